This design comes from an exercise in tuning for small area on the open sky130 flow, not from production work.
Where RTL was checked, it was by simulation tests only, not by an equivalence proof against the original.
Order is by start time. A run may have started before the one above it ended, and the first run may already hold edits.
Not every run is shown, and edits may drop behaviour that the tests do not exercise.
For runs 3 to 6 and 14, only the layout was checked, not whether the RTL still works.

$ cat design/flow/run.sh
#!/bin/bash
# synth_recipe.tcl (not shown) runs the flow's synth.tcl, then flattens the netlist and writes it again
# the make line also repeats each setting of config.mk as NAME=value (left out here)
make -C /OpenROAD-flow-scripts/flow DESIGN_CONFIG=/design/flow/config.mk WORK_HOME=/design/flow/orfs CLKGATE_MAP_FILE= SYNTH_SCRIPT=/design/flow/synth_recipe.tcl finish
$ cat design/flow/config.mk
export PLATFORM = sky130hd
export DESIGN_NAME = matched_filter_despreader_sync
export DESIGN_NICKNAME = matched_filter_despreader_sync
export VERILOG_FILES = /design/flow/design.v
export SDC_FILE = /design/flow/constraint.sdc
export NUM_CORES = 4
export LEC_CHECK = 0
export CAP_MARGIN = 20
export CORE_MARGIN = 2
export CORE_UTILIZATION = 40
export SLEW_MARGIN = 20
$ cat design/flow/constraint.sdc
create_clock -name core_clock -period 10.0 [get_ports {clk}]
set_input_delay 2.0000 -clock core_clock [delete_from_list [all_inputs] [get_ports {clk}]]
set_output_delay 2.0000 -clock core_clock [all_outputs]
set_load 0.01 [all_outputs]
$ cat design/flow/design.v
module matched_filter_despreader_sync (sample_i, sample_q, input_sample_valid,clk,reset,
										despread_sample_i, despread_sample_q, despread_sample_valid);
input [15:0] sample_i,sample_q;
input input_sample_valid,clk,reset;
output [31:0] despread_sample_i,despread_sample_q;
output despread_sample_valid;
reg signed [31:0] correlator_i  [0:19];
reg signed [31:0] correlator_q  [0:19];
reg despread_sample_valid_d;
integer index_array;
function signed [15:0] BarkerCode_array (input integer idx);
	case (idx)
	19: BarkerCode_array = 128;
	18: BarkerCode_array = -5;
	17: BarkerCode_array = -138;
	16: BarkerCode_array = -30;
	15: BarkerCode_array = 204;
	14: BarkerCode_array = 218;
	13: BarkerCode_array =  -8;
	12: BarkerCode_array = -140;
	11: BarkerCode_array = -25;
	10: BarkerCode_array = 121;
	9: BarkerCode_array = 139;
	8: BarkerCode_array = 129;
	7: BarkerCode_array = 155;
	6: BarkerCode_array = 99;
	5: BarkerCode_array = -57;
	4: BarkerCode_array = -157;
	3: BarkerCode_array = -141;
	2: BarkerCode_array = -120;
	1: BarkerCode_array = -130;
	default: BarkerCode_array = -87;
	endcase
endfunction
always@(posedge clk or posedge reset)
if (reset) begin
	despread_sample_valid_d <= 1'b0;
	for (index_array=0;index_array<=19;index_array=index_array+1) begin
		correlator_i[index_array] <= 32'd0;
		correlator_q[index_array] <= 32'd0;
	end
	end
else begin
		despread_sample_valid_d <= input_sample_valid;
		if (input_sample_valid) begin
			correlator_i[19] <= $signed(sample_i)*BarkerCode_array(19);
	        correlator_q[19] <=  $signed(sample_q)*BarkerCode_array(19);
	    for (index_array=18;index_array>=0;index_array=index_array-1) begin
                correlator_i[index_array] <=  correlator_i[index_array+1] + $signed(sample_i)*BarkerCode_array(index_array);
			    correlator_q[index_array] <=  correlator_q[index_array+1] + $signed(sample_q)*BarkerCode_array(index_array);
	    end
    end
end
assign 	despread_sample_i = correlator_i[0];
assign	despread_sample_q = correlator_q[0];
assign  despread_sample_valid = despread_sample_valid_d;
endmodule
==> impl_results.md, run 1 <==
* Status: finished clean
* Seq cells post-synth at 1231
* Fraction of layout cells with a size suffix above 1 at 10.5%
* Antenna-violating nets left at 0
* Design area at 174000 µm²
* Routed vias/inst at 5.38
* DP Area at 168000 µm²
* Clk_skew at 0.0972 ns
* PortBufs at 99
* First-pass GRT wire length at 778 mm
* Routed via count at 118000
* Final #Nets at 20600
* Worst-Margin Slew at 1.23 ns
* Die X at 633 µm
* Critical path's most frequent cell: a21oi_1
* Commonest non-fill, non-tap cell in the layout: inv_1
* Slowest library cell on the worst path: clkdlybuf4s50_1
* Initial core utilization at 40.1%
* Core Box Area at 395000 µm²
* Crit path launch: sample_q[2]
* Setup violations, final at 0
* Number of cells upsized or downsized after cts at 0
* Dominant cells by area after synthesis: ha_1 (20%), dfrtp_1 (19%), fa_1 (19%), mux2_2 (6.4%), inv_1 (6.4%)
* Gr usage total at 25.9%
* Worst-path clk slew at 0.06 ns
* Post-synthesis cell count at 16100
* DR pass1 iterations at 9
* HP Class: reg2reg
* FMAX at 108 MHz
* Initial antenna violation count at 18
* CTS max path bufs at 4
* Syn Area/Cell at 9.84 µm²
* CTS buffer count at 178
* Tmin final at 9.25 ns
* Final wirelength at 515 mm
* Row count at 231
* Number of synthesized flops with an enable pin at 0
* Vias in the first global route at 121000
* CTS tree: done
* DP HPWL at 423 mm
* Root Buffer: clkbuf_16
* Async S/R FF share, synth at 100%
* Syn. warnings at 3
* Post-synth top flop: dfrtp_1
* Die area at 401000 µm²
* Later-pin clock latency in the skew report at 0.97 ns
* Slew headroom at 18.1%
* Grt ovf at 0
* Setup Fix Bufs, Post-CTS at 0
* Worst setup SP type: input pin
* Synth Cell Area at 158000 µm²
* Worst Hold Launch: correlator_i[9][14]
* Max_cap viols at 0
* Fin. max-slew vios at 0
* WL/cell at 23.5 µm
* CP Data Required Time at 10.77 ns
* Slowest stage delay, CP at 0.63 ns
* Largest net degree at the start of global routing at 166
* CP endpoint kind: flop
* Hold-fix buffers, CTS at 0
* Final Cycle Share at 92.5%
* Commonest cells after routing, fill and taps aside: inv_1 (2683), ha_1 (2578), fa_1 (1504)
* Overall die height at 633 µm
* FF-to-FF Start: correlator_q[1][4]
* Post-synthesis sequential area ratio at 19.4%
* Synth top area share at 20.4%
* Cell taking the most area after synthesis: ha_1
* Crit Path Category: in2reg
* Netlist cell types at 109
* Number of I/O pins at 100
* Final Wtd Congestion at 0.980
* RSZ-0062 raised after global routing: false
* Num Clock Sinks at 1231
* Worst Path Max Fanout at 6
* CP arrival at 10.02 ns
* # DRC at 0
* DR iter-0 viols at 8257
* Fin. Hold Viols at 0
* CTS H-tree lvls at 4
* Area grow syn2layout at 9.93%
* Syn nets at 20200
==> layer usage <==
metal | global-route usage (%) | share of wire [%]
met5 | 0 | 0.0050
met4 | 10.2 | 4.8
met3 | 3.91 | 5.7
met2 | 41.7 | 45
met1 | 34.8 | 44
==> cells in the mapped netlist (30+ instances only) <==
| cell | instances |
|---|---|
| and3_1 | 88 |
| o21bai_1 | 166 |
| nand3_1 | 212 |
| nor3_1 | 207 |
| and2_1 | 60 |
| o211ai_1 | 48 |
| nand4_1 | 64 |
| inv_1 | 2686 |
| a31o_2 | 35 |
| nand2b_1 | 128 |
| o21ai_1 | 50 |
| fa_1 | 1504 |
| mux2i_1 | 50 |
| o31ai_1 | 109 |
| o21ai_0 | 519 |
| nor2_1 | 714 |
| nor2b_1 | 136 |
| a21o_1 | 458 |
| a31oi_1 | 95 |
| nand2_1 | 650 |
| or2_2 | 35 |
| xnor2_1 | 1033 |
| clkbuf_1 | 188 |
| a211oi_1 | 108 |
| a21oi_1 | 1005 |
| dfrtp_1 | 1231 |
| xor2_1 | 293 |
| o21a_1 | 137 |
| a21boi_0 | 30 |
| or3_1 | 65 |
| a211o_1 | 41 |
| mux2_2 | 898 |
| ha_1 | 2578 |
| buf_1 | 33 |
==> final timing paths <==
path	endpoint	slack, ns	cells past startpoint
min in group asynchronous	correlator_q[15][25]	1.55	2
setup reg to reg	correlator_q[0][30]	3.67	23
max in group asynchronous	correlator_i[0][23]	6.44	4
hold reg to reg	correlator_i[9][14]	0.48	1
hold / removal	correlator_i[9][14]	0.48	1
setup / recovery	correlator_q[1][28]	0.75	32
==> registers in the layout, indices dropped and copies added (netlist names) <==
signal and cells:
correlator_i 615, correlator_q 615, despread_sample_valid_d 1
==> logic make-up after synthesis <==
group / share of synthesized area, %
xor gates and xnor gates: 7.35
adders and majority gates: 39.4
muxes: 6.71
buffers and inverters: 6.91
DFF: 19.4
AOI/OAI and AO/OA: 12.9
and+or+nand+nor: 7.32
==> stage by stage <==
step           worst slack [ns]  util (%)  std cells  hold WS [ns]  setup TNS (ns)
6_report                  0.754      44.1      21900         0.481               0
5_1_grt                   0.362      44.1      21900         0.501               0
4_1_cts                   0.883      44.1      21900         0.484               0
3_5_place_dp            -0.0519      42.5      21600         0.470         -0.0954
3_3_place_gp            -0.0500      42.5      21600         0.465          -0.128
2_1_floorplan             -9.01         -      16100         0.450               -
==> final cells by class <==
class	instances	area, µm²
antenna	6	15.0
clock buffer	246	5200
clock inverter	75	893
fill	38200	221000
inverter	2687	10100
multi-input combinational	12000	117000
sequential	1231	30800
tap	5242	6560
timing repair buffer	467	3890
==> critical path, delay by kind of cell <==
kind | cells | cell delay [ns]
AOI/OAI and AO/OA | 15 | 3.40
and+or+nand+nor | 3 | 0.36
muxes | 1 | 0.26
xor gates and xnor gates | 3 | 0.46
adders and majority gates | 6 | 2.30
buffers and inverters | 4 | 1.23
Power of run 1 is not shown: default switching activity piles up to over one toggle a cycle in this logic, so the estimate is an artifact.
==> inputs of run 2 (changes only) <==
==> design/flow/design.v (replaced) <==
module matched_filter_despreader_sync (sample_i, sample_q, input_sample_valid,clk,reset,
										despread_sample_i, despread_sample_q, despread_sample_valid);
input [15:0] sample_i,sample_q;
input input_sample_valid,clk,reset;
output [31:0] despread_sample_i,despread_sample_q;
output despread_sample_valid;
reg s0, s1, s2, s3, vout;
reg [4:0] cnt;
always @(posedge clk or posedge reset)
if (reset) begin
	s0 <= 1'b0; s1 <= 1'b0; s2 <= 1'b0; s3 <= 1'b0; vout <= 1'b0;
	cnt <= 5'd0;
end else begin
	s0 <= input_sample_valid; s1 <= s0; s2 <= s1; s3 <= s2; vout <= s3;
	if (input_sample_valid && cnt != 5'd20) cnt <= cnt + 5'd1;
end
wire sh = s0 | s1 | s2 | s3;
wire v0 = cnt > 5'd0;
wire v1 = cnt > 5'd1;
wire v2 = cnt > 5'd2;
wire v3 = cnt > 5'd3;
wire v4 = cnt > 5'd4;
wire v5 = cnt > 5'd5;
wire v6 = cnt > 5'd6;
wire v7 = cnt > 5'd7;
wire v8 = cnt > 5'd8;
wire v9 = cnt > 5'd9;
wire v10 = cnt > 5'd10;
wire v11 = cnt > 5'd11;
wire v12 = cnt > 5'd12;
wire v13 = cnt > 5'd13;
wire v14 = cnt > 5'd14;
wire v15 = cnt > 5'd15;
wire v16 = cnt > 5'd16;
wire v17 = cnt > 5'd17;
wire v18 = cnt > 5'd18;
wire v19 = cnt > 5'd19;
reg [319:0] ci, cq;
wire [15:0] li = {sample_i[3:0], sample_i[7:4], sample_i[11:8], ~sample_i[15], sample_i[14:12]};
wire [15:0] lq = {sample_q[3:0], sample_q[7:4], sample_q[11:8], ~sample_q[15], sample_q[14:12]};
always @(posedge clk) begin
	ci[3:0] <= li[3:0];
	cq[3:0] <= lq[3:0];
	ci[15:4] <= input_sample_valid ? li[15:4] : ci[11:0];
	cq[15:4] <= input_sample_valid ? lq[15:4] : cq[11:0];
	if (sh) begin
		ci[319:16] <= ci[315:12];
		cq[319:16] <= cq[315:12];
	end
end
reg [15:0] ti, tq;
reg [11:0] li_r, lq_r;
wire gi0 = ci[12] & v0;
wire gi1 = ~(ci[12] & v0);
wire gi2 = ci[13] & v0;
wire gi3 = ~(ci[13] & v0);
wire gi4 = ci[14] & v0;
wire gi5 = ~(ci[14] & v0);
wire gi6 = v0 ? ci[15] : s3;
wire gi7 = v0 ? ~ci[15] : ~s3;
wire gi8 = ~(ci[28] & v1);
wire gi9 = ~(ci[29] & v1);
wire gi10 = ~(ci[30] & v1);
wire gi11 = v1 ? ~ci[31] : ~s3;
wire gi12 = ci[44] & v2;
wire gi13 = ~(ci[44] & v2);
wire gi14 = ci[45] & v2;
wire gi15 = ~(ci[45] & v2);
wire gi16 = ci[46] & v2;
wire gi17 = ~(ci[46] & v2);
wire gi18 = v2 ? ci[47] : s3;
wire gi19 = v2 ? ~ci[47] : ~s3;
wire gi20 = ci[60] & v3;
wire gi21 = ~(ci[60] & v3);
wire gi22 = ci[61] & v3;
wire gi23 = ~(ci[61] & v3);
wire gi24 = ci[62] & v3;
wire gi25 = ~(ci[62] & v3);
wire gi26 = v3 ? ci[63] : s3;
wire gi27 = v3 ? ~ci[63] : ~s3;
wire gi28 = ci[76] & v4;
wire gi29 = ~(ci[76] & v4);
wire gi30 = ci[77] & v4;
wire gi31 = ~(ci[77] & v4);
wire gi32 = ci[78] & v4;
wire gi33 = ~(ci[78] & v4);
wire gi34 = v4 ? ci[79] : s3;
wire gi35 = v4 ? ~ci[79] : ~s3;
wire gi36 = ci[92] & v5;
wire gi37 = ~(ci[92] & v5);
wire gi38 = ci[93] & v5;
wire gi39 = ~(ci[93] & v5);
wire gi40 = ci[94] & v5;
wire gi41 = ~(ci[94] & v5);
wire gi42 = v5 ? ci[95] : s3;
wire gi43 = v5 ? ~ci[95] : ~s3;
wire gi44 = ci[108] & v6;
wire gi45 = ~(ci[108] & v6);
wire gi46 = ci[109] & v6;
wire gi47 = ~(ci[109] & v6);
wire gi48 = ci[110] & v6;
wire gi49 = ~(ci[110] & v6);
wire gi50 = v6 ? ci[111] : s3;
wire gi51 = v6 ? ~ci[111] : ~s3;
wire gi52 = ci[124] & v7;
wire gi53 = ~(ci[124] & v7);
wire gi54 = ci[125] & v7;
wire gi55 = ~(ci[125] & v7);
wire gi56 = ci[126] & v7;
wire gi57 = ~(ci[126] & v7);
wire gi58 = v7 ? ci[127] : s3;
wire gi59 = v7 ? ~ci[127] : ~s3;
wire gi60 = ci[140] & v8;
wire gi61 = ci[141] & v8;
wire gi62 = ci[142] & v8;
wire gi63 = v8 ? ci[143] : s3;
wire gi64 = ci[156] & v9;
wire gi65 = ~(ci[156] & v9);
wire gi66 = ci[157] & v9;
wire gi67 = ~(ci[157] & v9);
wire gi68 = ci[158] & v9;
wire gi69 = ~(ci[158] & v9);
wire gi70 = v9 ? ci[159] : s3;
wire gi71 = v9 ? ~ci[159] : ~s3;
wire gi72 = ci[172] & v10;
wire gi73 = ~(ci[172] & v10);
wire gi74 = ci[173] & v10;
wire gi75 = ~(ci[173] & v10);
wire gi76 = ci[174] & v10;
wire gi77 = ~(ci[174] & v10);
wire gi78 = v10 ? ci[175] : s3;
wire gi79 = v10 ? ~ci[175] : ~s3;
wire gi80 = ci[188] & v11;
wire gi81 = ~(ci[188] & v11);
wire gi82 = ci[189] & v11;
wire gi83 = ~(ci[189] & v11);
wire gi84 = ci[190] & v11;
wire gi85 = ~(ci[190] & v11);
wire gi86 = v11 ? ci[191] : s3;
wire gi87 = v11 ? ~ci[191] : ~s3;
wire gi88 = ci[204] & v12;
wire gi89 = ~(ci[204] & v12);
wire gi90 = ci[205] & v12;
wire gi91 = ~(ci[205] & v12);
wire gi92 = ci[206] & v12;
wire gi93 = ~(ci[206] & v12);
wire gi94 = v12 ? ci[207] : s3;
wire gi95 = v12 ? ~ci[207] : ~s3;
wire gi96 = ~(ci[220] & v13);
wire gi97 = ~(ci[221] & v13);
wire gi98 = ~(ci[222] & v13);
wire gi99 = v13 ? ~ci[223] : ~s3;
wire gi100 = ci[236] & v14;
wire gi101 = ~(ci[236] & v14);
wire gi102 = ci[237] & v14;
wire gi103 = ~(ci[237] & v14);
wire gi104 = ci[238] & v14;
wire gi105 = ~(ci[238] & v14);
wire gi106 = v14 ? ci[239] : s3;
wire gi107 = v14 ? ~ci[239] : ~s3;
wire gi108 = ci[252] & v15;
wire gi109 = ~(ci[252] & v15);
wire gi110 = ci[253] & v15;
wire gi111 = ~(ci[253] & v15);
wire gi112 = ci[254] & v15;
wire gi113 = ~(ci[254] & v15);
wire gi114 = v15 ? ci[255] : s3;
wire gi115 = v15 ? ~ci[255] : ~s3;
wire gi116 = ci[268] & v16;
wire gi117 = ~(ci[268] & v16);
wire gi118 = ci[269] & v16;
wire gi119 = ~(ci[269] & v16);
wire gi120 = ci[270] & v16;
wire gi121 = ~(ci[270] & v16);
wire gi122 = v16 ? ci[271] : s3;
wire gi123 = v16 ? ~ci[271] : ~s3;
wire gi124 = ~(ci[284] & v17);
wire gi125 = ~(ci[285] & v17);
wire gi126 = ~(ci[286] & v17);
wire gi127 = v17 ? ~ci[287] : ~s3;
wire gi128 = ~(ci[300] & v18);
wire gi129 = ~(ci[301] & v18);
wire gi130 = ~(ci[302] & v18);
wire gi131 = v18 ? ~ci[303] : ~s3;
wire gi132 = ci[316] & v19;
wire gi133 = ci[317] & v19;
wire gi134 = ci[318] & v19;
wire gi135 = v19 ? ci[319] : s3;
wire fi136 = ti[4] & ~s0;
wire fi137 = ti[5] & ~s0;
wire fi138 = ti[6] & ~s0;
wire fi139 = ti[7] & ~s0;
wire fi140 = ti[8] & ~s0;
wire fi141 = ti[9] & ~s0;
wire fi142 = ti[10] & ~s0;
wire fi143 = ti[11] & ~s0;
wire fi144 = ti[12] & ~s0;
wire fi145 = ti[13] & ~s0;
wire fi146 = ti[14] & ~s0;
wire fi147 = ~(ti[15] & ~s0);
wire ai148 = fi136 ^ gi0 ^ gi21;
wire ai149 = (fi136 & gi0) | (fi136 & gi21) | (gi0 & gi21);
wire ai150 = gi29 ^ gi37 ^ gi45;
wire ai151 = (gi29 & gi37) | (gi29 & gi45) | (gi37 & gi45);
wire ai152 = gi53 ^ gi60 ^ gi65;
wire ai153 = (gi53 & gi60) | (gi53 & gi65) | (gi60 & gi65);
wire ai154 = gi72 ^ gi81 ^ gi128;
wire ai155 = (gi72 & gi81) | (gi72 & gi128) | (gi81 & gi128);
wire ai156 = ai148 ^ ai150 ^ ai152;
wire ai157 = (ai148 & ai150) | (ai148 & ai152) | (ai150 & ai152);
wire ai158 = ai154 ^ ai156;
wire ai159 = ai154 & ai156;
wire ai160 = fi137 ^ gi2 ^ gi8;
wire ai161 = (fi137 & gi2) | (fi137 & gi8) | (gi2 & gi8);
wire ai162 = gi23 ^ gi31 ^ gi39;
wire ai163 = (gi23 & gi31) | (gi23 & gi39) | (gi31 & gi39);
wire ai164 = gi47 ^ gi55 ^ gi61;
wire ai165 = (gi47 & gi55) | (gi47 & gi61) | (gi55 & gi61);
wire ai166 = gi67 ^ gi74 ^ gi83;
wire ai167 = (gi67 & gi74) | (gi67 & gi83) | (gi74 & gi83);
wire ai168 = gi100 ^ gi116 ^ gi124;
wire ai169 = (gi100 & gi116) | (gi100 & gi124) | (gi116 & gi124);
wire ai170 = gi129 ^ ai149 ^ ai151;
wire ai171 = (gi129 & ai149) | (gi129 & ai151) | (ai149 & ai151);
wire ai172 = ai153 ^ ai155 ^ ai160;
wire ai173 = (ai153 & ai155) | (ai153 & ai160) | (ai155 & ai160);
wire ai174 = ai162 ^ ai164 ^ ai166;
wire ai175 = (ai162 & ai164) | (ai162 & ai166) | (ai164 & ai166);
wire ai176 = ai168 ^ ai157 ^ ai170;
wire ai177 = (ai168 & ai157) | (ai168 & ai170) | (ai157 & ai170);
wire ai178 = ai172 ^ ai174 ^ ai159;
wire ai179 = (ai172 & ai174) | (ai172 & ai159) | (ai174 & ai159);
wire ai180 = ai176 ^ ai178;
wire ai181 = ai176 & ai178;
wire ai182 = ~(fi138 ^ gi4);
wire ai183 = fi138 | gi4;
wire ai184 = gi9 ^ gi25 ^ gi20;
wire ai185 = (gi9 & gi25) | (gi9 & gi20) | (gi25 & gi20);
wire ai186 = gi33 ^ gi28 ^ gi41;
wire ai187 = (gi33 & gi28) | (gi33 & gi41) | (gi28 & gi41);
wire ai188 = gi49 ^ gi44 ^ gi57;
wire ai189 = (gi49 & gi44) | (gi49 & gi57) | (gi44 & gi57);
wire ai190 = gi53 ^ gi62 ^ gi69;
wire ai191 = (gi53 & gi62) | (gi53 & gi69) | (gi62 & gi69);
wire ai192 = gi65 ^ gi76 ^ gi85;
wire ai193 = (gi65 & gi76) | (gi65 & gi85) | (gi76 & gi85);
wire ai194 = gi88 ^ gi102 ^ gi109;
wire ai195 = (gi88 & gi102) | (gi88 & gi109) | (gi102 & gi109);
wire ai196 = gi118 ^ gi125 ^ gi130;
wire ai197 = (gi118 & gi125) | (gi118 & gi130) | (gi125 & gi130);
wire ai198 = gi128 ^ ai182 ^ ai161;
wire ai199 = (gi128 & ai182) | (gi128 & ai161) | (ai182 & ai161);
wire ai200 = ai163 ^ ai165 ^ ai167;
wire ai201 = (ai163 & ai165) | (ai163 & ai167) | (ai165 & ai167);
wire ai202 = ai169 ^ ai184 ^ ai186;
wire ai203 = (ai169 & ai184) | (ai169 & ai186) | (ai184 & ai186);
wire ai204 = ai188 ^ ai190 ^ ai192;
wire ai205 = (ai188 & ai190) | (ai188 & ai192) | (ai190 & ai192);
wire ai206 = ai194 ^ ai196 ^ ai171;
wire ai207 = (ai194 & ai196) | (ai194 & ai171) | (ai196 & ai171);
wire ai208 = ai173 ^ ai175 ^ ai198;
wire ai209 = (ai173 & ai175) | (ai173 & ai198) | (ai175 & ai198);
wire ai210 = ai200 ^ ai202 ^ ai204;
wire ai211 = (ai200 & ai202) | (ai200 & ai204) | (ai202 & ai204);
wire ai212 = ai206 ^ ai177 ^ ai208;
wire ai213 = (ai206 & ai177) | (ai206 & ai208) | (ai177 & ai208);
wire ai214 = ai210 ^ ai179 ^ ai212;
wire ai215 = (ai210 & ai179) | (ai210 & ai212) | (ai179 & ai212);
wire ai216 = ai181 ^ ai214;
wire ai217 = ai181 & ai214;
wire ai218 = ~s3 ^ fi139 ^ gi6;
wire ai219 = (~s3 & fi139) | (~s3 & gi6) | (fi139 & gi6);
wire ai220 = gi0 ^ gi10 ^ gi12;
wire ai221 = (gi0 & gi10) | (gi0 & gi12) | (gi10 & gi12);
wire ai222 = gi27 ^ gi22 ^ gi35;
wire ai223 = (gi27 & gi22) | (gi27 & gi35) | (gi22 & gi35);
wire ai224 = gi30 ^ gi43 ^ gi36;
wire ai225 = (gi30 & gi43) | (gi30 & gi36) | (gi43 & gi36);
wire ai226 = gi51 ^ gi46 ^ gi59;
wire ai227 = (gi51 & gi46) | (gi51 & gi59) | (gi46 & gi59);
wire ai228 = gi55 ^ gi63 ^ gi71;
wire ai229 = (gi55 & gi63) | (gi55 & gi71) | (gi63 & gi71);
wire ai230 = gi67 ^ gi78 ^ gi73;
wire ai231 = (gi67 & gi78) | (gi67 & gi73) | (gi78 & gi73);
wire ai232 = gi87 ^ gi80 ^ gi90;
wire ai233 = (gi87 & gi80) | (gi87 & gi90) | (gi80 & gi90);
wire ai234 = gi96 ^ gi104 ^ gi101;
wire ai235 = (gi96 & gi104) | (gi96 & gi101) | (gi104 & gi101);
wire ai236 = gi111 ^ gi120 ^ gi126;
wire ai237 = (gi111 & gi120) | (gi111 & gi126) | (gi120 & gi126);
wire ai238 = gi124 ^ gi131 ^ gi129;
wire ai239 = (gi124 & gi131) | (gi124 & gi129) | (gi131 & gi129);
wire ai240 = ai183 ^ ai185 ^ ai187;
wire ai241 = (ai183 & ai185) | (ai183 & ai187) | (ai185 & ai187);
wire ai242 = ai189 ^ ai191 ^ ai193;
wire ai243 = (ai189 & ai191) | (ai189 & ai193) | (ai191 & ai193);
wire ai244 = ai195 ^ ai197 ^ ai218;
wire ai245 = (ai195 & ai197) | (ai195 & ai218) | (ai197 & ai218);
wire ai246 = ai220 ^ ai222 ^ ai224;
wire ai247 = (ai220 & ai222) | (ai220 & ai224) | (ai222 & ai224);
wire ai248 = ai226 ^ ai228 ^ ai230;
wire ai249 = (ai226 & ai228) | (ai226 & ai230) | (ai228 & ai230);
wire ai250 = ai232 ^ ai234 ^ ai236;
wire ai251 = (ai232 & ai234) | (ai232 & ai236) | (ai234 & ai236);
wire ai252 = ai238 ^ ai199 ^ ai201;
wire ai253 = (ai238 & ai199) | (ai238 & ai201) | (ai199 & ai201);
wire ai254 = ai203 ^ ai205 ^ ai240;
wire ai255 = (ai203 & ai205) | (ai203 & ai240) | (ai205 & ai240);
wire ai256 = ai242 ^ ai244 ^ ai246;
wire ai257 = (ai242 & ai244) | (ai242 & ai246) | (ai244 & ai246);
wire ai258 = ai248 ^ ai250 ^ ai207;
wire ai259 = (ai248 & ai250) | (ai248 & ai207) | (ai250 & ai207);
wire ai260 = ai252 ^ ai209 ^ ai211;
wire ai261 = (ai252 & ai209) | (ai252 & ai211) | (ai209 & ai211);
wire ai262 = ai254 ^ ai256 ^ ai258;
wire ai263 = (ai254 & ai256) | (ai254 & ai258) | (ai256 & ai258);
wire ai264 = ai213 ^ ai260 ^ ai262;
wire ai265 = (ai213 & ai260) | (ai213 & ai262) | (ai260 & ai262);
wire ai266 = ai215 ^ ai217 ^ ai264;
wire ai267 = (ai215 & ai217) | (ai215 & ai264) | (ai217 & ai264);
wire ai268 = ~s3 ^ fi140 ^ gi2;
wire ai269 = (~s3 & fi140) | (~s3 & gi2) | (fi140 & gi2);
wire ai270 = gi11 ^ gi14 ^ gi24;
wire ai271 = (gi11 & gi14) | (gi11 & gi24) | (gi14 & gi24);
wire ai272 = gi21 ^ gi32 ^ gi38;
wire ai273 = (gi21 & gi32) | (gi21 & gi38) | (gi32 & gi38);
wire ai274 = gi48 ^ gi57 ^ gi69;
wire ai275 = (gi48 & gi57) | (gi48 & gi69) | (gi57 & gi69);
wire ai276 = gi64 ^ gi75 ^ gi82;
wire ai277 = (gi64 & gi75) | (gi64 & gi82) | (gi75 & gi82);
wire ai278 = gi92 ^ gi89 ^ gi97;
wire ai279 = (gi92 & gi89) | (gi92 & gi97) | (gi89 & gi97);
wire ai280 = gi106 ^ gi103 ^ gi113;
wire ai281 = (gi106 & gi103) | (gi106 & gi113) | (gi103 & gi113);
wire ai282 = gi108 ^ gi122 ^ gi127;
wire ai283 = (gi108 & gi122) | (gi108 & gi127) | (gi122 & gi127);
wire ai284 = gi125 ^ gi130 ^ ai219;
wire ai285 = (gi125 & gi130) | (gi125 & ai219) | (gi130 & ai219);
wire ai286 = ai221 ^ ai223 ^ ai225;
wire ai287 = (ai221 & ai223) | (ai221 & ai225) | (ai223 & ai225);
wire ai288 = ai227 ^ ai229 ^ ai231;
wire ai289 = (ai227 & ai229) | (ai227 & ai231) | (ai229 & ai231);
wire ai290 = ai233 ^ ai235 ^ ai237;
wire ai291 = (ai233 & ai235) | (ai233 & ai237) | (ai235 & ai237);
wire ai292 = ai239 ^ ai268 ^ ai270;
wire ai293 = (ai239 & ai268) | (ai239 & ai270) | (ai268 & ai270);
wire ai294 = ai272 ^ ai274 ^ ai276;
wire ai295 = (ai272 & ai274) | (ai272 & ai276) | (ai274 & ai276);
wire ai296 = ai278 ^ ai280 ^ ai282;
wire ai297 = (ai278 & ai280) | (ai278 & ai282) | (ai280 & ai282);
wire ai298 = ai241 ^ ai243 ^ ai245;
wire ai299 = (ai241 & ai243) | (ai241 & ai245) | (ai243 & ai245);
wire ai300 = ai247 ^ ai249 ^ ai251;
wire ai301 = (ai247 & ai249) | (ai247 & ai251) | (ai249 & ai251);
wire ai302 = ai284 ^ ai286 ^ ai288;
wire ai303 = (ai284 & ai286) | (ai284 & ai288) | (ai286 & ai288);
wire ai304 = ai290 ^ ai292 ^ ai294;
wire ai305 = (ai290 & ai292) | (ai290 & ai294) | (ai292 & ai294);
wire ai306 = ai296 ^ ai253 ^ ai255;
wire ai307 = (ai296 & ai253) | (ai296 & ai255) | (ai253 & ai255);
wire ai308 = ai257 ^ ai298 ^ ai300;
wire ai309 = (ai257 & ai298) | (ai257 & ai300) | (ai298 & ai300);
wire ai310 = ai302 ^ ai304 ^ ai259;
wire ai311 = (ai302 & ai304) | (ai302 & ai259) | (ai304 & ai259);
wire ai312 = ai261 ^ ai306 ^ ai308;
wire ai313 = (ai261 & ai306) | (ai261 & ai308) | (ai306 & ai308);
wire ai314 = ai263 ^ ai310 ^ ai312;
wire ai315 = (ai263 & ai310) | (ai263 & ai312) | (ai310 & ai312);
wire ai316 = ai265 ^ ai314 ^ ai267;
wire ai317 = (ai265 & ai314) | (ai265 & ai267) | (ai314 & ai267);
wire ai318 = ~(fi141 ^ gi4);
wire ai319 = fi141 | gi4;
wire ai320 = gi0 ^ gi16 ^ gi26;
wire ai321 = (gi0 & gi16) | (gi0 & gi26) | (gi16 & gi26);
wire ai322 = gi23 ^ gi34 ^ gi29;
wire ai323 = (gi23 & gi34) | (gi23 & gi29) | (gi34 & gi29);
wire ai324 = gi40 ^ gi50 ^ gi45;
wire ai325 = (gi40 & gi50) | (gi40 & gi45) | (gi50 & gi45);
wire ai326 = gi59 ^ gi52 ^ gi71;
wire ai327 = (gi59 & gi52) | (gi59 & gi71) | (gi52 & gi71);
wire ai328 = gi66 ^ gi77 ^ gi84;
wire ai329 = (gi66 & gi77) | (gi66 & gi84) | (gi77 & gi84);
wire ai330 = gi81 ^ gi94 ^ gi91;
wire ai331 = (gi81 & gi94) | (gi81 & gi91) | (gi94 & gi91);
wire ai332 = gi98 ^ gi105 ^ gi101;
wire ai333 = (gi98 & gi105) | (gi98 & gi101) | (gi105 & gi101);
wire ai334 = gi115 ^ gi110 ^ gi117;
wire ai335 = (gi115 & gi110) | (gi115 & gi117) | (gi110 & gi117);
wire ai336 = gi126 ^ gi131 ^ ai318;
wire ai337 = (gi126 & gi131) | (gi126 & ai318) | (gi131 & ai318);
wire ai338 = ai269 ^ ai271 ^ ai273;
wire ai339 = (ai269 & ai271) | (ai269 & ai273) | (ai271 & ai273);
wire ai340 = ai275 ^ ai277 ^ ai279;
wire ai341 = (ai275 & ai277) | (ai275 & ai279) | (ai277 & ai279);
wire ai342 = ai281 ^ ai283 ^ ai320;
wire ai343 = (ai281 & ai283) | (ai281 & ai320) | (ai283 & ai320);
wire ai344 = ai322 ^ ai324 ^ ai326;
wire ai345 = (ai322 & ai324) | (ai322 & ai326) | (ai324 & ai326);
wire ai346 = ai328 ^ ai330 ^ ai332;
wire ai347 = (ai328 & ai330) | (ai328 & ai332) | (ai330 & ai332);
wire ai348 = ai334 ^ ai336 ^ ai285;
wire ai349 = (ai334 & ai336) | (ai334 & ai285) | (ai336 & ai285);
wire ai350 = ai287 ^ ai289 ^ ai291;
wire ai351 = (ai287 & ai289) | (ai287 & ai291) | (ai289 & ai291);
wire ai352 = ai293 ^ ai295 ^ ai297;
wire ai353 = (ai293 & ai295) | (ai293 & ai297) | (ai295 & ai297);
wire ai354 = ai338 ^ ai340 ^ ai342;
wire ai355 = (ai338 & ai340) | (ai338 & ai342) | (ai340 & ai342);
wire ai356 = ai344 ^ ai346 ^ ai348;
wire ai357 = (ai344 & ai346) | (ai344 & ai348) | (ai346 & ai348);
wire ai358 = ai350 ^ ai299 ^ ai301;
wire ai359 = (ai350 & ai299) | (ai350 & ai301) | (ai299 & ai301);
wire ai360 = ai303 ^ ai305 ^ ai352;
wire ai361 = (ai303 & ai305) | (ai303 & ai352) | (ai305 & ai352);
wire ai362 = ai354 ^ ai307 ^ ai356;
wire ai363 = (ai354 & ai307) | (ai354 & ai356) | (ai307 & ai356);
wire ai364 = ai309 ^ ai358 ^ ai360;
wire ai365 = (ai309 & ai358) | (ai309 & ai360) | (ai358 & ai360);
wire ai366 = ai311 ^ ai362 ^ ai313;
wire ai367 = (ai311 & ai362) | (ai311 & ai313) | (ai362 & ai313);
wire ai368 = ai364 ^ ai315 ^ ai366;
wire ai369 = (ai364 & ai315) | (ai364 & ai366) | (ai315 & ai366);
wire ai370 = ai368 ^ ai317;
wire ai371 = ai368 & ai317;
wire ai372 = s3 ^ fi142 ^ gi6;
wire ai373 = (s3 & fi142) | (s3 & gi6) | (fi142 & gi6);
wire ai374 = gi2 ^ gi18 ^ gi25;
wire ai375 = (gi2 & gi18) | (gi2 & gi25) | (gi18 & gi25);
wire ai376 = gi31 ^ gi42 ^ gi37;
wire ai377 = (gi31 & gi42) | (gi31 & gi37) | (gi42 & gi37);
wire ai378 = gi47 ^ gi54 ^ gi68;
wire ai379 = (gi47 & gi54) | (gi47 & gi68) | (gi54 & gi68);
wire ai380 = gi79 ^ gi86 ^ gi83;
wire ai381 = (gi79 & gi86) | (gi79 & gi83) | (gi86 & gi83);
wire ai382 = gi93 ^ gi99 ^ gi107;
wire ai383 = (gi93 & gi99) | (gi93 & gi107) | (gi99 & gi107);
wire ai384 = gi103 ^ gi112 ^ gi109;
wire ai385 = (gi103 & gi112) | (gi103 & gi109) | (gi112 & gi109);
wire ai386 = gi119 ^ gi127 ^ ai319;
wire ai387 = (gi119 & gi127) | (gi119 & ai319) | (gi127 & ai319);
wire ai388 = ai321 ^ ai323 ^ ai325;
wire ai389 = (ai321 & ai323) | (ai321 & ai325) | (ai323 & ai325);
wire ai390 = ai327 ^ ai329 ^ ai331;
wire ai391 = (ai327 & ai329) | (ai327 & ai331) | (ai329 & ai331);
wire ai392 = ai333 ^ ai335 ^ ai372;
wire ai393 = (ai333 & ai335) | (ai333 & ai372) | (ai335 & ai372);
wire ai394 = ai374 ^ ai376 ^ ai378;
wire ai395 = (ai374 & ai376) | (ai374 & ai378) | (ai376 & ai378);
wire ai396 = ai380 ^ ai382 ^ ai384;
wire ai397 = (ai380 & ai382) | (ai380 & ai384) | (ai382 & ai384);
wire ai398 = ai337 ^ ai386 ^ ai339;
wire ai399 = (ai337 & ai386) | (ai337 & ai339) | (ai386 & ai339);
wire ai400 = ai341 ^ ai343 ^ ai345;
wire ai401 = (ai341 & ai343) | (ai341 & ai345) | (ai343 & ai345);
wire ai402 = ai347 ^ ai388 ^ ai390;
wire ai403 = (ai347 & ai388) | (ai347 & ai390) | (ai388 & ai390);
wire ai404 = ai392 ^ ai394 ^ ai396;
wire ai405 = (ai392 & ai394) | (ai392 & ai396) | (ai394 & ai396);
wire ai406 = ai349 ^ ai351 ^ ai398;
wire ai407 = (ai349 & ai351) | (ai349 & ai398) | (ai351 & ai398);
wire ai408 = ai353 ^ ai355 ^ ai400;
wire ai409 = (ai353 & ai355) | (ai353 & ai400) | (ai355 & ai400);
wire ai410 = ai402 ^ ai404 ^ ai357;
wire ai411 = (ai402 & ai404) | (ai402 & ai357) | (ai404 & ai357);
wire ai412 = ai359 ^ ai406 ^ ai361;
wire ai413 = (ai359 & ai406) | (ai359 & ai361) | (ai406 & ai361);
wire ai414 = ai408 ^ ai363 ^ ai410;
wire ai415 = (ai408 & ai363) | (ai408 & ai410) | (ai363 & ai410);
wire ai416 = ai365 ^ ai412 ^ ai414;
wire ai417 = (ai365 & ai412) | (ai365 & ai414) | (ai412 & ai414);
wire ai418 = ai367 ^ ai416 ^ ai369;
wire ai419 = (ai367 & ai416) | (ai367 & ai369) | (ai416 & ai369);
wire ai420 = ai418 ^ ai371;
wire ai421 = ai418 & ai371;
wire ai422 = fi143 ^ gi4 ^ gi1;
wire ai423 = (fi143 & gi4) | (fi143 & gi1) | (gi4 & gi1);
wire ai424 = gi8 ^ gi13 ^ gi27;
wire ai425 = (gi8 & gi13) | (gi8 & gi27) | (gi13 & gi27);
wire ai426 = gi21 ^ gi33 ^ gi29;
wire ai427 = (gi21 & gi33) | (gi21 & gi29) | (gi33 & gi29);
wire ai428 = gi39 ^ gi49 ^ gi44;
wire ai429 = (gi39 & gi49) | (gi39 & gi44) | (gi49 & gi44);
wire ai430 = gi56 ^ gi52 ^ gi60;
wire ai431 = (gi56 & gi52) | (gi56 & gi60) | (gi52 & gi60);
wire ai432 = gi70 ^ gi64 ^ gi72;
wire ai433 = (gi70 & gi64) | (gi70 & gi72) | (gi64 & gi72);
wire ai434 = gi85 ^ gi95 ^ gi89;
wire ai435 = (gi85 & gi95) | (gi85 & gi89) | (gi95 & gi89);
wire ai436 = gi105 ^ gi114 ^ gi111;
wire ai437 = (gi105 & gi114) | (gi105 & gi111) | (gi114 & gi111);
wire ai438 = gi121 ^ gi124 ^ gi132;
wire ai439 = (gi121 & gi124) | (gi121 & gi132) | (gi124 & gi132);
wire ai440 = ai373 ^ ai375 ^ ai377;
wire ai441 = (ai373 & ai375) | (ai373 & ai377) | (ai375 & ai377);
wire ai442 = ai379 ^ ai381 ^ ai383;
wire ai443 = (ai379 & ai381) | (ai379 & ai383) | (ai381 & ai383);
wire ai444 = ai385 ^ ai422 ^ ai424;
wire ai445 = (ai385 & ai422) | (ai385 & ai424) | (ai422 & ai424);
wire ai446 = ai426 ^ ai428 ^ ai430;
wire ai447 = (ai426 & ai428) | (ai426 & ai430) | (ai428 & ai430);
wire ai448 = ai432 ^ ai434 ^ ai436;
wire ai449 = (ai432 & ai434) | (ai432 & ai436) | (ai434 & ai436);
wire ai450 = ai438 ^ ai387 ^ ai389;
wire ai451 = (ai438 & ai387) | (ai438 & ai389) | (ai387 & ai389);
wire ai452 = ai391 ^ ai393 ^ ai395;
wire ai453 = (ai391 & ai393) | (ai391 & ai395) | (ai393 & ai395);
wire ai454 = ai397 ^ ai440 ^ ai442;
wire ai455 = (ai397 & ai440) | (ai397 & ai442) | (ai440 & ai442);
wire ai456 = ai444 ^ ai446 ^ ai448;
wire ai457 = (ai444 & ai446) | (ai444 & ai448) | (ai446 & ai448);
wire ai458 = ai399 ^ ai450 ^ ai401;
wire ai459 = (ai399 & ai450) | (ai399 & ai401) | (ai450 & ai401);
wire ai460 = ai403 ^ ai405 ^ ai452;
wire ai461 = (ai403 & ai405) | (ai403 & ai452) | (ai405 & ai452);
wire ai462 = ai454 ^ ai456 ^ ai407;
wire ai463 = (ai454 & ai456) | (ai454 & ai407) | (ai456 & ai407);
wire ai464 = ai409 ^ ai458 ^ ai460;
wire ai465 = (ai409 & ai458) | (ai409 & ai460) | (ai458 & ai460);
wire ai466 = ai411 ^ ai462 ^ ai413;
wire ai467 = (ai411 & ai462) | (ai411 & ai413) | (ai462 & ai413);
wire ai468 = ai464 ^ ai415 ^ ai466;
wire ai469 = (ai464 & ai415) | (ai464 & ai466) | (ai415 & ai466);
wire ai470 = ai417 ^ ai468 ^ ai419;
wire ai471 = (ai417 & ai468) | (ai417 & ai419) | (ai468 & ai419);
wire ai472 = ai470 ^ ai421;
wire ai473 = ai470 & ai421;
wire ai474 = ~s3 ^ fi144 ^ gi6;
wire ai475 = (~s3 & fi144) | (~s3 & gi6) | (fi144 & gi6);
wire ai476 = gi3 ^ gi9 ^ gi15;
wire ai477 = (gi3 & gi9) | (gi3 & gi15) | (gi9 & gi15);
wire ai478 = gi23 ^ gi35 ^ gi31;
wire ai479 = (gi23 & gi35) | (gi23 & gi31) | (gi35 & gi31);
wire ai480 = gi41 ^ gi51 ^ gi46;
wire ai481 = (gi41 & gi51) | (gi41 & gi46) | (gi51 & gi46);
wire ai482 = gi58 ^ gi54 ^ gi61;
wire ai483 = (gi58 & gi54) | (gi58 & gi61) | (gi54 & gi61);
wire ai484 = gi66 ^ gi74 ^ gi87;
wire ai485 = (gi66 & gi74) | (gi66 & gi87) | (gi74 & gi87);
wire ai486 = gi91 ^ gi107 ^ gi100;
wire ai487 = (gi91 & gi107) | (gi91 & gi100) | (gi107 & gi100);
wire ai488 = gi113 ^ gi108 ^ gi123;
wire ai489 = (gi113 & gi108) | (gi113 & gi123) | (gi108 & gi123);
wire ai490 = gi125 ^ gi133 ^ ai423;
wire ai491 = (gi125 & gi133) | (gi125 & ai423) | (gi133 & ai423);
wire ai492 = ai425 ^ ai427 ^ ai429;
wire ai493 = (ai425 & ai427) | (ai425 & ai429) | (ai427 & ai429);
wire ai494 = ai431 ^ ai433 ^ ai435;
wire ai495 = (ai431 & ai433) | (ai431 & ai435) | (ai433 & ai435);
wire ai496 = ai437 ^ ai439 ^ ai474;
wire ai497 = (ai437 & ai439) | (ai437 & ai474) | (ai439 & ai474);
wire ai498 = ai476 ^ ai478 ^ ai480;
wire ai499 = (ai476 & ai478) | (ai476 & ai480) | (ai478 & ai480);
wire ai500 = ai482 ^ ai484 ^ ai486;
wire ai501 = (ai482 & ai484) | (ai482 & ai486) | (ai484 & ai486);
wire ai502 = ai488 ^ ai441 ^ ai443;
wire ai503 = (ai488 & ai441) | (ai488 & ai443) | (ai441 & ai443);
wire ai504 = ai445 ^ ai447 ^ ai449;
wire ai505 = (ai445 & ai447) | (ai445 & ai449) | (ai447 & ai449);
wire ai506 = ai490 ^ ai492 ^ ai494;
wire ai507 = (ai490 & ai492) | (ai490 & ai494) | (ai492 & ai494);
wire ai508 = ai496 ^ ai498 ^ ai500;
wire ai509 = (ai496 & ai498) | (ai496 & ai500) | (ai498 & ai500);
wire ai510 = ai451 ^ ai502 ^ ai453;
wire ai511 = (ai451 & ai502) | (ai451 & ai453) | (ai502 & ai453);
wire ai512 = ai455 ^ ai457 ^ ai504;
wire ai513 = (ai455 & ai457) | (ai455 & ai504) | (ai457 & ai504);
wire ai514 = ai506 ^ ai508 ^ ai459;
wire ai515 = (ai506 & ai508) | (ai506 & ai459) | (ai508 & ai459);
wire ai516 = ai461 ^ ai510 ^ ai512;
wire ai517 = (ai461 & ai510) | (ai461 & ai512) | (ai510 & ai512);
wire ai518 = ai463 ^ ai514 ^ ai465;
wire ai519 = (ai463 & ai514) | (ai463 & ai465) | (ai514 & ai465);
wire ai520 = ai516 ^ ai467 ^ ai518;
wire ai521 = (ai516 & ai467) | (ai516 & ai518) | (ai467 & ai518);
wire ai522 = ai469 ^ ai520 ^ ai471;
wire ai523 = (ai469 & ai520) | (ai469 & ai471) | (ai520 & ai471);
wire ai524 = ai473 ^ ai522;
wire ai525 = ai473 & ai522;
wire ai526 = fi145 ^ gi5 ^ gi10;
wire ai527 = (fi145 & gi5) | (fi145 & gi10) | (gi5 & gi10);
wire ai528 = gi17 ^ gi25 ^ gi33;
wire ai529 = (gi17 & gi25) | (gi17 & gi33) | (gi25 & gi33);
wire ai530 = gi43 ^ gi48 ^ gi56;
wire ai531 = (gi43 & gi48) | (gi43 & gi56) | (gi48 & gi56);
wire ai532 = gi62 ^ gi68 ^ gi76;
wire ai533 = (gi62 & gi68) | (gi62 & gi76) | (gi68 & gi76);
wire ai534 = gi93 ^ gi102 ^ gi115;
wire ai535 = (gi93 & gi102) | (gi93 & gi115) | (gi102 & gi115);
wire ai536 = gi110 ^ gi126 ^ gi134;
wire ai537 = (gi110 & gi126) | (gi110 & gi134) | (gi126 & gi134);
wire ai538 = ai475 ^ ai477 ^ ai479;
wire ai539 = (ai475 & ai477) | (ai475 & ai479) | (ai477 & ai479);
wire ai540 = ai481 ^ ai483 ^ ai485;
wire ai541 = (ai481 & ai483) | (ai481 & ai485) | (ai483 & ai485);
wire ai542 = ai487 ^ ai489 ^ ai526;
wire ai543 = (ai487 & ai489) | (ai487 & ai526) | (ai489 & ai526);
wire ai544 = ai528 ^ ai530 ^ ai532;
wire ai545 = (ai528 & ai530) | (ai528 & ai532) | (ai530 & ai532);
wire ai546 = ai534 ^ ai536 ^ ai491;
wire ai547 = (ai534 & ai536) | (ai534 & ai491) | (ai536 & ai491);
wire ai548 = ai493 ^ ai495 ^ ai497;
wire ai549 = (ai493 & ai495) | (ai493 & ai497) | (ai495 & ai497);
wire ai550 = ai499 ^ ai501 ^ ai538;
wire ai551 = (ai499 & ai501) | (ai499 & ai538) | (ai501 & ai538);
wire ai552 = ai540 ^ ai542 ^ ai544;
wire ai553 = (ai540 & ai542) | (ai540 & ai544) | (ai542 & ai544);
wire ai554 = ai503 ^ ai546 ^ ai505;
wire ai555 = (ai503 & ai546) | (ai503 & ai505) | (ai546 & ai505);
wire ai556 = ai507 ^ ai509 ^ ai548;
wire ai557 = (ai507 & ai509) | (ai507 & ai548) | (ai509 & ai548);
wire ai558 = ai550 ^ ai552 ^ ai511;
wire ai559 = (ai550 & ai552) | (ai550 & ai511) | (ai552 & ai511);
wire ai560 = ai513 ^ ai554 ^ ai556;
wire ai561 = (ai513 & ai554) | (ai513 & ai556) | (ai554 & ai556);
wire ai562 = ai515 ^ ai558 ^ ai517;
wire ai563 = (ai515 & ai558) | (ai515 & ai517) | (ai558 & ai517);
wire ai564 = ai560 ^ ai519 ^ ai562;
wire ai565 = (ai560 & ai519) | (ai560 & ai562) | (ai519 & ai562);
wire ai566 = ai521 ^ ai564 ^ ai523;
wire ai567 = (ai521 & ai564) | (ai521 & ai523) | (ai564 & ai523);
wire ai568 = ai525 ^ ai566;
wire ai569 = ai525 & ai566;
wire ai570 = ~s3 ^ fi146 ^ gi7;
wire ai571 = (~s3 & fi146) | (~s3 & gi7) | (fi146 & gi7);
wire ai572 = gi11 ^ gi19 ^ gi27;
wire ai573 = (gi11 & gi19) | (gi11 & gi27) | (gi19 & gi27);
wire ai574 = gi35 ^ gi50 ^ gi58;
wire ai575 = (gi35 & gi50) | (gi35 & gi58) | (gi50 & gi58);
wire ai576 = gi63 ^ gi70 ^ gi78;
wire ai577 = (gi63 & gi70) | (gi63 & gi78) | (gi70 & gi78);
wire ai578 = gi95 ^ gi104 ^ gi112;
wire ai579 = (gi95 & gi104) | (gi95 & gi112) | (gi104 & gi112);
wire ai580 = gi127 ^ gi135 ^ ai527;
wire ai581 = (gi127 & gi135) | (gi127 & ai527) | (gi135 & ai527);
wire ai582 = ai529 ^ ai531 ^ ai533;
wire ai583 = (ai529 & ai531) | (ai529 & ai533) | (ai531 & ai533);
wire ai584 = ai535 ^ ai537 ^ ai570;
wire ai585 = (ai535 & ai537) | (ai535 & ai570) | (ai537 & ai570);
wire ai586 = ai572 ^ ai574 ^ ai576;
wire ai587 = (ai572 & ai574) | (ai572 & ai576) | (ai574 & ai576);
wire ai588 = ai578 ^ ai539 ^ ai541;
wire ai589 = (ai578 & ai539) | (ai578 & ai541) | (ai539 & ai541);
wire ai590 = ai543 ^ ai545 ^ ai580;
wire ai591 = (ai543 & ai545) | (ai543 & ai580) | (ai545 & ai580);
wire ai592 = ai582 ^ ai584 ^ ai586;
wire ai593 = (ai582 & ai584) | (ai582 & ai586) | (ai584 & ai586);
wire ai594 = ai547 ^ ai588 ^ ai549;
wire ai595 = (ai547 & ai588) | (ai547 & ai549) | (ai588 & ai549);
wire ai596 = ai551 ^ ai553 ^ ai590;
wire ai597 = (ai551 & ai553) | (ai551 & ai590) | (ai553 & ai590);
wire ai598 = ai592 ^ ai555 ^ ai557;
wire ai599 = (ai592 & ai555) | (ai592 & ai557) | (ai555 & ai557);
wire ai600 = ai594 ^ ai596 ^ ai559;
wire ai601 = (ai594 & ai596) | (ai594 & ai559) | (ai596 & ai559);
wire ai602 = ai561 ^ ai598 ^ ai600;
wire ai603 = (ai561 & ai598) | (ai561 & ai600) | (ai598 & ai600);
wire ai604 = ai563 ^ ai602 ^ ai565;
wire ai605 = (ai563 & ai602) | (ai563 & ai565) | (ai602 & ai565);
wire ai606 = ai604 ^ ai567 ^ ai569;
wire ai607 = (ai604 & ai567) | (ai604 & ai569) | (ai567 & ai569);
wire ai608 = ~(fi147 ^ gi106);
wire ai609 = fi147 | gi106;
wire ai610 = gi114 ^ ai608 ^ ai571;
wire ai611 = (gi114 & ai608) | (gi114 & ai571) | (ai608 & ai571);
wire ai612 = ai573 ^ ai575 ^ ai577;
wire ai613 = (ai573 & ai575) | (ai573 & ai577) | (ai575 & ai577);
wire ai614 = ai579 ^ ai581 ^ ai583;
wire ai615 = (ai579 & ai581) | (ai579 & ai583) | (ai581 & ai583);
wire ai616 = ai585 ^ ai587 ^ ai610;
wire ai617 = (ai585 & ai587) | (ai585 & ai610) | (ai587 & ai610);
wire ai618 = ai612 ^ ai589 ^ ai614;
wire ai619 = (ai612 & ai589) | (ai612 & ai614) | (ai589 & ai614);
wire ai620 = ai591 ^ ai593 ^ ai616;
wire ai621 = (ai591 & ai593) | (ai591 & ai616) | (ai593 & ai616);
wire ai622 = ai595 ^ ai618 ^ ai597;
wire ai623 = (ai595 & ai618) | (ai595 & ai597) | (ai618 & ai597);
wire ai624 = ai620 ^ ai599 ^ ai622;
wire ai625 = (ai620 & ai599) | (ai620 & ai622) | (ai599 & ai622);
wire ai626 = ai601 ^ ai624 ^ ai603;
wire ai627 = (ai601 & ai624) | (ai601 & ai603) | (ai624 & ai603);
wire ai628 = ai626 ^ ai605 ^ ai607;
wire ai629 = (ai626 & ai605) | (ai626 & ai607) | (ai605 & ai607);
wire ai630 = ai609 ^ ai611 ^ ai613;
wire ai631 = (ai609 & ai611) | (ai609 & ai613) | (ai611 & ai613);
wire ai632 = ai615 ^ ai630 ^ ai617;
wire ai633 = (ai615 & ai630) | (ai615 & ai617) | (ai630 & ai617);
wire ai634 = ai619 ^ ai621 ^ ai632;
wire ai635 = (ai619 & ai621) | (ai619 & ai632) | (ai621 & ai632);
wire ai636 = ai623 ^ ai634 ^ ai625;
wire ai637 = (ai623 & ai634) | (ai623 & ai625) | (ai634 & ai625);
wire ai638 = ai636 ^ ai627 ^ ai629;
wire ai639 = (ai636 & ai627) | (ai636 & ai629) | (ai627 & ai629);
wire ai640 = ~(ai631 ^ ai633);
wire ai641 = ai631 | ai633;
wire ai642 = ai640 ^ ai635 ^ ai637;
wire ai643 = (ai640 & ai635) | (ai640 & ai637) | (ai635 & ai637);
wire ai644 = ai642 ^ ai639;
wire ai645 = ai642 & ai639;
wire ai646 = ai641 ^ ai643 ^ ai645;
wire ai647 = (ai641 & ai643) | (ai641 & ai645) | (ai643 & ai645);
wire ai648 = ~ai647;
wire gq649 = cq[12] & v0;
wire gq650 = ~(cq[12] & v0);
wire gq651 = cq[13] & v0;
wire gq652 = ~(cq[13] & v0);
wire gq653 = cq[14] & v0;
wire gq654 = ~(cq[14] & v0);
wire gq655 = v0 ? cq[15] : s3;
wire gq656 = v0 ? ~cq[15] : ~s3;
wire gq657 = ~(cq[28] & v1);
wire gq658 = ~(cq[29] & v1);
wire gq659 = ~(cq[30] & v1);
wire gq660 = v1 ? ~cq[31] : ~s3;
wire gq661 = cq[44] & v2;
wire gq662 = ~(cq[44] & v2);
wire gq663 = cq[45] & v2;
wire gq664 = ~(cq[45] & v2);
wire gq665 = cq[46] & v2;
wire gq666 = ~(cq[46] & v2);
wire gq667 = v2 ? cq[47] : s3;
wire gq668 = v2 ? ~cq[47] : ~s3;
wire gq669 = cq[60] & v3;
wire gq670 = ~(cq[60] & v3);
wire gq671 = cq[61] & v3;
wire gq672 = ~(cq[61] & v3);
wire gq673 = cq[62] & v3;
wire gq674 = ~(cq[62] & v3);
wire gq675 = v3 ? cq[63] : s3;
wire gq676 = v3 ? ~cq[63] : ~s3;
wire gq677 = cq[76] & v4;
wire gq678 = ~(cq[76] & v4);
wire gq679 = cq[77] & v4;
wire gq680 = ~(cq[77] & v4);
wire gq681 = cq[78] & v4;
wire gq682 = ~(cq[78] & v4);
wire gq683 = v4 ? cq[79] : s3;
wire gq684 = v4 ? ~cq[79] : ~s3;
wire gq685 = cq[92] & v5;
wire gq686 = ~(cq[92] & v5);
wire gq687 = cq[93] & v5;
wire gq688 = ~(cq[93] & v5);
wire gq689 = cq[94] & v5;
wire gq690 = ~(cq[94] & v5);
wire gq691 = v5 ? cq[95] : s3;
wire gq692 = v5 ? ~cq[95] : ~s3;
wire gq693 = cq[108] & v6;
wire gq694 = ~(cq[108] & v6);
wire gq695 = cq[109] & v6;
wire gq696 = ~(cq[109] & v6);
wire gq697 = cq[110] & v6;
wire gq698 = ~(cq[110] & v6);
wire gq699 = v6 ? cq[111] : s3;
wire gq700 = v6 ? ~cq[111] : ~s3;
wire gq701 = cq[124] & v7;
wire gq702 = ~(cq[124] & v7);
wire gq703 = cq[125] & v7;
wire gq704 = ~(cq[125] & v7);
wire gq705 = cq[126] & v7;
wire gq706 = ~(cq[126] & v7);
wire gq707 = v7 ? cq[127] : s3;
wire gq708 = v7 ? ~cq[127] : ~s3;
wire gq709 = cq[140] & v8;
wire gq710 = cq[141] & v8;
wire gq711 = cq[142] & v8;
wire gq712 = v8 ? cq[143] : s3;
wire gq713 = cq[156] & v9;
wire gq714 = ~(cq[156] & v9);
wire gq715 = cq[157] & v9;
wire gq716 = ~(cq[157] & v9);
wire gq717 = cq[158] & v9;
wire gq718 = ~(cq[158] & v9);
wire gq719 = v9 ? cq[159] : s3;
wire gq720 = v9 ? ~cq[159] : ~s3;
wire gq721 = cq[172] & v10;
wire gq722 = ~(cq[172] & v10);
wire gq723 = cq[173] & v10;
wire gq724 = ~(cq[173] & v10);
wire gq725 = cq[174] & v10;
wire gq726 = ~(cq[174] & v10);
wire gq727 = v10 ? cq[175] : s3;
wire gq728 = v10 ? ~cq[175] : ~s3;
wire gq729 = cq[188] & v11;
wire gq730 = ~(cq[188] & v11);
wire gq731 = cq[189] & v11;
wire gq732 = ~(cq[189] & v11);
wire gq733 = cq[190] & v11;
wire gq734 = ~(cq[190] & v11);
wire gq735 = v11 ? cq[191] : s3;
wire gq736 = v11 ? ~cq[191] : ~s3;
wire gq737 = cq[204] & v12;
wire gq738 = ~(cq[204] & v12);
wire gq739 = cq[205] & v12;
wire gq740 = ~(cq[205] & v12);
wire gq741 = cq[206] & v12;
wire gq742 = ~(cq[206] & v12);
wire gq743 = v12 ? cq[207] : s3;
wire gq744 = v12 ? ~cq[207] : ~s3;
wire gq745 = ~(cq[220] & v13);
wire gq746 = ~(cq[221] & v13);
wire gq747 = ~(cq[222] & v13);
wire gq748 = v13 ? ~cq[223] : ~s3;
wire gq749 = cq[236] & v14;
wire gq750 = ~(cq[236] & v14);
wire gq751 = cq[237] & v14;
wire gq752 = ~(cq[237] & v14);
wire gq753 = cq[238] & v14;
wire gq754 = ~(cq[238] & v14);
wire gq755 = v14 ? cq[239] : s3;
wire gq756 = v14 ? ~cq[239] : ~s3;
wire gq757 = cq[252] & v15;
wire gq758 = ~(cq[252] & v15);
wire gq759 = cq[253] & v15;
wire gq760 = ~(cq[253] & v15);
wire gq761 = cq[254] & v15;
wire gq762 = ~(cq[254] & v15);
wire gq763 = v15 ? cq[255] : s3;
wire gq764 = v15 ? ~cq[255] : ~s3;
wire gq765 = cq[268] & v16;
wire gq766 = ~(cq[268] & v16);
wire gq767 = cq[269] & v16;
wire gq768 = ~(cq[269] & v16);
wire gq769 = cq[270] & v16;
wire gq770 = ~(cq[270] & v16);
wire gq771 = v16 ? cq[271] : s3;
wire gq772 = v16 ? ~cq[271] : ~s3;
wire gq773 = ~(cq[284] & v17);
wire gq774 = ~(cq[285] & v17);
wire gq775 = ~(cq[286] & v17);
wire gq776 = v17 ? ~cq[287] : ~s3;
wire gq777 = ~(cq[300] & v18);
wire gq778 = ~(cq[301] & v18);
wire gq779 = ~(cq[302] & v18);
wire gq780 = v18 ? ~cq[303] : ~s3;
wire gq781 = cq[316] & v19;
wire gq782 = cq[317] & v19;
wire gq783 = cq[318] & v19;
wire gq784 = v19 ? cq[319] : s3;
wire fq785 = tq[4] & ~s0;
wire fq786 = tq[5] & ~s0;
wire fq787 = tq[6] & ~s0;
wire fq788 = tq[7] & ~s0;
wire fq789 = tq[8] & ~s0;
wire fq790 = tq[9] & ~s0;
wire fq791 = tq[10] & ~s0;
wire fq792 = tq[11] & ~s0;
wire fq793 = tq[12] & ~s0;
wire fq794 = tq[13] & ~s0;
wire fq795 = tq[14] & ~s0;
wire fq796 = ~(tq[15] & ~s0);
wire aq797 = fq785 ^ gq649 ^ gq670;
wire aq798 = (fq785 & gq649) | (fq785 & gq670) | (gq649 & gq670);
wire aq799 = gq678 ^ gq686 ^ gq694;
wire aq800 = (gq678 & gq686) | (gq678 & gq694) | (gq686 & gq694);
wire aq801 = gq702 ^ gq709 ^ gq714;
wire aq802 = (gq702 & gq709) | (gq702 & gq714) | (gq709 & gq714);
wire aq803 = gq721 ^ gq730 ^ gq777;
wire aq804 = (gq721 & gq730) | (gq721 & gq777) | (gq730 & gq777);
wire aq805 = aq797 ^ aq799 ^ aq801;
wire aq806 = (aq797 & aq799) | (aq797 & aq801) | (aq799 & aq801);
wire aq807 = aq803 ^ aq805;
wire aq808 = aq803 & aq805;
wire aq809 = fq786 ^ gq651 ^ gq657;
wire aq810 = (fq786 & gq651) | (fq786 & gq657) | (gq651 & gq657);
wire aq811 = gq672 ^ gq680 ^ gq688;
wire aq812 = (gq672 & gq680) | (gq672 & gq688) | (gq680 & gq688);
wire aq813 = gq696 ^ gq704 ^ gq710;
wire aq814 = (gq696 & gq704) | (gq696 & gq710) | (gq704 & gq710);
wire aq815 = gq716 ^ gq723 ^ gq732;
wire aq816 = (gq716 & gq723) | (gq716 & gq732) | (gq723 & gq732);
wire aq817 = gq749 ^ gq765 ^ gq773;
wire aq818 = (gq749 & gq765) | (gq749 & gq773) | (gq765 & gq773);
wire aq819 = gq778 ^ aq798 ^ aq800;
wire aq820 = (gq778 & aq798) | (gq778 & aq800) | (aq798 & aq800);
wire aq821 = aq802 ^ aq804 ^ aq809;
wire aq822 = (aq802 & aq804) | (aq802 & aq809) | (aq804 & aq809);
wire aq823 = aq811 ^ aq813 ^ aq815;
wire aq824 = (aq811 & aq813) | (aq811 & aq815) | (aq813 & aq815);
wire aq825 = aq817 ^ aq806 ^ aq819;
wire aq826 = (aq817 & aq806) | (aq817 & aq819) | (aq806 & aq819);
wire aq827 = aq821 ^ aq823 ^ aq808;
wire aq828 = (aq821 & aq823) | (aq821 & aq808) | (aq823 & aq808);
wire aq829 = aq825 ^ aq827;
wire aq830 = aq825 & aq827;
wire aq831 = ~(fq787 ^ gq653);
wire aq832 = fq787 | gq653;
wire aq833 = gq658 ^ gq674 ^ gq669;
wire aq834 = (gq658 & gq674) | (gq658 & gq669) | (gq674 & gq669);
wire aq835 = gq682 ^ gq677 ^ gq690;
wire aq836 = (gq682 & gq677) | (gq682 & gq690) | (gq677 & gq690);
wire aq837 = gq698 ^ gq693 ^ gq706;
wire aq838 = (gq698 & gq693) | (gq698 & gq706) | (gq693 & gq706);
wire aq839 = gq702 ^ gq711 ^ gq718;
wire aq840 = (gq702 & gq711) | (gq702 & gq718) | (gq711 & gq718);
wire aq841 = gq714 ^ gq725 ^ gq734;
wire aq842 = (gq714 & gq725) | (gq714 & gq734) | (gq725 & gq734);
wire aq843 = gq737 ^ gq751 ^ gq758;
wire aq844 = (gq737 & gq751) | (gq737 & gq758) | (gq751 & gq758);
wire aq845 = gq767 ^ gq774 ^ gq779;
wire aq846 = (gq767 & gq774) | (gq767 & gq779) | (gq774 & gq779);
wire aq847 = gq777 ^ aq831 ^ aq810;
wire aq848 = (gq777 & aq831) | (gq777 & aq810) | (aq831 & aq810);
wire aq849 = aq812 ^ aq814 ^ aq816;
wire aq850 = (aq812 & aq814) | (aq812 & aq816) | (aq814 & aq816);
wire aq851 = aq818 ^ aq833 ^ aq835;
wire aq852 = (aq818 & aq833) | (aq818 & aq835) | (aq833 & aq835);
wire aq853 = aq837 ^ aq839 ^ aq841;
wire aq854 = (aq837 & aq839) | (aq837 & aq841) | (aq839 & aq841);
wire aq855 = aq843 ^ aq845 ^ aq820;
wire aq856 = (aq843 & aq845) | (aq843 & aq820) | (aq845 & aq820);
wire aq857 = aq822 ^ aq824 ^ aq847;
wire aq858 = (aq822 & aq824) | (aq822 & aq847) | (aq824 & aq847);
wire aq859 = aq849 ^ aq851 ^ aq853;
wire aq860 = (aq849 & aq851) | (aq849 & aq853) | (aq851 & aq853);
wire aq861 = aq855 ^ aq826 ^ aq857;
wire aq862 = (aq855 & aq826) | (aq855 & aq857) | (aq826 & aq857);
wire aq863 = aq859 ^ aq828 ^ aq861;
wire aq864 = (aq859 & aq828) | (aq859 & aq861) | (aq828 & aq861);
wire aq865 = aq830 ^ aq863;
wire aq866 = aq830 & aq863;
wire aq867 = ~s3 ^ fq788 ^ gq655;
wire aq868 = (~s3 & fq788) | (~s3 & gq655) | (fq788 & gq655);
wire aq869 = gq649 ^ gq659 ^ gq661;
wire aq870 = (gq649 & gq659) | (gq649 & gq661) | (gq659 & gq661);
wire aq871 = gq676 ^ gq671 ^ gq684;
wire aq872 = (gq676 & gq671) | (gq676 & gq684) | (gq671 & gq684);
wire aq873 = gq679 ^ gq692 ^ gq685;
wire aq874 = (gq679 & gq692) | (gq679 & gq685) | (gq692 & gq685);
wire aq875 = gq700 ^ gq695 ^ gq708;
wire aq876 = (gq700 & gq695) | (gq700 & gq708) | (gq695 & gq708);
wire aq877 = gq704 ^ gq712 ^ gq720;
wire aq878 = (gq704 & gq712) | (gq704 & gq720) | (gq712 & gq720);
wire aq879 = gq716 ^ gq727 ^ gq722;
wire aq880 = (gq716 & gq727) | (gq716 & gq722) | (gq727 & gq722);
wire aq881 = gq736 ^ gq729 ^ gq739;
wire aq882 = (gq736 & gq729) | (gq736 & gq739) | (gq729 & gq739);
wire aq883 = gq745 ^ gq753 ^ gq750;
wire aq884 = (gq745 & gq753) | (gq745 & gq750) | (gq753 & gq750);
wire aq885 = gq760 ^ gq769 ^ gq775;
wire aq886 = (gq760 & gq769) | (gq760 & gq775) | (gq769 & gq775);
wire aq887 = gq773 ^ gq780 ^ gq778;
wire aq888 = (gq773 & gq780) | (gq773 & gq778) | (gq780 & gq778);
wire aq889 = aq832 ^ aq834 ^ aq836;
wire aq890 = (aq832 & aq834) | (aq832 & aq836) | (aq834 & aq836);
wire aq891 = aq838 ^ aq840 ^ aq842;
wire aq892 = (aq838 & aq840) | (aq838 & aq842) | (aq840 & aq842);
wire aq893 = aq844 ^ aq846 ^ aq867;
wire aq894 = (aq844 & aq846) | (aq844 & aq867) | (aq846 & aq867);
wire aq895 = aq869 ^ aq871 ^ aq873;
wire aq896 = (aq869 & aq871) | (aq869 & aq873) | (aq871 & aq873);
wire aq897 = aq875 ^ aq877 ^ aq879;
wire aq898 = (aq875 & aq877) | (aq875 & aq879) | (aq877 & aq879);
wire aq899 = aq881 ^ aq883 ^ aq885;
wire aq900 = (aq881 & aq883) | (aq881 & aq885) | (aq883 & aq885);
wire aq901 = aq887 ^ aq848 ^ aq850;
wire aq902 = (aq887 & aq848) | (aq887 & aq850) | (aq848 & aq850);
wire aq903 = aq852 ^ aq854 ^ aq889;
wire aq904 = (aq852 & aq854) | (aq852 & aq889) | (aq854 & aq889);
wire aq905 = aq891 ^ aq893 ^ aq895;
wire aq906 = (aq891 & aq893) | (aq891 & aq895) | (aq893 & aq895);
wire aq907 = aq897 ^ aq899 ^ aq856;
wire aq908 = (aq897 & aq899) | (aq897 & aq856) | (aq899 & aq856);
wire aq909 = aq901 ^ aq858 ^ aq860;
wire aq910 = (aq901 & aq858) | (aq901 & aq860) | (aq858 & aq860);
wire aq911 = aq903 ^ aq905 ^ aq907;
wire aq912 = (aq903 & aq905) | (aq903 & aq907) | (aq905 & aq907);
wire aq913 = aq862 ^ aq909 ^ aq911;
wire aq914 = (aq862 & aq909) | (aq862 & aq911) | (aq909 & aq911);
wire aq915 = aq864 ^ aq866 ^ aq913;
wire aq916 = (aq864 & aq866) | (aq864 & aq913) | (aq866 & aq913);
wire aq917 = ~s3 ^ fq789 ^ gq651;
wire aq918 = (~s3 & fq789) | (~s3 & gq651) | (fq789 & gq651);
wire aq919 = gq660 ^ gq663 ^ gq673;
wire aq920 = (gq660 & gq663) | (gq660 & gq673) | (gq663 & gq673);
wire aq921 = gq670 ^ gq681 ^ gq687;
wire aq922 = (gq670 & gq681) | (gq670 & gq687) | (gq681 & gq687);
wire aq923 = gq697 ^ gq706 ^ gq718;
wire aq924 = (gq697 & gq706) | (gq697 & gq718) | (gq706 & gq718);
wire aq925 = gq713 ^ gq724 ^ gq731;
wire aq926 = (gq713 & gq724) | (gq713 & gq731) | (gq724 & gq731);
wire aq927 = gq741 ^ gq738 ^ gq746;
wire aq928 = (gq741 & gq738) | (gq741 & gq746) | (gq738 & gq746);
wire aq929 = gq755 ^ gq752 ^ gq762;
wire aq930 = (gq755 & gq752) | (gq755 & gq762) | (gq752 & gq762);
wire aq931 = gq757 ^ gq771 ^ gq776;
wire aq932 = (gq757 & gq771) | (gq757 & gq776) | (gq771 & gq776);
wire aq933 = gq774 ^ gq779 ^ aq868;
wire aq934 = (gq774 & gq779) | (gq774 & aq868) | (gq779 & aq868);
wire aq935 = aq870 ^ aq872 ^ aq874;
wire aq936 = (aq870 & aq872) | (aq870 & aq874) | (aq872 & aq874);
wire aq937 = aq876 ^ aq878 ^ aq880;
wire aq938 = (aq876 & aq878) | (aq876 & aq880) | (aq878 & aq880);
wire aq939 = aq882 ^ aq884 ^ aq886;
wire aq940 = (aq882 & aq884) | (aq882 & aq886) | (aq884 & aq886);
wire aq941 = aq888 ^ aq917 ^ aq919;
wire aq942 = (aq888 & aq917) | (aq888 & aq919) | (aq917 & aq919);
wire aq943 = aq921 ^ aq923 ^ aq925;
wire aq944 = (aq921 & aq923) | (aq921 & aq925) | (aq923 & aq925);
wire aq945 = aq927 ^ aq929 ^ aq931;
wire aq946 = (aq927 & aq929) | (aq927 & aq931) | (aq929 & aq931);
wire aq947 = aq890 ^ aq892 ^ aq894;
wire aq948 = (aq890 & aq892) | (aq890 & aq894) | (aq892 & aq894);
wire aq949 = aq896 ^ aq898 ^ aq900;
wire aq950 = (aq896 & aq898) | (aq896 & aq900) | (aq898 & aq900);
wire aq951 = aq933 ^ aq935 ^ aq937;
wire aq952 = (aq933 & aq935) | (aq933 & aq937) | (aq935 & aq937);
wire aq953 = aq939 ^ aq941 ^ aq943;
wire aq954 = (aq939 & aq941) | (aq939 & aq943) | (aq941 & aq943);
wire aq955 = aq945 ^ aq902 ^ aq904;
wire aq956 = (aq945 & aq902) | (aq945 & aq904) | (aq902 & aq904);
wire aq957 = aq906 ^ aq947 ^ aq949;
wire aq958 = (aq906 & aq947) | (aq906 & aq949) | (aq947 & aq949);
wire aq959 = aq951 ^ aq953 ^ aq908;
wire aq960 = (aq951 & aq953) | (aq951 & aq908) | (aq953 & aq908);
wire aq961 = aq910 ^ aq955 ^ aq957;
wire aq962 = (aq910 & aq955) | (aq910 & aq957) | (aq955 & aq957);
wire aq963 = aq912 ^ aq959 ^ aq961;
wire aq964 = (aq912 & aq959) | (aq912 & aq961) | (aq959 & aq961);
wire aq965 = aq914 ^ aq963 ^ aq916;
wire aq966 = (aq914 & aq963) | (aq914 & aq916) | (aq963 & aq916);
wire aq967 = ~(fq790 ^ gq653);
wire aq968 = fq790 | gq653;
wire aq969 = gq649 ^ gq665 ^ gq675;
wire aq970 = (gq649 & gq665) | (gq649 & gq675) | (gq665 & gq675);
wire aq971 = gq672 ^ gq683 ^ gq678;
wire aq972 = (gq672 & gq683) | (gq672 & gq678) | (gq683 & gq678);
wire aq973 = gq689 ^ gq699 ^ gq694;
wire aq974 = (gq689 & gq699) | (gq689 & gq694) | (gq699 & gq694);
wire aq975 = gq708 ^ gq701 ^ gq720;
wire aq976 = (gq708 & gq701) | (gq708 & gq720) | (gq701 & gq720);
wire aq977 = gq715 ^ gq726 ^ gq733;
wire aq978 = (gq715 & gq726) | (gq715 & gq733) | (gq726 & gq733);
wire aq979 = gq730 ^ gq743 ^ gq740;
wire aq980 = (gq730 & gq743) | (gq730 & gq740) | (gq743 & gq740);
wire aq981 = gq747 ^ gq754 ^ gq750;
wire aq982 = (gq747 & gq754) | (gq747 & gq750) | (gq754 & gq750);
wire aq983 = gq764 ^ gq759 ^ gq766;
wire aq984 = (gq764 & gq759) | (gq764 & gq766) | (gq759 & gq766);
wire aq985 = gq775 ^ gq780 ^ aq967;
wire aq986 = (gq775 & gq780) | (gq775 & aq967) | (gq780 & aq967);
wire aq987 = aq918 ^ aq920 ^ aq922;
wire aq988 = (aq918 & aq920) | (aq918 & aq922) | (aq920 & aq922);
wire aq989 = aq924 ^ aq926 ^ aq928;
wire aq990 = (aq924 & aq926) | (aq924 & aq928) | (aq926 & aq928);
wire aq991 = aq930 ^ aq932 ^ aq969;
wire aq992 = (aq930 & aq932) | (aq930 & aq969) | (aq932 & aq969);
wire aq993 = aq971 ^ aq973 ^ aq975;
wire aq994 = (aq971 & aq973) | (aq971 & aq975) | (aq973 & aq975);
wire aq995 = aq977 ^ aq979 ^ aq981;
wire aq996 = (aq977 & aq979) | (aq977 & aq981) | (aq979 & aq981);
wire aq997 = aq983 ^ aq985 ^ aq934;
wire aq998 = (aq983 & aq985) | (aq983 & aq934) | (aq985 & aq934);
wire aq999 = aq936 ^ aq938 ^ aq940;
wire aq1000 = (aq936 & aq938) | (aq936 & aq940) | (aq938 & aq940);
wire aq1001 = aq942 ^ aq944 ^ aq946;
wire aq1002 = (aq942 & aq944) | (aq942 & aq946) | (aq944 & aq946);
wire aq1003 = aq987 ^ aq989 ^ aq991;
wire aq1004 = (aq987 & aq989) | (aq987 & aq991) | (aq989 & aq991);
wire aq1005 = aq993 ^ aq995 ^ aq997;
wire aq1006 = (aq993 & aq995) | (aq993 & aq997) | (aq995 & aq997);
wire aq1007 = aq999 ^ aq948 ^ aq950;
wire aq1008 = (aq999 & aq948) | (aq999 & aq950) | (aq948 & aq950);
wire aq1009 = aq952 ^ aq954 ^ aq1001;
wire aq1010 = (aq952 & aq954) | (aq952 & aq1001) | (aq954 & aq1001);
wire aq1011 = aq1003 ^ aq956 ^ aq1005;
wire aq1012 = (aq1003 & aq956) | (aq1003 & aq1005) | (aq956 & aq1005);
wire aq1013 = aq958 ^ aq1007 ^ aq1009;
wire aq1014 = (aq958 & aq1007) | (aq958 & aq1009) | (aq1007 & aq1009);
wire aq1015 = aq960 ^ aq1011 ^ aq962;
wire aq1016 = (aq960 & aq1011) | (aq960 & aq962) | (aq1011 & aq962);
wire aq1017 = aq1013 ^ aq964 ^ aq1015;
wire aq1018 = (aq1013 & aq964) | (aq1013 & aq1015) | (aq964 & aq1015);
wire aq1019 = aq1017 ^ aq966;
wire aq1020 = aq1017 & aq966;
wire aq1021 = s3 ^ fq791 ^ gq655;
wire aq1022 = (s3 & fq791) | (s3 & gq655) | (fq791 & gq655);
wire aq1023 = gq651 ^ gq667 ^ gq674;
wire aq1024 = (gq651 & gq667) | (gq651 & gq674) | (gq667 & gq674);
wire aq1025 = gq680 ^ gq691 ^ gq686;
wire aq1026 = (gq680 & gq691) | (gq680 & gq686) | (gq691 & gq686);
wire aq1027 = gq696 ^ gq703 ^ gq717;
wire aq1028 = (gq696 & gq703) | (gq696 & gq717) | (gq703 & gq717);
wire aq1029 = gq728 ^ gq735 ^ gq732;
wire aq1030 = (gq728 & gq735) | (gq728 & gq732) | (gq735 & gq732);
wire aq1031 = gq742 ^ gq748 ^ gq756;
wire aq1032 = (gq742 & gq748) | (gq742 & gq756) | (gq748 & gq756);
wire aq1033 = gq752 ^ gq761 ^ gq758;
wire aq1034 = (gq752 & gq761) | (gq752 & gq758) | (gq761 & gq758);
wire aq1035 = gq768 ^ gq776 ^ aq968;
wire aq1036 = (gq768 & gq776) | (gq768 & aq968) | (gq776 & aq968);
wire aq1037 = aq970 ^ aq972 ^ aq974;
wire aq1038 = (aq970 & aq972) | (aq970 & aq974) | (aq972 & aq974);
wire aq1039 = aq976 ^ aq978 ^ aq980;
wire aq1040 = (aq976 & aq978) | (aq976 & aq980) | (aq978 & aq980);
wire aq1041 = aq982 ^ aq984 ^ aq1021;
wire aq1042 = (aq982 & aq984) | (aq982 & aq1021) | (aq984 & aq1021);
wire aq1043 = aq1023 ^ aq1025 ^ aq1027;
wire aq1044 = (aq1023 & aq1025) | (aq1023 & aq1027) | (aq1025 & aq1027);
wire aq1045 = aq1029 ^ aq1031 ^ aq1033;
wire aq1046 = (aq1029 & aq1031) | (aq1029 & aq1033) | (aq1031 & aq1033);
wire aq1047 = aq986 ^ aq1035 ^ aq988;
wire aq1048 = (aq986 & aq1035) | (aq986 & aq988) | (aq1035 & aq988);
wire aq1049 = aq990 ^ aq992 ^ aq994;
wire aq1050 = (aq990 & aq992) | (aq990 & aq994) | (aq992 & aq994);
wire aq1051 = aq996 ^ aq1037 ^ aq1039;
wire aq1052 = (aq996 & aq1037) | (aq996 & aq1039) | (aq1037 & aq1039);
wire aq1053 = aq1041 ^ aq1043 ^ aq1045;
wire aq1054 = (aq1041 & aq1043) | (aq1041 & aq1045) | (aq1043 & aq1045);
wire aq1055 = aq998 ^ aq1000 ^ aq1047;
wire aq1056 = (aq998 & aq1000) | (aq998 & aq1047) | (aq1000 & aq1047);
wire aq1057 = aq1002 ^ aq1004 ^ aq1049;
wire aq1058 = (aq1002 & aq1004) | (aq1002 & aq1049) | (aq1004 & aq1049);
wire aq1059 = aq1051 ^ aq1053 ^ aq1006;
wire aq1060 = (aq1051 & aq1053) | (aq1051 & aq1006) | (aq1053 & aq1006);
wire aq1061 = aq1008 ^ aq1055 ^ aq1010;
wire aq1062 = (aq1008 & aq1055) | (aq1008 & aq1010) | (aq1055 & aq1010);
wire aq1063 = aq1057 ^ aq1012 ^ aq1059;
wire aq1064 = (aq1057 & aq1012) | (aq1057 & aq1059) | (aq1012 & aq1059);
wire aq1065 = aq1014 ^ aq1061 ^ aq1063;
wire aq1066 = (aq1014 & aq1061) | (aq1014 & aq1063) | (aq1061 & aq1063);
wire aq1067 = aq1016 ^ aq1065 ^ aq1018;
wire aq1068 = (aq1016 & aq1065) | (aq1016 & aq1018) | (aq1065 & aq1018);
wire aq1069 = aq1067 ^ aq1020;
wire aq1070 = aq1067 & aq1020;
wire aq1071 = fq792 ^ gq653 ^ gq650;
wire aq1072 = (fq792 & gq653) | (fq792 & gq650) | (gq653 & gq650);
wire aq1073 = gq657 ^ gq662 ^ gq676;
wire aq1074 = (gq657 & gq662) | (gq657 & gq676) | (gq662 & gq676);
wire aq1075 = gq670 ^ gq682 ^ gq678;
wire aq1076 = (gq670 & gq682) | (gq670 & gq678) | (gq682 & gq678);
wire aq1077 = gq688 ^ gq698 ^ gq693;
wire aq1078 = (gq688 & gq698) | (gq688 & gq693) | (gq698 & gq693);
wire aq1079 = gq705 ^ gq701 ^ gq709;
wire aq1080 = (gq705 & gq701) | (gq705 & gq709) | (gq701 & gq709);
wire aq1081 = gq719 ^ gq713 ^ gq721;
wire aq1082 = (gq719 & gq713) | (gq719 & gq721) | (gq713 & gq721);
wire aq1083 = gq734 ^ gq744 ^ gq738;
wire aq1084 = (gq734 & gq744) | (gq734 & gq738) | (gq744 & gq738);
wire aq1085 = gq754 ^ gq763 ^ gq760;
wire aq1086 = (gq754 & gq763) | (gq754 & gq760) | (gq763 & gq760);
wire aq1087 = gq770 ^ gq773 ^ gq781;
wire aq1088 = (gq770 & gq773) | (gq770 & gq781) | (gq773 & gq781);
wire aq1089 = aq1022 ^ aq1024 ^ aq1026;
wire aq1090 = (aq1022 & aq1024) | (aq1022 & aq1026) | (aq1024 & aq1026);
wire aq1091 = aq1028 ^ aq1030 ^ aq1032;
wire aq1092 = (aq1028 & aq1030) | (aq1028 & aq1032) | (aq1030 & aq1032);
wire aq1093 = aq1034 ^ aq1071 ^ aq1073;
wire aq1094 = (aq1034 & aq1071) | (aq1034 & aq1073) | (aq1071 & aq1073);
wire aq1095 = aq1075 ^ aq1077 ^ aq1079;
wire aq1096 = (aq1075 & aq1077) | (aq1075 & aq1079) | (aq1077 & aq1079);
wire aq1097 = aq1081 ^ aq1083 ^ aq1085;
wire aq1098 = (aq1081 & aq1083) | (aq1081 & aq1085) | (aq1083 & aq1085);
wire aq1099 = aq1087 ^ aq1036 ^ aq1038;
wire aq1100 = (aq1087 & aq1036) | (aq1087 & aq1038) | (aq1036 & aq1038);
wire aq1101 = aq1040 ^ aq1042 ^ aq1044;
wire aq1102 = (aq1040 & aq1042) | (aq1040 & aq1044) | (aq1042 & aq1044);
wire aq1103 = aq1046 ^ aq1089 ^ aq1091;
wire aq1104 = (aq1046 & aq1089) | (aq1046 & aq1091) | (aq1089 & aq1091);
wire aq1105 = aq1093 ^ aq1095 ^ aq1097;
wire aq1106 = (aq1093 & aq1095) | (aq1093 & aq1097) | (aq1095 & aq1097);
wire aq1107 = aq1048 ^ aq1099 ^ aq1050;
wire aq1108 = (aq1048 & aq1099) | (aq1048 & aq1050) | (aq1099 & aq1050);
wire aq1109 = aq1052 ^ aq1054 ^ aq1101;
wire aq1110 = (aq1052 & aq1054) | (aq1052 & aq1101) | (aq1054 & aq1101);
wire aq1111 = aq1103 ^ aq1105 ^ aq1056;
wire aq1112 = (aq1103 & aq1105) | (aq1103 & aq1056) | (aq1105 & aq1056);
wire aq1113 = aq1058 ^ aq1107 ^ aq1109;
wire aq1114 = (aq1058 & aq1107) | (aq1058 & aq1109) | (aq1107 & aq1109);
wire aq1115 = aq1060 ^ aq1111 ^ aq1062;
wire aq1116 = (aq1060 & aq1111) | (aq1060 & aq1062) | (aq1111 & aq1062);
wire aq1117 = aq1113 ^ aq1064 ^ aq1115;
wire aq1118 = (aq1113 & aq1064) | (aq1113 & aq1115) | (aq1064 & aq1115);
wire aq1119 = aq1066 ^ aq1117 ^ aq1068;
wire aq1120 = (aq1066 & aq1117) | (aq1066 & aq1068) | (aq1117 & aq1068);
wire aq1121 = aq1119 ^ aq1070;
wire aq1122 = aq1119 & aq1070;
wire aq1123 = ~s3 ^ fq793 ^ gq655;
wire aq1124 = (~s3 & fq793) | (~s3 & gq655) | (fq793 & gq655);
wire aq1125 = gq652 ^ gq658 ^ gq664;
wire aq1126 = (gq652 & gq658) | (gq652 & gq664) | (gq658 & gq664);
wire aq1127 = gq672 ^ gq684 ^ gq680;
wire aq1128 = (gq672 & gq684) | (gq672 & gq680) | (gq684 & gq680);
wire aq1129 = gq690 ^ gq700 ^ gq695;
wire aq1130 = (gq690 & gq700) | (gq690 & gq695) | (gq700 & gq695);
wire aq1131 = gq707 ^ gq703 ^ gq710;
wire aq1132 = (gq707 & gq703) | (gq707 & gq710) | (gq703 & gq710);
wire aq1133 = gq715 ^ gq723 ^ gq736;
wire aq1134 = (gq715 & gq723) | (gq715 & gq736) | (gq723 & gq736);
wire aq1135 = gq740 ^ gq756 ^ gq749;
wire aq1136 = (gq740 & gq756) | (gq740 & gq749) | (gq756 & gq749);
wire aq1137 = gq762 ^ gq757 ^ gq772;
wire aq1138 = (gq762 & gq757) | (gq762 & gq772) | (gq757 & gq772);
wire aq1139 = gq774 ^ gq782 ^ aq1072;
wire aq1140 = (gq774 & gq782) | (gq774 & aq1072) | (gq782 & aq1072);
wire aq1141 = aq1074 ^ aq1076 ^ aq1078;
wire aq1142 = (aq1074 & aq1076) | (aq1074 & aq1078) | (aq1076 & aq1078);
wire aq1143 = aq1080 ^ aq1082 ^ aq1084;
wire aq1144 = (aq1080 & aq1082) | (aq1080 & aq1084) | (aq1082 & aq1084);
wire aq1145 = aq1086 ^ aq1088 ^ aq1123;
wire aq1146 = (aq1086 & aq1088) | (aq1086 & aq1123) | (aq1088 & aq1123);
wire aq1147 = aq1125 ^ aq1127 ^ aq1129;
wire aq1148 = (aq1125 & aq1127) | (aq1125 & aq1129) | (aq1127 & aq1129);
wire aq1149 = aq1131 ^ aq1133 ^ aq1135;
wire aq1150 = (aq1131 & aq1133) | (aq1131 & aq1135) | (aq1133 & aq1135);
wire aq1151 = aq1137 ^ aq1090 ^ aq1092;
wire aq1152 = (aq1137 & aq1090) | (aq1137 & aq1092) | (aq1090 & aq1092);
wire aq1153 = aq1094 ^ aq1096 ^ aq1098;
wire aq1154 = (aq1094 & aq1096) | (aq1094 & aq1098) | (aq1096 & aq1098);
wire aq1155 = aq1139 ^ aq1141 ^ aq1143;
wire aq1156 = (aq1139 & aq1141) | (aq1139 & aq1143) | (aq1141 & aq1143);
wire aq1157 = aq1145 ^ aq1147 ^ aq1149;
wire aq1158 = (aq1145 & aq1147) | (aq1145 & aq1149) | (aq1147 & aq1149);
wire aq1159 = aq1100 ^ aq1151 ^ aq1102;
wire aq1160 = (aq1100 & aq1151) | (aq1100 & aq1102) | (aq1151 & aq1102);
wire aq1161 = aq1104 ^ aq1106 ^ aq1153;
wire aq1162 = (aq1104 & aq1106) | (aq1104 & aq1153) | (aq1106 & aq1153);
wire aq1163 = aq1155 ^ aq1157 ^ aq1108;
wire aq1164 = (aq1155 & aq1157) | (aq1155 & aq1108) | (aq1157 & aq1108);
wire aq1165 = aq1110 ^ aq1159 ^ aq1161;
wire aq1166 = (aq1110 & aq1159) | (aq1110 & aq1161) | (aq1159 & aq1161);
wire aq1167 = aq1112 ^ aq1163 ^ aq1114;
wire aq1168 = (aq1112 & aq1163) | (aq1112 & aq1114) | (aq1163 & aq1114);
wire aq1169 = aq1165 ^ aq1116 ^ aq1167;
wire aq1170 = (aq1165 & aq1116) | (aq1165 & aq1167) | (aq1116 & aq1167);
wire aq1171 = aq1118 ^ aq1169 ^ aq1120;
wire aq1172 = (aq1118 & aq1169) | (aq1118 & aq1120) | (aq1169 & aq1120);
wire aq1173 = aq1122 ^ aq1171;
wire aq1174 = aq1122 & aq1171;
wire aq1175 = fq794 ^ gq654 ^ gq659;
wire aq1176 = (fq794 & gq654) | (fq794 & gq659) | (gq654 & gq659);
wire aq1177 = gq666 ^ gq674 ^ gq682;
wire aq1178 = (gq666 & gq674) | (gq666 & gq682) | (gq674 & gq682);
wire aq1179 = gq692 ^ gq697 ^ gq705;
wire aq1180 = (gq692 & gq697) | (gq692 & gq705) | (gq697 & gq705);
wire aq1181 = gq711 ^ gq717 ^ gq725;
wire aq1182 = (gq711 & gq717) | (gq711 & gq725) | (gq717 & gq725);
wire aq1183 = gq742 ^ gq751 ^ gq764;
wire aq1184 = (gq742 & gq751) | (gq742 & gq764) | (gq751 & gq764);
wire aq1185 = gq759 ^ gq775 ^ gq783;
wire aq1186 = (gq759 & gq775) | (gq759 & gq783) | (gq775 & gq783);
wire aq1187 = aq1124 ^ aq1126 ^ aq1128;
wire aq1188 = (aq1124 & aq1126) | (aq1124 & aq1128) | (aq1126 & aq1128);
wire aq1189 = aq1130 ^ aq1132 ^ aq1134;
wire aq1190 = (aq1130 & aq1132) | (aq1130 & aq1134) | (aq1132 & aq1134);
wire aq1191 = aq1136 ^ aq1138 ^ aq1175;
wire aq1192 = (aq1136 & aq1138) | (aq1136 & aq1175) | (aq1138 & aq1175);
wire aq1193 = aq1177 ^ aq1179 ^ aq1181;
wire aq1194 = (aq1177 & aq1179) | (aq1177 & aq1181) | (aq1179 & aq1181);
wire aq1195 = aq1183 ^ aq1185 ^ aq1140;
wire aq1196 = (aq1183 & aq1185) | (aq1183 & aq1140) | (aq1185 & aq1140);
wire aq1197 = aq1142 ^ aq1144 ^ aq1146;
wire aq1198 = (aq1142 & aq1144) | (aq1142 & aq1146) | (aq1144 & aq1146);
wire aq1199 = aq1148 ^ aq1150 ^ aq1187;
wire aq1200 = (aq1148 & aq1150) | (aq1148 & aq1187) | (aq1150 & aq1187);
wire aq1201 = aq1189 ^ aq1191 ^ aq1193;
wire aq1202 = (aq1189 & aq1191) | (aq1189 & aq1193) | (aq1191 & aq1193);
wire aq1203 = aq1152 ^ aq1195 ^ aq1154;
wire aq1204 = (aq1152 & aq1195) | (aq1152 & aq1154) | (aq1195 & aq1154);
wire aq1205 = aq1156 ^ aq1158 ^ aq1197;
wire aq1206 = (aq1156 & aq1158) | (aq1156 & aq1197) | (aq1158 & aq1197);
wire aq1207 = aq1199 ^ aq1201 ^ aq1160;
wire aq1208 = (aq1199 & aq1201) | (aq1199 & aq1160) | (aq1201 & aq1160);
wire aq1209 = aq1162 ^ aq1203 ^ aq1205;
wire aq1210 = (aq1162 & aq1203) | (aq1162 & aq1205) | (aq1203 & aq1205);
wire aq1211 = aq1164 ^ aq1207 ^ aq1166;
wire aq1212 = (aq1164 & aq1207) | (aq1164 & aq1166) | (aq1207 & aq1166);
wire aq1213 = aq1209 ^ aq1168 ^ aq1211;
wire aq1214 = (aq1209 & aq1168) | (aq1209 & aq1211) | (aq1168 & aq1211);
wire aq1215 = aq1170 ^ aq1213 ^ aq1172;
wire aq1216 = (aq1170 & aq1213) | (aq1170 & aq1172) | (aq1213 & aq1172);
wire aq1217 = aq1174 ^ aq1215;
wire aq1218 = aq1174 & aq1215;
wire aq1219 = ~s3 ^ fq795 ^ gq656;
wire aq1220 = (~s3 & fq795) | (~s3 & gq656) | (fq795 & gq656);
wire aq1221 = gq660 ^ gq668 ^ gq676;
wire aq1222 = (gq660 & gq668) | (gq660 & gq676) | (gq668 & gq676);
wire aq1223 = gq684 ^ gq699 ^ gq707;
wire aq1224 = (gq684 & gq699) | (gq684 & gq707) | (gq699 & gq707);
wire aq1225 = gq712 ^ gq719 ^ gq727;
wire aq1226 = (gq712 & gq719) | (gq712 & gq727) | (gq719 & gq727);
wire aq1227 = gq744 ^ gq753 ^ gq761;
wire aq1228 = (gq744 & gq753) | (gq744 & gq761) | (gq753 & gq761);
wire aq1229 = gq776 ^ gq784 ^ aq1176;
wire aq1230 = (gq776 & gq784) | (gq776 & aq1176) | (gq784 & aq1176);
wire aq1231 = aq1178 ^ aq1180 ^ aq1182;
wire aq1232 = (aq1178 & aq1180) | (aq1178 & aq1182) | (aq1180 & aq1182);
wire aq1233 = aq1184 ^ aq1186 ^ aq1219;
wire aq1234 = (aq1184 & aq1186) | (aq1184 & aq1219) | (aq1186 & aq1219);
wire aq1235 = aq1221 ^ aq1223 ^ aq1225;
wire aq1236 = (aq1221 & aq1223) | (aq1221 & aq1225) | (aq1223 & aq1225);
wire aq1237 = aq1227 ^ aq1188 ^ aq1190;
wire aq1238 = (aq1227 & aq1188) | (aq1227 & aq1190) | (aq1188 & aq1190);
wire aq1239 = aq1192 ^ aq1194 ^ aq1229;
wire aq1240 = (aq1192 & aq1194) | (aq1192 & aq1229) | (aq1194 & aq1229);
wire aq1241 = aq1231 ^ aq1233 ^ aq1235;
wire aq1242 = (aq1231 & aq1233) | (aq1231 & aq1235) | (aq1233 & aq1235);
wire aq1243 = aq1196 ^ aq1237 ^ aq1198;
wire aq1244 = (aq1196 & aq1237) | (aq1196 & aq1198) | (aq1237 & aq1198);
wire aq1245 = aq1200 ^ aq1202 ^ aq1239;
wire aq1246 = (aq1200 & aq1202) | (aq1200 & aq1239) | (aq1202 & aq1239);
wire aq1247 = aq1241 ^ aq1204 ^ aq1206;
wire aq1248 = (aq1241 & aq1204) | (aq1241 & aq1206) | (aq1204 & aq1206);
wire aq1249 = aq1243 ^ aq1245 ^ aq1208;
wire aq1250 = (aq1243 & aq1245) | (aq1243 & aq1208) | (aq1245 & aq1208);
wire aq1251 = aq1210 ^ aq1247 ^ aq1249;
wire aq1252 = (aq1210 & aq1247) | (aq1210 & aq1249) | (aq1247 & aq1249);
wire aq1253 = aq1212 ^ aq1251 ^ aq1214;
wire aq1254 = (aq1212 & aq1251) | (aq1212 & aq1214) | (aq1251 & aq1214);
wire aq1255 = aq1253 ^ aq1216 ^ aq1218;
wire aq1256 = (aq1253 & aq1216) | (aq1253 & aq1218) | (aq1216 & aq1218);
wire aq1257 = ~(fq796 ^ gq755);
wire aq1258 = fq796 | gq755;
wire aq1259 = gq763 ^ aq1257 ^ aq1220;
wire aq1260 = (gq763 & aq1257) | (gq763 & aq1220) | (aq1257 & aq1220);
wire aq1261 = aq1222 ^ aq1224 ^ aq1226;
wire aq1262 = (aq1222 & aq1224) | (aq1222 & aq1226) | (aq1224 & aq1226);
wire aq1263 = aq1228 ^ aq1230 ^ aq1232;
wire aq1264 = (aq1228 & aq1230) | (aq1228 & aq1232) | (aq1230 & aq1232);
wire aq1265 = aq1234 ^ aq1236 ^ aq1259;
wire aq1266 = (aq1234 & aq1236) | (aq1234 & aq1259) | (aq1236 & aq1259);
wire aq1267 = aq1261 ^ aq1238 ^ aq1263;
wire aq1268 = (aq1261 & aq1238) | (aq1261 & aq1263) | (aq1238 & aq1263);
wire aq1269 = aq1240 ^ aq1242 ^ aq1265;
wire aq1270 = (aq1240 & aq1242) | (aq1240 & aq1265) | (aq1242 & aq1265);
wire aq1271 = aq1244 ^ aq1267 ^ aq1246;
wire aq1272 = (aq1244 & aq1267) | (aq1244 & aq1246) | (aq1267 & aq1246);
wire aq1273 = aq1269 ^ aq1248 ^ aq1271;
wire aq1274 = (aq1269 & aq1248) | (aq1269 & aq1271) | (aq1248 & aq1271);
wire aq1275 = aq1250 ^ aq1273 ^ aq1252;
wire aq1276 = (aq1250 & aq1273) | (aq1250 & aq1252) | (aq1273 & aq1252);
wire aq1277 = aq1275 ^ aq1254 ^ aq1256;
wire aq1278 = (aq1275 & aq1254) | (aq1275 & aq1256) | (aq1254 & aq1256);
wire aq1279 = aq1258 ^ aq1260 ^ aq1262;
wire aq1280 = (aq1258 & aq1260) | (aq1258 & aq1262) | (aq1260 & aq1262);
wire aq1281 = aq1264 ^ aq1279 ^ aq1266;
wire aq1282 = (aq1264 & aq1279) | (aq1264 & aq1266) | (aq1279 & aq1266);
wire aq1283 = aq1268 ^ aq1270 ^ aq1281;
wire aq1284 = (aq1268 & aq1270) | (aq1268 & aq1281) | (aq1270 & aq1281);
wire aq1285 = aq1272 ^ aq1283 ^ aq1274;
wire aq1286 = (aq1272 & aq1283) | (aq1272 & aq1274) | (aq1283 & aq1274);
wire aq1287 = aq1285 ^ aq1276 ^ aq1278;
wire aq1288 = (aq1285 & aq1276) | (aq1285 & aq1278) | (aq1276 & aq1278);
wire aq1289 = ~(aq1280 ^ aq1282);
wire aq1290 = aq1280 | aq1282;
wire aq1291 = aq1289 ^ aq1284 ^ aq1286;
wire aq1292 = (aq1289 & aq1284) | (aq1289 & aq1286) | (aq1284 & aq1286);
wire aq1293 = aq1291 ^ aq1288;
wire aq1294 = aq1291 & aq1288;
wire aq1295 = aq1290 ^ aq1292 ^ aq1294;
wire aq1296 = (aq1290 & aq1292) | (aq1290 & aq1294) | (aq1292 & aq1294);
wire aq1297 = ~aq1296;
wire [15:0] ni = {ai648, ai646, ai644, ai638, ai628, ai606, ai568, ai524, ai472, ai420, ai370, ai316, ai266, ai216, ai180, ai158};
wire [15:0] nq = {aq1297, aq1295, aq1293, aq1287, aq1277, aq1255, aq1217, aq1173, aq1121, aq1069, aq1019, aq965, aq915, aq865, aq829, aq807};
always @(posedge clk) begin
	ti <= ni; tq <= nq;
	li_r <= {ti[3:0], li_r[11:4]};
	lq_r <= {tq[3:0], lq_r[11:4]};
end
assign despread_sample_i = {{4{ti[15]}}, ti, li_r};
assign despread_sample_q = {{4{tq[15]}}, tq, lq_r};
assign despread_sample_valid = vout;
endmodule
==> run 2 against run 1 <==
Net effect:
- first-iteration DRC count shrank 82%
- cell count shrank 83%
- maximum frequency shrank 4.1%
- final area shrank 77%
- wire length shrank 83%
- clock skew shrank 0.058 ns
- sequential share of layout area grew 33 points
- synthesized cell count shrank 86%
- via count shrank 86%
- critical path type is now reg2reg
==> impl_results.md, run 2 <==
* Root Buffer: clkbuf_16 (unchanged)
* WHS at 0.347 ns (was 0.481 ns)
* # DRC at 0 (unchanged)
* Number of diodes at 0 (was 6)
* Tmin final at 9.64 ns (was 9.25 ns)
* Commonest non-fill, non-tap cell in the layout: edfxtp_1 (was inv_1)
* Worst setup SP type: flop (was input pin)
* Commonest cells after routing, fill and taps aside: edfxtp_1 (608), inv_1 (533), fa_1 (446) (was inv_1 (2683), ha_1 (2578), fa_1 (1504))
* Max_cap viols at 0 (unchanged)
* Syn nets at 2736 (was 20200)
* DR iter-0 viols at 1469 (was 8257)
* Overall die height at 299 µm (was 633 µm)
* Final wirelength at 86.6 mm (was 515 mm)
* CP endpoint kind: flop (unchanged)
* DR pass1 iterations at 5 (was 9)
* Fin. max-slew vios at 0 (unchanged)
* Status: finished clean (unchanged)
* PortBufs at 99 (unchanged)
* Fin. Hold Viols at 0 (unchanged)
* Synth top cells by count: edfxtp_1 (608), inv_1 (534), fa_1 (448) (was inv_1 (2686), ha_1 (2578), fa_1 (1504))
* Later-pin clock latency in the skew report at 0.65 ns (was 0.97 ns)
* Cell taking the most area after synthesis: edfxtp_1 (was ha_1)
* Clk_skew at 0.0390 ns (was 0.0972 ns)
* Die X at 299 µm (was 633 µm)
* First-pass GRT wire length at 127 mm (was 778 mm)
* Vias in the first global route at 18300 (was 121000)
* Final Wtd Congestion at 0.927 (was 0.980)
* Netlist cell types at 58 (was 109)
* Initial core utilization at 40.3% (was 40.1%)
* RSZ-0062 raised after global routing: false (unchanged)
* Slowest stage delay, CP at 0.60 ns (was 0.63 ns)
* Antenna-violating nets left at 0 (unchanged)
* CP Data Required Time at 10.52 ns (was 10.77 ns)
* Core Box Area at 86500 µm² (was 395000 µm²)
* Hold worst-path end: li_r[4] (was correlator_i[9][14])
* Worst-path clk slew at 0.07 ns (was 0.06 ns)
* Area grow syn2layout at 15.6% (was 9.93%)
* R2R setup slack at 0.36 ns (was 3.67 ns)
* Worst R2R Path Depth at 27 (was 23)
* WL/cell at 23.8 µm (was 23.5 µm)
* Dominant cells by area after synthesis: edfxtp_1 (52%), fa_1 (26%), inv_1 (5.8%), dfxtp_1 (5.1%), ha_1 (1.8%) (was ha_1 (20%), dfrtp_1 (19%), fa_1 (19%), mux2_2 (6.4%), inv_1 (6.4%))
* Async S/R FF share, synth at 1.42% (was 100%)
* Number of I/O pins at 100 (unchanged)
* Post-synthesis sequential area ratio at 58.2% (was 19.4%)
* Number of synthesized flops with an enable pin at 608 (was 0)
* Initial antenna violation count at 3 (was 18)
* Seq cells post-synth at 706 (was 1231)
* Routed via count at 17000 (was 118000)
* Syn Area/Cell at 15.8 µm² (was 9.84 µm²)
* CP arrival at 10.16 ns (was 10.02 ns)
* Num Clock Sinks at 706 (was 1231)
* Post-synth top flop: edfxtp_1 (was dfrtp_1)
* Syn. warnings at 1 (was 3)
* Worst Hold Launch: li_r[8] (was correlator_i[9][14])
* FF-to-FF Start: cnt[0] (was correlator_q[1][4])
* Routed vias/inst at 4.67 (was 5.38)
* Biggest regs: ci (320), cq (320) (was correlator_i (615), correlator_q (615), despread_sample_valid_d (1))
* DP Area at 37500 µm² (was 168000 µm²)
* Crit Reg-Reg Endpoint: tq[14] (was correlator_q[0][30])
* Die area at 89400 µm² (was 401000 µm²)
* CTS max path bufs at 3 (was 4)
* CTS H-tree lvls at 3 (was 4)
* Slowest library cell on the worst path: fa_1 (was clkdlybuf4s50_1)
* Min-Delay Path Depth at 0 (was 1)
* Row count at 108 (was 231)
* Crit Path Category: reg2reg (was in2reg)
* Top-count cell post-synth: edfxtp_1 (was inv_1)
* HP Class: reg2reg (unchanged)
* CTS buffer count at 77 (was 178)
* Post-synthesis cell count at 2204 (was 16100)
* Slew headroom at 27.2% (was 18.1%)
* Fin Setup TNS at 0 ns (unchanged)
* Synth Cell Area at 34800 µm² (was 158000 µm²)
* Design area at 40300 µm² (was 174000 µm²)
* Setup violations, final at 0 (unchanged)
* Fraction of layout cells with a size suffix above 1 at 10.5% (about the same)
* Grt ovf at 0 (unchanged)
* CTS tree: done (unchanged)
* Largest net degree at the start of global routing at 175 (was 166)
* Worst Path Max Fanout at 14 (was 6)
* Hold-fix buffers, CTS at 0 (unchanged)
* Critical path's most frequent cell: fa_1 (was a21oi_1)
* FMAX at 104 MHz (was 108 MHz)
* DP HPWL at 69.5 mm (was 423 mm)
* Synth top area share at 52.4% (was 20.4%)
* Final Cycle Share at 96.4% (was 92.5%)
* Final #Nets at 2945 (was 20600)
* Worst-Margin Slew at 1.09 ns (was 1.23 ns)
* Gr usage total at 20.1% (was 25.9%)
-- run 2: logic make-up (layout without fill, tap and decap cells) --
family	count (synthesis)	after routing	synth area share [%]
adder cells (fa/ha/maj)	503	503	27.7
AO/OA/AOI/OAI	99	99	1.95
buffers and inverters	579	851	6.48
XOR/XNOR	33	33	0.916
AND/OR/NAND/NOR	238	238	3.32
multiplexers	46	46	1.44
flip-flops	706	706	58.2
-- run 2: cell type report --
cell class / count / area [µm²]
Clock buffer: 96 / 2100
Multi-Input combinational cell: 919 / 12300
Clock inverter: 46 / 556
Tap cell: 1155 / 1450
Fill cell: 7646 / 46200
Timing Repair Buffer: 171 / 1550
Sequential cell: 706 / 20300
Inverter: 538 / 2020
-- run 2: worst max-delay path, delay by kind of cell (launching register included) --
family                   cells  cell delay [ns]
AO/OA/AOI/OAI                1             0.32
adder cells (fa/ha/maj)     18             7.81
buffers and inverters        7             0.76
flip-flops                   1             0.41
AND/OR/NAND/NOR              1             0.21
-- run 2: timing repair --
action / in CTS / in global routing
setup endpoints to repair: 0 / 2
gates resized for setup: 0 / 6
buffers inserted: 0 / 5
endpoints found under the hold margin: 0 / 0
-- run 2: metrics by stage --
stage,utilization [%],std cells,setup slack (ns)
6_report,46.6,3631,0.362
3_3_place_gp,43.4,3484,0.116
4_1_cts,46.5,3626,0.0975
5_1_grt,46.6,3631,0.0186
2_1_floorplan,-,2204,0.540
3_5_place_dp,43.4,3484,0.128
-- run 2: how the worst max path moves through the flow --
stage           start      to  slack, ns  cells past startpoint
4_1_cts        cnt[0]  tq[14]        0.1                     31
3_5_place_dp   cnt[1]  tq[14]       0.13                     31
2_1_floorplan      s3  tq[14]       0.54                     26
6_report       cnt[0]  tq[14]       0.36                     27
3_3_place_gp   cnt[0]  tq[14]       0.12                     31
5_1_grt        cnt[1]  tq[14]       0.02                     30
-- run 2: per-layer routing --
metal / vias up / global-route usage [%] / wire length (µm)
li1: 7446 / - / -
met1: 9056 / 31.6 / 42800
met2: 395 / 29.8 / 38300
met3: 61 / 3.05 / 4190
met4: 0 / 4.33 / 1220
met5: - / 0 / 0
Power of run 2 is left out for the same reason.
==> run 3: too many edits to list; what changed since run 2 <==
design/flow/design.v: 1361 -> 1294 lines; modules unchanged: 0
  matched_filter_despreader_sync: edited, 1361 -> 1282 lines, shown in part
  mfd_fa: new, 6 lines
  mfd_ha: new, 6 lines
==> module matched_filter_despreader_sync, changes in run 3, first 52 of 2582 lines <==
@@ -4,17 +4,19 @@
 input input_sample_valid,clk,reset;
 output [31:0] despread_sample_i,despread_sample_q;
 output despread_sample_valid;
-reg s0, s1, s2, s3, vout;
+reg s0, s1, s2, s3, vout, en, enn;
 reg [4:0] cnt;
 always @(posedge clk or posedge reset)
 if (reset) begin
 	s0 <= 1'b0; s1 <= 1'b0; s2 <= 1'b0; s3 <= 1'b0; vout <= 1'b0;
+	en <= 1'b0; enn <= 1'b1;
 	cnt <= 5'd0;
 end else begin
 	s0 <= input_sample_valid; s1 <= s0; s2 <= s1; s3 <= s2; vout <= s3;
+	en <= input_sample_valid | s0 | s1 | s2;
+	enn <= ~(input_sample_valid | s0 | s1 | s2);
 	if (input_sample_valid && cnt != 5'd20) cnt <= cnt + 5'd1;
 end
-wire sh = s0 | s1 | s2 | s3;
 wire v0 = cnt > 5'd0;
 wire v1 = cnt > 5'd1;
 wire v2 = cnt > 5'd2;
@@ -35,1327 +37,1246 @@
 wire v17 = cnt > 5'd17;
 wire v18 = cnt > 5'd18;
 wire v19 = cnt > 5'd19;
+reg [15:0] ti, tq;
 reg [319:0] ci, cq;
 wire [15:0] li = {sample_i[3:0], sample_i[7:4], sample_i[11:8], ~sample_i[15], sample_i[14:12]};
 wire [15:0] lq = {sample_q[3:0], sample_q[7:4], sample_q[11:8], ~sample_q[15], sample_q[14:12]};
 always @(posedge clk) begin
-	ci[3:0] <= li[3:0];
-	cq[3:0] <= lq[3:0];
-	ci[15:4] <= input_sample_valid ? li[15:4] : ci[11:0];
-	cq[15:4] <= input_sample_valid ? lq[15:4] : cq[11:0];
-	if (sh) begin
-		ci[319:16] <= ci[315:12];
-		cq[319:16] <= cq[315:12];
-	end
+	ci[15:0] <= input_sample_valid ? li : {ci[11:0], ti[3:0]};
+	cq[15:0] <= input_sample_valid ? lq : {cq[11:0], tq[3:0]};
+	ci[319:16] <= ({304{en}} & ci[315:12]) | ({304{enn}} & ci[319:16]);
+	cq[319:16] <= ({304{en}} & cq[315:12]) | ({304{enn}} & cq[319:16]);
 end
-reg [15:0] ti, tq;
-reg [11:0] li_r, lq_r;
 wire gi0 = ci[12] & v0;
-wire gi1 = ~(ci[12] & v0);
-wire gi2 = ci[13] & v0;
-wire gi3 = ~(ci[13] & v0);
-wire gi4 = ci[14] & v0;
-wire gi5 = ~(ci[14] & v0);
==> module mfd_fa as of run 3 <==
module mfd_fa (a, b, c, s, co);
input a, b, c;
output s, co;
assign s = a ^ b ^ c;
assign co = (a & b) | (a & c) | (b & c);
endmodule
==> module mfd_ha as of run 3 <==
module mfd_ha (a, b, s, co);
input a, b;
output s, co;
assign s = a ^ b;
assign co = a & b;
endmodule
--- a/design/flow/config.mk
+++ b/design/flow/config.mk
@@ -7,5 +7,8 @@
 export LEC_CHECK = 0
 export CAP_MARGIN = 20
 export CORE_MARGIN = 2
-export CORE_UTILIZATION = 40
+export CORE_UTILIZATION = 60
+export CTS_BUF_LIST = sky130_fd_sc_hd__clkbuf_4
+export CTS_CLUSTER_SIZE = 30
 export SLEW_MARGIN = 20
+export SYNTH_HIERARCHICAL = 1
==> run 3 against run 2 <==
Net effect:
- synthesized cell count increased by 9.5%
- sequential share of layout area decreased by 11 points
- maximum frequency up 5.7%
- cell count is 8.9% lower
- final area is 14% lower
- utilization rose by 20 points
- non-clock buffer count decreased by 53
- first-iteration DRC count decreased by 1.8%
- die area down 39%
- register-to-register slack gained 0.52 ns
- critical endpoint is now ti[14]
- largest cell class is now multi-input gates
==> impl_results.md, run 3 <==
* Tmin final at 9.12 ns (was 9.64 ns)
* Met3 WL at 6.50 mm (was 4.19 mm)
* Overall die height at 233 µm (was 299 µm)
* Worst Path Max Fanout at 16 (was 14)
* Crit path launch: cnt[1] (was cnt[0])
* CP endpoint kind: flop (unchanged)
* Later-pin clock latency in the skew report at 1.00 ns (was 0.65 ns)
* CTS buffer count at 166 (was 77)
* Setup Fix Bufs, Post-CTS at 0 (unchanged)
* Syn nets at 2902 (was 2736)
* Routed via count at 19500 (was 17000)
* Worst-path clk slew at 0.06 ns (was 0.07 ns)
* Clk_skew at 0.0658 ns (was 0.0390 ns)
* Fraction of layout cells with a size suffix above 1 at 13.0% (was 10.5%)
* PortBufs at 99 (unchanged)
* Number of synthesized flops with an enable pin at 0 (was 608)
* Row count at 84 (was 108)
* Netlist cell types at 48 (was 58)
* Grt ovf at 0 (unchanged)
* Syn Area/Cell at 13.1 µm² (was 15.8 µm²)
* Largest net degree at the start of global routing at 116 (was 175)
* Gr usage total at 30.7% (was 20.1%)
* Num Clock Sinks at 684 (was 706)
* HP Class: reg2reg (unchanged)
* Die area at 54500 µm² (was 89400 µm²)
* Routed vias/inst at 5.90 (was 4.67)
* Post-synthesis cell count at 2414 (was 2204)
* Biggest regs: ci (320), cq (320) (unchanged)
* Dominant cells by area after synthesis: dfxtp_1 (43%), fa_1 (26%), a22o_1 (17%), mux2_2 (1.8%), ha_1 (1.7%) (was edfxtp_1 (52%), fa_1 (26%), inv_1 (5.8%), dfxtp_1 (5.1%), ha_1 (1.8%))
* Core Box Area at 52300 µm² (was 86500 µm²)
* Area grow syn2layout at 10.1% (was 15.6%)
* CTS H-tree lvls at 4 (was 3)
* Slew headroom at 20.1% (was 27.2%)
* Die X at 233 µm (was 299 µm)
* Critical path, cell by cell: inv_1 -> ha_1 -> o21bai_1 -> a21oi_2 -> nand2_1 -> fa_1 -> fa_1 -> fa_1 -> fa_1 -> fa_1 -> fa_1 -> fa_1 -> fa_1 -> fa_1 -> ha_1 -> fa_1 -> ha_1 -> ha_1 -> ha_1 -> ha_1 -> fa_1 -> fa_1
* Synth top cells by count: dfxtp_1 (672), a22o_1 (608), fa_1 (410) (was edfxtp_1 (608), inv_1 (534), fa_1 (448))
* Critical path's top delay family: adder cells (unchanged)
* CP arrival at 9.99 ns (was 10.16 ns)
* First-pass GRT wire length at 122 mm (was 127 mm)
* Worst-Margin Slew at 1.20 ns (was 1.09 ns)
* Synth Cell Area at 31600 µm² (was 34800 µm²)
* FF-to-FF Start: cnt[1] (was cnt[0])
* Seq cells post-synth at 684 (was 706)
* Commonest cells after routing, fill and taps aside: dfxtp_1 (672), a22o_1 (608), fa_1 (410) (was edfxtp_1 (608), inv_1 (533), fa_1 (446))
* Antenna-violating nets left at 0 (unchanged)
* Post-synthesis sequential area ratio at 43.5% (was 58.2%)
* Crit Path Category: reg2reg (unchanged)
* Layout fillers at 3902 (was 7646)
* DP HPWL at 61.2 mm (was 69.5 mm)
* Final wirelength at 80.2 mm (was 86.6 mm)
* Routed metal-1 wire length at 36.4 mm (was 42.8 mm)
* Syn. warnings at 7 (was 1)
* CTS max path bufs at 3 (unchanged)
* Fin. max-slew vios at 0 (unchanged)
* Worst setup SP type: flop (unchanged)
* CTS tree: done (unchanged)
* Post-synth top flop: dfxtp_1 (was edfxtp_1)
* FMAX at 110 MHz (was 104 MHz)
* R2R setup slack at 0.88 ns (was 0.36 ns)
* Met2 wire len at 35.5 mm (was 38.3 mm)
* Top Metal Used: met5 (was met4)
* Slowest stage delay, CP at 0.81 ns (was 0.60 ns)
* Worst Hold Launch: s2 (was li_r[8])
* Fin. Hold Viols at 0 (unchanged)
* Fin Setup TNS at 0 ns (unchanged)
* Setup violations, final at 0 (unchanged)
* Slowest library cell on the worst path: a21oi_2 (was fa_1)
* Status: finished clean (unchanged)
* Root Buffer: clkbuf_4 (was clkbuf_16)
* Final Cycle Share at 91.2% (was 96.4%)
* Final Wtd Congestion at 0.983 (was 0.927)
* WL/cell at 24.2 µm (was 23.8 µm)
* Initial core utilization at 60.3% (was 40.3%)
* Number of cells upsized or downsized after cts at 0 (unchanged)
* Hold-fix buffers, CTS at 0 (unchanged)
* # DRC at 0 (unchanged)
* Sequential cell area at 13800 µm² (was 20300 µm²)
* Final #Nets at 2995 (was 2945)
* Final core occ at 66.4% (was 46.6%)
* Synth top area share at 42.6% (was 52.4%)
* RSZ-0062 raised after global routing: false (unchanged)
* DR iter-0 viols at 1442 (was 1469)
* Async S/R FF share, synth at 1.75% (was 1.42%)
* DR pass1 iterations at 5 (unchanged)
* Max_cap viols at 0 (unchanged)
* Initial antenna violation count at 2 (was 3)
* Commonest non-fill, non-tap cell in the layout: dfxtp_1 (was edfxtp_1)
* Vias in the first global route at 20000 (was 18300)
* Cell taking the most area after synthesis: dfxtp_1 (was edfxtp_1)
* Worst Path Buf+Inv at 1 (was 7)
* CP Data Required Time at 10.88 ns (was 10.52 ns)
* Number of I/O pins at 100 (unchanged)
* Multi-input logic area at 16500 µm² (was 12300 µm²)
* Critical path's most frequent cell: fa_1 (unchanged)
* Top-count cell post-synth: dfxtp_1 (was edfxtp_1)
## run 3: changes by cell type in the layout (fill, tap and decap cells not counted), moves of 22 or more
cell | before | now
a22o_1 | 0 | 608
edfxtp_1 | 608 | 0
dfxtp_1 | 88 | 672
inv_1 | 533 | 128
clkbuf_4 | 0 | 231
clkbuf_16 | 80 | 0
buf_4 | 70 | 18
and2_1 | 30 | 71
fa_1 | 446 | 410
nand2_1 | 128 | 96
a21oi_1 | 34 | 6
clkinv_1 | 9 | 31
## run 3: kinds of logic after synthesis
family | synth area share, %
AO/OA/AOI/OAI | 17.9
XOR/XNOR | 0.111
adder cells (fa/ha/maj) | 27.7
buffers and inverters | 4.37
flip-flops | 43.5
multiplexers | 2.75
AND/OR/NAND/NOR | 3.67
## run 3: stage by stage
step                hold WS, ns  setup WS [ns]  std cells  area, µm²
global placement          0.353           1.18       3026      32700
floorplan                 0.346           1.85       2414      31600
global route              0.385          0.614       3309      34800
finish                    0.379          0.883       3309      34800
CTS                       0.383           1.05       3307      34700
detailed placement        0.364          0.975       3026      32700
## run 3: routing by layer
| metal | GRT usage [%] | up-vias |
|---|---|---|
| met4 | 9.79 | 2 |
| li1 | - | 8750 |
| met5 | 0 | - |
| met1 | 44.2 | 9990 |
| met2 | 44.1 | 651 |
| met3 | 10.3 | 117 |
## run 3: Yosys stat by module (local to each module, per instance)
module	cells	cell area (µm²)	copies in the design
matched_filter_despreader_sync	1988	23200	1
mfd_fa	1	20.0	410
mfd_ha	1	12.5	16
## run 3: final cells by class
| type | count | area share, % |
|---|---|---|
| antenna | 1 | 0.00720 |
| clock buffer | 231 | 4.99 |
| clock inverter | 50 | 0.925 |
| inverter | 129 | 1.39 |
| multi-input combinational | 1408 | 47.3 |
| sequential | 684 | 39.6 |
| tap | 688 | 2.48 |
| timing repair buffer | 118 | 3.30 |
## run 3: final timing paths
path                               end  cells after the start
worst max-delay path            ti[14]                     22
worst min-delay path                s3                      0
worst max register to register  ti[14]                     22
worst min register to register      s3                      0
max in group asynchronous           en                      2
min in group asynchronous         vout                      2
Power of run 3 is left out for the same reason.
==> inputs of run 4 (changes only) <==
--- a/design/flow/config.mk
+++ b/design/flow/config.mk
@@ -8,7 +8,5 @@
 export CAP_MARGIN = 20
 export CORE_MARGIN = 2
 export CORE_UTILIZATION = 60
-export CTS_BUF_LIST = sky130_fd_sc_hd__clkbuf_4
-export CTS_CLUSTER_SIZE = 30
 export SLEW_MARGIN = 20
 export SYNTH_HIERARCHICAL = 1
==> run 4 against run 3 <==
Net effect:
- clock skew decreased by 0.045 ns
- register-to-register slack hardly changed
- final area is 0.85% higher
- critical endpoint unchanged
- worst setup slack better by 0.0085 ns
- still clean on timing, DRC and antenna
- hold slack gained 0.0031 ns
- sequential share of layout area fell by 0.33 points
- critical path depth increased by 2
==> impl_results.md, run 4 <==
* Synth top area share at 42.6% (unchanged)
* Worst R2R Path Depth at 24 (was 22)
* WP depth at 24 (was 22)
* Status: finished clean (unchanged)
* Final Wtd Congestion at 0.983 (unchanged)
* Fraction of layout cells with a size suffix above 1 at 8.24% (was 13.0%)
* Final #Nets at 2897 (was 2995)
* HP Class: reg2reg (unchanged)
* Netlist cell types at 48 (unchanged)
* Biggest regs: ci (320), cq (320) (unchanged)
* Grt ovf at 0 (unchanged)
* Antenna-violating nets left at 0 (unchanged)
* Fin. Hold Viols at 0 (unchanged)
* Slowest library cell on the worst path: a21oi_2 (unchanged)
* Final Cycle Share at 91.1% (was 91.2%)
* Setup Fix Bufs, Post-CTS at 0 (unchanged)
* Commonest cells after routing, fill and taps aside: dfxtp_1 (672), a22o_1 (608), fa_1 (410) (unchanged)
* DR iter-0 viols at 1430 (was 1442)
* DR pass1 iterations at 5 (unchanged)
* Async S/R FF share, synth at 1.75% (unchanged)
* CTS H-tree lvls at 3 (was 4)
* Final wirelength at 79.5 mm (was 80.2 mm)
* Area grow syn2layout at 11.0% (was 10.1%)
* Max_cap viols at 0 (unchanged)
* Initial antenna violation count at 1 (was 2)
* Slowest stage delay, CP at 0.78 ns (was 0.81 ns)
* Dominant cells by area after synthesis: dfxtp_1 (43%), fa_1 (26%), a22o_1 (17%), mux2_2 (1.8%), ha_1 (1.7%) (unchanged)
* Later-pin clock latency in the skew report at 0.61 ns (was 1.00 ns)
* Row count at 84 (unchanged)
* DP HPWL at 61.2 mm (unchanged)
* First-pass GRT wire length at 120 mm (was 122 mm)
* FMAX at 110 MHz (about the same)
* Worst-path clk slew at 0.06 ns (about the same)
* Syn. warnings at 7 (unchanged)
* CTS buffer count at 69 (was 166)
* Final core occ at 67.0% (was 66.4%)
* RSZ-0062 raised after global routing: false (unchanged)
* Worst setup SP type: flop (unchanged)
* Slew headroom at 22.3% (was 20.1%)
* CTS tree: done (unchanged)
* CP arrival at 9.60 ns (was 9.99 ns)
* Crit path launch: cnt[1] (unchanged)
* Synth top cells by count: dfxtp_1 (672), a22o_1 (608), fa_1 (410) (unchanged)
* Commonest non-fill, non-tap cell in the layout: dfxtp_1 (unchanged)
* Worst Path Max Fanout at 16 (unchanged)
* CP endpoint kind: flop (unchanged)
* Hold-fix buffers, CTS at 0 (unchanged)
* Synth Cell Area at 31600 µm² (unchanged)
* Seq cells post-synth at 684 (unchanged)
* Post-synthesis cell count at 2414 (unchanged)
* Worst Path Buf+Inv at 2 (was 1)
* Gr usage total at 30.3% (was 30.7%)
* FF-to-FF Start: cnt[1] (unchanged)
* Syn nets at 2902 (unchanged)
* Number of I/O pins at 100 (unchanged)
* Worst Hold Launch: s2 (unchanged)
* Routed via count at 18900 (was 19500)
* Overall die height at 233 µm (unchanged)
* Die X at 233 µm (unchanged)
* CTS max path bufs at 3 (unchanged)
* Number of synthesized flops with an enable pin at 0 (unchanged)
* Die area at 54500 µm² (unchanged)
* Vias in the first global route at 19100 (was 20000)
* Top-count cell post-synth: dfxtp_1 (unchanged)
* Post-synthesis sequential area ratio at 43.5% (unchanged)
* WL/cell at 25.2 µm (was 24.2 µm)
* Post-synth top flop: dfxtp_1 (unchanged)
* Number of cells upsized or downsized after cts at 0 (unchanged)
* Critical path, cell by cell: inv_1 -> ha_1 -> o21bai_1 -> a21oi_2 -> and2_1 -> ha_1 -> inv_1 -> fa_1 -> fa_1 -> fa_1 -> fa_1 -> fa_1 -> fa_1 -> fa_1 -> fa_1 -> fa_1 -> ha_1 -> fa_1 -> ha_1 -> ha_1 -> ha_1 -> ha_1 -> fa_1 -> fa_1 (was inv_1 -> ha_1 -> o21bai_1 -> a21oi_2 -> nand2_1 -> fa_1 -> fa_1 -> fa_1 -> fa_1 -> fa_1 -> fa_1 -> fa_1 -> fa_1 -> fa_1 -> ha_1 -> fa_1 -> ha_1 -> ha_1 -> ha_1 -> ha_1 -> fa_1 -> fa_1)
* Cell taking the most area after synthesis: dfxtp_1 (unchanged)
* Worst-Margin Slew at 1.17 ns (was 1.20 ns)
* CP Data Required Time at 10.49 ns (was 10.88 ns)
* Clk_skew at 0.0212 ns (was 0.0658 ns)
* R2R setup slack at 0.89 ns (was 0.88 ns)
* PortBufs at 99 (unchanged)
* Setup violations, final at 0 (unchanged)
* # DRC at 0 (unchanged)
* Routed vias/inst at 5.98 (was 5.90)
* Crit Path Category: reg2reg (unchanged)
* Critical path's top delay family: adder cells (unchanged)
* Min-Delay Path Depth at 0 (unchanged)
* Tmin final at 9.11 ns (was 9.12 ns)
* Critical path's most frequent cell: fa_1 (unchanged)
* Fin. max-slew vios at 0 (unchanged)
* Fin Setup TNS at 0 ns (unchanged)
* Core Box Area at 52300 µm² (unchanged)
* Largest net degree at the start of global routing at 116 (unchanged)
* Num Clock Sinks at 684 (unchanged)
* Crit Reg-Reg Endpoint: ti[14] (unchanged)
* Number of diodes at 0 (was 1)
* Initial core utilization at 60.3% (unchanged)
* Hold worst-path end: s3 (unchanged)
* Syn Area/Cell at 13.1 µm² (unchanged)
* Root Buffer: clkbuf_16 (was clkbuf_4)
* WHS at 0.382 ns (was 0.379 ns)
[run 4: cell counts after synthesis]
Identical to the previous run, type by type.
[run 4: layout make-up]
cell class | count | area (µm²)
clock buffer | 95 | 1990
clock inverter | 30 | 397
fill | 3771 | 17300
inverter | 129 | 484
multi-input combinational | 1408 | 16500
sequential | 684 | 13800
tap | 688 | 861
timing repair buffer | 117 | 1120
[run 4: layer usage]
layer / global-route usage [%] / part of all wire (%) / wire length (µm)
met3: 8.24 / 7.6 / 6010
met2: 44.3 / 44 / 35000
met1: 44.3 / 46 / 36300
met5: 0 / 0.016 / 13
met4: 8.84 / 2.6 / 2080
[run 4: stage by stage]
step                      worst slack, ns  instance area (µm²)  std cells
final                               0.892                35100       3151
after global routing                0.554                35100       3151
after CTS                           0.957                35100       3151
after detailed placement            0.975                32700       3026
after global placement               1.18                32700       3026
after floorplan                      1.85                31600       2414
[run 4: logic make-up (layout without fill, tap and decap cells)]
kind of cell | after synthesis | count (layout) | synth area share [%]
muxes | 80 | 80 | 2.75
and+or+nand+nor | 222 | 222 | 3.67
AOI/OAI and AO/OA | 649 | 649 | 17.9
xor gates and xnor gates | 4 | 4 | 0.111
adders and majority gates | 453 | 453 | 27.7
DFF | 684 | 684 | 43.5
buffers and inverters | 322 | 371 | 4.37
[run 4: how the worst max path moves through the flow]
stage              to
6_report       ti[14]
3_3_place_gp   ti[14]
3_5_place_dp   ti[14]
4_1_cts        ti[14]
5_1_grt        ti[14]
2_1_floorplan  ti[14]
[run 4: Yosys stat by module (local to each module, per instance)]
module | cell area, µm² | times used | flops+latches | cells
matched_filter_despreader_sync | 23200 | 1 | 684 | 1988
mfd_fa | 20.0 | 410 | 0 | 1
mfd_ha | 12.5 | 16 | 0 | 1
Power of run 4 is left out for the same reason.
==> inputs of run 5 (changes only) <==
==> design/flow/flow/run.sh (new file) <==
#!/bin/bash
export CTS_ARGS="-sink_clustering_enable -repair_clock_nets -dont_use_dummy_load -buf_list sky130_fd_sc_hd__clkbuf_8 -sink_clustering_size 20 -sink_clustering_max_diameter 60"
bash standard.sh > standard.log 2>&1
==> design/flow/standard.sh (new file) <==
#!/bin/bash
# synth_recipe.tcl (not shown) runs the flow's synth.tcl, then flattens the netlist and writes it again
# the make line also repeats each setting of config.mk as NAME=value (left out here)
make -C /OpenROAD-flow-scripts/flow DESIGN_CONFIG=/design/flow/config.mk WORK_HOME=/design/flow/orfs CLKGATE_MAP_FILE= SYNTH_SCRIPT=/design/flow/synth_recipe.tcl "${@:-finish}"
removed: design/flow/run.sh
==> run 5 against run 4 <==
Net effect:
- synthesized area stayed put
- via count is 1.5% lower
- first-iteration DRC count rose by 5.0%
==> impl_results.md, run 5 <==
* Cell taking the most area after synthesis: dfxtp_1 (unchanged)
* Crit Path Category: reg2reg (unchanged)
* CP endpoint kind: flop (unchanged)
* CTS H-tree lvls at 2 (was 3)
* RSZ-0062 raised after global routing: false (unchanged)
* Final #Nets at 2873 (was 2897)
* Synth top area share at 42.6% (unchanged)
* Tmin final at 9.06 ns (was 9.11 ns)
* Later-pin clock latency in the skew report at 0.67 ns (was 0.61 ns)
* Biggest regs: ci (320), cq (320) (unchanged)
* Die X at 233 µm (unchanged)
* Syn. warnings at 7 (unchanged)
* Status: finished clean (unchanged)
* Min-Delay Path Depth at 0 (unchanged)
* Num Clock Sinks at 684 (unchanged)
* Number of I/O pins at 100 (unchanged)
* Routed vias/inst at 6.04 (was 5.98)
* Post-synthesis sequential area ratio at 43.5% (unchanged)
* Worst-Margin Slew at 1.19 ns (was 1.17 ns)
* Final Wtd Congestion at 0.983 (unchanged)
* DR pass1 iterations at 5 (unchanged)
* Commonest cells after routing, fill and taps aside: dfxtp_1 (672), a22o_1 (608), fa_1 (410) (unchanged)
* Initial antenna violation count at 2 (was 1)
* Hold-fix buffers, CTS at 0 (unchanged)
* First-pass GRT wire length at 118 mm (was 120 mm)
* Crit path launch: cnt[1] (unchanged)
* Routed via count at 18600 (was 18900)
* Syn Area/Cell at 13.1 µm² (unchanged)
* Slew headroom at 20.8% (was 22.3%)
* Synth Cell Area at 31600 µm² (unchanged)
* FF-to-FF Start: cnt[1] (unchanged)
* Seq cells post-synth at 684 (unchanged)
* Gr usage total at 29.6% (was 30.3%)
* CTS max path bufs at 3 (unchanged)
* PortBufs at 99 (unchanged)
* Post-synth top flop: dfxtp_1 (unchanged)
* Dominant cells by area after synthesis: dfxtp_1 (43%), fa_1 (26%), a22o_1 (17%), mux2_2 (1.8%), ha_1 (1.7%) (unchanged)
* Max_cap viols at 0 (unchanged)
* Vias in the first global route at 18700 (was 19100)
* Clk_skew at 0.0860 ns (was 0.0212 ns)
* Setup violations, final at 0 (unchanged)
* Setup Fix Bufs, Post-CTS at 0 (unchanged)
* Commonest non-fill, non-tap cell in the layout: dfxtp_1 (unchanged)
* Grt ovf at 0 (unchanged)
* Fin Setup TNS at 0 ns (unchanged)
* Worst R2R Path Depth at 24 (unchanged)
* Top-count cell post-synth: dfxtp_1 (unchanged)
* Area grow syn2layout at 5.44% (was 11.0%)
* Worst Path Max Fanout at 16 (unchanged)
* Worst-path clk slew at 0.12 ns (was 0.06 ns)
* Core Box Area at 52300 µm² (unchanged)
* Fin. max-slew vios at 0 (unchanged)
* Overall die height at 233 µm (unchanged)
* DR iter-0 viols at 1502 (was 1430)
* DP HPWL at 61.2 mm (unchanged)
* Netlist cell types at 48 (unchanged)
* Antenna-violating nets left at 0 (unchanged)
* Synth top cells by count: dfxtp_1 (672), a22o_1 (608), fa_1 (410) (unchanged)
* Number of synthesized flops with an enable pin at 0 (unchanged)
* CTS tree: done (unchanged)
* CTS buffer count at 45 (was 69)
* Final wirelength at 78.0 mm (was 79.5 mm)
* Fin. Hold Viols at 0 (unchanged)
* HP Class: reg2reg (unchanged)
* WL/cell at 25.4 µm (was 25.2 µm)
* # DRC at 0 (unchanged)
* Worst Hold Launch: s2 (unchanged)
* Number of cells upsized or downsized after cts at 0 (unchanged)
* CP Data Required Time at 10.55 ns (was 10.49 ns)
* Async S/R FF share, synth at 1.75% (unchanged)
* Worst setup SP type: flop (unchanged)
* Fraction of layout cells with a size suffix above 1 at 5.62% (was 8.24%)
* Post-synthesis cell count at 2414 (unchanged)
* FMAX at 110 MHz (about the same)
* Die area at 54500 µm² (unchanged)
* Initial core utilization at 60.3% (unchanged)
* Largest net degree at the start of global routing at 116 (unchanged)
* Final Cycle Share at 90.6% (was 91.1%)
* CP arrival at 9.61 ns (was 9.60 ns)
* Syn nets at 2902 (unchanged)
* Root Buffer: clkbuf_8 (was clkbuf_16)
* Row count at 84 (unchanged)
[run 5: cell counts after synthesis]
Identical to the previous run, type by type.
[run 5: final timing paths]
| path | endpoint | slack, ns |
|---|---|---|
| hold reg to reg | s3 | 0.37 |
| setup reg to reg | ti[14] | 0.94 |
| min in group asynchronous | cnt[2] | 1.70 |
| setup / recovery | ti[14] | 0.94 |
| hold / removal | s3 | 0.37 |
| max in group asynchronous | cnt[1] | 7.81 |
[run 5: critical path: stages (launching register included)]
cell and delay, ns:
dfrtp_1 0.65, inv_1 0.19, ha_1 0.23, o21bai_1 0.28
a21oi_2 0.80, and2_1 0.25, ha_1 0.14, inv_1 0.04
fa_1 0.37, fa_1 0.70, fa_1 0.54, fa_1 0.52
fa_1 0.45, fa_1 0.41, fa_1 0.44, fa_1 0.42
fa_1 0.38, ha_1 0.20, fa_1 0.38, ha_1 0.20
ha_1 0.20, ha_1 0.19, ha_1 0.19, fa_1 0.38
fa_1 0.43
[run 5: layer usage]
| layer | vias to the layer above | global-route usage, % | share of wire (%) |
|---|---|---|---|
| li1 | 8328 | - | - |
| met1 | 9589 | 44.3 | 46 |
| met2 | 544 | 43.2 | 44 |
| met3 | 111 | 7.90 | 7.5 |
| met4 | 2 | 6.84 | 2.3 |
| met5 | - | 0 | 0.017 |
[run 5: kinds of logic after synthesis]
kind of cell | Yosys count | synth area share (%)
flops | 684 | 43.5
compound gates | 649 | 17.9
fa+ha+maj | 453 | 27.7
buf+inv | 322 | 4.37
simple gates | 222 | 3.67
mux | 80 | 2.75
xor+xnor | 4 | 0.111
[run 5: metrics by stage]
stage | setup slack (ns) | utilization [%] | hold slack, ns | area (µm²) | std cells
finish | 0.942 | 63.6 | 0.374 | 33300 | 3073
global route | 0.661 | 63.6 | 0.367 | 33300 | 3072
CTS | 1.07 | 63.6 | 0.351 | 33300 | 3071
detailed placement | 0.975 | 62.4 | 0.364 | 32700 | 3026
floorplan | 1.85 | - | 0.346 | 31600 | 2414
global placement | 1.18 | 62.4 | 0.353 | 32700 | 3026
[run 5: Yosys stat by module, one instance, submodules excluded]
module / times used / flip-flops and latches / cell area (µm²)
mfd_fa: 410 / 0 / 20.0
mfd_ha: 16 / 0 / 12.5
matched_filter_despreader_sync: 1 / 684 / 23200
[run 5: area by class of cell]
class	instances	area, µm²
sequential	684	13800
multi-input combinational	1408	16500
fill	4006	19000
antenna	2	5.00
timing repair buffer	117	1120
tap	688	861
inverter	129	484
clock buffer	45	619
Power of run 5 is left out for the same reason.
==> inputs of run 6 (changes only) <==
==> design/flow/flow/run.sh (replaced) <==
#!/bin/bash
export CTS_ARGS="-sink_clustering_enable -repair_clock_nets -dont_use_dummy_load -buf_list sky130_fd_sc_hd__clkbuf_8"
bash standard.sh > standard.log 2>&1
==> run 6 against run 5 <==
Net effect:
- die area did not move
- first-iteration DRC count down 2.3%
- worst setup slack worse by 0.055 ns
- non-clock buffer count did not move
- wire length is 1.6% higher
- global-route usage increased by 0.58 points
- sequential share of layout area shrank 0.98 points
- register-to-register slack worse by 0.06 ns
- via count rose by 1.8%
- synthesized cell count did not move
- clock-buffer cell count grew 59
- cell count rose by 1.9%
- critical path type unchanged
- critical endpoint unchanged
==> impl_results.md, run 6 <==
* Number of synthesized flops with an enable pin at 0 (unchanged)
* Worst Path Max Fanout at 16 (unchanged)
* Hold worst-path end: s2 (was s3)
* Synth top area share at 42.6% (unchanged)
* Syn. warnings at 7 (unchanged)
* Worst R2R Path Depth at 22 (was 24)
* DP HPWL at 61.2 mm (unchanged)
* Grt met1 use at 44.5% (was 44.3%)
* First-pass GRT wire length at 120 mm (was 118 mm)
* HP Class: reg2reg (unchanged)
* Number of cells upsized or downsized after cts at 0 (unchanged)
* Crit Path Category: reg2reg (unchanged)
* Worst Hold Launch: s1 (was s2)
* WHS at 0.384 ns (was 0.374 ns)
* Setup Fix Bufs, Post-CTS at 0 (unchanged)
* PortBufs at 99 (unchanged)
* Fraction of layout cells with a size suffix above 1 at 7.90% (was 5.62%)
* Area grow syn2layout at 8.00% (was 5.44%)
* CTS H-tree lvls at 3 (was 2)
* Layout fillers at 3909 (was 4006)
* Setup violations, final at 0 (unchanged)
* FMAX at 110 MHz (about the same)
* Core Box Area at 52300 µm² (unchanged)
* Final Cycle Share at 91.1% (was 90.6%)
* Routed vias/inst at 6.04 (about the same)
* M2 GR Usage at 43.5% (was 43.2%)
* Fin. Hold Viols at 0 (unchanged)
* Die X at 233 µm (unchanged)
* CP arrival at 9.68 ns (was 9.61 ns)
* Commonest non-fill, non-tap cell in the layout: dfxtp_1 (unchanged)
* Final Wtd Congestion at 0.983 (unchanged)
* Slew headroom at 19.9% (was 20.8%)
* Row count at 84 (unchanged)
* Largest net degree at the start of global routing at 116 (unchanged)
* Min-Delay Path Depth at 0 (unchanged)
* Routed via count at 18900 (was 18600)
* Worst-Margin Slew at 1.20 ns (was 1.19 ns)
* CTS tree: done (unchanged)
* RSZ-0062 raised after global routing: false (unchanged)
* FF-to-FF Start: cnt[1] (unchanged)
* R2R setup slack at 0.89 ns (was 0.94 ns)
* Tmin final at 9.11 ns (was 9.06 ns)
* Grt ovf at 0 (unchanged)
* Fin Setup TNS at 0 ns (unchanged)
* Dominant cells by area after synthesis: dfxtp_1 (43%), fa_1 (26%), a22o_1 (17%), mux2_2 (1.8%), ha_1 (1.7%) (unchanged)
* Status: finished clean (unchanged)
* Syn Area/Cell at 13.1 µm² (unchanged)
* Num Clock Sinks at 684 (unchanged)
* Biggest regs: ci (320), cq (320) (unchanged)
* Vias in the first global route at 19300 (was 18700)
* Crit Reg-Reg Endpoint: ti[14] (unchanged)
* Post-synthesis cell count at 2414 (unchanged)
* Hold-fix buffers, CTS at 0 (unchanged)
* Initial core utilization at 60.3% (unchanged)
* # DRC at 0 (unchanged)
* Number of I/O pins at 100 (unchanged)
* DR iter-0 viols at 1467 (was 1502)
* Antenna-violating nets left at 0 (unchanged)
* Max_cap viols at 0 (unchanged)
* Syn nets at 2902 (unchanged)
* Die area at 54500 µm² (unchanged)
* Clk_skew at 0.0734 ns (was 0.0860 ns)
* Commonest cells after routing, fill and taps aside: dfxtp_1 (672), a22o_1 (608), fa_1 (410) (unchanged)
* CP endpoint kind: flop (unchanged)
* CTS max path bufs at 3 (unchanged)
* GR peak layer: met1 (unchanged)
* DR pass1 iterations at 7 (was 5)
* Number of diodes at 0 (was 2)
* Top-count cell post-synth: dfxtp_1 (unchanged)
* Post-synthesis sequential area ratio at 43.5% (unchanged)
* CP Data Required Time at 10.57 ns (was 10.55 ns)
* Async S/R FF share, synth at 1.75% (unchanged)
* Fin. max-slew vios at 0 (unchanged)
* Root Buffer: clkbuf_8 (unchanged)
* CTS buffer count at 104 (was 45)
* Netlist cell types at 48 (unchanged)
* Overall die height at 233 µm (unchanged)
* Worst-path clk slew at 0.06 ns (was 0.12 ns)
* Met3 Usage GRT at 8.65% (was 7.90%)
* Final wirelength at 79.3 mm (was 78.0 mm)
* Worst setup SP type: flop (unchanged)
* Later-pin clock latency in the skew report at 0.70 ns (was 0.67 ns)
* Synth Cell Area at 31600 µm² (unchanged)
* Final #Nets at 2932 (was 2873)
* Gr usage total at 30.2% (was 29.6%)
* WL/cell at 25.3 µm (was 25.4 µm)
* Post-synth top flop: dfxtp_1 (unchanged)
* Synth top cells by count: dfxtp_1 (672), a22o_1 (608), fa_1 (410) (unchanged)
* Seq cells post-synth at 684 (unchanged)
* Initial antenna violation count at 1 (was 2)
* Cell taking the most area after synthesis: dfxtp_1 (unchanged)
==> run 6: cell counts after synthesis <==
Identical to the previous run, type by type.
==> run 6: kinds of logic after synthesis <==
family / synth area share (%)
compound gates: 17.9
xor+xnor: 0.111
fa+ha+maj: 27.7
buf+inv: 4.37
flops: 43.5
mux: 2.75
simple gates: 3.67
==> run 6: final cells by class <==
class | instances | area (µm²) | share of cell area, %
timing repair buffer | 117 | 1120 | 3.29
inverter | 129 | 484 | 1.42
multi-input combinational | 1408 | 16500 | 48.2
clock buffer | 104 | 1430 | 4.20
sequential | 684 | 13800 | 40.3
tap | 688 | 861 | 2.52
==> run 6: worst max path at each step <==
stage,start,endpoint,depth (start not counted)
6_report,cnt[1],ti[14],22
5_1_grt,cnt[1],ti[14],22
4_1_cts,cnt[1],ti[14],22
3_5_place_dp,cnt[1],ti[14],20
3_3_place_gp,cnt[1],ti[14],22
2_1_floorplan,cnt[1],ti[14],24
==> run 6: critical path, stage by stage (launching register included) <==
cell and delay [ns]:
dfrtp_1 0.65, inv_1 0.18, ha_1 0.23, o21bai_1 0.28, a21oi_2 0.82, nand2_1 0.33
fa_1 0.49, fa_1 0.70, fa_1 0.54, fa_1 0.52, fa_1 0.45, fa_1 0.41
fa_1 0.44, fa_1 0.42, fa_1 0.39, ha_1 0.21, fa_1 0.38, ha_1 0.20
ha_1 0.20, ha_1 0.19, ha_1 0.19, fa_1 0.38, fa_1 0.43
==> run 6: metrics by stage <==
step | setup slack, ns | util [%] | std cells | instance area [µm²]
2_1_floorplan | 1.85 | - | 2414 | 31600
5_1_grt | 0.642 | 65.2 | 3130 | 34100
3_3_place_gp | 1.18 | 62.4 | 3026 | 32700
4_1_cts | 1.05 | 65.2 | 3130 | 34100
6_report | 0.886 | 65.2 | 3130 | 34100
3_5_place_dp | 0.975 | 62.4 | 3026 | 32700
==> run 6: Yosys stat by module, one instance, submodules excluded <==
module	cell area, µm²	cells inside	flip-flops and latches	times used
mfd_ha	12.5	1	0	16
matched_filter_despreader_sync	23200	1988	684	1
mfd_fa	20.0	1	0	410
==> run 6: layer usage <==
metal / part of all wire (%) / routed length (µm) / up-vias
met5: 0.016 / 13 / -
met4: 2.7 / 2110 / 2
met3: 7.7 / 6090 / 130
met2: 44 / 34500 / 568
met1: 46 / 36500 / 9766
li1: - / - / 8451
Power of run 6 is left out for the same reason.
--- run 7: outline of the changes from run 6 ---
design/flow/design.v: 1294 -> 1228 lines; modules unchanged: 2
  matched_filter_despreader_sync: edited, 1282 -> 1210 lines, shown in part
  mfd_fa1: new, 6 lines
==> module matched_filter_despreader_sync, changes in run 7, first 62 of 1971 lines <==
@@ -63,26 +63,26 @@
 wire gi13 = ~(ci[61] & v3);
 wire gi14 = ~(ci[62] & v3);
 wire gi15 = v3 ? ~ci[63] : ~s3;
-wire gi16 = ~(ci[76] & v4);
-wire gi17 = ~(ci[77] & v4);
-wire gi18 = ~(ci[78] & v4);
-wire gi19 = v4 ? ~ci[79] : ~s3;
-wire gi20 = ci[92] & v5;
-wire gi21 = ci[93] & v5;
-wire gi22 = ci[94] & v5;
-wire gi23 = v5 ? ci[95] : s3;
-wire gi24 = ~(ci[92] & v5);
-wire gi25 = ~(ci[93] & v5);
-wire gi26 = ~(ci[94] & v5);
-wire gi27 = v5 ? ~ci[95] : ~s3;
-wire gi28 = ci[108] & v6;
-wire gi29 = ci[109] & v6;
-wire gi30 = ci[110] & v6;
-wire gi31 = v6 ? ci[111] : s3;
-wire gi32 = ~(ci[108] & v6);
-wire gi33 = ~(ci[109] & v6);
-wire gi34 = ~(ci[110] & v6);
-wire gi35 = v6 ? ~ci[111] : ~s3;
+wire gi16 = ci[76] & v4;
+wire gi17 = ci[77] & v4;
+wire gi18 = ci[78] & v4;
+wire gi19 = v4 ? ci[79] : s3;
+wire gi20 = ~(ci[76] & v4);
+wire gi21 = ~(ci[77] & v4);
+wire gi22 = ~(ci[78] & v4);
+wire gi23 = v4 ? ~ci[79] : ~s3;
+wire gi24 = ci[92] & v5;
+wire gi25 = ci[93] & v5;
+wire gi26 = ci[94] & v5;
+wire gi27 = v5 ? ci[95] : s3;
+wire gi28 = ~(ci[92] & v5);
+wire gi29 = ~(ci[93] & v5);
+wire gi30 = ~(ci[94] & v5);
+wire gi31 = v5 ? ~ci[95] : ~s3;
+wire gi32 = ci[108] & v6;
+wire gi33 = ci[109] & v6;
+wire gi34 = ci[110] & v6;
+wire gi35 = v6 ? ci[111] : s3;
 wire gi36 = ci[124] & v7;
 wire gi37 = ci[125] & v7;
 wire gi38 = ci[126] & v7;
@@ -99,710 +99,710 @@
 wire gi49 = ci[157] & v9;
 wire gi50 = ci[158] & v9;
 wire gi51 = v9 ? ci[159] : s3;
-wire gi52 = ~(ci[156] & v9);
-wire gi53 = ~(ci[157] & v9);
-wire gi54 = ~(ci[158] & v9);
-wire gi55 = v9 ? ~ci[159] : ~s3;
-wire gi56 = ci[172] & v10;
-wire gi57 = ci[173] & v10;
-wire gi58 = ci[174] & v10;
-wire gi59 = v10 ? ci[175] : s3;
-wire gi60 = ~(ci[172] & v10);
-wire gi61 = ~(ci[173] & v10);
-wire gi62 = ~(ci[174] & v10);
==> module mfd_fa1 as of run 7 <==
module mfd_fa1 (a, b, s, co);
input a, b;
output s, co;
assign s = ~(a ^ b);
assign co = a | b;
endmodule
==> design/flow/flow/run.sh (replaced) <==
#!/bin/bash
# Own flow: the standard layout, with a leaner clock tree (no dummy loads,
# clusters of about 30 sinks per clkbuf_16) and the smallest buffer on each port.
# The ORFS output goes to standard.log in this folder.
export CTS_ARGS="-sink_clustering_enable -repair_clock_nets -dont_use_dummy_load -buf_list sky130_fd_sc_hd__clkbuf_16 -sink_clustering_size 30 -sink_clustering_max_diameter 80"
export BUFFER_PORTS_ARGS="-buffer_cell sky130_fd_sc_hd__buf_1"
bash standard.sh > standard.log 2>&1
==> run 7 against run 6 <==
Net effect:
- maximum frequency fell by 3.5%
- wire length fell by 3.9%
- sequential share of layout area rose by 1.9 points
- synthesized area fell by 1.5%
- critical path depth rose by 1
- hold slack improved by 0.0053 ns
- final area fell by 4.5%
- synthesized cell count fell by 2.7%
- critical endpoint is now tq[14]
- highest routed layer unchanged
==> impl_results.md, run 7 <==
* Status: finished clean (unchanged)
* Root Buffer: clkbuf_16 (was clkbuf_8)
* Final Wtd Congestion at 0.968 (was 0.983)
* Post-synthesis sequential area ratio at 44.2% (was 43.5%)
* Hold-fix buffers, CTS at 0 (unchanged)
* Number of cells upsized or downsized after cts at 0 (unchanged)
* Final Cycle Share at 94.5% (was 91.1%)
* Number of synthesized flops with an enable pin at 0 (unchanged)
* Seq cells post-synth at 684 (unchanged)
* Post-synth top flop: dfxtp_1 (unchanged)
* Netlist cell types at 41 (was 48)
* CTS buffer count at 35 (was 104)
* RSZ-0062 raised after global routing: false (unchanged)
* Initial antenna violation count at 2 (was 1)
* M2 GR Usage at 42.0% (was 43.5%)
* CP Data Required Time at 10.44 ns (was 10.57 ns)
* Synth top cells by count: dfxtp_1 (672), a22o_1 (608), fa_1 (406) (was dfxtp_1 (672), a22o_1 (608), fa_1 (410))
* Slew headroom at 28.6% (was 19.9%)
* First-pass GRT wire length at 115 mm (was 120 mm)
* Grt met1 use at 44.2% (was 44.5%)
* Final wirelength at 76.2 mm (was 79.3 mm)
* Commonest cells after routing, fill and taps aside: dfxtp_1 (672), a22o_1 (608), fa_1 (406) (was dfxtp_1 (672), a22o_1 (608), fa_1 (410))
* Row count at 83 (was 84)
* Final core occ at 63.5% (was 65.2%)
* FMAX at 106 MHz (was 110 MHz)
* Fin Setup TNS at 0 ns (unchanged)
* CTS H-tree lvls at 2 (was 3)
* Largest net degree at the start of global routing at 260 (was 116)
* Worst-path clk slew at 0.10 ns (was 0.06 ns)
* Max_cap viols at 0 (unchanged)
* Crit Path Category: reg2reg (unchanged)
* Core Box Area at 51300 µm² (was 52300 µm²)
* Final #Nets at 2803 (was 2932)
* Worst-Margin Slew at 1.07 ns (was 1.20 ns)
* Biggest regs: ci (320), cq (320) (unchanged)
* PortBufs at 99 (unchanged)
* Syn. warnings at 7 (unchanged)
* R2R setup slack at 0.55 ns (was 0.89 ns)
* Fraction of layout cells with a size suffix above 1 at 5.57% (was 7.90%)
* Worst setup SP type: flop (unchanged)
* Antenna-violating nets left at 0 (unchanged)
* Top-count cell post-synth: dfxtp_1 (unchanged)
* CTS tree: done (unchanged)
* CP arrival at 9.89 ns (was 9.68 ns)
* Syn Area/Cell at 13.3 µm² (was 13.1 µm²)
* Vias in the first global route at 18400 (was 19300)
* HP Class: reg2reg (unchanged)
* Async S/R FF share, synth at 1.75% (unchanged)
* Synth top area share at 43.2% (was 42.6%)
* Synth Cell Area at 31100 µm² (was 31600 µm²)
* Commonest non-fill, non-tap cell in the layout: dfxtp_1 (unchanged)
* Post-synthesis cell count at 2348 (was 2414)
* CTS max path bufs at 3 (unchanged)
* Worst Path Max Fanout at 11 (was 16)
* Syn nets at 2832 (was 2902)
* Fin. Hold Viols at 0 (unchanged)
* Routed vias/inst at 6.04 (about the same)
* # DRC at 0 (unchanged)
* Setup Fix Bufs, Post-CTS at 0 (unchanged)
* Gr usage total at 29.2% (was 30.2%)
* Clk_skew at 0.0921 ns (was 0.0734 ns)
* Die X at 232 µm (was 233 µm)
* CP endpoint kind: flop (unchanged)
* DR iter-0 viols at 1492 (was 1467)
* Setup violations, final at 0 (unchanged)
* WL/cell at 25.4 µm (was 25.3 µm)
* Routed via count at 18100 (was 18900)
* Area grow syn2layout at 4.69% (was 8.00%)
* Met3 Usage GRT at 7.94% (was 8.65%)
* DP HPWL at 59.4 mm (was 61.2 mm)
* Overall die height at 232 µm (was 233 µm)
* Cell taking the most area after synthesis: dfxtp_1 (unchanged)
* DR pass1 iterations at 5 (was 7)
* Grt ovf at 0 (unchanged)
* Num Clock Sinks at 684 (unchanged)
* Number of I/O pins at 100 (unchanged)
* Die area at 53700 µm² (was 54500 µm²)
* Later-pin clock latency in the skew report at 0.60 ns (was 0.70 ns)
* Fin. max-slew vios at 0 (unchanged)
* Tmin final at 9.45 ns (was 9.11 ns)
* Dominant cells by area after synthesis: dfxtp_1 (43%), fa_1 (26%), a22o_1 (17%), mux2_2 (2.0%), ha_1 (1.7%) (was dfxtp_1 (43%), fa_1 (26%), a22o_1 (17%), mux2_2 (1.8%), ha_1 (1.7%))
* GR peak layer: met1 (unchanged)
* Initial core utilization at 60.7% (was 60.3%)
[run 7: metrics by stage]
stage	instances	setup slack (ns)	instance area, µm²	hold WS [ns]
6_report	2998	0.552	32600	0.389
5_1_grt	2997	0.277	32600	0.402
4_1_cts	2996	0.599	32600	0.387
3_5_place_dp	2961	0.577	31700	0.357
3_3_place_gp	2961	0.787	31700	0.353
2_1_floorplan	2348	1.46	31100	0.346
[run 7: kinds of logic after synthesis]
logic type | Yosys count | share of synthesized area [%]
DFF | 684 | 44.2
AOI/OAI and AO/OA | 640 | 17.8
adders and majority gates | 449 | 27.8
buffers and inverters | 294 | 4.10
and+or+nand+nor | 204 | 3.38
muxes | 76 | 2.66
xor gates and xnor gates | 1 | 0.0281
[run 7: worst paths after layout]
path	start	to	depth (start not counted)
max	cnt[1]	tq[14]	23
min	s2	s3	0
max reg2reg	cnt[1]	tq[14]	23
min reg2reg	s2	s3	0
max in group asynchronous	reset	cnt[1]	2
min in group asynchronous	reset	vout	2
[run 7: Yosys stat by module (local to each module, per instance)]
module                          cells  flip-flops and latches  times used
mfd_ha                              1                       0          24
mfd_fa1                             5                       0          14
mfd_fa                              1                       0         406
matched_filter_despreader_sync   1848                     684           1
[run 7: critical path: stages, from the launching register on]
cell,delay (ns)
dfrtp_1,0.55
inv_1,0.16
ha_1,0.21
nand2b_1,0.14
o21ai_1,0.72
mux2_2,0.46
fa_1,0.55
fa_1,0.44
fa_1,0.50
fa_1,0.53
fa_1,0.57
fa_1,0.44
fa_1,0.44
ha_1,0.22
fa_1,0.40
fa_1,0.40
fa_1,0.42
fa_1,0.40
fa_1,0.40
ha_1,0.20
ha_1,0.18
ha_1,0.20
fa_1,0.38
fa_1,0.44
[run 7: area by class of cell]
cell class                 instances  area [µm²]
antenna                            1        2.50
multi-input combinational       1370       16100
sequential                       684       13800
clock buffer                      35         876
fill                            3936       18700
timing repair buffer             124         598
inverter                         104         390
tap                              680         851
[run 7: per-layer routing]
layer,vias up,part of all wire (%),wire length (µm)
li1,8146,-,-
met1,9360,47,35700
met2,511,43,32800
met3,94,7.6,5810
met4,2,2.5,1870
met5,-,0.017,13
Power of run 7 is left out for the same reason.
==> inputs of run 8 (changes only) <==
==> design/flow/flow/run.sh (replaced) <==
#!/bin/bash
# Own flow: the standard layout, with a leaner clock tree (no dummy loads,
# clusters of about 16 sinks per clkbuf_8) and the smallest buffer on each port.
# The ORFS output goes to standard.log in this folder.
export CTS_ARGS="-sink_clustering_enable -repair_clock_nets -dont_use_dummy_load -buf_list sky130_fd_sc_hd__clkbuf_8 -sink_clustering_size 16 -sink_clustering_max_diameter 50"
export BUFFER_PORTS_ARGS="-buffer_cell sky130_fd_sc_hd__buf_1"
bash standard.sh > standard.log 2>&1
==> run 8 against run 7 <==
Net effect:
- global-route usage rose by 0.22 points
- cell count is 0.83% higher
- wire length rose by 0.31%
- non-clock buffer count down 1
- utilization decreased by 0.15 points
- critical path type unchanged
- first-iteration DRC count rose by 6.5%
- via count is 1.1% higher
- critical endpoint unchanged
- final area down 0.24%
==> impl_results.md, run 8 <==
* Final #Nets at 2826 (was 2803)
* CTS H-tree lvls at 2 (unchanged)
* Vias in the first global route at 18700 (was 18400)
* # DRC at 0 (unchanged)
* Max_cap viols at 0 (unchanged)
* Post-synth top flop: dfxtp_1 (unchanged)
* Tmin final at 9.45 ns (about the same)
* Worst setup SP type: flop (unchanged)
* Clk_skew at 0.0873 ns (was 0.0921 ns)
* Seq cells post-synth at 684 (unchanged)
* Initial antenna violation count at 1 (was 2)
* Setup violations, final at 0 (unchanged)
* Syn nets at 2832 (unchanged)
* RSZ-0062 raised after global routing: false (unchanged)
* CP endpoint kind: flop (unchanged)
* Post-synthesis sequential area ratio at 44.2% (unchanged)
* DP HPWL at 59.4 mm (unchanged)
* Worst Path Max Fanout at 11 (unchanged)
* Worst-Margin Slew at 1.14 ns (was 1.07 ns)
* Top-count cell post-synth: dfxtp_1 (unchanged)
* Routed via count at 18300 (was 18100)
* Final Cycle Share at 94.5% (about the same)
* CP Data Required Time at 10.53 ns (was 10.44 ns)
* CTS max path bufs at 3 (unchanged)
* Grt ovf at 0 (unchanged)
* Worst-path clk slew at 0.10 ns (about the same)
* Later-pin clock latency in the skew report at 0.72 ns (was 0.60 ns)
* Syn. warnings at 7 (unchanged)
* CTS tree: done (unchanged)
* Synth top area share at 43.2% (unchanged)
* PortBufs at 99 (unchanged)
* Commonest non-fill, non-tap cell in the layout: dfxtp_1 (unchanged)
* FMAX at 106 MHz (about the same)
* Cell taking the most area after synthesis: dfxtp_1 (unchanged)
* Post-synthesis cell count at 2348 (unchanged)
* Number of synthesized flops with an enable pin at 0 (unchanged)
* Async S/R FF share, synth at 1.75% (unchanged)
* CP arrival at 9.98 ns (was 9.89 ns)
* DR iter-0 viols at 1589 (was 1492)
* Commonest cells after routing, fill and taps aside: dfxtp_1 (672), a22o_1 (608), fa_1 (406) (unchanged)
* Area grow syn2layout at 4.44% (was 4.69%)
* Num Clock Sinks at 684 (unchanged)
* Root Buffer: clkbuf_8 (was clkbuf_16)
* Fin. Hold Viols at 0 (unchanged)
* Core Box Area at 51300 µm² (unchanged)
* Final core occ at 63.4% (was 63.5%)
* Setup Fix Bufs, Post-CTS at 0 (unchanged)
* Hold-fix buffers, CTS at 0 (unchanged)
* HP Class: reg2reg (unchanged)
* Final Wtd Congestion at 0.968 (unchanged)
* Fraction of layout cells with a size suffix above 1 at 6.50% (was 5.57%)
* Initial core utilization at 60.7% (unchanged)
* Routed vias/inst at 6.06 (was 6.04)
* Die X at 232 µm (unchanged)
* Overall die height at 232 µm (unchanged)
* First-pass GRT wire length at 117 mm (was 115 mm)
* Number of cells upsized or downsized after cts at 0 (unchanged)
* Antenna-violating nets left at 0 (unchanged)
* Slew headroom at 24.3% (was 28.6%)
* Largest net degree at the start of global routing at 260 (unchanged)
* Synth top cells by count: dfxtp_1 (672), a22o_1 (608), fa_1 (406) (unchanged)
* Fin Setup TNS at 0 ns (unchanged)
* Dominant cells by area after synthesis: dfxtp_1 (43%), fa_1 (26%), a22o_1 (17%), mux2_2 (2.0%), ha_1 (1.7%) (unchanged)
* Synth Cell Area at 31100 µm² (unchanged)
* Number of I/O pins at 100 (unchanged)
* WL/cell at 25.3 µm (was 25.4 µm)
* Crit Path Category: reg2reg (unchanged)
* Biggest regs: ci (320), cq (320) (unchanged)
* Die area at 53700 µm² (unchanged)
* Syn Area/Cell at 13.3 µm² (unchanged)
* Final wirelength at 76.4 mm (was 76.2 mm)
* Status: finished clean (unchanged)
* DR pass1 iterations at 5 (unchanged)
* Layout fillers at 3953 (was 3936)
* Netlist cell types at 41 (unchanged)
* Row count at 83 (unchanged)
* Gr usage total at 29.4% (was 29.2%)
* CTS buffer count at 59 (was 35)
* Fin. max-slew vios at 0 (unchanged)
run 8: cell count changes in the layout (fill, tap and decap cells not counted):
cell	delta
buf_12	-1
clkbuf_16	-35
diode_2	+2
clkbuf_8	+59
run 8: worst paths after layout:
check / start / endpoint / slack, ns / depth (start not counted)
max reg2reg: cnt[1] / tq[14] / 0.55 / 23
max in group asynchronous: reset / cnt[1] / 8.21 / 2
min reg2reg: s2 / s3 / 0.38 / 0
min: s2 / s3 / 0.38 / 0
min in group asynchronous: reset / en / 1.33 / 2
max: cnt[1] / tq[14] / 0.55 / 23
run 8: final cells by class:
cell class	count	area, µm²	area share (%)
well taps	680	851	2.62
multi-input cells	1370	16100	49.5
clock buffers	59	812	2.50
diodes	3	7.51	0.0231
flip-flops and latches	684	13800	42.3
repair buffers	123	578	1.78
inverters	104	390	1.20
run 8: per-stage QoR:
| stage | cells | instance area (µm²) | hold WS (ns) | setup WS (ns) |
|---|---|---|---|---|
| detailed placement | 2961 | 31700 | 0.357 | 0.577 |
| CTS | 3020 | 32500 | 0.386 | 0.581 |
| floorplan | 2348 | 31100 | 0.346 | 1.46 |
| finish | 3023 | 32500 | 0.385 | 0.546 |
| global route | 3021 | 32500 | 0.393 | 0.272 |
| global placement | 2961 | 31700 | 0.353 | 0.787 |
run 8: per-module statistics from Yosys, one instance, submodules excluded:
module                          area, µm²  copies in the design  flops+latches  cells inside
mfd_fa1                              27.5                    14              0             5
matched_filter_despreader_sync      22300                     1            684          1848
mfd_fa                               20.0                   406              0             1
mfd_ha                               12.5                    24              0             1
run 8: critical path, cell delays in order (launching register included):
cell	delay, ns
dfrtp_1	0.55
inv_1	0.16
ha_1	0.21
nand2b_1	0.14
o21ai_1	0.73
mux2_2	0.46
fa_1	0.54
fa_1	0.44
fa_1	0.50
fa_1	0.53
fa_1	0.57
fa_1	0.44
fa_1	0.44
ha_1	0.22
fa_1	0.40
fa_1	0.40
fa_1	0.41
fa_1	0.40
fa_1	0.40
ha_1	0.21
ha_1	0.18
ha_1	0.20
fa_1	0.38
fa_1	0.44
run 8: logic make-up (layout without fill, tap and decap cells):
group	count (synthesis)	count (layout)	synth area share (%)
compound gates	640	640	17.8
xor+xnor	1	1	0.0281
fa+ha+maj	449	449	27.8
buf+inv	294	286	4.10
flops	684	684	44.2
mux	76	76	2.66
other cells	0	3	0
simple gates	204	204	3.38
run 8: metal layers:
layer / GRT usage (%) / wire, µm / vias up
met1: 46.5 / 37200 / 9532
met5: 0 / 0 / -
li1: - / - / 8192
met2: 42.8 / 33000 / 488
met4: 7.37 / 1770 / 0
met3: 4.14 / 4450 / 101
Power of run 8 is left out for the same reason.
==> inputs of run 9 (changes only) <==
==> design/flow/flow/run.sh (replaced) <==
#!/bin/bash
# Own flow: the standard layout, with a leaner clock tree (no dummy loads,
# clusters of about 12 sinks per clkbuf_4) and the smallest buffer on each port.
# The ORFS output goes to standard.log in this folder.
export CTS_ARGS="-sink_clustering_enable -repair_clock_nets -dont_use_dummy_load -buf_list sky130_fd_sc_hd__clkbuf_4 -sink_clustering_size 12 -sink_clustering_max_diameter 40"
export BUFFER_PORTS_ARGS="-buffer_cell sky130_fd_sc_hd__buf_1"
bash standard.sh > standard.log 2>&1
==> run 9 against run 8 <==
Net effect:
- still clean on timing, DRC and antenna
- final area down 0.52%
- worst setup slack worse by 0.014 ns
- first-iteration DRC count up 2.6%
- die area unchanged
- maximum frequency down 0.14%
==> impl_results.md, run 9 <==
* Die area at 53700 µm² (unchanged)
* Routed vias/inst at 6.06 (about the same)
* Final wirelength at 76.4 mm (about the same)
* CP arrival at 10.14 ns (was 9.98 ns)
* Fin. Hold Viols at 0 (unchanged)
* Critical path's top delay family: adder cells (unchanged)
* CTS tree: done (unchanged)
* Post-synthesis cell count at 2348 (unchanged)
* CTS max path bufs at 3 (unchanged)
* Biggest regs: ci (320), cq (320) (unchanged)
* Dominant cells by area after synthesis: dfxtp_1 (43%), fa_1 (26%), a22o_1 (17%), mux2_2 (2.0%), ha_1 (1.7%) (unchanged)
* DP HPWL at 59.4 mm (unchanged)
* Final Wtd Congestion at 0.968 (unchanged)
* Synth Cell Area at 31100 µm² (unchanged)
* Worst setup SP type: flop (unchanged)
* WL/cell at 25.1 µm (was 25.3 µm)
* Worst Path Buf+Inv at 1 (unchanged)
* Slowest stage delay, CP at 0.74 ns (was 0.73 ns)
* PortBufs at 99 (unchanged)
* RSZ-0062 raised after global routing: false (unchanged)
* Worst-Margin Slew at 1.09 ns (was 1.14 ns)
* Crit Path Category: reg2reg (unchanged)
* Largest net degree at the start of global routing at 260 (unchanged)
* Fraction of layout cells with a size suffix above 1 at 7.56% (was 6.50%)
* Hold-fix buffers, CTS at 0 (unchanged)
* FMAX at 106 MHz (about the same)
* Layout fillers at 3979 (was 3953)
* Dpl cells at 2961 (unchanged)
* Status: finished clean (unchanged)
* Number of synthesized flops with an enable pin at 0 (unchanged)
* DR pass1 iterations at 5 (unchanged)
* Final Cycle Share at 94.7% (was 94.5%)
* Final Instance Count excl. Fillers at 3049 (was 3023)
* Max_cap viols at 0 (unchanged)
* Seq cells post-synth at 684 (unchanged)
* Slew headroom at 27.3% (was 24.3%)
* Min-Delay Path Depth at 0 (unchanged)
* CP endpoint kind: flop (unchanged)
* DR iter-0 viols at 1630 (was 1589)
* Num Clock Sinks at 684 (unchanged)
* Fin Setup TNS at 0 ns (unchanged)
* Routed via count at 18500 (was 18300)
* Clk_skew at 0.121 ns (was 0.0873 ns)
* Core Box Area at 51300 µm² (unchanged)
* Critical path, cell by cell: inv_1 -> ha_1 -> nand2b_1 -> o21ai_1 -> mux2_2 -> fa_1 -> fa_1 -> fa_1 -> fa_1 -> fa_1 -> fa_1 -> fa_1 -> ha_1 -> fa_1 -> fa_1 -> fa_1 -> fa_1 -> fa_1 -> ha_1 -> ha_1 -> ha_1 -> fa_1 -> fa_1 (unchanged)
* Worst Path Max Fanout at 11 (unchanged)
* Later-pin clock latency in the skew report at 0.87 ns (was 0.72 ns)
* HP Class: reg2reg (unchanged)
* Row count at 83 (unchanged)
* Final core occ at 63.0% (was 63.4%)
* Final #Nets at 2853 (was 2826)
* Gr usage total at 29.5% (was 29.4%)
* Commonest cells after routing, fill and taps aside: dfxtp_1 (672), a22o_1 (608), fa_1 (406) (unchanged)
* CTS H-tree lvls at 3 (was 2)
* Slowest library cell on the worst path: o21ai_1 (unchanged)
* Synth top cells by count: dfxtp_1 (672), a22o_1 (608), fa_1 (406) (unchanged)
* Critical path's most frequent cell: fa_1 (unchanged)
* Antenna-violating nets left at 0 (unchanged)
* FF-to-FF Start: cnt[1] (unchanged)
* Synth top area share at 43.2% (unchanged)
* Async S/R FF share, synth at 1.75% (unchanged)
* Post-synthesis sequential area ratio at 44.2% (unchanged)
* Syn. warnings at 7 (unchanged)
* Grt ovf at 0 (unchanged)
* Hold worst-path end: s2 (was s3)
* # DRC at 0 (unchanged)
* Overall die height at 232 µm (unchanged)
* Initial core utilization at 60.7% (unchanged)
* Netlist cell types at 41 (unchanged)
* R2R setup slack at 0.53 ns (was 0.55 ns)
* Die X at 232 µm (unchanged)
* Post-synth top flop: dfxtp_1 (unchanged)
* Setup violations, final at 0 (unchanged)
* Number of I/O pins at 100 (unchanged)
* Worst Hold Launch: s1 (was s2)
* Number of cells upsized or downsized after cts at 0 (unchanged)
* Initial antenna violation count at 1 (unchanged)
* Cell taking the most area after synthesis: dfxtp_1 (unchanged)
* CP Data Required Time at 10.67 ns (was 10.53 ns)
* Syn Area/Cell at 13.3 µm² (unchanged)
* Setup Fix Bufs, Post-CTS at 0 (unchanged)
* Root Buffer: clkbuf_4 (was clkbuf_8)
* Tmin final at 9.47 ns (was 9.45 ns)
* Worst R2R Path Depth at 23 (unchanged)
* Fin. max-slew vios at 0 (unchanged)
* CTS buffer count at 86 (was 59)
* Commonest non-fill, non-tap cell in the layout: dfxtp_1 (unchanged)
* Area grow syn2layout at 3.90% (was 4.44%)
* First-pass GRT wire length at 117 mm (about the same)
* Vias in the first global route at 18900 (was 18700)
* Top-count cell post-synth: dfxtp_1 (unchanged)
* Syn nets at 2832 (unchanged)
* Worst-path clk slew at 0.11 ns (was 0.10 ns)
* Crit Reg-Reg Endpoint: tq[14] (unchanged)
run 9: cell counts after synthesis:
No cell type changed its count.
run 9: Yosys stat by module, one instance, submodules excluded:
| module | copies in the design | cells |
|---|---|---|
| mfd_fa | 406 | 1 |
| mfd_ha | 24 | 1 |
| matched_filter_despreader_sync | 1 | 1848 |
| mfd_fa1 | 14 | 5 |
run 9: logic make-up after synthesis:
group	count (synthesis)	synth area share, %
AOI/OAI and AO/OA	640	17.8
buffers and inverters	294	4.10
xor gates and xnor gates	1	0.0281
muxes	76	2.66
and+or+nand+nor	204	3.38
adders and majority gates	449	27.8
DFF	684	44.2
run 9: cell type report:
type / count / area, µm² / share of cell area [%]
antenna: 2 / 5.00 / 0.0155
clock buffer: 86 / 646 / 2.00
sequential: 684 / 13800 / 42.6
timing repair buffer: 123 / 578 / 1.79
multi-input combinational: 1370 / 16100 / 49.8
tap: 680 / 851 / 2.63
inverter: 104 / 390 / 1.21
run 9: through the flow:
step / worst slack (ns) / hold WS, ns / cell area, µm²
CTS: 0.586 / 0.389 / 32300
detailed placement: 0.577 / 0.357 / 31700
floorplan: 1.46 / 0.346 / 31100
global route: 0.290 / 0.403 / 32300
finish: 0.532 / 0.386 / 32300
global placement: 0.787 / 0.353 / 31700
run 9: worst max path at each step:
stage | start | to | slack, ns | depth (start not counted)
floorplan | cnt[1] | ti[14] | 1.46 | 25
CTS | cnt[1] | tq[14] | 0.59 | 23
finish | cnt[1] | tq[14] | 0.53 | 23
detailed placement | cnt[1] | tq[14] | 0.58 | 23
global route | cnt[1] | ti[14] | 0.29 | 23
global placement | cnt[1] | tq[14] | 0.79 | 23
run 9: metal layers:
| layer | vias to the layer above | part of all wire (%) | global-route usage [%] |
|---|---|---|---|
| met4 | 0 | 1.9 | 7.37 |
| met2 | 524 | 44 | 42.9 |
| met1 | 9585 | 48 | 45.7 |
| met5 | - | 0 | 0 |
| met3 | 93 | 6.3 | 5.44 |
| li1 | 8276 | - | - |
run 9: worst register-to-register path, stage by stage (launching register included):
cell and delay [ns]:
dfrtp_1 0.55, inv_1 0.16, ha_1 0.21, nand2b_1 0.14
o21ai_1 0.74, mux2_2 0.46, fa_1 0.54, fa_1 0.44
fa_1 0.50, fa_1 0.53, fa_1 0.57, fa_1 0.44
fa_1 0.44, ha_1 0.22, fa_1 0.41, fa_1 0.40
fa_1 0.42, fa_1 0.40, fa_1 0.39, ha_1 0.20
ha_1 0.18, ha_1 0.20, fa_1 0.38, fa_1 0.44
Power of run 9 is left out for the same reason.
==> inputs of run 10 (changes only) <==
==> design/flow/flow/run.sh (replaced) <==
#!/bin/bash
# Own flow: the standard layout, with a leaner clock tree (no dummy loads,
# clusters of about 16 sinks per clkbuf_8) and the smallest buffer on each port.
# The ORFS output goes to standard.log in this folder.
export CTS_ARGS="-sink_clustering_enable -repair_clock_nets -dont_use_dummy_load -buf_list sky130_fd_sc_hd__clkbuf_8 -sink_clustering_size 16 -sink_clustering_max_diameter 50"
export BUFFER_PORTS_ARGS="-buffer_cell sky130_fd_sc_hd__buf_1"
bash standard.sh > standard.log 2>&1
--- a/design/flow/config.mk
+++ b/design/flow/config.mk
@@ -7,6 +7,6 @@
 export LEC_CHECK = 0
 export CAP_MARGIN = 20
 export CORE_MARGIN = 2
-export CORE_UTILIZATION = 60
+export CORE_UTILIZATION = 75
 export SLEW_MARGIN = 20
 export SYNTH_HIERARCHICAL = 1
==> run 10 against run 9 <==
Net effect:
- hold slack got worse by 0.0022 ns
- non-clock buffer count down 3
- maximum frequency grew 1.4%
- global-route usage rose by 8.0 points
- cell count is 6.1% lower
- via count grew 4.1%
- synthesized area unchanged
- critical path type unchanged
==> impl_results.md, run 10 <==
* Number of diodes at 0 (was 2)
* Vias in the first global route at 20000 (was 18900)
* Synth top area share at 43.2% (unchanged)
* Fraction of layout cells with a size suffix above 1 at 6.05% (was 7.56%)
* CTS tree: done (unchanged)
* DP HPWL at 59.1 mm (was 59.4 mm)
* Root Buffer: clkbuf_8 (was clkbuf_4)
* # DRC at 0 (unchanged)
* Setup violations, final at 0 (unchanged)
* Core Box Area at 40900 µm² (was 51300 µm²)
* WL/cell at 27.6 µm (was 25.1 µm)
* Routed vias/inst at 6.72 (was 6.06)
* Post-synthesis sequential area ratio at 44.2% (unchanged)
* CTS H-tree lvls at 2 (was 3)
* RSZ-0062 raised after global routing: false (unchanged)
* Clk_skew at 0.0840 ns (was 0.121 ns)
* Tmin final at 9.34 ns (was 9.47 ns)
* Fin. max-slew vios at 0 (unchanged)
* CP Data Required Time at 10.54 ns (was 10.67 ns)
* Setup Fix Bufs, Post-CTS at 0 (unchanged)
* Status: finished clean (unchanged)
* R2R setup slack at 0.66 ns (was 0.53 ns)
* CP endpoint kind: flop (unchanged)
* Netlist cell types at 41 (unchanged)
* CTS buffer count at 53 (was 86)
* Slew headroom at 23.1% (was 27.3%)
* Number of cells upsized or downsized after cts at 0 (unchanged)
* Hold-fix buffers, CTS at 0 (unchanged)
* Post-synthesis cell count at 2348 (unchanged)
* PortBufs at 99 (unchanged)
* Top-count cell post-synth: dfxtp_1 (unchanged)
* Commonest non-fill, non-tap cell in the layout: dfxtp_1 (unchanged)
* Dominant cells by area after synthesis: dfxtp_1 (43%), fa_1 (26%), a22o_1 (17%), mux2_2 (2.0%), ha_1 (1.7%) (unchanged)
* Seq cells post-synth at 684 (unchanged)
* Number of synthesized flops with an enable pin at 0 (unchanged)
* Syn. warnings at 7 (unchanged)
* Worst Path Max Fanout at 11 (unchanged)
* Later-pin clock latency in the skew report at 0.69 ns (was 0.87 ns)
* Grt ovf at 0 (unchanged)
* Die area at 43100 µm² (was 53700 µm²)
* Final #Nets at 2817 (was 2853)
* First-pass GRT wire length at 122 mm (was 117 mm)
* Final wirelength at 79.1 mm (was 76.4 mm)
* Crit Path Category: reg2reg (unchanged)
* FMAX at 107 MHz (was 106 MHz)
* CTS max path bufs at 3 (unchanged)
* Routed via count at 19200 (was 18500)
* Biggest regs: ci (320), cq (320) (unchanged)
* Post-synth top flop: dfxtp_1 (unchanged)
* CP arrival at 9.88 ns (was 10.14 ns)
* Fin Setup TNS at 0 ns (unchanged)
* Num Clock Sinks at 684 (unchanged)
* Async S/R FF share, synth at 1.75% (unchanged)
* Max_cap viols at 0 (unchanged)
* Row count at 74 (was 83)
* Overall die height at 208 µm (was 232 µm)
* Antenna-violating nets left at 0 (unchanged)
* Cell taking the most area after synthesis: dfxtp_1 (unchanged)
* Initial antenna violation count at 1 (unchanged)
* Synth top cells by count: dfxtp_1 (672), a22o_1 (608), fa_1 (406) (unchanged)
* Fin. Hold Viols at 0 (unchanged)
* Syn nets at 2832 (unchanged)
* Largest net degree at the start of global routing at 234 (was 260)
* Final Cycle Share at 93.4% (was 94.7%)
* Worst-path clk slew at 0.10 ns (was 0.11 ns)
* Area grow syn2layout at 3.45% (was 3.90%)
* DR pass1 iterations at 6 (was 5)
* Worst setup SP type: flop (unchanged)
* Gr usage total at 37.5% (was 29.5%)
* Number of I/O pins at 100 (unchanged)
* Syn Area/Cell at 13.3 µm² (unchanged)
* Worst-Margin Slew at 1.15 ns (was 1.09 ns)
* HP Class: reg2reg (unchanged)
* DR iter-0 viols at 2152 (was 1630)
* Die X at 208 µm (was 232 µm)
* Synth Cell Area at 31100 µm² (unchanged)
* Final core occ at 78.7% (was 63.0%)
* Final Wtd Congestion at 0.989 (was 0.968)
* Initial core utilization at 76.1% (was 60.7%)
* Commonest cells after routing, fill and taps aside: dfxtp_1 (672), a22o_1 (608), fa_1 (406) (unchanged)
-- run 10: routing by layer --
metal	routed length (µm)	global-route usage, %
met3	6440	7.46
met2	36300	57.7
met4	2300	10.1
met5	0	0
met1	34100	55.4
-- run 10: cell type report --
type	count	area [µm²]
Clock buffer	53	729
Fill cell	2199	8730
Inverter	104	390
Multi-Input combinational cell	1370	16100
Sequential cell	684	13800
Tap cell	532	666
Timing Repair Buffer	120	556
-- run 10: worst paths after layout --
| path | depth (start not counted) | end | start |
|---|---|---|---|
| max | 23 | ti[14] | cnt[1] |
| min | 0 | s2 | s1 |
| max reg2reg | 23 | ti[14] | cnt[1] |
| min reg2reg | 0 | s2 | s1 |
| max in group asynchronous | 2 | cnt[0] | reset |
| min in group asynchronous | 2 | cnt[4] | reset |
-- run 10: cell families (layout without fill, tap and decap cells) --
family / count (synthesis) / in the layout / share of synthesized area, %
flops: 684 / 684 / 44.2
compound gates: 640 / 640 / 17.8
fa+ha+maj: 449 / 449 / 27.8
buf+inv: 294 / 277 / 4.10
simple gates: 204 / 204 / 3.38
mux: 76 / 76 / 2.66
xor+xnor: 1 / 1 / 0.0281
-- run 10: modules after synthesis (local to each module, per instance) --
module                          copies in the design  flops+latches  cells inside  cell area [µm²]
mfd_ha                                            24              0             1             12.5
mfd_fa                                           406              0             1             20.0
matched_filter_despreader_sync                     1            684          1848            22300
mfd_fa1                                           14              0             5             27.5
-- run 10: critical path, stage by stage, from the launching register on --
cell and delay, ns:
dfrtp_1 0.55, inv_1 0.15, ha_1 0.24, nand2b_1 0.16
o21ai_1 0.60, mux2_2 0.45, fa_1 0.53, fa_1 0.43
fa_1 0.49, fa_1 0.52, fa_1 0.57, fa_1 0.43
fa_1 0.45, ha_1 0.22, fa_1 0.42, fa_1 0.39
fa_1 0.39, fa_1 0.40, fa_1 0.39, ha_1 0.20
ha_1 0.19, ha_1 0.21, fa_1 0.40, fa_1 0.43
-- run 10: per-stage QoR --
stage | instance area [µm²] | setup slack (ns) | hold slack (ns) | cells
global route | 32200 | 0.369 | 0.398 | 2863
floorplan | 31100 | 1.46 | 0.346 | 2348
global placement | 31500 | 0.918 | 0.354 | 2810
CTS | 32200 | 0.666 | 0.376 | 2863
finish | 32200 | 0.659 | 0.384 | 2863
detailed placement | 31500 | 0.713 | 0.365 | 2810
Power of run 10 is left out for the same reason.
--- run 11: outline of the changes from run 10 ---
design/flow/design.v: 1228 -> 1188 lines; modules unchanged: 2
  matched_filter_despreader_sync: edited, 1210 -> 1166 lines, shown in part
  mfd_xnor: new, 5 lines
  mfd_or: new, 5 lines
  removed: mfd_fa1
==> module matched_filter_despreader_sync, changes in run 11, first 62 of 2055 lines <==
@@ -51,46 +51,46 @@
 wire gi1 = ci[13] & v0;
 wire gi2 = ci[14] & v0;
 wire gi3 = v0 ? ci[15] : s3;
-wire gi4 = ~(ci[28] & v1);
-wire gi5 = ~(ci[29] & v1);
-wire gi6 = ~(ci[30] & v1);
-wire gi7 = v1 ? ~ci[31] : ~s3;
-wire gi8 = ci[44] & v2;
-wire gi9 = ci[45] & v2;
-wire gi10 = ci[46] & v2;
-wire gi11 = v2 ? ci[47] : s3;
-wire gi12 = ~(ci[60] & v3);
-wire gi13 = ~(ci[61] & v3);
-wire gi14 = ~(ci[62] & v3);
-wire gi15 = v3 ? ~ci[63] : ~s3;
-wire gi16 = ci[76] & v4;
-wire gi17 = ci[77] & v4;
-wire gi18 = ci[78] & v4;
-wire gi19 = v4 ? ci[79] : s3;
-wire gi20 = ~(ci[76] & v4);
-wire gi21 = ~(ci[77] & v4);
-wire gi22 = ~(ci[78] & v4);
-wire gi23 = v4 ? ~ci[79] : ~s3;
-wire gi24 = ci[92] & v5;
-wire gi25 = ci[93] & v5;
-wire gi26 = ci[94] & v5;
-wire gi27 = v5 ? ci[95] : s3;
-wire gi28 = ~(ci[92] & v5);
-wire gi29 = ~(ci[93] & v5);
-wire gi30 = ~(ci[94] & v5);
-wire gi31 = v5 ? ~ci[95] : ~s3;
-wire gi32 = ci[108] & v6;
-wire gi33 = ci[109] & v6;
-wire gi34 = ci[110] & v6;
-wire gi35 = v6 ? ci[111] : s3;
-wire gi36 = ci[124] & v7;
-wire gi37 = ci[125] & v7;
-wire gi38 = ci[126] & v7;
-wire gi39 = v7 ? ci[127] : s3;
-wire gi40 = ~(ci[124] & v7);
-wire gi41 = ~(ci[125] & v7);
-wire gi42 = ~(ci[126] & v7);
-wire gi43 = v7 ? ~ci[127] : ~s3;
+wire gi4 = ~(ci[12] & v0);
+wire gi5 = ~(ci[13] & v0);
+wire gi6 = ~(ci[14] & v0);
+wire gi7 = v0 ? ~ci[15] : ~s3;
+wire gi8 = ~(ci[28] & v1);
+wire gi9 = ~(ci[29] & v1);
+wire gi10 = ~(ci[30] & v1);
+wire gi11 = v1 ? ~ci[31] : ~s3;
+wire gi12 = ci[44] & v2;
+wire gi13 = ci[45] & v2;
+wire gi14 = ci[46] & v2;
+wire gi15 = v2 ? ci[47] : s3;
+wire gi16 = ~(ci[44] & v2);
+wire gi17 = ~(ci[45] & v2);
+wire gi18 = ~(ci[46] & v2);
+wire gi19 = v2 ? ~ci[47] : ~s3;
+wire gi20 = ~(ci[60] & v3);
+wire gi21 = ~(ci[61] & v3);
==> module mfd_xnor as of run 11 <==
module mfd_xnor (a, b, y);
input a, b;
output y;
assign y = ~(a ^ b);
endmodule
==> module mfd_or as of run 11 <==
module mfd_or (a, b, y);
input a, b;
output y;
assign y = a | b;
endmodule
==> run 11 against run 10 <==
Net effect:
- still clean on timing, DRC and antenna
- maximum frequency up 0.37%
- clock skew shrank 0.0094 ns
- first-iteration DRC count decreased by 15%
- hold slack improved by 0.012 ns
- clock-buffer cell count stayed put
- sequential share of layout area is 1.2 points higher
- utilization barely moved
- synthesized area down 2.8%
- critical path depth grew 1
- synthesized cell count down 2.9%
- critical path type unchanged
- critical endpoint unchanged
- highest routed layer unchanged
==> impl_results.md, run 11 <==
* PortBufs at 99 (unchanged)
* CTS buffer count at 53 (unchanged)
* Die X at 205 µm (was 208 µm)
* Overall die height at 205 µm (was 208 µm)
* Top-count cell post-synth: dfxtp_1 (unchanged)
* Number of cells upsized or downsized after cts at 0 (unchanged)
* WL/cell at 25.6 µm (was 27.6 µm)
* Final #Nets at 2697 (was 2817)
* Initial core utilization at 76.0% (was 76.1%)
* Antenna-violating nets left at 0 (unchanged)
* Fin Setup TNS at 0 ns (unchanged)
* Largest net degree at the start of global routing at 278 (was 234)
* Vias in the first global route at 18600 (was 20000)
* Post-synth top flop: dfxtp_1 (unchanged)
* DP Area at 30600 µm² (was 31500 µm²)
* Dominant cells by area after synthesis: dfxtp_1 (44%), fa_1 (24%), a22o_1 (18%), mux2_2 (1.8%), clkbuf_1 (1.5%) (was dfxtp_1 (43%), fa_1 (26%), a22o_1 (17%), mux2_2 (2.0%), ha_1 (1.7%))
* Max_cap viols at 0 (unchanged)
* CTS H-tree lvls at 2 (unchanged)
* Routed vias/inst at 6.58 (was 6.72)
* Num Clock Sinks at 684 (unchanged)
* Fin. max-slew vios at 0 (unchanged)
* Area grow syn2layout at 3.55% (was 3.45%)
* Multi-input logic area at 15500 µm² (was 16100 µm²)
* Slew headroom at 28.8% (was 23.1%)
* Syn nets at 2715 (was 2832)
* Final Wtd Congestion at 0.991 (was 0.989)
* HP Class: reg2reg (unchanged)
* Setup violations, final at 0 (unchanged)
* Routed via count at 18300 (was 19200)
* DR pass1 iterations at 6 (unchanged)
* Number of I/O pins at 100 (unchanged)
* Layout fillers at 2260 (was 2199)
* CTS max path bufs at 3 (unchanged)
* First-pass GRT wire length at 109 mm (was 122 mm)
* Hold-fix buffers, CTS at 0 (unchanged)
* Seq cells post-synth at 684 (unchanged)
* Sequential cell area at 13800 µm² (unchanged)
* DR iter-0 viols at 1826 (was 2152)
* Setup Fix Bufs, Post-CTS at 0 (unchanged)
* CP endpoint kind: flop (unchanged)
* Number of diodes at 0 (unchanged)
* Root Buffer: clkbuf_8 (unchanged)
* Netlist cell types at 43 (was 41)
* Tmin final at 9.31 ns (was 9.34 ns)
* RSZ-0062 raised after global routing: false (unchanged)
* Worst-Margin Slew at 1.07 ns (was 1.15 ns)
* Commonest cells after routing, fill and taps aside: dfxtp_1 (672), a22o_1 (608), fa_1 (368) (was dfxtp_1 (672), a22o_1 (608), fa_1 (406))
* Synth top area share at 44.5% (was 43.2%)
* Cell taking the most area after synthesis: dfxtp_1 (unchanged)
* Worst setup SP type: flop (unchanged)
* Syn Area/Cell at 13.3 µm² (about the same)
* Status: finished clean (unchanged)
* Synth top cells by count: dfxtp_1 (672), a22o_1 (608), fa_1 (368) (was dfxtp_1 (672), a22o_1 (608), fa_1 (406))
* Async S/R FF share, synth at 1.75% (unchanged)
* Fin. Hold Viols at 0 (unchanged)
* Die area at 42000 µm² (was 43100 µm²)
* Syn. warnings at 7 (unchanged)
* Biggest regs: ci (320), cq (320) (unchanged)
* CTS tree: done (unchanged)
* Row count at 73 (was 74)
* Post-synthesis sequential area ratio at 45.5% (was 44.2%)
* Number of synthesized flops with an enable pin at 0 (unchanged)
* Post-synthesis cell count at 2281 (was 2348)
* DP HPWL at 53.7 mm (was 59.1 mm)
* Worst-path clk slew at 0.10 ns (about the same)
* Fraction of layout cells with a size suffix above 1 at 6.06% (was 6.05%)
* FMAX at 107 MHz (about the same)
* Worst Path Max Fanout at 11 (unchanged)
* Final wirelength at 71.3 mm (was 79.1 mm)
* Grt ovf at 0 (unchanged)
* CP Data Required Time at 10.55 ns (was 10.54 ns)
* Clk_skew at 0.0746 ns (was 0.0840 ns)
* Later-pin clock latency in the skew report at 0.67 ns (was 0.69 ns)
* Design area at 31300 µm² (was 32200 µm²)
* Core Box Area at 39800 µm² (was 40900 µm²)
* Crit Path Category: reg2reg (unchanged)
* Final Cycle Share at 93.1% (was 93.4%)
* Commonest non-fill, non-tap cell in the layout: dfxtp_1 (unchanged)
* Initial antenna violation count at 0 (was 1)
* Synth Cell Area at 30300 µm² (was 31100 µm²)
* # DRC at 0 (unchanged)
* Gr usage total at 34.9% (was 37.5%)
* CP arrival at 9.86 ns (was 9.88 ns)
==> run 11: cells by family (layout without fill, tap and decap cells) <==
| family | count (synthesis) | in the layout | synth area share [%] |
|---|---|---|---|
| adders and majority gates | 399 | 399 | 25.6 |
| muxes | 70 | 70 | 2.51 |
| xor gates and xnor gates | 23 | 23 | 0.666 |
| buffers and inverters | 236 | 216 | 3.46 |
| and+or+nand+nor | 227 | 227 | 3.90 |
| DFF | 684 | 684 | 45.5 |
| AOI/OAI and AO/OA | 642 | 642 | 18.4 |
==> run 11: Yosys stat by module, one instance, submodules excluded <==
module,cells,flip-flops and latches,times used
mfd_ha,1,0,26
matched_filter_despreader_sync,1843,684,1
mfd_fa,1,0,368
mfd_or,1,0,22
mfd_xnor,1,0,22
==> run 11: final timing paths <==
check / start / end / slack, ns / cells after the start
worst min register to register: s1 / s2 / 0.40 / 0
worst max register to register: cnt[1] / ti[14] / 0.69 / 24
min in group asynchronous: reset / cnt[2] / 1.36 / 2
worst max-delay path: cnt[1] / ti[14] / 0.69 / 24
max in group asynchronous: reset / en / 8.21 / 2
worst min-delay path: s1 / s2 / 0.40 / 0
==> run 11: final cells by class <==
type	instances	share of cell area, %
multi-input combinational	1361	49.3
clock buffer	53	2.33
timing repair buffer	117	1.76
tap	525	2.10
inverter	46	0.551
sequential	684	43.9
==> run 11: critical path: stages (launching register included) <==
cell,delay [ns]
dfrtp_1,0.58
inv_1,0.15
ha_1,0.21
o21bai_1,0.26
o21ai_2,0.51
nand2_1,0.24
or2_1,0.27
fa_1,0.39
fa_1,0.40
fa_1,0.51
fa_1,0.46
fa_1,0.41
fa_1,0.46
fa_1,0.51
fa_1,0.42
fa_1,0.41
fa_1,0.41
ha_1,0.22
fa_1,0.39
ha_1,0.21
fa_1,0.38
fa_1,0.37
ha_1,0.20
fa_1,0.39
fa_1,0.43
==> run 11: through the flow <==
step	setup WS [ns]	std cells	hold slack [ns]	utilization, %
after floorplan	1.45	2281	0.346	-
after global placement	0.976	2732	0.352	76.8
after detailed placement	0.780	2732	0.370	76.8
after CTS	0.779	2785	0.384	78.6
after global routing	0.410	2786	0.402	78.7
final	0.693	2786	0.396	78.7
==> run 11: per-layer routing <==
| layer | routed length [µm] | up-vias | global-route usage (%) |
|---|---|---|---|
| li1 | - | 8019 | - |
| met1 | 31300 | 9475 | 51.6 |
| met2 | 32900 | 723 | 54.4 |
| met3 | 5600 | 121 | 6.52 |
| met4 | 1470 | 0 | 8.07 |
| met5 | 0 | - | 0 |
Power of run 11 is left out for the same reason.
==> inputs of run 12 (changes only) <==
--- a/design/flow/config.mk
+++ b/design/flow/config.mk
@@ -7,6 +7,6 @@
 export LEC_CHECK = 0
 export CAP_MARGIN = 20
 export CORE_MARGIN = 2
-export CORE_UTILIZATION = 75
+export CORE_UTILIZATION = 85
 export SLEW_MARGIN = 20
 export SYNTH_HIERARCHICAL = 1
==> run 12 against run 11 <==
Net effect:
- clock skew grew 0.0030 ns
- hold slack worse by 0.020 ns
- first-iteration DRC count increased by 29%
- register-to-register slack improved by 0.08 ns
- cell count decreased by 2.4%
- final area is 0.42% lower
==> impl_results.md, run 12 <==
* Worst setup SP type: flop (unchanged)
* Final #Nets at 2694 (was 2697)
* Number of diodes at 0 (unchanged)
* CTS H-tree lvls at 2 (unchanged)
* Number of cells upsized or downsized after cts at 0 (unchanged)
* Area grow syn2layout at 3.11% (was 3.55%)
* Commonest cells after routing, fill and taps aside: dfxtp_1 (672), a22o_1 (608), fa_1 (368) (unchanged)
* PortBufs at 99 (unchanged)
* Setup Fix Bufs, Post-CTS at 0 (unchanged)
* Setup violations, final at 0 (unchanged)
* Seq cells post-synth at 684 (unchanged)
* Initial antenna violation count at 2 (was 0)
* Netlist cell types at 43 (unchanged)
* # DRC at 0 (unchanged)
* Min-Delay Path Depth at 0 (unchanged)
* Final Wtd Congestion at 1.04 (was 0.991)
* Crit Path Category: reg2reg (unchanged)
* Routed vias/inst at 7.19 (was 6.58)
* Overall die height at 193 µm (was 205 µm)
* Hold-fix buffers, CTS at 0 (unchanged)
* Clk_skew at 0.0776 ns (was 0.0746 ns)
* Core Box Area at 35300 µm² (was 39800 µm²)
* Die area at 37100 µm² (was 42000 µm²)
* Status: finished clean (unchanged)
* FMAX at 108 MHz (was 107 MHz)
* Top-count cell post-synth: dfxtp_1 (unchanged)
* DP HPWL at 53.6 mm (was 53.7 mm)
* Routed via count at 19600 (was 18300)
* Fraction of layout cells with a size suffix above 1 at 5.98% (was 6.06%)
* Gr usage total at 41.7% (was 34.9%)
* Worst-Margin Slew at 1.15 ns (was 1.07 ns)
* HP Class: reg2reg (unchanged)
* Fin Setup TNS at 0 ns (unchanged)
* Post-synthesis sequential area ratio at 45.5% (unchanged)
* Later-pin clock latency in the skew report at 0.69 ns (was 0.67 ns)
* Initial core utilization at 85.7% (was 76.0%)
* CP Data Required Time at 10.54 ns (was 10.55 ns)
* Post-synth top flop: dfxtp_1 (unchanged)
* Syn Area/Cell at 13.3 µm² (unchanged)
* RSZ-0062 raised after global routing: false (unchanged)
* CTS buffer count at 52 (was 53)
* Final wirelength at 78.6 mm (was 71.3 mm)
* CTS max path bufs at 3 (unchanged)
* Largest net degree at the start of global routing at 197 (was 278)
* Root Buffer: clkbuf_8 (unchanged)
* DR iter-0 viols at 2355 (was 1826)
* Row count at 69 (was 73)
* CTS tree: done (unchanged)
* Number of synthesized flops with an enable pin at 0 (unchanged)
* Antenna-violating nets left at 0 (unchanged)
* Synth top area share at 44.5% (unchanged)
* CP arrival at 9.77 ns (was 9.86 ns)
* Worst Path Max Fanout at 16 (was 11)
* Slew headroom at 23.5% (was 28.8%)
* Die X at 193 µm (was 205 µm)
* CP endpoint kind: flop (unchanged)
* Worst R2R Path Depth at 21 (was 24)
* Async S/R FF share, synth at 1.75% (unchanged)
* Fin. Hold Viols at 0 (unchanged)
* Dominant cells by area after synthesis: dfxtp_1 (44%), fa_1 (24%), a22o_1 (18%), mux2_2 (1.8%), clkbuf_1 (1.5%) (unchanged)
* Biggest regs: ci (320), cq (320) (unchanged)
* Commonest non-fill, non-tap cell in the layout: dfxtp_1 (unchanged)
* Post-synthesis cell count at 2281 (unchanged)
* Number of I/O pins at 100 (unchanged)
* Tmin final at 9.23 ns (was 9.31 ns)
* Syn nets at 2715 (unchanged)
* Num Clock Sinks at 684 (unchanged)
* Worst-path clk slew at 0.10 ns (about the same)
* Grt ovf at 0 (unchanged)
* Synth Cell Area at 30300 µm² (unchanged)
* WL/cell at 28.9 µm (was 25.6 µm)
* First-pass GRT wire length at 114 mm (was 109 mm)
* Synth top cells by count: dfxtp_1 (672), a22o_1 (608), fa_1 (368) (unchanged)
* Syn. warnings at 7 (unchanged)
* Fin. max-slew vios at 0 (unchanged)
* Max_cap viols at 0 (unchanged)
* Vias in the first global route at 19700 (was 18600)
* Cell taking the most area after synthesis: dfxtp_1 (unchanged)
* Final Cycle Share at 92.3% (was 93.1%)
* DR pass1 iterations at 5 (was 6)
run 12: area by class of cell:
type                    instances  area (µm²)
inverters                      46         173
clock buffers                  52         716
repair buffers                115         513
flip-flops and latches        684       13800
fillers                      1398        4110
well taps                     461         577
multi-input cells            1361       15500
run 12: per-module statistics from Yosys, one instance, submodules excluded:
module	area, µm²	flip-flops and latches
mfd_fa	20.0	0
mfd_ha	12.5	0
matched_filter_despreader_sync	22200	684
mfd_or	6.26	0
mfd_xnor	8.76	0
run 12: worst max-delay path: stages, from the launching register on:
cell and delay (ns):
dfrtp_1 0.65, nor2_1 0.25, a21oi_2 0.74, nand2_1 0.28
fa_1 0.58, fa_1 0.45, fa_1 0.44, fa_1 0.49
fa_1 0.45, fa_1 0.47, fa_1 0.51, fa_1 0.43
fa_1 0.39, fa_1 0.38, ha_1 0.20, fa_1 0.37
ha_1 0.22, fa_1 0.39, fa_1 0.38, ha_1 0.20
fa_1 0.37, fa_1 0.44
run 12: path summary, 6_finish.rpt:
path,slack [ns],start,end
worst max-delay path,0.77,cnt[3],tq[14]
worst min-delay path,0.38,s2,s3
worst max register to register,0.77,cnt[3],tq[14]
worst min register to register,0.38,s2,s3
max in group asynchronous,8.16,reset,s3
min in group asynchronous,1.37,reset,cnt[2]
run 12: through the flow:
step / std cells / area (µm²) / setup slack, ns / hold slack [ns] / utilization (%)
floorplan: 2281 / 30300 / 1.45 / 0.346 / -
global placement: 2667 / 30500 / 1.05 / 0.354 / 86.3
detailed placement: 2667 / 30500 / 0.831 / 0.356 / 86.3
CTS: 2719 / 31200 / 0.802 / 0.378 / 88.3
global route: 2719 / 31200 / 0.502 / 0.403 / 88.4
finish: 2719 / 31200 / 0.769 / 0.376 / 88.4
run 12: logic make-up (layout without fill, tap and decap cells):
kind of cell / count (synthesis) / after routing / share of synthesized area (%)
compound gates: 642 / 642 / 18.4
flops: 684 / 684 / 45.5
simple gates: 227 / 227 / 3.90
fa+ha+maj: 399 / 399 / 25.6
mux: 70 / 70 / 2.51
xor+xnor: 23 / 23 / 0.666
buf+inv: 236 / 213 / 3.46
run 12: routing by layer:
| layer | wire, µm | track usage, % | part of all wire (%) |
|---|---|---|---|
| met5 | 29 | 0 | 0.037 |
| met1 | 29000 | 56.6 | 37 |
| met3 | 8260 | 8.53 | 11 |
| met2 | 37500 | 66.8 | 48 |
| met4 | 3820 | 17.0 | 4.9 |
Power of run 12 is left out for the same reason.
==> inputs of run 13 (changes only) <==
--- a/design/flow/config.mk
+++ b/design/flow/config.mk
@@ -5,6 +5,7 @@
 export SDC_FILE = /design/flow/constraint.sdc
 export NUM_CORES = 4
 export LEC_CHECK = 0
+export ABC_AREA = 1
 export CAP_MARGIN = 20
 export CORE_MARGIN = 2
 export CORE_UTILIZATION = 85
==> run 13 against run 12 <==
Net effect:
- via count up 20%
- final area up 3.1%
- hold slack worse by 0.030 ns
- highest routed layer unchanged
- still clean
- worst setup slack better by 0.19 ns
- clock skew up 0.031 ns
- global-route usage up 5.6 points
- critical path depth up 5
- maximum frequency up 2.1%
- die area up 3.5%
- register-to-register slack better by 0.19 ns
- sequential share of layout area down 1.4 points
- non-clock buffer count down 6
==> impl_results.md, run 13 <==
* Worst Path Buf+Inv at 4 (was 0)
* Slowest library cell on the worst path: fa_1 (was a21oi_2)
* # DRC at 0 (unchanged)
* WHS at 0.346 ns (was 0.376 ns)
* Setup Fix Bufs, Post-CTS at 0 (unchanged)
* Commonest cells after routing, fill and taps aside: inv_1 (793), dfxtp_1 (672), o22ai_1 (600) (was dfxtp_1 (672), a22o_1 (608), fa_1 (368))
* XOR/XNOR Fraction of Synth Area at 0.0559% (was 0.666%)
* Final wirelength at 88.8 mm (was 78.6 mm)
* Worst Path Max Fanout at 8 (was 16)
* RSZ-0062 raised after global routing: false (unchanged)
* WL/cell at 24.6 µm (was 28.9 µm)
* Grt ovf at 0 (unchanged)
* Row count at 70 (was 69)
* Routed via count at 23500 (was 19600)
* DP Area at 31400 µm² (was 30500 µm²)
* Num Clock Sinks at 684 (unchanged)
* Final #Nets at 3585 (was 2694)
* Synth Area in Adders at 24.7% (was 25.6%)
* Worst-Margin Slew at 1.10 ns (was 1.15 ns)
* CP Data Required Time at 10.64 ns (was 10.54 ns)
* Commonest non-fill, non-tap cell in the layout: inv_1 (was dfxtp_1)
* Worst-path clk slew at 0.10 ns (about the same)
* Number of diodes at 0 (unchanged)
* Syn Area/Cell at 9.89 µm² (was 13.3 µm²)
* Antenna-violating nets left at 0 (unchanged)
* Fraction of layout cells with a size suffix above 1 at 3.02% (was 5.98%)
* Number of synthesized flops with an enable pin at 0 (unchanged)
* Hold-fix buffers, CTS at 0 (unchanged)
* Mux contribution to synthesized area at 0% (was 2.51%)
* Setup violations, final at 0 (unchanged)
* Dominant cells by area after synthesis: dfxtp_1 (43%), fa_1 (24%), o22ai_1 (12%), inv_1 (9.5%), nand2_1 (3.6%) (was dfxtp_1 (44%), fa_1 (24%), a22o_1 (18%), mux2_2 (1.8%), clkbuf_1 (1.5%))
* Post-synthesis cell count at 3169 (was 2281)
* First-pass GRT wire length at 135 mm (was 114 mm)
* Root Buffer: clkbuf_8 (unchanged)
* DP HPWL at 61.8 mm (was 53.6 mm)
* CTS H-tree lvls at 2 (unchanged)
* CP arrival at 9.69 ns (was 9.77 ns)
* DR pass1 iterations at 8 (was 5)
* Post-synthesis compound-gate area fraction at 13.0% (was 18.4%)
* Final Cycle Share at 90.4% (was 92.3%)
* Crit Path Category: reg2reg (unchanged)
* Status: finished clean (unchanged)
* Slew headroom at 26.6% (was 23.5%)
* DR iter-0 viols at 3280 (was 2355)
* Tmin final at 9.04 ns (was 9.23 ns)
* Biggest regs: ci (320), cq (320) (unchanged)
* Fin. Hold Viols at 0 (unchanged)
* Synth top cells by count: inv_1 (794), dfxtp_1 (672), o22ai_1 (600) (was dfxtp_1 (672), a22o_1 (608), fa_1 (368))
* Cell taking the most area after synthesis: dfxtp_1 (unchanged)
* Critical path's top delay family: adder cells (unchanged)
* Seq cells post-synth at 684 (unchanged)
* CTS tree: done (unchanged)
* Slowest stage delay, CP at 0.58 ns (was 0.74 ns)
* R2R setup slack at 0.96 ns (was 0.77 ns)
* Post-synth top flop: dfxtp_1 (unchanged)
* Die X at 196 µm (was 193 µm)
* Simple-Gate Fraction of Synth Area at 5.55% (was 3.90%)
* Top-count cell post-synth: inv_1 (was dfxtp_1)
* Routed vias/inst at 6.49 (was 7.19)
* FMAX at 111 MHz (was 108 MHz)
* Layout fillers at 1498 (was 1398)
* Overall die height at 196 µm (was 193 µm)
* Die area at 38400 µm² (was 37100 µm²)
* Initial antenna violation count at 2 (unchanged)
* Post-synthesis sequential area ratio at 43.9% (was 45.5%)
* Max_cap viols at 0 (unchanged)
* CTS max path bufs at 3 (unchanged)
* Syn. warnings at 7 (unchanged)
* Fin. max-slew vios at 0 (unchanged)
* Gr usage total at 47.3% (was 41.7%)
* Design area at 32200 µm² (was 31200 µm²)
* Initial core utilization at 86.0% (was 85.7%)
* Synth top area share at 42.9% (was 44.5%)
* CP endpoint kind: flop (unchanged)
* Final Wtd Congestion at 1.05 (was 1.04)
* Netlist cell types at 30 (was 43)
* CTS buffer count at 53 (was 52)
* Fin Setup TNS at 0 ns (unchanged)
* Largest family of logic cells by synthesized area: adder cells (unchanged)
* Synth Cell Area at 31300 µm² (was 30300 µm²)
* PortBufs at 99 (unchanged)
* Vias in the first global route at 24000 (was 19700)
* Clk_skew at 0.108 ns (was 0.0776 ns)
* HP Class: reg2reg (unchanged)
* Later-pin clock latency in the skew report at 0.73 ns (was 0.69 ns)
* Area grow syn2layout at 2.63% (was 3.11%)
* Critical path's most frequent cell: fa_1 (unchanged)
* Number of cells upsized or downsized after cts at 0 (unchanged)
* Final core occ at 88.3% (was 88.4%)
* Worst setup SP type: flop (unchanged)
* Number of I/O pins at 100 (unchanged)
* Async S/R FF share, synth at 1.75% (unchanged)
* Core Box Area at 36400 µm² (was 35300 µm²)
* Syn nets at 3603 (was 2715)
* Largest net degree at the start of global routing at 250 (was 197)
==> run 13: cell count changes after synthesis, sizes merged, moves of 48 or more <==
cell and delta:
inv +760, a22o -608, o22ai +600, nand2 +212, nor2 +95, clkbuf -86, buf +78, and2 -55
mux2 -48
==> run 13: logic make-up (layout without fill, tap and decap cells) <==
kind of cell	after synthesis	count (layout)
adder cells (fa/ha/maj)	399	399
flip-flops	684	684
AND/OR/NAND/NOR	435	435
XOR/XNOR	2	2
AO/OA/AOI/OAI	660	660
buffers and inverters	989	969
==> run 13: final timing paths <==
check | startpoint | endpoint | depth (start not counted)
max | cnt[0] | tq[15] | 26
min | s2 | s3 | 0
max reg2reg | cnt[0] | tq[15] | 26
min reg2reg | s2 | s3 | 0
max in group asynchronous | reset | cnt[3] | 2
min in group asynchronous | reset | cnt[1] | 2
==> run 13: metal layers <==
layer / GRT usage [%] / part of all wire [%] / vias to the layer above
met1: 60.4 / 34 / 11200
met4: 25.4 / 6.5 / 4
li1: - / - / 9919
met3: 11.7 / 12 / 469
met5: 0 / 0.074 / -
met2: 75.6 / 47 / 1867
==> run 13: stage by stage <==
step                      setup slack [ns]  instances
final                                0.958       3617
after global routing                 0.714       3617
after CTS                             1.01       3617
after detailed placement              1.04       3564
after global placement                1.19       3564
after floorplan                       1.80       3169
==> run 13: per-module statistics from Yosys (local to each module, per instance) <==
| module | cells | area (µm²) | flops+latches | copies in the design |
|---|---|---|---|---|
| mfd_fa | 1 | 20.0 | 0 | 368 |
| mfd_xnor | 5 | 18.8 | 0 | 22 |
| mfd_or | 3 | 11.3 | 0 | 22 |
| matched_filter_despreader_sync | 2599 | 23000 | 684 | 1 |
| mfd_ha | 1 | 12.5 | 0 | 26 |
==> run 13: cell type report <==
type	instances	area, µm²	share of cell area, %
Clock buffer	53	729	2.27
Tap cell	468	586	1.82
Inverter	807	3050	9.47
Sequential cell	684	13800	42.8
Multi-Input combinational cell	1496	13600	42.2
Timing Repair Buffer	109	472	1.47
Power of run 13 is left out for the same reason.
==> inputs of run 14 (changes only) <==
==> design/flow/design.v (replaced) <==
module matched_filter_despreader_sync (sample_i, sample_q, input_sample_valid,clk,reset,
										despread_sample_i, despread_sample_q, despread_sample_valid);
input [15:0] sample_i,sample_q;
input input_sample_valid,clk,reset;
output [31:0] despread_sample_i,despread_sample_q;
output despread_sample_valid;
reg s0, s1, s2, s3, vout, en, enn;
reg [4:0] cnt;
always @(posedge clk or posedge reset)
if (reset) begin
	s0 <= 1'b0; s1 <= 1'b0; s2 <= 1'b0; s3 <= 1'b0; vout <= 1'b0;
	en <= 1'b0; enn <= 1'b1;
	cnt <= 5'd0;
end else begin
	s0 <= input_sample_valid; s1 <= s0; s2 <= s1; s3 <= s2; vout <= s3;
	en <= input_sample_valid | s0 | s1 | s2;
	enn <= ~(input_sample_valid | s0 | s1 | s2);
	if (input_sample_valid && cnt != 5'd20) cnt <= cnt + 5'd1;
end
wire v0 = cnt > 5'd0;
wire v1 = cnt > 5'd1;
wire v2 = cnt > 5'd2;
wire v3 = cnt > 5'd3;
wire v4 = cnt > 5'd4;
wire v5 = cnt > 5'd5;
wire v6 = cnt > 5'd6;
wire v7 = cnt > 5'd7;
wire v8 = cnt > 5'd8;
wire v9 = cnt > 5'd9;
wire v10 = cnt > 5'd10;
wire v11 = cnt > 5'd11;
wire v12 = cnt > 5'd12;
wire v13 = cnt > 5'd13;
wire v14 = cnt > 5'd14;
wire v15 = cnt > 5'd15;
wire v16 = cnt > 5'd16;
wire v17 = cnt > 5'd17;
wire v18 = cnt > 5'd18;
wire v19 = cnt > 5'd19;
reg [15:0] ti, tq;
reg [319:0] ci, cq;
wire [15:0] li = {sample_i[3:0], sample_i[7:4], sample_i[11:8], ~sample_i[15], sample_i[14:12]};
wire [15:0] lq = {sample_q[3:0], sample_q[7:4], sample_q[11:8], ~sample_q[15], sample_q[14:12]};
always @(posedge clk) begin
	ci[15:0] <= input_sample_valid ? li : {ci[11:0], ti[3:0]};
	cq[15:0] <= input_sample_valid ? lq : {cq[11:0], tq[3:0]};
	ci[319:16] <= ({304{en}} & ci[315:12]) | ({304{enn}} & ci[319:16]);
	cq[319:16] <= ({304{en}} & cq[315:12]) | ({304{enn}} & cq[319:16]);
end
wire gi0 = ci[12] & v0;
wire gi1 = ci[13] & v0;
wire gi2 = ci[14] & v0;
wire gi3 = v0 ? ci[15] : s3;
wire gi4 = ~(ci[12] & v0);
wire gi5 = ~(ci[13] & v0);
wire gi6 = ~(ci[14] & v0);
wire gi7 = v0 ? ~ci[15] : ~s3;
wire gi8 = ~(ci[28] & v1);
wire gi9 = ~(ci[29] & v1);
wire gi10 = ~(ci[30] & v1);
wire gi11 = v1 ? ~ci[31] : ~s3;
wire gi12 = ci[44] & v2;
wire gi13 = ci[45] & v2;
wire gi14 = ci[46] & v2;
wire gi15 = v2 ? ci[47] : s3;
wire gi16 = ~(ci[44] & v2);
wire gi17 = ~(ci[45] & v2);
wire gi18 = ~(ci[46] & v2);
wire gi19 = v2 ? ~ci[47] : ~s3;
wire gi20 = ~(ci[60] & v3);
wire gi21 = ~(ci[61] & v3);
wire gi22 = ~(ci[62] & v3);
wire gi23 = v3 ? ~ci[63] : ~s3;
wire gi24 = ~(ci[76] & v4);
wire gi25 = ~(ci[77] & v4);
wire gi26 = ~(ci[78] & v4);
wire gi27 = v4 ? ~ci[79] : ~s3;
wire gi28 = ci[76] & v4;
wire gi29 = ci[77] & v4;
wire gi30 = ci[78] & v4;
wire gi31 = v4 ? ci[79] : s3;
wire gi32 = ~(ci[92] & v5);
wire gi33 = ~(ci[93] & v5);
wire gi34 = ~(ci[94] & v5);
wire gi35 = v5 ? ~ci[95] : ~s3;
wire gi36 = ci[108] & v6;
wire gi37 = ci[109] & v6;
wire gi38 = ci[110] & v6;
wire gi39 = v6 ? ci[111] : s3;
wire gi40 = ci[124] & v7;
wire gi41 = ci[125] & v7;
wire gi42 = ci[126] & v7;
wire gi43 = v7 ? ci[127] : s3;
wire gi44 = ci[140] & v8;
wire gi45 = ci[141] & v8;
wire gi46 = ci[142] & v8;
wire gi47 = v8 ? ci[143] : s3;
wire gi48 = ci[156] & v9;
wire gi49 = ci[157] & v9;
wire gi50 = ci[158] & v9;
wire gi51 = v9 ? ci[159] : s3;
wire gi52 = ~(ci[172] & v10);
wire gi53 = ~(ci[173] & v10);
wire gi54 = ~(ci[174] & v10);
wire gi55 = v10 ? ~ci[175] : ~s3;
wire gi56 = ci[172] & v10;
wire gi57 = ci[173] & v10;
wire gi58 = ci[174] & v10;
wire gi59 = v10 ? ci[175] : s3;
wire gi60 = ~(ci[188] & v11);
wire gi61 = ~(ci[189] & v11);
wire gi62 = ~(ci[190] & v11);
wire gi63 = v11 ? ~ci[191] : ~s3;
wire gi64 = ~(ci[204] & v12);
wire gi65 = ~(ci[205] & v12);
wire gi66 = ~(ci[206] & v12);
wire gi67 = v12 ? ~ci[207] : ~s3;
wire gi68 = ~(ci[220] & v13);
wire gi69 = ~(ci[221] & v13);
wire gi70 = ~(ci[222] & v13);
wire gi71 = v13 ? ~ci[223] : ~s3;
wire gi72 = ci[236] & v14;
wire gi73 = ci[237] & v14;
wire gi74 = ci[238] & v14;
wire gi75 = v14 ? ci[239] : s3;
wire gi76 = ci[252] & v15;
wire gi77 = ci[253] & v15;
wire gi78 = ci[254] & v15;
wire gi79 = v15 ? ci[255] : s3;
wire gi80 = ~(ci[268] & v16);
wire gi81 = ~(ci[269] & v16);
wire gi82 = ~(ci[270] & v16);
wire gi83 = v16 ? ~ci[271] : ~s3;
wire gi84 = ci[268] & v16;
wire gi85 = ci[269] & v16;
wire gi86 = ci[270] & v16;
wire gi87 = v16 ? ci[271] : s3;
wire gi88 = ci[284] & v17;
wire gi89 = ci[285] & v17;
wire gi90 = ci[286] & v17;
wire gi91 = v17 ? ci[287] : s3;
wire gi92 = ~(ci[284] & v17);
wire gi93 = ~(ci[285] & v17);
wire gi94 = ~(ci[286] & v17);
wire gi95 = v17 ? ~ci[287] : ~s3;
wire gi96 = ~(ci[300] & v18);
wire gi97 = ~(ci[301] & v18);
wire gi98 = ~(ci[302] & v18);
wire gi99 = v18 ? ~ci[303] : ~s3;
wire gi100 = ci[316] & v19;
wire gi101 = ci[317] & v19;
wire gi102 = ci[318] & v19;
wire gi103 = v19 ? ci[319] : s3;
wire pi104, pi105;
mfd_ha u_pi104 (.a(gi28), .b(gi36), .s(pi104), .co(pi105));
wire pi106, pi107;
mfd_fa u_pi106 (.a(gi29), .b(gi37), .c(pi105), .s(pi106), .co(pi107));
wire pi108, pi109;
mfd_fa u_pi108 (.a(gi30), .b(gi38), .c(pi107), .s(pi108), .co(pi109));
wire pi110, pi111;
mfd_fa u_pi110 (.a(gi31), .b(gi39), .c(pi109), .s(pi110), .co(pi111));
wire pi112 = ~pi104;
wire pi113 = ~pi106;
wire pi114 = ~pi108;
wire pi115 = ~pi110;
wire pi116 = ~pi111;
wire pi117, pi118;
mfd_ha u_pi117 (.a(gi40), .b(gi48), .s(pi117), .co(pi118));
wire pi119, pi120;
mfd_fa u_pi119 (.a(gi41), .b(gi49), .c(pi118), .s(pi119), .co(pi120));
wire pi121, pi122;
mfd_fa u_pi121 (.a(gi42), .b(gi50), .c(pi120), .s(pi121), .co(pi122));
wire pi123, pi124;
mfd_fa u_pi123 (.a(gi43), .b(gi51), .c(pi122), .s(pi123), .co(pi124));
wire pi125 = ~pi117;
wire pi126 = ~pi119;
wire pi127 = ~pi121;
wire pi128 = ~pi123;
wire pi129 = ~pi124;
wire pi130, pi131;
mfd_ha u_pi130 (.a(gi4), .b(gi72), .s(pi130), .co(pi131));
wire pi132, pi133;
mfd_fa u_pi132 (.a(gi5), .b(gi73), .c(pi131), .s(pi132), .co(pi133));
wire pi134, pi135;
mfd_fa u_pi134 (.a(gi6), .b(gi74), .c(pi133), .s(pi134), .co(pi135));
wire pi136, pi137;
mfd_fa u_pi136 (.a(gi7), .b(gi75), .c(pi135), .s(pi136), .co(pi137));
wire pi138, pi139;
mfd_xnor u_pi138 (.a(gi20), .b(gi64), .y(pi138));
mfd_or u_pi139 (.a(gi20), .b(gi64), .y(pi139));
wire pi140, pi141;
mfd_fa u_pi140 (.a(gi21), .b(gi65), .c(pi139), .s(pi140), .co(pi141));
wire pi142, pi143;
mfd_fa u_pi142 (.a(gi22), .b(gi66), .c(pi141), .s(pi142), .co(pi143));
wire pi144, pi145;
mfd_fa u_pi144 (.a(gi23), .b(gi67), .c(pi143), .s(pi144), .co(pi145));
wire pi146, pi147;
mfd_xnor u_pi146 (.a(pi138), .b(pi117), .y(pi146));
mfd_or u_pi147 (.a(pi138), .b(pi117), .y(pi147));
wire pi148, pi149;
mfd_fa u_pi148 (.a(pi147), .b(pi119), .c(pi140), .s(pi148), .co(pi149));
wire pi150, pi151;
mfd_fa u_pi150 (.a(pi121), .b(pi142), .c(pi149), .s(pi150), .co(pi151));
wire pi152, pi153;
mfd_fa u_pi152 (.a(pi123), .b(pi144), .c(pi151), .s(pi152), .co(pi153));
wire pi154, pi155;
mfd_fa u_pi154 (.a(pi124), .b(pi145), .c(pi153), .s(pi154), .co(pi155));
wire pi156, pi157;
mfd_xnor u_pi156 (.a(gi32), .b(gi60), .y(pi156));
mfd_or u_pi157 (.a(gi32), .b(gi60), .y(pi157));
wire pi158, pi159;
mfd_fa u_pi158 (.a(gi33), .b(gi61), .c(pi157), .s(pi158), .co(pi159));
wire pi160, pi161;
mfd_fa u_pi160 (.a(gi34), .b(gi62), .c(pi159), .s(pi160), .co(pi161));
wire pi162, pi163;
mfd_fa u_pi162 (.a(gi35), .b(gi63), .c(pi161), .s(pi162), .co(pi163));
wire pi164, pi165;
mfd_xnor u_pi164 (.a(gi76), .b(gi92), .y(pi164));
mfd_or u_pi165 (.a(gi76), .b(gi92), .y(pi165));
wire pi166, pi167;
mfd_fa u_pi166 (.a(gi77), .b(gi93), .c(pi165), .s(pi166), .co(pi167));
wire pi168, pi169;
mfd_fa u_pi168 (.a(gi78), .b(gi94), .c(pi167), .s(pi168), .co(pi169));
wire pi170, pi171;
mfd_fa u_pi170 (.a(gi79), .b(gi95), .c(pi169), .s(pi170), .co(pi171));
wire pi172, pi173;
mfd_ha u_pi172 (.a(pi164), .b(pi146), .s(pi172), .co(pi173));
wire pi174, pi175;
mfd_fa u_pi174 (.a(pi166), .b(pi173), .c(pi148), .s(pi174), .co(pi175));
wire pi176, pi177;
mfd_fa u_pi176 (.a(pi168), .b(pi150), .c(pi175), .s(pi176), .co(pi177));
wire pi178, pi179;
mfd_fa u_pi178 (.a(pi170), .b(pi152), .c(pi177), .s(pi178), .co(pi179));
wire pi180, pi181;
mfd_fa u_pi180 (.a(pi171), .b(pi154), .c(pi179), .s(pi180), .co(pi181));
wire pi182, pi183;
mfd_ha u_pi182 (.a(pi155), .b(pi181), .s(pi182), .co(pi183));
wire pi184, pi185;
mfd_xnor u_pi184 (.a(pi156), .b(pi130), .y(pi184));
mfd_or u_pi185 (.a(pi156), .b(pi130), .y(pi185));
wire pi186, pi187;
mfd_fa u_pi186 (.a(pi185), .b(pi132), .c(pi158), .s(pi186), .co(pi187));
wire pi188, pi189;
mfd_fa u_pi188 (.a(pi134), .b(pi160), .c(pi187), .s(pi188), .co(pi189));
wire pi190, pi191;
mfd_fa u_pi190 (.a(pi136), .b(pi162), .c(pi189), .s(pi190), .co(pi191));
wire pi192, pi193;
mfd_fa u_pi192 (.a(pi137), .b(pi163), .c(pi191), .s(pi192), .co(pi193));
wire pi194, pi195;
mfd_ha u_pi194 (.a(gi8), .b(gi72), .s(pi194), .co(pi195));
wire pi196, pi197;
mfd_fa u_pi196 (.a(gi9), .b(gi73), .c(pi195), .s(pi196), .co(pi197));
wire pi198, pi199;
mfd_fa u_pi198 (.a(gi10), .b(gi74), .c(pi197), .s(pi198), .co(pi199));
wire pi200, pi201;
mfd_fa u_pi200 (.a(gi11), .b(gi75), .c(pi199), .s(pi200), .co(pi201));
wire pi202, pi203;
mfd_xnor u_pi202 (.a(pi104), .b(pi194), .y(pi202));
mfd_or u_pi203 (.a(pi104), .b(pi194), .y(pi203));
wire pi204, pi205;
mfd_fa u_pi204 (.a(pi203), .b(pi106), .c(pi196), .s(pi204), .co(pi205));
wire pi206, pi207;
mfd_fa u_pi206 (.a(pi108), .b(pi198), .c(pi205), .s(pi206), .co(pi207));
wire pi208, pi209;
mfd_fa u_pi208 (.a(pi110), .b(pi200), .c(pi207), .s(pi208), .co(pi209));
wire pi210, pi211;
mfd_fa u_pi210 (.a(pi111), .b(pi201), .c(pi209), .s(pi210), .co(pi211));
wire pi212, pi213;
mfd_ha u_pi212 (.a(gi44), .b(gi56), .s(pi212), .co(pi213));
wire pi214, pi215;
mfd_fa u_pi214 (.a(gi45), .b(gi57), .c(pi213), .s(pi214), .co(pi215));
wire pi216, pi217;
mfd_fa u_pi216 (.a(gi46), .b(gi58), .c(pi215), .s(pi216), .co(pi217));
wire pi218, pi219;
mfd_fa u_pi218 (.a(gi47), .b(gi59), .c(pi217), .s(pi218), .co(pi219));
wire fi220 = ti[4] | s0;
wire fi221 = ti[5] | s0;
wire fi222 = ti[6] | s0;
wire fi223 = ti[7] & ~s0;
wire fi224 = ti[8] | s0;
wire fi225 = ti[9] | s0;
wire fi226 = ti[10] | s0;
wire fi227 = ti[11] | s0;
wire fi228 = ti[12] | s0;
wire fi229 = ti[13] | s0;
wire fi230 = ti[14] & ~s0;
wire fi231 = ~(ti[15] & ~s0);
wire ai232, ai233;
mfd_xnor u_ai232 (.a(fi220), .b(gi0), .y(ai232));
mfd_or u_ai233 (.a(fi220), .b(gi0), .y(ai233));
wire ai234, ai235;
mfd_fa u_ai234 (.a(gi20), .b(gi96), .c(pi156), .s(ai234), .co(ai235));
wire ai236, ai237;
mfd_fa u_ai236 (.a(ai232), .b(pi104), .c(pi212), .s(ai236), .co(ai237));
wire ai238, ai239;
mfd_fa u_ai238 (.a(pi125), .b(ai234), .c(ai236), .s(ai238), .co(ai239));
wire ai240, ai241;
mfd_fa u_ai240 (.a(fi221), .b(gi1), .c(gi21), .s(ai240), .co(ai241));
wire ai242, ai243;
mfd_fa u_ai242 (.a(gi84), .b(gi88), .c(gi97), .s(ai242), .co(ai243));
wire ai244, ai245;
mfd_fa u_ai244 (.a(ai233), .b(ai240), .c(ai242), .s(ai244), .co(ai245));
wire ai246, ai247;
mfd_fa u_ai246 (.a(pi202), .b(ai235), .c(pi106), .s(ai246), .co(ai247));
wire ai248, ai249;
mfd_fa u_ai248 (.a(pi158), .b(pi214), .c(ai237), .s(ai248), .co(ai249));
wire ai250, ai251;
mfd_fa u_ai250 (.a(pi126), .b(ai244), .c(ai239), .s(ai250), .co(ai251));
wire ai252, ai253;
mfd_fa u_ai252 (.a(ai246), .b(ai248), .c(ai250), .s(ai252), .co(ai253));
wire ai254, ai255;
mfd_fa u_ai254 (.a(s3), .b(fi222), .c(gi2), .s(ai254), .co(ai255));
wire ai256, ai257;
mfd_fa u_ai256 (.a(gi22), .b(gi85), .c(gi89), .s(ai256), .co(ai257));
wire ai258, ai259;
mfd_fa u_ai258 (.a(gi96), .b(gi98), .c(ai241), .s(ai258), .co(ai259));
wire ai260, ai261;
mfd_fa u_ai260 (.a(ai243), .b(ai254), .c(ai256), .s(ai260), .co(ai261));
wire ai262, ai263;
mfd_fa u_ai262 (.a(ai245), .b(ai258), .c(ai260), .s(ai262), .co(ai263));
wire ai264, ai265;
mfd_fa u_ai264 (.a(pi172), .b(pi108), .c(pi160), .s(ai264), .co(ai265));
wire ai266, ai267;
mfd_fa u_ai266 (.a(pi216), .b(ai247), .c(ai249), .s(ai266), .co(ai267));
wire ai268, ai269;
mfd_fa u_ai268 (.a(pi204), .b(pi127), .c(ai262), .s(ai268), .co(ai269));
wire ai270, ai271;
mfd_fa u_ai270 (.a(ai251), .b(ai264), .c(ai266), .s(ai270), .co(ai271));
wire ai272, ai273;
mfd_fa u_ai272 (.a(ai268), .b(ai253), .c(ai270), .s(ai272), .co(ai273));
wire ai274, ai275;
mfd_fa u_ai274 (.a(~s3), .b(fi223), .c(gi3), .s(ai274), .co(ai275));
wire ai276, ai277;
mfd_fa u_ai276 (.a(gi12), .b(gi23), .c(gi52), .s(ai276), .co(ai277));
wire ai278, ai279;
mfd_fa u_ai278 (.a(gi68), .b(gi86), .c(gi90), .s(ai278), .co(ai279));
wire ai280, ai281;
mfd_fa u_ai280 (.a(gi97), .b(gi99), .c(ai255), .s(ai280), .co(ai281));
wire ai282, ai283;
mfd_fa u_ai282 (.a(ai257), .b(ai274), .c(ai276), .s(ai282), .co(ai283));
wire ai284, ai285;
mfd_fa u_ai284 (.a(ai278), .b(pi184), .c(ai259), .s(ai284), .co(ai285));
wire ai286, ai287;
mfd_fa u_ai286 (.a(ai261), .b(ai280), .c(ai282), .s(ai286), .co(ai287));
wire ai288, ai289;
mfd_fa u_ai288 (.a(pi172), .b(ai284), .c(ai263), .s(ai288), .co(ai289));
wire ai290, ai291;
mfd_fa u_ai290 (.a(ai286), .b(pi110), .c(pi162), .s(ai290), .co(ai291));
wire ai292, ai293;
mfd_fa u_ai292 (.a(pi218), .b(ai265), .c(ai267), .s(ai292), .co(ai293));
wire ai294, ai295;
mfd_fa u_ai294 (.a(pi128), .b(pi206), .c(pi174), .s(ai294), .co(ai295));
wire ai296, ai297;
mfd_fa u_ai296 (.a(ai269), .b(ai288), .c(ai290), .s(ai296), .co(ai297));
wire ai298, ai299;
mfd_fa u_ai298 (.a(ai271), .b(ai292), .c(ai294), .s(ai298), .co(ai299));
wire ai300, ai301;
mfd_fa u_ai300 (.a(ai296), .b(ai273), .c(ai298), .s(ai300), .co(ai301));
wire ai302, ai303;
mfd_fa u_ai302 (.a(fi224), .b(gi13), .c(gi40), .s(ai302), .co(ai303));
wire ai304, ai305;
mfd_fa u_ai304 (.a(gi53), .b(gi69), .c(gi87), .s(ai304), .co(ai305));
wire ai306, ai307;
mfd_fa u_ai306 (.a(gi91), .b(gi98), .c(ai275), .s(ai306), .co(ai307));
wire ai308, ai309;
mfd_fa u_ai308 (.a(ai277), .b(ai279), .c(ai302), .s(ai308), .co(ai309));
wire ai310, ai311;
mfd_fa u_ai310 (.a(ai304), .b(pi184), .c(ai281), .s(ai310), .co(ai311));
wire ai312, ai313;
mfd_fa u_ai312 (.a(ai283), .b(ai306), .c(ai308), .s(ai312), .co(ai313));
wire ai314, ai315;
mfd_fa u_ai314 (.a(pi186), .b(ai285), .c(ai310), .s(ai314), .co(ai315));
wire ai316, ai317;
mfd_fa u_ai316 (.a(ai287), .b(ai312), .c(pi111), .s(ai316), .co(ai317));
wire ai318, ai319;
mfd_fa u_ai318 (.a(pi163), .b(pi219), .c(pi129), .s(ai318), .co(ai319));
wire ai320, ai321;
mfd_fa u_ai320 (.a(pi174), .b(ai314), .c(ai289), .s(ai320), .co(ai321));
wire ai322, ai323;
mfd_fa u_ai322 (.a(ai291), .b(ai316), .c(ai293), .s(ai322), .co(ai323));
wire ai324, ai325;
mfd_fa u_ai324 (.a(pi208), .b(ai318), .c(pi176), .s(ai324), .co(ai325));
wire ai326, ai327;
mfd_fa u_ai326 (.a(ai295), .b(ai320), .c(ai297), .s(ai326), .co(ai327));
wire ai328, ai329;
mfd_fa u_ai328 (.a(ai322), .b(ai299), .c(ai324), .s(ai328), .co(ai329));
wire ai330, ai331;
mfd_fa u_ai330 (.a(ai326), .b(ai301), .c(ai328), .s(ai330), .co(ai331));
wire ai332, ai333;
mfd_fa u_ai332 (.a(fi225), .b(gi14), .c(gi32), .s(ai332), .co(ai333));
wire ai334, ai335;
mfd_fa u_ai334 (.a(gi41), .b(gi54), .c(gi70), .s(ai334), .co(ai335));
wire ai336, ai337;
mfd_fa u_ai336 (.a(gi80), .b(gi99), .c(pi112), .s(ai336), .co(ai337));
wire ai338, ai339;
mfd_fa u_ai338 (.a(ai303), .b(ai305), .c(ai332), .s(ai338), .co(ai339));
wire ai340, ai341;
mfd_fa u_ai340 (.a(ai334), .b(ai307), .c(ai309), .s(ai340), .co(ai341));
wire ai342, ai343;
mfd_fa u_ai342 (.a(ai336), .b(ai338), .c(pi186), .s(ai342), .co(ai343));
wire ai344, ai345;
mfd_fa u_ai344 (.a(ai311), .b(ai313), .c(ai340), .s(ai344), .co(ai345));
wire ai346, ai347;
mfd_fa u_ai346 (.a(pi188), .b(ai315), .c(ai342), .s(ai346), .co(ai347));
wire ai348, ai349;
mfd_fa u_ai348 (.a(ai344), .b(ai317), .c(ai319), .s(ai348), .co(ai349));
wire ai350, ai351;
mfd_fa u_ai350 (.a(pi176), .b(ai346), .c(ai321), .s(ai350), .co(ai351));
wire ai352, ai353;
mfd_fa u_ai352 (.a(ai323), .b(ai348), .c(pi210), .s(ai352), .co(ai353));
wire ai354, ai355;
mfd_fa u_ai354 (.a(pi178), .b(ai325), .c(ai350), .s(ai354), .co(ai355));
wire ai356, ai357;
mfd_fa u_ai356 (.a(ai327), .b(ai352), .c(ai329), .s(ai356), .co(ai357));
wire ai358, ai359;
mfd_fa u_ai358 (.a(ai354), .b(ai331), .c(ai356), .s(ai358), .co(ai359));
wire ai360, ai361;
mfd_xnor u_ai360 (.a(fi226), .b(gi15), .y(ai360));
mfd_or u_ai361 (.a(fi226), .b(gi15), .y(ai361));
wire ai362, ai363;
mfd_fa u_ai362 (.a(gi33), .b(gi42), .c(gi55), .s(ai362), .co(ai363));
wire ai364, ai365;
mfd_fa u_ai364 (.a(gi71), .b(gi76), .c(gi81), .s(ai364), .co(ai365));
wire ai366, ai367;
mfd_fa u_ai366 (.a(ai360), .b(pi130), .c(ai333), .s(ai366), .co(ai367));
wire ai368, ai369;
mfd_fa u_ai368 (.a(ai335), .b(ai362), .c(ai364), .s(ai368), .co(ai369));
wire ai370, ai371;
mfd_fa u_ai370 (.a(ai337), .b(pi113), .c(ai339), .s(ai370), .co(ai371));
wire ai372, ai373;
mfd_fa u_ai372 (.a(ai366), .b(ai368), .c(ai341), .s(ai372), .co(ai373));
wire ai374, ai375;
mfd_fa u_ai374 (.a(ai370), .b(pi188), .c(ai343), .s(ai374), .co(ai375));
wire ai376, ai377;
mfd_fa u_ai376 (.a(ai345), .b(ai372), .c(pi190), .s(ai376), .co(ai377));
wire ai378, ai379;
mfd_fa u_ai378 (.a(ai347), .b(ai374), .c(ai349), .s(ai378), .co(ai379));
wire ai380, ai381;
mfd_fa u_ai380 (.a(pi211), .b(pi178), .c(ai376), .s(ai380), .co(ai381));
wire ai382, ai383;
mfd_fa u_ai382 (.a(ai351), .b(ai378), .c(ai353), .s(ai382), .co(ai383));
wire ai384, ai385;
mfd_fa u_ai384 (.a(pi180), .b(ai380), .c(ai355), .s(ai384), .co(ai385));
wire ai386, ai387;
mfd_fa u_ai386 (.a(ai382), .b(ai357), .c(ai384), .s(ai386), .co(ai387));
wire ai388, ai389;
mfd_ha u_ai388 (.a(ai359), .b(ai386), .s(ai388), .co(ai389));
wire ai390, ai391;
mfd_fa u_ai390 (.a(fi227), .b(gi16), .c(gi34), .s(ai390), .co(ai391));
wire ai392, ai393;
mfd_fa u_ai392 (.a(gi43), .b(gi77), .c(gi82), .s(ai392), .co(ai393));
wire ai394, ai395;
mfd_fa u_ai394 (.a(gi100), .b(ai361), .c(pi212), .s(ai394), .co(ai395));
wire ai396, ai397;
mfd_fa u_ai396 (.a(ai363), .b(ai365), .c(ai390), .s(ai396), .co(ai397));
wire ai398, ai399;
mfd_fa u_ai398 (.a(ai392), .b(pi202), .c(pi132), .s(ai398), .co(ai399));
wire ai400, ai401;
mfd_fa u_ai400 (.a(ai367), .b(ai394), .c(ai369), .s(ai400), .co(ai401));
wire ai402, ai403;
mfd_fa u_ai402 (.a(ai396), .b(pi172), .c(ai398), .s(ai402), .co(ai403));
wire ai404, ai405;
mfd_fa u_ai404 (.a(pi114), .b(ai371), .c(ai400), .s(ai404), .co(ai405));
wire ai406, ai407;
mfd_fa u_ai406 (.a(ai402), .b(ai373), .c(ai404), .s(ai406), .co(ai407));
wire ai408, ai409;
mfd_fa u_ai408 (.a(pi190), .b(ai375), .c(ai406), .s(ai408), .co(ai409));
wire ai410, ai411;
mfd_fa u_ai410 (.a(pi192), .b(ai377), .c(ai408), .s(ai410), .co(ai411));
wire ai412, ai413;
mfd_fa u_ai412 (.a(ai379), .b(pi180), .c(ai381), .s(ai412), .co(ai413));
wire ai414, ai415;
mfd_fa u_ai414 (.a(ai410), .b(pi182), .c(ai383), .s(ai414), .co(ai415));
wire ai416, ai417;
mfd_fa u_ai416 (.a(ai412), .b(ai385), .c(ai414), .s(ai416), .co(ai417));
wire ai418, ai419;
mfd_fa u_ai418 (.a(ai387), .b(ai416), .c(ai389), .s(ai418), .co(ai419));
wire ai420, ai421;
mfd_xnor u_ai420 (.a(fi228), .b(gi17), .y(ai420));
mfd_or u_ai421 (.a(fi228), .b(gi17), .y(ai421));
wire ai422, ai423;
mfd_fa u_ai422 (.a(gi24), .b(gi35), .c(gi78), .s(ai422), .co(ai423));
wire ai424, ai425;
mfd_fa u_ai424 (.a(gi83), .b(gi101), .c(ai420), .s(ai424), .co(ai425));
wire ai426, ai427;
mfd_fa u_ai426 (.a(ai391), .b(ai393), .c(ai422), .s(ai426), .co(ai427));
wire ai428, ai429;
mfd_fa u_ai428 (.a(pi214), .b(ai395), .c(ai424), .s(ai428), .co(ai429));
wire ai430, ai431;
mfd_fa u_ai430 (.a(ai397), .b(ai426), .c(pi134), .s(ai430), .co(ai431));
wire ai432, ai433;
mfd_fa u_ai432 (.a(ai399), .b(pi204), .c(ai428), .s(ai432), .co(ai433));
wire ai434, ai435;
mfd_fa u_ai434 (.a(ai401), .b(pi115), .c(ai403), .s(ai434), .co(ai435));
wire ai436, ai437;
mfd_fa u_ai436 (.a(ai430), .b(pi174), .c(ai432), .s(ai436), .co(ai437));
wire ai438, ai439;
mfd_fa u_ai438 (.a(ai405), .b(ai434), .c(ai436), .s(ai438), .co(ai439));
wire ai440, ai441;
mfd_fa u_ai440 (.a(ai407), .b(pi193), .c(pi192), .s(ai440), .co(ai441));
wire ai442, ai443;
mfd_fa u_ai442 (.a(ai438), .b(ai409), .c(ai440), .s(ai442), .co(ai443));
wire ai444, ai445;
mfd_fa u_ai444 (.a(ai411), .b(pi183), .c(pi182), .s(ai444), .co(ai445));
wire ai446, ai447;
mfd_fa u_ai446 (.a(ai413), .b(ai442), .c(ai444), .s(ai446), .co(ai447));
wire ai448, ai449;
mfd_fa u_ai448 (.a(ai415), .b(ai417), .c(ai446), .s(ai448), .co(ai449));
wire ai450, ai451;
mfd_ha u_ai450 (.a(ai448), .b(ai419), .s(ai450), .co(ai451));
wire ai452, ai453;
mfd_fa u_ai452 (.a(fi229), .b(gi18), .c(gi25), .s(ai452), .co(ai453));
wire ai454, ai455;
mfd_fa u_ai454 (.a(gi79), .b(gi102), .c(ai421), .s(ai454), .co(ai455));
wire ai456, ai457;
mfd_fa u_ai456 (.a(ai423), .b(ai452), .c(ai425), .s(ai456), .co(ai457));
wire ai458, ai459;
mfd_fa u_ai458 (.a(ai454), .b(ai427), .c(pi216), .s(ai458), .co(ai459));
wire ai460, ai461;
mfd_fa u_ai460 (.a(ai429), .b(ai456), .c(pi136), .s(ai460), .co(ai461));
wire ai462, ai463;
mfd_fa u_ai462 (.a(pi116), .b(ai431), .c(pi206), .s(ai462), .co(ai463));
wire ai464, ai465;
mfd_fa u_ai464 (.a(ai433), .b(ai458), .c(ai460), .s(ai464), .co(ai465));
wire ai466, ai467;
mfd_fa u_ai466 (.a(ai435), .b(pi176), .c(ai437), .s(ai466), .co(ai467));
wire ai468, ai469;
mfd_fa u_ai468 (.a(ai462), .b(pi193), .c(ai464), .s(ai468), .co(ai469));
wire ai470, ai471;
mfd_fa u_ai470 (.a(ai439), .b(ai466), .c(ai441), .s(ai470), .co(ai471));
wire ai472, ai473;
mfd_fa u_ai472 (.a(ai468), .b(pi183), .c(ai443), .s(ai472), .co(ai473));
wire ai474, ai475;
mfd_fa u_ai474 (.a(ai470), .b(ai445), .c(ai472), .s(ai474), .co(ai475));
wire ai476, ai477;
mfd_fa u_ai476 (.a(ai447), .b(ai474), .c(ai449), .s(ai476), .co(ai477));
wire ai478, ai479;
mfd_ha u_ai478 (.a(ai451), .b(ai476), .s(ai478), .co(ai479));
wire ai480, ai481;
mfd_fa u_ai480 (.a(fi230), .b(gi19), .c(gi26), .s(ai480), .co(ai481));
wire ai482, ai483;
mfd_fa u_ai482 (.a(gi103), .b(ai453), .c(ai480), .s(ai482), .co(ai483));
wire ai484, ai485;
mfd_fa u_ai484 (.a(ai455), .b(ai482), .c(ai457), .s(ai484), .co(ai485));
wire ai486, ai487;
mfd_fa u_ai486 (.a(pi137), .b(pi218), .c(ai484), .s(ai486), .co(ai487));
wire ai488, ai489;
mfd_fa u_ai488 (.a(ai459), .b(ai461), .c(ai486), .s(ai488), .co(ai489));
wire ai490, ai491;
mfd_fa u_ai490 (.a(pi208), .b(ai463), .c(ai465), .s(ai490), .co(ai491));
wire ai492, ai493;
mfd_fa u_ai492 (.a(ai488), .b(pi178), .c(ai467), .s(ai492), .co(ai493));
wire ai494, ai495;
mfd_fa u_ai494 (.a(ai469), .b(ai490), .c(ai492), .s(ai494), .co(ai495));
wire ai496, ai497;
mfd_fa u_ai496 (.a(ai471), .b(ai494), .c(ai473), .s(ai496), .co(ai497));
wire ai498, ai499;
mfd_fa u_ai498 (.a(ai475), .b(ai496), .c(ai477), .s(ai498), .co(ai499));
wire ai500, ai501;
mfd_ha u_ai500 (.a(ai479), .b(ai498), .s(ai500), .co(ai501));
wire ai502, ai503;
mfd_xnor u_ai502 (.a(fi231), .b(gi27), .y(ai502));
mfd_or u_ai503 (.a(fi231), .b(gi27), .y(ai503));
wire ai504, ai505;
mfd_fa u_ai504 (.a(ai502), .b(ai481), .c(ai483), .s(ai504), .co(ai505));
wire ai506, ai507;
mfd_fa u_ai506 (.a(ai504), .b(pi219), .c(ai485), .s(ai506), .co(ai507));
wire ai508, ai509;
mfd_fa u_ai508 (.a(ai487), .b(ai506), .c(ai489), .s(ai508), .co(ai509));
wire ai510, ai511;
mfd_fa u_ai510 (.a(pi210), .b(ai491), .c(ai508), .s(ai510), .co(ai511));
wire ai512, ai513;
mfd_fa u_ai512 (.a(pi180), .b(ai493), .c(ai510), .s(ai512), .co(ai513));
wire ai514, ai515;
mfd_fa u_ai514 (.a(ai495), .b(ai512), .c(ai497), .s(ai514), .co(ai515));
wire ai516, ai517;
mfd_fa u_ai516 (.a(ai514), .b(ai499), .c(ai501), .s(ai516), .co(ai517));
wire ai518, ai519;
mfd_fa u_ai518 (.a(ai503), .b(ai505), .c(ai507), .s(ai518), .co(ai519));
wire ai520, ai521;
mfd_fa u_ai520 (.a(ai518), .b(pi211), .c(ai509), .s(ai520), .co(ai521));
wire ai522, ai523;
mfd_fa u_ai522 (.a(pi182), .b(ai511), .c(ai520), .s(ai522), .co(ai523));
wire ai524, ai525;
mfd_fa u_ai524 (.a(ai513), .b(ai522), .c(ai515), .s(ai524), .co(ai525));
wire ai526, ai527;
mfd_ha u_ai526 (.a(ai524), .b(ai517), .s(ai526), .co(ai527));
wire ai528, ai529;
mfd_xnor u_ai528 (.a(ai519), .b(pi183), .y(ai528));
mfd_or u_ai529 (.a(ai519), .b(pi183), .y(ai529));
wire ai530, ai531;
mfd_fa u_ai530 (.a(ai521), .b(ai528), .c(ai523), .s(ai530), .co(ai531));
wire ai532, ai533;
mfd_fa u_ai532 (.a(ai530), .b(ai525), .c(ai527), .s(ai532), .co(ai533));
wire ai534, ai535;
mfd_fa u_ai534 (.a(ai529), .b(ai531), .c(ai533), .s(ai534), .co(ai535));
wire ai536 = ~ai535;
wire gq537 = cq[12] & v0;
wire gq538 = cq[13] & v0;
wire gq539 = cq[14] & v0;
wire gq540 = v0 ? cq[15] : s3;
wire gq541 = ~(cq[12] & v0);
wire gq542 = ~(cq[13] & v0);
wire gq543 = ~(cq[14] & v0);
wire gq544 = v0 ? ~cq[15] : ~s3;
wire gq545 = ~(cq[28] & v1);
wire gq546 = ~(cq[29] & v1);
wire gq547 = ~(cq[30] & v1);
wire gq548 = v1 ? ~cq[31] : ~s3;
wire gq549 = cq[44] & v2;
wire gq550 = cq[45] & v2;
wire gq551 = cq[46] & v2;
wire gq552 = v2 ? cq[47] : s3;
wire gq553 = ~(cq[44] & v2);
wire gq554 = ~(cq[45] & v2);
wire gq555 = ~(cq[46] & v2);
wire gq556 = v2 ? ~cq[47] : ~s3;
wire gq557 = ~(cq[60] & v3);
wire gq558 = ~(cq[61] & v3);
wire gq559 = ~(cq[62] & v3);
wire gq560 = v3 ? ~cq[63] : ~s3;
wire gq561 = ~(cq[76] & v4);
wire gq562 = ~(cq[77] & v4);
wire gq563 = ~(cq[78] & v4);
wire gq564 = v4 ? ~cq[79] : ~s3;
wire gq565 = cq[76] & v4;
wire gq566 = cq[77] & v4;
wire gq567 = cq[78] & v4;
wire gq568 = v4 ? cq[79] : s3;
wire gq569 = ~(cq[92] & v5);
wire gq570 = ~(cq[93] & v5);
wire gq571 = ~(cq[94] & v5);
wire gq572 = v5 ? ~cq[95] : ~s3;
wire gq573 = cq[108] & v6;
wire gq574 = cq[109] & v6;
wire gq575 = cq[110] & v6;
wire gq576 = v6 ? cq[111] : s3;
wire gq577 = cq[124] & v7;
wire gq578 = cq[125] & v7;
wire gq579 = cq[126] & v7;
wire gq580 = v7 ? cq[127] : s3;
wire gq581 = cq[140] & v8;
wire gq582 = cq[141] & v8;
wire gq583 = cq[142] & v8;
wire gq584 = v8 ? cq[143] : s3;
wire gq585 = cq[156] & v9;
wire gq586 = cq[157] & v9;
wire gq587 = cq[158] & v9;
wire gq588 = v9 ? cq[159] : s3;
wire gq589 = ~(cq[172] & v10);
wire gq590 = ~(cq[173] & v10);
wire gq591 = ~(cq[174] & v10);
wire gq592 = v10 ? ~cq[175] : ~s3;
wire gq593 = cq[172] & v10;
wire gq594 = cq[173] & v10;
wire gq595 = cq[174] & v10;
wire gq596 = v10 ? cq[175] : s3;
wire gq597 = ~(cq[188] & v11);
wire gq598 = ~(cq[189] & v11);
wire gq599 = ~(cq[190] & v11);
wire gq600 = v11 ? ~cq[191] : ~s3;
wire gq601 = ~(cq[204] & v12);
wire gq602 = ~(cq[205] & v12);
wire gq603 = ~(cq[206] & v12);
wire gq604 = v12 ? ~cq[207] : ~s3;
wire gq605 = ~(cq[220] & v13);
wire gq606 = ~(cq[221] & v13);
wire gq607 = ~(cq[222] & v13);
wire gq608 = v13 ? ~cq[223] : ~s3;
wire gq609 = cq[236] & v14;
wire gq610 = cq[237] & v14;
wire gq611 = cq[238] & v14;
wire gq612 = v14 ? cq[239] : s3;
wire gq613 = cq[252] & v15;
wire gq614 = cq[253] & v15;
wire gq615 = cq[254] & v15;
wire gq616 = v15 ? cq[255] : s3;
wire gq617 = ~(cq[268] & v16);
wire gq618 = ~(cq[269] & v16);
wire gq619 = ~(cq[270] & v16);
wire gq620 = v16 ? ~cq[271] : ~s3;
wire gq621 = cq[268] & v16;
wire gq622 = cq[269] & v16;
wire gq623 = cq[270] & v16;
wire gq624 = v16 ? cq[271] : s3;
wire gq625 = cq[284] & v17;
wire gq626 = cq[285] & v17;
wire gq627 = cq[286] & v17;
wire gq628 = v17 ? cq[287] : s3;
wire gq629 = ~(cq[284] & v17);
wire gq630 = ~(cq[285] & v17);
wire gq631 = ~(cq[286] & v17);
wire gq632 = v17 ? ~cq[287] : ~s3;
wire gq633 = ~(cq[300] & v18);
wire gq634 = ~(cq[301] & v18);
wire gq635 = ~(cq[302] & v18);
wire gq636 = v18 ? ~cq[303] : ~s3;
wire gq637 = cq[316] & v19;
wire gq638 = cq[317] & v19;
wire gq639 = cq[318] & v19;
wire gq640 = v19 ? cq[319] : s3;
wire pq641, pq642;
mfd_ha u_pq641 (.a(gq565), .b(gq573), .s(pq641), .co(pq642));
wire pq643, pq644;
mfd_fa u_pq643 (.a(gq566), .b(gq574), .c(pq642), .s(pq643), .co(pq644));
wire pq645, pq646;
mfd_fa u_pq645 (.a(gq567), .b(gq575), .c(pq644), .s(pq645), .co(pq646));
wire pq647, pq648;
mfd_fa u_pq647 (.a(gq568), .b(gq576), .c(pq646), .s(pq647), .co(pq648));
wire pq649 = ~pq641;
wire pq650 = ~pq643;
wire pq651 = ~pq645;
wire pq652 = ~pq647;
wire pq653 = ~pq648;
wire pq654, pq655;
mfd_ha u_pq654 (.a(gq577), .b(gq585), .s(pq654), .co(pq655));
wire pq656, pq657;
mfd_fa u_pq656 (.a(gq578), .b(gq586), .c(pq655), .s(pq656), .co(pq657));
wire pq658, pq659;
mfd_fa u_pq658 (.a(gq579), .b(gq587), .c(pq657), .s(pq658), .co(pq659));
wire pq660, pq661;
mfd_fa u_pq660 (.a(gq580), .b(gq588), .c(pq659), .s(pq660), .co(pq661));
wire pq662 = ~pq654;
wire pq663 = ~pq656;
wire pq664 = ~pq658;
wire pq665 = ~pq660;
wire pq666 = ~pq661;
wire pq667, pq668;
mfd_ha u_pq667 (.a(gq541), .b(gq609), .s(pq667), .co(pq668));
wire pq669, pq670;
mfd_fa u_pq669 (.a(gq542), .b(gq610), .c(pq668), .s(pq669), .co(pq670));
wire pq671, pq672;
mfd_fa u_pq671 (.a(gq543), .b(gq611), .c(pq670), .s(pq671), .co(pq672));
wire pq673, pq674;
mfd_fa u_pq673 (.a(gq544), .b(gq612), .c(pq672), .s(pq673), .co(pq674));
wire pq675, pq676;
mfd_xnor u_pq675 (.a(gq557), .b(gq601), .y(pq675));
mfd_or u_pq676 (.a(gq557), .b(gq601), .y(pq676));
wire pq677, pq678;
mfd_fa u_pq677 (.a(gq558), .b(gq602), .c(pq676), .s(pq677), .co(pq678));
wire pq679, pq680;
mfd_fa u_pq679 (.a(gq559), .b(gq603), .c(pq678), .s(pq679), .co(pq680));
wire pq681, pq682;
mfd_fa u_pq681 (.a(gq560), .b(gq604), .c(pq680), .s(pq681), .co(pq682));
wire pq683, pq684;
mfd_xnor u_pq683 (.a(pq675), .b(pq654), .y(pq683));
mfd_or u_pq684 (.a(pq675), .b(pq654), .y(pq684));
wire pq685, pq686;
mfd_fa u_pq685 (.a(pq684), .b(pq656), .c(pq677), .s(pq685), .co(pq686));
wire pq687, pq688;
mfd_fa u_pq687 (.a(pq658), .b(pq679), .c(pq686), .s(pq687), .co(pq688));
wire pq689, pq690;
mfd_fa u_pq689 (.a(pq660), .b(pq681), .c(pq688), .s(pq689), .co(pq690));
wire pq691, pq692;
mfd_fa u_pq691 (.a(pq661), .b(pq682), .c(pq690), .s(pq691), .co(pq692));
wire pq693, pq694;
mfd_xnor u_pq693 (.a(gq569), .b(gq597), .y(pq693));
mfd_or u_pq694 (.a(gq569), .b(gq597), .y(pq694));
wire pq695, pq696;
mfd_fa u_pq695 (.a(gq570), .b(gq598), .c(pq694), .s(pq695), .co(pq696));
wire pq697, pq698;
mfd_fa u_pq697 (.a(gq571), .b(gq599), .c(pq696), .s(pq697), .co(pq698));
wire pq699, pq700;
mfd_fa u_pq699 (.a(gq572), .b(gq600), .c(pq698), .s(pq699), .co(pq700));
wire pq701, pq702;
mfd_xnor u_pq701 (.a(gq613), .b(gq629), .y(pq701));
mfd_or u_pq702 (.a(gq613), .b(gq629), .y(pq702));
wire pq703, pq704;
mfd_fa u_pq703 (.a(gq614), .b(gq630), .c(pq702), .s(pq703), .co(pq704));
wire pq705, pq706;
mfd_fa u_pq705 (.a(gq615), .b(gq631), .c(pq704), .s(pq705), .co(pq706));
wire pq707, pq708;
mfd_fa u_pq707 (.a(gq616), .b(gq632), .c(pq706), .s(pq707), .co(pq708));
wire pq709, pq710;
mfd_ha u_pq709 (.a(pq701), .b(pq683), .s(pq709), .co(pq710));
wire pq711, pq712;
mfd_fa u_pq711 (.a(pq703), .b(pq710), .c(pq685), .s(pq711), .co(pq712));
wire pq713, pq714;
mfd_fa u_pq713 (.a(pq705), .b(pq687), .c(pq712), .s(pq713), .co(pq714));
wire pq715, pq716;
mfd_fa u_pq715 (.a(pq707), .b(pq689), .c(pq714), .s(pq715), .co(pq716));
wire pq717, pq718;
mfd_fa u_pq717 (.a(pq708), .b(pq691), .c(pq716), .s(pq717), .co(pq718));
wire pq719, pq720;
mfd_ha u_pq719 (.a(pq692), .b(pq718), .s(pq719), .co(pq720));
wire pq721, pq722;
mfd_xnor u_pq721 (.a(pq693), .b(pq667), .y(pq721));
mfd_or u_pq722 (.a(pq693), .b(pq667), .y(pq722));
wire pq723, pq724;
mfd_fa u_pq723 (.a(pq722), .b(pq669), .c(pq695), .s(pq723), .co(pq724));
wire pq725, pq726;
mfd_fa u_pq725 (.a(pq671), .b(pq697), .c(pq724), .s(pq725), .co(pq726));
wire pq727, pq728;
mfd_fa u_pq727 (.a(pq673), .b(pq699), .c(pq726), .s(pq727), .co(pq728));
wire pq729, pq730;
mfd_fa u_pq729 (.a(pq674), .b(pq700), .c(pq728), .s(pq729), .co(pq730));
wire pq731, pq732;
mfd_ha u_pq731 (.a(gq545), .b(gq609), .s(pq731), .co(pq732));
wire pq733, pq734;
mfd_fa u_pq733 (.a(gq546), .b(gq610), .c(pq732), .s(pq733), .co(pq734));
wire pq735, pq736;
mfd_fa u_pq735 (.a(gq547), .b(gq611), .c(pq734), .s(pq735), .co(pq736));
wire pq737, pq738;
mfd_fa u_pq737 (.a(gq548), .b(gq612), .c(pq736), .s(pq737), .co(pq738));
wire pq739, pq740;
mfd_xnor u_pq739 (.a(pq641), .b(pq731), .y(pq739));
mfd_or u_pq740 (.a(pq641), .b(pq731), .y(pq740));
wire pq741, pq742;
mfd_fa u_pq741 (.a(pq740), .b(pq643), .c(pq733), .s(pq741), .co(pq742));
wire pq743, pq744;
mfd_fa u_pq743 (.a(pq645), .b(pq735), .c(pq742), .s(pq743), .co(pq744));
wire pq745, pq746;
mfd_fa u_pq745 (.a(pq647), .b(pq737), .c(pq744), .s(pq745), .co(pq746));
wire pq747, pq748;
mfd_fa u_pq747 (.a(pq648), .b(pq738), .c(pq746), .s(pq747), .co(pq748));
wire pq749, pq750;
mfd_ha u_pq749 (.a(gq581), .b(gq593), .s(pq749), .co(pq750));
wire pq751, pq752;
mfd_fa u_pq751 (.a(gq582), .b(gq594), .c(pq750), .s(pq751), .co(pq752));
wire pq753, pq754;
mfd_fa u_pq753 (.a(gq583), .b(gq595), .c(pq752), .s(pq753), .co(pq754));
wire pq755, pq756;
mfd_fa u_pq755 (.a(gq584), .b(gq596), .c(pq754), .s(pq755), .co(pq756));
wire fq757 = tq[4] | s0;
wire fq758 = tq[5] | s0;
wire fq759 = tq[6] | s0;
wire fq760 = tq[7] & ~s0;
wire fq761 = tq[8] | s0;
wire fq762 = tq[9] | s0;
wire fq763 = tq[10] | s0;
wire fq764 = tq[11] | s0;
wire fq765 = tq[12] | s0;
wire fq766 = tq[13] | s0;
wire fq767 = tq[14] & ~s0;
wire fq768 = ~(tq[15] & ~s0);
wire aq769, aq770;
mfd_xnor u_aq769 (.a(fq757), .b(gq537), .y(aq769));
mfd_or u_aq770 (.a(fq757), .b(gq537), .y(aq770));
wire aq771, aq772;
mfd_fa u_aq771 (.a(gq557), .b(gq633), .c(pq693), .s(aq771), .co(aq772));
wire aq773, aq774;
mfd_fa u_aq773 (.a(aq769), .b(pq641), .c(pq749), .s(aq773), .co(aq774));
wire aq775, aq776;
mfd_fa u_aq775 (.a(pq662), .b(aq771), .c(aq773), .s(aq775), .co(aq776));
wire aq777, aq778;
mfd_fa u_aq777 (.a(fq758), .b(gq538), .c(gq558), .s(aq777), .co(aq778));
wire aq779, aq780;
mfd_fa u_aq779 (.a(gq621), .b(gq625), .c(gq634), .s(aq779), .co(aq780));
wire aq781, aq782;
mfd_fa u_aq781 (.a(aq770), .b(aq777), .c(aq779), .s(aq781), .co(aq782));
wire aq783, aq784;
mfd_fa u_aq783 (.a(pq739), .b(aq772), .c(pq643), .s(aq783), .co(aq784));
wire aq785, aq786;
mfd_fa u_aq785 (.a(pq695), .b(pq751), .c(aq774), .s(aq785), .co(aq786));
wire aq787, aq788;
mfd_fa u_aq787 (.a(pq663), .b(aq781), .c(aq776), .s(aq787), .co(aq788));
wire aq789, aq790;
mfd_fa u_aq789 (.a(aq783), .b(aq785), .c(aq787), .s(aq789), .co(aq790));
wire aq791, aq792;
mfd_fa u_aq791 (.a(s3), .b(fq759), .c(gq539), .s(aq791), .co(aq792));
wire aq793, aq794;
mfd_fa u_aq793 (.a(gq559), .b(gq622), .c(gq626), .s(aq793), .co(aq794));
wire aq795, aq796;
mfd_fa u_aq795 (.a(gq633), .b(gq635), .c(aq778), .s(aq795), .co(aq796));
wire aq797, aq798;
mfd_fa u_aq797 (.a(aq780), .b(aq791), .c(aq793), .s(aq797), .co(aq798));
wire aq799, aq800;
mfd_fa u_aq799 (.a(aq782), .b(aq795), .c(aq797), .s(aq799), .co(aq800));
wire aq801, aq802;
mfd_fa u_aq801 (.a(pq709), .b(pq645), .c(pq697), .s(aq801), .co(aq802));
wire aq803, aq804;
mfd_fa u_aq803 (.a(pq753), .b(aq784), .c(aq786), .s(aq803), .co(aq804));
wire aq805, aq806;
mfd_fa u_aq805 (.a(pq741), .b(pq664), .c(aq799), .s(aq805), .co(aq806));
wire aq807, aq808;
mfd_fa u_aq807 (.a(aq788), .b(aq801), .c(aq803), .s(aq807), .co(aq808));
wire aq809, aq810;
mfd_fa u_aq809 (.a(aq805), .b(aq790), .c(aq807), .s(aq809), .co(aq810));
wire aq811, aq812;
mfd_fa u_aq811 (.a(~s3), .b(fq760), .c(gq540), .s(aq811), .co(aq812));
wire aq813, aq814;
mfd_fa u_aq813 (.a(gq549), .b(gq560), .c(gq589), .s(aq813), .co(aq814));
wire aq815, aq816;
mfd_fa u_aq815 (.a(gq605), .b(gq623), .c(gq627), .s(aq815), .co(aq816));
wire aq817, aq818;
mfd_fa u_aq817 (.a(gq634), .b(gq636), .c(aq792), .s(aq817), .co(aq818));
wire aq819, aq820;
mfd_fa u_aq819 (.a(aq794), .b(aq811), .c(aq813), .s(aq819), .co(aq820));
wire aq821, aq822;
mfd_fa u_aq821 (.a(aq815), .b(pq721), .c(aq796), .s(aq821), .co(aq822));
wire aq823, aq824;
mfd_fa u_aq823 (.a(aq798), .b(aq817), .c(aq819), .s(aq823), .co(aq824));
wire aq825, aq826;
mfd_fa u_aq825 (.a(pq709), .b(aq821), .c(aq800), .s(aq825), .co(aq826));
wire aq827, aq828;
mfd_fa u_aq827 (.a(aq823), .b(pq647), .c(pq699), .s(aq827), .co(aq828));
wire aq829, aq830;
mfd_fa u_aq829 (.a(pq755), .b(aq802), .c(aq804), .s(aq829), .co(aq830));
wire aq831, aq832;
mfd_fa u_aq831 (.a(pq665), .b(pq743), .c(pq711), .s(aq831), .co(aq832));
wire aq833, aq834;
mfd_fa u_aq833 (.a(aq806), .b(aq825), .c(aq827), .s(aq833), .co(aq834));
wire aq835, aq836;
mfd_fa u_aq835 (.a(aq808), .b(aq829), .c(aq831), .s(aq835), .co(aq836));
wire aq837, aq838;
mfd_fa u_aq837 (.a(aq833), .b(aq810), .c(aq835), .s(aq837), .co(aq838));
wire aq839, aq840;
mfd_fa u_aq839 (.a(fq761), .b(gq550), .c(gq577), .s(aq839), .co(aq840));
wire aq841, aq842;
mfd_fa u_aq841 (.a(gq590), .b(gq606), .c(gq624), .s(aq841), .co(aq842));
wire aq843, aq844;
mfd_fa u_aq843 (.a(gq628), .b(gq635), .c(aq812), .s(aq843), .co(aq844));
wire aq845, aq846;
mfd_fa u_aq845 (.a(aq814), .b(aq816), .c(aq839), .s(aq845), .co(aq846));
wire aq847, aq848;
mfd_fa u_aq847 (.a(aq841), .b(pq721), .c(aq818), .s(aq847), .co(aq848));
wire aq849, aq850;
mfd_fa u_aq849 (.a(aq820), .b(aq843), .c(aq845), .s(aq849), .co(aq850));
wire aq851, aq852;
mfd_fa u_aq851 (.a(pq723), .b(aq822), .c(aq847), .s(aq851), .co(aq852));
wire aq853, aq854;
mfd_fa u_aq853 (.a(aq824), .b(aq849), .c(pq648), .s(aq853), .co(aq854));
wire aq855, aq856;
mfd_fa u_aq855 (.a(pq700), .b(pq756), .c(pq666), .s(aq855), .co(aq856));
wire aq857, aq858;
mfd_fa u_aq857 (.a(pq711), .b(aq851), .c(aq826), .s(aq857), .co(aq858));
wire aq859, aq860;
mfd_fa u_aq859 (.a(aq828), .b(aq853), .c(aq830), .s(aq859), .co(aq860));
wire aq861, aq862;
mfd_fa u_aq861 (.a(pq745), .b(aq855), .c(pq713), .s(aq861), .co(aq862));
wire aq863, aq864;
mfd_fa u_aq863 (.a(aq832), .b(aq857), .c(aq834), .s(aq863), .co(aq864));
wire aq865, aq866;
mfd_fa u_aq865 (.a(aq859), .b(aq836), .c(aq861), .s(aq865), .co(aq866));
wire aq867, aq868;
mfd_fa u_aq867 (.a(aq863), .b(aq838), .c(aq865), .s(aq867), .co(aq868));
wire aq869, aq870;
mfd_fa u_aq869 (.a(fq762), .b(gq551), .c(gq569), .s(aq869), .co(aq870));
wire aq871, aq872;
mfd_fa u_aq871 (.a(gq578), .b(gq591), .c(gq607), .s(aq871), .co(aq872));
wire aq873, aq874;
mfd_fa u_aq873 (.a(gq617), .b(gq636), .c(pq649), .s(aq873), .co(aq874));
wire aq875, aq876;
mfd_fa u_aq875 (.a(aq840), .b(aq842), .c(aq869), .s(aq875), .co(aq876));
wire aq877, aq878;
mfd_fa u_aq877 (.a(aq871), .b(aq844), .c(aq846), .s(aq877), .co(aq878));
wire aq879, aq880;
mfd_fa u_aq879 (.a(aq873), .b(aq875), .c(pq723), .s(aq879), .co(aq880));
wire aq881, aq882;
mfd_fa u_aq881 (.a(aq848), .b(aq850), .c(aq877), .s(aq881), .co(aq882));
wire aq883, aq884;
mfd_fa u_aq883 (.a(pq725), .b(aq852), .c(aq879), .s(aq883), .co(aq884));
wire aq885, aq886;
mfd_fa u_aq885 (.a(aq881), .b(aq854), .c(aq856), .s(aq885), .co(aq886));
wire aq887, aq888;
mfd_fa u_aq887 (.a(pq713), .b(aq883), .c(aq858), .s(aq887), .co(aq888));
wire aq889, aq890;
mfd_fa u_aq889 (.a(aq860), .b(aq885), .c(pq747), .s(aq889), .co(aq890));
wire aq891, aq892;
mfd_fa u_aq891 (.a(pq715), .b(aq862), .c(aq887), .s(aq891), .co(aq892));
wire aq893, aq894;
mfd_fa u_aq893 (.a(aq864), .b(aq889), .c(aq866), .s(aq893), .co(aq894));
wire aq895, aq896;
mfd_fa u_aq895 (.a(aq891), .b(aq868), .c(aq893), .s(aq895), .co(aq896));
wire aq897, aq898;
mfd_xnor u_aq897 (.a(fq763), .b(gq552), .y(aq897));
mfd_or u_aq898 (.a(fq763), .b(gq552), .y(aq898));
wire aq899, aq900;
mfd_fa u_aq899 (.a(gq570), .b(gq579), .c(gq592), .s(aq899), .co(aq900));
wire aq901, aq902;
mfd_fa u_aq901 (.a(gq608), .b(gq613), .c(gq618), .s(aq901), .co(aq902));
wire aq903, aq904;
mfd_fa u_aq903 (.a(aq897), .b(pq667), .c(aq870), .s(aq903), .co(aq904));
wire aq905, aq906;
mfd_fa u_aq905 (.a(aq872), .b(aq899), .c(aq901), .s(aq905), .co(aq906));
wire aq907, aq908;
mfd_fa u_aq907 (.a(aq874), .b(pq650), .c(aq876), .s(aq907), .co(aq908));
wire aq909, aq910;
mfd_fa u_aq909 (.a(aq903), .b(aq905), .c(aq878), .s(aq909), .co(aq910));
wire aq911, aq912;
mfd_fa u_aq911 (.a(aq907), .b(pq725), .c(aq880), .s(aq911), .co(aq912));
wire aq913, aq914;
mfd_fa u_aq913 (.a(aq882), .b(aq909), .c(pq727), .s(aq913), .co(aq914));
wire aq915, aq916;
mfd_fa u_aq915 (.a(aq884), .b(aq911), .c(aq886), .s(aq915), .co(aq916));
wire aq917, aq918;
mfd_fa u_aq917 (.a(pq748), .b(pq715), .c(aq913), .s(aq917), .co(aq918));
wire aq919, aq920;
mfd_fa u_aq919 (.a(aq888), .b(aq915), .c(aq890), .s(aq919), .co(aq920));
wire aq921, aq922;
mfd_fa u_aq921 (.a(pq717), .b(aq917), .c(aq892), .s(aq921), .co(aq922));
wire aq923, aq924;
mfd_fa u_aq923 (.a(aq919), .b(aq894), .c(aq921), .s(aq923), .co(aq924));
wire aq925, aq926;
mfd_ha u_aq925 (.a(aq896), .b(aq923), .s(aq925), .co(aq926));
wire aq927, aq928;
mfd_fa u_aq927 (.a(fq764), .b(gq553), .c(gq571), .s(aq927), .co(aq928));
wire aq929, aq930;
mfd_fa u_aq929 (.a(gq580), .b(gq614), .c(gq619), .s(aq929), .co(aq930));
wire aq931, aq932;
mfd_fa u_aq931 (.a(gq637), .b(aq898), .c(pq749), .s(aq931), .co(aq932));
wire aq933, aq934;
mfd_fa u_aq933 (.a(aq900), .b(aq902), .c(aq927), .s(aq933), .co(aq934));
wire aq935, aq936;
mfd_fa u_aq935 (.a(aq929), .b(pq739), .c(pq669), .s(aq935), .co(aq936));
wire aq937, aq938;
mfd_fa u_aq937 (.a(aq904), .b(aq931), .c(aq906), .s(aq937), .co(aq938));
wire aq939, aq940;
mfd_fa u_aq939 (.a(aq933), .b(pq709), .c(aq935), .s(aq939), .co(aq940));
wire aq941, aq942;
mfd_fa u_aq941 (.a(pq651), .b(aq908), .c(aq937), .s(aq941), .co(aq942));
wire aq943, aq944;
mfd_fa u_aq943 (.a(aq939), .b(aq910), .c(aq941), .s(aq943), .co(aq944));
wire aq945, aq946;
mfd_fa u_aq945 (.a(pq727), .b(aq912), .c(aq943), .s(aq945), .co(aq946));
wire aq947, aq948;
mfd_fa u_aq947 (.a(pq729), .b(aq914), .c(aq945), .s(aq947), .co(aq948));
wire aq949, aq950;
mfd_fa u_aq949 (.a(aq916), .b(pq717), .c(aq918), .s(aq949), .co(aq950));
wire aq951, aq952;
mfd_fa u_aq951 (.a(aq947), .b(pq719), .c(aq920), .s(aq951), .co(aq952));
wire aq953, aq954;
mfd_fa u_aq953 (.a(aq949), .b(aq922), .c(aq951), .s(aq953), .co(aq954));
wire aq955, aq956;
mfd_fa u_aq955 (.a(aq924), .b(aq953), .c(aq926), .s(aq955), .co(aq956));
wire aq957, aq958;
mfd_xnor u_aq957 (.a(fq765), .b(gq554), .y(aq957));
mfd_or u_aq958 (.a(fq765), .b(gq554), .y(aq958));
wire aq959, aq960;
mfd_fa u_aq959 (.a(gq561), .b(gq572), .c(gq615), .s(aq959), .co(aq960));
wire aq961, aq962;
mfd_fa u_aq961 (.a(gq620), .b(gq638), .c(aq957), .s(aq961), .co(aq962));
wire aq963, aq964;
mfd_fa u_aq963 (.a(aq928), .b(aq930), .c(aq959), .s(aq963), .co(aq964));
wire aq965, aq966;
mfd_fa u_aq965 (.a(pq751), .b(aq932), .c(aq961), .s(aq965), .co(aq966));
wire aq967, aq968;
mfd_fa u_aq967 (.a(aq934), .b(aq963), .c(pq671), .s(aq967), .co(aq968));
wire aq969, aq970;
mfd_fa u_aq969 (.a(aq936), .b(pq741), .c(aq965), .s(aq969), .co(aq970));
wire aq971, aq972;
mfd_fa u_aq971 (.a(aq938), .b(pq652), .c(aq940), .s(aq971), .co(aq972));
wire aq973, aq974;
mfd_fa u_aq973 (.a(aq967), .b(pq711), .c(aq969), .s(aq973), .co(aq974));
wire aq975, aq976;
mfd_fa u_aq975 (.a(aq942), .b(aq971), .c(aq973), .s(aq975), .co(aq976));
wire aq977, aq978;
mfd_fa u_aq977 (.a(aq944), .b(pq730), .c(pq729), .s(aq977), .co(aq978));
wire aq979, aq980;
mfd_fa u_aq979 (.a(aq975), .b(aq946), .c(aq977), .s(aq979), .co(aq980));
wire aq981, aq982;
mfd_fa u_aq981 (.a(aq948), .b(pq720), .c(pq719), .s(aq981), .co(aq982));
wire aq983, aq984;
mfd_fa u_aq983 (.a(aq950), .b(aq979), .c(aq981), .s(aq983), .co(aq984));
wire aq985, aq986;
mfd_fa u_aq985 (.a(aq952), .b(aq954), .c(aq983), .s(aq985), .co(aq986));
wire aq987, aq988;
mfd_ha u_aq987 (.a(aq985), .b(aq956), .s(aq987), .co(aq988));
wire aq989, aq990;
mfd_fa u_aq989 (.a(fq766), .b(gq555), .c(gq562), .s(aq989), .co(aq990));
wire aq991, aq992;
mfd_fa u_aq991 (.a(gq616), .b(gq639), .c(aq958), .s(aq991), .co(aq992));
wire aq993, aq994;
mfd_fa u_aq993 (.a(aq960), .b(aq989), .c(aq962), .s(aq993), .co(aq994));
wire aq995, aq996;
mfd_fa u_aq995 (.a(aq991), .b(aq964), .c(pq753), .s(aq995), .co(aq996));
wire aq997, aq998;
mfd_fa u_aq997 (.a(aq966), .b(aq993), .c(pq673), .s(aq997), .co(aq998));
wire aq999, aq1000;
mfd_fa u_aq999 (.a(pq653), .b(aq968), .c(pq743), .s(aq999), .co(aq1000));
wire aq1001, aq1002;
mfd_fa u_aq1001 (.a(aq970), .b(aq995), .c(aq997), .s(aq1001), .co(aq1002));
wire aq1003, aq1004;
mfd_fa u_aq1003 (.a(aq972), .b(pq713), .c(aq974), .s(aq1003), .co(aq1004));
wire aq1005, aq1006;
mfd_fa u_aq1005 (.a(aq999), .b(pq730), .c(aq1001), .s(aq1005), .co(aq1006));
wire aq1007, aq1008;
mfd_fa u_aq1007 (.a(aq976), .b(aq1003), .c(aq978), .s(aq1007), .co(aq1008));
wire aq1009, aq1010;
mfd_fa u_aq1009 (.a(aq1005), .b(pq720), .c(aq980), .s(aq1009), .co(aq1010));
wire aq1011, aq1012;
mfd_fa u_aq1011 (.a(aq1007), .b(aq982), .c(aq1009), .s(aq1011), .co(aq1012));
wire aq1013, aq1014;
mfd_fa u_aq1013 (.a(aq984), .b(aq1011), .c(aq986), .s(aq1013), .co(aq1014));
wire aq1015, aq1016;
mfd_ha u_aq1015 (.a(aq988), .b(aq1013), .s(aq1015), .co(aq1016));
wire aq1017, aq1018;
mfd_fa u_aq1017 (.a(fq767), .b(gq556), .c(gq563), .s(aq1017), .co(aq1018));
wire aq1019, aq1020;
mfd_fa u_aq1019 (.a(gq640), .b(aq990), .c(aq1017), .s(aq1019), .co(aq1020));
wire aq1021, aq1022;
mfd_fa u_aq1021 (.a(aq992), .b(aq1019), .c(aq994), .s(aq1021), .co(aq1022));
wire aq1023, aq1024;
mfd_fa u_aq1023 (.a(pq674), .b(pq755), .c(aq1021), .s(aq1023), .co(aq1024));
wire aq1025, aq1026;
mfd_fa u_aq1025 (.a(aq996), .b(aq998), .c(aq1023), .s(aq1025), .co(aq1026));
wire aq1027, aq1028;
mfd_fa u_aq1027 (.a(pq745), .b(aq1000), .c(aq1002), .s(aq1027), .co(aq1028));
wire aq1029, aq1030;
mfd_fa u_aq1029 (.a(aq1025), .b(pq715), .c(aq1004), .s(aq1029), .co(aq1030));
wire aq1031, aq1032;
mfd_fa u_aq1031 (.a(aq1006), .b(aq1027), .c(aq1029), .s(aq1031), .co(aq1032));
wire aq1033, aq1034;
mfd_fa u_aq1033 (.a(aq1008), .b(aq1031), .c(aq1010), .s(aq1033), .co(aq1034));
wire aq1035, aq1036;
mfd_fa u_aq1035 (.a(aq1012), .b(aq1033), .c(aq1014), .s(aq1035), .co(aq1036));
wire aq1037, aq1038;
mfd_ha u_aq1037 (.a(aq1016), .b(aq1035), .s(aq1037), .co(aq1038));
wire aq1039, aq1040;
mfd_xnor u_aq1039 (.a(fq768), .b(gq564), .y(aq1039));
mfd_or u_aq1040 (.a(fq768), .b(gq564), .y(aq1040));
wire aq1041, aq1042;
mfd_fa u_aq1041 (.a(aq1039), .b(aq1018), .c(aq1020), .s(aq1041), .co(aq1042));
wire aq1043, aq1044;
mfd_fa u_aq1043 (.a(aq1041), .b(pq756), .c(aq1022), .s(aq1043), .co(aq1044));
wire aq1045, aq1046;
mfd_fa u_aq1045 (.a(aq1024), .b(aq1043), .c(aq1026), .s(aq1045), .co(aq1046));
wire aq1047, aq1048;
mfd_fa u_aq1047 (.a(pq747), .b(aq1028), .c(aq1045), .s(aq1047), .co(aq1048));
wire aq1049, aq1050;
mfd_fa u_aq1049 (.a(pq717), .b(aq1030), .c(aq1047), .s(aq1049), .co(aq1050));
wire aq1051, aq1052;
mfd_fa u_aq1051 (.a(aq1032), .b(aq1049), .c(aq1034), .s(aq1051), .co(aq1052));
wire aq1053, aq1054;
mfd_fa u_aq1053 (.a(aq1051), .b(aq1036), .c(aq1038), .s(aq1053), .co(aq1054));
wire aq1055, aq1056;
mfd_fa u_aq1055 (.a(aq1040), .b(aq1042), .c(aq1044), .s(aq1055), .co(aq1056));
wire aq1057, aq1058;
mfd_fa u_aq1057 (.a(aq1055), .b(pq748), .c(aq1046), .s(aq1057), .co(aq1058));
wire aq1059, aq1060;
mfd_fa u_aq1059 (.a(pq719), .b(aq1048), .c(aq1057), .s(aq1059), .co(aq1060));
wire aq1061, aq1062;
mfd_fa u_aq1061 (.a(aq1050), .b(aq1059), .c(aq1052), .s(aq1061), .co(aq1062));
wire aq1063, aq1064;
mfd_ha u_aq1063 (.a(aq1061), .b(aq1054), .s(aq1063), .co(aq1064));
wire aq1065, aq1066;
mfd_xnor u_aq1065 (.a(aq1056), .b(pq720), .y(aq1065));
mfd_or u_aq1066 (.a(aq1056), .b(pq720), .y(aq1066));
wire aq1067, aq1068;
mfd_fa u_aq1067 (.a(aq1058), .b(aq1065), .c(aq1060), .s(aq1067), .co(aq1068));
wire aq1069, aq1070;
mfd_fa u_aq1069 (.a(aq1067), .b(aq1062), .c(aq1064), .s(aq1069), .co(aq1070));
wire aq1071, aq1072;
mfd_fa u_aq1071 (.a(aq1066), .b(aq1068), .c(aq1070), .s(aq1071), .co(aq1072));
wire aq1073 = ~aq1072;
wire [15:0] ni = {ai536, ai534, ai532, ai526, ai516, ai500, ai478, ai450, ai418, ai388, ai358, ai330, ai300, ai272, ai252, ai238};
wire [15:0] nq = {aq1073, aq1071, aq1069, aq1063, aq1053, aq1037, aq1015, aq987, aq955, aq925, aq895, aq867, aq837, aq809, aq789, aq775};
always @(posedge clk) begin
	ti <= ni; tq <= nq;
end
assign despread_sample_i = {{4{ti[15]}}, ti, ci[3:0], ci[7:4], ci[11:8]};
assign despread_sample_q = {{4{tq[15]}}, tq, cq[3:0], cq[7:4], cq[11:8]};
assign despread_sample_valid = vout;
endmodule
module mfd_fa (a, b, c, s, co);
input a, b, c;
output s, co;
assign s = a ^ b ^ c;
assign co = (a & b) | (a & c) | (b & c);
endmodule
module mfd_xnor (a, b, y);
input a, b;
output y;
assign y = ~(a ^ b);
endmodule
module mfd_or (a, b, y);
input a, b;
output y;
assign y = a | b;
endmodule
module mfd_ha (a, b, s, co);
input a, b;
output s, co;
assign s = a ^ b;
assign co = a & b;
endmodule
--- a/design/flow/config.mk
+++ b/design/flow/config.mk
@@ -5,7 +5,6 @@
 export SDC_FILE = /design/flow/constraint.sdc
 export NUM_CORES = 4
 export LEC_CHECK = 0
-export ABC_AREA = 1
 export CAP_MARGIN = 20
 export CORE_MARGIN = 2
 export CORE_UTILIZATION = 85
==> run 14 against run 13 <==
Net effect:
- critical path depth is 3 lower
- maximum frequency decreased by 3.7%
- via count fell by 13%
- clock skew decreased by 0.019 ns
- global-route usage is 2.3 points lower
==> impl_results.md, run 14 <==
* Status: finished clean (unchanged)
* Root Buffer: clkbuf_8 (unchanged)
* CP Data Required Time at 10.54 ns (was 10.64 ns)
* Final Wtd Congestion at 1.03 (was 1.05)
* Area grow syn2layout at 3.44% (was 2.63%)
* Design area at 31200 µm² (was 32200 µm²)
* Post-synth top flop: dfxtp_1 (unchanged)
* Syn. warnings at 7 (unchanged)
* Critical path's most frequent cell: fa_1 (unchanged)
* CP Capture Point: ti[14] (was tq[15])
* Worst Path Max Fanout at 11 (was 8)
* Crit Path Category: reg2reg (unchanged)
* Post-synthesis cell count at 2275 (was 3169)
* CTS H-tree lvls at 2 (unchanged)
* DR iter-0 viols at 3058 (was 3280)
* Netlist cell types at 44 (was 30)
* CP arrival at 9.93 ns (was 9.69 ns)
* Commonest non-fill, non-tap cell in the layout: dfxtp_1 (was inv_1)
* Seq cells post-synth at 684 (unchanged)
* CP endpoint kind: flop (unchanged)
* Core Box Area at 34700 µm² (was 36400 µm²)
* Hold-fix buffers, CTS at 0 (unchanged)
* Grt ovf at 0 (unchanged)
* DP Area at 30400 µm² (was 31400 µm²)
* Critical path, cell by cell: inv_1 -> ha_1 -> o21bai_1 -> o21ai_2 -> nand2_1 -> xnor2_1 -> fa_1 -> fa_1 -> fa_1 -> fa_1 -> fa_1 -> fa_1 -> fa_1 -> fa_1 -> fa_1 -> fa_1 -> fa_1 -> fa_1 -> ha_1 -> fa_1 -> ha_1 -> fa_1 -> fa_1
* Fin Setup TNS at 0 ns (unchanged)
* Final Instance Count excl. Fillers at 2714 (was 3617)
* CTS max path bufs at 3 (unchanged)
* Post-synthesis sequential area ratio at 45.6% (was 43.9%)
* Syn nets at 2703 (was 3603)
* Worst setup SP type: flop (unchanged)
* Die X at 192 µm (was 196 µm)
* Post-synthesis compound-gate area fraction at 18.4% (was 13.0%)
* Syn Area/Cell at 13.3 µm² (was 9.89 µm²)
* XOR/XNOR Fraction of Synth Area at 0.668% (was 0.0559%)
* Fin. Hold Viols at 0 (unchanged)
* HP Class: reg2reg (unchanged)
* # DRC at 0 (unchanged)
* Commonest cells after routing, fill and taps aside: dfxtp_1 (672), a22o_1 (608), fa_1 (364) (was inv_1 (793), dfxtp_1 (672), o22ai_1 (600))
* CTS buffer count at 53 (unchanged)
* Worst-Margin Slew at 1.25 ns (was 1.10 ns)
* WL/cell at 31.8 µm (was 24.6 µm)
* Crit Reg-Reg Endpoint: ti[14] (was tq[15])
* Fraction of layout cells with a size suffix above 1 at 6.96% (was 3.02%)
* Slew headroom at 16.5% (was 26.6%)
* Max_cap viols at 0 (unchanged)
* Fin. max-slew vios at 0 (unchanged)
* CTS tree: done (unchanged)
* Vias in the first global route at 20800 (was 24000)
* Synth top cells by count: dfxtp_1 (672), a22o_1 (608), fa_1 (364) (was inv_1 (794), dfxtp_1 (672), o22ai_1 (600))
* Final #Nets at 2687 (was 3585)
* Async S/R FF share, synth at 1.75% (unchanged)
* Num Clock Sinks at 684 (unchanged)
* Initial antenna violation count at 1 (was 2)
* Worst-path clk slew at 0.10 ns (about the same)
* Simple-Gate Fraction of Synth Area at 3.92% (was 5.55%)
* Final Cycle Share at 93.9% (was 90.4%)
* Number of cells upsized or downsized after cts at 0 (unchanged)
* R2R setup slack at 0.61 ns (was 0.96 ns)
* Gr usage total at 45.0% (was 47.3%)
* Number of synthesized flops with an enable pin at 0 (unchanged)
* Crit path launch: cnt[1] (was cnt[0])
* Overall die height at 192 µm (was 196 µm)
* Tmin final at 9.39 ns (was 9.04 ns)
* Biggest regs: ci (320), cq (320) (unchanged)
* Largest family of logic cells by synthesized area: adder cells (unchanged)
* Top-count cell post-synth: dfxtp_1 (was inv_1)
* Routed via count at 20500 (was 23500)
* FF-to-FF Start: cnt[1] (was cnt[0])
* Number of I/O pins at 100 (unchanged)
* Dominant cells by area after synthesis: dfxtp_1 (45%), fa_1 (24%), a22o_1 (18%), mux2_2 (1.8%), clkbuf_1 (1.5%) (was dfxtp_1 (43%), fa_1 (24%), o22ai_1 (12%), inv_1 (9.5%), nand2_1 (3.6%))
* DP HPWL at 54.0 mm (was 61.8 mm)
* Slowest stage delay, CP at 0.56 ns (was 0.58 ns)
* Routed vias/inst at 7.56 (was 6.49)
* Synth Area in Adders at 25.4% (was 24.7%)
* First-pass GRT wire length at 122 mm (was 135 mm)
* Largest net degree at the start of global routing at 271 (was 250)
* Mux contribution to synthesized area at 2.52% (was 0%)
* Row count at 68 (was 70)
* FMAX at 106 MHz (was 111 MHz)
* Dpl cells at 2656 (was 3564)
* Synth Cell Area at 30100 µm² (was 31300 µm²)
* Initial core utilization at 86.8% (was 86.0%)
* Clk_skew at 0.0890 ns (was 0.108 ns)
* PortBufs at 99 (unchanged)
* Antenna-violating nets left at 0 (unchanged)
* Die area at 37000 µm² (was 38400 µm²)
* Worst R2R Path Depth at 23 (was 26)
* Later-pin clock latency in the skew report at 0.73 ns (about the same)
* Setup Fix Bufs, Post-CTS at 0 (unchanged)
* Synth top area share at 44.6% (was 42.9%)
* Cell taking the most area after synthesis: dfxtp_1 (unchanged)
* Final core occ at 89.8% (was 88.3%)
* Setup violations, final at 0 (unchanged)
* DR pass1 iterations at 8 (unchanged)
* Slowest library cell on the worst path: dfrtp_1 (was fa_1)
* RSZ-0062 raised after global routing: false (unchanged)
* Final wirelength at 86.4 mm (was 88.8 mm)
==> run 14: per-module statistics from Yosys, one instance, submodules excluded <==
module / cells / area [µm²] / times used
matched_filter_despreader_sync: 1843 / 22200 / 1
mfd_fa: 1 / 20.0 / 364
mfd_ha: 1 / 12.5 / 24
mfd_xnor: 1 / 8.76 / 22
mfd_or: 1 / 6.26 / 22
==> run 14: logic make-up (layout without fill, tap and decap cells) <==
logic type                 after synthesis  count (layout)
AOI/OAI and AO/OA                      642             642
xor gates and xnor gates                23              23
adders and majority gates              393             393
buffers and inverters                  236             218
DFF                                    684             684
muxes                                   70              70
other                                    0               2
and+or+nand+nor                        227             227
==> run 14: how the worst min path moves through the flow <==
stage	depth (start not counted)	start	slack, ns	end
global route	1	ci[227]	0.44	ci[231]
floorplan	0	s2	0.35	s3
global placement	0	s1	0.35	s2
detailed placement	0	s2	0.36	s3
CTS	1	ci[227]	0.42	ci[231]
finish	1	ci[227]	0.42	ci[231]
==> run 14: worst max-delay path: cells and delay by family, from the launching register on <==
kind	cells	cell delay [ns]
AO/OA/AOI/OAI	2	0.78
AND/OR/NAND/NOR	1	0.25
buffers and inverters	1	0.15
adder cells (fa/ha/maj)	18	7.18
flip-flops	1	0.56
XOR/XNOR	1	0.29
==> run 14: final cells by class <==
| type | count | area [µm²] |
|---|---|---|
| multi-input combinational | 1355 | 15400 |
| sequential | 684 | 13800 |
| fill | 1260 | 3530 |
| clock buffer | 53 | 729 |
| timing repair buffer | 119 | 588 |
| tap | 455 | 569 |
| inverter | 46 | 173 |
| antenna | 2 | 5.00 |
==> run 14: through the flow <==
stage / setup slack [ns] / hold slack [ns]
floorplan: 1.53 / 0.346
global placement: 1.11 / 0.353
detailed placement: 0.862 / 0.360
CTS: 0.749 / 0.422
global route: 0.359 / 0.438
finish: 0.608 / 0.420
==> run 14: metal layers <==
metal / GRT usage, % / up-vias / share of wire [%]
met5: 0 / - / 0.014
li1: - / 7998 / -
met2: 70.4 / 1801 / 46
met4: 21.8 / 2 / 6.3
met3: 12.5 / 477 / 13
met1: 58.8 / 10200 / 35
Power of run 14 is left out for the same reason.
==> inputs of run 15 (changes only) <==
--- a/design/flow/design.v
+++ b/design/flow/design.v
@@ -47,14 +47,14 @@
 	ci[319:16] <= ({304{en}} & ci[315:12]) | ({304{enn}} & ci[319:16]);
 	cq[319:16] <= ({304{en}} & cq[315:12]) | ({304{enn}} & cq[319:16]);
 end
-wire gi0 = ci[12] & v0;
-wire gi1 = ci[13] & v0;
-wire gi2 = ci[14] & v0;
-wire gi3 = v0 ? ci[15] : s3;
-wire gi4 = ~(ci[12] & v0);
-wire gi5 = ~(ci[13] & v0);
-wire gi6 = ~(ci[14] & v0);
-wire gi7 = v0 ? ~ci[15] : ~s3;
+wire gi0 = ci[12];
+wire gi1 = ci[13];
+wire gi2 = ci[14];
+wire gi3 = ci[15];
+wire gi4 = ~ci[12];
+wire gi5 = ~ci[13];
+wire gi6 = ~ci[14];
+wire gi7 = ~ci[15];
 wire gi8 = ~(ci[28] & v1);
 wire gi9 = ~(ci[29] & v1);
 wire gi10 = ~(ci[30] & v1);
@@ -595,14 +595,14 @@
 wire ai534, ai535;
 mfd_fa u_ai534 (.a(ai529), .b(ai531), .c(ai533), .s(ai534), .co(ai535));
 wire ai536 = ~ai535;
-wire gq537 = cq[12] & v0;
-wire gq538 = cq[13] & v0;
-wire gq539 = cq[14] & v0;
-wire gq540 = v0 ? cq[15] : s3;
-wire gq541 = ~(cq[12] & v0);
-wire gq542 = ~(cq[13] & v0);
-wire gq543 = ~(cq[14] & v0);
-wire gq544 = v0 ? ~cq[15] : ~s3;
+wire gq537 = cq[12];
+wire gq538 = cq[13];
+wire gq539 = cq[14];
+wire gq540 = cq[15];
+wire gq541 = ~cq[12];
+wire gq542 = ~cq[13];
+wire gq543 = ~cq[14];
+wire gq544 = ~cq[15];
 wire gq545 = ~(cq[28] & v1);
 wire gq546 = ~(cq[29] & v1);
 wire gq547 = ~(cq[30] & v1);
==> design/flow/flow/run.sh (replaced) <==
#!/bin/bash
# Own flow: the standard layout, with a leaner clock tree (no dummy loads,
# clusters of about 14 sinks per clkbuf_8) and the smallest buffer on each port.
# The ORFS output goes to standard.log in this folder.
export CTS_ARGS="-sink_clustering_enable -repair_clock_nets -dont_use_dummy_load -buf_list sky130_fd_sc_hd__clkbuf_8 -sink_clustering_size 14 -sink_clustering_max_diameter 45"
export BUFFER_PORTS_ARGS="-buffer_cell sky130_fd_sc_hd__buf_1"
bash standard.sh > standard.log 2>&1
==> run 15 against run 14 <==
Net effect:
- still clean
- synthesized cell count fell by 0.62%
- sequential share of layout area hardly changed
- flip-flop and latch count stayed put
- clock-buffer cell count increased by 7
- cell count is 0.44% lower
- non-clock buffer count decreased by 4
- largest cell class unchanged
==> impl_results.md, run 15 <==
* Die area at 36900 µm² (was 37000 µm²)
* DR iter-0 viols at 2110 (was 3058)
* FF-to-FF Start: cnt[0] (was cnt[1])
* Critical path's most frequent cell: fa_1 (unchanged)
* CP endpoint kind: flop (unchanged)
* Number of I/O pins at 100 (unchanged)
* Mux contribution to synthesized area at 2.53% (was 2.52%)
* CTS buffer count at 60 (was 53)
* Slowest library cell on the worst path: dfrtp_1 (unchanged)
* Final Wtd Congestion at 1.24 (was 1.03)
* Number of cells upsized or downsized after cts at 0 (unchanged)
* Vias in the first global route at 19700 (was 20800)
* Num Clock Sinks at 684 (unchanged)
* Initial core utilization at 86.7% (was 86.8%)
* Later-pin clock latency in the skew report at 0.70 ns (was 0.73 ns)
* Worst setup SP type: flop (unchanged)
* Critical path, cell by cell: ha_1 -> and3_1 -> ha_1 -> nor2_1 -> and2_1 -> fa_1 -> fa_1 -> fa_1 -> fa_1 -> fa_1 -> fa_1 -> fa_1 -> fa_1 -> fa_1 -> fa_1 -> fa_1 -> fa_1 -> ha_1 -> fa_1 -> ha_1 -> fa_1 -> fa_1 (was inv_1 -> ha_1 -> o21bai_1 -> o21ai_2 -> nand2_1 -> xnor2_1 -> fa_1 -> fa_1 -> fa_1 -> fa_1 -> fa_1 -> fa_1 -> fa_1 -> fa_1 -> fa_1 -> fa_1 -> fa_1 -> fa_1 -> ha_1 -> fa_1 -> ha_1 -> fa_1 -> fa_1)
* Syn nets at 2689 (was 2703)
* Antenna-violating nets left at 0 (unchanged)
* Final wirelength at 70.9 mm (was 86.4 mm)
* First-pass GRT wire length at 110 mm (was 122 mm)
* Design area at 31200 µm² (about the same)
* WL/cell at 26.2 µm (was 31.8 µm)
* Synth top area share at 44.7% (was 44.6%)
* Post-synthesis cell count at 2261 (was 2275)
* Worst Path Buf+Inv at 0 (was 1)
* Async S/R FF share, synth at 1.75% (unchanged)
* Commonest non-fill, non-tap cell in the layout: dfxtp_1 (unchanged)
* Root Buffer: clkbuf_8 (unchanged)
* Crit Reg-Reg Endpoint: tq[14] (was ti[14])
* Max_cap viols at 0 (unchanged)
* Routed vias/inst at 6.95 (was 7.56)
* PortBufs at 99 (unchanged)
* Netlist cell types at 43 (was 44)
* CTS H-tree lvls at 2 (unchanged)
* Syn. warnings at 7 (unchanged)
* Post-synth top flop: dfxtp_1 (unchanged)
* Overall die height at 192 µm (about the same)
* Fraction of layout cells with a size suffix above 1 at 7.21% (was 6.96%)
* Row count at 68 (unchanged)
* Top-count cell post-synth: dfxtp_1 (unchanged)
* Clk_skew at 0.0745 ns (was 0.0890 ns)
* Worst-Margin Slew at 1.11 ns (was 1.25 ns)
* Cell taking the most area after synthesis: dfxtp_1 (unchanged)
* Setup violations, final at 0 (unchanged)
* Number of diodes at 0 (was 2)
* # DRC at 0 (unchanged)
* R2R setup slack at 0.56 ns (was 0.61 ns)
* Routed via count at 18800 (was 20500)
* CP arrival at 9.94 ns (was 9.93 ns)
* Dominant cells by area after synthesis: dfxtp_1 (45%), fa_1 (24%), a22o_1 (18%), mux2_2 (1.8%), clkbuf_1 (1.6%) (was dfxtp_1 (45%), fa_1 (24%), a22o_1 (18%), mux2_2 (1.8%), clkbuf_1 (1.5%))
* Final Cycle Share at 94.4% (was 93.9%)
* Grt ovf at 0 (unchanged)
* Post-synthesis sequential area ratio at 45.7% (was 45.6%)
* Min-Delay Path Depth at 0 (was 1)
* RSZ-0062 raised after global routing: false (unchanged)
* Slew headroom at 25.9% (was 16.5%)
* CP Data Required Time at 10.51 ns (was 10.54 ns)
* Initial antenna violation count at 2 (was 1)
* Tmin final at 9.44 ns (was 9.39 ns)
* Synth Cell Area at 30100 µm² (about the same)
* Worst Path Max Fanout at 11 (unchanged)
* DR pass1 iterations at 9 (was 8)
* Synth Area in Adders at 25.4% (about the same)
* FMAX at 106 MHz (about the same)
* DP Area at 30300 µm² (was 30400 µm²)
* Largest family of logic cells by synthesized area: adder cells (unchanged)
* Slowest stage delay, CP at 0.54 ns (was 0.56 ns)
* XOR/XNOR Fraction of Synth Area at 0.669% (was 0.668%)
* Fin. max-slew vios at 0 (unchanged)
* Syn Area/Cell at 13.3 µm² (about the same)
* CTS tree: done (unchanged)
* Hold-fix buffers, CTS at 0 (unchanged)
* Worst Hold Launch: s1 (was ci[227])
* Synth top cells by count: dfxtp_1 (672), a22o_1 (608), fa_1 (364) (unchanged)
* Die X at 192 µm (about the same)
* Number of synthesized flops with an enable pin at 0 (unchanged)
* Area grow syn2layout at 3.51% (was 3.44%)
* Post-synthesis compound-gate area fraction at 18.5% (was 18.4%)
* HP Class: reg2reg (unchanged)
* Biggest regs: ci (320), cq (320) (unchanged)
* DP HPWL at 51.9 mm (was 54.0 mm)
* Final #Nets at 2677 (was 2687)
* Crit Path Category: reg2reg (unchanged)
* Fin. Hold Viols at 0 (unchanged)
* Commonest cells after routing, fill and taps aside: dfxtp_1 (672), a22o_1 (608), fa_1 (364) (unchanged)
* Layout fillers at 1448 (was 1260)
* Simple-Gate Fraction of Synth Area at 3.72% (was 3.92%)
* Core Box Area at 34700 µm² (unchanged)
* Hold worst-path end: s2 (was ci[231])
* Worst R2R Path Depth at 22 (was 23)
* Critical path's top delay family: adder cells (unchanged)
* Status: finished clean (unchanged)
* Worst-path clk slew at 0.09 ns (was 0.10 ns)
* Gr usage total at 40.3% (was 45.0%)
* Fin Setup TNS at 0 ns (unchanged)
* CTS max path bufs at 3 (unchanged)
* Largest net degree at the start of global routing at 195 (was 271)
* Setup Fix Bufs, Post-CTS at 0 (unchanged)
* Seq cells post-synth at 684 (unchanged)
-- run 15: changes by cell type after synthesis, moves of 2 or more --
cell	before	now
nand2_1	95	85
buf_1	19	13
and2b_1	4	0
clkbuf_1	121	125
nor2b_1	12	16
buf_2	16	19
a21oi_1	7	5
inv_1	45	47
-- run 15: area by class of cell --
class                      instances  area [µm²]  area share, %
inverter                          48         180          0.578
clock buffer                      60         826           2.65
timing repair buffer             115         505           1.62
sequential                       684       13800           44.2
multi-input combinational       1340       15300           49.1
tap                              455         569           1.83
-- run 15: worst reg2reg max path, delay by kind of cell, from the launching register on --
family / cells / cell delay (ns)
AND/OR/NAND/NOR: 3 / 1.05
adder cells (fa/ha/maj): 19 / 7.68
flip-flops: 1 / 0.54
-- run 15: worst max path at each step --
stage               startpoint      to  slack, ns  cells past startpoint
detailed placement      cnt[1]  tq[14]       0.71                     22
global placement        cnt[0]  tq[14]       1.06                     22
CTS                     cnt[1]  tq[14]       0.63                     22
global route            cnt[1]  tq[14]       0.32                     22
floorplan               cnt[1]  ti[14]       1.48                     23
finish                  cnt[0]  tq[14]       0.56                     22
-- run 15: through the flow --
stage          std cells  setup slack [ns]  utilization, %  hold slack, ns
6_report            2702             0.565            89.7           0.390
4_1_cts             2702             0.629            89.7           0.381
3_3_place_gp        2642              1.06            87.4           0.353
5_1_grt             2702             0.320            89.7           0.405
2_1_floorplan       2261              1.48               -           0.346
3_5_place_dp        2642             0.708            87.4           0.358
-- run 15: cells by family (layout without fill, tap and decap cells) --
logic type	Yosys count	in the layout
xor+xnor	23	23
fa+ha+maj	393	393
mux	70	70
flops	684	684
buf+inv	237	223
compound gates	640	640
simple gates	214	214
-- run 15: Yosys stat by module, one instance, submodules excluded --
| module | flops+latches | copies in the design | area (µm²) | cells inside |
|---|---|---|---|---|
| mfd_fa | 0 | 364 | 20.0 | 1 |
| matched_filter_despreader_sync | 684 | 1 | 22200 | 1829 |
| mfd_xnor | 0 | 22 | 8.76 | 1 |
| mfd_ha | 0 | 24 | 12.5 | 1 |
| mfd_or | 0 | 22 | 6.26 | 1 |
-- run 15: metal layers --
| metal | vias to the layer above | GRT usage, % | routed length (µm) |
|---|---|---|---|
| met3 | 294 | 13.9 | 8720 |
| met4 | 0 | 20.9 | 3770 |
| met1 | 9409 | 53.4 | 26800 |
| li1 | 7964 | - | - |
| met5 | - | 0 | 0 |
| met2 | 1107 | 59.3 | 31700 |
Power of run 15 is left out for the same reason.
==> inputs of run 16 (changes only) <==
==> design/flow/flow/run.sh (replaced) <==
#!/bin/bash
# Own flow: the standard layout, with a leaner clock tree (no dummy loads,
# clusters of about 16 sinks per clkbuf_8) and the smallest buffer on each port.
# The ORFS output goes to standard.log in this folder.
export CTS_ARGS="-sink_clustering_enable -repair_clock_nets -dont_use_dummy_load -buf_list sky130_fd_sc_hd__clkbuf_8 -sink_clustering_size 16 -sink_clustering_max_diameter 50"
export BUFFER_PORTS_ARGS="-buffer_cell sky130_fd_sc_hd__buf_1"
bash standard.sh > standard.log 2>&1
==> run 16 against run 15 <==
Net effect:
- cell count fell by 0.26%
- maximum frequency fell by 1.3%
- die area did not move
- global-route usage rose by 1.3 points
- final area fell by 0.35%
- sequential share of layout area rose by 0.15 points
- via count rose by 1.1%
- worst setup slack got worse by 0.13 ns
- synthesized cell count did not move
- clock-buffer cell count fell by 8
- largest cell class unchanged
==> impl_results.md, run 16 <==
* CP arrival at 10.05 ns (was 9.94 ns)
* Critical path's top delay family: adder cells (unchanged)
* CP Data Required Time at 10.49 ns (was 10.51 ns)
* Grt ovf at 0 (unchanged)
* Final wirelength at 73.0 mm (was 70.9 mm)
* Gr usage total at 41.6% (was 40.3%)
* Fin. max-slew vios at 0 (unchanged)
* Root Buffer: clkbuf_8 (unchanged)
* FMAX at 105 MHz (was 106 MHz)
* Post-synthesis sequential area ratio at 45.7% (unchanged)
* Slew headroom at 26.4% (was 25.9%)
* Initial antenna violation count at 3 (was 2)
* Synth Cell Area at 30100 µm² (unchanged)
* Worst Hold Launch: s1 (unchanged)
* Crit Path Category: reg2reg (unchanged)
* Antenna-violating nets left at 0 (unchanged)
* Syn nets at 2689 (unchanged)
* Syn Area/Cell at 13.3 µm² (unchanged)
* Routed vias/inst at 7.04 (was 6.95)
* CP Capture Point: tq[14] (unchanged)
* Number of synthesized flops with an enable pin at 0 (unchanged)
* Setup Fix Bufs, Post-CTS at 0 (unchanged)
* Status: finished clean (unchanged)
* Synth top cells by count: dfxtp_1 (672), a22o_1 (608), fa_1 (364) (unchanged)
* Clk_skew at 0.0678 ns (was 0.0745 ns)
* Later-pin clock latency in the skew report at 0.68 ns (was 0.70 ns)
* Worst-Margin Slew at 1.10 ns (was 1.11 ns)
* DR iter-0 viols at 2465 (was 2110)
* Post-synthesis cell count at 2261 (unchanged)
* Core Box Area at 34700 µm² (unchanged)
* Row count at 68 (unchanged)
* First-pass GRT wire length at 113 mm (was 110 mm)
* CTS buffer count at 52 (was 60)
* Area grow syn2layout at 3.15% (was 3.51%)
* HP Class: reg2reg (unchanged)
* Critical path, cell by cell: inv_1 -> ha_1 -> o21bai_1 -> o21ai_2 -> mux2i_1 -> fa_1 -> fa_1 -> fa_1 -> fa_1 -> fa_1 -> fa_1 -> fa_1 -> fa_1 -> fa_1 -> fa_1 -> fa_1 -> fa_1 -> ha_1 -> fa_1 -> ha_1 -> fa_1 -> fa_1 (was ha_1 -> and3_1 -> ha_1 -> nor2_1 -> and2_1 -> fa_1 -> fa_1 -> fa_1 -> fa_1 -> fa_1 -> fa_1 -> fa_1 -> fa_1 -> fa_1 -> fa_1 -> fa_1 -> fa_1 -> ha_1 -> fa_1 -> ha_1 -> fa_1 -> fa_1)
* Setup violations, final at 0 (unchanged)
* Slowest library cell on the worst path: dfrtp_1 (unchanged)
* Worst setup SP type: flop (unchanged)
* Critical path's most frequent cell: fa_1 (unchanged)
* Fraction of layout cells with a size suffix above 1 at 6.88% (was 7.21%)
* Dominant cells by area after synthesis: dfxtp_1 (45%), fa_1 (24%), a22o_1 (18%), mux2_2 (1.8%), clkbuf_1 (1.6%) (unchanged)
* RSZ-0062 raised after global routing: false (unchanged)
* Final Wtd Congestion at 1.24 (unchanged)
* Overall die height at 192 µm (unchanged)
* CTS H-tree lvls at 2 (unchanged)
* Vias in the first global route at 19700 (about the same)
* PortBufs at 99 (unchanged)
* DR pass1 iterations at 8 (was 9)
* Fin Setup TNS at 0 ns (unchanged)
* Worst R2R Path Depth at 22 (unchanged)
* Commonest non-fill, non-tap cell in the layout: dfxtp_1 (unchanged)
* Crit Reg-Reg Endpoint: tq[14] (unchanged)
* Number of cells upsized or downsized after cts at 0 (unchanged)
* Worst Path Max Fanout at 11 (unchanged)
* Routed via count at 19000 (was 18800)
* Die X at 192 µm (unchanged)
* Worst Path Buf+Inv at 1 (was 0)
* R2R setup slack at 0.44 ns (was 0.56 ns)
* Number of I/O pins at 100 (unchanged)
* Commonest cells after routing, fill and taps aside: dfxtp_1 (672), a22o_1 (608), fa_1 (364) (unchanged)
* WP depth at 22 (unchanged)
* Crit path launch: cnt[1] (was cnt[0])
* FF-to-FF Start: cnt[1] (was cnt[0])
* Post-synth top flop: dfxtp_1 (unchanged)
* Max_cap viols at 0 (unchanged)
* Synth top area share at 44.7% (unchanged)
* CTS tree: done (unchanged)
* Largest net degree at the start of global routing at 195 (unchanged)
* WHS at 0.383 ns (was 0.390 ns)
* Top-count cell post-synth: dfxtp_1 (unchanged)
* Syn. warnings at 7 (unchanged)
* Slowest stage delay, CP at 0.60 ns (was 0.54 ns)
* WL/cell at 27.1 µm (was 26.2 µm)
* Hold-fix buffers, CTS at 0 (unchanged)
* Worst-path clk slew at 0.11 ns (was 0.09 ns)
* Tmin final at 9.56 ns (was 9.44 ns)
* Initial core utilization at 86.7% (unchanged)
* Netlist cell types at 43 (unchanged)
* # DRC at 0 (unchanged)
* Async S/R FF share, synth at 1.75% (unchanged)
* Final #Nets at 2669 (was 2677)
* Cell taking the most area after synthesis: dfxtp_1 (unchanged)
* Num Clock Sinks at 684 (unchanged)
* Fin. Hold Viols at 0 (unchanged)
* Final Cycle Share at 95.6% (was 94.4%)
* DP HPWL at 51.9 mm (unchanged)
* CP endpoint kind: flop (unchanged)
* Die area at 36900 µm² (unchanged)
* Seq cells post-synth at 684 (unchanged)
* CTS max path bufs at 3 (unchanged)
* Biggest regs: ci (320), cq (320) (unchanged)
==> run 16: cell counts after synthesis <==
No cell type changed its count.
==> run 16: area by class of cell <==
cell class,instances,area [µm²]
multi-input cells,1340,15300
flip-flops and latches,684,13800
fillers,1437,3670
clock buffers,52,716
well taps,455,569
repair buffers,115,505
inverters,48,180
diodes,1,2.50
==> run 16: routing by layer <==
metal	vias to the layer above	track usage, %	part of all wire, %
li1	7937	-	-
met1	9404	54.4	36
met2	1257	61.1	44
met3	378	14.4	13
met4	6	23.8	6.6
met5	-	0	0.13
==> run 16: how the worst min path moves through the flow <==
| stage | end | slack (ns) | cells past startpoint |
|---|---|---|---|
| 6_report | s2 | 0.38 | 0 |
| 3_5_place_dp | s2 | 0.36 | 0 |
| 2_1_floorplan | s3 | 0.35 | 0 |
| 4_1_cts | s2 | 0.38 | 0 |
| 3_3_place_gp | s2 | 0.35 | 0 |
| 5_1_grt | s2 | 0.39 | 0 |
==> run 16: cell families (layout without fill, tap and decap cells) <==
group | after synthesis | in the layout | synth area share [%]
flip-flops | 684 | 684 | 45.7
AO/OA/AOI/OAI | 640 | 640 | 18.5
adder cells (fa/ha/maj) | 393 | 393 | 25.4
buffers and inverters | 237 | 215 | 3.43
AND/OR/NAND/NOR | 214 | 214 | 3.72
multiplexers | 70 | 70 | 2.53
XOR/XNOR | 23 | 23 | 0.669
other | 0 | 1 | 0
==> run 16: per-module statistics from Yosys (local to each module, per instance) <==
module                          copies in the design  flops+latches  cell area (µm²)
mfd_xnor                                          22              0             8.76
matched_filter_despreader_sync                     1            684            22200
mfd_or                                            22              0             6.26
mfd_ha                                            24              0             12.5
mfd_fa                                           364              0             20.0
==> run 16: per-stage QoR <==
step           area (µm²)  util [%]  worst slack (ns)  std cells
3_5_place_dp        30300      87.4             0.708       2642
6_report            31000      89.4             0.440       2695
2_1_floorplan       30100         -              1.48       2261
5_1_grt             31000      89.4             0.245       2694
3_3_place_gp        30300      87.4              1.06       2642
4_1_cts             31000      89.4             0.510       2694
Power of run 16 is left out for the same reason.
==> inputs of run 17 (changes only) <==
--- a/design/flow/config.mk
+++ b/design/flow/config.mk
@@ -7,6 +7,6 @@
 export LEC_CHECK = 0
 export CAP_MARGIN = 20
 export CORE_MARGIN = 2
-export CORE_UTILIZATION = 85
+export CORE_UTILIZATION = 90
 export SLEW_MARGIN = 20
 export SYNTH_HIERARCHICAL = 1
==> run 17 against run 16 <==
Net effect:
- critical path depth unchanged
- hold slack improved by 0.011 ns
- synthesized area stayed put
- utilization grew 5.6 points
- clock-buffer cell count shrank 2
- clock skew rose by 0.00097 ns
- global-route usage increased by 13 points
- die area decreased by 5.4%
- wire length up 28%
- now fails the layout checks on setup timing
- first-iteration DRC count increased by 52%
- cell count hardly changed
- flip-flop and latch count stayed put
- critical path type unchanged
==> impl_results.md, run 17 <==
* Worst-Margin Slew at 1.20 ns (was 1.10 ns)
* Biggest regs: ci (320), cq (320) (unchanged)
* Final wirelength at 93.5 mm (was 73.0 mm)
* Critical path's most frequent cell: fa_1 (unchanged)
* PortBufs at 99 (unchanged)
* Fraction of layout cells with a size suffix above 1 at 6.92% (was 6.88%)
* DR pass1 iterations at 17 (was 8)
* Overall die height at 187 µm (was 192 µm)
* Number of synthesized flops with an enable pin at 0 (unchanged)
* Routed vias/inst at 7.95 (was 7.04)
* Fin. Hold Viols at 0 (unchanged)
* Final setup margin at -0.00453 ns (was 0.440 ns)
* Synth Cell Area at 30100 µm² (unchanged)
* Async S/R FF share, synth at 1.75% (unchanged)
* Cell taking the most area after synthesis: dfxtp_1 (unchanged)
* Layout fillers at 667 (was 1437)
* Post-synthesis sequential area ratio at 45.7% (unchanged)
* Syn Area/Cell at 13.3 µm² (unchanged)
* Fin Setup TNS at -0.00453 ns (was 0 ns)
* DP HPWL at 56.9 mm (was 51.9 mm)
* Design area at 31100 µm² (was 31000 µm²)
* Initial antenna violation count at 12 (was 3)
* CP endpoint kind: flop (unchanged)
* Top Metal Used: met5 (unchanged)
* Num Clock Sinks at 684 (unchanged)
* Area grow syn2layout at 3.23% (was 3.15%)
* Slew headroom at 20.1% (was 26.4%)
* Slowest stage delay, CP at 0.73 ns (was 0.60 ns)
* Initial core utilization at 92.0% (was 86.7%)
* Largest net degree at the start of global routing at 254 (was 195)
* CP Data Required Time at 10.55 ns (was 10.49 ns)
* CTS max path bufs at 3 (unchanged)
* DR iter-0 viols at 3739 (was 2465)
* Final Cycle Share at 100% (was 95.6%)
* Tmin final at 10.00 ns (was 9.56 ns)
* Root Buffer: clkbuf_8 (unchanged)
* Clk_skew at 0.0688 ns (was 0.0678 ns)
* Critical path, cell by cell: inv_1 -> ha_1 -> o21bai_1 -> o21ai_2 -> nand2_1 -> or2_1 -> fa_1 -> fa_1 -> fa_1 -> fa_1 -> fa_1 -> fa_1 -> fa_1 -> fa_1 -> fa_1 -> fa_1 -> fa_1 -> ha_1 -> fa_1 -> ha_1 -> fa_1 -> fa_1 (was inv_1 -> ha_1 -> o21bai_1 -> o21ai_2 -> mux2i_1 -> fa_1 -> fa_1 -> fa_1 -> fa_1 -> fa_1 -> fa_1 -> fa_1 -> fa_1 -> fa_1 -> fa_1 -> fa_1 -> fa_1 -> ha_1 -> fa_1 -> ha_1 -> fa_1 -> fa_1)
* Routed metal-1 wire length at 28.2 mm (was 26.6 mm)
* Antenna-violating nets left at 0 (unchanged)
* RSZ-0062 raised after global routing: false (unchanged)
* Critical path's top delay family: adder cells (unchanged)
* Post-synthesis cell count at 2261 (unchanged)
* Vias in the first global route at 22700 (was 19700)
* Status: finished with violations (was finished clean)
* Worst setup SP type: flop (unchanged)
* Post-synth top flop: dfxtp_1 (unchanged)
* Final #Nets at 2670 (was 2669)
* Met2 wire len at 40.4 mm (was 32.3 mm)
* Number of I/O pins at 100 (unchanged)
* Seq cells post-synth at 684 (unchanged)
* Worst Path Buf+Inv at 1 (unchanged)
* Commonest non-fill, non-tap cell in the layout: dfxtp_1 (unchanged)
* Gr usage total at 55.1% (was 41.6%)
* Commonest cells after routing, fill and taps aside: dfxtp_1 (672), a22o_1 (608), fa_1 (364) (unchanged)
* Dominant cells by area after synthesis: dfxtp_1 (45%), fa_1 (24%), a22o_1 (18%), mux2_2 (1.8%), clkbuf_1 (1.6%) (unchanged)
* Core Box Area at 32700 µm² (was 34700 µm²)
* Met3 WL at 15.4 mm (was 9.16 mm)
* Routed via count at 21400 (was 19000)
* Fin. max-slew vios at 0 (unchanged)
* Worst Path Max Fanout at 11 (unchanged)
* CTS tree: done (unchanged)
* WL/cell at 34.7 µm (was 27.1 µm)
* Netlist cell types at 43 (unchanged)
* Later-pin clock latency in the skew report at 0.69 ns (was 0.68 ns)
* HP Class: reg2reg (unchanged)
* First-pass GRT wire length at 140 mm (was 113 mm)
* CP arrival at 10.55 ns (was 10.05 ns)
* Grt ovf at 0 (unchanged)
* Slowest library cell on the worst path: fa_1 (was dfrtp_1)
* CTS buffer count at 50 (was 52)
* FMAX at 100 MHz (was 105 MHz)
* Syn. warnings at 7 (unchanged)
* SO Viols: setup timing
* Crit Path Category: reg2reg (unchanged)
* Setup violations, final at 1 (was 0)
* DP Area at 30300 µm² (about the same)
* Synth top cells by count: dfxtp_1 (672), a22o_1 (608), fa_1 (364) (unchanged)
* Die X at 187 µm (was 192 µm)
* Row count at 66 (was 68)
* Syn nets at 2689 (unchanged)
* Max_cap viols at 0 (unchanged)
* Die area at 34900 µm² (was 36900 µm²)
* Worst-path clk slew at 0.11 ns (about the same)
* Top-count cell post-synth: dfxtp_1 (unchanged)
* CTS H-tree lvls at 2 (unchanged)
* Synth top area share at 44.7% (unchanged)
* Final Wtd Congestion at 1.18 (was 1.24)
* # DRC at 0 (unchanged)
run 17: cell count changes in the layout (fill, tap and decap cells not counted), sizes merged:
cell / change
clkbuf: -2
diode: +10
buf: +3
run 17: cell families after synthesis:
group,share of synthesized area (%)
flip-flops,45.7
XOR/XNOR,0.669
multiplexers,2.53
AND/OR/NAND/NOR,3.72
buffers and inverters,3.43
adder cells (fa/ha/maj),25.4
AO/OA/AOI/OAI,18.5
run 17: final timing paths:
check	cells past startpoint	slack, ns	startpoint	endpoint
setup / recovery	22	-0.005	cnt[1]	ti[14]
hold reg to reg	0	0.39	s1	s2
max in group asynchronous	2	8.19	reset	en
setup reg to reg	22	-0.005	cnt[1]	ti[14]
hold / removal	0	0.39	s1	s2
min in group asynchronous	2	1.36	reset	cnt[2]
run 17: through the flow:
stage,hold WS (ns),setup slack (ns),cells,util [%]
3_5_place_dp,0.357,0.534,2628,92.7
3_3_place_gp,0.352,1.07,2628,92.7
2_1_floorplan,0.346,1.48,2261,-
4_1_cts,0.392,0.291,2678,94.8
5_1_grt,0.398,0.0199,2682,94.9
6_report,0.394,-0.00453,2693,95.0
run 17: worst register-to-register path, cell delays in order, from the launching register on:
cell      delay, ns
dfrtp_1        0.66
inv_1          0.25
ha_1           0.29
o21bai_1       0.32
o21ai_2        0.65
nand2_1        0.28
or2_1          0.29
fa_1           0.39
fa_1           0.41
fa_1           0.55
fa_1           0.62
fa_1           0.47
fa_1           0.50
fa_1           0.73
fa_1           0.55
fa_1           0.43
fa_1           0.39
fa_1           0.44
ha_1           0.21
fa_1           0.38
ha_1           0.22
fa_1           0.39
fa_1           0.45
run 17: layout make-up:
cell class              instances  area [µm²]  share of cell area [%]
well taps                     442         553                    1.78
clock buffers                  50         688                    2.21
inverters                      48         180                   0.580
multi-input cells            1340       15300                    49.3
diodes                         11        27.5                  0.0886
repair buffers                118         541                    1.74
flip-flops and latches        684       13800                    44.3
run 17: metal layers:
layer  GRT usage [%]  up-vias
li1                -     7963
met1            61.3    10200
met2            79.0     2284
met3            29.4      946
met4            43.2        8
met5            3.16        -
run 17: per-module statistics from Yosys (local to each module, per instance):
module                          area, µm²  flops+latches  cells inside  times used
mfd_fa                               20.0              0             1         364
matched_filter_despreader_sync      22200            684          1829           1
mfd_xnor                             8.76              0             1          22
mfd_ha                               12.5              0             1          24
mfd_or                               6.26              0             1          22
run 17: repair_timing:
item	CTS	global route
setup endpoints to repair	0	4
hold buffers	0	0
gates resized for setup	0	1
buffers inserted	0	4
Power of run 17 is left out for the same reason.
==> inputs of run 18 (changes only) <==
==> design/flow/design.v (replaced) <==
module matched_filter_despreader_sync (sample_i, sample_q, input_sample_valid,clk,reset,
										despread_sample_i, despread_sample_q, despread_sample_valid);
input [15:0] sample_i,sample_q;
input input_sample_valid,clk,reset;
output [31:0] despread_sample_i,despread_sample_q;
output despread_sample_valid;
reg s0, s1, s2, s3, vout, en, enn;
reg [4:0] cnt;
always @(posedge clk or posedge reset)
if (reset) begin
	s0 <= 1'b0; s1 <= 1'b0; s2 <= 1'b0; s3 <= 1'b0; vout <= 1'b0;
	en <= 1'b0; enn <= 1'b1;
	cnt <= 5'd0;
end else begin
	s0 <= input_sample_valid; s1 <= s0; s2 <= s1; s3 <= s2; vout <= s3;
	en <= input_sample_valid | s0 | s1 | s2;
	enn <= ~(input_sample_valid | s0 | s1 | s2);
	if (input_sample_valid && cnt != 5'd20) cnt <= cnt + 5'd1;
end
wire v0 = cnt > 5'd0;
wire v1 = cnt > 5'd1;
wire v2 = cnt > 5'd2;
wire v3 = cnt > 5'd3;
wire v4 = cnt > 5'd4;
wire v5 = cnt > 5'd5;
wire v6 = cnt > 5'd6;
wire v7 = cnt > 5'd7;
wire v8 = cnt > 5'd8;
wire v9 = cnt > 5'd9;
wire v10 = cnt > 5'd10;
wire v11 = cnt > 5'd11;
wire v12 = cnt > 5'd12;
wire v13 = cnt > 5'd13;
wire v14 = cnt > 5'd14;
wire v15 = cnt > 5'd15;
wire v16 = cnt > 5'd16;
wire v17 = cnt > 5'd17;
wire v18 = cnt > 5'd18;
wire v19 = cnt > 5'd19;
reg [15:0] ti, tq;
reg [319:0] ci, cq;
wire [15:0] li = {sample_i[3:0], sample_i[7:4], sample_i[11:8], ~sample_i[15], sample_i[14:12]};
wire [15:0] lq = {sample_q[3:0], sample_q[7:4], sample_q[11:8], ~sample_q[15], sample_q[14:12]};
always @(posedge clk) begin
	ci[15:0] <= input_sample_valid ? li : {ci[11:0], ti[3:0]};
	cq[15:0] <= input_sample_valid ? lq : {cq[11:0], tq[3:0]};
	ci[319:16] <= ({304{en}} & ci[315:12]) | ({304{enn}} & ci[319:16]);
	cq[319:16] <= ({304{en}} & cq[315:12]) | ({304{enn}} & cq[319:16]);
end
wire gi0 = ci[12];
wire gi1 = ci[13];
wire gi2 = ci[14];
wire gi3 = ci[15];
wire gi4 = ~ci[12];
wire gi5 = ~ci[13];
wire gi6 = ~ci[14];
wire gi7 = ~ci[15];
wire gi8 = ~(ci[28] & v1);
wire gi9 = ~(ci[29] & v1);
wire gi10 = ~(ci[30] & v1);
wire gi11 = v1 ? ~ci[31] : ~s3;
wire gi12 = ci[44] & v2;
wire gi13 = ci[45] & v2;
wire gi14 = ci[46] & v2;
wire gi15 = v2 ? ci[47] : s3;
wire gi16 = ~(ci[44] & v2);
wire gi17 = ~(ci[45] & v2);
wire gi18 = ~(ci[46] & v2);
wire gi19 = v2 ? ~ci[47] : ~s3;
wire gi20 = ~(ci[60] & v3);
wire gi21 = ~(ci[61] & v3);
wire gi22 = ~(ci[62] & v3);
wire gi23 = v3 ? ~ci[63] : ~s3;
wire gi24 = ~(ci[76] & v4);
wire gi25 = ~(ci[77] & v4);
wire gi26 = ~(ci[78] & v4);
wire gi27 = v4 ? ~ci[79] : ~s3;
wire gi28 = ~(ci[92] & v5);
wire gi29 = ~(ci[93] & v5);
wire gi30 = ~(ci[94] & v5);
wire gi31 = v5 ? ~ci[95] : ~s3;
wire gi32 = ci[108] & v6;
wire gi33 = ci[109] & v6;
wire gi34 = ci[110] & v6;
wire gi35 = v6 ? ci[111] : s3;
wire gi36 = ~(ci[108] & v6);
wire gi37 = ~(ci[109] & v6);
wire gi38 = ~(ci[110] & v6);
wire gi39 = v6 ? ~ci[111] : ~s3;
wire gi40 = ci[124] & v7;
wire gi41 = ci[125] & v7;
wire gi42 = ci[126] & v7;
wire gi43 = v7 ? ci[127] : s3;
wire gi44 = ci[140] & v8;
wire gi45 = ci[141] & v8;
wire gi46 = ci[142] & v8;
wire gi47 = v8 ? ci[143] : s3;
wire gi48 = ci[156] & v9;
wire gi49 = ci[157] & v9;
wire gi50 = ci[158] & v9;
wire gi51 = v9 ? ci[159] : s3;
wire gi52 = ~(ci[172] & v10);
wire gi53 = ~(ci[173] & v10);
wire gi54 = ~(ci[174] & v10);
wire gi55 = v10 ? ~ci[175] : ~s3;
wire gi56 = ci[172] & v10;
wire gi57 = ci[173] & v10;
wire gi58 = ci[174] & v10;
wire gi59 = v10 ? ci[175] : s3;
wire gi60 = ~(ci[188] & v11);
wire gi61 = ~(ci[189] & v11);
wire gi62 = ~(ci[190] & v11);
wire gi63 = v11 ? ~ci[191] : ~s3;
wire gi64 = ~(ci[204] & v12);
wire gi65 = ~(ci[205] & v12);
wire gi66 = ~(ci[206] & v12);
wire gi67 = v12 ? ~ci[207] : ~s3;
wire gi68 = ~(ci[220] & v13);
wire gi69 = ~(ci[221] & v13);
wire gi70 = ~(ci[222] & v13);
wire gi71 = v13 ? ~ci[223] : ~s3;
wire gi72 = ci[236] & v14;
wire gi73 = ci[237] & v14;
wire gi74 = ci[238] & v14;
wire gi75 = v14 ? ci[239] : s3;
wire gi76 = ci[252] & v15;
wire gi77 = ci[253] & v15;
wire gi78 = ci[254] & v15;
wire gi79 = v15 ? ci[255] : s3;
wire gi80 = ~(ci[268] & v16);
wire gi81 = ~(ci[269] & v16);
wire gi82 = ~(ci[270] & v16);
wire gi83 = v16 ? ~ci[271] : ~s3;
wire gi84 = ci[268] & v16;
wire gi85 = ci[269] & v16;
wire gi86 = ci[270] & v16;
wire gi87 = v16 ? ci[271] : s3;
wire gi88 = ~(ci[284] & v17);
wire gi89 = ~(ci[285] & v17);
wire gi90 = ~(ci[286] & v17);
wire gi91 = v17 ? ~ci[287] : ~s3;
wire gi92 = ~(ci[300] & v18);
wire gi93 = ~(ci[301] & v18);
wire gi94 = ~(ci[302] & v18);
wire gi95 = v18 ? ~ci[303] : ~s3;
wire gi96 = ci[316] & v19;
wire gi97 = ci[317] & v19;
wire gi98 = ci[318] & v19;
wire gi99 = v19 ? ci[319] : s3;
wire pi100, pi101;
mfd_xnor u_pi100 (.a(gi20), .b(gi24), .y(pi100));
mfd_or u_pi101 (.a(gi20), .b(gi24), .y(pi101));
wire pi102, pi103;
mfd_fa u_pi102 (.a(gi21), .b(gi25), .c(pi101), .s(pi102), .co(pi103));
wire pi104, pi105;
mfd_fa u_pi104 (.a(gi22), .b(gi26), .c(pi103), .s(pi104), .co(pi105));
wire pi106, pi107;
mfd_fa u_pi106 (.a(gi23), .b(gi27), .c(pi105), .s(pi106), .co(pi107));
wire pi108, pi109;
mfd_ha u_pi108 (.a(gi40), .b(gi48), .s(pi108), .co(pi109));
wire pi110, pi111;
mfd_fa u_pi110 (.a(gi41), .b(gi49), .c(pi109), .s(pi110), .co(pi111));
wire pi112, pi113;
mfd_fa u_pi112 (.a(gi42), .b(gi50), .c(pi111), .s(pi112), .co(pi113));
wire pi114, pi115;
mfd_fa u_pi114 (.a(gi43), .b(gi51), .c(pi113), .s(pi114), .co(pi115));
wire pi116 = ~pi108;
wire pi117 = ~pi110;
wire pi118 = ~pi112;
wire pi119 = ~pi114;
wire pi120 = ~pi115;
wire pi121, pi122;
mfd_ha u_pi121 (.a(pi100), .b(pi108), .s(pi121), .co(pi122));
wire pi123, pi124;
mfd_fa u_pi123 (.a(pi122), .b(pi102), .c(pi110), .s(pi123), .co(pi124));
wire pi125, pi126;
mfd_fa u_pi125 (.a(pi104), .b(pi112), .c(pi124), .s(pi125), .co(pi126));
wire pi127, pi128;
mfd_fa u_pi127 (.a(pi106), .b(pi114), .c(pi126), .s(pi127), .co(pi128));
wire pi129, pi130;
mfd_fa u_pi129 (.a(pi107), .b(pi115), .c(pi128), .s(pi129), .co(pi130));
wire pi131, pi132;
mfd_ha u_pi131 (.a(gi4), .b(gi72), .s(pi131), .co(pi132));
wire pi133, pi134;
mfd_fa u_pi133 (.a(gi5), .b(gi73), .c(pi132), .s(pi133), .co(pi134));
wire pi135, pi136;
mfd_fa u_pi135 (.a(gi6), .b(gi74), .c(pi134), .s(pi135), .co(pi136));
wire pi137, pi138;
mfd_fa u_pi137 (.a(gi7), .b(gi75), .c(pi136), .s(pi137), .co(pi138));
wire pi139, pi140;
mfd_xnor u_pi139 (.a(gi28), .b(gi60), .y(pi139));
mfd_or u_pi140 (.a(gi28), .b(gi60), .y(pi140));
wire pi141, pi142;
mfd_fa u_pi141 (.a(gi29), .b(gi61), .c(pi140), .s(pi141), .co(pi142));
wire pi143, pi144;
mfd_fa u_pi143 (.a(gi30), .b(gi62), .c(pi142), .s(pi143), .co(pi144));
wire pi145, pi146;
mfd_fa u_pi145 (.a(gi31), .b(gi63), .c(pi144), .s(pi145), .co(pi146));
wire pi147, pi148;
mfd_ha u_pi147 (.a(gi64), .b(gi76), .s(pi147), .co(pi148));
wire pi149, pi150;
mfd_fa u_pi149 (.a(gi65), .b(gi77), .c(pi148), .s(pi149), .co(pi150));
wire pi151, pi152;
mfd_fa u_pi151 (.a(gi66), .b(gi78), .c(pi150), .s(pi151), .co(pi152));
wire pi153, pi154;
mfd_fa u_pi153 (.a(gi67), .b(gi79), .c(pi152), .s(pi153), .co(pi154));
wire pi155, pi156;
mfd_xnor u_pi155 (.a(pi147), .b(pi121), .y(pi155));
mfd_or u_pi156 (.a(pi147), .b(pi121), .y(pi156));
wire pi157, pi158;
mfd_fa u_pi157 (.a(pi149), .b(pi156), .c(pi123), .s(pi157), .co(pi158));
wire pi159, pi160;
mfd_fa u_pi159 (.a(pi151), .b(pi125), .c(pi158), .s(pi159), .co(pi160));
wire pi161, pi162;
mfd_fa u_pi161 (.a(pi153), .b(pi127), .c(pi160), .s(pi161), .co(pi162));
wire pi163, pi164;
mfd_fa u_pi163 (.a(pi154), .b(pi129), .c(pi162), .s(pi163), .co(pi164));
wire pi165, pi166;
mfd_xnor u_pi165 (.a(pi130), .b(pi164), .y(pi165));
mfd_or u_pi166 (.a(pi130), .b(pi164), .y(pi166));
wire pi167, pi168;
mfd_xnor u_pi167 (.a(pi139), .b(pi131), .y(pi167));
mfd_or u_pi168 (.a(pi139), .b(pi131), .y(pi168));
wire pi169, pi170;
mfd_fa u_pi169 (.a(pi168), .b(pi133), .c(pi141), .s(pi169), .co(pi170));
wire pi171, pi172;
mfd_fa u_pi171 (.a(pi135), .b(pi143), .c(pi170), .s(pi171), .co(pi172));
wire pi173, pi174;
mfd_fa u_pi173 (.a(pi137), .b(pi145), .c(pi172), .s(pi173), .co(pi174));
wire pi175, pi176;
mfd_fa u_pi175 (.a(pi138), .b(pi146), .c(pi174), .s(pi175), .co(pi176));
wire pi177, pi178;
mfd_ha u_pi177 (.a(gi8), .b(gi32), .s(pi177), .co(pi178));
wire pi179, pi180;
mfd_fa u_pi179 (.a(gi9), .b(gi33), .c(pi178), .s(pi179), .co(pi180));
wire pi181, pi182;
mfd_fa u_pi181 (.a(gi10), .b(gi34), .c(pi180), .s(pi181), .co(pi182));
wire pi183, pi184;
mfd_fa u_pi183 (.a(gi11), .b(gi35), .c(pi182), .s(pi183), .co(pi184));
wire pi185, pi186;
mfd_ha u_pi185 (.a(gi44), .b(gi56), .s(pi185), .co(pi186));
wire pi187, pi188;
mfd_fa u_pi187 (.a(gi45), .b(gi57), .c(pi186), .s(pi187), .co(pi188));
wire pi189, pi190;
mfd_fa u_pi189 (.a(gi46), .b(gi58), .c(pi188), .s(pi189), .co(pi190));
wire pi191, pi192;
mfd_fa u_pi191 (.a(gi47), .b(gi59), .c(pi190), .s(pi191), .co(pi192));
wire pi193, pi194;
mfd_xnor u_pi193 (.a(gi72), .b(gi88), .y(pi193));
mfd_or u_pi194 (.a(gi72), .b(gi88), .y(pi194));
wire pi195, pi196;
mfd_fa u_pi195 (.a(gi73), .b(gi89), .c(pi194), .s(pi195), .co(pi196));
wire pi197, pi198;
mfd_fa u_pi197 (.a(gi74), .b(gi90), .c(pi196), .s(pi197), .co(pi198));
wire pi199, pi200;
mfd_fa u_pi199 (.a(gi75), .b(gi91), .c(pi198), .s(pi199), .co(pi200));
wire pi201, pi202;
mfd_ha u_pi201 (.a(pi193), .b(pi177), .s(pi201), .co(pi202));
wire pi203, pi204;
mfd_fa u_pi203 (.a(pi202), .b(pi179), .c(pi195), .s(pi203), .co(pi204));
wire pi205, pi206;
mfd_fa u_pi205 (.a(pi181), .b(pi197), .c(pi204), .s(pi205), .co(pi206));
wire pi207, pi208;
mfd_fa u_pi207 (.a(pi183), .b(pi199), .c(pi206), .s(pi207), .co(pi208));
wire pi209, pi210;
mfd_fa u_pi209 (.a(pi184), .b(pi200), .c(pi208), .s(pi209), .co(pi210));
wire fi211 = ti[4] & ~s0;
wire fi212 = ti[5] | s0;
wire fi213 = ti[6] | s0;
wire fi214 = ti[7] | s0;
wire fi215 = ti[8] & ~s0;
wire fi216 = ti[9] | s0;
wire fi217 = ti[10] | s0;
wire fi218 = ti[11] & ~s0;
wire fi219 = ti[12] | s0;
wire fi220 = ti[13] | s0;
wire fi221 = ti[14] & ~s0;
wire fi222 = ~(ti[15] | s0);
wire ai223, ai224;
mfd_fa u_ai223 (.a(fi211), .b(gi0), .c(gi32), .s(ai223), .co(ai224));
wire ai225, ai226;
mfd_fa u_ai225 (.a(gi92), .b(pi100), .c(pi139), .s(ai225), .co(ai226));
wire ai227, ai228;
mfd_fa u_ai227 (.a(pi185), .b(pi116), .c(ai223), .s(ai227), .co(ai228));
wire ai229, ai230;
mfd_ha u_ai229 (.a(ai225), .b(ai227), .s(ai229), .co(ai230));
wire ai231, ai232;
mfd_fa u_ai231 (.a(fi212), .b(gi1), .c(gi33), .s(ai231), .co(ai232));
wire ai233, ai234;
mfd_fa u_ai233 (.a(gi84), .b(gi93), .c(ai224), .s(ai233), .co(ai234));
wire ai235, ai236;
mfd_fa u_ai235 (.a(ai231), .b(pi201), .c(ai226), .s(ai235), .co(ai236));
wire ai237, ai238;
mfd_fa u_ai237 (.a(pi102), .b(pi141), .c(pi187), .s(ai237), .co(ai238));
wire ai239, ai240;
mfd_fa u_ai239 (.a(pi117), .b(ai228), .c(ai233), .s(ai239), .co(ai240));
wire ai241, ai242;
mfd_fa u_ai241 (.a(ai235), .b(ai230), .c(ai237), .s(ai241), .co(ai242));
wire ai243, ai244;
mfd_ha u_ai243 (.a(ai239), .b(ai241), .s(ai243), .co(ai244));
wire ai245, ai246;
mfd_fa u_ai245 (.a(s3), .b(fi213), .c(gi2), .s(ai245), .co(ai246));
wire ai247, ai248;
mfd_fa u_ai247 (.a(gi34), .b(gi85), .c(gi92), .s(ai247), .co(ai248));
wire ai249, ai250;
mfd_fa u_ai249 (.a(gi94), .b(ai232), .c(ai245), .s(ai249), .co(ai250));
wire ai251, ai252;
mfd_fa u_ai251 (.a(ai247), .b(ai234), .c(ai249), .s(ai251), .co(ai252));
wire ai253, ai254;
mfd_fa u_ai253 (.a(pi155), .b(ai236), .c(pi104), .s(ai253), .co(ai254));
wire ai255, ai256;
mfd_fa u_ai255 (.a(pi143), .b(pi189), .c(ai238), .s(ai255), .co(ai256));
wire ai257, ai258;
mfd_fa u_ai257 (.a(pi203), .b(pi118), .c(ai240), .s(ai257), .co(ai258));
wire ai259, ai260;
mfd_fa u_ai259 (.a(ai251), .b(ai242), .c(ai253), .s(ai259), .co(ai260));
wire ai261, ai262;
mfd_fa u_ai261 (.a(ai255), .b(ai257), .c(ai244), .s(ai261), .co(ai262));
wire ai263, ai264;
mfd_ha u_ai263 (.a(ai259), .b(ai261), .s(ai263), .co(ai264));
wire ai265, ai266;
mfd_xnor u_ai265 (.a(fi214), .b(gi3), .y(ai265));
mfd_or u_ai266 (.a(fi214), .b(gi3), .y(ai266));
wire ai267, ai268;
mfd_fa u_ai267 (.a(gi12), .b(gi35), .c(gi52), .s(ai267), .co(ai268));
wire ai269, ai270;
mfd_fa u_ai269 (.a(gi68), .b(gi86), .c(gi88), .s(ai269), .co(ai270));
wire ai271, ai272;
mfd_fa u_ai271 (.a(gi93), .b(gi95), .c(ai265), .s(ai271), .co(ai272));
wire ai273, ai274;
mfd_fa u_ai273 (.a(ai246), .b(ai248), .c(ai267), .s(ai273), .co(ai274));
wire ai275, ai276;
mfd_fa u_ai275 (.a(ai269), .b(pi167), .c(ai271), .s(ai275), .co(ai276));
wire ai277, ai278;
mfd_fa u_ai277 (.a(ai250), .b(ai273), .c(pi155), .s(ai277), .co(ai278));
wire ai279, ai280;
mfd_fa u_ai279 (.a(ai275), .b(ai252), .c(ai277), .s(ai279), .co(ai280));
wire ai281, ai282;
mfd_fa u_ai281 (.a(pi106), .b(pi145), .c(pi191), .s(ai281), .co(ai282));
wire ai283, ai284;
mfd_fa u_ai283 (.a(ai254), .b(ai256), .c(pi119), .s(ai283), .co(ai284));
wire ai285, ai286;
mfd_fa u_ai285 (.a(pi205), .b(pi157), .c(ai258), .s(ai285), .co(ai286));
wire ai287, ai288;
mfd_fa u_ai287 (.a(ai279), .b(ai281), .c(ai260), .s(ai287), .co(ai288));
wire ai289, ai290;
mfd_fa u_ai289 (.a(ai283), .b(ai285), .c(ai262), .s(ai289), .co(ai290));
wire ai291, ai292;
mfd_fa u_ai291 (.a(ai287), .b(ai264), .c(ai289), .s(ai291), .co(ai292));
wire ai293, ai294;
mfd_xnor u_ai293 (.a(fi215), .b(gi13), .y(ai293));
mfd_or u_ai294 (.a(fi215), .b(gi13), .y(ai294));
wire ai295, ai296;
mfd_fa u_ai295 (.a(gi24), .b(gi40), .c(gi53), .s(ai295), .co(ai296));
wire ai297, ai298;
mfd_fa u_ai297 (.a(gi69), .b(gi87), .c(gi89), .s(ai297), .co(ai298));
wire ai299, ai300;
mfd_fa u_ai299 (.a(gi94), .b(ai266), .c(ai293), .s(ai299), .co(ai300));
wire ai301, ai302;
mfd_fa u_ai301 (.a(ai268), .b(ai270), .c(ai295), .s(ai301), .co(ai302));
wire ai303, ai304;
mfd_fa u_ai303 (.a(ai297), .b(pi167), .c(ai272), .s(ai303), .co(ai304));
wire ai305, ai306;
mfd_fa u_ai305 (.a(ai299), .b(ai274), .c(ai301), .s(ai305), .co(ai306));
wire ai307, ai308;
mfd_fa u_ai307 (.a(ai276), .b(ai303), .c(pi169), .s(ai307), .co(ai308));
wire ai309, ai310;
mfd_fa u_ai309 (.a(ai278), .b(ai305), .c(pi107), .s(ai309), .co(ai310));
wire ai311, ai312;
mfd_fa u_ai311 (.a(pi146), .b(pi192), .c(pi120), .s(ai311), .co(ai312));
wire ai313, ai314;
mfd_fa u_ai313 (.a(pi157), .b(ai307), .c(ai280), .s(ai313), .co(ai314));
wire ai315, ai316;
mfd_fa u_ai315 (.a(ai282), .b(ai309), .c(ai284), .s(ai315), .co(ai316));
wire ai317, ai318;
mfd_fa u_ai317 (.a(pi207), .b(ai311), .c(pi159), .s(ai317), .co(ai318));
wire ai319, ai320;
mfd_fa u_ai319 (.a(ai286), .b(ai313), .c(ai288), .s(ai319), .co(ai320));
wire ai321, ai322;
mfd_fa u_ai321 (.a(ai315), .b(ai317), .c(ai290), .s(ai321), .co(ai322));
wire ai323, ai324;
mfd_fa u_ai323 (.a(ai319), .b(ai292), .c(ai321), .s(ai323), .co(ai324));
wire ai325, ai326;
mfd_xnor u_ai325 (.a(fi216), .b(gi14), .y(ai325));
mfd_or u_ai326 (.a(fi216), .b(gi14), .y(ai326));
wire ai327, ai328;
mfd_fa u_ai327 (.a(gi25), .b(gi28), .c(gi36), .s(ai327), .co(ai328));
wire ai329, ai330;
mfd_fa u_ai329 (.a(gi41), .b(gi54), .c(gi70), .s(ai329), .co(ai330));
wire ai331, ai332;
mfd_fa u_ai331 (.a(gi80), .b(gi90), .c(gi95), .s(ai331), .co(ai332));
wire ai333, ai334;
mfd_fa u_ai333 (.a(ai294), .b(ai325), .c(ai296), .s(ai333), .co(ai334));
wire ai335, ai336;
mfd_fa u_ai335 (.a(ai298), .b(ai327), .c(ai329), .s(ai335), .co(ai336));
wire ai337, ai338;
mfd_fa u_ai337 (.a(ai331), .b(ai300), .c(ai302), .s(ai337), .co(ai338));
wire ai339, ai340;
mfd_fa u_ai339 (.a(ai333), .b(ai335), .c(ai304), .s(ai339), .co(ai340));
wire ai341, ai342;
mfd_fa u_ai341 (.a(pi169), .b(ai306), .c(ai337), .s(ai341), .co(ai342));
wire ai343, ai344;
mfd_fa u_ai343 (.a(ai339), .b(pi171), .c(ai308), .s(ai343), .co(ai344));
wire ai345, ai346;
mfd_fa u_ai345 (.a(ai341), .b(ai310), .c(ai312), .s(ai345), .co(ai346));
wire ai347, ai348;
mfd_fa u_ai347 (.a(pi159), .b(ai343), .c(ai314), .s(ai347), .co(ai348));
wire ai349, ai350;
mfd_fa u_ai349 (.a(ai316), .b(ai345), .c(pi209), .s(ai349), .co(ai350));
wire ai351, ai352;
mfd_fa u_ai351 (.a(pi161), .b(ai318), .c(ai347), .s(ai351), .co(ai352));
wire ai353, ai354;
mfd_fa u_ai353 (.a(ai320), .b(ai349), .c(ai322), .s(ai353), .co(ai354));
wire ai355, ai356;
mfd_fa u_ai355 (.a(ai351), .b(ai324), .c(ai353), .s(ai355), .co(ai356));
wire ai357, ai358;
mfd_fa u_ai357 (.a(fi217), .b(gi15), .c(gi26), .s(ai357), .co(ai358));
wire ai359, ai360;
mfd_fa u_ai359 (.a(gi29), .b(gi37), .c(gi42), .s(ai359), .co(ai360));
wire ai361, ai362;
mfd_fa u_ai361 (.a(gi55), .b(gi71), .c(gi76), .s(ai361), .co(ai362));
wire ai363, ai364;
mfd_fa u_ai363 (.a(gi81), .b(gi91), .c(ai326), .s(ai363), .co(ai364));
wire ai365, ai366;
mfd_fa u_ai365 (.a(pi131), .b(ai328), .c(ai330), .s(ai365), .co(ai366));
wire ai367, ai368;
mfd_fa u_ai367 (.a(ai332), .b(ai357), .c(ai359), .s(ai367), .co(ai368));
wire ai369, ai370;
mfd_fa u_ai369 (.a(ai361), .b(ai363), .c(ai334), .s(ai369), .co(ai370));
wire ai371, ai372;
mfd_fa u_ai371 (.a(ai336), .b(ai365), .c(ai367), .s(ai371), .co(ai372));
wire ai373, ai374;
mfd_fa u_ai373 (.a(ai369), .b(ai338), .c(ai371), .s(ai373), .co(ai374));
wire ai375, ai376;
mfd_fa u_ai375 (.a(ai340), .b(pi171), .c(ai342), .s(ai375), .co(ai376));
wire ai377, ai378;
mfd_fa u_ai377 (.a(ai373), .b(pi173), .c(ai344), .s(ai377), .co(ai378));
wire ai379, ai380;
mfd_fa u_ai379 (.a(ai375), .b(ai346), .c(pi210), .s(ai379), .co(ai380));
wire ai381, ai382;
mfd_fa u_ai381 (.a(pi161), .b(ai377), .c(ai348), .s(ai381), .co(ai382));
wire ai383, ai384;
mfd_fa u_ai383 (.a(ai350), .b(ai379), .c(pi163), .s(ai383), .co(ai384));
wire ai385, ai386;
mfd_fa u_ai385 (.a(ai352), .b(ai381), .c(ai383), .s(ai385), .co(ai386));
wire ai387, ai388;
mfd_fa u_ai387 (.a(ai354), .b(ai385), .c(ai356), .s(ai387), .co(ai388));
wire ai389, ai390;
mfd_fa u_ai389 (.a(fi218), .b(gi16), .c(gi27), .s(ai389), .co(ai390));
wire ai391, ai392;
mfd_fa u_ai391 (.a(gi30), .b(gi38), .c(gi43), .s(ai391), .co(ai392));
wire ai393, ai394;
mfd_fa u_ai393 (.a(gi77), .b(gi82), .c(gi96), .s(ai393), .co(ai394));
wire ai395, ai396;
mfd_fa u_ai395 (.a(pi185), .b(ai358), .c(ai360), .s(ai395), .co(ai396));
wire ai397, ai398;
mfd_fa u_ai397 (.a(ai362), .b(ai389), .c(ai391), .s(ai397), .co(ai398));
wire ai399, ai400;
mfd_fa u_ai399 (.a(ai393), .b(pi201), .c(ai364), .s(ai399), .co(ai400));
wire ai401, ai402;
mfd_fa u_ai401 (.a(pi133), .b(ai366), .c(ai368), .s(ai401), .co(ai402));
wire ai403, ai404;
mfd_fa u_ai403 (.a(ai395), .b(ai397), .c(pi155), .s(ai403), .co(ai404));
wire ai405, ai406;
mfd_fa u_ai405 (.a(ai399), .b(ai370), .c(ai372), .s(ai405), .co(ai406));
wire ai407, ai408;
mfd_fa u_ai407 (.a(ai401), .b(ai403), .c(ai374), .s(ai407), .co(ai408));
wire ai409, ai410;
mfd_fa u_ai409 (.a(ai405), .b(pi173), .c(ai376), .s(ai409), .co(ai410));
wire ai411, ai412;
mfd_fa u_ai411 (.a(ai407), .b(pi175), .c(ai378), .s(ai411), .co(ai412));
wire ai413, ai414;
mfd_fa u_ai413 (.a(ai409), .b(ai380), .c(pi163), .s(ai413), .co(ai414));
wire ai415, ai416;
mfd_fa u_ai415 (.a(ai411), .b(ai382), .c(pi165), .s(ai415), .co(ai416));
wire ai417, ai418;
mfd_fa u_ai417 (.a(ai384), .b(ai413), .c(ai415), .s(ai417), .co(ai418));
wire ai419, ai420;
mfd_fa u_ai419 (.a(ai386), .b(ai417), .c(ai388), .s(ai419), .co(ai420));
wire ai421, ai422;
mfd_fa u_ai421 (.a(fi219), .b(gi17), .c(gi31), .s(ai421), .co(ai422));
wire ai423, ai424;
mfd_fa u_ai423 (.a(gi39), .b(gi78), .c(gi83), .s(ai423), .co(ai424));
wire ai425, ai426;
mfd_fa u_ai425 (.a(gi97), .b(ai390), .c(ai392), .s(ai425), .co(ai426));
wire ai427, ai428;
mfd_fa u_ai427 (.a(ai394), .b(ai421), .c(ai423), .s(ai427), .co(ai428));
wire ai429, ai430;
mfd_fa u_ai429 (.a(pi187), .b(ai396), .c(ai398), .s(ai429), .co(ai430));
wire ai431, ai432;
mfd_fa u_ai431 (.a(ai425), .b(ai427), .c(ai400), .s(ai431), .co(ai432));
wire ai433, ai434;
mfd_fa u_ai433 (.a(pi135), .b(pi203), .c(ai402), .s(ai433), .co(ai434));
wire ai435, ai436;
mfd_fa u_ai435 (.a(ai429), .b(ai404), .c(ai431), .s(ai435), .co(ai436));
wire ai437, ai438;
mfd_fa u_ai437 (.a(pi157), .b(ai406), .c(ai433), .s(ai437), .co(ai438));
wire ai439, ai440;
mfd_fa u_ai439 (.a(ai435), .b(ai408), .c(ai437), .s(ai439), .co(ai440));
wire ai441, ai442;
mfd_fa u_ai441 (.a(pi176), .b(pi175), .c(ai410), .s(ai441), .co(ai442));
wire ai443, ai444;
mfd_fa u_ai443 (.a(ai439), .b(ai412), .c(ai441), .s(ai443), .co(ai444));
wire ai445, ai446;
mfd_fa u_ai445 (.a(pi166), .b(pi165), .c(ai414), .s(ai445), .co(ai446));
wire ai447, ai448;
mfd_fa u_ai447 (.a(ai443), .b(ai416), .c(ai445), .s(ai447), .co(ai448));
wire ai449, ai450;
mfd_fa u_ai449 (.a(ai418), .b(ai447), .c(ai420), .s(ai449), .co(ai450));
wire ai451, ai452;
mfd_fa u_ai451 (.a(fi220), .b(gi18), .c(gi79), .s(ai451), .co(ai452));
wire ai453, ai454;
mfd_fa u_ai453 (.a(gi98), .b(ai422), .c(ai424), .s(ai453), .co(ai454));
wire ai455, ai456;
mfd_fa u_ai455 (.a(ai451), .b(ai426), .c(ai428), .s(ai455), .co(ai456));
wire ai457, ai458;
mfd_fa u_ai457 (.a(ai453), .b(pi189), .c(ai430), .s(ai457), .co(ai458));
wire ai459, ai460;
mfd_fa u_ai459 (.a(ai455), .b(ai432), .c(pi137), .s(ai459), .co(ai460));
wire ai461, ai462;
mfd_fa u_ai461 (.a(pi205), .b(ai434), .c(ai457), .s(ai461), .co(ai462));
wire ai463, ai464;
mfd_fa u_ai463 (.a(ai436), .b(ai459), .c(pi159), .s(ai463), .co(ai464));
wire ai465, ai466;
mfd_fa u_ai465 (.a(ai438), .b(ai461), .c(pi176), .s(ai465), .co(ai466));
wire ai467, ai468;
mfd_fa u_ai467 (.a(ai463), .b(ai440), .c(ai465), .s(ai467), .co(ai468));
wire ai469, ai470;
mfd_fa u_ai469 (.a(ai442), .b(pi166), .c(ai467), .s(ai469), .co(ai470));
wire ai471, ai472;
mfd_fa u_ai471 (.a(ai444), .b(ai446), .c(ai469), .s(ai471), .co(ai472));
wire ai473, ai474;
mfd_fa u_ai473 (.a(ai448), .b(ai471), .c(ai450), .s(ai473), .co(ai474));
wire ai475, ai476;
mfd_fa u_ai475 (.a(fi221), .b(gi19), .c(gi99), .s(ai475), .co(ai476));
wire ai477, ai478;
mfd_fa u_ai477 (.a(ai452), .b(ai475), .c(ai454), .s(ai477), .co(ai478));
wire ai479, ai480;
mfd_fa u_ai479 (.a(ai477), .b(ai456), .c(pi138), .s(ai479), .co(ai480));
wire ai481, ai482;
mfd_fa u_ai481 (.a(pi191), .b(ai458), .c(ai460), .s(ai481), .co(ai482));
wire ai483, ai484;
mfd_fa u_ai483 (.a(ai479), .b(pi207), .c(ai462), .s(ai483), .co(ai484));
wire ai485, ai486;
mfd_fa u_ai485 (.a(ai481), .b(pi161), .c(ai464), .s(ai485), .co(ai486));
wire ai487, ai488;
mfd_fa u_ai487 (.a(ai483), .b(ai466), .c(ai485), .s(ai487), .co(ai488));
wire ai489, ai490;
mfd_fa u_ai489 (.a(ai468), .b(ai487), .c(ai470), .s(ai489), .co(ai490));
wire ai491, ai492;
mfd_fa u_ai491 (.a(ai472), .b(ai489), .c(ai474), .s(ai491), .co(ai492));
wire ai493, ai494;
mfd_fa u_ai493 (.a(fi222), .b(ai476), .c(ai478), .s(ai493), .co(ai494));
wire ai495, ai496;
mfd_fa u_ai495 (.a(pi192), .b(ai493), .c(ai480), .s(ai495), .co(ai496));
wire ai497, ai498;
mfd_fa u_ai497 (.a(ai482), .b(ai495), .c(pi209), .s(ai497), .co(ai498));
wire ai499, ai500;
mfd_fa u_ai499 (.a(ai484), .b(pi163), .c(ai486), .s(ai499), .co(ai500));
wire ai501, ai502;
mfd_fa u_ai501 (.a(ai497), .b(ai488), .c(ai499), .s(ai501), .co(ai502));
wire ai503, ai504;
mfd_fa u_ai503 (.a(ai501), .b(ai490), .c(ai492), .s(ai503), .co(ai504));
wire ai505, ai506;
mfd_fa u_ai505 (.a(ai494), .b(ai496), .c(pi210), .s(ai505), .co(ai506));
wire ai507, ai508;
mfd_fa u_ai507 (.a(ai498), .b(ai505), .c(pi165), .s(ai507), .co(ai508));
wire ai509, ai510;
mfd_fa u_ai509 (.a(ai500), .b(ai507), .c(ai502), .s(ai509), .co(ai510));
wire ai511, ai512;
mfd_ha u_ai511 (.a(ai509), .b(ai504), .s(ai511), .co(ai512));
wire ai513, ai514;
mfd_xnor u_ai513 (.a(ai506), .b(pi166), .y(ai513));
mfd_or u_ai514 (.a(ai506), .b(pi166), .y(ai514));
wire ai515, ai516;
mfd_fa u_ai515 (.a(ai513), .b(ai508), .c(ai510), .s(ai515), .co(ai516));
wire ai517, ai518;
mfd_ha u_ai517 (.a(ai515), .b(ai512), .s(ai517), .co(ai518));
wire ai519, ai520;
mfd_fa u_ai519 (.a(ai514), .b(ai516), .c(ai518), .s(ai519), .co(ai520));
wire ai521 = ~ai520;
wire gq522 = cq[12];
wire gq523 = cq[13];
wire gq524 = cq[14];
wire gq525 = cq[15];
wire gq526 = ~cq[12];
wire gq527 = ~cq[13];
wire gq528 = ~cq[14];
wire gq529 = ~cq[15];
wire gq530 = ~(cq[28] & v1);
wire gq531 = ~(cq[29] & v1);
wire gq532 = ~(cq[30] & v1);
wire gq533 = v1 ? ~cq[31] : ~s3;
wire gq534 = cq[44] & v2;
wire gq535 = cq[45] & v2;
wire gq536 = cq[46] & v2;
wire gq537 = v2 ? cq[47] : s3;
wire gq538 = ~(cq[44] & v2);
wire gq539 = ~(cq[45] & v2);
wire gq540 = ~(cq[46] & v2);
wire gq541 = v2 ? ~cq[47] : ~s3;
wire gq542 = ~(cq[60] & v3);
wire gq543 = ~(cq[61] & v3);
wire gq544 = ~(cq[62] & v3);
wire gq545 = v3 ? ~cq[63] : ~s3;
wire gq546 = ~(cq[76] & v4);
wire gq547 = ~(cq[77] & v4);
wire gq548 = ~(cq[78] & v4);
wire gq549 = v4 ? ~cq[79] : ~s3;
wire gq550 = ~(cq[92] & v5);
wire gq551 = ~(cq[93] & v5);
wire gq552 = ~(cq[94] & v5);
wire gq553 = v5 ? ~cq[95] : ~s3;
wire gq554 = cq[108] & v6;
wire gq555 = cq[109] & v6;
wire gq556 = cq[110] & v6;
wire gq557 = v6 ? cq[111] : s3;
wire gq558 = ~(cq[108] & v6);
wire gq559 = ~(cq[109] & v6);
wire gq560 = ~(cq[110] & v6);
wire gq561 = v6 ? ~cq[111] : ~s3;
wire gq562 = cq[124] & v7;
wire gq563 = cq[125] & v7;
wire gq564 = cq[126] & v7;
wire gq565 = v7 ? cq[127] : s3;
wire gq566 = cq[140] & v8;
wire gq567 = cq[141] & v8;
wire gq568 = cq[142] & v8;
wire gq569 = v8 ? cq[143] : s3;
wire gq570 = cq[156] & v9;
wire gq571 = cq[157] & v9;
wire gq572 = cq[158] & v9;
wire gq573 = v9 ? cq[159] : s3;
wire gq574 = ~(cq[172] & v10);
wire gq575 = ~(cq[173] & v10);
wire gq576 = ~(cq[174] & v10);
wire gq577 = v10 ? ~cq[175] : ~s3;
wire gq578 = cq[172] & v10;
wire gq579 = cq[173] & v10;
wire gq580 = cq[174] & v10;
wire gq581 = v10 ? cq[175] : s3;
wire gq582 = ~(cq[188] & v11);
wire gq583 = ~(cq[189] & v11);
wire gq584 = ~(cq[190] & v11);
wire gq585 = v11 ? ~cq[191] : ~s3;
wire gq586 = ~(cq[204] & v12);
wire gq587 = ~(cq[205] & v12);
wire gq588 = ~(cq[206] & v12);
wire gq589 = v12 ? ~cq[207] : ~s3;
wire gq590 = ~(cq[220] & v13);
wire gq591 = ~(cq[221] & v13);
wire gq592 = ~(cq[222] & v13);
wire gq593 = v13 ? ~cq[223] : ~s3;
wire gq594 = cq[236] & v14;
wire gq595 = cq[237] & v14;
wire gq596 = cq[238] & v14;
wire gq597 = v14 ? cq[239] : s3;
wire gq598 = cq[252] & v15;
wire gq599 = cq[253] & v15;
wire gq600 = cq[254] & v15;
wire gq601 = v15 ? cq[255] : s3;
wire gq602 = ~(cq[268] & v16);
wire gq603 = ~(cq[269] & v16);
wire gq604 = ~(cq[270] & v16);
wire gq605 = v16 ? ~cq[271] : ~s3;
wire gq606 = cq[268] & v16;
wire gq607 = cq[269] & v16;
wire gq608 = cq[270] & v16;
wire gq609 = v16 ? cq[271] : s3;
wire gq610 = ~(cq[284] & v17);
wire gq611 = ~(cq[285] & v17);
wire gq612 = ~(cq[286] & v17);
wire gq613 = v17 ? ~cq[287] : ~s3;
wire gq614 = ~(cq[300] & v18);
wire gq615 = ~(cq[301] & v18);
wire gq616 = ~(cq[302] & v18);
wire gq617 = v18 ? ~cq[303] : ~s3;
wire gq618 = cq[316] & v19;
wire gq619 = cq[317] & v19;
wire gq620 = cq[318] & v19;
wire gq621 = v19 ? cq[319] : s3;
wire pq622, pq623;
mfd_xnor u_pq622 (.a(gq542), .b(gq546), .y(pq622));
mfd_or u_pq623 (.a(gq542), .b(gq546), .y(pq623));
wire pq624, pq625;
mfd_fa u_pq624 (.a(gq543), .b(gq547), .c(pq623), .s(pq624), .co(pq625));
wire pq626, pq627;
mfd_fa u_pq626 (.a(gq544), .b(gq548), .c(pq625), .s(pq626), .co(pq627));
wire pq628, pq629;
mfd_fa u_pq628 (.a(gq545), .b(gq549), .c(pq627), .s(pq628), .co(pq629));
wire pq630, pq631;
mfd_ha u_pq630 (.a(gq562), .b(gq570), .s(pq630), .co(pq631));
wire pq632, pq633;
mfd_fa u_pq632 (.a(gq563), .b(gq571), .c(pq631), .s(pq632), .co(pq633));
wire pq634, pq635;
mfd_fa u_pq634 (.a(gq564), .b(gq572), .c(pq633), .s(pq634), .co(pq635));
wire pq636, pq637;
mfd_fa u_pq636 (.a(gq565), .b(gq573), .c(pq635), .s(pq636), .co(pq637));
wire pq638 = ~pq630;
wire pq639 = ~pq632;
wire pq640 = ~pq634;
wire pq641 = ~pq636;
wire pq642 = ~pq637;
wire pq643, pq644;
mfd_ha u_pq643 (.a(pq622), .b(pq630), .s(pq643), .co(pq644));
wire pq645, pq646;
mfd_fa u_pq645 (.a(pq644), .b(pq624), .c(pq632), .s(pq645), .co(pq646));
wire pq647, pq648;
mfd_fa u_pq647 (.a(pq626), .b(pq634), .c(pq646), .s(pq647), .co(pq648));
wire pq649, pq650;
mfd_fa u_pq649 (.a(pq628), .b(pq636), .c(pq648), .s(pq649), .co(pq650));
wire pq651, pq652;
mfd_fa u_pq651 (.a(pq629), .b(pq637), .c(pq650), .s(pq651), .co(pq652));
wire pq653, pq654;
mfd_ha u_pq653 (.a(gq526), .b(gq594), .s(pq653), .co(pq654));
wire pq655, pq656;
mfd_fa u_pq655 (.a(gq527), .b(gq595), .c(pq654), .s(pq655), .co(pq656));
wire pq657, pq658;
mfd_fa u_pq657 (.a(gq528), .b(gq596), .c(pq656), .s(pq657), .co(pq658));
wire pq659, pq660;
mfd_fa u_pq659 (.a(gq529), .b(gq597), .c(pq658), .s(pq659), .co(pq660));
wire pq661, pq662;
mfd_xnor u_pq661 (.a(gq550), .b(gq582), .y(pq661));
mfd_or u_pq662 (.a(gq550), .b(gq582), .y(pq662));
wire pq663, pq664;
mfd_fa u_pq663 (.a(gq551), .b(gq583), .c(pq662), .s(pq663), .co(pq664));
wire pq665, pq666;
mfd_fa u_pq665 (.a(gq552), .b(gq584), .c(pq664), .s(pq665), .co(pq666));
wire pq667, pq668;
mfd_fa u_pq667 (.a(gq553), .b(gq585), .c(pq666), .s(pq667), .co(pq668));
wire pq669, pq670;
mfd_ha u_pq669 (.a(gq586), .b(gq598), .s(pq669), .co(pq670));
wire pq671, pq672;
mfd_fa u_pq671 (.a(gq587), .b(gq599), .c(pq670), .s(pq671), .co(pq672));
wire pq673, pq674;
mfd_fa u_pq673 (.a(gq588), .b(gq600), .c(pq672), .s(pq673), .co(pq674));
wire pq675, pq676;
mfd_fa u_pq675 (.a(gq589), .b(gq601), .c(pq674), .s(pq675), .co(pq676));
wire pq677, pq678;
mfd_xnor u_pq677 (.a(pq669), .b(pq643), .y(pq677));
mfd_or u_pq678 (.a(pq669), .b(pq643), .y(pq678));
wire pq679, pq680;
mfd_fa u_pq679 (.a(pq671), .b(pq678), .c(pq645), .s(pq679), .co(pq680));
wire pq681, pq682;
mfd_fa u_pq681 (.a(pq673), .b(pq647), .c(pq680), .s(pq681), .co(pq682));
wire pq683, pq684;
mfd_fa u_pq683 (.a(pq675), .b(pq649), .c(pq682), .s(pq683), .co(pq684));
wire pq685, pq686;
mfd_fa u_pq685 (.a(pq676), .b(pq651), .c(pq684), .s(pq685), .co(pq686));
wire pq687, pq688;
mfd_xnor u_pq687 (.a(pq652), .b(pq686), .y(pq687));
mfd_or u_pq688 (.a(pq652), .b(pq686), .y(pq688));
wire pq689, pq690;
mfd_xnor u_pq689 (.a(pq661), .b(pq653), .y(pq689));
mfd_or u_pq690 (.a(pq661), .b(pq653), .y(pq690));
wire pq691, pq692;
mfd_fa u_pq691 (.a(pq690), .b(pq655), .c(pq663), .s(pq691), .co(pq692));
wire pq693, pq694;
mfd_fa u_pq693 (.a(pq657), .b(pq665), .c(pq692), .s(pq693), .co(pq694));
wire pq695, pq696;
mfd_fa u_pq695 (.a(pq659), .b(pq667), .c(pq694), .s(pq695), .co(pq696));
wire pq697, pq698;
mfd_fa u_pq697 (.a(pq660), .b(pq668), .c(pq696), .s(pq697), .co(pq698));
wire pq699, pq700;
mfd_ha u_pq699 (.a(gq530), .b(gq554), .s(pq699), .co(pq700));
wire pq701, pq702;
mfd_fa u_pq701 (.a(gq531), .b(gq555), .c(pq700), .s(pq701), .co(pq702));
wire pq703, pq704;
mfd_fa u_pq703 (.a(gq532), .b(gq556), .c(pq702), .s(pq703), .co(pq704));
wire pq705, pq706;
mfd_fa u_pq705 (.a(gq533), .b(gq557), .c(pq704), .s(pq705), .co(pq706));
wire pq707, pq708;
mfd_ha u_pq707 (.a(gq566), .b(gq578), .s(pq707), .co(pq708));
wire pq709, pq710;
mfd_fa u_pq709 (.a(gq567), .b(gq579), .c(pq708), .s(pq709), .co(pq710));
wire pq711, pq712;
mfd_fa u_pq711 (.a(gq568), .b(gq580), .c(pq710), .s(pq711), .co(pq712));
wire pq713, pq714;
mfd_fa u_pq713 (.a(gq569), .b(gq581), .c(pq712), .s(pq713), .co(pq714));
wire pq715, pq716;
mfd_xnor u_pq715 (.a(gq594), .b(gq610), .y(pq715));
mfd_or u_pq716 (.a(gq594), .b(gq610), .y(pq716));
wire pq717, pq718;
mfd_fa u_pq717 (.a(gq595), .b(gq611), .c(pq716), .s(pq717), .co(pq718));
wire pq719, pq720;
mfd_fa u_pq719 (.a(gq596), .b(gq612), .c(pq718), .s(pq719), .co(pq720));
wire pq721, pq722;
mfd_fa u_pq721 (.a(gq597), .b(gq613), .c(pq720), .s(pq721), .co(pq722));
wire pq723, pq724;
mfd_ha u_pq723 (.a(pq715), .b(pq699), .s(pq723), .co(pq724));
wire pq725, pq726;
mfd_fa u_pq725 (.a(pq724), .b(pq701), .c(pq717), .s(pq725), .co(pq726));
wire pq727, pq728;
mfd_fa u_pq727 (.a(pq703), .b(pq719), .c(pq726), .s(pq727), .co(pq728));
wire pq729, pq730;
mfd_fa u_pq729 (.a(pq705), .b(pq721), .c(pq728), .s(pq729), .co(pq730));
wire pq731, pq732;
mfd_fa u_pq731 (.a(pq706), .b(pq722), .c(pq730), .s(pq731), .co(pq732));
wire fq733 = tq[4] & ~s0;
wire fq734 = tq[5] | s0;
wire fq735 = tq[6] | s0;
wire fq736 = tq[7] | s0;
wire fq737 = tq[8] & ~s0;
wire fq738 = tq[9] | s0;
wire fq739 = tq[10] | s0;
wire fq740 = tq[11] & ~s0;
wire fq741 = tq[12] | s0;
wire fq742 = tq[13] | s0;
wire fq743 = tq[14] & ~s0;
wire fq744 = ~(tq[15] | s0);
wire aq745, aq746;
mfd_fa u_aq745 (.a(fq733), .b(gq522), .c(gq554), .s(aq745), .co(aq746));
wire aq747, aq748;
mfd_fa u_aq747 (.a(gq614), .b(pq622), .c(pq661), .s(aq747), .co(aq748));
wire aq749, aq750;
mfd_fa u_aq749 (.a(pq707), .b(pq638), .c(aq745), .s(aq749), .co(aq750));
wire aq751, aq752;
mfd_ha u_aq751 (.a(aq747), .b(aq749), .s(aq751), .co(aq752));
wire aq753, aq754;
mfd_fa u_aq753 (.a(fq734), .b(gq523), .c(gq555), .s(aq753), .co(aq754));
wire aq755, aq756;
mfd_fa u_aq755 (.a(gq606), .b(gq615), .c(aq746), .s(aq755), .co(aq756));
wire aq757, aq758;
mfd_fa u_aq757 (.a(aq753), .b(pq723), .c(aq748), .s(aq757), .co(aq758));
wire aq759, aq760;
mfd_fa u_aq759 (.a(pq624), .b(pq663), .c(pq709), .s(aq759), .co(aq760));
wire aq761, aq762;
mfd_fa u_aq761 (.a(pq639), .b(aq750), .c(aq755), .s(aq761), .co(aq762));
wire aq763, aq764;
mfd_fa u_aq763 (.a(aq757), .b(aq752), .c(aq759), .s(aq763), .co(aq764));
wire aq765, aq766;
mfd_ha u_aq765 (.a(aq761), .b(aq763), .s(aq765), .co(aq766));
wire aq767, aq768;
mfd_fa u_aq767 (.a(s3), .b(fq735), .c(gq524), .s(aq767), .co(aq768));
wire aq769, aq770;
mfd_fa u_aq769 (.a(gq556), .b(gq607), .c(gq614), .s(aq769), .co(aq770));
wire aq771, aq772;
mfd_fa u_aq771 (.a(gq616), .b(aq754), .c(aq767), .s(aq771), .co(aq772));
wire aq773, aq774;
mfd_fa u_aq773 (.a(aq769), .b(aq756), .c(aq771), .s(aq773), .co(aq774));
wire aq775, aq776;
mfd_fa u_aq775 (.a(pq677), .b(aq758), .c(pq626), .s(aq775), .co(aq776));
wire aq777, aq778;
mfd_fa u_aq777 (.a(pq665), .b(pq711), .c(aq760), .s(aq777), .co(aq778));
wire aq779, aq780;
mfd_fa u_aq779 (.a(pq725), .b(pq640), .c(aq762), .s(aq779), .co(aq780));
wire aq781, aq782;
mfd_fa u_aq781 (.a(aq773), .b(aq764), .c(aq775), .s(aq781), .co(aq782));
wire aq783, aq784;
mfd_fa u_aq783 (.a(aq777), .b(aq779), .c(aq766), .s(aq783), .co(aq784));
wire aq785, aq786;
mfd_ha u_aq785 (.a(aq781), .b(aq783), .s(aq785), .co(aq786));
wire aq787, aq788;
mfd_xnor u_aq787 (.a(fq736), .b(gq525), .y(aq787));
mfd_or u_aq788 (.a(fq736), .b(gq525), .y(aq788));
wire aq789, aq790;
mfd_fa u_aq789 (.a(gq534), .b(gq557), .c(gq574), .s(aq789), .co(aq790));
wire aq791, aq792;
mfd_fa u_aq791 (.a(gq590), .b(gq608), .c(gq610), .s(aq791), .co(aq792));
wire aq793, aq794;
mfd_fa u_aq793 (.a(gq615), .b(gq617), .c(aq787), .s(aq793), .co(aq794));
wire aq795, aq796;
mfd_fa u_aq795 (.a(aq768), .b(aq770), .c(aq789), .s(aq795), .co(aq796));
wire aq797, aq798;
mfd_fa u_aq797 (.a(aq791), .b(pq689), .c(aq793), .s(aq797), .co(aq798));
wire aq799, aq800;
mfd_fa u_aq799 (.a(aq772), .b(aq795), .c(pq677), .s(aq799), .co(aq800));
wire aq801, aq802;
mfd_fa u_aq801 (.a(aq797), .b(aq774), .c(aq799), .s(aq801), .co(aq802));
wire aq803, aq804;
mfd_fa u_aq803 (.a(pq628), .b(pq667), .c(pq713), .s(aq803), .co(aq804));
wire aq805, aq806;
mfd_fa u_aq805 (.a(aq776), .b(aq778), .c(pq641), .s(aq805), .co(aq806));
wire aq807, aq808;
mfd_fa u_aq807 (.a(pq727), .b(pq679), .c(aq780), .s(aq807), .co(aq808));
wire aq809, aq810;
mfd_fa u_aq809 (.a(aq801), .b(aq803), .c(aq782), .s(aq809), .co(aq810));
wire aq811, aq812;
mfd_fa u_aq811 (.a(aq805), .b(aq807), .c(aq784), .s(aq811), .co(aq812));
wire aq813, aq814;
mfd_fa u_aq813 (.a(aq809), .b(aq786), .c(aq811), .s(aq813), .co(aq814));
wire aq815, aq816;
mfd_xnor u_aq815 (.a(fq737), .b(gq535), .y(aq815));
mfd_or u_aq816 (.a(fq737), .b(gq535), .y(aq816));
wire aq817, aq818;
mfd_fa u_aq817 (.a(gq546), .b(gq562), .c(gq575), .s(aq817), .co(aq818));
wire aq819, aq820;
mfd_fa u_aq819 (.a(gq591), .b(gq609), .c(gq611), .s(aq819), .co(aq820));
wire aq821, aq822;
mfd_fa u_aq821 (.a(gq616), .b(aq788), .c(aq815), .s(aq821), .co(aq822));
wire aq823, aq824;
mfd_fa u_aq823 (.a(aq790), .b(aq792), .c(aq817), .s(aq823), .co(aq824));
wire aq825, aq826;
mfd_fa u_aq825 (.a(aq819), .b(pq689), .c(aq794), .s(aq825), .co(aq826));
wire aq827, aq828;
mfd_fa u_aq827 (.a(aq821), .b(aq796), .c(aq823), .s(aq827), .co(aq828));
wire aq829, aq830;
mfd_fa u_aq829 (.a(aq798), .b(aq825), .c(pq691), .s(aq829), .co(aq830));
wire aq831, aq832;
mfd_fa u_aq831 (.a(aq800), .b(aq827), .c(pq629), .s(aq831), .co(aq832));
wire aq833, aq834;
mfd_fa u_aq833 (.a(pq668), .b(pq714), .c(pq642), .s(aq833), .co(aq834));
wire aq835, aq836;
mfd_fa u_aq835 (.a(pq679), .b(aq829), .c(aq802), .s(aq835), .co(aq836));
wire aq837, aq838;
mfd_fa u_aq837 (.a(aq804), .b(aq831), .c(aq806), .s(aq837), .co(aq838));
wire aq839, aq840;
mfd_fa u_aq839 (.a(pq729), .b(aq833), .c(pq681), .s(aq839), .co(aq840));
wire aq841, aq842;
mfd_fa u_aq841 (.a(aq808), .b(aq835), .c(aq810), .s(aq841), .co(aq842));
wire aq843, aq844;
mfd_fa u_aq843 (.a(aq837), .b(aq839), .c(aq812), .s(aq843), .co(aq844));
wire aq845, aq846;
mfd_fa u_aq845 (.a(aq841), .b(aq814), .c(aq843), .s(aq845), .co(aq846));
wire aq847, aq848;
mfd_xnor u_aq847 (.a(fq738), .b(gq536), .y(aq847));
mfd_or u_aq848 (.a(fq738), .b(gq536), .y(aq848));
wire aq849, aq850;
mfd_fa u_aq849 (.a(gq547), .b(gq550), .c(gq558), .s(aq849), .co(aq850));
wire aq851, aq852;
mfd_fa u_aq851 (.a(gq563), .b(gq576), .c(gq592), .s(aq851), .co(aq852));
wire aq853, aq854;
mfd_fa u_aq853 (.a(gq602), .b(gq612), .c(gq617), .s(aq853), .co(aq854));
wire aq855, aq856;
mfd_fa u_aq855 (.a(aq816), .b(aq847), .c(aq818), .s(aq855), .co(aq856));
wire aq857, aq858;
mfd_fa u_aq857 (.a(aq820), .b(aq849), .c(aq851), .s(aq857), .co(aq858));
wire aq859, aq860;
mfd_fa u_aq859 (.a(aq853), .b(aq822), .c(aq824), .s(aq859), .co(aq860));
wire aq861, aq862;
mfd_fa u_aq861 (.a(aq855), .b(aq857), .c(aq826), .s(aq861), .co(aq862));
wire aq863, aq864;
mfd_fa u_aq863 (.a(pq691), .b(aq828), .c(aq859), .s(aq863), .co(aq864));
wire aq865, aq866;
mfd_fa u_aq865 (.a(aq861), .b(pq693), .c(aq830), .s(aq865), .co(aq866));
wire aq867, aq868;
mfd_fa u_aq867 (.a(aq863), .b(aq832), .c(aq834), .s(aq867), .co(aq868));
wire aq869, aq870;
mfd_fa u_aq869 (.a(pq681), .b(aq865), .c(aq836), .s(aq869), .co(aq870));
wire aq871, aq872;
mfd_fa u_aq871 (.a(aq838), .b(aq867), .c(pq731), .s(aq871), .co(aq872));
wire aq873, aq874;
mfd_fa u_aq873 (.a(pq683), .b(aq840), .c(aq869), .s(aq873), .co(aq874));
wire aq875, aq876;
mfd_fa u_aq875 (.a(aq842), .b(aq871), .c(aq844), .s(aq875), .co(aq876));
wire aq877, aq878;
mfd_fa u_aq877 (.a(aq873), .b(aq846), .c(aq875), .s(aq877), .co(aq878));
wire aq879, aq880;
mfd_fa u_aq879 (.a(fq739), .b(gq537), .c(gq548), .s(aq879), .co(aq880));
wire aq881, aq882;
mfd_fa u_aq881 (.a(gq551), .b(gq559), .c(gq564), .s(aq881), .co(aq882));
wire aq883, aq884;
mfd_fa u_aq883 (.a(gq577), .b(gq593), .c(gq598), .s(aq883), .co(aq884));
wire aq885, aq886;
mfd_fa u_aq885 (.a(gq603), .b(gq613), .c(aq848), .s(aq885), .co(aq886));
wire aq887, aq888;
mfd_fa u_aq887 (.a(pq653), .b(aq850), .c(aq852), .s(aq887), .co(aq888));
wire aq889, aq890;
mfd_fa u_aq889 (.a(aq854), .b(aq879), .c(aq881), .s(aq889), .co(aq890));
wire aq891, aq892;
mfd_fa u_aq891 (.a(aq883), .b(aq885), .c(aq856), .s(aq891), .co(aq892));
wire aq893, aq894;
mfd_fa u_aq893 (.a(aq858), .b(aq887), .c(aq889), .s(aq893), .co(aq894));
wire aq895, aq896;
mfd_fa u_aq895 (.a(aq891), .b(aq860), .c(aq893), .s(aq895), .co(aq896));
wire aq897, aq898;
mfd_fa u_aq897 (.a(aq862), .b(pq693), .c(aq864), .s(aq897), .co(aq898));
wire aq899, aq900;
mfd_fa u_aq899 (.a(aq895), .b(pq695), .c(aq866), .s(aq899), .co(aq900));
wire aq901, aq902;
mfd_fa u_aq901 (.a(aq897), .b(aq868), .c(pq732), .s(aq901), .co(aq902));
wire aq903, aq904;
mfd_fa u_aq903 (.a(pq683), .b(aq899), .c(aq870), .s(aq903), .co(aq904));
wire aq905, aq906;
mfd_fa u_aq905 (.a(aq872), .b(aq901), .c(pq685), .s(aq905), .co(aq906));
wire aq907, aq908;
mfd_fa u_aq907 (.a(aq874), .b(aq903), .c(aq905), .s(aq907), .co(aq908));
wire aq909, aq910;
mfd_fa u_aq909 (.a(aq876), .b(aq907), .c(aq878), .s(aq909), .co(aq910));
wire aq911, aq912;
mfd_fa u_aq911 (.a(fq740), .b(gq538), .c(gq549), .s(aq911), .co(aq912));
wire aq913, aq914;
mfd_fa u_aq913 (.a(gq552), .b(gq560), .c(gq565), .s(aq913), .co(aq914));
wire aq915, aq916;
mfd_fa u_aq915 (.a(gq599), .b(gq604), .c(gq618), .s(aq915), .co(aq916));
wire aq917, aq918;
mfd_fa u_aq917 (.a(pq707), .b(aq880), .c(aq882), .s(aq917), .co(aq918));
wire aq919, aq920;
mfd_fa u_aq919 (.a(aq884), .b(aq911), .c(aq913), .s(aq919), .co(aq920));
wire aq921, aq922;
mfd_fa u_aq921 (.a(aq915), .b(pq723), .c(aq886), .s(aq921), .co(aq922));
wire aq923, aq924;
mfd_fa u_aq923 (.a(pq655), .b(aq888), .c(aq890), .s(aq923), .co(aq924));
wire aq925, aq926;
mfd_fa u_aq925 (.a(aq917), .b(aq919), .c(pq677), .s(aq925), .co(aq926));
wire aq927, aq928;
mfd_fa u_aq927 (.a(aq921), .b(aq892), .c(aq894), .s(aq927), .co(aq928));
wire aq929, aq930;
mfd_fa u_aq929 (.a(aq923), .b(aq925), .c(aq896), .s(aq929), .co(aq930));
wire aq931, aq932;
mfd_fa u_aq931 (.a(aq927), .b(pq695), .c(aq898), .s(aq931), .co(aq932));
wire aq933, aq934;
mfd_fa u_aq933 (.a(aq929), .b(pq697), .c(aq900), .s(aq933), .co(aq934));
wire aq935, aq936;
mfd_fa u_aq935 (.a(aq931), .b(aq902), .c(pq685), .s(aq935), .co(aq936));
wire aq937, aq938;
mfd_fa u_aq937 (.a(aq933), .b(aq904), .c(pq687), .s(aq937), .co(aq938));
wire aq939, aq940;
mfd_fa u_aq939 (.a(aq906), .b(aq935), .c(aq937), .s(aq939), .co(aq940));
wire aq941, aq942;
mfd_fa u_aq941 (.a(aq908), .b(aq939), .c(aq910), .s(aq941), .co(aq942));
wire aq943, aq944;
mfd_fa u_aq943 (.a(fq741), .b(gq539), .c(gq553), .s(aq943), .co(aq944));
wire aq945, aq946;
mfd_fa u_aq945 (.a(gq561), .b(gq600), .c(gq605), .s(aq945), .co(aq946));
wire aq947, aq948;
mfd_fa u_aq947 (.a(gq619), .b(aq912), .c(aq914), .s(aq947), .co(aq948));
wire aq949, aq950;
mfd_fa u_aq949 (.a(aq916), .b(aq943), .c(aq945), .s(aq949), .co(aq950));
wire aq951, aq952;
mfd_fa u_aq951 (.a(pq709), .b(aq918), .c(aq920), .s(aq951), .co(aq952));
wire aq953, aq954;
mfd_fa u_aq953 (.a(aq947), .b(aq949), .c(aq922), .s(aq953), .co(aq954));
wire aq955, aq956;
mfd_fa u_aq955 (.a(pq657), .b(pq725), .c(aq924), .s(aq955), .co(aq956));
wire aq957, aq958;
mfd_fa u_aq957 (.a(aq951), .b(aq926), .c(aq953), .s(aq957), .co(aq958));
wire aq959, aq960;
mfd_fa u_aq959 (.a(pq679), .b(aq928), .c(aq955), .s(aq959), .co(aq960));
wire aq961, aq962;
mfd_fa u_aq961 (.a(aq957), .b(aq930), .c(aq959), .s(aq961), .co(aq962));
wire aq963, aq964;
mfd_fa u_aq963 (.a(pq698), .b(pq697), .c(aq932), .s(aq963), .co(aq964));
wire aq965, aq966;
mfd_fa u_aq965 (.a(aq961), .b(aq934), .c(aq963), .s(aq965), .co(aq966));
wire aq967, aq968;
mfd_fa u_aq967 (.a(pq688), .b(pq687), .c(aq936), .s(aq967), .co(aq968));
wire aq969, aq970;
mfd_fa u_aq969 (.a(aq965), .b(aq938), .c(aq967), .s(aq969), .co(aq970));
wire aq971, aq972;
mfd_fa u_aq971 (.a(aq940), .b(aq969), .c(aq942), .s(aq971), .co(aq972));
wire aq973, aq974;
mfd_fa u_aq973 (.a(fq742), .b(gq540), .c(gq601), .s(aq973), .co(aq974));
wire aq975, aq976;
mfd_fa u_aq975 (.a(gq620), .b(aq944), .c(aq946), .s(aq975), .co(aq976));
wire aq977, aq978;
mfd_fa u_aq977 (.a(aq973), .b(aq948), .c(aq950), .s(aq977), .co(aq978));
wire aq979, aq980;
mfd_fa u_aq979 (.a(aq975), .b(pq711), .c(aq952), .s(aq979), .co(aq980));
wire aq981, aq982;
mfd_fa u_aq981 (.a(aq977), .b(aq954), .c(pq659), .s(aq981), .co(aq982));
wire aq983, aq984;
mfd_fa u_aq983 (.a(pq727), .b(aq956), .c(aq979), .s(aq983), .co(aq984));
wire aq985, aq986;
mfd_fa u_aq985 (.a(aq958), .b(aq981), .c(pq681), .s(aq985), .co(aq986));
wire aq987, aq988;
mfd_fa u_aq987 (.a(aq960), .b(aq983), .c(pq698), .s(aq987), .co(aq988));
wire aq989, aq990;
mfd_fa u_aq989 (.a(aq985), .b(aq962), .c(aq987), .s(aq989), .co(aq990));
wire aq991, aq992;
mfd_fa u_aq991 (.a(aq964), .b(pq688), .c(aq989), .s(aq991), .co(aq992));
wire aq993, aq994;
mfd_fa u_aq993 (.a(aq966), .b(aq968), .c(aq991), .s(aq993), .co(aq994));
wire aq995, aq996;
mfd_fa u_aq995 (.a(aq970), .b(aq993), .c(aq972), .s(aq995), .co(aq996));
wire aq997, aq998;
mfd_fa u_aq997 (.a(fq743), .b(gq541), .c(gq621), .s(aq997), .co(aq998));
wire aq999, aq1000;
mfd_fa u_aq999 (.a(aq974), .b(aq997), .c(aq976), .s(aq999), .co(aq1000));
wire aq1001, aq1002;
mfd_fa u_aq1001 (.a(aq999), .b(aq978), .c(pq660), .s(aq1001), .co(aq1002));
wire aq1003, aq1004;
mfd_fa u_aq1003 (.a(pq713), .b(aq980), .c(aq982), .s(aq1003), .co(aq1004));
wire aq1005, aq1006;
mfd_fa u_aq1005 (.a(aq1001), .b(pq729), .c(aq984), .s(aq1005), .co(aq1006));
wire aq1007, aq1008;
mfd_fa u_aq1007 (.a(aq1003), .b(pq683), .c(aq986), .s(aq1007), .co(aq1008));
wire aq1009, aq1010;
mfd_fa u_aq1009 (.a(aq1005), .b(aq988), .c(aq1007), .s(aq1009), .co(aq1010));
wire aq1011, aq1012;
mfd_fa u_aq1011 (.a(aq990), .b(aq1009), .c(aq992), .s(aq1011), .co(aq1012));
wire aq1013, aq1014;
mfd_fa u_aq1013 (.a(aq994), .b(aq1011), .c(aq996), .s(aq1013), .co(aq1014));
wire aq1015, aq1016;
mfd_fa u_aq1015 (.a(fq744), .b(aq998), .c(aq1000), .s(aq1015), .co(aq1016));
wire aq1017, aq1018;
mfd_fa u_aq1017 (.a(pq714), .b(aq1015), .c(aq1002), .s(aq1017), .co(aq1018));
wire aq1019, aq1020;
mfd_fa u_aq1019 (.a(aq1004), .b(aq1017), .c(pq731), .s(aq1019), .co(aq1020));
wire aq1021, aq1022;
mfd_fa u_aq1021 (.a(aq1006), .b(pq685), .c(aq1008), .s(aq1021), .co(aq1022));
wire aq1023, aq1024;
mfd_fa u_aq1023 (.a(aq1019), .b(aq1010), .c(aq1021), .s(aq1023), .co(aq1024));
wire aq1025, aq1026;
mfd_fa u_aq1025 (.a(aq1023), .b(aq1012), .c(aq1014), .s(aq1025), .co(aq1026));
wire aq1027, aq1028;
mfd_fa u_aq1027 (.a(aq1016), .b(aq1018), .c(pq732), .s(aq1027), .co(aq1028));
wire aq1029, aq1030;
mfd_fa u_aq1029 (.a(aq1020), .b(aq1027), .c(pq687), .s(aq1029), .co(aq1030));
wire aq1031, aq1032;
mfd_fa u_aq1031 (.a(aq1022), .b(aq1029), .c(aq1024), .s(aq1031), .co(aq1032));
wire aq1033, aq1034;
mfd_ha u_aq1033 (.a(aq1031), .b(aq1026), .s(aq1033), .co(aq1034));
wire aq1035, aq1036;
mfd_xnor u_aq1035 (.a(aq1028), .b(pq688), .y(aq1035));
mfd_or u_aq1036 (.a(aq1028), .b(pq688), .y(aq1036));
wire aq1037, aq1038;
mfd_fa u_aq1037 (.a(aq1035), .b(aq1030), .c(aq1032), .s(aq1037), .co(aq1038));
wire aq1039, aq1040;
mfd_ha u_aq1039 (.a(aq1037), .b(aq1034), .s(aq1039), .co(aq1040));
wire aq1041, aq1042;
mfd_fa u_aq1041 (.a(aq1036), .b(aq1038), .c(aq1040), .s(aq1041), .co(aq1042));
wire aq1043 = ~aq1042;
wire [15:0] ni = {ai521, ai519, ai517, ai511, ai503, ai491, ai473, ai449, ai419, ai387, ai355, ai323, ai291, ai263, ai243, ai229};
wire [15:0] nq = {aq1043, aq1041, aq1039, aq1033, aq1025, aq1013, aq995, aq971, aq941, aq909, aq877, aq845, aq813, aq785, aq765, aq751};
always @(posedge clk) begin
	ti <= ni; tq <= nq;
end
assign despread_sample_i = {{4{ti[15]}}, ti, ci[3:0], ci[7:4], ci[11:8]};
assign despread_sample_q = {{4{tq[15]}}, tq, cq[3:0], cq[7:4], cq[11:8]};
assign despread_sample_valid = vout;
endmodule
module mfd_fa (a, b, c, s, co);
input a, b, c;
output s, co;
assign s = a ^ b ^ c;
assign co = (a & b) | (a & c) | (b & c);
endmodule
module mfd_xnor (a, b, y);
input a, b;
output y;
assign y = ~(a ^ b);
endmodule
module mfd_or (a, b, y);
input a, b;
output y;
assign y = a | b;
endmodule
module mfd_ha (a, b, s, co);
input a, b;
output s, co;
assign s = a ^ b;
assign co = a & b;
endmodule
--- a/design/flow/config.mk
+++ b/design/flow/config.mk
@@ -7,6 +7,6 @@
 export LEC_CHECK = 0
 export CAP_MARGIN = 20
 export CORE_MARGIN = 2
-export CORE_UTILIZATION = 90
+export CORE_UTILIZATION = 85
 export SLEW_MARGIN = 20
 export SYNTH_HIERARCHICAL = 1
==> run 18 against run 17 <==
Net effect:
- now clean on timing, DRC and antenna
- critical endpoint is now tq[14]
- maximum frequency rose by 5.5%
- critical path depth rose by 2
- global-route usage fell by 16 points
- flip-flop and latch count did not move
- hold slack got worse by 0.0057 ns
- critical path type unchanged
==> impl_results.md, run 18 <==
* RSZ-0062 raised after global routing: false (unchanged)
* Row count at 68 (was 66)
* CTS tree: done (unchanged)
* Number of cells upsized or downsized after cts at 0 (unchanged)
* Syn nets at 2654 (was 2689)
* Fin Setup TNS at 0 ns (was -0.00453 ns)
* Post-synthesis sequential area ratio at 46.0% (was 45.7%)
* Sequential cell area at 13800 µm² (about the same)
* CP arrival at 10.01 ns (was 10.55 ns)
* Worst setup SP type: flop (unchanged)
* Slew headroom at 22.2% (was 20.1%)
* CTS buffer count at 51 (was 50)
* Async S/R FF share, synth at 1.75% (unchanged)
* Final Cycle Share at 94.8% (was 100%)
* Dominant cells by area after synthesis: dfxtp_1 (45%), fa_1 (24%), a22o_1 (18%), mux2_2 (1.7%), clkbuf_1 (1.3%) (was dfxtp_1 (45%), fa_1 (24%), a22o_1 (18%), mux2_2 (1.8%), clkbuf_1 (1.6%))
* CP Data Required Time at 10.53 ns (was 10.55 ns)
* Initial antenna violation count at 2 (was 12)
* Vias in the first global route at 19200 (was 22700)
* Syn Area/Cell at 13.4 µm² (was 13.3 µm²)
* Synth top cells by count: dfxtp_1 (672), a22o_1 (608), fa_1 (360) (was dfxtp_1 (672), a22o_1 (608), fa_1 (364))
* Syn. warnings at 7 (unchanged)
* Routed via count at 18700 (was 21400)
* Hold-fix buffers, CTS at 0 (unchanged)
* Core Box Area at 34600 µm² (was 32700 µm²)
* Fin. Hold Viols at 0 (unchanged)
* PortBufs at 99 (unchanged)
* DP HPWL at 51.8 mm (was 56.9 mm)
* WHS at 0.388 ns (was 0.394 ns)
* Area grow syn2layout at 3.00% (was 3.23%)
* Final Wtd Congestion at 1.08 (was 1.18)
* Later-pin clock latency in the skew report at 0.67 ns (was 0.69 ns)
* Gr usage total at 39.6% (was 55.1%)
* Multi-input logic area at 15100 µm² (was 15300 µm²)
* Number of synthesized flops with an enable pin at 0 (unchanged)
* Slowest stage delay, CP at 0.58 ns (was 0.73 ns)
* CTS max path bufs at 3 (unchanged)
* Design area at 30800 µm² (was 31100 µm²)
* Worst Path Max Fanout at 10 (was 11)
* Overall die height at 192 µm (was 187 µm)
* Setup Fix Bufs, Post-CTS at 0 (unchanged)
* Post-synth top flop: dfxtp_1 (unchanged)
* Synth Cell Area at 29900 µm² (was 30100 µm²)
* Final core occ at 88.9% (was 95.0%)
* Initial core utilization at 86.3% (was 92.0%)
* CP endpoint kind: flop (unchanged)
* Fraction of layout cells with a size suffix above 1 at 6.27% (was 6.92%)
* CTS H-tree lvls at 2 (unchanged)
* Worst Path Buf+Inv at 1 (unchanged)
* Clk_skew at 0.0537 ns (was 0.0688 ns)
* Tmin final at 9.48 ns (was 10.00 ns)
* Routed vias/inst at 7.05 (was 7.95)
* Root Buffer: clkbuf_8 (unchanged)
* Critical path's most frequent cell: fa_1 (unchanged)
* Largest net degree at the start of global routing at 256 (was 254)
* Commonest non-fill, non-tap cell in the layout: dfxtp_1 (unchanged)
* Critical path's top delay family: adder cells (unchanged)
* Critical path, cell by cell: inv_1 -> ha_1 -> o21bai_1 -> o21ai_2 -> nand2_1 -> or2_1 -> fa_1 -> fa_1 -> fa_1 -> ha_1 -> fa_1 -> fa_1 -> fa_1 -> fa_1 -> fa_1 -> fa_1 -> fa_1 -> fa_1 -> fa_1 -> fa_1 -> fa_1 -> ha_1 -> ha_1 -> fa_1 (was inv_1 -> ha_1 -> o21bai_1 -> o21ai_2 -> nand2_1 -> or2_1 -> fa_1 -> fa_1 -> fa_1 -> fa_1 -> fa_1 -> fa_1 -> fa_1 -> fa_1 -> fa_1 -> fa_1 -> fa_1 -> ha_1 -> fa_1 -> ha_1 -> fa_1 -> fa_1)
* Top-count cell post-synth: dfxtp_1 (unchanged)
* Number of I/O pins at 100 (unchanged)
* Synth top area share at 45.0% (was 44.7%)
* Antenna-violating nets left at 0 (unchanged)
* Biggest regs: ci (320), cq (320) (unchanged)
* Num Clock Sinks at 684 (unchanged)
* Layout fillers at 1518 (was 667)
* Crit Path Category: reg2reg (unchanged)
* Fin. max-slew vios at 0 (unchanged)
* Final #Nets at 2626 (was 2670)
* Final wirelength at 69.9 mm (was 93.5 mm)
* Netlist cell types at 43 (unchanged)
* Die area at 36700 µm² (was 34900 µm²)
* Commonest cells after routing, fill and taps aside: dfxtp_1 (672), a22o_1 (608), fa_1 (360) (was dfxtp_1 (672), a22o_1 (608), fa_1 (364))
* Die X at 192 µm (was 187 µm)
* Max_cap viols at 0 (unchanged)
* FMAX at 105 MHz (was 100 MHz)
* Worst-path clk slew at 0.10 ns (was 0.11 ns)
* WL/cell at 26.3 µm (was 34.7 µm)
* Cell taking the most area after synthesis: dfxtp_1 (unchanged)
* Worst-Margin Slew at 1.17 ns (was 1.20 ns)
* Grt ovf at 0 (unchanged)
* DP Area at 30100 µm² (was 30300 µm²)
* DR pass1 iterations at 6 (was 17)
* Post-synthesis cell count at 2230 (was 2261)
* Status: finished clean (was finished with violations)
* Slowest library cell on the worst path: fa_1 (unchanged)
* First-pass GRT wire length at 108 mm (was 140 mm)
* Seq cells post-synth at 684 (unchanged)
* Setup violations, final at 0 (was 1)
* DR iter-0 viols at 2445 (was 3739)
* HP Class: reg2reg (unchanged)
* # DRC at 0 (unchanged)
## run 18: cell types whose count changed in the layout (fill, tap and decap cells not counted), moves of 3 or more
cell	previous run	this run
mux2_2	48	44
and2_1	55	49
diode_2	11	1
inv_1	47	34
buf_4	17	2
fa_1	364	360
nand2_1	85	91
buf_12	2	5
or2_2	18	14
## run 18: cell families after synthesis
family                     after synthesis  share of synthesized area [%]
AOI/OAI and AO/OA                      641                           18.7
and+or+nand+nor                        207                           3.58
adders and majority gates              389                           25.3
xor gates and xnor gates                21                          0.615
muxes                                   66                           2.39
DFF                                    684                           46.0
buffers and inverters                  222                           3.36
## run 18: final timing paths
| check | slack (ns) | from | endpoint | cells past startpoint |
|---|---|---|---|---|
| min in group asynchronous | 1.37 | reset | s1 | 2 |
| setup / recovery | 0.52 | cnt[1] | tq[14] | 24 |
| hold / removal | 0.39 | s2 | s3 | 0 |
| max in group asynchronous | 8.16 | reset | en | 2 |
| setup reg to reg | 0.52 | cnt[1] | tq[14] | 24 |
| hold reg to reg | 0.39 | s2 | s3 | 0 |
## run 18: through the flow
stage	instances	setup slack, ns
6_report	2656	0.519
5_1_grt	2655	0.266
4_1_cts	2654	0.599
3_5_place_dp	2603	0.595
3_3_place_gp	2603	0.975
2_1_floorplan	2230	1.45
## run 18: layout make-up
class,instances,area share (%)
repair buffers,106,1.59
multi-input cells,1324,49.1
diodes,1,0.00813
inverters,35,0.427
well taps,455,1.85
flip-flops and latches,684,44.7
clock buffers,51,2.28
## run 18: modules after synthesis, one instance, submodules excluded
| module | times used | flops+latches |
|---|---|---|
| mfd_or | 20 | 0 |
| mfd_xnor | 20 | 0 |
| mfd_fa | 360 | 0 |
| matched_filter_despreader_sync | 1 | 684 |
| mfd_ha | 24 | 0 |
## run 18: routing by layer
layer | share of wire (%) | track usage [%] | vias to the layer above
li1 | - | - | 7841
met1 | 37 | 53.5 | 9328
met2 | 45 | 59.2 | 1180
met3 | 11 | 10.8 | 371
met4 | 6.3 | 20.9 | 0
met5 | 0 | 0 | -
Power of run 18 is left out for the same reason.
==> inputs of run 19 (changes only) <==
==> design/flow/flow/run.sh (replaced) <==
#!/bin/bash
# Own flow: the standard layout, with a leaner clock tree (no dummy loads,
# clusters of about 10 sinks per clkbuf_4) and the smallest buffer on each port.
# The ORFS output goes to standard.log in this folder.
export CTS_ARGS="-sink_clustering_enable -repair_clock_nets -dont_use_dummy_load -buf_list sky130_fd_sc_hd__clkbuf_4 -sink_clustering_size 10 -sink_clustering_max_diameter 30"
export BUFFER_PORTS_ARGS="-buffer_cell sky130_fd_sc_hd__buf_1"
bash standard.sh > standard.log 2>&1
==> run 19 against run 18 <==
Net effect:
- non-clock buffer count did not move
- first-iteration DRC count down 7.1%
- critical endpoint unchanged
- critical path depth down 2
- clock-buffer cell count grew 50
- cell count rose by 1.9%
- clock skew increased by 0.096 ns
==> impl_results.md, run 19 <==
* CP arrival at 10.24 ns (was 10.01 ns)
* Final #Nets at 2676 (was 2626)
* Fin Setup TNS at 0 ns (unchanged)
* Commonest non-fill, non-tap cell in the layout: dfxtp_1 (unchanged)
* CTS max path bufs at 3 (unchanged)
* DR pass1 iterations at 7 (was 6)
* Routed vias/inst at 7.06 (was 7.05)
* Top-count cell post-synth: dfxtp_1 (unchanged)
* Max_cap viols at 0 (unchanged)
* Syn. warnings at 7 (unchanged)
* Vias in the first global route at 19800 (was 19200)
* Layout fillers at 1503 (was 1518)
* Async S/R FF share, synth at 1.75% (unchanged)
* First-pass GRT wire length at 111 mm (was 108 mm)
* Synth Cell Area at 29900 µm² (unchanged)
* Tmin final at 9.62 ns (was 9.48 ns)
* Post-synthesis cell count at 2230 (unchanged)
* Initial core utilization at 86.3% (unchanged)
* CTS tree: done (unchanged)
* Fin. max-slew vios at 0 (unchanged)
* Worst setup SP type: flop (unchanged)
* CTS buffer count at 101 (was 51)
* Worst Path Max Fanout at 10 (unchanged)
* Seq cells post-synth at 684 (unchanged)
* Syn nets at 2654 (unchanged)
* Antenna-violating nets left at 0 (unchanged)
* Post-synthesis sequential area ratio at 46.0% (unchanged)
* Setup Fix Bufs, Post-CTS at 0 (unchanged)
* CP endpoint kind: flop (unchanged)
* Final core occ at 89.1% (was 88.9%)
* Final Wtd Congestion at 1.08 (unchanged)
* Dominant cells by area after synthesis: dfxtp_1 (45%), fa_1 (24%), a22o_1 (18%), mux2_2 (1.7%), clkbuf_1 (1.3%) (unchanged)
* Fin. Hold Viols at 0 (unchanged)
* Worst-Margin Slew at 1.23 ns (was 1.17 ns)
* Hold-fix buffers, CTS at 0 (unchanged)
* Clk_skew at 0.150 ns (was 0.0537 ns)
* Final wirelength at 71.2 mm (was 69.9 mm)
* Status: finished clean (unchanged)
* Final Cycle Share at 96.2% (was 94.8%)
* Initial antenna violation count at 1 (was 2)
* FMAX at 104 MHz (was 105 MHz)
* CTS H-tree lvls at 3 (was 2)
* Synth top cells by count: dfxtp_1 (672), a22o_1 (608), fa_1 (360) (unchanged)
* WHS at 0.351 ns (was 0.388 ns)
* Root Buffer: clkbuf_4 (was clkbuf_8)
* Post-synth top flop: dfxtp_1 (unchanged)
* Setup violations, final at 0 (unchanged)
* Number of synthesized flops with an enable pin at 0 (unchanged)
* Die area at 36700 µm² (unchanged)
* DP HPWL at 51.8 mm (unchanged)
* Die X at 192 µm (unchanged)
* Num Clock Sinks at 684 (unchanged)
* Slew headroom at 17.9% (was 22.2%)
* Commonest cells after routing, fill and taps aside: dfxtp_1 (672), a22o_1 (608), fa_1 (360) (unchanged)
* # DRC at 0 (unchanged)
* PortBufs at 99 (unchanged)
* Fraction of layout cells with a size suffix above 1 at 8.36% (was 6.27%)
* Cell taking the most area after synthesis: dfxtp_1 (unchanged)
* CP Data Required Time at 10.62 ns (was 10.53 ns)
* Synth top area share at 45.0% (unchanged)
* WL/cell at 26.3 µm (about the same)
* Routed via count at 19100 (was 18700)
* HP Class: reg2reg (unchanged)
* DR iter-0 viols at 2271 (was 2445)
* Syn Area/Cell at 13.4 µm² (unchanged)
* Crit Path Category: reg2reg (unchanged)
* Core Box Area at 34600 µm² (unchanged)
* Grt ovf at 0 (unchanged)
* Biggest regs: ci (320), cq (320) (unchanged)
* Overall die height at 192 µm (unchanged)
* Largest net degree at the start of global routing at 256 (unchanged)
* RSZ-0062 raised after global routing: false (unchanged)
* Worst-path clk slew at 0.09 ns (was 0.10 ns)
* Number of I/O pins at 100 (unchanged)
* Number of cells upsized or downsized after cts at 0 (unchanged)
* Gr usage total at 40.6% (was 39.6%)
* Area grow syn2layout at 3.19% (was 3.00%)
* Netlist cell types at 43 (unchanged)
* Later-pin clock latency in the skew report at 0.85 ns (was 0.67 ns)
* Row count at 68 (unchanged)
==> run 19: changes by cell type in the layout (fill, tap and decap cells not counted) <==
| cell | before | now |
|---|---|---|
| clkbuf_8 | 51 | 0 |
| clkbuf_4 | 0 | 101 |
==> run 19: path summary, 6_finish.rpt <==
kind / slack, ns / start / end / cells after the start
hold reg to reg: 0.35 / s1 / s2 / 0
max in group asynchronous: 8.27 / reset / en / 2
setup / recovery: 0.38 / cnt[0] / tq[14] / 22
min in group asynchronous: 1.23 / reset / cnt[4] / 2
hold / removal: 0.35 / s1 / s2 / 0
setup reg to reg: 0.38 / cnt[0] / tq[14] / 22
==> run 19: stage by stage <==
step / cell area, µm² / setup WS (ns) / std cells
3_5_place_dp: 30100 / 0.595 / 2603
2_1_floorplan: 29900 / 1.45 / 2230
3_3_place_gp: 30100 / 0.975 / 2603
5_1_grt: 30800 / 0.185 / 2706
6_report: 30800 / 0.385 / 2706
4_1_cts: 30800 / 0.483 / 2704
==> run 19: logic make-up (layout without fill, tap and decap cells) <==
group	after synthesis	in the layout	synth area share [%]
buffers and inverters	222	242	3.36
multiplexers	66	66	2.39
AO/OA/AOI/OAI	641	641	18.7
AND/OR/NAND/NOR	207	207	3.58
other	0	1	0
XOR/XNOR	21	21	0.615
flip-flops	684	684	46.0
adder cells (fa/ha/maj)	389	389	25.3
==> run 19: layout make-up <==
| type | count | area [µm²] | area share [%] |
|---|---|---|---|
| diodes | 1 | 2.50 | 0.00811 |
| clock buffers | 101 | 758 | 2.46 |
| inverters | 35 | 131 | 0.426 |
| multi-input cells | 1324 | 15100 | 49.1 |
| flip-flops and latches | 684 | 13800 | 44.6 |
| well taps | 455 | 569 | 1.85 |
| repair buffers | 106 | 488 | 1.58 |
==> run 19: modules after synthesis (local to each module, per instance) <==
module | area (µm²) | cells | flip-flops and latches | copies in the design
mfd_ha | 12.5 | 1 | 0 | 24
matched_filter_despreader_sync | 22100 | 1806 | 684 | 1
mfd_xnor | 8.76 | 1 | 0 | 20
mfd_fa | 20.0 | 1 | 0 | 360
mfd_or | 6.26 | 1 | 0 | 20
==> run 19: layer usage <==
metal,track usage [%],vias to the layer above,wire [µm]
met4,22.1,0,4350
met2,60.5,1285,32100
met1,54.0,9482,26400
met3,12.4,367,8350
met5,0,-,0
li1,-,7960,-
==> run 19: critical path, stage by stage (launching register included) <==
cell,delay (ns)
dfrtp_1,0.52
ha_1,0.38
and3_1,0.25
ha_1,0.20
nor2_1,0.73
and2_1,0.34
ha_1,0.29
xnor2_1,0.57
fa_1,0.57
fa_1,0.50
fa_1,0.53
fa_1,0.48
fa_1,0.45
fa_1,0.42
fa_1,0.39
fa_1,0.39
fa_1,0.38
fa_1,0.41
fa_1,0.41
fa_1,0.38
ha_1,0.21
ha_1,0.20
fa_1,0.42
Power of run 19 is left out for the same reason.
==> inputs of run 20 (changes only) <==
==> design/flow/flow/run.sh (replaced) <==
#!/bin/bash
# Own flow: the standard layout, with a leaner clock tree (no dummy loads,
# clusters of about 26 sinks per clkbuf_16) and the smallest buffer on each port.
# The ORFS output goes to standard.log in this folder.
export CTS_ARGS="-sink_clustering_enable -repair_clock_nets -dont_use_dummy_load -buf_list sky130_fd_sc_hd__clkbuf_16 -sink_clustering_size 26 -sink_clustering_max_diameter 60"
export BUFFER_PORTS_ARGS="-buffer_cell sky130_fd_sc_hd__buf_1"
bash standard.sh > standard.log 2>&1
==> run 20 against run 19 <==
Net effect:
- highest routed layer unchanged
- critical path depth decreased by 1
- still clean
- clock-buffer cell count decreased by 63
- worst setup slack got worse by 0.0072 ns
- utilization increased by 0.56 points
- sequential share of layout area decreased by 0.28 points
==> impl_results.md, run 20 <==
* Initial core utilization at 86.3% (unchanged)
* Final wirelength at 75.8 mm (was 71.2 mm)
* Gr usage total at 42.9% (was 40.6%)
* Hold worst-path end: s2 (unchanged)
* CTS max path bufs at 3 (unchanged)
* Worst setup SP type: flop (unchanged)
* FMAX at 104 MHz (about the same)
* Syn Area/Cell at 13.4 µm² (unchanged)
* Final #Nets at 2613 (was 2676)
* Commonest cells after routing, fill and taps aside: dfxtp_1 (672), a22o_1 (608), fa_1 (360) (unchanged)
* Later-pin clock latency in the skew report at 0.57 ns (was 0.85 ns)
* Top-count cell post-synth: dfxtp_1 (unchanged)
* Dominant cells by area after synthesis: dfxtp_1 (45%), fa_1 (24%), a22o_1 (18%), mux2_2 (1.7%), clkbuf_1 (1.3%) (unchanged)
* Post-synthesis cell count at 2230 (unchanged)
* Post-synthesis sequential area ratio at 46.0% (unchanged)
* DR pass1 iterations at 9 (was 7)
* Worst R2R Path Depth at 21 (was 22)
* Largest net degree at the start of global routing at 256 (unchanged)
* Fin Setup TNS at 0 ns (unchanged)
* Fin. Hold Viols at 0 (unchanged)
* # DRC at 0 (unchanged)
* Commonest non-fill, non-tap cell in the layout: dfxtp_1 (unchanged)
* Fin. max-slew vios at 0 (unchanged)
* Worst Path Max Fanout at 13 (was 10)
* Clk_skew at 0.0618 ns (was 0.150 ns)
* CP endpoint kind: flop (unchanged)
* CP Data Required Time at 10.42 ns (was 10.62 ns)
* Worst-Margin Slew at 1.17 ns (was 1.23 ns)
* Post-synth top flop: dfxtp_1 (unchanged)
* Seq cells post-synth at 684 (unchanged)
* Netlist cell types at 43 (unchanged)
* CP arrival at 10.04 ns (was 10.24 ns)
* Crit Path Category: reg2reg (unchanged)
* Worst-path clk slew at 0.10 ns (was 0.09 ns)
* Syn nets at 2654 (unchanged)
* First-pass GRT wire length at 116 mm (was 111 mm)
* Final Cycle Share at 96.2% (about the same)
* RSZ-0062 raised after global routing: false (unchanged)
* Tmin final at 9.62 ns (about the same)
* Die X at 192 µm (unchanged)
* Overall die height at 192 µm (unchanged)
* Cell taking the most area after synthesis: dfxtp_1 (unchanged)
* PortBufs at 99 (unchanged)
* CTS tree: done (unchanged)
* Min-Delay Path Depth at 0 (unchanged)
* DR iter-0 viols at 2741 (was 2271)
* Die area at 36700 µm² (unchanged)
* Setup Fix Bufs, Post-CTS at 0 (unchanged)
* FF-to-FF Start: cnt[2] (was cnt[0])
* Setup violations, final at 0 (unchanged)
* Hold-fix buffers, CTS at 0 (unchanged)
* Async S/R FF share, synth at 1.75% (unchanged)
* Synth Cell Area at 29900 µm² (unchanged)
* Worst Hold Launch: s1 (unchanged)
* Initial antenna violation count at 0 (was 1)
* Slew headroom at 21.7% (was 17.9%)
* DP HPWL at 51.8 mm (unchanged)
* Root Buffer: clkbuf_16 (was clkbuf_4)
* CTS H-tree lvls at 2 (was 3)
* Syn. warnings at 7 (unchanged)
* Grt ovf at 0 (unchanged)
* R2R setup slack at 0.38 ns (about the same)
* Core Box Area at 34600 µm² (unchanged)
* HP Class: reg2reg (unchanged)
* CTS buffer count at 38 (was 101)
* Vias in the first global route at 19800 (about the same)
* Routed vias/inst at 7.27 (was 7.06)
* Biggest regs: ci (320), cq (320) (unchanged)
* Fraction of layout cells with a size suffix above 1 at 5.72% (was 8.36%)
* Row count at 68 (unchanged)
* Synth top cells by count: dfxtp_1 (672), a22o_1 (608), fa_1 (360) (unchanged)
* WL/cell at 28.7 µm (was 26.3 µm)
* Final Wtd Congestion at 1.08 (unchanged)
* Number of synthesized flops with an enable pin at 0 (unchanged)
* Num Clock Sinks at 684 (unchanged)
* Routed via count at 19200 (was 19100)
* Area grow syn2layout at 3.83% (was 3.19%)
* Crit Reg-Reg Endpoint: tq[14] (unchanged)
* Number of I/O pins at 100 (unchanged)
* Antenna-violating nets left at 0 (unchanged)
* Max_cap viols at 0 (unchanged)
* Number of cells upsized or downsized after cts at 0 (unchanged)
* Synth top area share at 45.0% (unchanged)
* Status: finished clean (unchanged)
-- run 20: cell counts after synthesis --
No cell type changed its count.
-- run 20: layout make-up --
type	instances	area (µm²)
Antenna cell	1	2.50
Sequential cell	684	13800
Inverter	35	131
Multi-Input combinational cell	1324	15100
Timing Repair Buffer	106	488
Tap cell	455	569
Fill cell	1371	3590
Clock buffer	38	951
-- run 20: metrics by stage --
step | instance area, µm² | hold slack [ns] | util, % | setup slack, ns | instances
2_1_floorplan | 29900 | 0.346 | - | 1.45 | 2230
3_3_place_gp | 30100 | 0.354 | 86.8 | 0.975 | 2603
3_5_place_dp | 30100 | 0.359 | 86.8 | 0.595 | 2603
4_1_cts | 31000 | 0.381 | 89.6 | 0.516 | 2641
5_1_grt | 31000 | 0.391 | 89.6 | 0.190 | 2642
6_report | 31000 | 0.382 | 89.6 | 0.378 | 2643
-- run 20: routing by layer --
| metal | global-route usage (%) | part of all wire (%) | vias up |
|---|---|---|---|
| met5 | 0.549 | 0 | - |
| met4 | 24.3 | 7.3 | 0 |
| met3 | 14.4 | 12 | 496 |
| met2 | 64.1 | 45 | 1375 |
| met1 | 55.5 | 36 | 9536 |
| li1 | - | - | 7816 |
-- run 20: cell families after synthesis --
logic type | count (synthesis) | synth area share, %
AOI/OAI and AO/OA | 641 | 18.7
adders and majority gates | 389 | 25.3
muxes | 66 | 2.39
DFF | 684 | 46.0
and+or+nand+nor | 207 | 3.58
buffers and inverters | 222 | 3.36
xor gates and xnor gates | 21 | 0.615
-- run 20: how the worst max path moves through the flow --
stage	from	cells past startpoint	endpoint	slack, ns
6_report	cnt[2]	21	tq[14]	0.38
5_1_grt	cnt[1]	24	tq[14]	0.19
4_1_cts	cnt[0]	22	tq[14]	0.52
3_5_place_dp	cnt[1]	24	tq[14]	0.59
3_3_place_gp	cnt[1]	24	tq[14]	0.98
2_1_floorplan	cnt[1]	25	ti[14]	1.45
-- run 20: worst max-delay path, stage by stage (launching register included) --
cell     delay, ns
dfrtp_1       0.68
inv_1         0.19
o21ai_2       0.64
nand2_1       0.29
or2_1         0.32
fa_1          0.62
fa_1          0.48
fa_1          0.73
fa_1          0.51
fa_1          0.51
fa_1          0.42
fa_1          0.45
fa_1          0.42
fa_1          0.39
fa_1          0.39
fa_1          0.39
fa_1          0.42
fa_1          0.41
fa_1          0.40
ha_1          0.20
ha_1          0.19
fa_1          0.43
-- run 20: modules after synthesis (local to each module, per instance) --
module	flip-flops and latches	cells	copies in the design	area, µm²
mfd_or	0	1	20	6.26
mfd_fa	0	1	360	20.0
matched_filter_despreader_sync	684	1806	1	22100
mfd_xnor	0	1	20	8.76
mfd_ha	0	1	24	12.5
Power of run 20 is left out for the same reason.

-- port drivers added, routing unchanged --
In the flow no input, the clock included, has a driving cell. The finished layouts below were timed again as built, in two steps.
Step 1: set_driving_cell puts a clkbuf_16 on clk and a buf_2 on each other input, an assumption about the parent block.
Step 2 adds t to the input delays and takes it off the output delays; t is the mean of the earliest and latest rising clock arrival at the registers after step 1. Input paths then give back, and output paths get back, about the clock's delay inside the block.
Three values: ideal, step 1, step 2; two values: the first two.
run	t (ns)	setup slack, ns	slew at the worst register clock pin (ns)	worst data-port slew with drivers (ns)	pins driven straight from the clock port
run 1	1.028	0.754 / 0.836 / -0.192	0.07 / 0.07	0.18	1
run 2	0.703	0.362 / 0.362 / 0.362	0.07 / 0.07	0.04	1
run 3	1.022	0.883 / 0.883 / 0.883	0.08 / 0.08	0.07	1
run 4	0.663	0.892 / 0.892 / 0.892	0.07 / 0.07	0.06	1
run 5	0.689	0.942 / 0.942 / 0.942	0.12 / 0.12	0.07	1
run 6	0.718	0.886 / 0.886 / 0.886	0.07 / 0.07	0.07	1
run 7	0.615	0.552 / 0.552 / 0.552	0.11 / 0.11	0.04	1
run 8	0.726	0.546 / 0.546 / 0.546	0.10 / 0.10	0.04	1
run 9	0.863	0.532 / 0.532 / 0.532	0.12 / 0.12	0.04	1
run 10	0.707	0.659 / 0.659 / 0.659	0.11 / 0.11	0.04	1
run 11	0.694	0.693 / 0.693 / 0.693	0.11 / 0.11	0.05	1
run 12	0.695	0.769 / 0.769 / 0.769	0.11 / 0.11	0.05	1
run 13	0.733	0.958 / 0.958 / 0.958	0.11 / 0.11	0.05	1
run 14	0.735	0.608 / 0.608 / 0.608	0.12 / 0.12	0.09	1
run 15	0.710	0.565 / 0.565 / 0.565	0.09 / 0.09	0.04	1
run 16	0.705	0.440 / 0.440 / 0.440	0.11 / 0.11	0.05	1
run 17	0.716	-0.005 / -0.005 / -0.005	0.11 / 0.11	0.06	1
run 18	0.689	0.519 / 0.519 / 0.519	0.11 / 0.11	0.05	1
run 19	0.834	0.385 / 0.385 / 0.385	0.11 / 0.11	0.05	1
run 20	0.601	0.378 / 0.378 / 0.378	0.10 / 0.10	0.05	1
Met with ideal ports but missed after step 2: setup timing in run 1. The setup slack of run 1, which loses most, moves by +0.082 ns with the drivers and by -0.946 ns with both steps.
